This design comes from an exercise in tuning for small area, a short achievable clock period and few clock cycles per item on the open sky130 flow, not from production work.
Where RTL was checked, it was by simulation tests only, not by an equivalence proof against the original.
Runs are listed by start time; runs that overlapped did not see each other's results, and the first one shown may already differ from the original design.
Some runs may be left out. An edit can pass the tests and still lose a function that they never use.
For runs 6, 8, 9, 12 to 19, 23, 25 and 34 to 37, only the layout was checked, not whether the RTL still works.

==> design/flow/design.v <==
module cordic #(
    parameter WL = 16,       
    parameter FL = 14,       
    parameter N_ITER = 15    
)(
    input  wire                clk,         
    input  wire                rst_n,       
    input  wire                start,       
    input  wire signed [WL-1:0] angle_in,   
    output reg  signed [WL-1:0] cos_out,    
    output reg  signed [WL-1:0] sin_out,    
    output reg                 done         
);
    reg signed [WL-1:0] atan_i;
    always @(*) begin
        case (i)
            5'd0:    atan_i = 16'sb0011_0010_0100_0100;    
            5'd1:    atan_i = 16'sb0001_1101_1010_1100;    
            5'd2:    atan_i = 16'sb0000_1111_1010_1110;    
            5'd3:    atan_i = 16'sb0000_0111_1111_0101;    
            5'd4:    atan_i = 16'sb0000_0011_1111_1111;    
            5'd5:    atan_i = 16'sb0000_0010_0000_0000;    
            5'd6:    atan_i = 16'sb0000_0001_0000_0000;    
            5'd7:    atan_i = 16'sb0000_0000_1000_0000;    
            5'd8:    atan_i = 16'sb0000_0000_0100_0000;    
            5'd9:    atan_i = 16'sb0000_0000_0010_0000;    
            5'd10:   atan_i = 16'sb0000_0000_0001_0000;    
            5'd11:   atan_i = 16'sb0000_0000_0000_1000;    
            5'd12:   atan_i = 16'sb0000_0000_0000_0100;    
            5'd13:   atan_i = 16'sb0000_0000_0000_0010;    
            5'd14:   atan_i = 16'sb0000_0000_0000_0001;    
            default: atan_i = 16'sb0000_0000_0000_0000;
        endcase
    end
    reg signed [WL-1:0] x;               
    reg signed [WL-1:0] y;               
    reg signed [WL-1:0] z;               
    reg [4:0] i;                         
    reg [1:0] state, next_state;         
    localparam IDLE   = 2'd0;
    localparam ROTATE = 2'd1;
    localparam DONE   = 2'd2;
    localparam signed [WL-1:0] K = 16'sd9949;
    always @(posedge clk or negedge rst_n) begin
        if (!rst_n)
            state <= IDLE;
        else
            state <= next_state;
    end
    always @(*) begin
        case (state)
            IDLE:    next_state = start ? ROTATE : IDLE;
            ROTATE:  next_state = (i == N_ITER-1) ? DONE : ROTATE;
            DONE:    next_state = IDLE;
            default: next_state = IDLE;
        endcase 
    end
    always @(posedge clk or negedge rst_n) begin
        if (!rst_n) begin
            cos_out <= 0;
            sin_out <= 0;
            i       <= 0;
        end 
        else begin
            case (state)
                IDLE: begin
                    if (start) begin
                        x <= K;          
                        y <= 0;          
                        z <= angle_in;   
                        i <= 0;          
                    end
                end
                ROTATE: begin
                    if (z[WL-1] == 0) begin
                        x <= x - (y >>> i);
                        y <= y + (x >>> i);
                        z <= z - atan_i;
                    end 
                    else begin
                        x <= x + (y >>> i);
                        y <= y - (x >>> i);
                        z <= z + atan_i;
                    end
                    i <= i + 1;   
                end
                DONE: begin
                    cos_out <= x;   
                    sin_out <= y;   
                end
            endcase
        end
    end
    always @(posedge clk or negedge rst_n) begin
        if (!rst_n)
            done <= 0;
        else begin
            case (state)
                IDLE:    done <= 0;
                DONE:    done <= 1;
                default: done <= done;
            endcase
        end
    end
endmodule
==> design/flow/run.sh <==
#!/bin/bash
# synth_recipe.tcl (not shown) runs the flow's synth.tcl, then flattens the netlist and writes it again
# the make line also repeats each setting of config.mk as NAME=value (left out here)
make -C /OpenROAD-flow-scripts/flow DESIGN_CONFIG=/design/flow/config.mk WORK_HOME=/design/flow/orfs CLKGATE_MAP_FILE= SYNTH_SCRIPT=/design/flow/synth_recipe.tcl finish
==> design/flow/config.mk <==
export PLATFORM = sky130hd
export DESIGN_NAME = cordic
export DESIGN_NICKNAME = cordic
export VERILOG_FILES = /design/flow/design.v
export SDC_FILE = /design/flow/constraint.sdc
export NUM_CORES = 4
export LEC_CHECK = 0
export CAP_MARGIN = 20
export CORE_MARGIN = 2
export CORE_UTILIZATION = 40
export SLEW_MARGIN = 20
==> design/flow/constraint.sdc <==
create_clock -name core_clock -period 7.0 [get_ports {clk}]
set_input_delay 1.4000 -clock core_clock [delete_from_list [all_inputs] [get_ports {clk}]]
set_output_delay 1.4000 -clock core_clock [all_outputs]
set_load 0.01 [all_outputs]
==> run_results.csv, run 1 <==
group,metric,value,unit
detailed_routing,finalWirelength,22000,um
sta,max_freq,167,MHz
floorplanning,rows,52,
cts,clock_sinks,88,
sta,final.setup.tns,0,ns
detailed_routing,drt_iter0_drc,423,
detailed_routing,ant_nets,0,
cts,cts_resized,0,
yosys,syn_area,8370,um^2
run_status,status,"no timing/DRC/antenna violations",
cts,ctsHoldBuffers,0,
floorplanning,initial_core_util,0.411,
setup_path,crit_type,"reg2reg",
detailed_routing,wire_per_inst,18.4,um
global_route,grt_max_degree,45,
global_route,grt_pass1_vias,6504,
layout,final_cell_mix,"95 x nand2_1, 81 x nor2_1, 58 x a21oi_1, 58 x ha_1, 50 x clkdlybuf4s50_1",
layout,final_cell_area,9360,um^2
sta,fin_crit_sh,0.855,
floorplanning,chipHeight,149,um
placed_design,hpwlAfterDp,15900,um
sta,hold_viol_final,0,
layout,final_nets,1000,
yosys,synth_seq_area_share,0.292,
sta,drv_slew,0,
global_route,grt_pass1_wl,35500,um
cts,clk_pin_slew,0.07,ns
yosys,synth_cell_types,84,
placed_design,port_buffers,51,
cts,clock-root-buffer,"clkbuf_16",
yosys,yosysWarnings,1,
min_path,hold_class,"reg2reg",
global_route,grt_usage,0.204,
yosys,synth_cells,897,
placed_design,dp_slack,1.12,ns
detailed_routing,route.detailed.drc,0,
global_route,grt-ovfl-total,0,
floorplanning,die_w,149,um
cts,worstSkewPairLatency,0.37,ns
sta,rsz0062_at_grt,"no",
sta,relSlewSlack,0.321,
placed_design,gp_congestion,0.930,
detailed_routing,dr.pass1.iters,6,
cts,clk_path_buf_depth,2,
run,max_cap_viol_count,0,
layout,layout-drive-gt1-share,0.137,
layout,syn_to_final_growth,11.8,%
cts,postCtsSetupBuffers,0,
sta,tightest_slew,1.02,ns
detailed_routing,vias,6841,
yosys,postSynthAreaPerCell,9.34,um^2
floorplanning,design.core.area,20400,um^2
detailed_routing,via_per_inst,5.72,
setup_path,path_max_fanout,44,
setup_path,cp_data_required_time,7.21,ns
cts,tritoncts,"yes",
setup_path,arrival,6.20,ns
yosys,syn_nets,977,
cts,h-tree-depth,3,
yosys,yosys_most_used_dff,"edfxtp_1",
global_route,antenna_found_initial,0,
floorplanning,die_area,22100,um^2
layout,n_antenna_cell,0,
sta,min_period,5.98,ns
setup_path,start_kind,"flip-flop",
placed_design,placed_cell_area,9080,um^2
sta,clock_skew,0.0134,ns
layout,final_common_cell,"nand2_1",
sta,setup_viol,0,
floorplanning,ios,52,
sta,fin_ws,1.02,ns
setup_path,setup.worst_path.end_class,"flip-flop",
cts,cts_buffers,9,
yosys,synth_seq_cells,88,
yosys,async_reset_ff_frac,0.455,
yosys,synth-edff-count,48,
-- Yosys cell counts, types with 15 or more instances --
master | n | share of area
xnor2_1 | 36 | 0.038
a21o_1 | 19 | 0.017
clkbuf_1 | 33 | 0.015
inv_1 | 26 | 0.012
dfrtp_1 | 40 | 0.12
nand2_1 | 95 | 0.043
mux2i_1 | 15 | 0.018
o21ai_0 | 34 | 0.020
mux4_2 | 17 | 0.046
nor3_1 | 24 | 0.014
xor2_1 | 36 | 0.038
mux2_2 | 41 | 0.055
a21oi_1 | 58 | 0.035
nor2_1 | 82 | 0.037
ha_1 | 58 | 0.087
edfxtp_1 | 48 | 0.17
-- path summary, 6_finish.rpt --
check | slack [ns] | from | cells past startpoint | endpoint
setup reg to reg | 1.02 | i[0] | 18 | x[15]
hold reg to reg | 0.51 | done | 2 | done
min in group asynchronous | 1.10 | rst_n | 2 | cos_out[14]
setup / recovery | 1.02 | i[0] | 18 | x[15]
max in group asynchronous | 5.48 | rst_n | 2 | i[1]
hold / removal | 0.51 | done | 2 | done
-- metal layers --
layer | routed length (um) | up-vias | track usage
met3 | 1320 | 26 | 0.0383
met2 | 9670 | 193 | 0.318
met4 | 349 | 0 | 0.0557
li1 | - | 3364 | -
met1 | 10700 | 3258 | 0.293
met5 | 0 | - | 0
-- state kept, by name, summed over array words and instances (netlist names) --
signal   count
done         1
state        2
sin_out     16
x           16
z           16
y           16
i            5
cos_out     16
-- final cells by class --
type	instances	area [um^2]
clock buffers	10	229
inverters	28	105
multi-input cells	728	5580
fillers	1987	11000
repair buffers	65	611
clock inverters	6	48.8
well taps	270	338
flip-flops and latches	88	2440
-- critical path: stages (launching register included) --
cell and delay, ns:
dfrtp_2 1.04, clkinv_1 0.54, mux2i_1 0.42, o221a_2 0.26, and2_1 0.16, ha_1 0.21
nand3_1 0.13, nor2_1 0.27, nand3_1 0.14, a31oi_1 0.19, o221ai_1 0.15, ha_1 0.35
a21o_1 0.19, a21oi_1 0.26, o22ai_1 0.14, a2111oi_0 0.78, o31ai_1 0.21, or2_2 0.31
mux2i_1 0.12
-- cell families after synthesis --
family | synth area share
buffers and inverters | 0.0435
multiplexers | 0.141
adder cells (fa/ha/maj) | 0.0938
AO/OA/AOI/OAI | 0.186
flip-flops | 0.292
XOR/XNOR | 0.0753
AND/OR/NAND/NOR | 0.169
-- per-stage QoR --
step                      cells   util  hold WS, ns
after global routing       1195  0.460        0.527
final                      1195  0.460        0.505
after global placement     1179  0.446        0.481
after CTS                  1195  0.460        0.510
after detailed placement   1179  0.446        0.483
after floorplan             897      -        0.509
Testbench counts, summed over its fixed seeds: cycles 27,208, items 1,600.
Power of run 1 is left out: the tool's default activity adds up to more than one toggle a clock period on the data nets, which glitch-free logic cannot reach.
==> inputs of run 2 (changes only) <==
==> design/flow/design.v (replaced) <==
module cordic (
    input  wire               clk,
    input  wire               rst_n,
    input  wire               start,
    input  wire signed [15:0] angle_in,
    output wire signed [15:0] cos_out,
    output wire signed [15:0] sin_out,
    output reg                done
);
    localparam signed [15:0] K = 16'sd9949;
    reg signed [15:0] x, y, z;
    reg [3:0] cnt;
    reg busy;
    reg [15:0] atan_i;
    always @(*) begin
        case (cnt)
            4'd1:    atan_i = 16'h1DAC;
            4'd2:    atan_i = 16'h0FAE;
            4'd3:    atan_i = 16'h07F5;
            4'd4:    atan_i = 16'h03FF;
            4'd5:    atan_i = 16'h0200;
            4'd6:    atan_i = 16'h0100;
            4'd7:    atan_i = 16'h0080;
            4'd8:    atan_i = 16'h0040;
            4'd9:    atan_i = 16'h0020;
            4'd10:   atan_i = 16'h0010;
            4'd11:   atan_i = 16'h0008;
            4'd12:   atan_i = 16'h0004;
            4'd13:   atan_i = 16'h0002;
            4'd14:   atan_i = 16'h0001;
            default: atan_i = 16'h0000;
        endcase
    end
    wire dz = ~z[15];                        
    wire signed [15:0] ysh = y >>> cnt;
    wire signed [15:0] xsh = x >>> cnt;
    wire [15:0] x_n = x + (ysh ^ {16{dz}}) + {15'd0, dz};
    wire [15:0] y_n = y + (xsh ^ {16{~dz}}) + {15'd0, ~dz};
    wire [15:0] z_n = z + (atan_i ^ {16{dz}}) + {15'd0, dz};
    wire d0 = ~angle_in[15];
    wire [15:0] z1 = d0 ? angle_in - 16'h3244 : angle_in + 16'h3244;
    always @(posedge clk) begin
        if (start) begin
            x   <= K;
            y   <= d0 ? K : -K;
            z   <= z1;
            cnt <= 4'd1;
        end else begin
            x   <= x_n;
            y   <= y_n;
            z   <= z_n;
            cnt <= cnt + 4'd1;
        end
    end
    wire last = (cnt == 4'd14);
    always @(posedge clk or negedge rst_n) begin
        if (!rst_n) begin
            busy <= 1'b0;
            done <= 1'b0;
        end else begin
            busy <= start | (busy & ~last);
            done <= busy & last;
        end
    end
    assign cos_out = x;
    assign sin_out = y;
endmodule
==> run 2 against run 1 <==
  * Clock skew is 0.0015 ns lower
  * Count of clock-buffer cells in the layout stayed put
  * Hold slack worse by 0.027 ns
  * Final cell count is 16% lower
  * Sequential share of layout area is 7.6 points lower
==> run_results.csv, run 2 <==
group,metric,value,unit
global_route,grt_usage,0.197,
global_route,grt_pass1_wl,26200,um
detailed_routing,ant_nets,0,
sta,drv_slew,0,
placed_design,port_buffers,51,
cts,postCtsSetupBuffers,0,
floorplanning,initial_core_util,0.404,
setup_path,critical_path.cell_chain,"mux2_2 -> nor2_1 -> a21oi_1 -> inv_1 -> mux4_2 -> xnor2_1 -> ha_1 -> nor2b_1 -> o21ai_0 -> a21boi_0 -> o21ai_0 -> a21oi_1 -> o21ai_0 -> a21oi_1 -> o41ai_1 -> mux2_2",
detailed_routing,drt_iter0_drc,393,
setup_path,start_kind,"flip-flop",
layout,final_cell_mix,"71 x xnor2_1, 67 x o21ai_0, 64 x ha_1, 63 x a21oi_1, 62 x dfxtp_1",
yosys,synth_cell_types,53,
yosys,synth_seq_cells,67,
global_route,grt_pass1_vias,5204,
cts,ctsHoldBuffers,0,
yosys,synth_top_cell_by_area,"dfxtp_1",
detailed_routing,route.detailed.drc,0,
cts,clk_path_buf_depth,2,
detailed_routing,vias,5431,
yosys,synth_seq_area_share,0.213,
yosys,yosys.area.top_type_share,0.205,
yosys,synth-edff-count,0,
layout,n_antenna_cell,0,
sta,setup_viol,0,
yosys,synth.most_common_cell,"xnor2_1",
placed_design,gp_congestion,0.874,
setup_path,critical-path-top-delay-family,"compound AO/OA/AOI/OAI gates",
floorplanning,design.core.area,15700,um^2
cts,tritoncts,"yes",
global_route,antenna_found_initial,0,
run,max_cap_viol_count,0,
setup_path,crit_buf_inv,1,
layout,final_common_cell,"xnor2_1",
floorplanning,die_w,130,um
setup_path,arrival,4.91,ns
layout,syn_to_final_growth,15.0,%
yosys,postSynthAreaPerCell,8.48,um^2
run_status,status,"no timing/DRC/antenna violations",
yosys,async_reset_ff_frac,0.0299,
cts,cts_resized,0,
sta,fin_crit_sh,0.667,
detailed_routing,via_per_inst,5.44,
floorplanning,ios,52,
detailed_routing,wire_per_inst,16.0,um
cts,clk_pin_slew,0.07,ns
cts,clock-root-buffer,"clkbuf_16",
sta,rsz0062_at_grt,"no",
placed_design,hpwlAfterDp,11900,um
floorplanning,die_area,16900,um^2
cts,worstSkewPairLatency,0.35,ns
yosys,synth_cells,749,
yosys,synth_area_leaders,"dfxtp_1 20%, ha_1 13%, xnor2_1 9.8%, mux2i_1 7.7%, o21ai_0 5.3%",
floorplanning,chipHeight,130,um
sta,tightest_slew,1.09,ns
setup_path,path_max_fanout,47,
cts,cts_buffers,9,
detailed_routing,dr.pass1.iters,5,
cts,h-tree-depth,3,
yosys,yosys_most_used_dff,"dfxtp_1",
global_route,grt_max_degree,75,
yosys,yosysWarnings,1,
setup_path,crit_type,"reg2reg",
floorplanning,rows,46,
layout,final_nets,865,
sta,min_period,4.67,ns
global_route,grt-ovfl-total,0,
sta,final.setup.tns,0,ns
detailed_routing,finalWirelength,16000,um
min_path,hold_class,"reg2reg",
sta,clock_skew,0.0119,ns
setup_path,cp_data_required_time,7.24,ns
cts,clock_sinks,67,
setup_path,cpMaxStageDelayCell,"dfxtp_2",
layout,reg_top3,"x (16), y (16), z (16)",
sta,max_freq,214,MHz
sta,hold_viol_final,0,
yosys,syn_nets,836,
sta,relSlewSlack,0.272,
setup_path,setup.worst_path.end_class,"flip-flop",
yosys,ys_top_cells_by_count,"71 x xnor2_1, 67 x o21ai_0, 65 x dfxtp_1, 64 x ha_1, 63 x a21oi_1",
setup_path,max_stage_delay,1.05,ns
yosys,syn_area,6350,um^2
layout,layout-drive-gt1-share,0.0817,
run 2: worst paths after layout:
path	from	slack (ns)	cells after the start	endpoint
max	cnt[1]	2.33	16	x[14]
min	busy	0.48	1	busy
max reg2reg	cnt[1]	2.33	16	x[14]
min reg2reg	busy	0.48	1	busy
max in group asynchronous	rst_n	5.67	1	busy
min in group asynchronous	rst_n	1.21	1	done
run 2: layout make-up:
class | count | area (um^2)
Clock buffer | 10 | 239
Clock inverter | 6 | 71.3
Fill cell | 1547 | 8400
Inverter | 28 | 105
Multi-Input combinational cell | 616 | 4720
Sequential cell | 67 | 1360
Tap cell | 216 | 270
Timing Repair Buffer | 56 | 543
run 2: kinds of logic after synthesis:
group           Yosys count  synth area share
mux                      80             0.155
buf+inv                  66            0.0435
compound gates          202             0.195
xor+xnor                 96             0.132
fa+ha+maj                68             0.139
simple gates            170             0.123
flops                    67             0.213
run 2: per-stage QoR:
| stage | utilization | hold slack (ns) | area (um^2) | worst slack (ns) | cells |
|---|---|---|---|---|---|
| 2_1_floorplan | - | 0.450 | 6350 | 2.80 | 749 |
| 3_3_place_gp | 0.445 | 0.461 | 7000 | 2.25 | 983 |
| 3_5_place_dp | 0.445 | 0.470 | 7000 | 2.23 | 983 |
| 4_1_cts | 0.465 | 0.484 | 7310 | 2.36 | 999 |
| 5_1_grt | 0.465 | 0.502 | 7310 | 1.99 | 999 |
| 6_report | 0.465 | 0.478 | 7310 | 2.33 | 999 |
run 2: layer usage:
layer  track usage  share of wire  up-vias
li1              -              -     2722
met1         0.249           0.45     2599
met2         0.345           0.51       93
met3        0.0369          0.030       17
met4        0.0512          0.015        0
met5             0              0        -
run 2: worst reg2reg max path, cell delays in order, from the launching register on:
cell and delay, ns:
dfxtp_2 1.05, mux2_2 0.35, nor2_1 0.04, a21oi_1 0.13
inv_1 0.05, mux4_2 0.46, xnor2_1 0.15, ha_1 0.36
nor2b_1 0.17, o21ai_0 0.20, a21boi_0 0.15, o21ai_0 0.29
a21oi_1 0.11, o21ai_0 0.24, a21oi_1 0.15, o41ai_1 0.28
mux2_2 0.38
Testbench counts for the RTL of run 2, summed over its fixed seeds: cycles 24,008, items 1,600.
Power of run 2 is not shown: the default activity estimate is doubtful for this run.
==> inputs of run 3 (changes only) <==
--- a/design/flow/config.mk
+++ b/design/flow/config.mk
@@ -8,4 +8,5 @@
 export CAP_MARGIN = 20
 export CORE_MARGIN = 2
-export CORE_UTILIZATION = 40
+export CORE_UTILIZATION = 65
+export SETUP_SLACK_MARGIN = 3.0
 export SLEW_MARGIN = 20
==> run 3 against run 2 <==
  * Synthesized cell count is the same
  * Sequential share of layout area grew 0.091 points
  * First-iteration DRC count shrank 11%
  * Largest cell class unchanged
==> run_results.csv, run 3 <==
group,metric,value,unit
sta,holdWs,0.489,ns
yosys,syn_area,6350,um^2
sta,hold_viol_final,0,
floorplanning,initial_core_util,0.659,
setup_path,arrival,4.21,ns
floorplanning,rows,36,
setup_path,cp_data_required_time,7.25,ns
setup_path,crit_type,"reg2reg",
layout,final_nets,880,
layout,nFillCells,766,
global_route,grt_max_degree,75,
layout,final_cell_mix,"71 x xnor2_1, 65 x o21ai_0, 63 x ha_1, 60 x a21oi_1, 58 x dfxtp_1",
min_path,hold_class,"reg2reg",
placed_design,port_buffers,51,
detailed_routing,wire_per_inst,17.2,um
yosys,synth-edff-count,0,
placed_design,gp_congestion,0.907,
cts,cts_buffers,9,
sta,rsz0062_at_grt,"yes",
detailed_routing,finalWirelength,16000,um
layout,multi_input_area,4760,um^2
layout,stdcell_count,931,
yosys,synth_cell_types,53,
detailed_routing,route.detailed.drc,0,
detailed_routing,dr.pass1.iters,4,
sta,relSlewSlack,0.388,
floorplanning,die_w,103,um
cts,clock-root-buffer,"clkbuf_8",
yosys,syn_nets,836,
yosys,synth_area_leaders,"dfxtp_1 20%, ha_1 13%, xnor2_1 9.8%, mux2i_1 7.7%, o21ai_0 5.3%",
sta,min_period,3.96,ns
cts,clk_path_buf_depth,2,
detailed_routing,via_per_inst,6.13,
floorplanning,ios,52,
yosys,ys_top_cells_by_count,"71 x xnor2_1, 67 x o21ai_0, 65 x dfxtp_1, 64 x ha_1, 63 x a21oi_1",
detailed_routing,ant_nets,0,
layout,reg_top3,"x (16), y (16), z (16)",
global_route,grt_pass1_vias,5277,
yosys,async_reset_ff_frac,0.0299,
global_route,grt-ovfl-total,0,
setup_path,setup.worst_path.end_class,"flip-flop",
placed_design,place_inst,900,
yosys,synth_cells,749,
layout,syn_to_final_growth,15.5,%
layout,final_common_cell,"xnor2_1",
setup_path,start_kind,"flip-flop",
floorplanning,die_area,10600,um^2
cts,h-tree-depth,3,
yosys,synth_top_cell_by_area,"dfxtp_1",
setup_path,path_max_fanout,12,
sta,fin_crit_sh,0.566,
yosys,yosysWarnings,1,
floorplanning,chipHeight,103,um
floorplanning,design.core.area,9640,um^2
placed_design,placed_cell_area,6890,um^2
sta,drv_slew,0,
global_route,grt_usage,0.307,
sta,max_freq,252,MHz
detailed_routing,drt_iter0_drc,348,
global_route,antenna_found_initial,0,
cts,worstSkewPairLatency,0.36,ns
sta,clock_skew,0.00770,ns
global_route,grt_pass1_wl,25100,um
sta,final.setup.tns,0,ns
yosys,yosys_most_used_dff,"dfxtp_1",
yosys,synth_seq_area_share,0.213,
detailed_routing,vias,5703,
yosys,postSynthAreaPerCell,8.48,um^2
run,max_cap_viol_count,0,
placed_design,hpwlAfterDp,11500,um
cts,clk_pin_slew,0.08,ns
layout,final_cell_area,7340,um^2
sta,setup_viol,0,
cts,ctsHoldBuffers,0,
sta,tightest_slew,0.915,ns
yosys,yosys.area.top_type_share,0.205,
cts,tritoncts,"yes",
layout,regArea,1370,um^2
yosys,synth_seq_cells,67,
layout,n_antenna_cell,0,
layout,layout-drive-gt1-share,0.118,
yosys,synth.most_common_cell,"xnor2_1",
cts,clock_sinks,67,
run_status,status,"no timing/DRC/antenna violations",
[run 3: cells by family after synthesis]
kind of cell	Yosys count	synth area share
and+or+nand+nor	170	0.123
xor gates and xnor gates	96	0.132
muxes	80	0.155
AOI/OAI and AO/OA	202	0.195
adders and majority gates	68	0.139
buffers and inverters	66	0.0435
DFF	67	0.213
[run 3: per-stage QoR]
stage	utilization	setup slack (ns)
6_report	0.761	3.04
5_1_grt	0.761	2.86
4_1_cts	0.744	2.99
3_5_place_dp	0.715	2.30
3_3_place_gp	0.715	2.39
2_1_floorplan	-	3.08
[run 3: final timing paths]
path	from	to	slack [ns]	cells after the start
worst min register to register	busy	busy	0.49	1
worst max register to register	cnt[3]	x[14]	3.04	16
worst max-delay path	cnt[3]	x[14]	3.04	16
min in group asynchronous	rst_n	busy	1.19	1
worst min-delay path	busy	busy	0.49	1
max in group asynchronous	rst_n	done	5.69	1
[run 3: per-layer routing]
layer / global-route usage / vias up / part of all wire
li1: - / 2760 / -
met1: 0.375 / 2733 / 0.42
met2: 0.541 / 176 / 0.51
met3: 0.0569 / 34 / 0.048
met4: 0.105 / 0 / 0.021
met5: 0 / - / 0
[run 3: worst max-delay path: stages (launching register included)]
cell and delay, ns:
dfxtp_4 0.47, buf_4 0.16, mux2i_1 0.09, mux4_2 0.48, mux2i_2 0.23, mux2_2 0.41, inv_1 0.08, fa_1 0.17
nor2b_1 0.06, o21ai_0 0.20, a21boi_0 0.16, o21ai_1 0.18, a21oi_1 0.09, o21ai_0 0.24, a21oi_1 0.15, o41ai_1 0.29
mux2_2 0.37
[run 3: what timing repair did]
item,in CTS,in global routing
cloned,0,2
setup endpoints to repair,17,11
setup buffers,4,9
gates resized for setup,11,19
[run 3: cell type report]
class | count | share of cell area
clock buffer | 10 | 0.0188
clock inverter | 6 | 0.00989
inverter | 28 | 0.0153
multi-input combinational | 616 | 0.649
sequential | 67 | 0.186
tap | 133 | 0.0227
timing repair buffer | 70 | 0.0972
timing repair inverter | 1 | 0.000682
Power of run 3 is not shown: the default activity estimate is doubtful for this run.
==> inputs of run 4 (changes only) <==
--- a/design/flow/config.mk
+++ b/design/flow/config.mk
@@ -6,7 +6,7 @@
 export NUM_CORES = 4
 export LEC_CHECK = 0
+export ABC_CLOCK_PERIOD_IN_PS = 3000
 export CAP_MARGIN = 20
 export CORE_MARGIN = 2
 export CORE_UTILIZATION = 65
-export SETUP_SLACK_MARGIN = 3.0
 export SLEW_MARGIN = 20
==> run 4 against run 3 <==
  * Setup slack got worse by 0.77 ns
  * Non-clock buffer count decreased by 15
  * Highest routed layer unchanged
  * Via count decreased by 2.7%
  * Maximum frequency decreased by 16%
  * Clock skew increased by 0.0096 ns
  * Hold slack got worse by 0.00055 ns
  * Still clean on timing, DRC and antenna
  * Register-to-register slack got worse by 0.77 ns
==> run_results.csv, run 4 <==
group,metric,value,unit
setup_path,start_kind,"flip-flop",
sta,final.setup.tns,0,ns
layout,final_common_cell,"xnor2_1",
layout,final_cell_mix,"71 x xnor2_1, 67 x o21ai_0, 64 x ha_1, 63 x a21oi_1, 62 x dfxtp_1",
detailed_routing,route.detailed.drc,0,
sta,max_freq,211,MHz
yosys,synth.most_common_cell,"xnor2_1",
yosys,synth_cells,749,
run,max_cap_viol_count,0,
floorplanning,design.core.area,9640,um^2
detailed_routing,dr.pass1.iters,5,
global_route,grt_pass1_vias,5206,
sta,min_period,4.73,ns
global_route,grt_usage,0.308,
yosys,async_reset_ff_frac,0.0299,
setup_path,path_max_fanout,47,
global_route,gr-usage-met1,0.390,
cts,clock_sinks,67,
detailed_routing,finalWirelength,15600,um
cts,h-tree-depth,3,
sta,hold_viol_final,0,
placed_design,gp_congestion,0.896,
yosys,syn_nets,836,
cts,ctsHoldBuffers,0,
yosys,syn_area,6350,um^2
yosys,synth_seq_cells,67,
sta,rsz0062_at_grt,"no",
yosys,yosys_most_used_dff,"dfxtp_1",
cts,tritoncts,"yes",
detailed_routing,wire_per_inst,17.1,um
min_path,hold_class,"reg2reg",
detailed_routing,ant_nets,0,
floorplanning,ios,52,
floorplanning,die_w,103,um
cts,postCtsSetupBuffers,0,
sta,setup_viol,0,
global_route,use_met3,0.0563,
cts,cts_resized,0,
run_status,status,"no timing/DRC/antenna violations",
layout,nFillCells,759,
setup_path,arrival,4.98,ns
yosys,ys_top_cells_by_count,"71 x xnor2_1, 67 x o21ai_0, 65 x dfxtp_1, 64 x ha_1, 63 x a21oi_1",
yosys,synth_cell_types,53,
layout,syn_to_final_growth,12.2,%
yosys,yosys.area.top_type_share,0.205,
detailed_routing,vias,5547,
layout,layout-drive-gt1-share,0.0781,
detailed_routing,drt_iter0_drc,323,
detailed_routing,via_per_inst,6.07,
layout,n_antenna_cell,0,
yosys,synth-edff-count,0,
setup_path,crit_type,"reg2reg",
layout,reg_top3,"x (16), y (16), z (16)",
global_route,grt_max_degree,75,
yosys,synth_area_leaders,"dfxtp_1 20%, ha_1 13%, xnor2_1 9.8%, mux2i_1 7.7%, o21ai_0 5.3%",
global_route,grt-ovfl-total,0,
sta,drv_slew,0,
global_route,antenna_found_initial,0,
cts,clk_path_buf_depth,2,
global_route,grt-busiest-layer,"met2",
floorplanning,rows,36,
cts,clock-root-buffer,"clkbuf_8",
floorplanning,chipHeight,103,um
yosys,synth_seq_area_share,0.213,
floorplanning,initial_core_util,0.659,
sta,fin_crit_sh,0.676,
yosys,yosysWarnings,1,
cts,cts_buffers,9,
cts,worstSkewPairLatency,0.37,ns
placed_design,hpwlAfterDp,11500,um
global_route,grt_pass1_wl,25300,um
yosys,postSynthAreaPerCell,8.48,um^2
sta,relSlewSlack,0.305,
setup_path,setup.worst_path.end_class,"flip-flop",
sta,clock_skew,0.0173,ns
layout,regArea,1360,um^2
layout,multi_input_area,4720,um^2
placed_design,port_buffers,51,
global_route,grt_util_met2,0.529,
cts,clk_pin_slew,0.09,ns
layout,final_nets,864,
floorplanning,die_area,10600,um^2
setup_path,cp_data_required_time,7.24,ns
yosys,synth_top_cell_by_area,"dfxtp_1",
sta,tightest_slew,1.04,ns
==> run 4: cell count changes in the layout (fill, tap and decap cells not counted), moves of 3 or more <==
cell        before  now
dfxtp_1         58   62
buf_12           3    0
dfxtp_4          3    0
clkinvlp_4       3    0
a21oi_1         60   63
mux2i_2          3    0
mux2i_1         46   49
buf_4           12    4
==> run 4: per-layer routing <==
layer,share of wire,vias up
met2,0.51,149
li1,-,2712
met3,0.039,25
met1,0.43,2661
met4,0.025,0
met5,0,-
==> run 4: final timing paths <==
kind	startpoint	end	slack [ns]	cells after the start
setup reg to reg	cnt[3]	x[14]	2.27	15
setup / recovery	cnt[3]	x[14]	2.27	15
hold / removal	busy	busy	0.49	1
hold reg to reg	busy	busy	0.49	1
max in group asynchronous	rst_n	busy	5.68	1
min in group asynchronous	rst_n	done	1.20	1
==> run 4: per-stage QoR <==
| stage | area, um^2 | hold WS, ns | std cells | setup slack [ns] | util |
|---|---|---|---|---|---|
| after global placement | 6890 | 0.460 | 899 | 2.42 | 0.714 |
| after detailed placement | 6890 | 0.479 | 899 | 2.35 | 0.714 |
| after floorplan | 6350 | 0.450 | 749 | 2.80 | - |
| after CTS | 7130 | 0.494 | 914 | 2.31 | 0.739 |
| after global routing | 7130 | 0.513 | 914 | 1.94 | 0.739 |
| final | 7130 | 0.489 | 914 | 2.27 | 0.739 |
==> run 4: cells by family after synthesis <==
kind of cell,count (synthesis),synth area share
compound gates,202,0.195
buf+inv,66,0.0435
flops,67,0.213
xor+xnor,96,0.132
mux,80,0.155
simple gates,170,0.123
fa+ha+maj,68,0.139
==> run 4: critical path, stage by stage (launching register included) <==
cell	delay (ns)
dfxtp_2	1.00
mux2i_1	0.22
mux4_2	0.50
mux2i_1	0.26
mux2_2	0.42
inv_1	0.08
fa_1	0.18
nor2b_1	0.06
o21ai_0	0.19
a21boi_0	0.18
o21ai_0	0.32
a21oi_1	0.11
o21ai_0	0.24
a21oi_1	0.15
o41ai_1	0.29
mux2_2	0.37
==> run 4: cell type report <==
| type | count | area share |
|---|---|---|
| Clock buffer | 11 | 0.0198 |
| Clock inverter | 4 | 0.0139 |
| Inverter | 28 | 0.0147 |
| Multi-Input combinational cell | 616 | 0.663 |
| Sequential cell | 67 | 0.190 |
| Tap cell | 133 | 0.0233 |
| Timing Repair Buffer | 55 | 0.0751 |
Power of run 4 is not shown: the default activity estimate is doubtful for this run.
==> inputs of run 5 (changes only) <==
--- a/design/flow/config.mk
+++ b/design/flow/config.mk
@@ -6,7 +6,7 @@
 export NUM_CORES = 4
 export LEC_CHECK = 0
-export ABC_CLOCK_PERIOD_IN_PS = 3000
 export CAP_MARGIN = 20
 export CORE_MARGIN = 2
 export CORE_UTILIZATION = 65
+export SETUP_SLACK_MARGIN = 4.0
 export SLEW_MARGIN = 20
==> run 5 against run 4 <==
  * Core utilization is 12 points higher
  * Routed wire length is 24% higher
  * Critical endpoint is now x[15]
  * Setup slack better by 1.1 ns
==> run_results.csv, run 5 <==
group,metric,value,unit
run_status,status,"no timing/DRC/antenna violations",
detailed_routing,finalWirelength,19400,um
detailed_routing,route.detailed.drc,0,
yosys,yosys.area.top_type_share,0.205,
cts,clock_sinks,67,
cts,clock-root-buffer,"clkbuf_8",
yosys,syn_area,6350,um^2
setup_path,cpMaxStageDelayCell,"mux4_2",
global_route,grt_pass1_wl,28000,um
layout,final_cell_mix,"67 x xnor2_1, 58 x ha_1, 58 x buf_4, 56 x dfxtp_1, 49 x nor2_1",
floorplanning,rows,36,
cts,tritoncts,"yes",
floorplanning,ios,52,
floorplanning,die_area,10600,um^2
cts,clk_pin_slew,0.09,ns
setup_path,critical_path.cell_chain,"buf_12 -> mux4_2 -> and2_1 -> a311oi_2 -> a21oi_2 -> xnor2_1 -> ha_1 -> a21oi_2 -> o21ai_0 -> a21oi_1 -> o21ai_1 -> a21oi_1 -> o221ai_1 -> a31oi_1 -> xor2_1 -> nor2_1",
layout,syn_to_final_growth,29.8,%
sta,tightest_slew,0.946,ns
layout,final_nets,936,
global_route,grt-ovfl-total,0,
setup_path,path_max_fanout,6,
yosys,synth-edff-count,0,
layout,final_common_cell,"xnor2_1",
sta,hold_viol_final,0,
global_route,grt_max_degree,69,
yosys,async_reset_ff_frac,0.0299,
floorplanning,die_w,103,um
layout,n_antenna_cell,0,
sta,drv_slew,0,
setup_path,start_kind,"flip-flop",
yosys,yosys_most_used_dff,"dfxtp_1",
placed_design,port_buffers,51,
yosys,synth_cells,749,
global_route,grt_usage,0.345,
detailed_routing,drt_iter0_drc,630,
setup_path,cp_data_required_time,7.25,ns
cts,cts_buffers,9,
detailed_routing,vias,6219,
yosys,ys_top_cells_by_count,"71 x xnor2_1, 67 x o21ai_0, 65 x dfxtp_1, 64 x ha_1, 63 x a21oi_1",
placed_design,hpwlAfterDp,11600,um
yosys,synth_area_leaders,"dfxtp_1 20%, ha_1 13%, xnor2_1 9.8%, mux2i_1 7.7%, o21ai_0 5.3%",
setup_path,crit_type,"reg2reg",
detailed_routing,via_per_inst,6.31,
run,max_cap_viol_count,0,
global_route,antenna_found_initial,0,
placed_design,gp_congestion,0.932,
detailed_routing,ant_nets,0,
setup_path,critical-path-top-delay-family,"compound AO/OA/AOI/OAI gates",
sta,fin_crit_sh,0.526,
sta,min_period,3.68,ns
cts,clk_path_buf_depth,2,
yosys,postSynthAreaPerCell,8.48,um^2
sta,clock_skew,0.0157,ns
sta,rsz0062_at_grt,"yes",
detailed_routing,dr.pass1.iters,6,
yosys,synth.most_common_cell,"xnor2_1",
min_path,hold_class,"reg2reg",
floorplanning,initial_core_util,0.659,
layout,nFillCells,545,
yosys,synth_top_cell_by_area,"dfxtp_1",
global_route,grt_pass1_vias,5757,
sta,setup_viol,0,
setup_path,max_stage_delay,0.53,ns
sta,relSlewSlack,0.367,
layout,layout-drive-gt1-share,0.256,
yosys,synth_cell_types,53,
sta,max_freq,272,MHz
yosys,synth_seq_area_share,0.213,
cts,worstSkewPairLatency,0.38,ns
setup_path,arrival,3.93,ns
yosys,synth_seq_cells,67,
setup_path,crit_buf_inv,1,
yosys,syn_nets,836,
detailed_routing,wire_per_inst,19.7,um
floorplanning,design.core.area,9640,um^2
cts,h-tree-depth,3,
floorplanning,chipHeight,103,um
layout,reg_top3,"x (16), y (16), z (16)",
setup_path,setup.worst_path.end_class,"flip-flop",
sta,final.setup.tns,0,ns
yosys,yosysWarnings,1,
==> run 5: cell counts after synthesis <==
Identical to the previous run, type by type.
==> run 5: cell type report <==
class / count / area [um^2] / share of cell area
clock inverter: 6 / 90.1 / 0.0109
clock buffer: 9 / 124 / 0.0150
sequential: 67 / 1380 / 0.167
tap: 133 / 166 / 0.0202
multi-input combinational: 616 / 5120 / 0.621
timing repair inverter: 1 / 7.51 / 0.000910
timing repair buffer: 126 / 1250 / 0.151
inverter: 28 / 113 / 0.0137
==> run 5: repair_timing <==
item	4_1_cts	5_1_grt
setup buffers	36	31
endpoints found under the setup margin	43	30
gates cloned	4	0
gates resized for setup	73	35
pin swaps	34	42
hold buffers	0	0
==> run 5: worst paths after layout <==
check	from	slack [ns]	to	cells past startpoint
setup / recovery	cnt[1]	3.32	x[15]	16
hold / removal	busy	0.48	busy	1
setup reg to reg	cnt[1]	3.32	x[15]	16
hold reg to reg	busy	0.48	busy	1
max in group asynchronous	rst_n	5.70	busy	1
min in group asynchronous	rst_n	1.18	done	1
==> run 5: per-layer routing <==
metal,GRT usage,share of wire,up-vias,routed length [um]
li1,-,-,2850,-
met1,0.405,0.36,2909,7080
met2,0.597,0.49,342,9490
met3,0.0624,0.088,118,1710
met4,0.187,0.058,0,1120
met5,0,0,-,0
==> run 5: logic make-up after synthesis <==
kind of cell / share of synthesized area
AO/OA/AOI/OAI: 0.195
XOR/XNOR: 0.132
adder cells (fa/ha/maj): 0.139
buffers and inverters: 0.0435
flip-flops: 0.213
multiplexers: 0.155
AND/OR/NAND/NOR: 0.123
==> run 5: through the flow <==
| stage | cells | util | worst slack [ns] | hold WS (ns) | area (um^2) |
|---|---|---|---|---|---|
| finish | 986 | 0.856 | 3.32 | 0.485 | 8250 |
| global route | 986 | 0.856 | 3.14 | 0.517 | 8250 |
| CTS | 955 | 0.818 | 3.45 | 0.487 | 7890 |
| detailed placement | 900 | 0.732 | 2.62 | 0.471 | 7060 |
| global placement | 900 | 0.732 | 2.72 | 0.459 | 7060 |
| floorplan | 749 | - | 3.54 | 0.450 | 6610 |
Power of run 5 is not shown: the default activity estimate is doubtful for this run.
==> inputs of run 6 (changes only) <==
--- a/design/flow/design.v
+++ b/design/flow/design.v
@@ -10,5 +10,7 @@
     localparam signed [15:0] K = 16'sd9949;
     reg signed [15:0] x, y, z;
-    reg [3:0] cnt;
+    reg [3:0] cnt;       
+    reg [3:0] cntb;      
+    reg dx, dy, dz;      
     reg busy;
     reg [15:0] atan_i;
@@ -32,9 +34,8 @@
         endcase
     end
-    wire dz = ~z[15];                        
     wire signed [15:0] ysh = y >>> cnt;
-    wire signed [15:0] xsh = x >>> cnt;
-    wire [15:0] x_n = x + (ysh ^ {16{dz}}) + {15'd0, dz};
-    wire [15:0] y_n = y + (xsh ^ {16{~dz}}) + {15'd0, ~dz};
+    wire signed [15:0] xsh = x >>> (~cntb);
+    wire [15:0] x_n = x + (ysh ^ {16{dx}}) + {15'd0, dx};
+    wire [15:0] y_n = y + (xsh ^ {16{~dy}}) + {15'd0, ~dy};
     wire [15:0] z_n = z + (atan_i ^ {16{dz}}) + {15'd0, dz};
     wire d0 = ~angle_in[15];
@@ -42,13 +43,21 @@
     always @(posedge clk) begin
         if (start) begin
-            x   <= K;
-            y   <= d0 ? K : -K;
-            z   <= z1;
-            cnt <= 4'd1;
+            x    <= K;
+            y    <= d0 ? K : -K;
+            z    <= z1;
+            cnt  <= 4'd1;
+            cntb <= ~4'd1;
+            dx   <= ~z1[15];
+            dy   <= ~z1[15];
+            dz   <= ~z1[15];
         end else begin
-            x   <= x_n;
-            y   <= y_n;
-            z   <= z_n;
-            cnt <= cnt + 4'd1;
+            x    <= x_n;
+            y    <= y_n;
+            z    <= z_n;
+            cnt  <= cnt + 4'd1;
+            cntb <= cntb - 4'd1;
+            dx   <= ~z_n[15];
+            dy   <= ~z_n[15];
+            dz   <= ~z_n[15];
         end
     end
==> run 6 against run 5 <==
  * Routed wire length increased by 5.7%
  * Final cell count increased by 5.7%
  * Critical endpoint unchanged
  * First-iteration DRC count increased by 5.1%
  * Final area increased by 4.1%
==> run_results.csv, run 6 <==
group,metric,value,unit
run_status,status,"no timing/DRC/antenna violations",
setup_path,startpoint,"cnt[1]",
setup_path,crit_type,"reg2reg",
global_route,grt-ovfl-total,0,
sta,tightest_slew,0.949,ns
layout,reg_top3,"x (16), y (16), z (16)",
detailed_routing,via_per_inst,6.52,
yosys,postSynthAreaPerCell,8.43,um^2
sta,holdWs,0.498,ns
setup_path,arrival,3.78,ns
cts,cts_buffers,9,
yosys,yosys_most_used_dff,"dfxtp_1",
cts,worstSkewPairLatency,0.39,ns
yosys,syn_area,6820,um^2
yosys,synth_top_cell_by_area,"dfxtp_1",
sta,setup_viol,0,
detailed_routing,drt_iter0_drc,662,
floorplanning,ios,52,
yosys,synth_area_leaders,"dfxtp_1 21%, ha_1 12%, xnor2_1 7.6%, mux2i_1 7.0%, mux4_2 5.3%",
detailed_routing,wire_per_inst,19.7,um
cts,ctsHoldBuffers,0,
placed_design,hpwlAfterDp,13200,um
detailed_routing,ant_nets,0,
run,max_cap_viol_count,0,
cts,clk_pin_slew,0.10,ns
floorplanning,rows,37,
cts,clock-root-buffer,"clkbuf_8",
setup_path,path_max_fanout,7,
sta,clock_skew,0.0133,ns
setup_path,critical_path.cell_chain,"buf_8 -> mux2_2 -> nor2_1 -> a21oi_1 -> inv_1 -> mux4_2 -> xnor2_1 -> ha_2 -> a21oi_2 -> o31ai_2 -> o31ai_2 -> o21a_1 -> o21ai_4 -> a31oi_1 -> mux2_2",
cts,h-tree-depth,3,
global_route,grt_usage,0.354,
setup_path,r2r_cells,15,
sta,relSlewSlack,0.365,
setup_path,cp.depth,15,
layout,final_common_cell,"nand2_1",
floorplanning,chipHeight,106,um
detailed_routing,vias,6790,
placed_design,port_buffers,51,
yosys,synth_cells,808,
setup_path,r2r-end,"x[15]",
yosys,synth.most_common_cell,"nand2_1",
yosys,ys_top_cells_by_count,"82 x nand2_1, 70 x dfxtp_1, 66 x o21ai_0, 65 x ha_1, 59 x xnor2_1",
cts,clock_sinks,72,
floorplanning,die_w,106,um
sta,drv_slew,0,
yosys,synth_cell_types,62,
sta,min_period,3.50,ns
layout,nFillCells,620,
yosys,yosys.area.top_type_share,0.206,
setup_path,ff2ff_setup_slack,3.50,ns
global_route,grt_pass1_vias,6471,
placed_design,gp_congestion,0.901,
yosys,async_reset_ff_frac,0.0278,
sta,fin_crit_sh,0.500,
layout,layout-drive-gt1-share,0.240,
layout,final_cell_mix,"78 x nand2_1, 62 x ha_1, 59 x buf_4, 56 x xnor2_1, 55 x dfxtp_1",
cts,clk_path_buf_depth,2,
yosys,syn_nets,896,
detailed_routing,finalWirelength,20500,um
sta,rsz0062_at_grt,"yes",
setup_path,endpoint,"x[15]",
detailed_routing,route.detailed.drc,0,
sta,max_freq,286,MHz
setup_path,setup.worst_path.end_class,"flip-flop",
sta,final.setup.tns,0,ns
setup_path,crit_buf_inv,2,
sta,hold_viol_final,0,
yosys,yosysWarnings,1,
yosys,synth_seq_area_share,0.213,
floorplanning,design.core.area,10200,um^2
setup_path,critical-path-top-delay-family,"compound AO/OA/AOI/OAI gates",
setup_path,max_stage_delay,0.47,ns
layout,final_cell_area,8580,um^2
setup_path,cp_data_required_time,7.28,ns
global_route,grt_max_degree,53,
setup_path,worstReg2RegStart,"cnt[1]",
layout,syn_to_final_growth,25.9,%
setup_path,cpMaxStageDelayCell,"mux4_2",
detailed_routing,dr.pass1.iters,8,
floorplanning,initial_core_util,0.666,
layout,final_nets,989,
min_path,hold_class,"reg2reg",
placed_design,placed_cell_area,7440,um^2
global_route,antenna_found_initial,0,
yosys,synth_seq_cells,72,
layout,n_antenna_cell,0,
floorplanning,die_area,11300,um^2
cts,tritoncts,"yes",
global_route,grt_pass1_wl,31700,um
setup_path,start_kind,"flip-flop",
yosys,synth-edff-count,0,
-- run 6: cell count changes after synthesis, sizes merged, moves of 6 or more --
cell	previous run	this run
nand2	48	82
nand2b	20	5
xnor2	71	59
a21oi	64	54
mux4	13	21
o31ai	1	7
-- run 6: worst min-delay path by stage --
stage	endpoint	cells after the start	startpoint	slack (ns)
CTS	busy	2	busy	0.50
finish	busy	2	busy	0.50
floorplan	busy	2	busy	0.45
global placement	busy	2	busy	0.47
detailed placement	busy	2	busy	0.48
global route	busy	2	busy	0.53
-- run 6: kinds of logic (layout without fill, tap and decap cells) --
| group | Yosys count | in the layout | share of synthesized area |
|---|---|---|---|
| AO/OA/AOI/OAI | 217 | 217 | 0.196 |
| XOR/XNOR | 89 | 89 | 0.114 |
| AND/OR/NAND/NOR | 208 | 208 | 0.139 |
| adder cells (fa/ha/maj) | 69 | 69 | 0.131 |
| buffers and inverters | 70 | 168 | 0.0404 |
| flip-flops | 72 | 72 | 0.213 |
| multiplexers | 83 | 83 | 0.166 |
-- run 6: final cells by class --
| cell class | count | area (um^2) | share of cell area |
|---|---|---|---|
| Clock buffer | 9 | 124 | 0.0144 |
| Sequential cell | 72 | 1490 | 0.173 |
| Timing Repair Buffer | 121 | 1090 | 0.127 |
| Clock inverter | 7 | 73.8 | 0.00860 |
| Tap cell | 136 | 170 | 0.0198 |
| Inverter | 31 | 128 | 0.0149 |
| Multi-Input combinational cell | 666 | 5500 | 0.641 |
-- run 6: per-stage QoR --
stage / setup WS (ns) / util / cells
6_report: 3.50 / 0.839 / 1042
5_1_grt: 3.34 / 0.839 / 1042
4_1_cts: 3.55 / 0.811 / 1030
3_5_place_dp: 2.72 / 0.727 / 960
3_3_place_gp: 2.83 / 0.727 / 960
2_1_floorplan: 3.53 / - / 808
-- run 6: timing repair --
action                                  CTS  global route
pin swaps                                39            34
endpoints found under the setup margin   54            34
setup buffers                            54            12
gates resized for setup                  86            47
-- run 6: tightest hold or removal path, cell delays in order, from the launching register on --
cell     delay, ns
dfrtp_1       0.36
nand2_1       0.05
nand2_1       0.06
-- run 6: per-layer routing --
metal	track usage	vias up	part of all wire
li1	-	3117	-
met1	0.445	3221	0.40
met3	0.0766	99	0.072
met4	0.134	0	0.043
met5	0	-	0
met2	0.594	353	0.48
Power of run 6 is not shown: the default activity estimate is doubtful for this run.
==> inputs of run 7 (changes only) <==
--- a/design/flow/design.v
+++ b/design/flow/design.v
@@ -10,7 +10,5 @@
     localparam signed [15:0] K = 16'sd9949;
     reg signed [15:0] x, y, z;
-    reg [3:0] cnt;       
-    reg [3:0] cntb;      
-    reg dx, dy, dz;      
+    reg [3:0] cnt;
     reg busy;
     reg [15:0] atan_i;
@@ -34,32 +32,29 @@
         endcase
     end
+    wire dz = ~z[15];                        
     wire signed [15:0] ysh = y >>> cnt;
-    wire signed [15:0] xsh = x >>> (~cntb);
-    wire [15:0] x_n = x + (ysh ^ {16{dx}}) + {15'd0, dx};
-    wire [15:0] y_n = y + (xsh ^ {16{~dy}}) + {15'd0, ~dy};
-    wire [15:0] z_n = z + (atan_i ^ {16{dz}}) + {15'd0, dz};
+    wire signed [15:0] xsh = x >>> cnt;
+    wire [15:0] x_n = x + (ysh ^ {16{dz}}) + {15'd0, dz};
+    wire [15:0] y_n = y + (xsh ^ {16{~dz}}) + {15'd0, ~dz};
     wire d0 = ~angle_in[15];
-    wire [15:0] z1 = d0 ? angle_in - 16'h3244 : angle_in + 16'h3244;
+    wire [15:0] za = start ? angle_in : z;
+    wire [15:0] ata = start ? 16'h3244 : atan_i;
+    wire        dza = start ? d0 : dz;
+    wire [15:0] z_n = za + (ata ^ {16{dza}}) + {15'd0, dza};
     always @(posedge clk) begin
         if (start) begin
-            x    <= K;
-            y    <= d0 ? K : -K;
-            z    <= z1;
-            cnt  <= 4'd1;
-            cntb <= ~4'd1;
-            dx   <= ~z1[15];
-            dy   <= ~z1[15];
-            dz   <= ~z1[15];
+            x   <= K;
+            y   <= d0 ? K : -K;
         end else begin
-            x    <= x_n;
-            y    <= y_n;
-            z    <= z_n;
-            cnt  <= cnt + 4'd1;
-            cntb <= cntb - 4'd1;
-            dx   <= ~z_n[15];
-            dy   <= ~z_n[15];
-            dz   <= ~z_n[15];
+            x   <= x_n;
+            y   <= y_n;
+        end
+        if (start) begin
+            cnt <= 4'd1;
+        end else begin
+            cnt <= cnt + 4'd1;
         end
     end
+    always @(posedge clk) z <= z_n;
     wire last = (cnt == 4'd14);
     always @(posedge clk or negedge rst_n) begin
--- a/design/flow/config.mk
+++ b/design/flow/config.mk
@@ -9,4 +9,4 @@
 export CORE_MARGIN = 2
 export CORE_UTILIZATION = 65
-export SETUP_SLACK_MARGIN = 4.0
+export SETUP_SLACK_MARGIN = 3.0
 export SLEW_MARGIN = 20
==> run 7 against run 6 <==
  * Still clean
  * Routed wire length shrank 19%
  * Clock skew grew 0.0015 ns
  * Sequential share of layout area up 2.1 points
  * Critical path type unchanged
  * Critical endpoint is now y[5]
  * Largest cell class unchanged
  * Highest routed layer unchanged
==> run_results.csv, run 7 <==
group,metric,value,unit
detailed_routing,ant_nets,0,
min_path,hold_start,"busy",
setup_path,crit_type,"reg2reg",
cts,cts_buffers,9,
yosys,syn_nets,827,
floorplanning,design.core.area,9240,um^2
detailed_routing,route.detailed.drc,0,
floorplanning,rows,35,
sta,rsz0062_at_grt,"yes",
sta,max_freq,253,MHz
setup_path,start_kind,"flip-flop",
yosys,synth_area_leaders,"dfxtp_1 21%, ha_1 11%, xnor2_1 6.9%, mux2i_1 6.0%, o21ai_0 5.8%",
global_route,grt-ovfl-total,0,
detailed_routing,vias,5746,
global_route,grt_max_degree,63,
sta,setup_viol,0,
yosys,synth_top_cell_by_area,"dfxtp_1",
min_path,hold_class,"reg2reg",
floorplanning,ios,52,
setup_path,arrival,4.18,ns
placed_design,port_buffers,51,
sta,fin_ws,3.05,ns
layout,final_cell_mix,"72 x nand2_1, 72 x o21ai_0, 63 x dfxtp_1, 61 x a21oi_1, 52 x ha_1",
placed_design,gp_congestion,0.951,
cts,clock-root-buffer,"clkbuf_8",
sta,final.setup.tns,0,ns
floorplanning,die_w,102,um
placed_design,dp_slack,2.55,ns
run,max_cap_viol_count,0,
detailed_routing,wire_per_inst,18.2,um
global_route,grt_usage,0.331,
layout,layout-drive-gt1-share,0.103,
yosys,ys_top_cells_by_count,"72 x nand2_1, 72 x o21ai_0, 65 x dfxtp_1, 64 x a21oi_1, 52 x ha_1",
yosys,async_reset_ff_frac,0.0299,
run_status,status,"no timing/DRC/antenna violations",
sta,drv_slew,0,
yosys,postSynthAreaPerCell,8.21,um^2
detailed_routing,drt_iter0_drc,392,
detailed_routing,via_per_inst,6.28,
min_path,hold_depth,2,
setup_path,ff2ff_setup_slack,3.05,ns
setup_path,r2r_cells,13,
setup_path,path_max_fanout,13,
detailed_routing,finalWirelength,16700,um
placed_design,hpwlAfterDp,12200,um
layout,final_nets,855,
yosys,yosysWarnings,1,
yosys,synth-edff-count,0,
sta,tightest_slew,1.03,ns
cts,clock_sinks,67,
layout,reg_top3,"x (16), y (16), z (16)",
cts,tritoncts,"yes",
detailed_routing,wl_met3,1120,um
yosys,synth_seq_area_share,0.219,
yosys,synth_cells,753,
layout,n_antenna_cell,0,
yosys,synth_seq_cells,67,
floorplanning,initial_core_util,0.669,
floorplanning,chipHeight,102,um
cts,clk_pin_slew,0.09,ns
sta,clock_skew,0.0148,ns
detailed_routing,met1_length,7360,um
yosys,yosys_most_used_dff,"dfxtp_1",
yosys,synth_cell_types,67,
yosys,syn_area,6180,um^2
yosys,yosys.area.top_type_share,0.211,
layout,syn_to_final_growth,12.8,%
sta,fin_crit_sh,0.565,
sta,hold_viol_final,0,
cts,ctsHoldBuffers,0,
global_route,grt_pass1_wl,26900,um
sta,min_period,3.95,ns
setup_path,setup.worst_path.end_class,"flip-flop",
detailed_routing,dr.max_layer_used,"met4",
global_route,antenna_found_initial,0,
detailed_routing,wl_met2,7590,um
setup_path,worstReg2RegStart,"cnt[1]",
min_path,holdPathEnd,"busy",
global_route,grt_pass1_vias,5492,
floorplanning,die_area,10300,um^2
cts,h-tree-depth,3,
detailed_routing,dr.pass1.iters,5,
setup_path,cp_data_required_time,7.22,ns
cts,worstSkewPairLatency,0.36,ns
cts,clk_path_buf_depth,2,
setup_path,r2r-end,"y[5]",
sta,relSlewSlack,0.310,
run 7: changes by cell type after synthesis, moves of 10 or more:
cell / previous run / this run
mux2_2: 13 / 32
ha_1: 65 / 52
mux2i_1: 48 / 37
a21oi_1: 54 / 64
inv_1: 31 / 21
nand2_1: 82 / 72
xnor2_1: 59 / 49
run 7: timing repair:
item	CTS	global route
endpoints found under the setup margin	25	19
setup buffers	1	1
resized for setup	2	7
run 7: final cells by class:
| type | count | area [um^2] |
|---|---|---|
| clock buffer | 9 | 124 |
| tap | 129 | 161 |
| inverter | 22 | 82.6 |
| multi-input combinational | 623 | 4600 |
| timing repair buffer | 58 | 577 |
| clock inverter | 7 | 76.3 |
| fill | 709 | 2270 |
| sequential | 67 | 1360 |
run 7: stage by stage:
stage	hold WS (ns)	utilization	std cells	area, um^2
after floorplan	0.447	-	753	6190
after global placement	0.459	0.726	897	6710
after detailed placement	0.464	0.726	897	6710
after CTS	0.485	0.750	914	6930
after global routing	0.537	0.755	915	6970
final	0.481	0.755	915	6970
run 7: routing by layer:
layer,track usage,vias up
li1,-,2759
met1,0.447,2680
met2,0.532,251
met3,0.0386,56
met4,0.147,0
met5,0,-
run 7: worst max-delay path, cell delays in order, from the launching register on:
cell,delay (ns)
dfxtp_4,0.49
buf_6,0.22
mux2i_1,0.12
nand2_1,0.09
o21ai_0,0.17
mux4_2,0.51
xnor2_1,0.26
ha_1,0.29
and3_1,0.22
nand2_1,0.07
nor3_1,0.05
a311oi_2,0.60
a2111oi_0,0.24
or4_1,0.51
run 7: how the worst max path moves through the flow:
stage                     endpoint   start
after global routing         x[15]  cnt[0]
final                         y[5]  cnt[1]
after floorplan              x[15]  cnt[1]
after global placement       y[12]  cnt[1]
after CTS                    x[15]  cnt[1]
after detailed placement     z[10]   start
run 7: cells by family (layout without fill, tap and decap cells):
logic type | after synthesis | in the layout | synth area share
adders and majority gates | 55 | 55 | 0.115
AOI/OAI and AO/OA | 218 | 218 | 0.216
and+or+nand+nor | 194 | 194 | 0.144
buffers and inverters | 63 | 96 | 0.0427
muxes | 79 | 79 | 0.154
DFF | 67 | 67 | 0.219
xor gates and xnor gates | 77 | 77 | 0.109
Testbench counts for the RTL of run 7, summed over its fixed seeds: cycles 24,008, items 1,600.
Power of run 7 is not shown: the default activity estimate is doubtful for this run.
==> inputs of run 8 (changes only) <==
==> design/flow/design.v (replaced) <==
module cordic (
    input  wire               clk,
    input  wire               rst_n,
    input  wire               start,
    input  wire signed [15:0] angle_in,
    output wire signed [15:0] cos_out,
    output wire signed [15:0] sin_out,
    output reg                done
);
    localparam signed [15:0] K = 16'sd9949;
    reg signed [15:0] x, y, z;
    reg [14:1] oh;       
    reg busy;
    wire [15:0] atan_i =
          ({16{oh[1]}}  & 16'h1DAC) | ({16{oh[2]}}  & 16'h0FAE)
        | ({16{oh[3]}}  & 16'h07F5) | ({16{oh[4]}}  & 16'h03FF)
        | ({16{oh[5]}}  & 16'h0200) | ({16{oh[6]}}  & 16'h0100)
        | ({16{oh[7]}}  & 16'h0080) | ({16{oh[8]}}  & 16'h0040)
        | ({16{oh[9]}}  & 16'h0020) | ({16{oh[10]}} & 16'h0010)
        | ({16{oh[11]}} & 16'h0008) | ({16{oh[12]}} & 16'h0004)
        | ({16{oh[13]}} & 16'h0002) | ({16{oh[14]}} & 16'h0001);
    function [15:0] shr(input [15:0] v, input [14:1] s);
        integer b, i;
        begin
            for (b = 0; b < 16; b = b + 1) begin
                shr[b] = 1'b0;
                for (i = 1; i < 15; i = i + 1)
                    shr[b] = shr[b] | (s[i] & v[(b + i > 15) ? 15 : b + i]);
            end
        end
    endfunction
    wire dz = ~z[15];                        
    wire [15:0] ysh = shr(y, oh);
    wire [15:0] xsh = shr(x, oh);
    wire [15:0] x_n = x + (ysh ^ {16{dz}}) + {15'd0, dz};
    wire [15:0] y_n = y + (xsh ^ {16{~dz}}) + {15'd0, ~dz};
    wire [15:0] z_n = z + (atan_i ^ {16{dz}}) + {15'd0, dz};
    wire d0 = ~angle_in[15];
    wire [15:0] z1 = d0 ? angle_in - 16'h3244 : angle_in + 16'h3244;
    always @(posedge clk) begin
        if (start) begin
            x  <= K;
            y  <= d0 ? K : -K;
            z  <= z1;
            oh <= 14'd1;
        end else begin
            x  <= x_n;
            y  <= y_n;
            z  <= z_n;
            oh <= {oh[13:1], 1'b0};
        end
    end
    always @(posedge clk or negedge rst_n) begin
        if (!rst_n) begin
            busy <= 1'b0;
            done <= 1'b0;
        end else begin
            busy <= start | (busy & ~oh[14]);
            done <= busy & oh[14];
        end
    end
    assign cos_out = x;
    assign sin_out = y;
endmodule
--- a/design/flow/config.mk
+++ b/design/flow/config.mk
@@ -6,4 +6,5 @@
 export NUM_CORES = 4
 export LEC_CHECK = 0
+export ABC_AREA = 1
 export CAP_MARGIN = 20
 export CORE_MARGIN = 2
==> run 8 against run 7 <==
  * Flip-flop and latch count decreased by 3
  * Hold slack improved by 0.0017 ns
  * Final cell count is 27% higher
  * Largest cell class unchanged
  * Critical endpoint is now y[14]
==> run_results.csv, run 8 <==
group,metric,value,unit
layout,final_nets,1105,
yosys,synth_top_cell_by_area,"dfxtp_1",
cts,cts_resized,0,
yosys,synth_cell_types,50,
yosys,async_reset_ff_frac,0.0313,
floorplanning,initial_core_util,0.667,
sta,final.setup.tns,0,ns
global_route,antenna_found_initial,0,
global_route,grt-ovfl-total,0,
layout,stdcell_count,1162,
yosys,ys_top_cells_by_count,"265 x nand2_1, 87 x a21oi_1, 78 x inv_1, 64 x nand3_1, 64 x o21ai_0",
global_route,grt_pass1_wl,33900,um
setup_path,start_kind,"flip-flop",
cts,postCtsSetupBuffers,0,
yosys,postSynthAreaPerCell,6.54,um^2
sta,clock_skew,0.0156,ns
setup_path,critPathMostFrequentCell,"nand3_1",
cts,worstSkewPairLatency,0.38,ns
detailed_routing,dr.pass1.iters,7,
floorplanning,rows,36,
detailed_routing,ant_nets,0,
floorplanning,die_w,104,um
detailed_routing,finalWirelength,21100,um
placed_design,placed_cell_area,7020,um^2
global_route,grt_pass1_vias,6768,
placed_design,hpwlAfterDp,15000,um
cts,clock-root-buffer,"clkbuf_8",
cts,clk_path_buf_depth,2,
setup_path,path_max_fanout,23,
yosys,synth.most_common_cell,"nand2_1",
layout,syn_to_final_growth,10.6,%
layout,final_common_cell,"nand2_1",
sta,min_period,3.84,ns
floorplanning,die_area,10800,um^2
cts,cts_buffers,9,
detailed_routing,vias,7329,
layout,n_antenna_cell,0,
setup_path,arrival,4.09,ns
yosys,syn_area,6520,um^2
layout,final_cell_area,7210,um^2
detailed_routing,drt_iter0_drc,1035,
sta,drv_slew,0,
layout,reg_top3,"x (16), y (16), z (16)",
cts,h-tree-depth,3,
yosys,yosysWarnings,1,
floorplanning,design.core.area,9770,um^2
cts,tritoncts,"yes",
cts,clock_sinks,64,
sta,fin_crit_sh,0.549,
sta,setup_viol,0,
cts,clk_pin_slew,0.07,ns
yosys,synth_seq_area_share,0.198,
cts,ctsHoldBuffers,0,
floorplanning,chipHeight,104,um
setup_path,critical_path.cell_chain,"inv_1 -> o22ai_1 -> a21oi_1 -> nand3_1 -> nor3_1 -> xor2_1 -> ha_1 -> nand2_1 -> nor2_1 -> nand3_1 -> nand3_1 -> a21oi_1 -> o21bai_1 -> or2_2 -> nand3_1 -> nand2_1",
placed_design,port_buffers,51,
setup_path,crit_type,"reg2reg",
setup_path,setup.worst_path.end_class,"flip-flop",
min_path,hold_class,"reg2reg",
detailed_routing,via_per_inst,6.31,
run_status,status,"no timing/DRC/antenna violations",
sta,max_freq,260,MHz
yosys,syn_nets,1078,
floorplanning,ios,52,
placed_design,place_inst,1146,
yosys,synth_seq_cells,64,
layout,layout-drive-gt1-share,0.0544,
detailed_routing,wire_per_inst,18.2,um
sta,holdWs,0.483,ns
sta,rsz0062_at_grt,"no",
sta,hold_viol_final,0,
sta,relSlewSlack,0.345,
detailed_routing,route.detailed.drc,0,
placed_design,gp_congestion,1.03,
setup_path,cp_data_required_time,7.25,ns
global_route,grt_max_degree,43,
setup_path,cpMaxStageDelayCell,"dfxtp_1",
sta,tightest_slew,0.981,ns
yosys,synth_area_leaders,"dfxtp_1 19%, nand2_1 15%, ha_1 11%, a21oi_1 6.7%, xor2_1 6.2%",
layout,final_cell_mix,"265 x nand2_1, 87 x a21oi_1, 78 x inv_1, 64 x nand3_1, 64 x o21ai_0",
yosys,yosys.area.top_type_share,0.190,
run,max_cap_viol_count,0,
yosys,synth_cells,997,
yosys,yosys_most_used_dff,"dfxtp_1",
setup_path,max_stage_delay,0.96,ns
global_route,grt_usage,0.388,
yosys,synth-edff-count,0,
-- run 8: cell types whose count changed in the layout (fill, tap and decap cells not counted), moves of 32 or more --
cell     change
mux2_2      -32
inv_1       +57
xnor2_1     -40
nand3_1     +56
mux2i_1     -37
nand2_1    +193
-- run 8: critical path, delay by kind of cell, from the launching register on --
kind | cells | cell delay (ns)
xor+xnor | 1 | 0.29
fa+ha+maj | 1 | 0.34
flops | 1 | 0.96
buf+inv | 1 | 0.48
simple gates | 9 | 1.04
compound gates | 4 | 0.62
-- run 8: final cells by class --
cell class,count,area [um^2]
inverter,87,327
clock buffer,14,173
sequential,64,1290
clock inverter,2,12.5
multi-input combinational,807,4700
fill,850,2570
tap,133,166
timing repair buffer,55,541
-- run 8: kinds of logic after synthesis --
| logic type | Yosys count | synth area share |
|---|---|---|
| simple gates | 444 | 0.297 |
| buf+inv | 126 | 0.0814 |
| flops | 64 | 0.198 |
| xor+xnor | 56 | 0.0764 |
| compound gates | 245 | 0.224 |
| fa+ha+maj | 62 | 0.124 |
-- run 8: through the flow --
stage                      util  worst slack, ns
after floorplan               -             3.92
after global placement    0.719             3.20
after global routing      0.737             3.01
after CTS                 0.737             3.39
final                     0.737             3.16
after detailed placement  0.719             3.09
-- run 8: layer usage --
layer | global-route usage | share of wire | vias to the layer above
met1 | 0.510 | 0.41 | 3226
met4 | 0.160 | 0.037 | 0
met3 | 0.110 | 0.13 | 99
li1 | - | - | 3488
met5 | 0 | 0 | -
met2 | 0.597 | 0.43 | 516
-- run 8: path summary, 6_finish.rpt --
kind | cells after the start | slack [ns] | startpoint | endpoint
max | 16 | 3.16 | oh[1] | y[14]
min | 2 | 0.48 | busy | done
max reg2reg | 16 | 3.16 | oh[1] | y[14]
min reg2reg | 2 | 0.48 | busy | done
max in group asynchronous | 1 | 5.68 | rst_n | done
min in group asynchronous | 1 | 1.20 | rst_n | busy
Power of run 8 is not shown: the default activity estimate is doubtful for this run.
==> inputs of run 9 (changes only) <==
--- a/design/flow/design.v
+++ b/design/flow/design.v
@@ -10,5 +10,7 @@
     localparam signed [15:0] K = 16'sd9949;
     reg signed [15:0] x, y, z;
-    reg [14:1] oh;       
+    reg [14:2] th;       
+    wire [15:1] t = {1'b0, th, 1'b1};
+    wire [14:1] oh = t[14:1] & ~t[15:2];     
     reg busy;
     wire [15:0] atan_i =
@@ -20,17 +22,17 @@
         | ({16{oh[11]}} & 16'h0008) | ({16{oh[12]}} & 16'h0004)
         | ({16{oh[13]}} & 16'h0002) | ({16{oh[14]}} & 16'h0001);
-    function [15:0] shr(input [15:0] v, input [14:1] s);
+    function [15:0] shr(input [15:0] v, input [14:1] s, input [15:1] tt);
         integer b, i;
         begin
             for (b = 0; b < 16; b = b + 1) begin
-                shr[b] = 1'b0;
-                for (i = 1; i < 15; i = i + 1)
-                    shr[b] = shr[b] | (s[i] & v[(b + i > 15) ? 15 : b + i]);
+                shr[b] = (b == 0) ? 1'b0 : (b == 15) ? v[15] : v[15] & tt[15 - b];
+                for (i = 1; b + i < 15; i = i + 1)
+                    shr[b] = shr[b] | (s[i] & v[b + i]);
             end
         end
     endfunction
     wire dz = ~z[15];                        
-    wire [15:0] ysh = shr(y, oh);
-    wire [15:0] xsh = shr(x, oh);
+    wire [15:0] ysh = shr(y, oh, t);
+    wire [15:0] xsh = shr(x, oh, t);
     wire [15:0] x_n = x + (ysh ^ {16{dz}}) + {15'd0, dz};
     wire [15:0] y_n = y + (xsh ^ {16{~dz}}) + {15'd0, ~dz};
@@ -43,10 +45,10 @@
             y  <= d0 ? K : -K;
             z  <= z1;
-            oh <= 14'd1;
+            th <= 13'd0;
         end else begin
             x  <= x_n;
             y  <= y_n;
             z  <= z_n;
-            oh <= {oh[13:1], 1'b0};
+            th <= {th[13:2], 1'b1};
         end
     end
==> run 9 against run 8 <==
  * Critical path depth increased by 1
  * Routed wire length increased by 2.8%
  * Die area decreased by 3.5%
  * Largest cell class unchanged
  * Register-to-register slack improved by 0.11 ns
  * Flip-flop and latch count fell by 1
  * Final cell count down 3.3%
==> run_results.csv, run 9 <==
group,metric,value,unit
cts,worstSkewPairLatency,0.38,ns
global_route,antenna_found_initial,0,
sta,tightest_slew,0.641,ns
layout,final_nets,1067,
sta,setup_viol,0,
layout,syn_to_final_growth,13.2,%
yosys,yosys.area.top_type_share,0.194,
placed_design,port_buffers,51,
detailed_routing,finalWirelength,21700,um
floorplanning,design.core.area,9330,um^2
setup_path,cp_data_required_time,7.26,ns
global_route,grt_pass1_vias,7003,
global_route,grt-ovfl-total,0,
detailed_routing,vias,7352,
layout,final_common_cell,"nand2_1",
cts,ctsHoldBuffers,0,
yosys,postSynthAreaPerCell,6.62,um^2
setup_path,setup.worst_path.end_class,"flip-flop",
floorplanning,rows,35,
sta,drv_slew,0,
cts,clock-root-buffer,"clkbuf_8",
yosys,synth-edff-count,0,
sta,rsz0062_at_grt,"no",
run,max_cap_viol_count,0,
global_route,grt_pass1_wl,34300,um
yosys,synth_cells,948,
yosys,synth_seq_area_share,0.202,
placed_design,gp_congestion,1.15,
floorplanning,die_w,102,um
yosys,ys_top_cells_by_count,"163 x nand2_1, 112 x inv_1, 87 x a21oi_1, 76 x nand3_1, 67 x nor2_1",
setup_path,crit_type,"reg2reg",
sta,clock_skew,0.0202,ns
cts,clock_sinks,63,
cts,cts_buffers,9,
yosys,yosys_most_used_dff,"dfxtp_1",
yosys,synth_seq_cells,63,
layout,layout-drive-gt1-share,0.0653,
setup_path,arrival,3.99,ns
floorplanning,die_area,10500,um^2
global_route,grt_max_degree,47,
sta,max_freq,268,MHz
floorplanning,chipHeight,102,um
sta,hold_viol_final,0,
yosys,synth.most_common_cell,"nand2_1",
layout,final_cell_mix,"163 x nand2_1, 110 x inv_1, 87 x a21oi_1, 76 x nand3_1, 63 x nor2_1",
sta,relSlewSlack,0.572,
min_path,hold_class,"reg2reg",
run_status,status,"no timing/DRC/antenna violations",
layout,reg_top3,"x (16), y (16), z (16)",
detailed_routing,dr.pass1.iters,8,
yosys,syn_area,6280,um^2
cts,clk_pin_slew,0.08,ns
layout,nFillCells,760,
detailed_routing,drt_iter0_drc,1077,
sta,final.setup.tns,0,ns
detailed_routing,route.detailed.drc,0,
layout,n_antenna_cell,0,
floorplanning,ios,52,
setup_path,start_kind,"flip-flop",
floorplanning,initial_core_util,0.673,
cts,h-tree-depth,3,
detailed_routing,via_per_inst,6.54,
yosys,yosysWarnings,1,
yosys,async_reset_ff_frac,0.0317,
yosys,syn_nets,1025,
detailed_routing,wire_per_inst,19.3,um
cts,tritoncts,"yes",
global_route,grt_usage,0.423,
placed_design,hpwlAfterDp,15900,um
sta,fin_crit_sh,0.533,
sta,min_period,3.73,ns
detailed_routing,ant_nets,0,
yosys,synth_top_cell_by_area,"dfxtp_1",
yosys,synth_cell_types,49,
cts,clk_path_buf_depth,2,
setup_path,path_max_fanout,14,
yosys,synth_area_leaders,"dfxtp_1 19%, ha_1 11%, nand2_1 9.7%, a21oi_1 6.9%, inv_1 6.7%",
## run 9: cell types whose count changed after synthesis, sizes merged, moves of 11 or more
cell   before  now
buf        26    9
o22ai      20   47
nand2     275  175
nand3      68   79
o21ai      75   64
inv        84  118
## run 9: cell type report
type / count / area [um^2] / share of cell area
clock inverters: 5 / 33.8 / 0.00475
well taps: 129 / 161 / 0.0227
repair buffers: 59 / 571 / 0.0802
flip-flops and latches: 63 / 1280 / 0.179
multi-input cells: 734 / 4450 / 0.625
clock buffers: 11 / 141 / 0.0199
inverters: 123 / 482 / 0.0677
## run 9: final timing paths
check / start / end / slack (ns) / cells after the start
worst max-delay path: th[3] / y[12] / 3.27 / 17
worst min register to register: busy / done / 0.48 / 2
worst max register to register: th[3] / y[12] / 3.27 / 17
worst min-delay path: busy / done / 0.48 / 2
min in group asynchronous: rst_n / done / 1.19 / 1
max in group asynchronous: rst_n / busy / 5.70 / 1
## run 9: kinds of logic (layout without fill, tap and decap cells)
| kind of cell | Yosys count | count (layout) | synth area share |
|---|---|---|---|
| simple gates | 353 | 353 | 0.249 |
| compound gates | 268 | 268 | 0.258 |
| buf+inv | 151 | 198 | 0.0936 |
| flops | 63 | 63 | 0.202 |
| fa+ha+maj | 58 | 58 | 0.120 |
| xor+xnor | 55 | 55 | 0.0767 |
## run 9: metal layers
layer,track usage,share of wire,up-vias
met5,0,0,-
met2,0.674,0.43,524
met3,0.131,0.12,162
met1,0.507,0.38,3276
li1,-,-,3390
met4,0.236,0.067,0
## run 9: stage by stage
stage          cell area (um^2)  utilization  setup slack [ns]  std cells  hold WS [ns]
2_1_floorplan              6280            -              3.89        948         0.436
3_3_place_gp               6860        0.736              2.45       1104         0.452
3_5_place_dp               6860        0.736              2.27       1104         0.460
4_1_cts                    7050        0.756              3.01       1120         0.477
5_1_grt                    7110        0.762              3.00       1124         0.511
6_report                   7110        0.762              3.27       1124         0.479
## run 9: critical path, stage by stage, from the launching register on
cell,delay [ns]
dfxtp_1,0.65
nor2_4,0.18
clkinvlp_4,0.15
o22ai_1,0.07
a221oi_1,0.26
nand2_1,0.08
nor4_1,0.25
xor2_1,0.17
fa_1,0.46
nand3_1,0.10
nand2_1,0.10
a21boi_1,0.26
o21ai_0,0.18
a21boi_1,0.24
o21ai_0,0.13
or2_0,0.21
nand3_1,0.07
nand2_1,0.06
## run 9: timing repair
| item | in CTS | in global routing |
|---|---|---|
| gates resized for setup | 3 | 10 |
| pin swaps | 0 | 0 |
| setup endpoints to repair | 26 | 15 |
| setup buffers | 0 | 4 |
Power of run 9 is not shown: the default activity estimate is doubtful for this run.
==> inputs of run 10 (changes only) <==
==> design/flow/design.v (replaced) <==
module cordic (
    input  wire               clk,
    input  wire               rst_n,
    input  wire               start,
    input  wire signed [15:0] angle_in,
    output wire signed [15:0] cos_out,
    output wire signed [15:0] sin_out,
    output reg                done
);
    localparam signed [15:0] K = 16'sd9949;
    reg signed [15:0] x, y, z;
    reg [3:0] cnt;
    reg busy;
    reg [15:0] atan_i;
    always @(*) begin
        case (cnt)
            4'd1:    atan_i = 16'h1DAC;
            4'd2:    atan_i = 16'h0FAE;
            4'd3:    atan_i = 16'h07F5;
            4'd4:    atan_i = 16'h03FF;
            4'd5:    atan_i = 16'h0200;
            4'd6:    atan_i = 16'h0100;
            4'd7:    atan_i = 16'h0080;
            4'd8:    atan_i = 16'h0040;
            4'd9:    atan_i = 16'h0020;
            4'd10:   atan_i = 16'h0010;
            4'd11:   atan_i = 16'h0008;
            4'd12:   atan_i = 16'h0004;
            4'd13:   atan_i = 16'h0002;
            4'd14:   atan_i = 16'h0001;
            default: atan_i = 16'h0000;
        endcase
    end
    wire dz = ~z[15];                        
    wire signed [15:0] ysh = y >>> cnt;
    wire signed [15:0] xsh = x >>> cnt;
    wire [15:0] x_n = x + (ysh ^ {16{dz}}) + {15'd0, dz};
    wire [15:0] y_n = y + (xsh ^ {16{~dz}}) + {15'd0, ~dz};
    wire d0 = ~angle_in[15];
    wire [15:0] za = start ? angle_in : z;
    wire [15:0] ata = start ? 16'h3244 : atan_i;
    wire        dza = start ? d0 : dz;
    wire [15:0] z_n = za + (ata ^ {16{dza}}) + {15'd0, dza};
    always @(posedge clk) begin
        if (start) begin
            x   <= K;
            y   <= d0 ? K : -K;
        end else begin
            x   <= x_n;
            y   <= y_n;
        end
        if (start) begin
            cnt <= 4'd1;
        end else begin
            cnt <= cnt + 4'd1;
        end
    end
    always @(posedge clk) z <= z_n;
    wire last = (cnt == 4'd14);
    always @(posedge clk or negedge rst_n) begin
        if (!rst_n) begin
            busy <= 1'b0;
            done <= 1'b0;
        end else begin
            busy <= start | (busy & ~last);
            done <= busy & last;
        end
    end
    assign cos_out = x;
    assign sin_out = y;
endmodule
--- a/design/flow/config.mk
+++ b/design/flow/config.mk
@@ -10,4 +10,4 @@
 export CORE_MARGIN = 2
 export CORE_UTILIZATION = 65
-export SETUP_SLACK_MARGIN = 3.0
+export SETUP_SLACK_MARGIN = 4.0
 export SLEW_MARGIN = 20
==> run 10 against run 9 <==
  * Via count up 8.2%
  * Synthesized cell count down 5.0%
  * Flip-flop and latch count up 4
  * Setup slack better by 0.30 ns
  * Global-route usage down 4.2 points
  * Critical endpoint is now z[12]
==> run_results.csv, run 10 <==
group,metric,value,unit
setup_path,ff2ff_setup_slack,3.71,ns
detailed_routing,route.detailed.drc,0,
yosys,synth_fa_ha_area_frac,0.118,
sta,fin_crit_sh,0.489,
detailed_routing,ant_nets,0,
layout,nFillCells,361,
floorplanning,ios,52,
global_route,grt_pass1_vias,6593,
sta,rsz0062_at_grt,"yes",
yosys,synth_cells,901,
setup_path,cpMaxStageDelayCell,"o21ai_1",
sta,hold_viol_final,0,
detailed_routing,wire_per_inst,22.9,um
sta,relSlewSlack,0.552,
detailed_routing,drt_iter0_drc,1301,
sta,final.setup.tns,0,ns
layout,final_nets,1098,
setup_path,path_max_fanout,6,
yosys,synth_top_cell_by_area,"dfxtp_1",
global_route,grt_pass1_wl,30800,um
yosys,synth_cell_types,45,
floorplanning,design.core.area,9110,um^2
yosys,synth_xor_xnor_area_share,0.0814,
yosys,synth_area_leaders,"dfxtp_1 22%, nand2_1 15%, ha_1 11%, o21ai_0 7.1%, nand3_1 6.2%",
cts,clock_sinks,67,
yosys,async_reset_ff_frac,0.0299,
floorplanning,die_area,10100,um^2
setup_path,crit_type,"in2reg",
layout,syn_to_final_growth,37.7,%
floorplanning,initial_core_util,0.662,
cts,clock-root-buffer,"clkbuf_8",
detailed_routing,via_per_inst,6.98,
sta,min_period,3.42,ns
yosys,ys_top_cells_by_count,"234 x nand2_1, 86 x o21ai_0, 75 x nand3_1, 69 x inv_1, 65 x dfxtp_1",
placed_design,port_buffers,51,
yosys,synth-simple-area-share,0.318,
sta,clock_skew,0.0146,ns
layout,reg_top3,"x (16), y (16), z (16)",
yosys,synthMuxAreaShare,0.00498,
detailed_routing,finalWirelength,26100,um
setup_path,r2r_cells,19,
detailed_routing,dr.pass1.iters,12,
yosys,synth_top_family_by_area,"simple AND/OR/NAND/NOR gates",
floorplanning,chipHeight,100,um
sta,max_freq,292,MHz
global_route,grt_usage,0.381,
global_route,antenna_found_initial,1,
sta,drv_slew,0,
setup_path,max_stage_delay,0.30,ns
setup_path,endpoint,"z[12]",
floorplanning,rows,35,
run,max_cap_viol_count,0,
yosys,yosysWarnings,1,
yosys,yosys.area.top_type_share,0.216,
setup_path,cp_data_required_time,7.28,ns
layout,final_cell_mix,"212 x nand2_1, 70 x nand3_1, 70 x buf_4, 63 x inv_1, 60 x dfxtp_1",
cts,tritoncts,"yes",
setup_path,startpoint,"start",
placed_design,hpwlAfterDp,11900,um
layout,n_antenna_cell,0,
yosys,syn_nets,975,
sta,setup_viol,0,
yosys,synth-edff-count,0,
min_path,hold_class,"reg2reg",
setup_path,critical_path.cell_chain,"buf_12 -> buf_12 -> inv_16 -> buf_4 -> nand2_1 -> o21ai_1 -> ha_4 -> a21oi_2 -> and2_4 -> nor3_4 -> nor2_2 -> o21ai_2 -> a21oi_1 -> nor2_1 -> nor2_1 -> xor2_1",
cts,clk_pin_slew,0.09,ns
layout,layout-drive-gt1-share,0.285,
yosys,synth_seq_cells,67,
run_status,status,"no timing/DRC/antenna violations",
cts,cts_buffers,9,
global_route,grt_max_degree,33,
cts,clk_path_buf_depth,2,
cts,worstSkewPairLatency,0.36,ns
setup_path,start_kind,"input port",
setup_path,worstReg2RegStart,"cnt[0]",
yosys,postSynthAreaPerCell,6.69,um^2
sta,tightest_slew,0.672,ns
layout,final_common_cell,"nand2_1",
detailed_routing,vias,7958,
global_route,grt-ovfl-total,0,
cts,h-tree-depth,3,
yosys,yosys_most_used_dff,"dfxtp_1",
setup_path,r2r-end,"y[12]",
placed_design,gp_congestion,0.997,
yosys,syn_area,6030,um^2
setup_path,arrival,3.70,ns
yosys,synth-compound-area-share,0.171,
setup_path,setup.worst_path.end_class,"flip-flop",
floorplanning,die_w,100,um
yosys,synth.most_common_cell,"nand2_1",
yosys,synth_seq_area_share,0.224,
## run 10: changes by cell type after synthesis, moves of 12 or more
cell | before | now
a21oi_1 | 87 | 55
a221oi_1 | 20 | 0
inv_1 | 112 | 69
nand2_1 | 163 | 234
nand2_2 | 9 | 21
nor2_1 | 67 | 48
o21ai_0 | 61 | 86
o21ai_1 | 0 | 14
o22ai_1 | 47 | 1
## run 10: cell type report
cell class / instances / area [um^2] / share of cell area
clock buffer: 9 / 124 / 0.0149
clock inverter: 7 / 98.8 / 0.0119
inverter: 75 / 357 / 0.0430
multi-input combinational: 723 / 4770 / 0.575
sequential: 67 / 1370 / 0.165
tap: 111 / 139 / 0.0167
timing repair buffer: 142 / 1390 / 0.167
timing repair inverter: 6 / 53.8 / 0.00648
## run 10: cells by family after synthesis
logic type	Yosys count
and+or+nand+nor	420
AOI/OAI and AO/OA	189
buffers and inverters	111
DFF	67
xor gates and xnor gates	56
adders and majority gates	55
muxes	3
## run 10: worst max-delay path: cells and delay by family
| kind | cells | cell delay, ns |
|---|---|---|
| xor+xnor | 1 | 0.20 |
| buf+inv | 4 | 0.45 |
| fa+ha+maj | 1 | 0.27 |
| compound gates | 4 | 0.69 |
| simple gates | 6 | 0.68 |
## run 10: how the worst min path moves through the flow
| stage | startpoint | to | cells past startpoint |
|---|---|---|---|
| CTS | busy | busy | 2 |
| global route | busy | busy | 2 |
| detailed placement | busy | busy | 2 |
| finish | busy | busy | 2 |
| global placement | busy | busy | 2 |
| floorplan | busy | busy | 2 |
## run 10: metal layers
layer	global-route usage	vias up	routed length, um
met2	0.654	875	11500
met3	0.0655	325	3480
met1	0.464	3517	8550
li1	-	3241	-
met4	0.174	0	2600
met5	0	-	0
## run 10: stage by stage
stage / hold slack [ns] / setup slack (ns) / cell area, um^2 / util / cells
finish: 0.487 / 3.58 / 8300 / 0.911 / 1140
detailed placement: 0.470 / 2.55 / 6540 / 0.718 / 1030
global route: 0.511 / 3.47 / 8300 / 0.911 / 1140
CTS: 0.490 / 3.80 / 7550 / 0.829 / 1107
floorplan: 0.442 / 3.50 / 6100 / - / 901
global placement: 0.454 / 2.64 / 6540 / 0.718 / 1030
## run 10: repair_timing
| action | CTS | global route |
|---|---|---|
| cloned | 7 | 3 |
| hold buffers | 0 | 0 |
| endpoints found under the setup margin | 45 | 32 |
| setup buffers | 54 | 30 |
| gates resized for setup | 92 | 130 |
| pin swaps | 46 | 41 |
Testbench counts for the RTL of run 10, summed over its fixed seeds: cycles 24,008, items 1,600.
Power of run 10 is not shown: the default activity estimate is doubtful for this run.
==> inputs of run 11 (changes only) <==
--- a/design/flow/config.mk
+++ b/design/flow/config.mk
@@ -10,4 +10,4 @@
 export CORE_MARGIN = 2
 export CORE_UTILIZATION = 65
-export SETUP_SLACK_MARGIN = 4.0
+export SETUP_SLACK_MARGIN = 3.0
 export SLEW_MARGIN = 20
==> run 11 against run 10 <==
  * Still clean
  * Die area stayed put
  * Register-to-register slack worse by 0.42 ns
  * Hold slack worse by 0.0064 ns
  * Core utilization is 17 points lower
  * Routed wire length is 40% lower
  * Area after synthesis stayed put
  * Flip-flop and latch count stayed put
  * Final cell count is 7.7% lower
  * Largest cell class unchanged
==> run_results.csv, run 11 <==
group,metric,value,unit
detailed_routing,wire_per_inst,15.0,um
yosys,yosys.area.top_type_share,0.216,
detailed_routing,ant_nets,0,
sta,tightest_slew,0.964,ns
placed_design,dp_slack,1.95,ns
global_route,grt_usage,0.319,
yosys,postSynthAreaPerCell,6.69,um^2
detailed_routing,vias,6082,
cts,clk_path_buf_depth,2,
setup_path,start_kind,"input port",
setup_path,critPathMostFrequentCell,"nor2_1",
floorplanning,die_w,100,um
yosys,synth_seq_area_share,0.224,
sta,fin_crit_sh,0.548,
detailed_routing,route.detailed.drc,0,
yosys,async_reset_ff_frac,0.0299,
layout,final_common_cell,"nand2_1",
sta,rsz0062_at_grt,"no",
placed_design,hpwlAfterDp,11900,um
global_route,antenna_found_initial,0,
global_route,grt-busiest-layer,"met2",
layout,final_cell_mix,"234 x nand2_1, 85 x o21ai_0, 75 x nand3_1, 68 x inv_1, 64 x dfxtp_1",
layout,syn_to_final_growth,12.0,%
global_route,grt_util_met2,0.536,
setup_path,critical-path-top-delay-family,"simple AND/OR/NAND/NOR gates",
setup_path,cpMaxStageDelayCell,"clkdlybuf4s50_1",
detailed_routing,drt_iter0_drc,403,
setup_path,path_max_fanout,8,
layout,final_nets,1011,
sta,final.setup.tns,0,ns
yosys,yosys_most_used_dff,"dfxtp_1",
cts,h-tree-depth,3,
cts,clk_pin_slew,0.08,ns
sta,relSlewSlack,0.356,
setup_path,cp_data_required_time,7.23,ns
sta,fin_ws,3.17,ns
min_path,hold_class,"reg2reg",
sta,clock_skew,0.0143,ns
global_route,grt_max_degree,47,
cts,cts_buffers,9,
sta,hold_viol_final,0,
yosys,synth_top_cell_by_area,"dfxtp_1",
setup_path,critical_path.cell_chain,"clkdlybuf4s50_1 -> nand2_4 -> nand2_4 -> clkinvlp_4 -> nand2_1 -> o21a_1 -> fa_1 -> nand3b_1 -> and2_1 -> nor3_1 -> nor2_1 -> o21ai_2 -> a21oi_1 -> nor2_1 -> nor2_1 -> xor2_1",
floorplanning,design.core.area,9110,um^2
run_status,status,"no timing/DRC/antenna violations",
yosys,synth_area_leaders,"dfxtp_1 22%, nand2_1 15%, ha_1 11%, o21ai_0 7.1%, nand3_1 6.2%",
floorplanning,rows,35,
yosys,synth-edff-count,0,
global_route,use_met3,0.0376,
setup_path,setup.worst_path.end_class,"flip-flop",
cts,tritoncts,"yes",
setup_path,arrival,4.07,ns
floorplanning,chipHeight,100,um
sta,max_freq,261,MHz
detailed_routing,finalWirelength,15800,um
global_route,grt_pass1_vias,5674,
cts,clock_sinks,67,
yosys,synth_seq_cells,67,
setup_path,crit_type,"in2reg",
yosys,yosysWarnings,1,
sta,setup_viol,0,
global_route,grt-ovfl-total,0,
yosys,synth.most_common_cell,"nand2_1",
floorplanning,ios,52,
sta,drv_slew,0,
global_route,grt_pass1_wl,25900,um
cts,clock-root-buffer,"clkbuf_8",
setup_path,max_stage_delay,0.48,ns
detailed_routing,dr.pass1.iters,5,
cts,worstSkewPairLatency,0.35,ns
yosys,ys_top_cells_by_count,"234 x nand2_1, 86 x o21ai_0, 75 x nand3_1, 69 x inv_1, 65 x dfxtp_1",
detailed_routing,via_per_inst,5.78,
placed_design,port_buffers,51,
sta,min_period,3.83,ns
yosys,synth_cell_types,45,
layout,n_antenna_cell,0,
cts,ctsHoldBuffers,0,
yosys,synth_cells,901,
yosys,syn_nets,975,
layout,reg_top3,"x (16), y (16), z (16)",
setup_path,crit_buf_inv,2,
floorplanning,die_area,10100,um^2
run,max_cap_viol_count,0,
floorplanning,initial_core_util,0.662,
global_route,gr-usage-met1,0.417,
yosys,syn_area,6030,um^2
placed_design,gp_congestion,0.944,
layout,layout-drive-gt1-share,0.0925,
[run 11: cell counts after synthesis]
Identical to the previous run, type by type.
[run 11: path summary, 6_finish.rpt]
check                              from  endpoint  slack (ns)  depth (start not counted)
max reg2reg                      cnt[3]     y[12]        3.29                         13
min reg2reg                        busy      busy        0.48                          2
min                                busy      busy        0.48                          2
max                        angle_in[15]     z[12]        3.17                         16
min in group asynchronous         rst_n      busy        1.22                          1
max in group asynchronous         rst_n      done        5.65                          1
[run 11: logic make-up after synthesis]
family,synth area share
buffers and inverters,0.0826
DFF,0.224
adders and majority gates,0.118
AOI/OAI and AO/OA,0.171
muxes,0.00498
xor gates and xnor gates,0.0814
and+or+nand+nor,0.318
[run 11: area by class of cell]
| class | count | area [um^2] |
|---|---|---|
| Clock buffer | 13 | 159 |
| Clock inverter | 2 | 12.5 |
| Fill cell | 803 | 2360 |
| Inverter | 75 | 299 |
| Multi-Input combinational cell | 723 | 4190 |
| Sequential cell | 67 | 1350 |
| Tap cell | 111 | 139 |
| Timing Repair Buffer | 60 | 592 |
| Timing Repair inverter | 1 | 7.51 |
[run 11: through the flow]
step                 util  hold WS [ns]  area (um^2)  cells
finish              0.741         0.481         6750   1052
global route        0.741         0.510         6750   1052
CTS                 0.734         0.486         6690   1047
detailed placement  0.714         0.467         6500   1032
global placement    0.714         0.454         6500   1032
floorplan               -         0.442         6030    901
[run 11: worst reg2reg max path: stages, from the launching register on]
cell and delay (ns):
dfxtp_1 0.81, clkinv_2 0.54, o21ai_0 0.22, o22ai_1 0.13
xor2_1 0.20, fa_1 0.47, nand3_1 0.09, nand2_1 0.09
a21oi_1 0.24, o21ai_1 0.12, a21boi_0 0.33, o21ai_1 0.12
xor2_1 0.17, o21ai_1 0.08
[run 11: what timing repair did]
item | CTS | global route
endpoints found under the hold margin | 0 | 0
buffers inserted | 0 | 4
resized for setup | 10 | 10
endpoints found under the setup margin | 15 | 6
cloned | 0 | 1
[run 11: layer usage]
metal	part of all wire	up-vias	routed length [um]
li1	-	3053	-
met1	0.43	2747	6750
met2	0.47	236	7440
met3	0.066	46	1050
met4	0.033	0	521
met5	0	-	0
Power of run 11 is not shown: the default activity estimate is doubtful for this run.
==> inputs of run 12 (changes only) <==
==> design/flow/design.v (replaced) <==
module cordic (
    input  wire               clk,
    input  wire               rst_n,
    input  wire               start,
    input  wire signed [15:0] angle_in,
    output wire signed [15:0] cos_out,
    output wire signed [15:0] sin_out,
    output reg                done
);
    localparam signed [15:0] K = 16'sd9949;
    reg signed [15:0] x, y, z;
    reg [14:2] th;       
    wire [15:1] t = {1'b0, th, 1'b1};
    wire [14:1] oh = t[14:1] & ~t[15:2];     
    reg busy;
    wire [15:0] atan_i =
          ({16{oh[1]}}  & 16'h1DAC) | ({16{oh[2]}}  & 16'h0FAE)
        | ({16{oh[3]}}  & 16'h07F5) | ({16{oh[4]}}  & 16'h03FF)
        | ({16{oh[5]}}  & 16'h0200) | ({16{oh[6]}}  & 16'h0100)
        | ({16{oh[7]}}  & 16'h0080) | ({16{oh[8]}}  & 16'h0040)
        | ({16{oh[9]}}  & 16'h0020) | ({16{oh[10]}} & 16'h0010)
        | ({16{oh[11]}} & 16'h0008) | ({16{oh[12]}} & 16'h0004)
        | ({16{oh[13]}} & 16'h0002) | ({16{oh[14]}} & 16'h0001);
    function [15:0] shr(input [15:0] v, input [14:1] s, input [15:1] tt);
        integer b, i;
        begin
            for (b = 0; b < 16; b = b + 1) begin
                shr[b] = (b == 0) ? 1'b0 : (b == 15) ? v[15] : v[15] & tt[15 - b];
                for (i = 1; b + i < 15; i = i + 1)
                    shr[b] = shr[b] | (s[i] & v[b + i]);
            end
        end
    endfunction
    wire dz = ~z[15];                        
    wire [15:0] ysh = shr(y, oh, t);
    wire [15:0] xsh = shr(x, oh, t);
    wire [15:0] xs = (x ^ {16{dz}}) + ysh;
    wire [15:0] ys = (y ^ {16{~dz}}) + xsh;
    wire [15:0] x_n = xs ^ {16{dz}};
    wire [15:0] y_n = ys ^ {16{~dz}};
    wire d0 = ~angle_in[15];
    wire [15:0] za = start ? angle_in : z;
    wire [15:0] ata = start ? 16'h3244 : atan_i;
    wire        dza = start ? d0 : dz;
    wire [15:0] z_n = za + (ata ^ {16{dza}}) + {15'd0, dza};
    always @(posedge clk) begin
        if (start) begin
            x  <= K;
            y  <= d0 ? K : -K;
            th <= 13'd0;
        end else begin
            x  <= x_n;
            y  <= y_n;
            th <= {th[13:2], 1'b1};
        end
    end
    always @(posedge clk) z <= z_n;
    always @(posedge clk or negedge rst_n) begin
        if (!rst_n) begin
            busy <= 1'b0;
            done <= 1'b0;
        end else begin
            busy <= start | (busy & ~oh[14]);
            done <= busy & oh[14];
        end
    end
    assign cos_out = x;
    assign sin_out = y;
endmodule
--- a/design/flow/config.mk
+++ b/design/flow/config.mk
@@ -9,5 +9,5 @@
 export CAP_MARGIN = 20
 export CORE_MARGIN = 2
-export CORE_UTILIZATION = 65
+export CORE_UTILIZATION = 60
 export SETUP_SLACK_MARGIN = 3.0
 export SLEW_MARGIN = 20
==> run 12 against run 11 <==
  * Final area increased by 2.7%
  * Routed wire length grew 43%
  * Global-route usage up 8.3 points
  * Synthesized cell count rose by 1.6%
  * Sequential share of layout area down 1.6 points
  * Setup slack improved by 0.013 ns
==> run_results.csv, run 12 <==
group,metric,value,unit
floorplanning,design.core.area,9770,um^2
yosys,synth_top_cell_by_area,"dfxtp_1",
cts,clk_pin_slew,0.08,ns
layout,final_nets,1013,
yosys,syn_nets,981,
setup_path,critPathMostFrequentCell,"nand2_1",
setup_path,arrival,4.07,ns
yosys,async_reset_ff_frac,0.0317,
yosys,synth_top_family_by_area,"compound AO/OA/AOI/OAI gates",
yosys,synth-compound-area-share,0.246,
yosys,synth_seq_area_share,0.210,
layout,final_cell_mix,"211 x nand2_1, 88 x inv_1, 75 x a21oi_1, 60 x dfxtp_1, 57 x o22ai_1",
yosys,synth_cells,915,
cts,ctsHoldBuffers,0,
layout,layout-drive-gt1-share,0.0473,
cts,clock_sinks,63,
global_route,grt_max_degree,61,
sta,max_freq,262,MHz
run_status,status,"no timing/DRC/antenna violations",
sta,drv_slew,0,
layout,final_common_cell,"nand2_1",
run,max_cap_viol_count,0,
setup_path,crit_type,"reg2reg",
yosys,synth-simple-area-share,0.244,
global_route,grt-ovfl-total,0,
setup_path,max_stage_delay,0.72,ns
cts,tritoncts,"yes",
layout,reg_top3,"x (16), y (16), z (16)",
yosys,ys_top_cells_by_count,"212 x nand2_1, 88 x inv_1, 75 x a21oi_1, 61 x dfxtp_1, 57 x o22ai_1",
cts,clock-root-buffer,"clkbuf_8",
placed_design,port_buffers,51,
floorplanning,ios,52,
setup_path,cpMaxStageDelayCell,"nand2_1",
setup_path,start_kind,"flip-flop",
layout,syn_to_final_growth,14.2,%
setup_path,critical_path.cell_chain,"inv_1 -> nand2_1 -> o22ai_1 -> a221oi_1 -> nand3_1 -> ha_1 -> or2_2 -> nand2_1 -> o21ai_0 -> nand3_1 -> nand2_1 -> nand2_1 -> nand3_1 -> nand2_1",
yosys,synth_xor_xnor_area_share,0.114,
yosys,synth_fa_ha_area_frac,0.101,
setup_path,path_max_fanout,23,
sta,setup_viol,0,
detailed_routing,vias,7143,
sta,clock_skew,0.0118,ns
detailed_routing,wire_per_inst,20.8,um
yosys,synthMuxAreaShare,0,
detailed_routing,drt_iter0_drc,1199,
yosys,synth.most_common_cell,"nand2_1",
sta,final.setup.tns,0,ns
yosys,syn_area,6070,um^2
detailed_routing,dr.pass1.iters,6,
setup_path,setup.worst_path.end_class,"flip-flop",
min_path,hold_class,"reg2reg",
yosys,synth_area_leaders,"dfxtp_1 20%, nand2_1 13%, ha_1 9.1%, xor2_1 7.1%, a21oi_1 6.2%",
yosys,postSynthAreaPerCell,6.63,um^2
sta,min_period,3.82,ns
global_route,grt_pass1_wl,34900,um
global_route,grt_usage,0.402,
sta,relSlewSlack,0.333,
detailed_routing,finalWirelength,22500,um
sta,tightest_slew,1.00,ns
detailed_routing,route.detailed.drc,0,
cts,worstSkewPairLatency,0.37,ns
setup_path,cp_data_required_time,7.25,ns
global_route,antenna_found_initial,0,
floorplanning,initial_core_util,0.621,
yosys,yosys.area.top_type_share,0.201,
cts,clk_path_buf_depth,2,
placed_design,hpwlAfterDp,16100,um
yosys,yosysWarnings,1,
setup_path,ff2ff_setup_slack,3.18,ns
sta,hold_viol_final,0,
floorplanning,rows,36,
floorplanning,die_area,10900,um^2
layout,n_antenna_cell,0,
detailed_routing,via_per_inst,6.58,
yosys,synth_cell_types,43,
yosys,synth_seq_cells,63,
yosys,yosys_most_used_dff,"dfxtp_1",
sta,fin_crit_sh,0.546,
global_route,grt_pass1_vias,6603,
detailed_routing,ant_nets,0,
yosys,synth-edff-count,0,
floorplanning,die_w,105,um
cts,cts_buffers,9,
placed_design,gp_congestion,1.03,
sta,rsz0062_at_grt,"no",
floorplanning,chipHeight,105,um
sta,holdWs,0.429,ns
cts,h-tree-depth,3,
run 12: cell count changes after synthesis, moves of 14 or more:
cell      change
o22ai_1      +56
o21ai_0      -39
a221oi_1     +22
nand2_1      -22
nand3_1      -21
a21oi_1      +20
inv_1        +19
nand2_2      -16
xnor2_1      +16
nand3_2      -14
run 12: area by class of cell:
cell class	instances	area [um^2]
Clock buffer	9	124
Clock inverter	7	103
Fill cell	804	2840
Inverter	94	353
Multi-Input combinational cell	719	4290
Sequential cell	63	1270
Tap cell	133	166
Timing Repair Buffer	60	623
run 12: per-layer routing:
layer / part of all wire / track usage / up-vias / wire length, um
met5: 0.00093 / 0.0190 / - / 21
li1: - / - / 3218 / -
met1: 0.38 / 0.514 / 3262 / 8530
met3: 0.13 / 0.0930 / 117 / 2850
met4: 0.047 / 0.196 / 2 / 1060
met2: 0.45 / 0.634 / 544 / 10100
run 12: cells by family after synthesis:
logic type / after synthesis
flip-flops: 63
adder cells (fa/ha/maj): 47
AO/OA/AOI/OAI: 243
XOR/XNOR: 79
buffers and inverters: 133
AND/OR/NAND/NOR: 350
run 12: worst max-delay path, delay by kind of cell (launching register included):
family	cells	cell delay (ns)
adders and majority gates	1	0.40
AOI/OAI and AO/OA	3	1.05
buffers and inverters	1	0.13
and+or+nand+nor	9	1.69
DFF	1	0.43
run 12: path summary, 6_finish.rpt:
check | start | endpoint | cells after the start
min in group asynchronous | rst_n | busy | 1
max in group asynchronous | rst_n | done | 1
worst min register to register | th[14] | done | 2
worst max register to register | th[5] | y[13] | 14
worst min-delay path | th[14] | done | 2
worst max-delay path | th[5] | y[13] | 14
run 12: timing repair:
item / CTS / global route
resized for setup: 7 / 4
endpoints found under the setup margin: 13 / 20
pin swaps: 0 / 0
gates cloned: 0 / 1
buffers inserted: 4 / 0
run 12: through the flow:
stage                     utilization  setup slack (ns)  area [um^2]  std cells
after floorplan                     -              3.44         6070        915
after global placement          0.676              2.22         6610       1064
after detailed placement        0.676              2.09         6610       1064
final                           0.709              3.18         6930       1085
after CTS                       0.705              3.00         6890       1084
after global routing            0.709              3.06         6930       1085
Power of run 12 is not shown: the default activity estimate is doubtful for this run.
==> inputs of run 13 (changes only) <==
==> design/flow/design.v (replaced) <==
module cordic (
    input  wire               clk,
    input  wire               rst_n,
    input  wire               start,
    input  wire signed [15:0] angle_in,
    output wire signed [15:0] cos_out,
    output wire signed [15:0] sin_out,
    output reg                done
);
    localparam signed [15:0] K = 16'sd9949;
    reg signed [15:0] x, y, z;
    reg [3:0] cnt;       
    reg [3:0] cntb;      
    reg busy;
    reg [15:0] atan_i;
    always @(*) begin
        case (cnt)
            4'd1:    atan_i = 16'h1DAC;
            4'd2:    atan_i = 16'h0FAE;
            4'd3:    atan_i = 16'h07F5;
            4'd4:    atan_i = 16'h03FF;
            4'd5:    atan_i = 16'h0200;
            4'd6:    atan_i = 16'h0100;
            4'd7:    atan_i = 16'h0080;
            4'd8:    atan_i = 16'h0040;
            4'd9:    atan_i = 16'h0020;
            4'd10:   atan_i = 16'h0010;
            4'd11:   atan_i = 16'h0008;
            4'd12:   atan_i = 16'h0004;
            4'd13:   atan_i = 16'h0002;
            4'd14:   atan_i = 16'h0001;
            default: atan_i = 16'h0000;
        endcase
    end
    wire dz = ~z[15];                        
    wire signed [15:0] ysh = y >>> cnt;
    wire signed [15:0] xsh = x >>> (~cntb);
    wire [15:0] x_n = x + (ysh ^ {16{dz}}) + {15'd0, dz};
    wire [15:0] y_n = y + (xsh ^ {16{~dz}}) + {15'd0, ~dz};
    wire d0 = ~angle_in[15];
    wire [15:0] za = start ? angle_in : z;
    wire [15:0] ata = start ? 16'h3244 : atan_i;
    wire        dza = start ? d0 : dz;
    wire [15:0] z_n = za + (ata ^ {16{dza}}) + {15'd0, dza};
    always @(posedge clk) begin
        if (start) begin
            x   <= K;
            y   <= d0 ? K : -K;
        end else begin
            x   <= x_n;
            y   <= y_n;
        end
        if (start) begin
            cnt  <= 4'd1;
            cntb <= ~4'd1;
        end else begin
            cnt  <= cnt + 4'd1;
            cntb <= cntb - 4'd1;
        end
    end
    always @(posedge clk) z <= z_n;
    wire last = (cnt == 4'd14);
    always @(posedge clk or negedge rst_n) begin
        if (!rst_n) begin
            busy <= 1'b0;
            done <= 1'b0;
        end else begin
            busy <= start | (busy & ~last);
            done <= busy & last;
        end
    end
    assign cos_out = x;
    assign sin_out = y;
endmodule
==> run 13 against run 12 <==
  * Still clean
  * Non-clock buffer count decreased by 1
  * Sequential share of layout area rose by 2.3 points
  * Clock skew fell by 0.0033 ns
  * Routed wire length down 26%
  * Register-to-register slack better by 0.18 ns
  * Die area increased by 0.96%
  * Critical endpoint is now z[12]
==> run_results.csv, run 13 <==
group,metric,value,unit
run_status,status,"no timing/DRC/antenna violations",
layout,syn_to_final_growth,13.5,%
yosys,synth_top_cell_by_area,"dfxtp_1",
cts,worstSkewPairLatency,0.37,ns
floorplanning,chipHeight,105,um
cts,cts_buffers,9,
yosys,syn_area,6130,um^2
yosys,synth_cell_types,46,
sta,holdWs,0.479,ns
detailed_routing,ant_nets,0,
floorplanning,rows,36,
placed_design,port_buffers,51,
global_route,grt_max_degree,26,
sta,rsz0062_at_grt,"yes",
layout,layout-drive-gt1-share,0.0831,
yosys,synth_seq_cells,71,
global_route,grt-ovfl-total,0,
detailed_routing,vias,6239,
sta,min_period,3.76,ns
floorplanning,initial_core_util,0.621,
sta,setup_viol,0,
floorplanning,die_area,11000,um^2
layout,final_common_cell,"nand2_1",
layout,final_cell_area,6950,um^2
detailed_routing,finalWirelength,16700,um
detailed_routing,dr.pass1.iters,6,
setup_path,setup.worst_path.end_class,"flip-flop",
placed_design,hpwlAfterDp,12500,um
yosys,postSynthAreaPerCell,6.65,um^2
placed_design,placed_cell_area,6630,um^2
yosys,yosys_most_used_dff,"dfxtp_1",
detailed_routing,via_per_inst,5.69,
sta,clock_skew,0.00850,ns
detailed_routing,drt_iter0_drc,506,
sta,relSlewSlack,0.465,
global_route,grt_usage,0.304,
floorplanning,design.core.area,9860,um^2
setup_path,arrival,4.02,ns
layout,final_cell_mix,"256 x nand2_1, 80 x nand3_1, 78 x o21ai_0, 68 x inv_1, 64 x dfxtp_1",
placed_design,gp_congestion,0.949,
floorplanning,die_w,105,um
layout,n_antenna_cell,0,
sta,fin_crit_sh,0.537,
placed_design,dp_slack,2.04,ns
detailed_routing,wire_per_inst,15.2,um
yosys,synth_area_leaders,"dfxtp_1 23%, nand2_1 16%, ha_1 11%, nand3_1 6.5%, o21ai_0 6.5%",
cts,clock_sinks,71,
layout,final_nets,1033,
global_route,antenna_found_initial,0,
cts,clock-root-buffer,"clkbuf_8",
setup_path,path_max_fanout,25,
yosys,synth_seq_area_share,0.234,
floorplanning,ios,52,
cts,tritoncts,"yes",
setup_path,crit_type,"in2reg",
setup_path,cp_data_required_time,7.27,ns
yosys,async_reset_ff_frac,0.0282,
cts,clk_path_buf_depth,2,
yosys,yosys.area.top_type_share,0.225,
run,max_cap_viol_count,0,
detailed_routing,route.detailed.drc,0,
sta,drv_slew,0,
yosys,syn_nets,997,
global_route,grt_pass1_vias,5781,
sta,hold_viol_final,0,
sta,max_freq,266,MHz
sta,final.setup.tns,0,ns
sta,tightest_slew,0.798,ns
min_path,hold_class,"reg2reg",
yosys,synth.most_common_cell,"nand2_1",
yosys,yosysWarnings,1,
global_route,grt_pass1_wl,27200,um
yosys,synth_cells,922,
cts,clk_pin_slew,0.08,ns
layout,reg_top3,"x (16), y (16), z (16)",
yosys,synth-edff-count,0,
cts,h-tree-depth,3,
yosys,ys_top_cells_by_count,"257 x nand2_1, 80 x nand3_1, 79 x o21ai_0, 70 x inv_1, 69 x dfxtp_1",
setup_path,start_kind,"input port",
sta,fin_ws,3.24,ns
run 13: cell types whose count changed after synthesis, moves of 14 or more:
cell      delta
o22ai_1     -54
xnor2_1     -14
inv_1       -18
a221oi_1    -22
a21oi_1     -21
o21ai_0     +32
nand3_1     +26
nand2_1     +45
run 13: cell type report:
class | count | area [um^2]
Clock buffer | 9 | 124
Clock inverter | 7 | 55.1
Fill cell | 835 | 2910
Inverter | 79 | 308
Multi-Input combinational cell | 737 | 4210
Sequential cell | 71 | 1440
Tap cell | 133 | 166
Timing Repair Buffer | 59 | 644
Timing Repair inverter | 1 | 5.00
run 13: critical path, cell delays in order:
cell and delay (ns):
dlygate4sd2_1 0.29, buf_12 0.16, clkinvlp_4 0.09, buf_12 0.17, nand2_1 0.10, nand2_1 0.09, o21ai_1 0.13, fa_2 0.43
nand3b_1 0.17, and2_1 0.20, nor3_1 0.16, nor2_1 0.10, o21ai_2 0.15, a21oi_1 0.08, nor2_1 0.10, nor2_1 0.06
xor2_1 0.13
run 13: timing repair:
action	CTS	global route
resized for setup	9	11
cloned	2	1
endpoints found under the setup margin	9	10
pin swaps	0	1
hold buffers	0	0
setup buffers	0	3
run 13: worst paths after layout:
| path | slack (ns) | to | startpoint | cells after the start |
|---|---|---|---|---|
| max | 3.24 | z[12] | start | 17 |
| min | 0.48 | busy | busy | 2 |
| max reg2reg | 3.36 | y[15] | cntb[0] | 17 |
| min reg2reg | 0.48 | busy | busy | 2 |
| max in group asynchronous | 5.69 | done | rst_n | 1 |
| min in group asynchronous | 1.19 | busy | rst_n | 1 |
run 13: kinds of logic (layout without fill, tap and decap cells):
kind of cell | count (synthesis) | in the layout | synth area share
AO/OA/AOI/OAI | 183 | 183 | 0.165
XOR/XNOR | 58 | 58 | 0.0829
adder cells (fa/ha/maj) | 56 | 56 | 0.118
buffers and inverters | 114 | 155 | 0.0809
flip-flops | 71 | 71 | 0.234
multiplexers | 4 | 4 | 0.00653
AND/OR/NAND/NOR | 436 | 436 | 0.313
run 13: through the flow:
step | std cells | utilization
after floorplan | 922 | -
after global placement | 1074 | 0.672
after detailed placement | 1074 | 0.672
after CTS | 1092 | 0.699
after global routing | 1096 | 0.705
final | 1096 | 0.705
run 13: layer usage:
layer / vias to the layer above / part of all wire / GRT usage
met4: 0 / 0.031 / 0.110
met5: - / 0 / 0
met1: 2817 / 0.44 / 0.398
met3: 43 / 0.063 / 0.0474
met2: 247 / 0.46 / 0.507
li1: 3132 / - / -
Power of run 13 is not shown: the default activity estimate is doubtful for this run.
==> inputs of run 14 (changes only) <==
--- a/design/flow/config.mk
+++ b/design/flow/config.mk
@@ -9,5 +9,5 @@
 export CAP_MARGIN = 20
 export CORE_MARGIN = 2
-export CORE_UTILIZATION = 60
-export SETUP_SLACK_MARGIN = 3.0
+export CORE_UTILIZATION = 55
+export SETUP_SLACK_MARGIN = 3.5
 export SLEW_MARGIN = 20
==> run 14 against run 13 <==
  * Non-clock buffer count grew 22
  * Maximum frequency grew 9.7%
  * Die area grew 8.7%
  * Still clean on timing, DRC and antenna
==> run_results.csv, run 14 <==
group,metric,value,unit
yosys,synth.most_common_cell,"nand2_1",
sta,final.setup.tns,0,ns
yosys,syn_nets,997,
yosys,synth-edff-count,0,
floorplanning,initial_core_util,0.565,
layout,final_cell_mix,"256 x nand2_1, 80 x nand3_1, 71 x o21ai_0, 68 x inv_1, 62 x dfxtp_1",
layout,final_cell_area,7290,um^2
setup_path,setup.worst_path.end_class,"flip-flop",
cts,h-tree-depth,3,
yosys,yosys.area.top_type_share,0.225,
floorplanning,ios,52,
yosys,async_reset_ff_frac,0.0282,
cts,clk_pin_slew,0.08,ns
layout,layout-drive-gt1-share,0.119,
sta,fin_crit_sh,0.489,
setup_path,r2r_cells,17,
detailed_routing,ant_nets,0,
layout,reg_top3,"x (16), y (16), z (16)",
setup_path,crit_type,"in2reg",
run,max_cap_viol_count,0,
yosys,syn_area,6130,um^2
sta,relSlewSlack,0.444,
yosys,ys_top_cells_by_count,"257 x nand2_1, 80 x nand3_1, 79 x o21ai_0, 70 x inv_1, 69 x dfxtp_1",
layout,syn_to_final_growth,18.9,%
detailed_routing,dr.pass1.iters,7,
min_path,holdPathEnd,"busy",
cts,tritoncts,"yes",
detailed_routing,wire_per_inst,15.7,um
placed_design,hpwlAfterDp,13100,um
cts,cts_buffers,9,
cts,clock_sinks,71,
detailed_routing,vias,6328,
setup_path,r2r-end,"x[12]",
sta,fin_ws,3.58,ns
yosys,yosysWarnings,1,
yosys,synth_area_leaders,"dfxtp_1 23%, nand2_1 16%, ha_1 11%, nand3_1 6.5%, o21ai_0 6.5%",
yosys,synth_top_cell_by_area,"dfxtp_1",
min_path,hold_depth,2,
global_route,grt_pass1_wl,27900,um
floorplanning,die_area,12000,um^2
sta,clock_skew,0.0116,ns
global_route,grt_usage,0.301,
cts,clock-root-buffer,"clkbuf_8",
yosys,synth_seq_area_share,0.234,
sta,tightest_slew,0.828,ns
layout,final_nets,1056,
sta,drv_slew,0,
sta,max_freq,292,MHz
layout,final_common_cell,"nand2_1",
min_path,hold_class,"reg2reg",
layout,stdcell_count,1126,
setup_path,ff2ff_setup_slack,3.72,ns
layout,regArea,1450,um^2
placed_design,port_buffers,51,
global_route,grt-ovfl-total,0,
sta,rsz0062_at_grt,"yes",
floorplanning,rows,38,
detailed_routing,route.detailed.drc,0,
yosys,yosys_most_used_dff,"dfxtp_1",
placed_design,gp_congestion,0.893,
placed_design,placed_cell_area,6680,um^2
yosys,synth_cell_types,46,
setup_path,path_max_fanout,7,
setup_path,arrival,3.68,ns
detailed_routing,via_per_inst,5.62,
global_route,grt_max_degree,31,
setup_path,startpoint,"start",
sta,hold_viol_final,0,
floorplanning,chipHeight,110,um
setup_path,worstReg2RegStart,"cnt[1]",
floorplanning,design.core.area,10800,um^2
yosys,postSynthAreaPerCell,6.65,um^2
placed_design,dp_slack,1.80,ns
setup_path,cp_data_required_time,7.26,ns
min_path,hold_start,"busy",
cts,worstSkewPairLatency,0.37,ns
layout,n_antenna_cell,0,
placed_design,place_inst,1081,
cts,clk_path_buf_depth,2,
layout,multi_input_area,4280,um^2
detailed_routing,drt_iter0_drc,597,
run_status,status,"no timing/DRC/antenna violations",
global_route,grt_pass1_vias,5610,
yosys,synth_seq_cells,71,
sta,min_period,3.42,ns
setup_path,start_kind,"input port",
global_route,antenna_found_initial,0,
floorplanning,die_w,110,um
layout,nFillCells,986,
sta,setup_viol,0,
detailed_routing,finalWirelength,17700,um
yosys,synth_cells,922,
-- run 14: worst max path at each step --
stage | endpoint | slack [ns] | cells past startpoint
2_1_floorplan | z[12] | 3.50 | 16
3_3_place_gp | z[12] | 1.88 | 18
3_5_place_dp | z[12] | 1.80 | 18
4_1_cts | z[12] | 3.51 | 17
5_1_grt | x[12] | 3.47 | 19
6_report | z[12] | 3.58 | 18
-- run 14: worst max-delay path, cell delays in order --
cell and delay (ns):
buf_4 0.14, buf_12 0.12, clkinvlp_4 0.12, nand2_4 0.12, nand2_8 0.09, clkinv_8 0.06
nand2_1 0.04, o21a_1 0.13, fa_2 0.40, nand3b_1 0.16, and2_4 0.16, nor3_4 0.12
nor2_2 0.07, o21ai_2 0.17, a21oi_2 0.07, nor2_1 0.11, nor2_1 0.05, xor2_1 0.14
-- run 14: cell type report --
cell class	count	area share
repair buffers	81	0.116
well taps	140	0.0240
flip-flops and latches	71	0.199
clock buffers	11	0.0194
inverters	79	0.0441
clock inverters	5	0.00790
repair inverters	2	0.00172
multi-input cells	737	0.588
-- run 14: cells by family (layout without fill, tap and decap cells) --
kind of cell             after synthesis  after routing  synth area share
buffers and inverters                114            178            0.0809
XOR/XNOR                              58             58            0.0829
adder cells (fa/ha/maj)               56             56             0.118
multiplexers                           4              4           0.00653
flip-flops                            71             71             0.234
AO/OA/AOI/OAI                        183            183             0.165
AND/OR/NAND/NOR                      436            436             0.313
-- run 14: stage by stage --
step | util | hold slack [ns]
finish | 0.672 | 0.478
global route | 0.672 | 0.515
CTS | 0.648 | 0.486
detailed placement | 0.616 | 0.469
global placement | 0.616 | 0.464
floorplan | - | 0.442
-- run 14: metal layers --
metal | share of wire | vias up | global-route usage
met4 | 0.025 | 0 | 0.114
met5 | 0 | - | 0
met1 | 0.45 | 2906 | 0.412
met2 | 0.46 | 213 | 0.467
met3 | 0.062 | 30 | 0.0575
li1 | - | 3179 | -
-- run 14: timing repair --
action                     CTS  global route
setup endpoints to repair   39            10
pin swaps                    2            10
setup buffers                4            20
hold buffers                 0             0
cloned                       4             1
resized for setup           26            32
Power of run 14 is not shown: the default activity estimate is doubtful for this run.
==> inputs of run 15 (changes only) <==
--- a/design/flow/config.mk
+++ b/design/flow/config.mk
@@ -10,4 +10,4 @@
 export CORE_MARGIN = 2
 export CORE_UTILIZATION = 55
-export SETUP_SLACK_MARGIN = 3.5
+export SETUP_SLACK_MARGIN = 4.0
 export SLEW_MARGIN = 20
==> run 15 against run 14 <==
  * Largest cell class unchanged
  * Non-clock buffer count increased by 44
  * Global-route usage is 0.53 points higher
  * Still clean
  * Core utilization rose by 7.9 points
  * Sequential share of layout area down 1.9 points
  * Critical path type unchanged
==> run_results.csv, run 15 <==
group,metric,value,unit
sta,max_freq,290,MHz
layout,nFillCells,817,
floorplanning,design.core.area,10800,um^2
sta,fin_crit_sh,0.492,
layout,final_common_cell,"nand2_1",
sta,clock_skew,0.00850,ns
global_route,grt-ovfl-total,0,
floorplanning,die_w,110,um
global_route,grt_pass1_wl,28700,um
detailed_routing,dr.pass1.iters,5,
placed_design,port_buffers,51,
detailed_routing,vias,6758,
layout,final_nets,1100,
sta,fin_ws,3.55,ns
cts,clock-root-buffer,"clkbuf_8",
detailed_routing,ant_nets,0,
sta,min_period,3.45,ns
layout,final_cell_mix,"241 x nand2_1, 76 x nand3_1, 66 x inv_1, 56 x dfxtp_1, 55 x buf_4",
detailed_routing,route.detailed.drc,0,
yosys,yosys_most_used_dff,"dfxtp_1",
setup_path,crit_type,"in2reg",
sta,final.setup.tns,0,ns
layout,fin_util,0.751,
yosys,synth.most_common_cell,"nand2_1",
global_route,grt_max_degree,31,
detailed_routing,wire_per_inst,16.9,um
cts,worstSkewPairLatency,0.36,ns
setup_path,start_kind,"input port",
layout,regArea,1460,um^2
setup_path,cp_data_required_time,7.24,ns
floorplanning,ios,52,
yosys,synth_cells,922,
sta,drv_slew,0,
layout,n_antenna_cell,0,
floorplanning,rows,38,
detailed_routing,drt_iter0_drc,581,
sta,tightest_slew,0.556,ns
cts,clock_sinks,71,
placed_design,hpwlAfterDp,12500,um
floorplanning,die_area,12000,um^2
sta,hold_viol_final,0,
yosys,yosys.area.top_type_share,0.225,
yosys,synth_seq_area_share,0.234,
yosys,synth_cell_types,46,
yosys,synth_seq_cells,71,
floorplanning,chipHeight,110,um
yosys,ys_top_cells_by_count,"257 x nand2_1, 80 x nand3_1, 79 x o21ai_0, 70 x inv_1, 69 x dfxtp_1",
setup_path,path_max_fanout,6,
cts,clk_path_buf_depth,2,
detailed_routing,finalWirelength,19800,um
yosys,synth-edff-count,0,
cts,tritoncts,"yes",
layout,reg_top3,"x (16), y (16), z (16)",
setup_path,ff2ff_setup_slack,3.99,ns
layout,layout-drive-gt1-share,0.236,
setup_path,arrival,3.69,ns
sta,rsz0062_at_grt,"yes",
sta,holdWs,0.480,ns
yosys,async_reset_ff_frac,0.0282,
yosys,synth_top_cell_by_area,"dfxtp_1",
sta,setup_viol,0,
placed_design,gp_congestion,0.915,
cts,ctsHoldBuffers,0,
floorplanning,initial_core_util,0.565,
global_route,grt_usage,0.306,
yosys,syn_area,6130,um^2
cts,h-tree-depth,3,
min_path,hold_class,"reg2reg",
global_route,grt_pass1_vias,6068,
global_route,antenna_found_initial,0,
layout,multi_input_area,4720,um^2
cts,clk_pin_slew,0.08,ns
detailed_routing,via_per_inst,5.78,
sta,relSlewSlack,0.628,
placed_design,dp_slack,1.99,ns
layout,syn_to_final_growth,32.8,%
yosys,synth_area_leaders,"dfxtp_1 23%, nand2_1 16%, ha_1 11%, nand3_1 6.5%, o21ai_0 6.5%",
yosys,syn_nets,997,
run_status,status,"no timing/DRC/antenna violations",
cts,cts_buffers,9,
setup_path,setup.worst_path.end_class,"flip-flop",
run,max_cap_viol_count,0,
yosys,yosysWarnings,1,
yosys,postSynthAreaPerCell,6.65,um^2
-- run 15: changes by cell type in the layout (fill, tap and decap cells not counted), moves of 13 or more --
cell,before,now
buf_4,25,55
buf_6,0,13
nand2_1,256,241
nand2_2,13,26
o21ai_0,71,43
o21ai_2,5,22
-- run 15: path summary, 6_finish.rpt --
| path | startpoint | to | cells past startpoint |
|---|---|---|---|
| worst max register to register | cntb[0] | y[15] | 18 |
| min in group asynchronous | rst_n | busy | 1 |
| worst min-delay path | busy | busy | 2 |
| worst min register to register | busy | busy | 2 |
| worst max-delay path | start | z[15] | 19 |
| max in group asynchronous | rst_n | done | 1 |
-- run 15: cell type report --
cell class                      count  share of cell area
Clock buffer                       10              0.0169
Clock inverter                      6             0.00846
Inverter                           79              0.0424
Multi-Input combinational cell    737               0.579
Sequential cell                    71               0.180
Tap cell                          140              0.0215
Timing Repair Buffer              125               0.150
Timing Repair inverter              2             0.00184
-- run 15: stage by stage --
step	instances	cell area (um^2)
floorplan	922	6260
global placement	1081	6730
detailed placement	1081	6730
CTS	1136	7510
global route	1170	8140
finish	1170	8140
-- run 15: cell families after synthesis --
kind of cell	after synthesis	share of synthesized area
compound gates	183	0.165
xor+xnor	58	0.0829
fa+ha+maj	56	0.118
buf+inv	114	0.0809
flops	71	0.234
mux	4	0.00653
simple gates	436	0.313
-- run 15: what timing repair did --
action	4_1_cts	5_1_grt
setup endpoints to repair	62	26
buffers inserted	35	34
gates cloned	4	0
gates resized for setup	77	108
pin swaps	27	60
-- run 15: worst max-delay path: stages --
cell        delay, ns
buf_8            0.10
buf_12           0.13
clkinvlp_4       0.06
buf_6            0.13
nand2_4          0.08
nand2_8          0.12
clkinv_8         0.07
buf_4            0.13
buf_6            0.12
nand2_1          0.05
o21ai_1          0.13
ha_4             0.35
nand2_4          0.07
nor2_4           0.14
nand3_2          0.12
o21ai_4          0.21
nand3_2          0.09
nand2_2          0.08
a31oi_1          0.09
-- run 15: layer usage --
layer  vias to the layer above  wire [um]  GRT usage
met5                         -          0          0
li1                       3278          -          -
met4                         0        616      0.103
met2                       261       9470      0.510
met1                      3172       8370      0.395
met3                        47       1350     0.0605
Power of run 15 is not shown: the default activity estimate is doubtful for this run.
==> inputs of run 16 (changes only) <==
--- a/design/flow/config.mk
+++ b/design/flow/config.mk
@@ -10,4 +10,5 @@
 export CORE_MARGIN = 2
 export CORE_UTILIZATION = 55
-export SETUP_SLACK_MARGIN = 4.0
+export SETUP_SLACK_MARGIN = 3.5
 export SLEW_MARGIN = 20
+export TNS_END_PERCENT = 5
==> run 16 against run 15 <==
  * Still clean on timing, DRC and antenna
  * Final cell count is 4.0% lower
  * Area after synthesis stayed put
  * Setup slack worse by 0.0099 ns
  * Critical path depth is 3 lower
  * First-iteration DRC count is 9.0% lower
  * Critical endpoint is now z[12]
  * Highest routed layer unchanged
==> run_results.csv, run 16 <==
group,metric,value,unit
sta,drv_slew,0,
min_path,hold_class,"reg2reg",
setup_path,critical_path.cell_chain,"buf_4 -> buf_12 -> clkinvlp_4 -> buf_8 -> nand2_1 -> o21a_1 -> fa_2 -> nand3b_1 -> and2_4 -> nor3_4 -> nor2_2 -> o21ai_2 -> a21oi_2 -> nor2_1 -> nor2_1 -> xor2_1",
layout,final_cell_mix,"256 x nand2_1, 80 x nand3_1, 71 x o21ai_0, 68 x inv_1, 62 x dfxtp_1",
detailed_routing,vias,6318,
layout,layout-drive-gt1-share,0.116,
yosys,yosys_most_used_dff,"dfxtp_1",
sta,min_period,3.46,ns
floorplanning,die_w,110,um
global_route,grt_max_degree,31,
cts,clock-root-buffer,"clkbuf_8",
yosys,ys_top_cells_by_count,"257 x nand2_1, 80 x nand3_1, 79 x o21ai_0, 70 x inv_1, 69 x dfxtp_1",
yosys,synth.most_common_cell,"nand2_1",
global_route,antenna_found_initial,0,
detailed_routing,finalWirelength,17700,um
detailed_routing,drt_iter0_drc,529,
layout,final_nets,1053,
sta,clock_skew,0.0124,ns
yosys,synth_top_cell_by_area,"dfxtp_1",
yosys,yosys.area.top_type_share,0.225,
layout,n_antenna_cell,0,
sta,hold_viol_final,0,
floorplanning,rows,38,
placed_design,gp_congestion,0.893,
placed_design,port_buffers,51,
floorplanning,design.core.area,10800,um^2
setup_path,setup.worst_path.end_class,"flip-flop",
cts,clk_path_buf_depth,2,
sta,setup_viol,0,
global_route,grt_pass1_wl,27900,um
run_status,status,"no timing/DRC/antenna violations",
floorplanning,die_area,12000,um^2
detailed_routing,route.detailed.drc,0,
floorplanning,initial_core_util,0.565,
setup_path,crit_buf_inv,4,
yosys,syn_area,6130,um^2
yosys,synth_cell_types,46,
setup_path,max_stage_delay,0.40,ns
setup_path,critical-path-top-delay-family,"simple AND/OR/NAND/NOR gates",
detailed_routing,wire_per_inst,15.8,um
yosys,synth_seq_cells,71,
cts,worstSkewPairLatency,0.37,ns
cts,clk_pin_slew,0.08,ns
floorplanning,chipHeight,110,um
layout,nFillCells,991,
cts,cts_buffers,9,
sta,fin_crit_sh,0.494,
global_route,grt-ovfl-total,0,
layout,syn_to_final_growth,18.5,%
cts,ctsHoldBuffers,0,
detailed_routing,via_per_inst,5.63,
yosys,synth_area_leaders,"dfxtp_1 23%, nand2_1 16%, ha_1 11%, nand3_1 6.5%, o21ai_0 6.5%",
yosys,synth_cells,922,
setup_path,arrival,3.72,ns
setup_path,cpMaxStageDelayCell,"fa_2",
yosys,synth_seq_area_share,0.234,
placed_design,hpwlAfterDp,13100,um
layout,final_common_cell,"nand2_1",
yosys,async_reset_ff_frac,0.0282,
setup_path,crit_type,"in2reg",
setup_path,ff2ff_setup_slack,3.70,ns
yosys,postSynthAreaPerCell,6.65,um^2
detailed_routing,dr.pass1.iters,6,
sta,tightest_slew,0.818,ns
placed_design,placed_cell_area,6680,um^2
detailed_routing,ant_nets,0,
yosys,yosysWarnings,1,
sta,max_freq,289,MHz
cts,h-tree-depth,3,
cts,tritoncts,"yes",
setup_path,cp_data_required_time,7.26,ns
cts,clock_sinks,71,
yosys,synth-edff-count,0,
setup_path,critPathMostFrequentCell,"nor2_1",
layout,reg_top3,"x (16), y (16), z (16)",
floorplanning,ios,52,
sta,rsz0062_at_grt,"yes",
sta,relSlewSlack,0.451,
setup_path,start_kind,"input port",
layout,final_cell_area,7260,um^2
yosys,syn_nets,997,
sta,final.setup.tns,0,ns
run,max_cap_viol_count,0,
global_route,grt_pass1_vias,5610,
setup_path,path_max_fanout,11,
global_route,grt_usage,0.301,
run 16: tightest hold or removal path: cells and delay by family, from the launching register on:
| family | cells | cell delay (ns) |
|---|---|---|
| simple gates | 2 | 0.10 |
| flops | 1 | 0.35 |
run 16: repair_timing:
item / 4_1_cts / 5_1_grt
gates resized for setup: 24 / 33
setup buffers: 4 / 17
hold endpoints to repair: 0 / 0
gates cloned: 4 / 1
setup endpoints to repair: 39 / 12
pin swaps: 2 / 9
run 16: layout make-up:
class,count,area (um^2),share of cell area
multi-input combinational,737,4280,0.590
clock buffer,11,141,0.0195
clock inverter,5,57.6,0.00793
timing repair inverter,2,12.5,0.00172
tap,140,175,0.0241
inverter,79,322,0.0443
sequential,71,1450,0.200
timing repair buffer,78,817,0.113
run 16: path summary, 6_finish.rpt:
path	startpoint	depth (start not counted)	endpoint
setup / recovery	start	16	z[12]
hold / removal	busy	2	busy
setup reg to reg	cnt[1]	17	x[12]
hold reg to reg	busy	2	busy
max in group asynchronous	rst_n	1	done
min in group asynchronous	rst_n	1	busy
run 16: metrics by stage:
stage	utilization	setup WS [ns]	std cells	hold WS (ns)
after floorplan	-	3.50	922	0.442
after global placement	0.616	1.88	1081	0.464
after detailed placement	0.616	1.80	1081	0.469
after CTS	0.648	3.48	1105	0.486
after global routing	0.670	3.45	1123	0.515
final	0.670	3.54	1123	0.478
run 16: kinds of logic after synthesis:
kind of cell               Yosys count  share of synthesized area
AOI/OAI and AO/OA                  183                      0.165
xor gates and xnor gates            58                     0.0829
adders and majority gates           56                      0.118
muxes                                4                    0.00653
and+or+nand+nor                    436                      0.313
DFF                                 71                      0.234
buffers and inverters              114                     0.0809
run 16: layer usage:
| layer | vias to the layer above | global-route usage | wire (um) |
|---|---|---|---|
| met5 | - | 0 | 0 |
| met4 | 0 | 0.114 | 460 |
| met3 | 35 | 0.0575 | 1120 |
| met2 | 214 | 0.467 | 8080 |
| met1 | 2904 | 0.412 | 8080 |
| li1 | 3165 | - | - |
Power of run 16 is not shown: the default activity estimate is doubtful for this run.
==> inputs of run 17 (changes only) <==
--- a/design/flow/config.mk
+++ b/design/flow/config.mk
@@ -10,5 +10,4 @@
 export CORE_MARGIN = 2
 export CORE_UTILIZATION = 55
-export SETUP_SLACK_MARGIN = 3.5
+export SETUP_SLACK_MARGIN = 3.7
 export SLEW_MARGIN = 20
-export TNS_END_PERCENT = 5
==> run 17 against run 16 <==
  * Still clean on timing, DRC and antenna
  * Hold slack about the same
  * Global-route usage up 0.63 points
  * First-iteration DRC count up 17%
  * Count of clock-buffer cells in the layout unchanged
  * Routed wire length up 5.4%
  * Final area up 5.5%
  * Highest routed layer unchanged
==> run_results.csv, run 17 <==
group,metric,value,unit
floorplanning,die_area,12000,um^2
yosys,yosysWarnings,1,
detailed_routing,finalWirelength,18700,um
yosys,synth_cell_types,46,
layout,final_nets,1083,
run,max_cap_viol_count,0,
layout,reg_top3,"x (16), y (16), z (16)",
sta,clock_skew,0.0109,ns
floorplanning,ios,52,
layout,final_cell_area,7660,um^2
yosys,synth.most_common_cell,"nand2_1",
sta,drv_slew,0,
setup_path,path_max_fanout,6,
sta,final.setup.tns,0,ns
layout,regArea,1450,um^2
global_route,grt-ovfl-total,0,
sta,setup_viol,0,
yosys,synth_seq_cells,71,
placed_design,hpwlAfterDp,13100,um
detailed_routing,route.detailed.drc,0,
setup_path,start_kind,"input port",
cts,h-tree-depth,3,
sta,tightest_slew,0.460,ns
yosys,synth_top_cell_by_area,"dfxtp_1",
floorplanning,chipHeight,110,um
detailed_routing,ant_nets,0,
setup_path,setup.worst_path.end_class,"flip-flop",
cts,ctsHoldBuffers,0,
global_route,grt_max_degree,31,
yosys,syn_nets,997,
floorplanning,rows,38,
yosys,async_reset_ff_frac,0.0282,
yosys,synth-edff-count,0,
placed_design,place_inst,1081,
detailed_routing,wire_per_inst,16.2,um
setup_path,cp_data_required_time,7.26,ns
sta,min_period,3.32,ns
detailed_routing,vias,6580,
sta,rsz0062_at_grt,"yes",
yosys,synth_cells,922,
cts,clock_sinks,71,
placed_design,gp_congestion,0.893,
cts,worstSkewPairLatency,0.37,ns
sta,hold_viol_final,0,
detailed_routing,dr.pass1.iters,6,
yosys,ys_top_cells_by_count,"257 x nand2_1, 80 x nand3_1, 79 x o21ai_0, 70 x inv_1, 69 x dfxtp_1",
placed_design,placed_cell_area,6680,um^2
floorplanning,design.core.area,10800,um^2
global_route,grt_usage,0.307,
setup_path,arrival,3.58,ns
sta,relSlewSlack,0.693,
layout,final_common_cell,"nand2_1",
setup_path,crit_type,"in2reg",
detailed_routing,drt_iter0_drc,620,
cts,clock-root-buffer,"clkbuf_8",
yosys,postSynthAreaPerCell,6.65,um^2
layout,multi_input_area,4420,um^2
sta,fin_crit_sh,0.474,
layout,n_antenna_cell,0,
layout,layout-drive-gt1-share,0.173,
yosys,syn_area,6130,um^2
layout,nFillCells,927,
global_route,grt_pass1_wl,28500,um
sta,max_freq,301,MHz
global_route,antenna_found_initial,0,
min_path,hold_class,"reg2reg",
run_status,status,"no timing/DRC/antenna violations",
cts,cts_buffers,9,
global_route,grt_pass1_vias,5748,
yosys,yosys_most_used_dff,"dfxtp_1",
cts,clk_path_buf_depth,2,
cts,clk_pin_slew,0.08,ns
placed_design,port_buffers,51,
yosys,synth_area_leaders,"dfxtp_1 23%, nand2_1 16%, ha_1 11%, nand3_1 6.5%, o21ai_0 6.5%",
floorplanning,die_w,110,um
yosys,yosys.area.top_type_share,0.225,
floorplanning,initial_core_util,0.565,
yosys,synth_seq_area_share,0.234,
layout,syn_to_final_growth,25.0,%
layout,stdcell_count,1153,
layout,final_cell_mix,"247 x nand2_1, 79 x nand3_1, 67 x inv_1, 62 x dfxtp_1, 59 x o21ai_0",
detailed_routing,via_per_inst,5.71,
cts,tritoncts,"yes",
layout,fin_util,0.706,
## run 17: cell count changes in the layout (fill, tap and decap cells not counted), moves of 7 or more
cell	change
o21ai_0	-12
o21ai_1	+7
nand2_1	-9
nand2_2	+9
buf_4	+23
## run 17: logic make-up (layout without fill, tap and decap cells)
kind of cell	count (synthesis)	count (layout)	share of synthesized area
AND/OR/NAND/NOR	436	436	0.313
AO/OA/AOI/OAI	183	183	0.165
buffers and inverters	114	205	0.0809
flip-flops	71	71	0.234
XOR/XNOR	58	58	0.0829
adder cells (fa/ha/maj)	56	56	0.118
multiplexers	4	4	0.00653
## run 17: critical path, stage by stage
cell	delay, ns
buf_12	0.08
buf_12	0.10
clkinvlp_4	0.14
nand2_4	0.12
nand2_8	0.08
clkinv_8	0.05
nand2_2	0.03
o21a_1	0.13
fa_2	0.37
nand3b_1	0.18
and2_4	0.19
nor3_4	0.11
nor2_2	0.07
o21ai_2	0.15
a21oi_1	0.08
nor2_1	0.09
nor2_1	0.05
xor2_1	0.14
## run 17: timing repair
item                       4_1_cts  5_1_grt
gates resized for setup         47       66
cloned                           4        3
setup buffers                   19       30
pin swaps                       13       35
setup endpoints to repair       49       14
## run 17: layout make-up
cell class | count | area share
well taps | 140 | 0.0229
repair buffers | 107 | 0.138
flip-flops and latches | 71 | 0.190
clock inverters | 5 | 0.00752
multi-input cells | 737 | 0.577
repair inverters | 3 | 0.00261
clock buffers | 11 | 0.0185
inverters | 79 | 0.0433
## run 17: worst paths after layout
check                      cells past startpoint  slack, ns  endpoint   start
hold reg to reg                                2       0.48      busy    busy
setup reg to reg                              20       3.79     x[12]  cnt[0]
hold / removal                                 2       0.48      busy    busy
max in group asynchronous                      1       5.69      done   rst_n
setup / recovery                              18       3.68     z[12]   start
min in group asynchronous                      1       1.19      busy   rst_n
## run 17: through the flow
step | setup WS (ns) | hold slack, ns
final | 3.68 | 0.478
after CTS | 3.66 | 0.486
after global placement | 1.88 | 0.464
after global routing | 3.54 | 0.515
after detailed placement | 1.80 | 0.469
after floorplan | 3.50 | 0.442
## run 17: routing by layer
| layer | vias up | global-route usage | wire (um) |
|---|---|---|---|
| li1 | 3235 | - | - |
| met1 | 3030 | 0.415 | 8220 |
| met2 | 260 | 0.480 | 8580 |
| met3 | 55 | 0.0646 | 1240 |
| met4 | 0 | 0.117 | 673 |
| met5 | - | 0 | 0 |
Power of run 17 is not shown: the default activity estimate is doubtful for this run.
==> inputs of run 18 (changes only) <==
--- a/design/flow/design.v
+++ b/design/flow/design.v
@@ -12,4 +12,5 @@
     reg [3:0] cnt;       
     reg [3:0] cntb;      
+    reg px;              
     reg busy;
     reg [15:0] atan_i;
@@ -34,8 +35,10 @@
     end
     wire dz = ~z[15];                        
-    wire signed [15:0] ysh = y >>> cnt;
-    wire signed [15:0] xsh = x >>> (~cntb);
-    wire [15:0] x_n = x + (ysh ^ {16{dz}}) + {15'd0, dz};
-    wire [15:0] y_n = y + (xsh ^ {16{~dz}}) + {15'd0, ~dz};
+    wire signed [15:0] yc = y ^ {16{px}};
+    wire signed [15:0] xc = x ^ {16{~px}};
+    wire signed [15:0] ysh = yc >>> cnt;
+    wire signed [15:0] xsh = xc >>> (~cntb);
+    wire [15:0] x_n = x + ysh + {15'd0, px};
+    wire [15:0] y_n = y + xsh + {15'd0, ~px};
     wire d0 = ~angle_in[15];
     wire [15:0] za = start ? angle_in : z;
@@ -59,5 +62,8 @@
         end
     end
-    always @(posedge clk) z <= z_n;
+    always @(posedge clk) begin
+        z  <= z_n;
+        px <= ~z_n[15];
+    end
     wire last = (cnt == 4'd14);
     always @(posedge clk or negedge rst_n) begin
--- a/design/flow/config.mk
+++ b/design/flow/config.mk
@@ -10,4 +10,4 @@
 export CORE_MARGIN = 2
 export CORE_UTILIZATION = 55
-export SETUP_SLACK_MARGIN = 3.7
+export SETUP_SLACK_MARGIN = 3.5
 export SLEW_MARGIN = 20
==> run 18 against run 17 <==
  * Critical path depth fell by 4
  * Area after synthesis rose by 10%
  * Via count rose by 6.9%
  * Still clean
  * Core utilization fell by 6.9 points
  * Count of clock-buffer cells in the layout fell by 2
  * Critical path type unchanged
  * Synthesized cell count rose by 23%
  * Setup slack improved by 0.077 ns
  * Clock skew fell by 0.0030 ns
  * First-iteration DRC count fell by 12%
==> run_results.csv, run 18 <==
group,metric,value,unit
run_status,status,"no timing/DRC/antenna violations",
yosys,synth_seq_cells,72,
yosys,synth_cell_types,43,
sta,clock_skew,0.00786,ns
floorplanning,chipHeight,115,um
cts,worstSkewPairLatency,0.36,ns
layout,reg_top3,"x (16), y (16), z (16)",
yosys,synth_area_leaders,"nand2_1 23%, dfxtp_1 21%, nand3_1 14%, ha_1 9.5%, inv_1 7.1%",
detailed_routing,drt_iter0_drc,543,
setup_path,critPathMostFrequentCell,"nand2_1",
setup_path,crit_buf_inv,4,
cts,clock-root-buffer,"clkbuf_16",
cts,cts_buffers,9,
global_route,antenna_found_initial,0,
yosys,syn_nets,1207,
floorplanning,rows,40,
global_route,grt_max_degree,28,
cts,clk_pin_slew,0.06,ns
sta,drv_slew,0,
sta,fin_ws,3.76,ns
detailed_routing,dr.pass1.iters,5,
setup_path,setup.worst_path.end_class,"flip-flop",
layout,n_antenna_cell,0,
detailed_routing,vias,7037,
layout,syn_to_final_growth,13.6,%
sta,final.setup.tns,0,ns
placed_design,gp_congestion,0.929,
yosys,synth-edff-count,0,
floorplanning,design.core.area,12000,um^2
layout,layout-drive-gt1-share,0.0522,
cts,h-tree-depth,3,
yosys,postSynthAreaPerCell,5.96,um^2
setup_path,cp_data_required_time,7.25,ns
sta,setup_viol,0,
setup_path,critical-path-top-delay-family,"simple AND/OR/NAND/NOR gates",
cts,tritoncts,"yes",
sta,relSlewSlack,0.558,
placed_design,dp_slack,2.45,ns
floorplanning,ios,52,
yosys,synth_seq_area_share,0.215,
yosys,yosys_most_used_dff,"dfxtp_1",
layout,final_nets,1239,
setup_path,critical_path.cell_chain,"clkbuf_2 -> buf_12 -> inv_16 -> nand2_2 -> nand2_8 -> xnor2_1 -> inv_1 -> ha_1 -> a21o_1 -> or2_2 -> a21oi_1 -> nand2_1 -> nand2_1 -> nand2_1",
floorplanning,initial_core_util,0.562,
sta,rsz0062_at_grt,"no",
sta,max_freq,309,MHz
detailed_routing,via_per_inst,5.35,
global_route,grt_pass1_wl,29800,um
cts,clock_sinks,72,
setup_path,path_max_fanout,27,
setup_path,cpMaxStageDelayCell,"ha_1",
sta,holdWs,0.490,ns
setup_path,crit_type,"in2reg",
detailed_routing,finalWirelength,18300,um
global_route,grt_pass1_vias,6264,
layout,final_common_cell,"nand2_1",
yosys,syn_area,6750,um^2
cts,clk_path_buf_depth,2,
sta,min_period,3.24,ns
layout,final_cell_mix,"409 x nand2_1, 192 x nand3_1, 127 x inv_1, 65 x dfxtp_1, 62 x nor2_1",
setup_path,start_kind,"input port",
placed_design,hpwlAfterDp,13800,um
yosys,synth_top_cell_by_area,"nand2_1",
min_path,hold_class,"reg2reg",
global_route,grt-ovfl-total,0,
floorplanning,die_w,115,um
yosys,yosys.area.top_type_share,0.228,
yosys,synth_cells,1132,
sta,fin_crit_sh,0.463,
yosys,yosysWarnings,1,
yosys,synth.most_common_cell,"nand2_1",
setup_path,arrival,3.50,ns
sta,hold_viol_final,0,
cts,ctsHoldBuffers,0,
setup_path,max_stage_delay,0.35,ns
yosys,async_reset_ff_frac,0.0278,
yosys,ys_top_cells_by_count,"410 x nand2_1, 192 x nand3_1, 127 x inv_1, 70 x dfxtp_1, 62 x nor2_1",
layout,fin_util,0.638,
global_route,grt_usage,0.288,
detailed_routing,wire_per_inst,13.9,um
detailed_routing,route.detailed.drc,0,
floorplanning,die_area,13200,um^2
sta,tightest_slew,0.662,ns
placed_design,port_buffers,51,
run,max_cap_viol_count,0,
detailed_routing,ant_nets,0,
[run 18: cell types whose count changed in the layout (fill, tap and decap cells not counted), moves of 21 or more]
cell	previous run	this run
xor2_1	42	19
buf_4	45	4
o21ai_0	59	21
o21ai_1	24	3
inv_1	67	127
nand3_1	79	192
nand2_1	247	409
[run 18: per-stage QoR]
stage                     std cells  instance area (um^2)
after floorplan                1132                  6750
after global placement         1294                  7250
after detailed placement       1294                  7250
after CTS                      1313                  7620
after global routing           1316                  7660
final                          1316                  7660
[run 18: timing repair]
action,CTS,global route
resized for setup,15,12
buffers inserted,1,3
gates cloned,2,0
setup endpoints to repair,28,20
pin swaps,0,1
[run 18: worst register-to-register path, stage by stage (launching register included)]
cell and delay (ns):
dfxtp_2 0.57, clkinv_2 0.34, nand2_1 0.18, nand2_1 0.07, nand2_1 0.07, nand3_1 0.08, nand3_1 0.12, nand2_1 0.08
fa_1 0.38, inv_1 0.11, fa_1 0.19, nand2_1 0.09, a21oi_2 0.28, nand2_1 0.08, nand2_1 0.13, nand2_1 0.06
nand2_1 0.10, nand2_1 0.06, nand2_1 0.05, nor2_1 0.04
[run 18: path summary, 6_finish.rpt]
| check | start | endpoint | slack [ns] | depth (start not counted) |
|---|---|---|---|---|
| hold reg to reg | busy | busy | 0.49 | 2 |
| min in group asynchronous | rst_n | busy | 1.20 | 1 |
| setup reg to reg | cnt[0] | x[14] | 3.81 | 19 |
| hold / removal | busy | busy | 0.49 | 2 |
| setup / recovery | start | z[14] | 3.76 | 14 |
| max in group asynchronous | rst_n | done | 5.68 | 1 |
[run 18: per-layer routing]
layer,GRT usage,part of all wire
met5,0,0
met3,0.0327,0.042
met4,0.111,0.025
met1,0.373,0.46
met2,0.493,0.47
[run 18: kinds of logic (layout without fill, tap and decap cells)]
kind of cell,count (synthesis),in the layout,synth area share
AO/OA/AOI/OAI,89,89,0.0727
XOR/XNOR,40,40,0.0541
adder cells (fa/ha/maj),56,56,0.109
buffers and inverters,171,208,0.105
flip-flops,72,72,0.215
AND/OR/NAND/NOR,704,704,0.444
[run 18: cell type report]
cell class / count / area (um^2)
clock buffers: 9 / 225
clock inverters: 7 / 55.1
fillers: 1242 / 4350
inverters: 133 / 522
multi-input cells: 889 / 4600
flip-flops and latches: 72 / 1460
well taps: 147 / 184
repair buffers: 58 / 606
repair inverters: 1 / 8.76
Power of run 18 is not shown: the default activity estimate is doubtful for this run.
==> inputs of run 19 (changes only) <==
--- a/design/flow/design.v
+++ b/design/flow/design.v
@@ -12,5 +12,4 @@
     reg [3:0] cnt;       
     reg [3:0] cntb;      
-    reg px;              
     reg busy;
     reg [15:0] atan_i;
@@ -35,10 +34,10 @@
     end
     wire dz = ~z[15];                        
-    wire signed [15:0] yc = y ^ {16{px}};
-    wire signed [15:0] xc = x ^ {16{~px}};
+    wire signed [15:0] yc = y ^ {16{dz}};
+    wire signed [15:0] xc = x ^ {16{~dz}};
     wire signed [15:0] ysh = yc >>> cnt;
     wire signed [15:0] xsh = xc >>> (~cntb);
-    wire [15:0] x_n = x + ysh + {15'd0, px};
-    wire [15:0] y_n = y + xsh + {15'd0, ~px};
+    wire [15:0] x_n = x + ysh + {15'd0, dz};
+    wire [15:0] y_n = y + xsh + {15'd0, ~dz};
     wire d0 = ~angle_in[15];
     wire [15:0] za = start ? angle_in : z;
@@ -62,8 +61,5 @@
         end
     end
-    always @(posedge clk) begin
-        z  <= z_n;
-        px <= ~z_n[15];
-    end
+    always @(posedge clk) z <= z_n;
     wire last = (cnt == 4'd14);
     always @(posedge clk or negedge rst_n) begin
==> run 19 against run 18 <==
  * Still clean on timing, DRC and antenna
  * Register-to-register slack worse by 0.07 ns
  * Sequential share of layout area down 0.46 points
  * Flip-flop and latch count down 1
  * Maximum frequency down 1.8%
  * Area after synthesis up 0.19%
  * Count of clock-buffer cells in the layout up 1
  * Final cell count down 0.53%
  * Via count about the same
  * Critical endpoint unchanged
  * Largest cell class unchanged
  * Highest routed layer unchanged
==> run_results.csv, run 19 <==
group,metric,value,unit
sta,min_period,3.30,ns
detailed_routing,dr.pass1.iters,5,
detailed_routing,finalWirelength,19000,um
sta,drv_slew,0,
setup_path,crit_type,"in2reg",
layout,layout-drive-gt1-share,0.0594,
setup_path,path_max_fanout,9,
cts,tritoncts,"yes",
cts,clock_sinks,71,
floorplanning,design.core.area,12000,um^2
sta,clock_skew,0.0132,ns
layout,final_nets,1232,
cts,clk_pin_slew,0.06,ns
yosys,yosysWarnings,1,
global_route,grt_pass1_wl,30700,um
sta,hold_viol_final,0,
placed_design,port_buffers,51,
cts,cts_buffers,9,
yosys,synth_cells,1127,
yosys,synth.most_common_cell,"nand2_1",
detailed_routing,ant_nets,0,
setup_path,worstReg2RegStart,"cntb[0]",
cts,ctsHoldBuffers,0,
yosys,ys_top_cells_by_count,"407 x nand2_1, 188 x nand3_1, 123 x inv_1, 69 x dfxtp_1, 55 x nor2_1",
sta,holdWs,0.491,ns
global_route,grt_usage,0.295,
sta,rsz0062_at_grt,"no",
yosys,synth_top_cell_by_area,"nand2_1",
yosys,synth_seq_area_share,0.212,
floorplanning,chipHeight,115,um
cts,h-tree-depth,3,
setup_path,ff2ff_setup_slack,3.74,ns
placed_design,gp_congestion,0.944,
sta,final.setup.tns,0,ns
floorplanning,initial_core_util,0.563,
yosys,yosys.area.top_type_share,0.226,
min_path,hold_start,"busy",
detailed_routing,vias,7040,
layout,final_cell_mix,"406 x nand2_1, 188 x nand3_1, 123 x inv_1, 66 x dfxtp_1, 55 x nor2_1",
sta,setup_viol,0,
layout,syn_to_final_growth,14.3,%
cts,clk_path_buf_depth,2,
detailed_routing,drt_iter0_drc,572,
cts,clock-root-buffer,"clkbuf_16",
yosys,yosys_most_used_dff,"dfxtp_1",
setup_path,start_kind,"input port",
yosys,postSynthAreaPerCell,6.00,um^2
floorplanning,ios,52,
setup_path,setup.worst_path.end_class,"flip-flop",
floorplanning,rows,40,
sta,tightest_slew,0.682,ns
detailed_routing,wire_per_inst,14.5,um
global_route,antenna_found_initial,0,
setup_path,arrival,3.54,ns
yosys,synth-edff-count,0,
min_path,hold_class,"reg2reg",
setup_path,cp_data_required_time,7.23,ns
global_route,grt-ovfl-total,0,
layout,n_antenna_cell,0,
placed_design,hpwlAfterDp,14600,um
sta,max_freq,303,MHz
detailed_routing,via_per_inst,5.38,
layout,reg_top3,"x (16), y (16), z (16)",
sta,fin_crit_sh,0.472,
yosys,async_reset_ff_frac,0.0282,
yosys,syn_area,6760,um^2
sta,relSlewSlack,0.545,
global_route,grt_pass1_vias,6339,
run,max_cap_viol_count,0,
layout,final_common_cell,"nand2_1",
floorplanning,die_area,13200,um^2
cts,worstSkewPairLatency,0.34,ns
setup_path,startpoint,"angle_in[15]",
yosys,synth_area_leaders,"nand2_1 23%, dfxtp_1 20%, nand3_1 14%, ha_1 9.4%, inv_1 6.8%",
run_status,status,"no timing/DRC/antenna violations",
global_route,grt_max_degree,23,
yosys,synth_seq_cells,71,
floorplanning,die_w,115,um
yosys,synth_cell_types,42,
detailed_routing,route.detailed.drc,0,
yosys,syn_nets,1202,
-- run 19: changes by cell type after synthesis, moves of 5 or more --
cell	delta
nand3_2	+10
buf_2	+8
nor2_1	-7
inv_2	+6
a21oi_1	-5
buf_4	-5
o21ai_1	+5
or2_2	-5
-- run 19: worst paths after layout --
path | to | depth (start not counted)
min in group asynchronous | done | 1
setup / recovery | z[14] | 14
setup reg to reg | y[6] | 18
hold reg to reg | busy | 2
hold / removal | busy | 2
max in group asynchronous | busy | 1
-- run 19: cell type report --
type	instances	area, um^2
multi-input combinational	885	4620
tap	147	184
timing repair buffer	58	641
inverter	132	515
fill	1214	4280
clock inverter	6	91.3
sequential	71	1440
clock buffer	10	239
-- run 19: worst max-delay path: stages --
cell	delay (ns)
clkdlybuf4s50_1	0.45
nand2_4	0.11
nand2_4	0.10
inv_4	0.12
nand2_1	0.06
o21a_1	0.13
fa_1	0.43
nand3b_1	0.19
nand2_2	0.12
nand2_1	0.06
nand2_1	0.10
nand3b_1	0.11
nand3_1	0.09
nand2_1	0.05
-- run 19: metal layers --
layer / up-vias / wire length (um) / global-route usage
met3: 23 / 1010 / 0.0543
met5: - / 0 / 0
met2: 204 / 8900 / 0.498
li1: 3683 / - / -
met1: 3130 / 8790 / 0.391
met4: 0 / 307 / 0.0755
-- run 19: cells by family (layout without fill, tap and decap cells) --
group,after synthesis,in the layout,share of synthesized area
XOR/XNOR,34,34,0.0463
flip-flops,71,71,0.212
adder cells (fa/ha/maj),56,56,0.109
buffers and inverters,171,206,0.106
AND/OR/NAND/NOR,702,702,0.452
AO/OA/AOI/OAI,93,93,0.0755
-- run 19: repair_timing --
| action | CTS | global route |
|---|---|---|
| pin swaps | 0 | 1 |
| resized for setup | 11 | 11 |
| setup endpoints to repair | 33 | 20 |
| gates cloned | 2 | 0 |
| setup buffers | 1 | 2 |
-- run 19: per-stage QoR --
step / area, um^2 / setup WS (ns) / std cells / util
after global placement: 7250 / 2.51 / 1288 / 0.604
after global routing: 7730 / 3.50 / 1309 / 0.644
after floorplan: 6760 / 3.76 / 1127 / -
after detailed placement: 7250 / 2.46 / 1288 / 0.604
after CTS: 7700 / 3.50 / 1307 / 0.641
final: 7730 / 3.70 / 1309 / 0.644
Power of run 19 is not shown: the default activity estimate is doubtful for this run.
==> inputs of run 20 (changes only) <==
--- a/design/flow/design.v
+++ b/design/flow/design.v
@@ -12,32 +12,21 @@
     reg [3:0] cnt;       
     reg [3:0] cntb;      
+    reg px;              
     reg busy;
-    reg [15:0] atan_i;
-    always @(*) begin
-        case (cnt)
-            4'd1:    atan_i = 16'h1DAC;
-            4'd2:    atan_i = 16'h0FAE;
-            4'd3:    atan_i = 16'h07F5;
-            4'd4:    atan_i = 16'h03FF;
-            4'd5:    atan_i = 16'h0200;
-            4'd6:    atan_i = 16'h0100;
-            4'd7:    atan_i = 16'h0080;
-            4'd8:    atan_i = 16'h0040;
-            4'd9:    atan_i = 16'h0020;
-            4'd10:   atan_i = 16'h0010;
-            4'd11:   atan_i = 16'h0008;
-            4'd12:   atan_i = 16'h0004;
-            4'd13:   atan_i = 16'h0002;
-            4'd14:   atan_i = 16'h0001;
-            default: atan_i = 16'h0000;
-        endcase
-    end
+    wire [15:0] atan_i =
+          ({16{cnt == 4'd1}} & 16'h1DAC) | ({16{cnt == 4'd2}} & 16'h0FAE)
+        | ({16{cnt == 4'd3}} & 16'h07F5) | ({16{cnt == 4'd4}} & 16'h03FF)
+        | ({16{cnt == 4'd5}} & 16'h0200) | ({16{cnt == 4'd6}} & 16'h0100)
+        | ({16{cnt == 4'd7}} & 16'h0080) | ({16{cnt == 4'd8}} & 16'h0040)
+        | ({16{cnt == 4'd9}} & 16'h0020) | ({16{cnt == 4'd10}} & 16'h0010)
+        | ({16{cnt == 4'd11}} & 16'h0008) | ({16{cnt == 4'd12}} & 16'h0004)
+        | ({16{cnt == 4'd13}} & 16'h0002) | ({16{cnt == 4'd14}} & 16'h0001);
     wire dz = ~z[15];                        
-    wire signed [15:0] yc = y ^ {16{dz}};
-    wire signed [15:0] xc = x ^ {16{~dz}};
+    wire signed [15:0] yc = y ^ {16{px}};
+    wire signed [15:0] xc = x ^ {16{~px}};
     wire signed [15:0] ysh = yc >>> cnt;
     wire signed [15:0] xsh = xc >>> (~cntb);
-    wire [15:0] x_n = x + ysh + {15'd0, dz};
-    wire [15:0] y_n = y + xsh + {15'd0, ~dz};
+    wire [15:0] x_n = x + ysh + {15'd0, px};
+    wire [15:0] y_n = y + xsh + {15'd0, ~px};
     wire d0 = ~angle_in[15];
     wire [15:0] za = start ? angle_in : z;
@@ -61,5 +50,8 @@
         end
     end
-    always @(posedge clk) z <= z_n;
+    always @(posedge clk) begin
+        z  <= z_n;
+        px <= ~z_n[15];
+    end
     wire last = (cnt == 4'd14);
     always @(posedge clk or negedge rst_n) begin
==> run 20 against run 19 <==
  * Flip-flop and latch count decreased by 12
  * Synthesized cell count shrank 13%
  * Non-clock buffer count rose by 16
  * Hold slack got worse by 0.016 ns
  * Critical path depth did not move
  * Still clean on timing, DRC and antenna
==> run_results.csv, run 20 <==
group,metric,value,unit
detailed_routing,ant_nets,0,
sta,rsz0062_at_grt,"yes",
sta,fin_crit_sh,0.483,
sta,tightest_slew,0.622,ns
setup_path,ff2ff_setup_slack,3.64,ns
floorplanning,rows,38,
yosys,synth_top_cell_by_area,"dfxtp_1",
floorplanning,die_area,11900,um^2
yosys,yosys.area.top_type_share,0.188,
detailed_routing,vias,6724,
cts,h-tree-depth,3,
layout,final_nets,1101,
setup_path,arrival,3.63,ns
placed_design,port_buffers,51,
yosys,synth-edff-count,0,
cts,worstSkewPairLatency,0.35,ns
cts,cts_buffers,9,
detailed_routing,drt_iter0_drc,688,
yosys,synth_cells,979,
yosys,ys_top_cells_by_count,"296 x nand2_1, 90 x inv_1, 84 x nand3_1, 82 x o21ai_0, 66 x a21oi_1",
placed_design,gp_congestion,0.942,
yosys,synth.most_common_cell,"nand2_1",
yosys,synth_area_leaders,"dfxtp_1 19%, nand2_1 18%, ha_1 9.7%, nand3_1 6.9%, o21ai_0 6.7%",
global_route,antenna_found_initial,0,
yosys,yosys_most_used_dff,"dfxtp_1",
detailed_routing,dr.pass1.iters,7,
yosys,syn_area,6080,um^2
cts,clk_pin_slew,0.06,ns
floorplanning,chipHeight,109,um
setup_path,path_max_fanout,11,
sta,setup_viol,0,
setup_path,r2r-end,"y[10]",
setup_path,cp_data_required_time,7.24,ns
setup_path,cpMaxStageDelayCell,"dlygate4sd2_1",
setup_path,worstReg2RegStart,"px",
sta,hold_viol_final,0,
detailed_routing,route.detailed.drc,0,
sta,min_period,3.38,ns
cts,clk_path_buf_depth,2,
cts,clock_sinks,59,
yosys,postSynthAreaPerCell,6.21,um^2
cts,tritoncts,"yes",
layout,final_cell_mix,"293 x nand2_1, 86 x inv_1, 82 x nand3_1, 75 x o21ai_0, 60 x a21oi_1",
setup_path,critPathMostFrequentCell,"nand2_1",
layout,syn_to_final_growth,18.2,%
floorplanning,design.core.area,10800,um^2
global_route,grt_usage,0.311,
setup_path,max_stage_delay,0.29,ns
floorplanning,die_w,109,um
detailed_routing,via_per_inst,5.73,
yosys,synth_cell_types,43,
min_path,hold_class,"reg2reg",
min_path,hold_start,"busy",
sta,max_freq,296,MHz
setup_path,r2r_cells,17,
global_route,grt_pass1_wl,29300,um
sta,relSlewSlack,0.585,
min_path,holdPathEnd,"busy",
cts,ctsHoldBuffers,0,
setup_path,critical_path.cell_chain,"dlygate4sd2_1 -> buf_12 -> buf_4 -> nor3_2 -> xor2_1 -> ha_1 -> buf_4 -> nand2_1 -> nor2_2 -> inv_1 -> nor3_1 -> nand2_1 -> nand3_1 -> nand2_1",
layout,n_antenna_cell,0,
cts,clock-root-buffer,"clkbuf_8",
sta,final.setup.tns,0,ns
placed_design,hpwlAfterDp,13700,um
layout,reg_top3,"x (16), y (16), z (16)",
setup_path,crit_type,"in2reg",
sta,clock_skew,0.0156,ns
run_status,status,"no timing/DRC/antenna violations",
global_route,grt_max_degree,29,
yosys,yosysWarnings,1,
detailed_routing,wire_per_inst,16.0,um
setup_path,setup.worst_path.end_class,"flip-flop",
global_route,grt-ovfl-total,0,
floorplanning,ios,52,
detailed_routing,finalWirelength,18700,um
floorplanning,initial_core_util,0.563,
yosys,synth_seq_cells,59,
global_route,grt_pass1_vias,6149,
layout,layout-drive-gt1-share,0.0909,
setup_path,start_kind,"input port",
sta,drv_slew,0,
layout,final_common_cell,"nand2_1",
yosys,async_reset_ff_frac,0.0339,
yosys,synth_seq_area_share,0.196,
run,max_cap_viol_count,0,
min_path,hold_depth,2,
yosys,syn_nets,1050,
==> run 20: changes by cell type after synthesis, moves of 11 or more <==
cell	previous run	this run
clkbuf_1	9	23
o211ai_1	2	25
xor2_1	15	26
dfxtp_1	69	57
nand3_1	188	84
o21ai_0	25	82
a21oi_1	43	66
nand2_1	407	296
inv_1	123	90
buf_2	19	5
==> run 20: worst max path at each step <==
stage / startpoint / endpoint / slack, ns / cells past startpoint
3_5_place_dp: start / z[8] / 2.07 / 15
4_1_cts: px / y[10] / 3.51 / 19
6_report: start / z[11] / 3.62 / 14
3_3_place_gp: start / z[8] / 2.21 / 15
5_1_grt: px / y[10] / 3.46 / 17
2_1_floorplan: start / z[8] / 3.56 / 13
==> run 20: logic make-up after synthesis <==
group                      count (synthesis)  share of synthesized area
adders and majority gates                 52                      0.113
AOI/OAI and AO/OA                        210                      0.194
buffers and inverters                    130                     0.0895
and+or+nand+nor                          474                      0.325
muxes                                      2                    0.00329
xor gates and xnor gates                  52                     0.0786
DFF                                       59                      0.196
==> run 20: final cells by class <==
cell class / count / area, um^2
clock inverters: 3 / 15.0
multi-input cells: 790 / 4490
flip-flops and latches: 59 / 1210
clock buffers: 12 / 145
inverters: 94 / 383
repair buffers: 74 / 759
repair inverters: 2 / 13.8
well taps: 140 / 175
fillers: 980 / 3610
==> run 20: what timing repair did <==
item / CTS / global route
setup endpoints to repair: 38 / 23
cloned: 2 / 1
resized for setup: 21 / 40
pin swaps: 0 / 10
endpoints found under the hold margin: 0 / 0
setup buffers: 3 / 18
==> run 20: routing by layer <==
layer / track usage / share of wire
met5: 0 / 0
met4: 0.107 / 0.028
met3: 0.0436 / 0.063
met2: 0.524 / 0.48
met1: 0.405 / 0.43
==> run 20: worst max-delay path: cells and delay by family <==
| family | cells | cell delay [ns] |
|---|---|---|
| xor+xnor | 1 | 0.29 |
| fa+ha+maj | 1 | 0.23 |
| buf+inv | 5 | 0.86 |
| simple gates | 7 | 0.84 |
==> run 20: stage by stage <==
step | setup slack (ns) | instance area (um^2) | hold slack, ns | util | instances
global placement | 2.21 | 6580 | 0.454 | 0.610 | 1135
floorplan | 3.56 | 6080 | 0.442 | - | 979
CTS | 3.51 | 6890 | 0.475 | 0.638 | 1155
finish | 3.62 | 7190 | 0.475 | 0.666 | 1174
detailed placement | 2.07 | 6580 | 0.460 | 0.610 | 1135
global route | 3.46 | 7190 | 0.504 | 0.666 | 1174
Testbench counts for the RTL of run 20, summed over its fixed seeds: cycles 24,008, items 1,600.
Power of run 20 is not shown: the default activity estimate is doubtful for this run.
==> inputs of run 21 (changes only) <==
--- a/design/flow/config.mk
+++ b/design/flow/config.mk
@@ -6,5 +6,4 @@
 export NUM_CORES = 4
 export LEC_CHECK = 0
-export ABC_AREA = 1
 export CAP_MARGIN = 20
 export CORE_MARGIN = 2
==> run 21 against run 20 <==
  * Critical path depth unchanged
  * Core utilization up 3.4 points
  * Via count down 21%
==> run_results.csv, run 21 <==
group,metric,value,unit
placed_design,placed_cell_area,6330,um^2
detailed_routing,route.detailed.drc,0,
setup_path,start_kind,"flip-flop",
detailed_routing,wire_per_inst,18.3,um
setup_path,worstReg2RegStart,"cntb[0]",
cts,clock_sinks,59,
cts,tritoncts,"yes",
setup_path,r2r-end,"y[15]",
yosys,postSynthAreaPerCell,8.53,um^2
min_path,holdPathEnd,"busy",
yosys,yosysWarnings,1,
floorplanning,design.core.area,10200,um^2
yosys,synth_area_leaders,"dfxtp_1 20%, ha_1 10%, xnor2_1 9.3%, mux4_2 8.6%, o21ai_0 5.1%",
setup_path,critical_path.cell_chain,"buf_12 -> mux4_2 -> mux2i_2 -> xnor2_1 -> mux2i_1 -> fa_2 -> buf_6 -> a211oi_4 -> o211ai_1 -> a31o_2 -> o31a_1 -> nand4_1 -> a31oi_1 -> o31a_1",
yosys,synth_cells,672,
setup_path,path_max_fanout,6,
setup_path,cp_data_required_time,7.23,ns
sta,relSlewSlack,0.383,
floorplanning,die_area,11300,um^2
layout,n_antenna_cell,0,
layout,final_common_cell,"xnor2_1",
yosys,synth_cell_types,55,
yosys,yosys_most_used_dff,"dfxtp_1",
floorplanning,ios,52,
global_route,grt-ovfl-total,0,
detailed_routing,vias,5310,
detailed_routing,via_per_inst,6.03,
layout,syn_to_final_growth,25.0,%
min_path,hold_class,"reg2reg",
yosys,syn_nets,743,
sta,min_period,3.70,ns
sta,max_freq,270,MHz
global_route,grt_usage,0.281,
min_path,hold_start,"busy",
placed_design,place_inst,827,
layout,final_nets,810,
setup_path,cpMaxStageDelayCell,"mux4_2",
sta,drv_slew,0,
cts,ctsHoldBuffers,0,
sta,fin_crit_sh,0.529,
floorplanning,rows,37,
global_route,antenna_found_initial,0,
setup_path,ff2ff_setup_slack,3.30,ns
setup_path,r2r_cells,14,
floorplanning,die_w,106,um
cts,clock-root-buffer,"clkbuf_8",
yosys,synth-edff-count,0,
yosys,synth.most_common_cell,"xnor2_1",
floorplanning,chipHeight,106,um
run_status,status,"no timing/DRC/antenna violations",
detailed_routing,drt_iter0_drc,284,
layout,fin_util,0.700,
global_route,grt_pass1_wl,24900,um
placed_design,hpwlAfterDp,11100,um
sta,rsz0062_at_grt,"yes",
setup_path,crit_type,"reg2reg",
cts,worstSkewPairLatency,0.35,ns
sta,setup_viol,0,
setup_path,critPathMostFrequentCell,"o31a_1",
cts,clk_pin_slew,0.07,ns
yosys,ys_top_cells_by_count,"61 x xnor2_1, 58 x o21ai_0, 57 x dfxtp_1, 57 x nor2_1",
detailed_routing,dr.pass1.iters,4,
yosys,syn_area,5730,um^2
yosys,yosys.area.top_type_share,0.199,
yosys,async_reset_ff_frac,0.0339,
cts,h-tree-depth,3,
min_path,hold_depth,2,
sta,final.setup.tns,0,ns
layout,stdcell_count,880,
cts,cts_buffers,9,
layout,layout-drive-gt1-share,0.214,
yosys,synth_seq_area_share,0.208,
layout,reg_top3,"x (16), y (16), z (16)",
run,max_cap_viol_count,0,
global_route,grt_max_degree,34,
sta,clock_skew,0.0114,ns
placed_design,gp_congestion,0.888,
sta,hold_viol_final,0,
yosys,synth_top_cell_by_area,"dfxtp_1",
setup_path,max_stage_delay,0.51,ns
layout,final_cell_area,7170,um^2
global_route,grt_pass1_vias,4996,
detailed_routing,ant_nets,0,
cts,clk_path_buf_depth,2,
floorplanning,initial_core_util,0.560,
setup_path,setup.worst_path.end_class,"flip-flop",
detailed_routing,finalWirelength,16100,um
yosys,synth_seq_cells,59,
setup_path,arrival,3.94,ns
sta,tightest_slew,0.924,ns
layout,final_cell_mix,"56 x xnor2_1, 54 x nor2_1, 51 x o21ai_0, 51 x dfxtp_1, 49 x clkdlybuf4s50_1",
placed_design,port_buffers,51,
-- run 21: changes by cell type in the layout (fill, tap and decap cells not counted), sizes merged, moves of 22 or more --
cell	change
nand2	-250
nand3	-79
inv	-70
xnor2	+37
o21ai	-33
mux2i	+22
mux4	+22
-- run 21: stage by stage --
| stage | worst slack, ns | hold slack (ns) |
|---|---|---|
| after floorplan | 3.42 | 0.447 |
| after global placement | 2.43 | 0.459 |
| after detailed placement | 2.28 | 0.465 |
| after CTS | 3.25 | 0.481 |
| after global routing | 3.15 | 0.530 |
| final | 3.30 | 0.478 |
-- run 21: how the worst max path moves through the flow --
stage | startpoint | to | slack (ns)
final | cntb[0] | y[15] | 3.30
after global routing | cntb[2] | y[15] | 3.15
after CTS | cntb[0] | y[14] | 3.25
after floorplan | cnt[0] | x[12] | 3.42
after detailed placement | start | z[10] | 2.28
after global placement | start | z[12] | 2.43
-- run 21: critical path, delay by kind of cell (launching register included) --
family / cells / cell delay, ns
compound gates: 6 / 1.32
mux: 3 / 0.83
fa+ha+maj: 1 / 0.48
flops: 1 / 0.42
buf+inv: 2 / 0.26
xor+xnor: 1 / 0.16
simple gates: 1 / 0.12
-- run 21: kinds of logic (layout without fill, tap and decap cells) --
family                     count (synthesis)  in the layout  synth area share
xor gates and xnor gates                  83             83             0.127
and+or+nand+nor                          158            158             0.126
buffers and inverters                     58            130            0.0391
muxes                                     67             67             0.170
adders and majority gates                 52             52             0.120
DFF                                       59             59             0.208
AOI/OAI and AO/OA                        195            195             0.211
-- run 21: area by class of cell --
| class | instances | area (um^2) |
|---|---|---|
| clock buffers | 14 | 163 |
| flip-flops and latches | 59 | 1210 |
| clock inverters | 2 | 10.0 |
| repair inverters | 1 | 5.00 |
| well taps | 136 | 170 |
| multi-input cells | 555 | 4570 |
| repair buffers | 91 | 948 |
| fillers | 829 | 3070 |
| inverters | 22 | 88.8 |
-- run 21: repair_timing --
action                                  CTS  global route
endpoints found under the hold margin     0             0
buffers inserted                         16            16
resized for setup                        32            51
endpoints found under the setup margin   35            30
pin swaps                                 8            27
cloned                                    2             3
-- run 21: layer usage --
layer / track usage / share of wire / vias up
li1: - / - / 2579
met1: 0.368 / 0.45 / 2550
met2: 0.481 / 0.50 / 156
met3: 0.0423 / 0.042 / 25
met4: 0.0818 / 0.017 / 0
met5: 0 / 0 / -
Power of run 21 is not shown: the default activity estimate is doubtful for this run.
==> inputs of run 22 (changes only) <==
--- a/design/flow/config.mk
+++ b/design/flow/config.mk
@@ -6,7 +6,9 @@
 export NUM_CORES = 4
 export LEC_CHECK = 0
+export ABC_AREA = 1
 export CAP_MARGIN = 20
 export CORE_MARGIN = 2
-export CORE_UTILIZATION = 55
+export CORE_UTILIZATION = 70
+export PLACE_DENSITY = 0.8
 export SETUP_SLACK_MARGIN = 3.5
 export SLEW_MARGIN = 20
==> run 22 against run 21 <==
  * Still clean on timing, DRC and antenna
  * Synthesized cell count is 46% higher
  * Final area is 1.5% higher
  * Flip-flop and latch count stayed put
  * Global-route usage is 10 points higher
  * Hold slack worse by 0.0015 ns
  * Area after synthesis is 6.0% higher
  * Die area is 16% lower
  * Final cell count is 31% higher
  * First-iteration DRC count grew to 3.7 times the previous value
  * Clock skew hardly changed
  * Routed wire length is 35% higher
  * Sequential share of layout area is 0.23 points lower
  * Largest cell class unchanged
==> run_results.csv, run 22 <==
group,metric,value,unit
yosys,synth_cells,979,
cts,h-tree-depth,3,
setup_path,critical-path-top-delay-family,"buffers and inverters",
floorplanning,rows,34,
cts,clock-root-buffer,"clkbuf_8",
cts,worstSkewPairLatency,0.35,ns
yosys,synth_top_cell_by_area,"dfxtp_1",
setup_path,arrival,3.85,ns
yosys,postSynthAreaPerCell,6.21,um^2
sta,hold_viol_final,0,
yosys,async_reset_ff_frac,0.0339,
global_route,grt-ovfl-total,0,
detailed_routing,vias,7616,
min_path,hold_class,"reg2reg",
run_status,status,"no timing/DRC/antenna violations",
setup_path,cp_data_required_time,7.24,ns
sta,tightest_slew,0.553,ns
yosys,ys_top_cells_by_count,"296 x nand2_1, 90 x inv_1, 84 x nand3_1, 82 x o21ai_0, 66 x a21oi_1",
setup_path,critPathMostFrequentCell,"nand2_1",
placed_design,hpwlAfterDp,13100,um
yosys,synth_area_leaders,"dfxtp_1 19%, nand2_1 18%, ha_1 9.7%, nand3_1 6.9%, o21ai_0 6.7%",
floorplanning,chipHeight,97.2,um
yosys,yosysWarnings,1,
global_route,grt_pass1_wl,30200,um
yosys,syn_nets,1050,
sta,drv_slew,0,
global_route,antenna_found_initial,0,
yosys,yosys_most_used_dff,"dfxtp_1",
cts,cts_buffers,9,
sta,clock_skew,0.0113,ns
sta,max_freq,277,MHz
placed_design,gp_congestion,0.978,
sta,relSlewSlack,0.631,
cts,ctsHoldBuffers,0,
setup_path,path_max_fanout,27,
detailed_routing,drt_iter0_drc,1052,
setup_path,start_kind,"input port",
yosys,yosys.area.top_type_share,0.188,
cts,clock_sinks,59,
setup_path,critical_path.cell_chain,"dlygate4sd2_1 -> buf_12 -> inv_16 -> nand2_2 -> nand2_4 -> clkinvlp_4 -> nand2_1 -> o21ai_0 -> ha_1 -> a21o_1 -> nand3_1 -> nand2_1 -> nor2_1 -> o21ai_1 -> xor2_1",
layout,reg_top3,"x (16), y (16), z (16)",
layout,syn_to_final_growth,19.6,%
setup_path,max_stage_delay,0.40,ns
yosys,synth_seq_cells,59,
cts,clk_pin_slew,0.07,ns
layout,final_common_cell,"nand2_1",
placed_design,placed_cell_area,6540,um^2
setup_path,crit_buf_inv,4,
run,max_cap_viol_count,0,
yosys,syn_area,6080,um^2
global_route,grt_usage,0.386,
detailed_routing,route.detailed.drc,0,
global_route,grt_pass1_vias,6578,
yosys,synth_seq_area_share,0.196,
detailed_routing,ant_nets,0,
setup_path,cpMaxStageDelayCell,"ha_1",
floorplanning,initial_core_util,0.711,
sta,rsz0062_at_grt,"yes",
setup_path,crit_type,"in2reg",
layout,layout-drive-gt1-share,0.110,
detailed_routing,finalWirelength,21800,um
floorplanning,die_w,97.2,um
sta,fin_crit_sh,0.516,
layout,nFillCells,493,
sta,setup_viol,0,
cts,tritoncts,"yes",
yosys,synth.most_common_cell,"nand2_1",
layout,final_nets,1114,
detailed_routing,via_per_inst,6.59,
layout,final_cell_mix,"287 x nand2_1, 85 x inv_1, 84 x nand3_1, 74 x o21ai_0, 60 x a21oi_1",
floorplanning,die_area,9450,um^2
detailed_routing,dr.pass1.iters,8,
layout,final_cell_area,7270,um^2
sta,min_period,3.61,ns
setup_path,setup.worst_path.end_class,"flip-flop",
sta,final.setup.tns,0,ns
yosys,synth-edff-count,0,
floorplanning,design.core.area,8550,um^2
cts,clk_path_buf_depth,2,
detailed_routing,wire_per_inst,18.8,um
layout,n_antenna_cell,0,
global_route,grt_max_degree,29,
yosys,synth_cell_types,43,
placed_design,port_buffers,51,
floorplanning,ios,52,
## run 22: cell count changes in the layout (fill, tap and decap cells not counted), sizes merged, moves of 11 or more
cell / before / now
nand2: 49 / 299
nand3: 9 / 88
inv: 21 / 90
xnor2: 61 / 24
o21ai: 60 / 93
mux2i: 24 / 2
mux4: 22 / 0
mux2: 21 / 0
o211ai: 4 / 25
a21oi: 49 / 66
a211oi: 12 / 0
a21boi: 11 / 0
## run 22: final timing paths
| check | slack [ns] | cells after the start | to | from |
|---|---|---|---|---|
| worst min register to register | 0.48 | 2 | busy | busy |
| worst min-delay path | 0.48 | 2 | busy | busy |
| min in group asynchronous | 1.21 | 1 | busy | rst_n |
| worst max-delay path | 3.39 | 15 | z[14] | start |
| max in group asynchronous | 5.68 | 1 | done | rst_n |
| worst max register to register | 3.51 | 20 | y[10] | px |
## run 22: through the flow
stage / std cells / utilization / hold WS [ns] / setup slack [ns]
6_report: 1156 / 0.851 / 0.477 / 3.39
5_1_grt: 1156 / 0.851 / 0.529 / 3.34
4_1_cts: 1131 / 0.817 / 0.478 / 3.54
3_5_place_dp: 1103 / 0.765 / 0.464 / 2.06
3_3_place_gp: 1103 / 0.765 / 0.454 / 2.25
2_1_floorplan: 979 / - / 0.442 / 3.56
## run 22: tightest hold or removal path, stage by stage (launching register included)
cell	delay (ns)
dfrtp_1	0.34
nand2_1	0.05
nand2_1	0.05
## run 22: kinds of logic after synthesis
kind of cell,share of synthesized area
fa+ha+maj,0.113
flops,0.196
simple gates,0.325
xor+xnor,0.0786
buf+inv,0.0895
compound gates,0.194
mux,0.00329
## run 22: timing repair
action	CTS	global route
gates resized for setup	23	39
buffers inserted	9	24
pin swaps	4	11
cloned	3	1
endpoints found under the setup margin	38	25
## run 22: final cells by class
| cell class | count | area, um^2 | share of cell area |
|---|---|---|---|
| tap | 108 | 135 | 0.0186 |
| timing repair inverter | 3 | 21.3 | 0.00292 |
| timing repair buffer | 86 | 833 | 0.115 |
| sequential | 59 | 1210 | 0.166 |
| multi-input combinational | 790 | 4450 | 0.612 |
| clock buffer | 11 | 141 | 0.0194 |
| inverter | 94 | 384 | 0.0528 |
| clock inverter | 5 | 100 | 0.0138 |
## run 22: routing by layer
metal / share of wire / vias up / global-route usage
li1: - / 3375 / -
met1: 0.36 / 3329 / 0.481
met2: 0.44 / 696 / 0.635
met3: 0.13 / 216 / 0.0885
met4: 0.075 / 0 / 0.173
met5: 0 / - / 0
Power of run 22 is not shown: the default activity estimate is doubtful for this run.
==> inputs of run 23 (changes only) <==
--- a/design/flow/design.v
+++ b/design/flow/design.v
@@ -9,8 +9,9 @@
 );
     localparam signed [15:0] K = 16'sd9949;
-    reg signed [15:0] x, y, z;
-    reg [3:0] cnt;       
-    reg [3:0] cntb;      
-    reg px;              
+    reg signed [15:0] xc, yc;    
+    reg signed [15:0] z;
+    reg d;                       
+    reg [3:0] cnt;               
+    reg [3:0] cntb;              
     reg busy;
     wire [15:0] atan_i =
@@ -22,11 +23,11 @@
         | ({16{cnt == 4'd11}} & 16'h0008) | ({16{cnt == 4'd12}} & 16'h0004)
         | ({16{cnt == 4'd13}} & 16'h0002) | ({16{cnt == 4'd14}} & 16'h0001);
-    wire dz = ~z[15];                        
-    wire signed [15:0] yc = y ^ {16{px}};
-    wire signed [15:0] xc = x ^ {16{~px}};
+    wire [15:0] x = xc ^ {16{~d}};
+    wire [15:0] y = yc ^ {16{d}};
     wire signed [15:0] ysh = yc >>> cnt;
     wire signed [15:0] xsh = xc >>> (~cntb);
-    wire [15:0] x_n = x + ysh + {15'd0, px};
-    wire [15:0] y_n = y + xsh + {15'd0, ~px};
+    wire [15:0] x_n = x + ysh + {15'd0, d};
+    wire [15:0] y_n = y + xsh + {15'd0, ~d};
+    wire dz = ~z[15];
     wire d0 = ~angle_in[15];
     wire [15:0] za = start ? angle_in : z;
@@ -34,12 +35,12 @@
     wire        dza = start ? d0 : dz;
     wire [15:0] z_n = za + (ata ^ {16{dza}}) + {15'd0, dza};
+    wire        d_n = ~z_n[15];
+    wire [15:0] x_v = start ? K : x_n;
+    wire [15:0] y_v = start ? (d0 ? K : -K) : y_n;
     always @(posedge clk) begin
-        if (start) begin
-            x   <= K;
-            y   <= d0 ? K : -K;
-        end else begin
-            x   <= x_n;
-            y   <= y_n;
-        end
+        xc <= x_v ^ {16{~d_n}};
+        yc <= y_v ^ {16{d_n}};
+        z  <= z_n;
+        d  <= d_n;
         if (start) begin
             cnt  <= 4'd1;
@@ -49,8 +50,4 @@
             cntb <= cntb - 4'd1;
         end
-    end
-    always @(posedge clk) begin
-        z  <= z_n;
-        px <= ~z_n[15];
     end
     wire last = (cnt == 4'd14);
--- a/design/flow/config.mk
+++ b/design/flow/config.mk
@@ -9,6 +9,5 @@
 export CAP_MARGIN = 20
 export CORE_MARGIN = 2
-export CORE_UTILIZATION = 70
-export PLACE_DENSITY = 0.8
-export SETUP_SLACK_MARGIN = 3.5
+export CORE_UTILIZATION = 55
+export SETUP_SLACK_MARGIN = 3.7
 export SLEW_MARGIN = 20
==> run 23 against run 22 <==
  * Via count is 6.3% lower
  * Area after synthesis is 0.56% lower
  * First-iteration DRC count is 38% lower
  * Synthesized cell count is 2.9% lower
  * Die area is 25% higher
  * Critical path type unchanged
==> run_results.csv, run 23 <==
group,metric,value,unit
sta,rsz0062_at_grt,"yes",
floorplanning,design.core.area,10800,um^2
setup_path,start_kind,"input port",
yosys,synth_seq_cells,59,
setup_path,critical_path.cell_chain,"buf_12 -> buf_12 -> inv_16 -> nand2_8 -> nand2_8 -> nand2_1 -> o21a_1 -> ha_1 -> nand2_2 -> nor2_1 -> nand2_1 -> o21ai_2 -> nand3_2 -> nand2_4 -> nand2_8 -> nand2_8 -> inv_8 -> xor2_1",
setup_path,crit_type,"in2reg",
floorplanning,chipHeight,109,um
layout,reg_top3,"xc (16), yc (16), z (16)",
global_route,antenna_found_initial,0,
yosys,syn_nets,1021,
placed_design,port_buffers,51,
run,max_cap_viol_count,0,
setup_path,ff2ff_setup_slack,3.50,ns
global_route,grt-ovfl-total,0,
layout,n_antenna_cell,0,
yosys,synth-edff-count,0,
floorplanning,initial_core_util,0.560,
setup_path,max_stage_delay,0.33,ns
detailed_routing,wire_per_inst,18.5,um
layout,final_nets,1109,
layout,syn_to_final_growth,31.6,%
run_status,status,"no timing/DRC/antenna violations",
min_path,hold_depth,2,
sta,min_period,3.62,ns
yosys,ys_top_cells_by_count,"279 x nand2_1, 93 x nand3_1, 85 x o21ai_0, 73 x inv_1",
setup_path,r2r-end,"xc[14]",
layout,final_common_cell,"nand2_1",
yosys,postSynthAreaPerCell,6.36,um^2
sta,max_freq,276,MHz
setup_path,arrival,3.84,ns
yosys,yosys_most_used_dff,"dfxtp_1",
floorplanning,die_w,109,um
detailed_routing,drt_iter0_drc,649,
global_route,grt_pass1_vias,6473,
yosys,yosysWarnings,1,
detailed_routing,vias,7134,
global_route,grt_usage,0.340,
layout,layout-drive-gt1-share,0.184,
sta,setup_viol,0,
layout,nFillCells,804,
yosys,synth_seq_area_share,0.197,
setup_path,cpMaxStageDelayCell,"ha_1",
setup_path,path_max_fanout,8,
yosys,yosys.area.top_type_share,0.189,
setup_path,r2r_cells,21,
detailed_routing,dr.pass1.iters,6,
layout,final_cell_mix,"262 x nand2_1, 91 x nand3_1, 65 x inv_1, 57 x o21ai_0, 52 x xor2_1",
detailed_routing,finalWirelength,21900,um
yosys,synth_top_cell_by_area,"dfxtp_1",
setup_path,critical-path-top-delay-family,"simple AND/OR/NAND/NOR gates",
setup_path,critPathMostFrequentCell,"nand2_8",
sta,hold_viol_final,0,
floorplanning,die_area,11800,um^2
cts,clk_pin_slew,0.07,ns
floorplanning,rows,38,
global_route,grt_pass1_wl,31300,um
detailed_routing,route.detailed.drc,0,
placed_design,hpwlAfterDp,13600,um
sta,relSlewSlack,0.653,
setup_path,worstReg2RegStart,"cnt[1]",
floorplanning,ios,52,
yosys,synth_cells,951,
cts,clk_path_buf_depth,2,
yosys,synth.most_common_cell,"nand2_1",
setup_path,setup.worst_path.end_class,"flip-flop",
setup_path,crit_buf_inv,4,
sta,final.setup.tns,0,ns
sta,tightest_slew,0.519,ns
cts,cts_buffers,9,
detailed_routing,via_per_inst,6.03,
cts,h-tree-depth,3,
yosys,syn_area,6050,um^2
min_path,hold_class,"reg2reg",
cts,clock_sinks,59,
sta,fin_crit_sh,0.517,
cts,clock-root-buffer,"clkbuf_8",
yosys,synth_cell_types,46,
placed_design,gp_congestion,1.02,
sta,drv_slew,0,
yosys,async_reset_ff_frac,0.0339,
cts,worstSkewPairLatency,0.35,ns
min_path,hold_start,"busy",
detailed_routing,ant_nets,0,
yosys,synth_area_leaders,"dfxtp_1 19%, nand2_1 17%, ha_1 9.9%, xor2_1 8.1%, nand3_1 7.7%",
min_path,holdPathEnd,"busy",
setup_path,cp_data_required_time,7.22,ns
global_route,grt_max_degree,30,
cts,tritoncts,"yes",
sta,clock_skew,0.00977,ns
==> run 23: cell types whose count changed after synthesis, sizes merged, moves of 14 or more <==
cell    previous run  this run
xor2              28        56
inv               93        78
nand2            299       285
nor2              61        45
o211ai            25         7
==> run 23: how the worst max path moves through the flow <==
stage / startpoint / slack, ns / endpoint / cells past startpoint
after global placement: start / 2.15 / yc[14] / 17
final: start / 3.38 / yc[14] / 18
after detailed placement: start / 2.02 / yc[14] / 17
after floorplan: start / 3.43 / z[14] / 19
after CTS: start / 3.68 / yc[14] / 17
after global routing: start / 3.36 / yc[14] / 18
==> run 23: routing by layer <==
metal	share of wire	GRT usage	vias to the layer above
met1	0.40	0.422	3319
met5	0	0	-
li1	-	-	3341
met3	0.069	0.0484	100
met4	0.048	0.142	0
met2	0.49	0.588	374
==> run 23: what timing repair did <==
action                     in CTS  in global routing
setup buffers                  36                 21
hold buffers                    0                  0
pin swaps                      29                 36
resized for setup              90                 83
setup endpoints to repair      80                 41
cloned                          8                  1
==> run 23: final cells by class <==
cell class	count	area [um^2]	share of cell area
Multi-Input combinational cell	776	4920	0.618
Sequential cell	59	1210	0.153
Tap cell	140	175	0.0220
Timing Repair inverter	3	28.8	0.00362
Clock inverter	5	52.6	0.00660
Clock buffer	11	141	0.0178
Timing Repair Buffer	111	1080	0.136
Inverter	79	344	0.0432
==> run 23: kinds of logic (layout without fill, tap and decap cells) <==
family                     count (synthesis)  count (layout)  share of synthesized area
adders and majority gates                 51              51                      0.109
DFF                                       59              59                      0.197
muxes                                      3               3                    0.00497
xor gates and xnor gates                  83              83                      0.120
AOI/OAI and AO/OA                        187             187                      0.173
buffers and inverters                    121             209                     0.0848
and+or+nand+nor                          447             452                      0.311
==> run 23: per-stage QoR <==
step,hold WS (ns),util,worst slack (ns),cell area (um^2),std cells
global route,0.535,0.737,3.36,7960,1184
CTS,0.477,0.692,3.68,7470,1162
finish,0.500,0.737,3.38,7960,1184
detailed placement,0.459,0.609,2.02,6580,1102
global placement,0.454,0.609,2.15,6580,1102
floorplan,0.442,-,3.43,6140,951
==> run 23: worst register-to-register path, stage by stage, from the launching register on <==
cell        delay, ns
dfxtp_4          0.37
clkinvlp_4       0.13
buf_4            0.19
ha_1             0.21
nand2_2          0.12
nand2_4          0.09
nor2_4           0.12
o21ai_1          0.12
nor2_2           0.24
nor2_2           0.08
a21oi_4          0.18
ha_4             0.24
a21oi_4          0.16
o21ai_1          0.09
a21oi_1          0.21
o21ai_2          0.12
nand3_2          0.10
nand2_4          0.08
nand2_8          0.18
nand2_8          0.13
inv_8            0.11
xor2_1           0.17
Power of run 23 is not shown: the default activity estimate is doubtful for this run.
==> inputs of run 24 (changes only) <==
--- a/design/flow/design.v
+++ b/design/flow/design.v
@@ -9,9 +9,8 @@
 );
     localparam signed [15:0] K = 16'sd9949;
-    reg signed [15:0] xc, yc;    
-    reg signed [15:0] z;
-    reg d;                       
-    reg [3:0] cnt;               
-    reg [3:0] cntb;              
+    reg signed [15:0] x, y, z;
+    reg [3:0] cnt;       
+    reg [3:0] cntb;      
+    reg px;              
     reg busy;
     wire [15:0] atan_i =
@@ -23,11 +22,11 @@
         | ({16{cnt == 4'd11}} & 16'h0008) | ({16{cnt == 4'd12}} & 16'h0004)
         | ({16{cnt == 4'd13}} & 16'h0002) | ({16{cnt == 4'd14}} & 16'h0001);
-    wire [15:0] x = xc ^ {16{~d}};
-    wire [15:0] y = yc ^ {16{d}};
+    wire dz = ~z[15];                        
+    wire signed [15:0] yc = y ^ {16{px}};
+    wire signed [15:0] xc = x ^ {16{~px}};
     wire signed [15:0] ysh = yc >>> cnt;
     wire signed [15:0] xsh = xc >>> (~cntb);
-    wire [15:0] x_n = x + ysh + {15'd0, d};
-    wire [15:0] y_n = y + xsh + {15'd0, ~d};
-    wire dz = ~z[15];
+    wire [15:0] x_n = x + ysh + {15'd0, px};
+    wire [15:0] y_n = y + xsh + {15'd0, ~px};
     wire d0 = ~angle_in[15];
     wire [15:0] za = start ? angle_in : z;
@@ -35,12 +34,12 @@
     wire        dza = start ? d0 : dz;
     wire [15:0] z_n = za + (ata ^ {16{dza}}) + {15'd0, dza};
-    wire        d_n = ~z_n[15];
-    wire [15:0] x_v = start ? K : x_n;
-    wire [15:0] y_v = start ? (d0 ? K : -K) : y_n;
     always @(posedge clk) begin
-        xc <= x_v ^ {16{~d_n}};
-        yc <= y_v ^ {16{d_n}};
-        z  <= z_n;
-        d  <= d_n;
+        if (start) begin
+            x   <= K;
+            y   <= d0 ? K : -K;
+        end else begin
+            x   <= x_n;
+            y   <= y_n;
+        end
         if (start) begin
             cnt  <= 4'd1;
@@ -50,4 +49,8 @@
             cntb <= cntb - 4'd1;
         end
+    end
+    always @(posedge clk) begin
+        z  <= z_n;
+        px <= ~z_n[15];
     end
     wire last = (cnt == 4'd14);
==> run 24 against run 23 <==
  * Non-clock buffer count down 26
  * Setup slack better by 0.45 ns
  * Die area up 0.53%
  * Largest cell class unchanged
  * Maximum frequency up 14%
  * Critical path depth up 1
  * Final area down 6.3%
==> run_results.csv, run 24 <==
group,metric,value,unit
min_path,hold_class,"reg2reg",
floorplanning,rows,38,
layout,reg_top3,"x (16), y (16), z (16)",
floorplanning,design.core.area,10800,um^2
cts,clock-root-buffer,"clkbuf_8",
sta,fin_crit_sh,0.453,
layout,n_antenna_cell,0,
sta,tightest_slew,0.596,ns
setup_path,cp.depth,19,
placed_design,port_buffers,51,
layout,final_nets,1113,
floorplanning,ios,52,
run,max_cap_viol_count,0,
placed_design,gp_congestion,0.968,
placed_design,dp_slack,2.19,ns
sta,final.setup.tns,0,ns
yosys,synth_area_leaders,"dfxtp_1 19%, nand2_1 18%, ha_1 9.7%, nand3_1 6.9%, o21ai_0 6.7%",
sta,fin_ws,3.83,ns
floorplanning,initial_core_util,0.563,
layout,nFillCells,930,
yosys,ys_top_cells_by_count,"296 x nand2_1, 90 x inv_1, 84 x nand3_1, 82 x o21ai_0, 66 x a21oi_1",
yosys,syn_nets,1050,
cts,clk_pin_slew,0.07,ns
yosys,yosys_most_used_dff,"dfxtp_1",
yosys,synth_seq_area_share,0.196,
setup_path,path_max_fanout,10,
detailed_routing,via_per_inst,5.75,
detailed_routing,vias,6830,
setup_path,critical_path.cell_chain,"buf_12 -> buf_4 -> xnor2_1 -> nand2_1 -> o21ai_1 -> o21ai_1 -> nand2_1 -> nand3_1 -> nand3_1 -> fa_2 -> inv_2 -> fa_2 -> nand3_1 -> nand2_2 -> inv_1 -> o21ai_4 -> a21oi_2 -> or2_0 -> nand3_1",
sta,relSlewSlack,0.602,
yosys,postSynthAreaPerCell,6.21,um^2
detailed_routing,finalWirelength,19100,um
yosys,synth.most_common_cell,"nand2_1",
setup_path,critPathMostFrequentCell,"nand3_1",
sta,max_freq,315,MHz
sta,setup_viol,0,
cts,clk_path_buf_depth,2,
sta,drv_slew,0,
global_route,grt-ovfl-total,0,
setup_path,cpMaxStageDelayCell,"dfxtp_4",
setup_path,setup.worst_path.end_class,"flip-flop",
layout,final_common_cell,"nand2_1",
setup_path,endpoint,"x[10]",
detailed_routing,wire_per_inst,16.1,um
yosys,yosys.area.top_type_share,0.188,
detailed_routing,route.detailed.drc,0,
sta,clock_skew,0.00909,ns
detailed_routing,ant_nets,0,
yosys,synth_cells,979,
setup_path,crit_buf_inv,4,
yosys,syn_area,6080,um^2
global_route,grt_max_degree,29,
yosys,yosysWarnings,1,
setup_path,max_stage_delay,0.37,ns
layout,syn_to_final_growth,22.6,%
cts,h-tree-depth,3,
detailed_routing,drt_iter0_drc,831,
setup_path,startpoint,"px",
setup_path,worstReg2RegStart,"px",
setup_path,cp_data_required_time,7.24,ns
cts,ctsHoldBuffers,0,
cts,tritoncts,"yes",
layout,fin_util,0.691,
detailed_routing,dr.pass1.iters,5,
sta,holdWs,0.477,ns
min_path,hold_depth,2,
floorplanning,die_w,109,um
cts,cts_buffers,9,
global_route,grt_usage,0.317,
layout,final_cell_mix,"285 x nand2_1, 82 x inv_1, 82 x nand3_1, 68 x o21ai_0, 57 x nor2_1",
yosys,synth-edff-count,0,
sta,rsz0062_at_grt,"yes",
setup_path,arrival,3.41,ns
sta,min_period,3.17,ns
yosys,synth_top_cell_by_area,"dfxtp_1",
sta,hold_viol_final,0,
setup_path,r2r-end,"x[10]",
run_status,status,"no timing/DRC/antenna violations",
layout,layout-drive-gt1-share,0.132,
floorplanning,die_area,11900,um^2
yosys,synth_seq_cells,59,
cts,worstSkewPairLatency,0.36,ns
placed_design,hpwlAfterDp,13600,um
global_route,grt_pass1_vias,6088,
setup_path,r2r_cells,19,
setup_path,ff2ff_setup_slack,3.83,ns
global_route,grt_pass1_wl,29600,um
global_route,antenna_found_initial,0,
setup_path,start_kind,"flip-flop",
yosys,synth_cell_types,43,
floorplanning,chipHeight,109,um
setup_path,critical-path-top-delay-family,"simple AND/OR/NAND/NOR gates",
cts,clock_sinks,59,
setup_path,crit_type,"reg2reg",
yosys,async_reset_ff_frac,0.0339,
run 24: area by class of cell:
cell class              instances  area, um^2  area share
multi-input cells             790        4610       0.619
flip-flops and latches         59        1210       0.162
well taps                     140         175      0.0235
repair buffers                 85         872       0.117
clock inverters                 2        10.0     0.00134
clock buffers                  14         163      0.0218
inverters                      94         397      0.0532
repair inverters                3        18.8     0.00252
run 24: worst reg2reg max path, stage by stage (launching register included):
cell and delay [ns]:
dfxtp_4 0.37, buf_12 0.16, buf_4 0.16, xnor2_1 0.31, nand2_1 0.13, o21ai_1 0.16, o21ai_1 0.10, nand2_1 0.08
nand3_1 0.10, nand3_1 0.12, fa_2 0.21, inv_2 0.05, fa_2 0.37, nand3_1 0.09, nand2_2 0.08, inv_1 0.13
o21ai_4 0.10, a21oi_2 0.17, or2_0 0.12, nand3_1 0.06
run 24: worst min-delay path by stage:
stage	startpoint	endpoint	slack, ns
6_report	busy	busy	0.48
5_1_grt	busy	busy	0.53
4_1_cts	busy	busy	0.48
3_5_place_dp	busy	busy	0.46
3_3_place_gp	busy	busy	0.45
2_1_floorplan	busy	busy	0.44
run 24: kinds of logic after synthesis:
family,share of synthesized area
AO/OA/AOI/OAI,0.194
XOR/XNOR,0.0786
adder cells (fa/ha/maj),0.113
buffers and inverters,0.0895
flip-flops,0.196
multiplexers,0.00329
AND/OR/NAND/NOR,0.325
run 24: routing by layer:
metal,part of all wire,up-vias,track usage
met3,0.063,49,0.0478
met1,0.44,3120,0.419
li1,-,3372,-
met2,0.46,289,0.515
met4,0.032,0,0.134
met5,0,-,0
run 24: per-stage QoR:
step,instances,area [um^2]
floorplan,979,6100
global placement,1135,6600
detailed placement,1135,6600
CTS,1161,7030
global route,1187,7460
finish,1187,7460
run 24: what timing repair did:
| item | 4_1_cts | 5_1_grt |
|---|---|---|
| setup buffers | 8 | 22 |
| pin swaps | 7 | 18 |
| setup endpoints to repair | 43 | 26 |
| gates resized for setup | 37 | 62 |
| gates cloned | 2 | 4 |
Testbench counts for the RTL of run 24, summed over its fixed seeds: cycles 24,008, items 1,600.
Power of run 24 is not shown: the default activity estimate is doubtful for this run.
==> inputs of run 25 (changes only) <==
--- a/design/flow/design.v
+++ b/design/flow/design.v
@@ -24,9 +24,9 @@
     wire dz = ~z[15];                        
     wire signed [15:0] yc = y ^ {16{px}};
-    wire signed [15:0] xc = x ^ {16{~px}};
+    wire signed [15:0] xc = x ^ {16{z[15]}};      
     wire signed [15:0] ysh = yc >>> cnt;
     wire signed [15:0] xsh = xc >>> (~cntb);
     wire [15:0] x_n = x + ysh + {15'd0, px};
-    wire [15:0] y_n = y + xsh + {15'd0, ~px};
+    wire [15:0] y_n = y + xsh + {15'd0, z[15]};
     wire d0 = ~angle_in[15];
     wire [15:0] za = start ? angle_in : z;
==> run 25 against run 24 <==
  * Hold slack worse by 0.00067 ns
  * Non-clock buffer count up 7
  * Global-route usage down 1.6 points
  * Critical endpoint is now z[13]
  * Still clean
  * Clock skew down 0.0021 ns
  * Highest routed layer unchanged
  * First-iteration DRC count down 19%
  * Critical path type is now in2reg
  * Final cell count up 0.51%
==> run_results.csv, run 25 <==
group,metric,value,unit
cts,worstSkewPairLatency,0.36,ns
layout,reg_top3,"x (16), y (16), z (16)",
detailed_routing,wire_per_inst,15.9,um
sta,clock_skew,0.00703,ns
setup_path,crit_type,"in2reg",
sta,fin_ws,3.72,ns
detailed_routing,ant_nets,0,
sta,fin_crit_sh,0.468,
cts,clock-root-buffer,"clkbuf_8",
yosys,yosys.area.top_type_share,0.198,
layout,fin_util,0.700,
global_route,grt_pass1_vias,5984,
floorplanning,chipHeight,109,um
cts,tritoncts,"yes",
yosys,synth_area_leaders,"nand2_1 20%, dfxtp_1 19%, ha_1 9.7%, nand3_1 7.0%, o21ai_0 6.1%",
sta,tightest_slew,0.704,ns
setup_path,path_max_fanout,7,
cts,clock_sinks,59,
cts,ctsHoldBuffers,0,
global_route,grt_usage,0.302,
global_route,grt_pass1_wl,28300,um
setup_path,cpMaxStageDelayCell,"or2_2",
yosys,ys_top_cells_by_count,"318 x nand2_1, 88 x inv_1, 85 x nand3_1, 74 x o21ai_0, 65 x a21oi_1",
sta,rsz0062_at_grt,"yes",
setup_path,startpoint,"start",
sta,drv_slew,0,
yosys,syn_area,6040,um^2
global_route,antenna_found_initial,0,
layout,final_cell_mix,"309 x nand2_1, 85 x nand3_1, 84 x inv_1, 66 x o21ai_0, 56 x a21oi_1",
detailed_routing,vias,6744,
detailed_routing,dr.pass1.iters,6,
run,max_cap_viol_count,0,
sta,hold_viol_final,0,
setup_path,critical_path.cell_chain,"buf_2 -> buf_12 -> clkinvlp_4 -> buf_12 -> or2_2 -> o21ai_2 -> inv_1 -> ha_1 -> nand2_1 -> nor2_1 -> nand3_1 -> nand2_2 -> nand2_1 -> nand3_1 -> nand2_1",
yosys,yosysWarnings,1,
sta,max_freq,305,MHz
sta,final.setup.tns,0,ns
detailed_routing,route.detailed.drc,0,
floorplanning,die_w,109,um
placed_design,dp_slack,2.34,ns
sta,setup_viol,0,
layout,nFillCells,932,
yosys,postSynthAreaPerCell,6.16,um^2
detailed_routing,finalWirelength,19000,um
yosys,syn_nets,1052,
cts,cts_buffers,9,
setup_path,critPathMostFrequentCell,"nand2_1",
layout,final_cell_area,7550,um^2
detailed_routing,via_per_inst,5.65,
layout,regArea,1210,um^2
yosys,synth-edff-count,0,
global_route,grt-ovfl-total,0,
run_status,status,"no timing/DRC/antenna violations",
yosys,synth.most_common_cell,"nand2_1",
layout,n_antenna_cell,0,
yosys,synth_cells,981,
placed_design,placed_cell_area,6580,um^2
cts,clk_pin_slew,0.07,ns
placed_design,gp_congestion,0.927,
cts,h-tree-depth,3,
yosys,synth_seq_area_share,0.197,
yosys,synth_cell_types,36,
layout,syn_to_final_growth,25.0,%
global_route,grt_max_degree,38,
floorplanning,design.core.area,10800,um^2
sta,min_period,3.28,ns
cts,clk_path_buf_depth,2,
floorplanning,ios,52,
sta,relSlewSlack,0.530,
setup_path,cp_data_required_time,7.25,ns
floorplanning,initial_core_util,0.560,
min_path,hold_start,"busy",
min_path,hold_class,"reg2reg",
layout,layout-drive-gt1-share,0.123,
detailed_routing,drt_iter0_drc,672,
floorplanning,die_area,11800,um^2
layout,final_common_cell,"nand2_1",
setup_path,worstReg2RegStart,"cnt[1]",
placed_design,port_buffers,51,
layout,multi_input_area,4600,um^2
setup_path,start_kind,"input port",
placed_design,hpwlAfterDp,13400,um
yosys,async_reset_ff_frac,0.0339,
floorplanning,rows,38,
setup_path,arrival,3.53,ns
yosys,synth_top_cell_by_area,"nand2_1",
yosys,yosys_most_used_dff,"dfxtp_1",
yosys,synth_seq_cells,59,
setup_path,max_stage_delay,0.28,ns
layout,final_nets,1119,
setup_path,setup.worst_path.end_class,"flip-flop",
run 25: changes by cell type in the layout (fill, tap and decap cells not counted), sizes merged, moves of 3 or more:
cell    previous run  this run
buf               31        37
clkinv             4         1
nand2            299       320
nand3             88        85
nor2              61        51
o21ai             93        81
or2               10         7
xnor2             24        27
xor2              28        32
run 25: worst paths after layout:
path	slack (ns)	cells past startpoint	endpoint
max	3.72	15	z[13]
min	0.48	2	busy
max reg2reg	3.91	17	z[12]
min reg2reg	0.48	2	busy
max in group asynchronous	5.68	1	busy
min in group asynchronous	1.20	1	done
run 25: area by class of cell:
type                    count  area share
clock buffers              12      0.0205
clock inverters             4     0.00961
inverters                  93      0.0499
multi-input cells         791       0.609
flip-flops and latches     59       0.161
well taps                 140      0.0232
repair buffers             92       0.126
repair inverters            2     0.00133
run 25: per-stage QoR:
stage / hold slack (ns) / cells
after CTS: 0.480 / 1156
after global placement: 0.454 / 1137
after global routing: 0.510 / 1193
final: 0.477 / 1193
after detailed placement: 0.462 / 1137
after floorplan: 0.442 / 981
run 25: cell families (layout without fill, tap and decap cells):
| logic type | count (synthesis) | after routing | share of synthesized area |
|---|---|---|---|
| and+or+nand+nor | 477 | 477 | 0.323 |
| adders and majority gates | 52 | 52 | 0.114 |
| DFF | 59 | 59 | 0.197 |
| xor gates and xnor gates | 59 | 59 | 0.0855 |
| AOI/OAI and AO/OA | 199 | 199 | 0.186 |
| muxes | 4 | 4 | 0.00663 |
| buffers and inverters | 131 | 203 | 0.0876 |
run 25: worst max-delay path: cells and delay by family:
family | cells | cell delay, ns
and+or+nand+nor | 8 | 0.98
buffers and inverters | 5 | 0.77
adders and majority gates | 1 | 0.27
AOI/OAI and AO/OA | 1 | 0.09
run 25: timing repair:
item                       4_1_cts  5_1_grt
hold endpoints to repair         0        0
setup endpoints to repair       32       32
resized for setup               28       69
cloned                           2        5
buffers inserted                 1       32
pin swaps                        1       20
run 25: per-layer routing:
layer,wire (um),GRT usage
met3,1080,0.0347
met4,590,0.113
met5,0,0
met2,8830,0.490
met1,8490,0.412
Power of run 25 is not shown: the default activity estimate is doubtful for this run.
==> inputs of run 26 (changes only) <==
--- a/design/flow/design.v
+++ b/design/flow/design.v
@@ -24,9 +24,9 @@
     wire dz = ~z[15];                        
     wire signed [15:0] yc = y ^ {16{px}};
-    wire signed [15:0] xc = x ^ {16{z[15]}};      
+    wire signed [15:0] xc = x ^ {16{~px}};
     wire signed [15:0] ysh = yc >>> cnt;
     wire signed [15:0] xsh = xc >>> (~cntb);
     wire [15:0] x_n = x + ysh + {15'd0, px};
-    wire [15:0] y_n = y + xsh + {15'd0, z[15]};
+    wire [15:0] y_n = y + xsh + {15'd0, ~px};
     wire d0 = ~angle_in[15];
     wire [15:0] za = start ? angle_in : z;
--- a/design/flow/config.mk
+++ b/design/flow/config.mk
@@ -9,5 +9,5 @@
 export CAP_MARGIN = 20
 export CORE_MARGIN = 2
-export CORE_UTILIZATION = 55
+export CORE_UTILIZATION = 45
 export SETUP_SLACK_MARGIN = 3.7
 export SLEW_MARGIN = 20
==> run 26 against run 25 <==
  * Area after synthesis increased by 0.64%
  * Register-to-register slack worse by 0.02 ns
  * Critical path depth stayed put
  * Core utilization shrank 12 points
  * Synthesized cell count down 0.20%
  * Final area is 1.0% higher
  * Global-route usage down 4.9 points
  * Critical path type unchanged
  * Highest routed layer unchanged
==> run_results.csv, run 26 <==
group,metric,value,unit
run_status,status,"no timing/DRC/antenna violations",
yosys,synthMuxAreaShare,0.00329,
setup_path,endpoint,"z[9]",
yosys,postSynthAreaPerCell,6.21,um^2
cts,ctsHoldBuffers,0,
detailed_routing,vias,6524,
setup_path,startpoint,"start",
layout,syn_to_final_growth,25.5,%
setup_path,setup.worst_path.end_class,"flip-flop",
layout,nFillCells,1368,
setup_path,ff2ff_setup_slack,3.89,ns
setup_path,cpMaxStageDelayCell,"ha_2",
yosys,ys_top_cells_by_count,"296 x nand2_1, 90 x inv_1, 84 x nand3_1, 82 x o21ai_0, 66 x a21oi_1",
detailed_routing,route.detailed.drc,0,
setup_path,crit_buf_inv,4,
detailed_routing,drt_iter0_drc,625,
layout,final_nets,1113,
yosys,yosys_most_used_dff,"dfxtp_1",
yosys,synth_fa_ha_area_frac,0.113,
yosys,synth-edff-count,0,
sta,final.setup.tns,0,ns
setup_path,critical-path-top-delay-family,"buffers and inverters",
layout,reg_top3,"x (16), y (16), z (16)",
setup_path,r2r-end,"x[10]",
setup_path,critPathMostFrequentCell,"nand2_1",
cts,clk_pin_slew,0.05,ns
yosys,synth_seq_cells,59,
sta,fin_crit_sh,0.448,
sta,rsz0062_at_grt,"no",
yosys,async_reset_ff_frac,0.0339,
global_route,grt-ovfl-total,0,
yosys,synth-compound-area-share,0.194,
global_route,antenna_found_initial,0,
yosys,synth_cells,979,
detailed_routing,dr.pass1.iters,5,
sta,setup_viol,0,
layout,final_common_cell,"nand2_1",
setup_path,worstReg2RegStart,"px",
layout,layout-drive-gt1-share,0.131,
cts,worstSkewPairLatency,0.34,ns
global_route,grt_max_degree,29,
global_route,grt_pass1_vias,5619,
global_route,gr-usage-met1,0.355,
setup_path,max_stage_delay,0.33,ns
cts,cts_buffers,9,
layout,regArea,1200,um^2
setup_path,start_kind,"input port",
sta,min_period,3.13,ns
detailed_routing,finalWirelength,18500,um
global_route,grt_util_met2,0.398,
floorplanning,rows,42,
detailed_routing,wire_per_inst,15.1,um
detailed_routing,ant_nets,0,
yosys,syn_area,6080,um^2
yosys,yosysWarnings,1,
sta,tightest_slew,0.588,ns
floorplanning,die_area,14500,um^2
sta,drv_slew,0,
cts,clock-root-buffer,"clkbuf_16",
yosys,synth_cell_types,43,
yosys,syn_nets,1050,
yosys,synth-simple-area-share,0.325,
cts,clk_path_buf_depth,2,
yosys,synth_top_family_by_area,"simple AND/OR/NAND/NOR gates",
setup_path,path_max_fanout,6,
yosys,synth_xor_xnor_area_share,0.0786,
cts,h-tree-depth,3,
floorplanning,die_w,120,um
global_route,grt_pass1_wl,28700,um
sta,hold_viol_final,0,
setup_path,cp_data_required_time,7.24,ns
floorplanning,chipHeight,120,um
setup_path,r2r_cells,19,
cts,clock_sinks,59,
sta,max_freq,319,MHz
floorplanning,initial_core_util,0.459,
yosys,synth.most_common_cell,"nand2_1",
floorplanning,design.core.area,13200,um^2
setup_path,arrival,3.37,ns
global_route,grt-busiest-layer,"met2",
global_route,use_met3,0.0387,
setup_path,crit_type,"in2reg",
min_path,hold_class,"reg2reg",
layout,multi_input_area,4580,um^2
detailed_routing,via_per_inst,5.33,
placed_design,hpwlAfterDp,13500,um
yosys,synth_area_leaders,"dfxtp_1 19%, nand2_1 18%, ha_1 9.7%, nand3_1 6.9%, o21ai_0 6.7%",
yosys,synth_top_cell_by_area,"dfxtp_1",
layout,final_cell_mix,"285 x nand2_1, 84 x inv_1, 80 x nand3_1, 70 x o21ai_0, 57 x a21oi_1",
setup_path,critical_path.cell_chain,"buf_2 -> buf_12 -> buf_4 -> buf_4 -> nor2_2 -> nor2_1 -> a21oi_1 -> ha_2 -> a21oi_2 -> o21a_1 -> nand2_2 -> nand2_1 -> nand2_1 -> nand2_1 -> nand2_1",
placed_design,port_buffers,51,
layout,n_antenna_cell,0,
yosys,yosys.area.top_type_share,0.188,
sta,clock_skew,0.00676,ns
sta,relSlewSlack,0.608,
yosys,synth_seq_area_share,0.196,
run,max_cap_viol_count,0,
setup_path,cp.depth,15,
floorplanning,ios,52,
global_route,grt_usage,0.253,
cts,tritoncts,"yes",
placed_design,gp_congestion,0.917,
-- run 26: cell count changes after synthesis, sizes merged, moves of 3 or more --
cell,previous run,this run
nand2,320,299
o21ai,81,93
nor2,51,61
xor2,32,28
nand3,85,88
or2,7,10
xnor2,27,24
-- run 26: tightest hold or removal path: cells and delay by family, from the launching register on --
kind,cells,cell delay [ns]
flip-flops,1,0.34
AND/OR/NAND/NOR,2,0.09
-- run 26: per-layer routing --
metal,vias up,part of all wire
li1,3383,-
met1,2907,0.48
met2,206,0.45
met3,28,0.046
met4,0,0.023
met5,-,0
-- run 26: layout make-up --
class,count,share of cell area
Multi-Input combinational cell,790,0.601
Tap cell,176,0.0289
Inverter,94,0.0507
Clock inverter,5,0.0131
Timing Repair inverter,2,0.00180
Clock buffer,11,0.0318
Sequential cell,59,0.158
Timing Repair Buffer,86,0.115
-- run 26: metrics by stage --
step                      setup WS, ns  hold WS (ns)  cells  cell area, um^2  utilization
final                             3.87         0.471   1223             7630        0.576
after global routing              3.69         0.523   1223             7630        0.576
after floorplan                   3.71         0.442    979             6100            -
after CTS                         3.70         0.481   1202             7250        0.548
after global placement            2.19         0.457   1173             6660        0.503
after detailed placement          2.14         0.468   1173             6660        0.503
-- run 26: repair_timing --
item,in CTS,in global routing
endpoints found under the setup margin,36,24
resized for setup,37,57
setup buffers,9,19
pin swaps,5,19
gates cloned,4,2
-- run 26: worst min path at each step --
stage               start  slack [ns]    to  depth (start not counted)
global route         busy        0.52  busy                          2
detailed placement   busy        0.47  busy                          2
CTS                  busy        0.48  busy                          2
global placement     busy        0.46  busy                          2
finish               busy        0.47  busy                          2
floorplan            busy        0.44  busy                          2
-- run 26: cell families after synthesis --
| family | Yosys count |
|---|---|
| xor gates and xnor gates | 52 |
| AOI/OAI and AO/OA | 210 |
| and+or+nand+nor | 474 |
| DFF | 59 |
| adders and majority gates | 52 |
| buffers and inverters | 130 |
| muxes | 2 |
Testbench counts for the RTL of run 26, summed over its fixed seeds: cycles 24,008, items 1,600.
Power of run 26 is not shown: the default activity estimate is doubtful for this run.
==> inputs of run 27 (changes only) <==
--- a/design/flow/config.mk
+++ b/design/flow/config.mk
@@ -9,5 +9,5 @@
 export CAP_MARGIN = 20
 export CORE_MARGIN = 2
-export CORE_UTILIZATION = 45
-export SETUP_SLACK_MARGIN = 3.7
+export CORE_UTILIZATION = 55
+export SETUP_SLACK_MARGIN = 3.85
 export SLEW_MARGIN = 20
==> run 27 against run 26 <==
  * Global-route usage is 7.0 points higher
  * Area after synthesis stayed put
  * Setup slack better by 0.041 ns
  * Sequential share of layout area is 0.17 points lower
  * Core utilization is 14 points higher
  * Routed wire length is 9.1% higher
  * Final cell count is 1.6% lower
  * Critical path type is now reg2reg
  * Largest cell class unchanged
==> run_results.csv, run 27 <==
group,metric,value,unit
layout,final_nets,1129,
layout,regArea,1210,um^2
detailed_routing,dr.pass1.iters,7,
yosys,synth_seq_cells,59,
yosys,synthMuxAreaShare,0.00329,
global_route,grt_usage,0.323,
detailed_routing,finalWirelength,20200,um
yosys,postSynthAreaPerCell,6.21,um^2
setup_path,cp_data_required_time,7.26,ns
sta,relSlewSlack,0.598,
setup_path,path_max_fanout,9,
floorplanning,design.core.area,10800,um^2
yosys,synth_top_family_by_area,"simple AND/OR/NAND/NOR gates",
setup_path,start_kind,"flip-flop",
yosys,synth_xor_xnor_area_share,0.0786,
yosys,synth_area_leaders,"dfxtp_1 19%, nand2_1 18%, ha_1 9.7%, nand3_1 6.9%, o21ai_0 6.7%",
yosys,yosys_most_used_dff,"dfxtp_1",
yosys,synth_cell_types,43,
detailed_routing,drt_iter0_drc,982,
yosys,synth_top_cell_by_area,"dfxtp_1",
floorplanning,initial_core_util,0.563,
setup_path,arrival,3.35,ns
cts,ctsHoldBuffers,0,
detailed_routing,vias,6992,
sta,max_freq,323,MHz
global_route,antenna_found_initial,0,
cts,clk_pin_slew,0.08,ns
cts,worstSkewPairLatency,0.36,ns
cts,tritoncts,"yes",
sta,min_period,3.09,ns
floorplanning,rows,38,
global_route,grt_max_degree,29,
placed_design,hpwlAfterDp,13400,um
yosys,synth.most_common_cell,"nand2_1",
yosys,syn_nets,1050,
yosys,yosysWarnings,1,
floorplanning,chipHeight,109,um
detailed_routing,via_per_inst,5.81,
yosys,synth_seq_area_share,0.196,
yosys,synth-edff-count,0,
layout,reg_top3,"x (16), y (16), z (16)",
cts,cts_buffers,9,
global_route,grt_pass1_vias,6180,
yosys,synth-simple-area-share,0.325,
setup_path,setup.worst_path.end_class,"flip-flop",
layout,syn_to_final_growth,27.4,%
sta,final.setup.tns,0,ns
setup_path,crit_type,"reg2reg",
layout,final_common_cell,"nand2_1",
detailed_routing,ant_nets,0,
sta,tightest_slew,0.603,ns
detailed_routing,wire_per_inst,16.8,um
sta,setup_viol,0,
sta,drv_slew,0,
yosys,syn_area,6080,um^2
yosys,synth_cells,979,
floorplanning,die_area,11900,um^2
global_route,grt_pass1_wl,29900,um
placed_design,port_buffers,51,
placed_design,gp_congestion,0.988,
yosys,synth_fa_ha_area_frac,0.113,
layout,final_cell_mix,"283 x nand2_1, 85 x inv_1, 75 x nand3_1, 65 x o21ai_0, 58 x nor2_1",
yosys,async_reset_ff_frac,0.0339,
layout,multi_input_area,4710,um^2
min_path,hold_class,"reg2reg",
cts,clock-root-buffer,"clkbuf_8",
yosys,synth-compound-area-share,0.194,
cts,clk_path_buf_depth,2,
yosys,yosys.area.top_type_share,0.188,
sta,rsz0062_at_grt,"yes",
sta,clock_skew,0.0143,ns
global_route,grt-ovfl-total,0,
layout,nFillCells,881,
floorplanning,ios,52,
sta,fin_crit_sh,0.442,
layout,layout-drive-gt1-share,0.161,
cts,clock_sinks,59,
detailed_routing,route.detailed.drc,0,
layout,n_antenna_cell,0,
run,max_cap_viol_count,0,
floorplanning,die_w,109,um
run_status,status,"no timing/DRC/antenna violations",
cts,h-tree-depth,3,
sta,fin_ws,3.91,ns
sta,hold_viol_final,0,
placed_design,dp_slack,2.58,ns
yosys,ys_top_cells_by_count,"296 x nand2_1, 90 x inv_1, 84 x nand3_1, 82 x o21ai_0, 66 x a21oi_1",
[run 27: cell counts after synthesis]
Identical to the previous run, type by type.
[run 27: layer usage]
metal  track usage  vias to the layer above  part of all wire
met5             0                        -                 0
li1              -                     3398                 -
met4         0.117                        0             0.028
met3        0.0550                       50             0.062
met1         0.420                     3246              0.44
met2         0.536                      298              0.47
[run 27: layout make-up]
type | instances | area share
inverter | 94 | 0.0507
clock inverter | 3 | 0.00872
tap | 140 | 0.0226
sequential | 59 | 0.156
multi-input combinational | 790 | 0.608
timing repair inverter | 4 | 0.00355
clock buffer | 13 | 0.0231
timing repair buffer | 100 | 0.127
[run 27: worst paths after layout]
path | start | end | slack, ns | cells after the start
worst max-delay path | px | x[14] | 3.91 | 19
worst min-delay path | busy | busy | 0.48 | 2
worst max register to register | px | x[14] | 3.91 | 19
worst min register to register | busy | busy | 0.48 | 2
max in group asynchronous | rst_n | done | 5.69 | 1
min in group asynchronous | rst_n | busy | 1.19 | 1
[run 27: repair_timing]
| action | in CTS | in global routing |
|---|---|---|
| pin swaps | 14 | 24 |
| gates resized for setup | 42 | 71 |
| cloned | 3 | 3 |
| hold endpoints to repair | 0 | 0 |
| setup endpoints to repair | 46 | 31 |
| setup buffers | 29 | 17 |
[run 27: cells by family after synthesis]
kind of cell	Yosys count
AND/OR/NAND/NOR	474
AO/OA/AOI/OAI	210
buffers and inverters	130
flip-flops	59
XOR/XNOR	52
adder cells (fa/ha/maj)	52
multiplexers	2
[run 27: critical path: stages (launching register included)]
cell,delay [ns]
dfxtp_4,0.35
buf_12,0.15
buf_16,0.16
xnor2_1,0.16
o21ai_2,0.21
nand2_1,0.11
o21ai_1,0.09
nand2_1,0.10
nand3_2,0.08
nand3_1,0.08
fa_1,0.37
inv_1,0.10
fa_2,0.22
nand3_1,0.09
nand2_2,0.11
inv_1,0.08
o21ai_4,0.20
nand3_2,0.10
a21oi_1,0.17
nor2_1,0.06
[run 27: per-stage QoR]
stage	area, um^2	std cells	hold WS, ns	util
global route	7750	1203	0.497	0.718
detailed placement	6620	1135	0.465	0.614
global placement	6620	1135	0.454	0.614
CTS	7300	1183	0.480	0.676
finish	7750	1203	0.478	0.718
floorplan	6130	979	0.442	-
Power of run 27 is not shown: the default activity estimate is doubtful for this run.
==> inputs of run 28 (changes only) <==
--- a/design/flow/config.mk
+++ b/design/flow/config.mk
@@ -9,5 +9,6 @@
 export CAP_MARGIN = 20
 export CORE_MARGIN = 2
-export CORE_UTILIZATION = 55
-export SETUP_SLACK_MARGIN = 3.85
+export CORE_UTILIZATION = 45
+export CTS_BUF_LIST = sky130_fd_sc_hd__clkbuf_4 sky130_fd_sc_hd__clkbuf_8
+export SETUP_SLACK_MARGIN = 3.7
 export SLEW_MARGIN = 20
==> run 28 against run 27 <==
  * Non-clock buffer count shrank 13
  * Largest cell class unchanged
  * Critical path depth shrank 4
  * First-iteration DRC count shrank 47%
  * Final area shrank 3.0%
  * Final cell count grew 1.7%
  * Critical endpoint is now z[11]
==> run_results.csv, run 28 <==
group,metric,value,unit
yosys,synth-edff-count,0,
run,max_cap_viol_count,0,
yosys,synth.most_common_cell,"nand2_1",
setup_path,ff2ff_setup_slack,3.85,ns
setup_path,max_stage_delay,0.40,ns
sta,min_period,3.25,ns
global_route,grt-ovfl-total,0,
detailed_routing,via_per_inst,5.33,
setup_path,startpoint,"start",
cts,clk_pin_slew,0.07,ns
sta,fin_crit_sh,0.465,
layout,fin_util,0.567,
yosys,synth_top_cell_by_area,"dfxtp_1",
floorplanning,chipHeight,120,um
sta,clock_skew,0.00857,ns
global_route,grt_pass1_wl,28700,um
layout,nFillCells,1375,
layout,final_common_cell,"nand2_1",
yosys,synth_cells,979,
layout,syn_to_final_growth,23.6,%
yosys,synth_seq_area_share,0.196,
sta,tightest_slew,0.591,ns
cts,clock-root-buffer,"clkbuf_8",
yosys,yosys.area.top_type_share,0.188,
cts,tritoncts,"yes",
yosys,syn_area,6080,um^2
setup_path,arrival,3.52,ns
run_status,status,"no timing/DRC/antenna violations",
cts,ctsHoldBuffers,0,
setup_path,endpoint,"z[11]",
setup_path,critical_path.cell_chain,"clkdlybuf4s15_2 -> buf_12 -> inv_16 -> nand2_2 -> nand2_4 -> buf_4 -> xor2_1 -> ha_1 -> nand2_1 -> nor2_2 -> inv_1 -> nor3_1 -> nand2_1 -> nand3_1 -> nand2_1",
layout,final_cell_mix,"285 x nand2_1, 85 x inv_1, 80 x nand3_1, 71 x o21ai_0, 57 x a21oi_1",
detailed_routing,dr.pass1.iters,5,
detailed_routing,route.detailed.drc,0,
global_route,antenna_found_initial,0,
cts,clock_sinks,59,
yosys,syn_nets,1050,
layout,final_nets,1114,
sta,setup_viol,0,
sta,rsz0062_at_grt,"yes",
floorplanning,die_w,120,um
setup_path,cp_data_required_time,7.27,ns
setup_path,path_max_fanout,27,
detailed_routing,drt_iter0_drc,521,
detailed_routing,wire_per_inst,15.1,um
setup_path,start_kind,"input port",
cts,worstSkewPairLatency,0.37,ns
yosys,synth_seq_cells,59,
detailed_routing,ant_nets,0,
layout,layout-drive-gt1-share,0.128,
cts,h-tree-depth,3,
setup_path,cp.depth,15,
sta,drv_slew,0,
placed_design,gp_congestion,0.917,
layout,reg_top3,"x (16), y (16), z (16)",
sta,relSlewSlack,0.606,
layout,regArea,1200,um^2
cts,clk_path_buf_depth,2,
floorplanning,ios,52,
setup_path,worstReg2RegStart,"px",
floorplanning,die_area,14500,um^2
setup_path,setup.worst_path.end_class,"flip-flop",
placed_design,port_buffers,51,
setup_path,r2r-end,"y[10]",
sta,hold_viol_final,0,
setup_path,crit_type,"in2reg",
sta,final.setup.tns,0,ns
layout,multi_input_area,4550,um^2
global_route,grt_max_degree,29,
min_path,hold_class,"reg2reg",
yosys,async_reset_ff_frac,0.0339,
setup_path,critPathMostFrequentCell,"nand2_1",
detailed_routing,finalWirelength,18500,um
yosys,ys_top_cells_by_count,"296 x nand2_1, 90 x inv_1, 84 x nand3_1, 82 x o21ai_0, 66 x a21oi_1",
floorplanning,initial_core_util,0.459,
sta,max_freq,308,MHz
floorplanning,design.core.area,13200,um^2
setup_path,critical-path-top-delay-family,"simple AND/OR/NAND/NOR gates",
global_route,grt_pass1_vias,5612,
detailed_routing,vias,6530,
cts,cts_buffers,9,
yosys,synth_cell_types,43,
setup_path,r2r_cells,20,
yosys,synth_area_leaders,"dfxtp_1 19%, nand2_1 18%, ha_1 9.7%, nand3_1 6.9%, o21ai_0 6.7%",
setup_path,crit_buf_inv,5,
floorplanning,rows,42,
setup_path,cpMaxStageDelayCell,"ha_1",
global_route,grt_usage,0.253,
layout,n_antenna_cell,0,
placed_design,hpwlAfterDp,13500,um
yosys,postSynthAreaPerCell,6.21,um^2
yosys,yosys_most_used_dff,"dfxtp_1",
yosys,yosysWarnings,1,
==> run 28: cell counts after synthesis <==
Identical to the previous run, type by type.
==> run 28: through the flow <==
step                      hold slack (ns)  setup slack, ns  area [um^2]  cells
after global routing                0.528             3.66         7510   1224
after floorplan                     0.442             3.71         6100    979
after detailed placement            0.468             2.14         6660   1173
final                               0.474             3.75         7510   1224
after global placement              0.457             2.19         6660   1173
after CTS                           0.485             3.70         7140   1201
==> run 28: logic make-up (layout without fill, tap and decap cells) <==
kind of cell / after synthesis / count (layout) / synth area share
adders and majority gates: 52 / 52 / 0.113
DFF: 59 / 59 / 0.196
muxes: 2 / 2 / 0.00329
and+or+nand+nor: 474 / 474 / 0.325
buffers and inverters: 130 / 199 / 0.0895
AOI/OAI and AO/OA: 210 / 210 / 0.194
xor gates and xnor gates: 52 / 52 / 0.0786
==> run 28: repair_timing <==
item / in CTS / in global routing
endpoints found under the setup margin: 36 / 26
cloned: 3 / 3
pin swaps: 4 / 19
resized for setup: 35 / 52
buffers inserted: 9 / 20
==> run 28: final cells by class <==
cell class,instances,area share
Timing Repair Buffer,87,0.119
Inverter,94,0.0515
Clock inverter,5,0.0133
Tap cell,176,0.0293
Clock buffer,11,0.0193
Multi-Input combinational cell,790,0.605
Timing Repair inverter,2,0.00183
Sequential cell,59,0.160
==> run 28: worst min path at each step <==
| stage | startpoint | end | slack (ns) | cells after the start |
|---|---|---|---|---|
| after detailed placement | busy | busy | 0.47 | 2 |
| after floorplan | busy | busy | 0.44 | 2 |
| final | busy | busy | 0.47 | 2 |
| after global routing | busy | done | 0.53 | 2 |
| after global placement | busy | busy | 0.46 | 2 |
| after CTS | busy | busy | 0.49 | 2 |
==> run 28: worst min-delay path, cell delays in order (launching register included) <==
cell and delay [ns]:
dfrtp_1 0.35, nand2_1 0.05, nand2_1 0.04
==> run 28: layer usage <==
metal | wire [um] | part of all wire | global-route usage | vias to the layer above
met4 | 425 | 0.023 | 0.0814 | 0
met1 | 8760 | 0.47 | 0.355 | 2912
met3 | 910 | 0.049 | 0.0415 | 33
li1 | - | - | - | 3380
met2 | 8370 | 0.45 | 0.395 | 205
met5 | 0 | 0 | 0 | -
Power of run 28 is not shown: the default activity estimate is doubtful for this run.
==> inputs of run 29 (changes only) <==
--- a/design/flow/config.mk
+++ b/design/flow/config.mk
@@ -10,5 +10,6 @@
 export CORE_MARGIN = 2
 export CORE_UTILIZATION = 45
-export CTS_BUF_LIST = sky130_fd_sc_hd__clkbuf_4 sky130_fd_sc_hd__clkbuf_8
+export CTS_BUF_LIST = sky130_fd_sc_hd__clkbuf_4
+export CTS_CLUSTER_SIZE = 20
 export SETUP_SLACK_MARGIN = 3.7
 export SLEW_MARGIN = 20
==> run 29 against run 28 <==
  * Non-clock buffer count rose by 5
  * Synthesized cell count is the same
  * First-iteration DRC count shrank 0.58%
  * Hold slack better by 0.0076 ns
  * Global-route usage is essentially flat
  * Final area is 0.93% lower
  * Final cell count rose by 0.57%
==> run_results.csv, run 29 <==
group,metric,value,unit
run_status,status,"no timing/DRC/antenna violations",
global_route,grt_pass1_vias,5604,
placed_design,hpwlAfterDp,13500,um
floorplanning,die_w,120,um
floorplanning,design.core.area,13200,um^2
layout,fin_util,0.562,
layout,reg_top3,"x (16), y (16), z (16)",
cts,ctsHoldBuffers,0,
setup_path,ff2ff_setup_slack,3.87,ns
layout,final_common_cell,"nand2_1",
yosys,synth-edff-count,0,
yosys,postSynthAreaPerCell,6.21,um^2
sta,tightest_slew,0.595,ns
setup_path,arrival,3.53,ns
global_route,grt_usage,0.252,
min_path,hold_start,"busy",
yosys,synth.most_common_cell,"nand2_1",
yosys,synth_seq_area_share,0.196,
global_route,antenna_found_initial,1,
global_route,grt-busiest-layer,"met2",
yosys,ys_top_cells_by_count,"296 x nand2_1, 90 x inv_1, 84 x nand3_1, 82 x o21ai_0, 66 x a21oi_1",
setup_path,crit_type,"in2reg",
sta,final.setup.tns,0,ns
sta,drv_slew,0,
detailed_routing,drt_iter0_drc,518,
detailed_routing,dr.pass1.iters,7,
yosys,yosys.area.top_type_share,0.188,
floorplanning,die_area,14500,um^2
yosys,synth_area_leaders,"dfxtp_1 19%, nand2_1 18%, ha_1 9.7%, nand3_1 6.9%, o21ai_0 6.7%",
sta,clock_skew,0.0133,ns
floorplanning,initial_core_util,0.459,
layout,final_nets,1119,
yosys,synth_cells,979,
yosys,synth_cell_types,43,
sta,relSlewSlack,0.602,
setup_path,path_max_fanout,10,
sta,rsz0062_at_grt,"yes",
setup_path,r2r_cells,19,
yosys,synth_seq_cells,59,
cts,worstSkewPairLatency,0.47,ns
layout,nFillCells,1389,
layout,syn_to_final_growth,22.4,%
min_path,hold_class,"reg2reg",
global_route,grt_max_degree,29,
detailed_routing,finalWirelength,18300,um
placed_design,gp_congestion,0.917,
cts,h-tree-depth,3,
global_route,grt-ovfl-total,0,
yosys,syn_area,6080,um^2
min_path,holdPathEnd,"busy",
detailed_routing,wire_per_inst,14.9,um
global_route,use_met3,0.0429,
run,max_cap_viol_count,0,
cts,cts_buffers,9,
sta,setup_viol,0,
detailed_routing,ant_nets,0,
cts,clk_path_buf_depth,2,
yosys,yosysWarnings,1,
setup_path,start_kind,"input port",
detailed_routing,vias,6473,
yosys,syn_nets,1050,
detailed_routing,via_per_inst,5.26,
yosys,async_reset_ff_frac,0.0339,
sta,hold_viol_final,0,
setup_path,cp_data_required_time,7.36,ns
cts,clock_sinks,59,
global_route,gr-usage-met1,0.354,
sta,fin_crit_sh,0.452,
floorplanning,chipHeight,120,um
setup_path,setup.worst_path.end_class,"flip-flop",
global_route,grt_pass1_wl,28600,um
cts,clk_pin_slew,0.10,ns
detailed_routing,route.detailed.drc,0,
layout,final_cell_mix,"289 x nand2_1, 85 x inv_1, 81 x nand3_1, 70 x o21ai_0, 59 x a21oi_1",
cts,tritoncts,"yes",
min_path,hold_depth,2,
yosys,synth_top_cell_by_area,"dfxtp_1",
sta,holdWs,0.482,ns
layout,layout-drive-gt1-share,0.120,
floorplanning,ios,52,
yosys,yosys_most_used_dff,"dfxtp_1",
placed_design,port_buffers,51,
global_route,grt_util_met2,0.392,
setup_path,r2r-end,"y[10]",
sta,max_freq,316,MHz
cts,clock-root-buffer,"clkbuf_4",
sta,min_period,3.16,ns
setup_path,worstReg2RegStart,"px",
floorplanning,rows,42,
-- run 29: repair_timing --
action                                  in CTS  in global routing
endpoints found under the setup margin      36                 26
resized for setup                           26                 47
pin swaps                                    1                 15
cloned                                       3                  2
buffers inserted                             9                 26
-- run 29: kinds of logic after synthesis --
group                    count (synthesis)  share of synthesized area
AND/OR/NAND/NOR                        474                      0.325
AO/OA/AOI/OAI                          210                      0.194
buffers and inverters                  130                     0.0895
flip-flops                              59                      0.196
XOR/XNOR                                52                     0.0786
adder cells (fa/ha/maj)                 52                      0.113
multiplexers                             2                    0.00329
-- run 29: cell type report --
type,instances,area [um^2],share of cell area
flip-flops and latches,59,1200,0.162
clock buffers,10,75.1,0.0101
repair buffers,92,930,0.125
well taps,176,220,0.0296
inverters,94,390,0.0524
clock inverters,6,104,0.0140
repair inverters,2,13.8,0.00185
multi-input cells,790,4500,0.605
diodes,2,5.00,0.000672
-- run 29: worst max-delay path, cell delays in order --
cell and delay (ns):
clkdlybuf4s50_1 0.52, nand2_4 0.08, nand2_4 0.10, inv_4 0.07
nand2_1 0.06, o21ai_0 0.11, ha_1 0.41, nand2_2 0.11
nor2_2 0.14, inv_1 0.08, nor3_1 0.21, nand2_1 0.11
nand3_1 0.07, nand2_1 0.05
-- run 29: worst max-delay path by stage --
stage                 startpoint  endpoint  slack, ns  cells after the start
floorplan                  start      z[8]       3.71                     14
global placement           start     z[15]       2.19                     13
detailed placement         start     z[14]       2.14                     16
CTS                       cnt[0]     z[15]       3.71                     15
global route              cnt[1]     z[14]       3.68                     18
finish              angle_in[15]     z[11]       3.84                     14
-- run 29: stage by stage --
step | std cells | setup WS, ns | cell area [um^2]
floorplan | 979 | 3.71 | 6100
CTS | 1201 | 3.71 | 7050
global placement | 1173 | 2.19 | 6660
global route | 1231 | 3.68 | 7440
finish | 1231 | 3.84 | 7440
detailed placement | 1173 | 2.14 | 6660
-- run 29: layer usage --
| layer | vias up | wire (um) |
|---|---|---|
| met2 | 184 | 8240 |
| met4 | 0 | 420 |
| met3 | 30 | 885 |
| met1 | 2873 | 8750 |
| li1 | 3386 | - |
| met5 | - | 0 |
Power of run 29 is not shown: the default activity estimate is doubtful for this run.
==> inputs of run 30 (changes only) <==
--- a/design/flow/config.mk
+++ b/design/flow/config.mk
@@ -12,4 +12,4 @@
 export CTS_BUF_LIST = sky130_fd_sc_hd__clkbuf_4
 export CTS_CLUSTER_SIZE = 20
-export SETUP_SLACK_MARGIN = 3.7
+export SETUP_SLACK_MARGIN = 4.0
 export SLEW_MARGIN = 20
==> run 30 against run 29 <==
  * Still clean
  * Core utilization up 6.8 points
  * Critical endpoint is now y[10]
  * Sequential share of layout area fell by 1.6 points
  * Critical path type is now reg2reg
  * Die area unchanged
  * Final cell count increased by 2.8%
==> run_results.csv, run 30 <==
group,metric,value,unit
detailed_routing,vias,6884,
setup_path,ff2ff_setup_slack,4.01,ns
min_path,hold_depth,2,
setup_path,startpoint,"px",
setup_path,setup.worst_path.end_class,"flip-flop",
setup_path,cp.depth,21,
global_route,antenna_found_initial,1,
run,max_cap_viol_count,0,
yosys,yosys.area.top_type_share,0.188,
cts,cts_buffers,9,
floorplanning,ios,52,
setup_path,r2r-end,"y[10]",
detailed_routing,route.detailed.drc,0,
setup_path,max_stage_delay,0.44,ns
yosys,syn_nets,1050,
setup_path,critPathMostFrequentCell,"nand3_2",
placed_design,port_buffers,51,
yosys,synth-edff-count,0,
setup_path,start_kind,"flip-flop",
setup_path,r2r_cells,21,
layout,reg_top3,"x (16), y (16), z (16)",
sta,fin_crit_sh,0.427,
yosys,synth_top_cell_by_area,"dfxtp_1",
yosys,synth_seq_area_share,0.196,
layout,nFillCells,1280,
sta,tightest_slew,0.598,ns
yosys,synth_cell_types,43,
detailed_routing,dr.pass1.iters,6,
detailed_routing,via_per_inst,5.44,
floorplanning,die_area,14500,um^2
min_path,hold_start,"busy",
cts,clk_path_buf_depth,2,
floorplanning,initial_core_util,0.459,
layout,syn_to_final_growth,37.2,%
cts,clock-root-buffer,"clkbuf_4",
floorplanning,design.core.area,13200,um^2
setup_path,crit_type,"reg2reg",
global_route,grt_pass1_vias,5936,
sta,clock_skew,0.0180,ns
floorplanning,chipHeight,120,um
cts,tritoncts,"yes",
placed_design,hpwlAfterDp,13900,um
yosys,synth.most_common_cell,"nand2_1",
sta,min_period,2.99,ns
setup_path,worstReg2RegStart,"px",
floorplanning,rows,42,
cts,clk_pin_slew,0.12,ns
setup_path,arrival,3.39,ns
global_route,grt_max_degree,28,
min_path,hold_class,"reg2reg",
yosys,async_reset_ff_frac,0.0339,
run_status,status,"no timing/DRC/antenna violations",
sta,rsz0062_at_grt,"yes",
yosys,syn_area,6080,um^2
yosys,synth_area_leaders,"dfxtp_1 19%, nand2_1 18%, ha_1 9.7%, nand3_1 6.9%, o21ai_0 6.7%",
setup_path,crit_buf_inv,3,
sta,final.setup.tns,0,ns
yosys,postSynthAreaPerCell,6.21,um^2
sta,relSlewSlack,0.601,
sta,hold_viol_final,0,
sta,setup_viol,0,
layout,final_nets,1154,
detailed_routing,finalWirelength,20400,um
setup_path,cp_data_required_time,7.40,ns
yosys,ys_top_cells_by_count,"296 x nand2_1, 90 x inv_1, 84 x nand3_1, 82 x o21ai_0, 66 x a21oi_1",
setup_path,critical_path.cell_chain,"buf_12 -> clkinvlp_4 -> nand2_2 -> nand2_4 -> nand2_4 -> nand2_2 -> nand2_2 -> nand3_2 -> nand3_2 -> o21ai_4 -> fa_2 -> fa_2 -> nand3_2 -> nand3_4 -> nand3_2 -> nand2_4 -> a21oi_2 -> inv_1 -> nand2_1 -> nand3_1 -> nand2_1",
yosys,synth_seq_cells,59,
layout,layout-drive-gt1-share,0.256,
cts,h-tree-depth,3,
setup_path,cpMaxStageDelayCell,"dfxtp_4",
yosys,yosys_most_used_dff,"dfxtp_1",
global_route,grt_usage,0.268,
cts,ctsHoldBuffers,0,
yosys,yosysWarnings,1,
layout,final_cell_mix,"264 x nand2_1, 80 x inv_1, 70 x nand3_1, 63 x buf_4, 53 x nor2_1",
layout,multi_input_area,5150,um^2
setup_path,critical-path-top-delay-family,"simple AND/OR/NAND/NOR gates",
global_route,grt-ovfl-total,0,
detailed_routing,wire_per_inst,16.1,um
sta,drv_slew,0,
global_route,grt_pass1_wl,30300,um
sta,max_freq,335,MHz
min_path,holdPathEnd,"busy",
layout,final_common_cell,"nand2_1",
setup_path,path_max_fanout,8,
layout,regArea,1220,um^2
detailed_routing,ant_nets,0,
cts,worstSkewPairLatency,0.46,ns
floorplanning,die_w,120,um
yosys,synth_cells,979,
detailed_routing,drt_iter0_drc,586,
cts,clock_sinks,59,
placed_design,gp_congestion,0.889,
-- run 30: cell count changes in the layout (fill, tap and decap cells not counted), sizes merged --
cell,previous run,this run
clkbuf,12,15
clkinvlp,6,5
dlygate4sd2,0,1
diode,2,1
clkdlybuf4s50,50,49
buf,39,73
clkinv,4,5
bufinv,3,0
inv,89,90
-- run 30: cell type report --
type	instances	share of cell area
Multi-Input combinational cell	790	0.617
Timing Repair Buffer	127	0.148
Sequential cell	59	0.146
Inverter	94	0.0474
Tap cell	176	0.0264
Clock buffer	12	0.0108
Clock inverter	4	0.00225
Timing Repair inverter	2	0.00210
Antenna cell	1	0.000300
-- run 30: worst min-delay path: stages (launching register included) --
cell     delay [ns]
dfrtp_1        0.37
nand2_1        0.05
nand2_1        0.05
-- run 30: per-stage QoR --
stage | area, um^2 | util | setup slack (ns) | hold slack [ns] | cells
after floorplan | 6220 | - | 3.98 | 0.442 | 979
after global placement | 6740 | 0.509 | 2.77 | 0.460 | 1172
after detailed placement | 6740 | 0.509 | 2.73 | 0.463 | 1172
after CTS | 7470 | 0.564 | 3.98 | 0.493 | 1224
after global routing | 8340 | 0.630 | 3.82 | 0.519 | 1265
final | 8340 | 0.630 | 4.01 | 0.491 | 1265
-- run 30: worst max-delay path by stage --
stage	to	slack, ns
after floorplan	z[14]	3.98
after global placement	z[12]	2.77
after detailed placement	z[14]	2.73
after CTS	y[10]	3.98
after global routing	y[10]	3.82
final	y[10]	4.01
-- run 30: what timing repair did --
| action | CTS | global route |
|---|---|---|
| gates resized for setup | 80 | 136 |
| endpoints found under the setup margin | 46 | 39 |
| pin swaps | 24 | 59 |
| gates cloned | 5 | 2 |
| setup buffers | 31 | 38 |
-- run 30: logic make-up after synthesis --
| logic type | Yosys count | share of synthesized area |
|---|---|---|
| buffers and inverters | 130 | 0.0895 |
| DFF | 59 | 0.196 |
| adders and majority gates | 52 | 0.113 |
| muxes | 2 | 0.00329 |
| AOI/OAI and AO/OA | 210 | 0.194 |
| xor gates and xnor gates | 52 | 0.0786 |
| and+or+nand+nor | 474 | 0.325 |
-- run 30: routing by layer --
metal / global-route usage / part of all wire / wire (um) / vias to the layer above
met5: 0 / 0 / 0 / -
met1: 0.381 / 0.46 / 9380 / 3156
met3: 0.0307 / 0.052 / 1060 / 35
li1: - / - / - / 3458
met4: 0.0908 / 0.022 / 459 / 0
met2: 0.424 / 0.47 / 9500 / 235
Power of run 30 is not shown: the default activity estimate is doubtful for this run.
==> inputs of run 31 (changes only) <==
--- a/design/flow/config.mk
+++ b/design/flow/config.mk
@@ -12,4 +12,4 @@
 export CTS_BUF_LIST = sky130_fd_sc_hd__clkbuf_4
 export CTS_CLUSTER_SIZE = 20
-export SETUP_SLACK_MARGIN = 4.0
+export SETUP_SLACK_MARGIN = 3.85
 export SLEW_MARGIN = 20
==> run 31 against run 30 <==
  * Count of clock-buffer cells in the layout decreased by 3
  * First-iteration DRC count is 11% lower
  * Die area is the same
  * Synthesized cell count unchanged
  * Non-clock buffer count shrank 33
  * Routed wire length decreased by 7.9%
  * Sequential share of layout area rose by 1.5 points
  * Setup slack got worse by 0.049 ns
  * Global-route usage fell by 1.3 points
  * Flip-flop and latch count unchanged
==> run_results.csv, run 31 <==
group,metric,value,unit
global_route,grt_usage,0.255,
run,max_cap_viol_count,0,
sta,final.setup.tns,0,ns
cts,tritoncts,"yes",
yosys,syn_area,6080,um^2
min_path,hold_start,"busy",
sta,relSlewSlack,0.608,
detailed_routing,route.detailed.drc,0,
yosys,yosys.area.top_type_share,0.188,
setup_path,worstReg2RegStart,"cntb[2]",
floorplanning,die_area,14500,um^2
global_route,grt-ovfl-total,0,
sta,fin_crit_sh,0.434,
cts,clock-root-buffer,"clkbuf_4",
yosys,synthMuxAreaShare,0.00329,
setup_path,start_kind,"input port",
yosys,ys_top_cells_by_count,"296 x nand2_1, 90 x inv_1, 84 x nand3_1, 82 x o21ai_0, 66 x a21oi_1",
yosys,synth_top_family_by_area,"simple AND/OR/NAND/NOR gates",
setup_path,startpoint,"start",
yosys,synth-simple-area-share,0.325,
yosys,synth_area_leaders,"dfxtp_1 19%, nand2_1 18%, ha_1 9.7%, nand3_1 6.9%, o21ai_0 6.7%",
layout,reg_top3,"x (16), y (16), z (16)",
sta,holdWs,0.481,ns
yosys,postSynthAreaPerCell,6.21,um^2
placed_design,place_inst,1172,
layout,n_antenna_cell,0,
sta,tightest_slew,0.588,ns
cts,h-tree-depth,3,
placed_design,placed_cell_area,6680,um^2
sta,setup_viol,0,
yosys,async_reset_ff_frac,0.0339,
sta,hold_viol_final,0,
layout,final_common_cell,"nand2_1",
layout,final_nets,1121,
placed_design,gp_congestion,0.913,
floorplanning,ios,52,
cts,ctsHoldBuffers,0,
yosys,synth_fa_ha_area_frac,0.113,
setup_path,arrival,3.41,ns
setup_path,crit_type,"in2reg",
sta,max_freq,329,MHz
floorplanning,design.core.area,13200,um^2
cts,clk_path_buf_depth,2,
cts,clock_sinks,59,
floorplanning,chipHeight,120,um
detailed_routing,dr.pass1.iters,5,
layout,syn_to_final_growth,24.1,%
run_status,status,"no timing/DRC/antenna violations",
placed_design,hpwlAfterDp,13400,um
sta,min_period,3.04,ns
placed_design,port_buffers,51,
yosys,yosysWarnings,1,
yosys,synth_cell_types,43,
sta,rsz0062_at_grt,"yes",
cts,cts_buffers,9,
floorplanning,initial_core_util,0.459,
yosys,synth-compound-area-share,0.194,
yosys,synth-edff-count,0,
layout,final_cell_mix,"283 x nand2_1, 83 x inv_1, 76 x nand3_1, 65 x o21ai_0, 58 x nor2_1",
yosys,synth_xor_xnor_area_share,0.0786,
cts,worstSkewPairLatency,0.47,ns
yosys,synth_seq_cells,59,
global_route,grt_pass1_vias,5699,
floorplanning,rows,42,
setup_path,path_max_fanout,27,
layout,stdcell_count,1231,
yosys,synth.most_common_cell,"nand2_1",
cts,clk_pin_slew,0.12,ns
floorplanning,die_w,120,um
yosys,syn_nets,1050,
detailed_routing,ant_nets,0,
min_path,hold_class,"reg2reg",
layout,final_cell_area,7550,um^2
global_route,grt_pass1_wl,28900,um
detailed_routing,finalWirelength,18800,um
global_route,grt_max_degree,29,
yosys,synth_seq_area_share,0.196,
detailed_routing,wire_per_inst,15.3,um
yosys,yosys_most_used_dff,"dfxtp_1",
yosys,synth_cells,979,
detailed_routing,vias,6646,
setup_path,cp_data_required_time,7.37,ns
sta,clock_skew,0.0150,ns
global_route,antenna_found_initial,0,
detailed_routing,via_per_inst,5.40,
sta,drv_slew,0,
setup_path,setup.worst_path.end_class,"flip-flop",
yosys,synth_top_cell_by_area,"dfxtp_1",
detailed_routing,drt_iter0_drc,522,
layout,layout-drive-gt1-share,0.151,
run 31: changes by cell type in the layout (fill, tap and decap cells not counted), sizes merged:
cell and delta:
dlymetal6s2s +1, bufinv +2, clkbuf -5, buf -33, bufbuf +2, diode -1, clkinv +1, dlygate4sd2 -1
run 31: worst paths after layout:
check                           endpoint  slack, ns  cells after the start
worst min-delay path                busy       0.48                      2
worst max register to register     y[13]       4.01                     14
worst min register to register      busy       0.48                      2
worst max-delay path               z[14]       3.96                     17
max in group asynchronous           done       5.79                      1
min in group asynchronous           busy       1.09                      1
run 31: layout make-up:
cell class | instances | area, um^2
Multi-Input combinational cell | 790 | 4630
Timing Repair inverter | 2 | 13.8
Sequential cell | 59 | 1210
Timing Repair Buffer | 94 | 941
Inverter | 94 | 387
Clock inverter | 7 | 82.6
Tap cell | 176 | 220
Clock buffer | 9 | 67.6
Fill cell | 1375 | 5700
run 31: kinds of logic (layout without fill, tap and decap cells):
family,Yosys count,after routing
AO/OA/AOI/OAI,210,210
XOR/XNOR,52,52
adder cells (fa/ha/maj),52,52
buffers and inverters,130,206
flip-flops,59,59
multiplexers,2,2
AND/OR/NAND/NOR,474,474
run 31: metal layers:
| metal | vias up | routed length (um) | track usage |
|---|---|---|---|
| met3 | 23 | 1030 | 0.0335 |
| met1 | 3024 | 8880 | 0.363 |
| met2 | 204 | 8570 | 0.406 |
| met5 | - | 0 | 0 |
| li1 | 3395 | - | - |
| met4 | 0 | 312 | 0.0727 |
run 31: critical path, stage by stage:
cell and delay (ns):
clkbuf_2 0.14, buf_12 0.17, inv_16 0.10, nand2_2 0.08
nand2_4 0.12, inv_4 0.07, nand2_1 0.06, o21ai_0 0.09
ha_1 0.35, buf_4 0.15, nand2_1 0.10, nor2_1 0.07
nor2_1 0.14, nor2_1 0.06, nor2_1 0.08, o21ai_1 0.08
xor2_1 0.14
run 31: per-stage QoR:
stage,utilization,worst slack (ns)
floorplan,-,3.85
global placement,0.504,2.56
detailed placement,0.504,2.55
CTS,0.544,3.85
global route,0.570,3.81
finish,0.570,3.96
run 31: repair_timing:
action,in CTS,in global routing
gates resized for setup,47,56
gates cloned,5,0
pin swaps,6,20
setup endpoints to repair,42,33
setup buffers,14,24
Power of run 31 is not shown: the default activity estimate is doubtful for this run.
==> inputs of run 32 (changes only) <==
--- a/design/flow/config.mk
+++ b/design/flow/config.mk
@@ -10,5 +10,5 @@
 export CORE_MARGIN = 2
 export CORE_UTILIZATION = 45
-export CTS_BUF_LIST = sky130_fd_sc_hd__clkbuf_4
+export CTS_BUF_LIST = sky130_fd_sc_hd__clkbuf_4 sky130_fd_sc_hd__clkbuf_8
 export CTS_CLUSTER_SIZE = 20
 export SETUP_SLACK_MARGIN = 3.85
==> run 32 against run 31 <==
  * Flip-flop and latch count is the same
  * Routed wire length is 1.7% higher
  * Non-clock buffer count rose by 6
  * Critical path type unchanged
  * Final area up 2.7%
  * Die area is the same
  * Final cell count grew 0.49%
  * Critical endpoint is now z[8]
  * Setup slack got worse by 0.040 ns
==> run_results.csv, run 32 <==
group,metric,value,unit
yosys,yosys.area.top_type_share,0.188,
sta,rsz0062_at_grt,"yes",
cts,worstSkewPairLatency,0.38,ns
layout,n_antenna_cell,0,
yosys,synth_seq_area_share,0.196,
floorplanning,rows,42,
yosys,synth_cells,979,
detailed_routing,vias,6636,
placed_design,gp_congestion,0.913,
sta,setup_viol,0,
detailed_routing,wire_per_inst,15.4,um
yosys,postSynthAreaPerCell,6.21,um^2
cts,h-tree-depth,3,
run,max_cap_viol_count,0,
global_route,use_met3,0.0335,
setup_path,r2r_cells,19,
min_path,hold_depth,2,
cts,tritoncts,"yes",
detailed_routing,via_per_inst,5.36,
global_route,grt-busiest-layer,"met2",
yosys,async_reset_ff_frac,0.0339,
placed_design,hpwlAfterDp,13400,um
cts,clk_path_buf_depth,2,
floorplanning,design.core.area,13200,um^2
floorplanning,initial_core_util,0.459,
global_route,grt_pass1_wl,28800,um
layout,final_cell_mix,"280 x nand2_1, 83 x inv_1, 78 x nand3_1, 64 x o21ai_0, 58 x nor2_1",
sta,min_period,3.08,ns
sta,drv_slew,0,
run_status,status,"no timing/DRC/antenna violations",
cts,ctsHoldBuffers,0,
yosys,synth-edff-count,0,
cts,cts_buffers,9,
yosys,synth_area_leaders,"dfxtp_1 19%, nand2_1 18%, ha_1 9.7%, nand3_1 6.9%, o21ai_0 6.7%",
sta,tightest_slew,0.550,ns
detailed_routing,ant_nets,0,
yosys,syn_nets,1050,
yosys,yosysWarnings,1,
setup_path,crit_type,"in2reg",
floorplanning,chipHeight,120,um
global_route,grt_max_degree,29,
sta,max_freq,325,MHz
sta,clock_skew,0.0113,ns
layout,syn_to_final_growth,27.4,%
cts,clk_pin_slew,0.08,ns
min_path,hold_start,"busy",
setup_path,arrival,3.36,ns
yosys,yosys_most_used_dff,"dfxtp_1",
sta,relSlewSlack,0.633,
setup_path,start_kind,"input port",
yosys,synth_cell_types,43,
sta,final.setup.tns,0,ns
detailed_routing,drt_iter0_drc,590,
setup_path,setup.worst_path.end_class,"flip-flop",
setup_path,worstReg2RegStart,"px",
global_route,grt_util_met2,0.409,
cts,clock-root-buffer,"clkbuf_8",
floorplanning,ios,52,
cts,clock_sinks,59,
setup_path,r2r-end,"x[14]",
global_route,grt_usage,0.255,
layout,final_cell_area,7750,um^2
yosys,synth.most_common_cell,"nand2_1",
global_route,grt-ovfl-total,0,
detailed_routing,finalWirelength,19100,um
detailed_routing,dr.pass1.iters,6,
layout,reg_top3,"x (16), y (16), z (16)",
sta,fin_crit_sh,0.440,
layout,final_nets,1127,
setup_path,cp_data_required_time,7.28,ns
floorplanning,die_area,14500,um^2
global_route,gr-usage-met1,0.358,
yosys,synth_seq_cells,59,
layout,layout-drive-gt1-share,0.160,
yosys,ys_top_cells_by_count,"296 x nand2_1, 90 x inv_1, 84 x nand3_1, 82 x o21ai_0, 66 x a21oi_1",
setup_path,path_max_fanout,27,
yosys,syn_area,6080,um^2
placed_design,port_buffers,51,
sta,hold_viol_final,0,
layout,final_common_cell,"nand2_1",
global_route,grt_pass1_vias,5706,
min_path,hold_class,"reg2reg",
yosys,synth_top_cell_by_area,"dfxtp_1",
detailed_routing,route.detailed.drc,0,
floorplanning,die_w,120,um
placed_design,placed_cell_area,6680,um^2
setup_path,ff2ff_setup_slack,4.01,ns
min_path,holdPathEnd,"busy",
global_route,antenna_found_initial,0,
## run 32: cell counts after synthesis
No cell type changed its count.
## run 32: repair_timing
item / 4_1_cts / 5_1_grt
endpoints found under the hold margin: 0 / 0
buffers inserted: 19 / 24
setup endpoints to repair: 42 / 32
cloned: 4 / 2
resized for setup: 48 / 69
pin swaps: 7 / 24
## run 32: cell type report
type / count / area (um^2)
clock buffer: 11 / 151
clock inverter: 5 / 75.1
fill: 1344 / 5490
inverter: 94 / 397
multi-input combinational: 790 / 4680
sequential: 59 / 1210
tap: 176 / 220
timing repair buffer: 100 / 1000
timing repair inverter: 2 / 13.8
## run 32: per-layer routing
| metal | wire [um] | part of all wire | vias up |
|---|---|---|---|
| met1 | 8970 | 0.47 | 3012 |
| li1 | - | - | 3405 |
| met4 | 270 | 0.014 | 0 |
| met5 | 0 | 0 | - |
| met3 | 944 | 0.049 | 22 |
| met2 | 8920 | 0.47 | 197 |
## run 32: kinds of logic (layout without fill, tap and decap cells)
| group | Yosys count | in the layout | share of synthesized area |
|---|---|---|---|
| AOI/OAI and AO/OA | 210 | 210 | 0.194 |
| xor gates and xnor gates | 52 | 52 | 0.0786 |
| adders and majority gates | 52 | 52 | 0.113 |
| buffers and inverters | 130 | 212 | 0.0895 |
| DFF | 59 | 59 | 0.196 |
| muxes | 2 | 2 | 0.00329 |
| and+or+nand+nor | 474 | 474 | 0.325 |
## run 32: how the worst max path moves through the flow
stage          startpoint    end  cells past startpoint
4_1_cts             start  z[14]                     13
5_1_grt             start  z[11]                     15
2_1_floorplan       start  z[14]                     12
3_5_place_dp        start     px                     17
3_3_place_gp        start   z[8]                     15
6_report            start   z[8]                     15
## run 32: metrics by stage
| step | instances | setup slack, ns | util | hold slack (ns) |
|---|---|---|---|---|
| after floorplan | 979 | 3.85 | - | 0.442 |
| after global placement | 1172 | 2.56 | 0.504 | 0.459 |
| after detailed placement | 1172 | 2.55 | 0.504 | 0.459 |
| after CTS | 1211 | 3.85 | 0.550 | 0.477 |
| after global routing | 1237 | 3.79 | 0.585 | 0.515 |
| final | 1237 | 3.92 | 0.585 | 0.474 |
## run 32: worst max-delay path, stage by stage
cell and delay (ns):
clkbuf_4 0.16, buf_12 0.15, clkinv_16 0.09, nand2_4 0.08, nand2_4 0.07, buf_4 0.13, nand2_2 0.08, nand2_1 0.09
fa_2 0.46, o21ai_4 0.20, a21oi_4 0.10, nor3_2 0.15, nor2_1 0.06, nand2_1 0.06, nand2_1 0.05
Power of run 32 is not shown: the default activity estimate is doubtful for this run.
==> inputs of run 33 (changes only) <==
--- a/design/flow/config.mk
+++ b/design/flow/config.mk
@@ -10,6 +10,6 @@
 export CORE_MARGIN = 2
 export CORE_UTILIZATION = 45
-export CTS_BUF_LIST = sky130_fd_sc_hd__clkbuf_4 sky130_fd_sc_hd__clkbuf_8
-export CTS_CLUSTER_SIZE = 20
+export CTS_BUF_LIST = sky130_fd_sc_hd__clkbuf_4
+export CTS_CLUSTER_SIZE = 12
 export SETUP_SLACK_MARGIN = 3.85
 export SLEW_MARGIN = 20
==> run 33 against run 32 <==
  * Still clean
  * Area after synthesis unchanged
  * Setup slack improved by 0.040 ns
  * Count of clock-buffer cells in the layout decreased by 2
  * Flip-flop and latch count unchanged
  * Global-route usage about the same
  * Non-clock buffer count decreased by 6
  * Largest cell class unchanged
==> run_results.csv, run 33 <==
group,metric,value,unit
sta,drv_slew,0,
run_status,status,"no timing/DRC/antenna violations",
floorplanning,rows,42,
yosys,postSynthAreaPerCell,6.21,um^2
sta,hold_viol_final,0,
cts,clk_path_buf_depth,2,
floorplanning,ios,52,
sta,tightest_slew,0.588,ns
setup_path,cpMaxStageDelayCell,"ha_1",
yosys,yosys.area.top_type_share,0.188,
yosys,syn_area,6080,um^2
sta,rsz0062_at_grt,"yes",
detailed_routing,route.detailed.drc,0,
yosys,synth_area_leaders,"dfxtp_1 19%, nand2_1 18%, ha_1 9.7%, nand3_1 6.9%, o21ai_0 6.7%",
yosys,synth_seq_area_share,0.196,
yosys,synth-edff-count,0,
run,max_cap_viol_count,0,
global_route,grt_pass1_vias,5699,
setup_path,max_stage_delay,0.35,ns
setup_path,crit_type,"in2reg",
global_route,grt_max_degree,29,
setup_path,setup.worst_path.end_class,"flip-flop",
sta,final.setup.tns,0,ns
layout,reg_top3,"x (16), y (16), z (16)",
setup_path,arrival,3.41,ns
setup_path,path_max_fanout,27,
sta,max_freq,329,MHz
detailed_routing,dr.pass1.iters,5,
cts,clk_pin_slew,0.12,ns
setup_path,critical_path.cell_chain,"clkbuf_2 -> buf_12 -> inv_16 -> nand2_2 -> nand2_4 -> inv_4 -> nand2_1 -> o21ai_0 -> ha_1 -> buf_4 -> nand2_1 -> nor2_1 -> nor2_1 -> nor2_1 -> nor2_1 -> o21ai_1 -> xor2_1",
yosys,async_reset_ff_frac,0.0339,
detailed_routing,drt_iter0_drc,522,
global_route,grt_pass1_wl,28900,um
setup_path,critPathMostFrequentCell,"nor2_1",
placed_design,gp_congestion,0.913,
layout,final_nets,1121,
min_path,hold_class,"reg2reg",
yosys,synth_cell_types,43,
floorplanning,design.core.area,13200,um^2
yosys,synth_top_cell_by_area,"dfxtp_1",
detailed_routing,wire_per_inst,15.3,um
yosys,ys_top_cells_by_count,"296 x nand2_1, 90 x inv_1, 84 x nand3_1, 82 x o21ai_0, 66 x a21oi_1",
layout,stdcell_count,1231,
yosys,yosys_most_used_dff,"dfxtp_1",
layout,syn_to_final_growth,24.1,%
cts,ctsHoldBuffers,0,
sta,min_period,3.04,ns
sta,fin_crit_sh,0.434,
layout,n_antenna_cell,0,
detailed_routing,ant_nets,0,
floorplanning,die_area,14500,um^2
layout,layout-drive-gt1-share,0.151,
cts,tritoncts,"yes",
cts,clock-root-buffer,"clkbuf_4",
cts,clock_sinks,59,
global_route,antenna_found_initial,0,
placed_design,place_inst,1172,
detailed_routing,vias,6646,
yosys,synth.most_common_cell,"nand2_1",
floorplanning,initial_core_util,0.459,
sta,clock_skew,0.0150,ns
detailed_routing,finalWirelength,18800,um
yosys,synth_seq_cells,59,
global_route,grt_usage,0.255,
detailed_routing,via_per_inst,5.40,
global_route,grt-ovfl-total,0,
cts,cts_buffers,9,
placed_design,placed_cell_area,6680,um^2
sta,setup_viol,0,
layout,fin_util,0.570,
sta,relSlewSlack,0.608,
setup_path,start_kind,"input port",
yosys,syn_nets,1050,
setup_path,cp_data_required_time,7.37,ns
floorplanning,die_w,120,um
placed_design,port_buffers,51,
layout,final_common_cell,"nand2_1",
cts,worstSkewPairLatency,0.47,ns
placed_design,hpwlAfterDp,13400,um
yosys,yosysWarnings,1,
layout,final_cell_area,7550,um^2
floorplanning,chipHeight,120,um
layout,final_cell_mix,"283 x nand2_1, 83 x inv_1, 76 x nand3_1, 65 x o21ai_0, 58 x nor2_1",
cts,h-tree-depth,3,
yosys,synth_cells,979,
==> run 33: cell counts after synthesis <==
No cell type changed its count.
==> run 33: stage by stage <==
step           hold WS [ns]  setup slack [ns]
2_1_floorplan         0.442              3.85
3_3_place_gp          0.459              2.56
3_5_place_dp          0.459              2.55
4_1_cts               0.486              3.85
5_1_grt               0.526              3.81
6_report              0.481              3.96
==> run 33: logic make-up (layout without fill, tap and decap cells) <==
kind of cell | after synthesis | count (layout) | share of synthesized area
AO/OA/AOI/OAI | 210 | 210 | 0.194
XOR/XNOR | 52 | 52 | 0.0786
multiplexers | 2 | 2 | 0.00329
adder cells (fa/ha/maj) | 52 | 52 | 0.113
AND/OR/NAND/NOR | 474 | 474 | 0.325
buffers and inverters | 130 | 206 | 0.0895
flip-flops | 59 | 59 | 0.196
==> run 33: cell type report <==
class | instances | area (um^2)
Multi-Input combinational cell | 790 | 4630
Timing Repair inverter | 2 | 13.8
Timing Repair Buffer | 94 | 941
Fill cell | 1375 | 5700
Inverter | 94 | 387
Clock buffer | 9 | 67.6
Clock inverter | 7 | 82.6
Sequential cell | 59 | 1210
Tap cell | 176 | 220
==> run 33: critical path: cells and delay by family <==
family	cells	cell delay, ns
AOI/OAI and AO/OA	2	0.17
xor gates and xnor gates	1	0.14
and+or+nand+nor	8	0.71
buffers and inverters	5	0.63
adders and majority gates	1	0.35
==> run 33: worst paths after layout <==
kind | startpoint | end | slack (ns) | cells after the start
max in group asynchronous | rst_n | done | 5.79 | 1
min reg2reg | busy | busy | 0.48 | 2
min | busy | busy | 0.48 | 2
max reg2reg | cntb[2] | y[13] | 4.01 | 14
min in group asynchronous | rst_n | busy | 1.09 | 1
max | start | z[14] | 3.96 | 17
==> run 33: layer usage <==
metal,GRT usage,vias to the layer above,part of all wire
met2,0.406,204,0.46
met5,0,-,0
met1,0.363,3024,0.47
li1,-,3395,-
met3,0.0335,23,0.055
met4,0.0727,0,0.017
==> run 33: repair_timing <==
| item | 4_1_cts | 5_1_grt |
|---|---|---|
| gates resized for setup | 47 | 56 |
| setup endpoints to repair | 42 | 33 |
| buffers inserted | 14 | 24 |
| gates cloned | 5 | 0 |
| hold endpoints to repair | 0 | 0 |
| pin swaps | 6 | 20 |
Power of run 33 is not shown: the default activity estimate is doubtful for this run.
==> inputs of run 34 (changes only) <==
--- a/design/flow/design.v
+++ b/design/flow/design.v
@@ -29,9 +29,8 @@
     wire [15:0] x_n = x + ysh + {15'd0, px};
     wire [15:0] y_n = y + xsh + {15'd0, ~px};
+    wire [15:0] z_n = z + (atan_i ^ {16{dz}}) + {15'd0, dz};
     wire d0 = ~angle_in[15];
-    wire [15:0] za = start ? angle_in : z;
-    wire [15:0] ata = start ? 16'h3244 : atan_i;
-    wire        dza = start ? d0 : dz;
-    wire [15:0] z_n = za + (ata ^ {16{dza}}) + {15'd0, dza};
+    wire [15:0] z1 = d0 ? angle_in - 16'h3244 : angle_in + 16'h3244;
+    wire [15:0] z_v = start ? z1 : z_n;
     always @(posedge clk) begin
         if (start) begin
@@ -51,6 +50,6 @@
     end
     always @(posedge clk) begin
-        z  <= z_n;
-        px <= ~z_n[15];
+        z  <= z_v;
+        px <= ~z_v[15];
     end
     wire last = (cnt == 4'd14);
--- a/design/flow/config.mk
+++ b/design/flow/config.mk
@@ -11,5 +11,5 @@
 export CORE_UTILIZATION = 45
 export CTS_BUF_LIST = sky130_fd_sc_hd__clkbuf_4
-export CTS_CLUSTER_SIZE = 12
+export CTS_CLUSTER_SIZE = 20
 export SETUP_SLACK_MARGIN = 3.85
 export SLEW_MARGIN = 20
==> run 34 against run 33 <==
  * Still clean on timing, DRC and antenna
  * Synthesized cell count grew 3.8%
  * Critical path depth grew 2
  * Hold slack got worse by 0.028 ns
  * Register-to-register slack barely moved
  * Maximum frequency grew 1.4%
  * Critical endpoint is now y[10]
  * Largest cell class unchanged
==> run_results.csv, run 34 <==
group,metric,value,unit
yosys,syn_area,6350,um^2
detailed_routing,drt_iter0_drc,464,
sta,max_freq,334,MHz
detailed_routing,finalWirelength,18800,um
yosys,yosys_most_used_dff,"dfxtp_1",
yosys,synth-edff-count,0,
yosys,async_reset_ff_frac,0.0339,
yosys,synth_seq_area_share,0.188,
min_path,hold_class,"reg2reg",
floorplanning,die_w,123,um
yosys,synthMuxAreaShare,0.00630,
global_route,grt_usage,0.252,
floorplanning,design.core.area,13800,um^2
run_status,status,"no timing/DRC/antenna violations",
floorplanning,die_area,15100,um^2
floorplanning,initial_core_util,0.459,
floorplanning,rows,43,
detailed_routing,vias,6750,
sta,drv_slew,0,
yosys,synth_xor_xnor_area_share,0.0745,
setup_path,cp_data_required_time,7.36,ns
setup_path,ff2ff_setup_slack,4.00,ns
cts,clk_path_buf_depth,2,
setup_path,r2r-end,"y[10]",
setup_path,arrival,3.35,ns
layout,reg_top3,"x (16), y (16), z (16)",
cts,clock_sinks,59,
global_route,grt_max_degree,47,
detailed_routing,dr.pass1.iters,5,
layout,n_antenna_cell,0,
yosys,synth_top_cell_by_area,"dfxtp_1",
yosys,synth_area_leaders,"dfxtp_1 18%, nand2_1 16%, ha_1 12%, nand3_1 7.4%, a21oi_1 6.9%",
cts,cts_buffers,9,
placed_design,hpwlAfterDp,14100,um
setup_path,crit_type,"reg2reg",
setup_path,worstReg2RegStart,"px",
yosys,synth_top_family_by_area,"simple AND/OR/NAND/NOR gates",
layout,final_common_cell,"nand2_1",
detailed_routing,ant_nets,0,
min_path,holdPathEnd,"cntb[0]",
cts,h-tree-depth,3,
run,max_cap_viol_count,0,
detailed_routing,via_per_inst,5.33,
sta,final.setup.tns,0,ns
setup_path,r2r_cells,19,
detailed_routing,wire_per_inst,14.8,um
cts,clk_pin_slew,0.11,ns
min_path,hold_start,"cntb[0]",
floorplanning,ios,52,
setup_path,start_kind,"flip-flop",
sta,clock_skew,0.0148,ns
detailed_routing,route.detailed.drc,0,
yosys,postSynthAreaPerCell,6.25,um^2
cts,ctsHoldBuffers,0,
layout,layout-drive-gt1-share,0.107,
yosys,yosysWarnings,1,
yosys,synth-compound-area-share,0.199,
placed_design,port_buffers,51,
setup_path,setup.worst_path.end_class,"flip-flop",
yosys,ys_top_cells_by_count,"277 x nand2_1, 94 x nand3_1, 93 x inv_1, 87 x a21oi_1, 81 x o21ai_0",
yosys,syn_nets,1101,
setup_path,path_max_fanout,7,
placed_design,gp_congestion,0.919,
sta,tightest_slew,0.962,ns
cts,worstSkewPairLatency,0.47,ns
yosys,synth_seq_cells,59,
sta,relSlewSlack,0.358,
yosys,synth_cells,1016,
sta,min_period,3.00,ns
yosys,synth_fa_ha_area_frac,0.137,
cts,tritoncts,"yes",
sta,setup_viol,0,
yosys,synth_cell_types,43,
cts,clock-root-buffer,"clkbuf_4",
layout,syn_to_final_growth,19.8,%
global_route,grt_pass1_vias,6059,
min_path,hold_depth,1,
sta,rsz0062_at_grt,"yes",
floorplanning,chipHeight,123,um
yosys,yosys.area.top_type_share,0.180,
yosys,synth.most_common_cell,"nand2_1",
layout,final_nets,1167,
global_route,antenna_found_initial,0,
layout,final_cell_mix,"272 x nand2_1, 90 x nand3_1, 89 x inv_1, 86 x a21oi_1, 70 x o21ai_0",
sta,hold_viol_final,0,
sta,fin_crit_sh,0.428,
yosys,synth-simple-area-share,0.309,
global_route,grt-ovfl-total,0,
global_route,grt_pass1_wl,29600,um
[run 34: changes by cell type after synthesis, sizes merged, moves of 9 or more]
cell | before | now
clkbuf | 23 | 14
ha | 47 | 60
nor2 | 61 | 71
nand2 | 299 | 279
o21ai | 93 | 105
a21oi | 66 | 87
o211ai | 25 | 12
[run 34: critical path, cell delays in order, from the launching register on]
cell and delay [ns]:
dfxtp_4 0.41, buf_6 0.14, buf_4 0.13, xnor2_1 0.13
nand2_1 0.06, nand2_1 0.06, nand2_1 0.05, o21ai_1 0.10
o21ai_2 0.19, o21ai_2 0.08, fa_2 0.39, fa_2 0.36
nand3_1 0.10, nand3_2 0.11, a21boi_2 0.19, nor2_2 0.08
nand2_1 0.08, nand3b_1 0.08, nand3_1 0.09, nand2_1 0.06
[run 34: through the flow]
step	hold slack [ns]	util	std cells	setup WS, ns	instance area [um^2]
after floorplan	0.442	-	1016	4.01	6350
after global placement	0.454	0.500	1217	3.14	6920
after detailed placement	0.463	0.500	1217	3.16	6920
after CTS	0.491	0.524	1247	3.83	7250
after global routing	0.472	0.550	1267	3.78	7610
final	0.453	0.550	1267	4.00	7610
[run 34: kinds of logic after synthesis]
group           Yosys count
mux                       4
flops                    59
buf+inv                 130
fa+ha+maj                66
simple gates            471
compound gates          232
xor+xnor                 54
[run 34: repair_timing]
| item | in CTS | in global routing |
|---|---|---|
| pin swaps | 3 | 12 |
| endpoints found under the setup margin | 37 | 33 |
| buffers inserted | 14 | 19 |
| cloned | 0 | 1 |
| resized for setup | 22 | 59 |
[run 34: how the worst max path moves through the flow]
stage	start	to	slack (ns)	depth (start not counted)
6_report	px	y[10]	4.00	19
5_1_grt	px	y[10]	3.78	18
4_1_cts	cnt[0]	x[10]	3.83	19
3_5_place_dp	px	x[10]	3.16	21
3_3_place_gp	px	x[10]	3.14	21
2_1_floorplan	px	y[14]	4.01	20
[run 34: metal layers]
metal | vias up | track usage | part of all wire
li1 | 3523 | - | -
met1 | 3038 | 0.334 | 0.47
met2 | 158 | 0.423 | 0.47
met3 | 31 | 0.0395 | 0.040
met4 | 0 | 0.0675 | 0.018
met5 | - | 0 | 0
[run 34: area by class of cell]
cell class	instances	area, um^2
Clock buffer	13	97.6
Sequential cell	59	1210
Tap cell	180	225
Fill cell	1440	6220
Inverter	99	387
Clock inverter	3	38.8
Timing Repair Buffer	86	837
Multi-Input combinational cell	827	4810
Power of run 34 is not shown: the default activity estimate is doubtful for this run.
==> inputs of run 35 (changes only) <==
--- a/design/flow/config.mk
+++ b/design/flow/config.mk
@@ -12,4 +12,4 @@
 export CTS_BUF_LIST = sky130_fd_sc_hd__clkbuf_4
 export CTS_CLUSTER_SIZE = 20
-export SETUP_SLACK_MARGIN = 3.85
+export SETUP_SLACK_MARGIN = 3.95
 export SLEW_MARGIN = 20
==> run 35 against run 34 <==
  * Critical path type is now reg2out
  * Highest routed layer unchanged
  * Critical endpoint is now sin_out[13]
  * Final cell count up 0.87%
  * Setup slack gained 0.012 ns
  * Register-to-register slack improved by 0.04 ns
  * Largest cell class unchanged
  * Flip-flop and latch count stayed put
  * Count of clock-buffer cells in the layout is the same
  * Core utilization is 1.9 points higher
==> run_results.csv, run 35 <==
group,metric,value,unit
global_route,antenna_found_initial,0,
setup_path,cp_data_required_time,5.60,ns
cts,clock_sinks,59,
cts,ctsHoldBuffers,0,
setup_path,arrival,1.58,ns
global_route,grt_max_degree,47,
run_status,status,"no timing/DRC/antenna violations",
yosys,synth_cells,1016,
sta,drv_slew,0,
setup_path,crit_buf_inv,1,
sta,rsz0062_at_grt,"yes",
global_route,grt_usage,0.252,
yosys,synth-edff-count,0,
floorplanning,die_area,15100,um^2
yosys,synth_cell_types,43,
yosys,synth.most_common_cell,"nand2_1",
cts,cts_buffers,9,
detailed_routing,finalWirelength,19000,um
floorplanning,rows,43,
layout,n_antenna_cell,0,
layout,syn_to_final_growth,24.0,%
global_route,grt-ovfl-total,0,
cts,worstSkewPairLatency,0.47,ns
layout,layout-drive-gt1-share,0.142,
yosys,syn_nets,1101,
floorplanning,initial_core_util,0.459,
sta,hold_viol_final,0,
global_route,grt_pass1_vias,6083,
detailed_routing,route.detailed.drc,0,
detailed_routing,dr.pass1.iters,5,
floorplanning,design.core.area,13800,um^2
yosys,ys_top_cells_by_count,"277 x nand2_1, 94 x nand3_1, 93 x inv_1, 87 x a21oi_1, 81 x o21ai_0",
setup_path,cpMaxStageDelayCell,"clkdlybuf4s50_1",
cts,tritoncts,"yes",
min_path,hold_class,"reg2reg",
yosys,syn_area,6350,um^2
setup_path,setup.worst_path.end_class,"primary output",
yosys,synth_seq_area_share,0.188,
floorplanning,die_w,123,um
layout,final_cell_area,7880,um^2
sta,max_freq,335,MHz
sta,fin_crit_sh,0.426,
sta,final.setup.tns,0,ns
sta,relSlewSlack,0.498,
yosys,async_reset_ff_frac,0.0339,
yosys,synth_seq_cells,59,
yosys,yosys.area.top_type_share,0.180,
setup_path,critical_path.cell_chain,"clkdlybuf4s50_1",
yosys,synth_area_leaders,"dfxtp_1 18%, nand2_1 16%, ha_1 12%, nand3_1 7.4%, a21oi_1 6.9%",
yosys,postSynthAreaPerCell,6.25,um^2
yosys,yosysWarnings,1,
cts,h-tree-depth,3,
yosys,synth_top_cell_by_area,"dfxtp_1",
setup_path,start_kind,"flip-flop",
yosys,yosys_most_used_dff,"dfxtp_1",
cts,clock-root-buffer,"clkbuf_4",
floorplanning,chipHeight,123,um
detailed_routing,ant_nets,0,
sta,setup_viol,0,
setup_path,crit_type,"reg2out",
floorplanning,ios,52,
setup_path,max_stage_delay,0.60,ns
global_route,grt_pass1_wl,29700,um
detailed_routing,vias,6849,
layout,final_common_cell,"nand2_1",
placed_design,placed_cell_area,6920,um^2
sta,min_period,2.98,ns
detailed_routing,drt_iter0_drc,374,
placed_design,gp_congestion,0.919,
layout,reg_top3,"x (16), y (16), z (16)",
sta,tightest_slew,0.753,ns
placed_design,hpwlAfterDp,14100,um
sta,clock_skew,0.0104,ns
detailed_routing,wire_per_inst,14.9,um
placed_design,port_buffers,51,
cts,clk_pin_slew,0.11,ns
layout,final_cell_mix,"267 x nand2_1, 87 x nand3_1, 87 x inv_1, 83 x a21oi_1, 66 x o21ai_0",
run,max_cap_viol_count,0,
layout,final_nets,1178,
cts,clk_path_buf_depth,2,
detailed_routing,via_per_inst,5.36,
setup_path,critical-path-top-delay-family,"buffers and inverters",
setup_path,path_max_fanout,3,
-- run 35: cell count changes in the layout (fill, tap and decap cells not counted), sizes merged --
cell           change
buf               +11
clkbuf             +1
clkdlybuf4s15      -1
clkinv             +1
clkinvlp           +1
inv                -2
-- run 35: path summary, 6_finish.rpt --
| path | from | end | slack [ns] | cells after the start |
|---|---|---|---|---|
| worst max-delay path | y[13] | sin_out[13] | 4.02 | 1 |
| worst min-delay path | cntb[0] | cntb[0] | 0.45 | 1 |
| worst max register to register | px | y[10] | 4.04 | 17 |
| worst min register to register | cntb[0] | cntb[0] | 0.45 | 1 |
| max in group asynchronous | rst_n | busy | 5.81 | 1 |
| min in group asynchronous | rst_n | done | 1.08 | 1 |
-- run 35: per-stage QoR --
step / setup slack [ns] / cells / hold slack [ns] / util
after CTS: 3.90 / 1248 / 0.491 / 0.526
after global routing: 3.87 / 1278 / 0.472 / 0.570
final: 4.02 / 1278 / 0.453 / 0.570
after detailed placement: 3.16 / 1217 / 0.463 / 0.500
after global placement: 3.14 / 1217 / 0.454 / 0.500
after floorplan: 4.01 / 1016 / 0.442 / -
-- run 35: layout make-up --
class	instances	area (um^2)
multi-input cells	827	4970
repair buffers	97	931
flip-flops and latches	59	1220
clock buffers	13	97.6
well taps	180	225
clock inverters	3	38.8
fillers	1402	5950
inverters	99	398
-- run 35: logic make-up after synthesis --
group,share of synthesized area
flops,0.188
simple gates,0.309
fa+ha+maj,0.137
mux,0.00630
xor+xnor,0.0745
buf+inv,0.0865
compound gates,0.199
-- run 35: what timing repair did --
item / CTS / global route
setup endpoints to repair: 42 / 35
pin swaps: 3 / 30
resized for setup: 29 / 99
cloned: 0 / 1
endpoints found under the hold margin: 0 / 0
buffers inserted: 15 / 29
-- run 35: metal layers --
metal,part of all wire,global-route usage
met3,0.036,0.0395
met2,0.47,0.424
met5,0,0
met4,0.021,0.0675
met1,0.47,0.335
Power of run 35 is not shown: the default activity estimate is doubtful for this run.
==> inputs of run 36 (changes only) <==
--- a/design/flow/config.mk
+++ b/design/flow/config.mk
@@ -12,4 +12,4 @@
 export CTS_BUF_LIST = sky130_fd_sc_hd__clkbuf_4
 export CTS_CLUSTER_SIZE = 20
-export SETUP_SLACK_MARGIN = 3.95
+export SETUP_SLACK_MARGIN = 3.75
 export SLEW_MARGIN = 20
==> run 36 against run 35 <==
  * Sequential share of layout area increased by 0.81 points
  * Setup slack got worse by 0.10 ns
  * Hold slack improved by 0.0014 ns
  * First-iteration DRC count increased by 13%
  * Clock skew increased by 0.0051 ns
  * Core utilization decreased by 3.0 points
  * Final cell count decreased by 1.5%
  * Final area decreased by 5.3%
  * Critical endpoint is now y[10]
  * Highest routed layer unchanged
==> run_results.csv, run 36 <==
group,metric,value,unit
min_path,hold_class,"reg2reg",
setup_path,cp.depth,19,
floorplanning,ios,52,
setup_path,cp_data_required_time,7.35,ns
yosys,synth_cells,1016,
floorplanning,chipHeight,123,um
setup_path,setup.worst_path.end_class,"flip-flop",
yosys,yosys_most_used_dff,"dfxtp_1",
cts,clock-root-buffer,"clkbuf_4",
layout,final_cell_mix,"273 x nand2_1, 90 x nand3_1, 89 x inv_1, 87 x a21oi_1, 77 x o21ai_0",
setup_path,start_kind,"flip-flop",
yosys,syn_nets,1101,
global_route,grt-ovfl-total,0,
layout,layout-drive-gt1-share,0.0890,
placed_design,port_buffers,51,
layout,final_common_cell,"nand2_1",
cts,cts_buffers,9,
cts,h-tree-depth,3,
cts,tritoncts,"yes",
layout,n_antenna_cell,0,
yosys,yosysWarnings,1,
yosys,synth.most_common_cell,"nand2_1",
cts,clk_pin_slew,0.10,ns
sta,hold_viol_final,0,
sta,relSlewSlack,0.352,
setup_path,path_max_fanout,7,
yosys,synth_seq_area_share,0.188,
detailed_routing,dr.pass1.iters,5,
run_status,status,"no timing/DRC/antenna violations",
yosys,yosys.area.top_type_share,0.180,
detailed_routing,drt_iter0_drc,421,
placed_design,placed_cell_area,6920,um^2
detailed_routing,ant_nets,0,
setup_path,critical-path-top-delay-family,"simple AND/OR/NAND/NOR gates",
setup_path,arrival,3.44,ns
yosys,syn_area,6350,um^2
layout,reg_top3,"x (16), y (16), z (16)",
min_path,hold_depth,1,
layout,final_nets,1159,
setup_path,max_stage_delay,0.46,ns
layout,final_cell_area,7460,um^2
yosys,synth_seq_cells,59,
setup_path,crit_buf_inv,1,
global_route,antenna_found_initial,0,
global_route,grt_pass1_wl,29300,um
floorplanning,die_area,15100,um^2
placed_design,gp_congestion,0.919,
setup_path,r2r_cells,19,
setup_path,critical_path.cell_chain,"buf_6 -> or2_1 -> nand2_1 -> nand2_1 -> nand2_1 -> nand2_1 -> o21ai_1 -> o21ai_1 -> o21ai_2 -> fa_2 -> fa_2 -> nand3_1 -> nand3_2 -> a21boi_2 -> nor2_2 -> nand2_1 -> nand3b_1 -> nand3_1 -> nand2_1",
layout,regArea,1210,um^2
sta,setup_viol,0,
detailed_routing,via_per_inst,5.33,
detailed_routing,wire_per_inst,14.7,um
sta,rsz0062_at_grt,"no",
sta,final.setup.tns,0,ns
placed_design,hpwlAfterDp,14100,um
sta,drv_slew,0,
global_route,grt_usage,0.249,
min_path,hold_start,"cntb[0]",
global_route,grt_pass1_vias,6000,
yosys,synth_area_leaders,"dfxtp_1 18%, nand2_1 16%, ha_1 12%, nand3_1 7.4%, a21oi_1 6.9%",
layout,nFillCells,1458,
run,max_cap_viol_count,0,
setup_path,crit_type,"reg2reg",
setup_path,worstReg2RegStart,"px",
setup_path,critPathMostFrequentCell,"nand2_1",
yosys,synth_cell_types,43,
sta,max_freq,324,MHz
layout,syn_to_final_growth,17.4,%
setup_path,cpMaxStageDelayCell,"dfxtp_4",
floorplanning,die_w,123,um
yosys,synth_top_cell_by_area,"dfxtp_1",
floorplanning,initial_core_util,0.459,
layout,fin_util,0.539,
sta,clock_skew,0.0155,ns
floorplanning,rows,43,
detailed_routing,finalWirelength,18500,um
detailed_routing,route.detailed.drc,0,
yosys,synth-edff-count,0,
sta,fin_crit_sh,0.441,
yosys,postSynthAreaPerCell,6.25,um^2
sta,min_period,3.09,ns
detailed_routing,vias,6709,
cts,ctsHoldBuffers,0,
global_route,grt_max_degree,47,
cts,clock_sinks,59,
sta,tightest_slew,0.971,ns
yosys,async_reset_ff_frac,0.0339,
yosys,ys_top_cells_by_count,"277 x nand2_1, 94 x nand3_1, 93 x inv_1, 87 x a21oi_1, 81 x o21ai_0",
floorplanning,design.core.area,13800,um^2
cts,worstSkewPairLatency,0.47,ns
setup_path,startpoint,"px",
cts,clk_path_buf_depth,2,
layout,multi_input_area,4730,um^2
==> run 36: cell types whose count changed in the layout (fill, tap and decap cells not counted), sizes merged <==
cell,previous run,this run
buf,45,25
inv,95,97
clkinv,3,2
clkinvlp,3,2
dlymetal6s2s,0,1
==> run 36: timing repair <==
action | 4_1_cts | 5_1_grt
cloned | 0 | 1
setup buffers | 8 | 17
setup endpoints to repair | 34 | 28
pin swaps | 0 | 9
gates resized for setup | 13 | 45
==> run 36: final timing paths <==
kind / endpoint / slack, ns
max: y[10] / 3.91
min: cntb[0] / 0.45
max reg2reg: y[10] / 3.91
min reg2reg: cntb[0] / 0.45
max in group asynchronous: busy / 5.81
min in group asynchronous: done / 1.08
==> run 36: final cells by class <==
class	count	area share
clock buffers	13	0.0131
clock inverters	3	0.00520
inverters	99	0.0515
multi-input cells	827	0.635
flip-flops and latches	59	0.163
well taps	180	0.0302
repair buffers	78	0.103
==> run 36: logic make-up (layout without fill, tap and decap cells) <==
family | Yosys count | after routing | share of synthesized area
buf+inv | 130 | 193 | 0.0865
mux | 4 | 4 | 0.00630
simple gates | 471 | 471 | 0.309
compound gates | 232 | 232 | 0.199
flops | 59 | 59 | 0.188
fa+ha+maj | 66 | 66 | 0.137
xor+xnor | 54 | 54 | 0.0745
==> run 36: per-stage QoR <==
stage          setup slack, ns  cells  hold slack, ns
2_1_floorplan             4.01   1016           0.442
3_3_place_gp              3.14   1217           0.454
3_5_place_dp              3.16   1217           0.463
4_1_cts                   3.70   1241           0.491
5_1_grt                   3.70   1259           0.469
6_report                  3.91   1259           0.454
==> run 36: routing by layer <==
layer	vias to the layer above	GRT usage	part of all wire
li1	3511	-	-
met1	3024	0.332	0.47
met2	145	0.421	0.47
met3	29	0.0390	0.038
met4	0	0.0589	0.017
met5	-	0	0
==> run 36: worst register-to-register path: stages, from the launching register on <==
cell and delay (ns):
dfxtp_4 0.46, buf_6 0.15, or2_1 0.11, nand2_1 0.08
nand2_1 0.07, nand2_1 0.06, nand2_1 0.05, o21ai_1 0.09
o21ai_1 0.25, o21ai_2 0.09, fa_2 0.40, fa_2 0.36
nand3_1 0.10, nand3_2 0.11, a21boi_2 0.21, nor2_2 0.08
nand2_1 0.08, nand3b_1 0.08, nand3_1 0.09, nand2_1 0.06
Power of run 36 is not shown: the default activity estimate is doubtful for this run.
==> inputs of run 37 (changes only) <==
--- a/design/flow/config.mk
+++ b/design/flow/config.mk
@@ -9,7 +9,7 @@
 export CAP_MARGIN = 20
 export CORE_MARGIN = 2
-export CORE_UTILIZATION = 45
+export CORE_UTILIZATION = 35
 export CTS_BUF_LIST = sky130_fd_sc_hd__clkbuf_4
 export CTS_CLUSTER_SIZE = 20
-export SETUP_SLACK_MARGIN = 3.75
+export SETUP_SLACK_MARGIN = 3.85
 export SLEW_MARGIN = 20
==> run 37 against run 36 <==
  * Flip-flop and latch count is the same
  * Setup slack gained 0.064 ns
  * Hold slack gained 0.0087 ns
  * First-iteration DRC count grew 29%
  * Critical path depth grew 3
  * Clock skew grew 0.0033 ns
  * Final area grew 1.8%
  * Non-clock buffer count shrank 3
  * Count of clock-buffer cells in the layout shrank 3
  * Critical endpoint is now x[10]
  * Highest routed layer unchanged
==> run_results.csv, run 37 <==
group,metric,value,unit
yosys,postSynthAreaPerCell,6.25,um^2
sta,drv_slew,0,
setup_path,start_kind,"flip-flop",
yosys,yosys.area.top_type_share,0.180,
setup_path,ff2ff_setup_slack,3.98,ns
yosys,yosysWarnings,1,
yosys,syn_nets,1101,
detailed_routing,ant_nets,0,
layout,final_cell_area,7600,um^2
floorplanning,chipHeight,139,um
global_route,grt_usage,0.192,
layout,final_common_cell,"nand2_1",
layout,final_nets,1156,
setup_path,setup.worst_path.end_class,"flip-flop",
placed_design,gp_congestion,0.915,
yosys,synth_area_leaders,"dfxtp_1 18%, nand2_1 16%, ha_1 12%, nand3_1 7.4%, a21oi_1 6.9%",
detailed_routing,wl_met2,8650,um
detailed_routing,dr.pass1.iters,7,
sta,hold_viol_final,0,
floorplanning,die_w,139,um
detailed_routing,wl_met3,598,um
placed_design,port_buffers,51,
sta,rsz0062_at_grt,"yes",
setup_path,critical_path.cell_chain,"clkbuf_16 -> nand2_1 -> nand2_2 -> nand2_1 -> o21ai_2 -> nand2_1 -> o21ai_2 -> nand2_2 -> nand3_2 -> nand3_2 -> fa_2 -> inv_2 -> fa_2 -> nand3_1 -> nand2_2 -> inv_1 -> o21ai_2 -> inv_2 -> nor2_4 -> nand2_2 -> nand3_1 -> nand3_1",
layout,stdcell_count,1306,
floorplanning,design.core.area,17900,um^2
sta,tightest_slew,0.967,ns
layout,final_cell_mix,"271 x nand2_1, 91 x nand3_1, 89 x inv_1, 81 x a21oi_1, 73 x o21ai_0",
cts,ctsHoldBuffers,0,
global_route,grt_pass1_vias,6213,
yosys,synth.most_common_cell,"nand2_1",
sta,clock_skew,0.0188,ns
min_path,hold_class,"reg2reg",
cts,h-tree-depth,3,
floorplanning,die_area,19200,um^2
sta,final.setup.tns,0,ns
setup_path,worstReg2RegStart,"px",
cts,clock-root-buffer,"clkbuf_4",
detailed_routing,drt_iter0_drc,544,
run,max_cap_viol_count,0,
cts,cts_buffers,9,
yosys,async_reset_ff_frac,0.0339,
yosys,syn_area,6350,um^2
detailed_routing,vias,6730,
detailed_routing,dr.max_layer_used,"met4",
cts,worstSkewPairLatency,0.47,ns
detailed_routing,finalWirelength,18500,um
detailed_routing,wire_per_inst,14.2,um
global_route,grt_pass1_wl,30300,um
setup_path,max_stage_delay,0.45,ns
yosys,synth_seq_area_share,0.188,
floorplanning,rows,49,
layout,fin_util,0.424,
yosys,synth_seq_cells,59,
setup_path,r2r-end,"x[10]",
setup_path,path_max_fanout,7,
global_route,grt_max_degree,47,
yosys,yosys_most_used_dff,"dfxtp_1",
cts,clk_path_buf_depth,2,
yosys,synth-edff-count,0,
layout,layout-drive-gt1-share,0.106,
cts,tritoncts,"yes",
setup_path,crit_type,"reg2reg",
floorplanning,ios,52,
sta,relSlewSlack,0.355,
sta,max_freq,331,MHz
placed_design,place_inst,1266,
setup_path,cpMaxStageDelayCell,"dfxtp_4",
yosys,ys_top_cells_by_count,"277 x nand2_1, 94 x nand3_1, 93 x inv_1, 87 x a21oi_1, 81 x o21ai_0",
setup_path,cp_data_required_time,7.31,ns
min_path,hold_start,"cnt[0]",
global_route,antenna_found_initial,1,
setup_path,arrival,3.34,ns
sta,fin_crit_sh,0.432,
placed_design,hpwlAfterDp,14000,um
detailed_routing,met1_length,8790,um
run_status,status,"no timing/DRC/antenna violations",
cts,clock_sinks,59,
cts,clk_pin_slew,0.11,ns
setup_path,critPathMostFrequentCell,"nand2_2",
placed_design,placed_cell_area,6980,um^2
sta,setup_viol,0,
global_route,grt-ovfl-total,0,
detailed_routing,via_per_inst,5.15,
yosys,synth_top_cell_by_area,"dfxtp_1",
yosys,synth_cell_types,43,
detailed_routing,route.detailed.drc,0,
layout,syn_to_final_growth,19.6,%
sta,min_period,3.02,ns
min_path,holdPathEnd,"cnt[0]",
layout,reg_top3,"x (16), y (16), z (16)",
floorplanning,initial_core_util,0.355,
min_path,hold_depth,1,
yosys,synth_cells,1016,
setup_path,r2r_cells,22,
==> run 37: cell counts after synthesis <==
No cell type changed its count.
==> run 37: worst max path at each step <==
stage,startpoint,endpoint,slack [ns],depth (start not counted)
after floorplan,px,y[14],4.01,20
after global placement,px,x[10],3.21,21
after detailed placement,px,x[10],3.20,21
after CTS,px,x[10],3.83,23
after global routing,px,x[10],3.73,23
final,px,x[10],3.98,22
==> run 37: timing repair <==
| action | CTS | global route |
|---|---|---|
| gates cloned | 0 | 2 |
| gates resized for setup | 21 | 66 |
| setup endpoints to repair | 36 | 31 |
| setup buffers | 8 | 13 |
| pin swaps | 1 | 17 |
==> run 37: final cells by class <==
type                       instances  area (um^2)
timing repair buffer              75          749
clock buffer                      10         75.1
tap                              229          287
multi-input combinational        827         4850
clock inverter                     6         32.5
sequential                        59         1210
antenna                            1         2.50
fill                            1983        10300
inverter                          99          389
==> run 37: per-stage QoR <==
stage,worst slack [ns],hold slack (ns)
after floorplan,4.01,0.442
after global placement,3.21,0.455
after detailed placement,3.20,0.461
after CTS,3.83,0.492
after global routing,3.73,0.485
final,3.98,0.463
==> run 37: per-layer routing <==
layer	GRT usage	vias up
met5	0	-
met4	0.0670	0
li1	-	3498
met1	0.255	3056
met2	0.325	146
met3	0.0197	30
==> run 37: cells by family (layout without fill, tap and decap cells) <==
logic type / Yosys count / after routing / synth area share
compound gates: 232 / 232 / 0.199
xor+xnor: 54 / 54 / 0.0745
buf+inv: 130 / 190 / 0.0865
other cells: 0 / 1 / 0
simple gates: 471 / 471 / 0.309
fa+ha+maj: 66 / 66 / 0.137
flops: 59 / 59 / 0.188
mux: 4 / 4 / 0.00630
==> run 37: critical path, delay by kind of cell, from the launching register on <==
family | cells | cell delay (ns)
AOI/OAI and AO/OA | 3 | 0.37
DFF | 1 | 0.45
buffers and inverters | 4 | 0.41
and+or+nand+nor | 13 | 1.05
adders and majority gates | 2 | 0.59
Power of run 37 is not shown: the default activity estimate is doubtful for this run.
==> inputs of run 38 (changes only) <==
--- a/design/flow/design.v
+++ b/design/flow/design.v
@@ -24,9 +24,9 @@
     wire dz = ~z[15];                        
     wire signed [15:0] yc = y ^ {16{px}};
-    wire signed [15:0] xc = x ^ {16{~px}};
+    wire signed [15:0] xc = x ^ {16{z[15]}};      
     wire signed [15:0] ysh = yc >>> cnt;
     wire signed [15:0] xsh = xc >>> (~cntb);
     wire [15:0] x_n = x + ysh + {15'd0, px};
-    wire [15:0] y_n = y + xsh + {15'd0, ~px};
+    wire [15:0] y_n = y + xsh + {15'd0, z[15]};
     wire [15:0] z_n = z + (atan_i ^ {16{dz}}) + {15'd0, dz};
     wire d0 = ~angle_in[15];
--- a/design/flow/config.mk
+++ b/design/flow/config.mk
@@ -9,7 +9,7 @@
 export CAP_MARGIN = 20
 export CORE_MARGIN = 2
-export CORE_UTILIZATION = 35
+export CORE_UTILIZATION = 45
 export CTS_BUF_LIST = sky130_fd_sc_hd__clkbuf_4
 export CTS_CLUSTER_SIZE = 20
-export SETUP_SLACK_MARGIN = 3.85
+export SETUP_SLACK_MARGIN = 3.92
 export SLEW_MARGIN = 20
==> run 38 against run 37 <==
  * Die area is 20% lower
  * Critical path depth is 2 lower
  * Core utilization is 12 points higher
  * Routed wire length is 2.3% higher
==> run_results.csv, run 38 <==
group,metric,value,unit
setup_path,crit_type,"reg2reg",
detailed_routing,drt_iter0_drc,432,
yosys,postSynthAreaPerCell,6.27,um^2
detailed_routing,finalWirelength,18900,um
layout,final_common_cell,"nand2_1",
setup_path,start_kind,"flip-flop",
cts,clk_path_buf_depth,2,
yosys,synth_fa_ha_area_frac,0.134,
yosys,synth-compound-area-share,0.190,
layout,fin_util,0.547,
yosys,synth_seq_area_share,0.184,
setup_path,cp_data_required_time,7.35,ns
floorplanning,ios,52,
yosys,synth.most_common_cell,"nand2_1",
detailed_routing,wire_per_inst,14.7,um
setup_path,cpMaxStageDelayCell,"dfxtp_4",
setup_path,critical_path.cell_chain,"buf_6 -> buf_4 -> xor2_2 -> nand2_1 -> o21ai_1 -> nand2_1 -> nand3_1 -> nand3_1 -> fa_1 -> inv_1 -> fa_2 -> nand3_1 -> nand2_1 -> inv_1 -> o21ai_2 -> inv_1 -> nor2_2 -> nand2_1 -> nand3_1 -> nand3_1",
yosys,synth_cell_types,47,
floorplanning,die_area,15400,um^2
sta,relSlewSlack,0.558,
floorplanning,design.core.area,14000,um^2
cts,ctsHoldBuffers,0,
layout,reg_top3,"x (16), y (16), z (16)",
yosys,async_reset_ff_frac,0.0339,
sta,hold_viol_final,0,
global_route,grt_usage,0.249,
cts,h-tree-depth,3,
layout,final_nets,1181,
setup_path,setup.worst_path.end_class,"flip-flop",
min_path,hold_class,"reg2reg",
sta,setup_viol,0,
yosys,syn_area,6490,um^2
setup_path,crit_buf_inv,5,
floorplanning,die_w,124,um
sta,tightest_slew,0.662,ns
yosys,ys_top_cells_by_count,"280 x nand2_1, 110 x inv_1, 89 x nand3_1, 83 x o21ai_0, 79 x a21oi_1",
sta,fin_crit_sh,0.430,
global_route,grt_pass1_wl,29800,um
yosys,synth_xor_xnor_area_share,0.0768,
setup_path,critical-path-top-delay-family,"simple AND/OR/NAND/NOR gates",
yosys,synth_seq_cells,59,
placed_design,gp_congestion,0.912,
placed_design,hpwlAfterDp,14700,um
detailed_routing,vias,6730,
placed_design,port_buffers,51,
yosys,synth-simple-area-share,0.316,
cts,cts_buffers,9,
floorplanning,initial_core_util,0.464,
layout,syn_to_final_growth,17.9,%
setup_path,arrival,3.36,ns
cts,tritoncts,"yes",
global_route,antenna_found_initial,2,
sta,rsz0062_at_grt,"yes",
sta,final.setup.tns,0,ns
layout,final_cell_mix,"277 x nand2_1, 105 x inv_1, 88 x nand3_1, 78 x a21oi_1, 68 x o21ai_0",
yosys,yosysWarnings,1,
setup_path,max_stage_delay,0.43,ns
sta,max_freq,332,MHz
cts,clk_pin_slew,0.12,ns
yosys,synth_cells,1035,
run,max_cap_viol_count,0,
floorplanning,rows,43,
floorplanning,chipHeight,124,um
global_route,grt_pass1_vias,6181,
layout,final_cell_area,7650,um^2
detailed_routing,ant_nets,0,
yosys,yosys_most_used_dff,"dfxtp_1",
yosys,synth_top_cell_by_area,"dfxtp_1",
setup_path,critPathMostFrequentCell,"nand3_1",
yosys,yosys.area.top_type_share,0.176,
sta,min_period,3.01,ns
sta,holdWs,0.489,ns
setup_path,path_max_fanout,7,
global_route,grt-ovfl-total,0,
cts,clock-root-buffer,"clkbuf_4",
detailed_routing,route.detailed.drc,0,
yosys,synth_area_leaders,"dfxtp_1 18%, nand2_1 16%, ha_1 12%, nand3_1 6.9%, o21ai_0 6.4%",
placed_design,placed_cell_area,7060,um^2
layout,nFillCells,1462,
cts,clock_sinks,59,
detailed_routing,dr.pass1.iters,5,
cts,worstSkewPairLatency,0.48,ns
layout,layout-drive-gt1-share,0.103,
global_route,grt_max_degree,34,
yosys,syn_nets,1120,
yosys,synth-edff-count,0,
yosys,synthMuxAreaShare,0.00617,
yosys,synth_top_family_by_area,"simple AND/OR/NAND/NOR gates",
run_status,status,"no timing/DRC/antenna violations",
sta,drv_slew,0,
sta,clock_skew,0.0133,ns
detailed_routing,via_per_inst,5.24,
==> run 38: cell types whose count changed in the layout (fill, tap and decap cells not counted), moves of 4 or more <==
cell / delta
inv_1: +16
o21ai_1: +9
nor3_1: +4
o21ai_2: -7
clkinvlp_4: +5
nand2_1: +6
buf_4: +5
o21ai_0: -5
a21oi_2: -4
==> run 38: through the flow <==
step	setup slack [ns]	std cells
after floorplan	4.09	1035
after CTS	3.91	1258
final	3.99	1284
after detailed placement	3.17	1238
after global placement	3.13	1238
after global routing	3.74	1284
==> run 38: worst paths after layout <==
path | cells after the start | slack [ns] | startpoint | endpoint
worst max-delay path | 20 | 3.99 | px | x[10]
worst min-delay path | 2 | 0.49 | busy | busy
worst max register to register | 20 | 3.99 | px | x[10]
worst min register to register | 2 | 0.49 | busy | busy
max in group asynchronous | 1 | 5.81 | rst_n | done
min in group asynchronous | 1 | 1.07 | rst_n | busy
==> run 38: worst reg2reg max path, delay by kind of cell, from the launching register on <==
kind,cells,cell delay [ns]
AOI/OAI and AO/OA,2,0.27
xor gates and xnor gates,1,0.16
buffers and inverters,5,0.57
adders and majority gates,2,0.60
and+or+nand+nor,10,0.86
DFF,1,0.43
==> run 38: kinds of logic after synthesis <==
logic type | Yosys count
and+or+nand+nor | 481
AOI/OAI and AO/OA | 225
buffers and inverters | 144
DFF | 59
muxes | 4
adders and majority gates | 66
xor gates and xnor gates | 56
==> run 38: what timing repair did <==
action | in CTS | in global routing
pin swaps | 0 | 6
endpoints found under the setup margin | 38 | 34
setup buffers | 2 | 23
gates resized for setup | 20 | 61
cloned | 2 | 0
==> run 38: layer usage <==
| metal | global-route usage | routed length, um | share of wire | vias to the layer above |
|---|---|---|---|---|
| met4 | 0.0765 | 352 | 0.019 | 0 |
| li1 | - | - | - | 3569 |
| met1 | 0.310 | 8560 | 0.45 | 3039 |
| met3 | 0.0435 | 566 | 0.030 | 23 |
| met2 | 0.438 | 9430 | 0.50 | 99 |
| met5 | 0 | 0 | 0 | - |
==> run 38: cell type report <==
class	instances	area, um^2	share of cell area
repair inverters	2	15.0	0.00196
clock inverters	7	92.6	0.0121
well taps	180	225	0.0294
repair buffers	78	737	0.0963
inverters	114	453	0.0592
flip-flops and latches	59	1220	0.159
multi-input cells	832	4830	0.632
diodes	3	7.51	0.000981
clock buffers	9	67.6	0.00883
Testbench counts for the RTL of run 38, summed over its fixed seeds: cycles 24,008, items 1,600.
Power of run 38 is not shown: the default activity estimate is doubtful for this run.
==> inputs of run 39 (changes only) <==
--- a/design/flow/config.mk
+++ b/design/flow/config.mk
@@ -12,4 +12,4 @@
 export CTS_BUF_LIST = sky130_fd_sc_hd__clkbuf_4
 export CTS_CLUSTER_SIZE = 20
-export SETUP_SLACK_MARGIN = 3.92
+export SETUP_SLACK_MARGIN = 3.85
 export SLEW_MARGIN = 20
==> run 39 against run 38 <==
  * Die area stayed put
  * Area after synthesis did not move
  * Core utilization shrank 0.29 points
  * Synthesized cell count unchanged
  * Final cell count about the same
  * Sequential share of layout area grew 0.051 points
  * Setup slack better by 0.035 ns
  * Flip-flop and latch count unchanged
  * Maximum frequency increased by 1.2%
  * Clock skew rose by 0.0014 ns
  * Via count barely moved
==> run_results.csv, run 39 <==
group,metric,value,unit
detailed_routing,finalWirelength,18800,um
detailed_routing,wire_per_inst,14.7,um
setup_path,critical-path-top-delay-family,"buffers and inverters",
setup_path,cp_data_required_time,5.60,ns
yosys,synth_seq_cells,59,
min_path,hold_class,"reg2reg",
detailed_routing,vias,6732,
layout,syn_to_final_growth,17.3,%
setup_path,r2r_cells,20,
sta,relSlewSlack,0.542,
yosys,async_reset_ff_frac,0.0339,
detailed_routing,route.detailed.drc,0,
sta,max_freq,336,MHz
sta,final.setup.tns,0,ns
setup_path,startpoint,"y[1]",
global_route,grt_usage,0.248,
placed_design,dp_slack,3.17,ns
sta,clock_skew,0.0147,ns
layout,layout-drive-gt1-share,0.0955,
yosys,synth_seq_area_share,0.184,
global_route,antenna_found_initial,2,
sta,hold_viol_final,0,
setup_path,critical_path.cell_chain,"clkdlybuf4s50_1",
sta,fin_crit_sh,0.425,
sta,drv_slew,0,
floorplanning,rows,43,
yosys,yosysWarnings,1,
yosys,ys_top_cells_by_count,"280 x nand2_1, 110 x inv_1, 89 x nand3_1, 83 x o21ai_0, 79 x a21oi_1",
global_route,grt_max_degree,34,
detailed_routing,dr.pass1.iters,5,
yosys,synth_top_cell_by_area,"dfxtp_1",
cts,tritoncts,"yes",
cts,h-tree-depth,3,
sta,fin_ws,4.03,ns
cts,cts_buffers,9,
yosys,synth_cells,1035,
global_route,grt_pass1_wl,29700,um
setup_path,cpMaxStageDelayCell,"clkdlybuf4s50_1",
detailed_routing,ant_nets,0,
floorplanning,design.core.area,14000,um^2
sta,min_period,2.97,ns
setup_path,path_max_fanout,4,
layout,final_cell_mix,"277 x nand2_1, 105 x inv_1, 88 x nand3_1, 78 x a21oi_1, 71 x o21ai_0",
sta,rsz0062_at_grt,"yes",
yosys,yosys.area.top_type_share,0.176,
floorplanning,die_w,124,um
global_route,grt_pass1_vias,6143,
sta,setup_viol,0,
placed_design,gp_congestion,0.912,
yosys,synth_area_leaders,"dfxtp_1 18%, nand2_1 16%, ha_1 12%, nand3_1 6.9%, o21ai_0 6.4%",
layout,final_nets,1180,
layout,final_common_cell,"nand2_1",
placed_design,port_buffers,51,
floorplanning,ios,52,
cts,clock-root-buffer,"clkbuf_4",
floorplanning,die_area,15400,um^2
setup_path,worstReg2RegStart,"px",
min_path,hold_depth,1,
floorplanning,initial_core_util,0.464,
floorplanning,chipHeight,124,um
placed_design,placed_cell_area,7060,um^2
setup_path,r2r-end,"x[10]",
yosys,postSynthAreaPerCell,6.27,um^2
cts,clk_path_buf_depth,2,
placed_design,hpwlAfterDp,14700,um
cts,clk_pin_slew,0.11,ns
global_route,grt-ovfl-total,0,
setup_path,crit_buf_inv,1,
detailed_routing,drt_iter0_drc,430,
setup_path,endpoint,"sin_out[1]",
sta,tightest_slew,0.687,ns
setup_path,crit_type,"reg2out",
yosys,syn_area,6490,um^2
setup_path,cp.depth,1,
yosys,synth-edff-count,0,
layout,reg_top3,"x (16), y (16), z (16)",
setup_path,arrival,1.57,ns
setup_path,start_kind,"flip-flop",
setup_path,ff2ff_setup_slack,4.06,ns
run,max_cap_viol_count,0,
cts,worstSkewPairLatency,0.47,ns
yosys,synth_cell_types,47,
yosys,syn_nets,1120,
yosys,yosys_most_used_dff,"dfxtp_1",
detailed_routing,via_per_inst,5.25,
run_status,status,"no timing/DRC/antenna violations",
setup_path,max_stage_delay,0.60,ns
setup_path,setup.worst_path.end_class,"primary output",
layout,final_cell_area,7610,um^2
cts,clock_sinks,59,
yosys,synth.most_common_cell,"nand2_1",
==> run 39: cell counts after synthesis <==
No cell type changed its count.
==> run 39: layout make-up <==
cell class / count / area [um^2]
clock inverters: 7 / 92.6
repair buffers: 77 / 729
repair inverters: 2 / 15.0
flip-flops and latches: 59 / 1220
well taps: 180 / 225
inverters: 114 / 444
diodes: 3 / 7.51
fillers: 1462 / 6380
multi-input cells: 832 / 4810
clock buffers: 9 / 67.6
==> run 39: layer usage <==
| layer | track usage | vias up | share of wire |
|---|---|---|---|
| met2 | 0.432 | 109 | 0.49 |
| met4 | 0.0808 | 0 | 0.022 |
| met3 | 0.0435 | 29 | 0.032 |
| met1 | 0.309 | 3031 | 0.45 |
| li1 | - | 3563 | - |
| met5 | 0 | - | 0 |
==> run 39: kinds of logic (layout without fill, tap and decap cells) <==
| logic type | count (synthesis) | in the layout | share of synthesized area |
|---|---|---|---|
| multiplexers | 4 | 4 | 0.00617 |
| adder cells (fa/ha/maj) | 66 | 66 | 0.134 |
| flip-flops | 59 | 59 | 0.184 |
| AO/OA/AOI/OAI | 225 | 225 | 0.190 |
| AND/OR/NAND/NOR | 481 | 481 | 0.316 |
| XOR/XNOR | 56 | 56 | 0.0768 |
| buffers and inverters | 144 | 209 | 0.0928 |
| other | 0 | 3 | 0 |
==> run 39: stage by stage <==
stage               instances  hold WS, ns   util
floorplan                1035        0.442      -
global placement         1238        0.456  0.505
detailed placement       1238        0.464  0.505
CTS                      1255        0.494  0.518
global route             1283        0.508  0.544
finish                   1283        0.489  0.544
==> run 39: how the worst min path moves through the flow <==
stage / to / slack (ns) / from
6_report: cnt[0] / 0.49 / cnt[0]
5_1_grt: cnt[0] / 0.51 / cnt[0]
4_1_cts: busy / 0.49 / busy
3_5_place_dp: busy / 0.46 / busy
3_3_place_gp: busy / 0.46 / busy
2_1_floorplan: busy / 0.44 / busy
==> run 39: worst register-to-register path: cells and delay by family (launching register included) <==
family                     cells  cell delay, ns
and+or+nand+nor                9            0.86
muxes                          1            0.17
xor gates and xnor gates       1            0.13
adders and majority gates      2            0.56
buffers and inverters          5            0.51
DFF                            1            0.37
AOI/OAI and AO/OA              2            0.25
==> run 39: timing repair <==
item                                    4_1_cts  5_1_grt
hold buffers                                  0        0
endpoints found under the setup margin       35       34
setup buffers                                 0       24
pin swaps                                     0        6
resized for setup                            15       51
gates cloned                                  1        1
Power of run 39 is not shown: the default activity estimate is doubtful for this run.
==> inputs of run 40 (changes only) <==
--- a/design/flow/config.mk
+++ b/design/flow/config.mk
@@ -12,4 +12,4 @@
 export CTS_BUF_LIST = sky130_fd_sc_hd__clkbuf_4
 export CTS_CLUSTER_SIZE = 20
-export SETUP_SLACK_MARGIN = 3.85
+export SETUP_SLACK_MARGIN = 3.8
 export SLEW_MARGIN = 20
==> run 40 against run 39 <==
  * Synthesized cell count unchanged
  * Largest cell class unchanged
  * Highest routed layer unchanged
  * Routed wire length is 0.24% lower
  * Die area is the same
  * Via count down 1.0%
  * Critical path type is now in2reg
  * Core utilization shrank 0.45 points
==> run_results.csv, run 40 <==
group,metric,value,unit
run_status,status,"no timing/DRC/antenna violations",
global_route,grt-ovfl-total,0,
sta,fin_crit_sh,0.426,
layout,reg_top3,"x (16), y (16), z (16)",
yosys,postSynthAreaPerCell,6.27,um^2
setup_path,cp_data_required_time,7.37,ns
setup_path,setup.worst_path.end_class,"flip-flop",
min_path,hold_class,"reg2reg",
yosys,synth_top_cell_by_area,"dfxtp_1",
placed_design,place_inst,1238,
layout,final_cell_mix,"278 x nand2_1, 105 x inv_1, 86 x nand3_1, 79 x a21oi_1, 71 x o21ai_0",
placed_design,port_buffers,51,
detailed_routing,vias,6662,
detailed_routing,ant_nets,0,
yosys,yosysWarnings,1,
detailed_routing,wire_per_inst,14.7,um
floorplanning,initial_core_util,0.464,
layout,final_common_cell,"nand2_1",
cts,tritoncts,"yes",
cts,h-tree-depth,3,
setup_path,start_kind,"input port",
sta,max_freq,335,MHz
layout,stdcell_count,1277,
detailed_routing,drt_iter0_drc,401,
yosys,synth_cells,1035,
yosys,async_reset_ff_frac,0.0339,
floorplanning,design.core.area,14000,um^2
floorplanning,rows,43,
yosys,yosys.area.top_type_share,0.176,
yosys,synth_cell_types,47,
cts,worstSkewPairLatency,0.47,ns
floorplanning,die_w,124,um
global_route,grt_usage,0.248,
setup_path,arrival,3.35,ns
yosys,syn_nets,1120,
yosys,synth.most_common_cell,"nand2_1",
min_path,hold_depth,1,
layout,final_nets,1176,
yosys,synth-edff-count,0,
yosys,syn_area,6490,um^2
floorplanning,ios,52,
setup_path,path_max_fanout,9,
yosys,synth_area_leaders,"dfxtp_1 18%, nand2_1 16%, ha_1 12%, nand3_1 6.9%, o21ai_0 6.4%",
placed_design,hpwlAfterDp,14700,um
detailed_routing,via_per_inst,5.22,
detailed_routing,dr.pass1.iters,5,
cts,cts_buffers,9,
cts,clk_path_buf_depth,2,
sta,final.setup.tns,0,ns
layout,syn_to_final_growth,16.4,%
sta,relSlewSlack,0.543,
sta,min_period,2.98,ns
sta,hold_viol_final,0,
cts,ctsHoldBuffers,0,
global_route,antenna_found_initial,1,
detailed_routing,route.detailed.drc,0,
placed_design,gp_congestion,0.912,
yosys,yosys_most_used_dff,"dfxtp_1",
sta,clock_skew,0.0152,ns
global_route,grt_pass1_wl,29700,um
sta,setup_viol,0,
cts,clk_pin_slew,0.12,ns
sta,rsz0062_at_grt,"no",
floorplanning,die_area,15400,um^2
cts,clock_sinks,59,
yosys,synth_seq_cells,59,
run,max_cap_viol_count,0,
floorplanning,chipHeight,124,um
layout,layout-drive-gt1-share,0.0885,
detailed_routing,finalWirelength,18800,um
setup_path,crit_type,"in2reg",
setup_path,r2r_cells,20,
sta,tightest_slew,0.685,ns
sta,drv_slew,0,
yosys,synth_seq_area_share,0.184,
global_route,grt_max_degree,34,
yosys,ys_top_cells_by_count,"280 x nand2_1, 110 x inv_1, 89 x nand3_1, 83 x o21ai_0, 79 x a21oi_1",
global_route,grt_pass1_vias,6143,
cts,clock-root-buffer,"clkbuf_4",
run 40: cell types whose count changed in the layout (fill, tap and decap cells not counted), sizes merged:
cell / delta
buf: -4
diode: -2
clkdlybuf4s15: -1
dlygate4sd2: +1
run 40: kinds of logic after synthesis:
kind of cell             count (synthesis)  synth area share
XOR/XNOR                                56            0.0768
AND/OR/NAND/NOR                        481             0.316
adder cells (fa/ha/maj)                 66             0.134
AO/OA/AOI/OAI                          225             0.190
flip-flops                              59             0.184
multiplexers                             4           0.00617
buffers and inverters                  144            0.0928
run 40: path summary, 6_finish.rpt:
path                               from     end  slack, ns
max in group asynchronous         rst_n    busy       5.81
min in group asynchronous         rst_n    done       1.07
hold reg to reg                  cnt[0]  cnt[0]       0.49
hold / removal                   cnt[0]  cnt[0]       0.49
setup / recovery           angle_in[15]    z[8]       4.02
setup reg to reg                     px   x[10]       4.04
run 40: what timing repair did:
item | in CTS | in global routing
endpoints found under the hold margin | 0 | 0
gates resized for setup | 15 | 46
cloned | 1 | 1
endpoints found under the setup margin | 35 | 32
setup buffers | 0 | 20
pin swaps | 0 | 9
run 40: metrics by stage:
step	hold WS [ns]	utilization	area (um^2)	worst slack, ns
finish	0.486	0.540	7550	4.02
global route	0.504	0.540	7550	3.76
CTS	0.494	0.518	7250	3.85
detailed placement	0.464	0.505	7060	3.17
global placement	0.456	0.505	7060	3.13
floorplan	0.442	-	6490	4.09
run 40: final cells by class:
cell class | instances | area [um^2]
repair inverters | 2 | 15.0
fillers | 1468 | 6440
inverters | 114 | 444
flip-flops and latches | 59 | 1220
clock inverters | 7 | 92.6
clock buffers | 9 | 67.6
multi-input cells | 832 | 4790
well taps | 180 | 225
diodes | 1 | 2.50
repair buffers | 73 | 694
run 40: routing by layer:
layer	up-vias	part of all wire	track usage
li1	3548	-	-
met1	2972	0.45	0.309
met2	118	0.49	0.432
met3	24	0.035	0.0435
met4	0	0.019	0.0808
met5	-	0	0
run 40: worst max-delay path: stages:
cell and delay [ns]:
dlygate4sd2_1 0.37, inv_2 0.18, ha_1 0.38, a21oi_1 0.22, o21ai_0 0.13, a21oi_1 0.21
nor2_1 0.06, nor3_1 0.32, nor2_1 0.08
Power of run 40 is not shown: the default activity estimate is doubtful for this run.
==> inputs of run 41 (changes only) <==
--- a/design/flow/config.mk
+++ b/design/flow/config.mk
@@ -11,5 +11,6 @@
 export CORE_UTILIZATION = 45
 export CTS_BUF_LIST = sky130_fd_sc_hd__clkbuf_4
-export CTS_CLUSTER_SIZE = 20
-export SETUP_SLACK_MARGIN = 3.8
+export CTS_CLUSTER_DIAMETER = 30
+export CTS_CLUSTER_SIZE = 10
+export SETUP_SLACK_MARGIN = 3.85
 export SLEW_MARGIN = 20
==> run 41 against run 40 <==
  * Via count increased by 1.1%
  * Critical path depth down 8
  * Flip-flop and latch count unchanged
  * Hold slack improved by 0.0027 ns
  * Non-clock buffer count up 4
  * Maximum frequency increased by 0.23%
  * Count of clock-buffer cells in the layout is the same
  * Critical endpoint is now sin_out[1]
==> run_results.csv, run 41 <==
group,metric,value,unit
setup_path,cp.depth,1,
setup_path,ff2ff_setup_slack,4.06,ns
setup_path,arrival,1.57,ns
yosys,yosys.area.top_type_share,0.176,
cts,cts_buffers,9,
sta,setup_viol,0,
setup_path,max_stage_delay,0.60,ns
sta,final.setup.tns,0,ns
setup_path,crit_buf_inv,1,
yosys,syn_area,6490,um^2
layout,final_nets,1180,
setup_path,cpMaxStageDelayCell,"clkdlybuf4s50_1",
setup_path,path_max_fanout,4,
sta,relSlewSlack,0.542,
yosys,yosysWarnings,1,
setup_path,endpoint,"sin_out[1]",
layout,nFillCells,1462,
sta,hold_viol_final,0,
sta,clock_skew,0.0147,ns
yosys,synth_seq_area_share,0.184,
yosys,synth-edff-count,0,
global_route,grt_pass1_wl,29700,um
detailed_routing,wire_per_inst,14.7,um
floorplanning,rows,43,
placed_design,gp_congestion,0.912,
detailed_routing,ant_nets,0,
detailed_routing,wl_met2,9260,um
layout,reg_top3,"x (16), y (16), z (16)",
cts,tritoncts,"yes",
detailed_routing,finalWirelength,18800,um
setup_path,worstReg2RegStart,"px",
run,max_cap_viol_count,0,
cts,clock-root-buffer,"clkbuf_4",
setup_path,r2r_cells,20,
run_status,status,"no timing/DRC/antenna violations",
floorplanning,chipHeight,124,um
yosys,synth_seq_cells,59,
setup_path,cp_data_required_time,5.60,ns
setup_path,critical_path.cell_chain,"clkdlybuf4s50_1",
yosys,async_reset_ff_frac,0.0339,
detailed_routing,dr.max_layer_used,"met4",
cts,clk_path_buf_depth,2,
sta,tightest_slew,0.687,ns
layout,final_common_cell,"nand2_1",
floorplanning,initial_core_util,0.464,
yosys,yosys_most_used_dff,"dfxtp_1",
global_route,antenna_found_initial,2,
min_path,hold_class,"reg2reg",
floorplanning,die_w,124,um
global_route,grt-ovfl-total,0,
floorplanning,ios,52,
sta,drv_slew,0,
detailed_routing,route.detailed.drc,0,
yosys,synth_area_leaders,"dfxtp_1 18%, nand2_1 16%, ha_1 12%, nand3_1 6.9%, o21ai_0 6.4%",
layout,layout-drive-gt1-share,0.0955,
detailed_routing,via_per_inst,5.25,
setup_path,crit_type,"reg2out",
yosys,synth_cells,1035,
global_route,grt_pass1_vias,6143,
detailed_routing,drt_iter0_drc,430,
yosys,synth_top_cell_by_area,"dfxtp_1",
layout,final_cell_mix,"277 x nand2_1, 105 x inv_1, 88 x nand3_1, 78 x a21oi_1, 71 x o21ai_0",
sta,rsz0062_at_grt,"yes",
setup_path,start_kind,"flip-flop",
detailed_routing,met1_length,8530,um
yosys,syn_nets,1120,
yosys,synth_cell_types,47,
cts,worstSkewPairLatency,0.47,ns
setup_path,startpoint,"y[1]",
sta,min_period,2.97,ns
detailed_routing,dr.pass1.iters,5,
cts,clock_sinks,59,
detailed_routing,vias,6732,
sta,max_freq,336,MHz
yosys,postSynthAreaPerCell,6.27,um^2
setup_path,setup.worst_path.end_class,"primary output",
global_route,grt_max_degree,34,
yosys,ys_top_cells_by_count,"280 x nand2_1, 110 x inv_1, 89 x nand3_1, 83 x o21ai_0, 79 x a21oi_1",
floorplanning,die_area,15400,um^2
min_path,hold_depth,1,
placed_design,port_buffers,51,
cts,h-tree-depth,3,
yosys,synth.most_common_cell,"nand2_1",
setup_path,r2r-end,"x[10]",
cts,clk_pin_slew,0.11,ns
sta,fin_crit_sh,0.425,
floorplanning,design.core.area,14000,um^2
detailed_routing,wl_met3,610,um
global_route,grt_usage,0.248,
setup_path,critical-path-top-delay-family,"buffers and inverters",
layout,syn_to_final_growth,17.3,%
placed_design,hpwlAfterDp,14700,um
## run 41: cell counts after synthesis
Identical to the previous run, type by type.
## run 41: area by class of cell
cell class	count	area [um^2]	area share
antenna	3	7.51	0.000986
clock buffer	9	67.6	0.00888
clock inverter	7	92.6	0.0122
inverter	114	444	0.0584
multi-input combinational	832	4810	0.632
sequential	59	1220	0.160
tap	180	225	0.0296
timing repair buffer	77	729	0.0958
timing repair inverter	2	15.0	0.00197
## run 41: routing by layer
layer / vias to the layer above / GRT usage
li1: 3563 / -
met1: 3031 / 0.309
met2: 109 / 0.432
met3: 29 / 0.0435
met4: 0 / 0.0808
met5: - / 0
## run 41: stage by stage
stage / cell area [um^2] / cells / util / hold slack, ns / worst slack (ns)
detailed placement: 7060 / 1238 / 0.505 / 0.464 / 3.17
CTS: 7250 / 1255 / 0.518 / 0.494 / 3.85
floorplan: 6490 / 1035 / - / 0.442 / 4.09
global route: 7610 / 1283 / 0.544 / 0.508 / 3.76
finish: 7610 / 1283 / 0.544 / 0.489 / 4.03
global placement: 7060 / 1238 / 0.505 / 0.456 / 3.13
## run 41: worst min-delay path by stage
stage | startpoint | end
6_report | cnt[0] | cnt[0]
4_1_cts | busy | busy
3_3_place_gp | busy | busy
3_5_place_dp | busy | busy
2_1_floorplan | busy | busy
5_1_grt | cnt[0] | cnt[0]
## run 41: what timing repair did
item	in CTS	in global routing
hold buffers	0	0
gates resized for setup	15	51
hold endpoints to repair	0	0
buffers inserted	0	24
endpoints found under the setup margin	35	34
gates cloned	1	1
pin swaps	0	6
## run 41: kinds of logic (layout without fill, tap and decap cells)
| group | Yosys count | after routing | synth area share |
|---|---|---|---|
| simple gates | 481 | 481 | 0.316 |
| compound gates | 225 | 225 | 0.190 |
| buf+inv | 144 | 209 | 0.0928 |
| fa+ha+maj | 66 | 66 | 0.134 |
| flops | 59 | 59 | 0.184 |
| xor+xnor | 56 | 56 | 0.0768 |
| mux | 4 | 4 | 0.00617 |
| other cells | 0 | 3 | 0 |
## run 41: worst reg2reg max path: stages, from the launching register on
cell	delay, ns
dfxtp_4	0.37
buf_4	0.16
buf_4	0.13
xnor2_1	0.13
nand2_1	0.06
o21ai_1	0.09
mux2i_1	0.17
or2_0	0.13
nand3_1	0.10
fa_2	0.36
inv_2	0.07
fa_2	0.20
nand3_1	0.08
nand2_2	0.10
inv_1	0.07
o21ai_2	0.16
inv_1	0.08
nor2_2	0.15
nand2_1	0.09
nand3_1	0.07
nand3_1	0.08
Power of run 41 is not shown: the default activity estimate is doubtful for this run.
==> inputs of run 42 (changes only) <==
--- a/design/flow/config.mk
+++ b/design/flow/config.mk
@@ -10,7 +10,7 @@
 export CORE_MARGIN = 2
 export CORE_UTILIZATION = 45
-export CTS_BUF_LIST = sky130_fd_sc_hd__clkbuf_4
-export CTS_CLUSTER_DIAMETER = 30
-export CTS_CLUSTER_SIZE = 10
+export CTS_BUF_LIST = sky130_fd_sc_hd__clkbuf_2 sky130_fd_sc_hd__clkbuf_4
+export CTS_CLUSTER_DIAMETER = 25
+export CTS_CLUSTER_SIZE = 8
 export SETUP_SLACK_MARGIN = 3.85
 export SLEW_MARGIN = 20
==> run 42 against run 41 <==
  * Highest routed layer unchanged
  * First-iteration DRC count stayed put
  * Global-route usage stayed put
  * Critical path type unchanged
  * Count of clock-buffer cells in the layout stayed put
  * Maximum frequency stayed put
==> run_results.csv, run 42 <==
group,metric,value,unit
detailed_routing,drt_iter0_drc,430,
placed_design,placed_cell_area,7060,um^2
setup_path,cp_data_required_time,5.60,ns
detailed_routing,wl_met2,9260,um
layout,fin_util,0.544,
setup_path,cpMaxStageDelayCell,"clkdlybuf4s50_1",
detailed_routing,finalWirelength,18800,um
layout,reg_top3,"x (16), y (16), z (16)",
layout,final_nets,1180,
sta,tightest_slew,0.687,ns
setup_path,critical_path.cell_chain,"clkdlybuf4s50_1",
layout,multi_input_area,4810,um^2
yosys,synth_top_cell_by_area,"dfxtp_1",
detailed_routing,dr.pass1.iters,5,
layout,final_cell_area,7610,um^2
sta,fin_crit_sh,0.425,
cts,worstSkewPairLatency,0.47,ns
setup_path,crit_type,"reg2out",
floorplanning,design.core.area,14000,um^2
global_route,grt-ovfl-total,0,
cts,cts_buffers,9,
global_route,antenna_found_initial,2,
layout,syn_to_final_growth,17.3,%
setup_path,ff2ff_setup_slack,4.06,ns
global_route,grt_max_degree,34,
cts,tritoncts,"yes",
setup_path,max_stage_delay,0.60,ns
setup_path,worstReg2RegStart,"px",
layout,final_cell_mix,"277 x nand2_1, 105 x inv_1, 88 x nand3_1, 78 x a21oi_1, 71 x o21ai_0",
setup_path,setup.worst_path.end_class,"primary output",
yosys,yosys_most_used_dff,"dfxtp_1",
min_path,hold_class,"reg2reg",
min_path,holdPathEnd,"cnt[0]",
yosys,synthMuxAreaShare,0.00617,
detailed_routing,wl_met3,610,um
layout,nFillCells,1462,
floorplanning,die_w,124,um
placed_design,hpwlAfterDp,14700,um
yosys,synth_seq_cells,59,
setup_path,r2r_cells,20,
global_route,grt_pass1_wl,29700,um
sta,clock_skew,0.0147,ns
yosys,synth.most_common_cell,"nand2_1",
global_route,grt_usage,0.248,
sta,setup_viol,0,
detailed_routing,vias,6732,
run,max_cap_viol_count,0,
yosys,synth_seq_area_share,0.184,
cts,clock_sinks,59,
sta,relSlewSlack,0.542,
yosys,yosys.area.top_type_share,0.176,
placed_design,gp_congestion,0.912,
detailed_routing,ant_nets,0,
yosys,async_reset_ff_frac,0.0339,
floorplanning,chipHeight,124,um
setup_path,crit_buf_inv,1,
detailed_routing,via_per_inst,5.25,
detailed_routing,route.detailed.drc,0,
setup_path,path_max_fanout,4,
detailed_routing,dr.max_layer_used,"met4",
yosys,syn_nets,1120,
global_route,grt_pass1_vias,6143,
floorplanning,rows,43,
yosys,syn_area,6490,um^2
placed_design,port_buffers,51,
yosys,synth_cell_types,47,
yosys,synth_fa_ha_area_frac,0.134,
yosys,synth_area_leaders,"dfxtp_1 18%, nand2_1 16%, ha_1 12%, nand3_1 6.9%, o21ai_0 6.4%",
sta,fin_ws,4.03,ns
yosys,synth-simple-area-share,0.316,
yosys,synth_cells,1035,
yosys,synth-compound-area-share,0.190,
yosys,yosysWarnings,1,
detailed_routing,wire_per_inst,14.7,um
yosys,synth-edff-count,0,
cts,clock-root-buffer,"clkbuf_4",
sta,hold_viol_final,0,
cts,h-tree-depth,3,
floorplanning,initial_core_util,0.464,
layout,regArea,1220,um^2
setup_path,r2r-end,"x[10]",
sta,final.setup.tns,0,ns
min_path,hold_depth,1,
yosys,synth_top_family_by_area,"simple AND/OR/NAND/NOR gates",
setup_path,start_kind,"flip-flop",
yosys,ys_top_cells_by_count,"280 x nand2_1, 110 x inv_1, 89 x nand3_1, 83 x o21ai_0, 79 x a21oi_1",
yosys,postSynthAreaPerCell,6.27,um^2
setup_path,critical-path-top-delay-family,"buffers and inverters",
yosys,synth_xor_xnor_area_share,0.0768,
min_path,hold_start,"cnt[0]",
layout,layout-drive-gt1-share,0.0955,
sta,max_freq,336,MHz
placed_design,dp_slack,3.17,ns
layout,final_common_cell,"nand2_1",
cts,clk_path_buf_depth,2,
sta,min_period,2.97,ns
cts,clk_pin_slew,0.11,ns
sta,rsz0062_at_grt,"yes",
detailed_routing,met1_length,8530,um
run_status,status,"no timing/DRC/antenna violations",
sta,drv_slew,0,
floorplanning,die_area,15400,um^2
setup_path,arrival,1.57,ns
floorplanning,ios,52,
-- run 42: final cells by class --
type / instances / share of cell area
Timing Repair inverter: 2 / 0.00197
Clock inverter: 7 / 0.0122
Sequential cell: 59 / 0.160
Tap cell: 180 / 0.0296
Multi-Input combinational cell: 832 / 0.632
Timing Repair Buffer: 77 / 0.0958
Inverter: 114 / 0.0584
Antenna cell: 3 / 0.000986
Clock buffer: 9 / 0.00888
-- run 42: cells by family (layout without fill, tap and decap cells) --
family                   Yosys count  count (layout)
XOR/XNOR                          56              56
multiplexers                       4               4
other                              0               3
AO/OA/AOI/OAI                    225             225
flip-flops                        59              59
buffers and inverters            144             209
adder cells (fa/ha/maj)           66              66
AND/OR/NAND/NOR                  481             481
-- run 42: worst max path at each step --
| stage | from | endpoint | slack, ns | cells after the start |
|---|---|---|---|---|
| floorplan | cnt[1] | z[15] | 4.09 | 16 |
| global placement | angle_in[15] | z[8] | 3.13 | 9 |
| detailed placement | angle_in[15] | z[8] | 3.17 | 9 |
| CTS | cntb[0] | y[14] | 3.85 | 16 |
| global route | px | x[10] | 3.76 | 20 |
| finish | y[1] | sin_out[1] | 4.03 | 1 |
-- run 42: repair_timing --
action,in CTS,in global routing
pin swaps,0,6
hold buffers,0,0
hold endpoints to repair,0,0
gates cloned,1,1
setup buffers,0,24
gates resized for setup,15,51
endpoints found under the setup margin,35,34
-- run 42: stage by stage --
step	hold WS, ns	instances
3_5_place_dp	0.464	1238
6_report	0.489	1283
4_1_cts	0.494	1255
2_1_floorplan	0.442	1035
5_1_grt	0.508	1283
3_3_place_gp	0.456	1238
-- run 42: routing by layer --
metal  vias up  GRT usage
met3        29     0.0435
met5         -          0
met2       109      0.432
met1      3031      0.309
li1       3563          -
met4         0     0.0808
Power of run 42 is not shown: the default activity estimate is doubtful for this run.
==> inputs of run 43 (changes only) <==
--- a/design/flow/config.mk
+++ b/design/flow/config.mk
@@ -10,7 +10,6 @@
 export CORE_MARGIN = 2
 export CORE_UTILIZATION = 45
-export CTS_BUF_LIST = sky130_fd_sc_hd__clkbuf_2 sky130_fd_sc_hd__clkbuf_4
-export CTS_CLUSTER_DIAMETER = 25
-export CTS_CLUSTER_SIZE = 8
+export CTS_BUF_LIST = sky130_fd_sc_hd__clkbuf_4 sky130_fd_sc_hd__clkbuf_8
+export CTS_CLUSTER_SIZE = 20
 export SETUP_SLACK_MARGIN = 3.85
 export SLEW_MARGIN = 20
==> run 43 against run 42 <==
  * Via count is 0.33% lower
  * Still clean
  * Die area stayed put
  * Global-route usage hardly changed
  * Routed wire length is 0.14% lower
  * Core utilization is 0.13 points lower
  * Register-to-register slack worse by 0.02 ns
  * Critical path type is now reg2reg
  * Highest routed layer unchanged
  * Non-clock buffer count is 9 lower
  * Final area is 0.25% lower
  * Area after synthesis stayed put
  * Critical path depth is 19 higher
==> run_results.csv, run 43 <==
group,metric,value,unit
min_path,hold_class,"reg2reg",
setup_path,arrival,3.20,ns
setup_path,critPathMostFrequentCell,"nand3_1",
yosys,synth_seq_area_share,0.184,
global_route,grt_util_met2,0.434,
setup_path,start_kind,"flip-flop",
floorplanning,initial_core_util,0.464,
setup_path,setup.worst_path.end_class,"flip-flop",
floorplanning,die_area,15400,um^2
sta,final.setup.tns,0,ns
yosys,async_reset_ff_frac,0.0339,
detailed_routing,drt_iter0_drc,379,
layout,n_antenna_cell,0,
detailed_routing,finalWirelength,18800,um
sta,clock_skew,0.00872,ns
sta,hold_viol_final,0,
setup_path,critical-path-top-delay-family,"simple AND/OR/NAND/NOR gates",
setup_path,cp_data_required_time,7.24,ns
global_route,grt_pass1_vias,6166,
cts,clock_sinks,59,
run,max_cap_viol_count,0,
detailed_routing,route.detailed.drc,0,
setup_path,ff2ff_setup_slack,4.04,ns
setup_path,critical_path.cell_chain,"buf_8 -> buf_4 -> xor2_2 -> nand2_1 -> o21ai_1 -> nand2_1 -> nand3_1 -> nand3_2 -> fa_2 -> inv_2 -> fa_2 -> nand3_1 -> nand2_2 -> inv_1 -> o21ai_2 -> inv_1 -> nor2_2 -> nand2_1 -> nand3_1 -> nand3_1",
floorplanning,chipHeight,124,um
cts,clock-root-buffer,"clkbuf_8",
setup_path,cpMaxStageDelayCell,"dfxtp_4",
sta,tightest_slew,0.665,ns
layout,final_cell_mix,"279 x nand2_1, 105 x inv_1, 87 x nand3_1, 78 x a21oi_1, 71 x o21ai_0",
cts,ctsHoldBuffers,0,
yosys,syn_nets,1120,
sta,fin_crit_sh,0.423,
sta,min_period,2.96,ns
floorplanning,die_w,124,um
cts,worstSkewPairLatency,0.38,ns
layout,layout-drive-gt1-share,0.0889,
yosys,syn_area,6490,um^2
setup_path,max_stage_delay,0.45,ns
yosys,synth_cell_types,47,
sta,rsz0062_at_grt,"yes",
setup_path,crit_buf_inv,5,
detailed_routing,vias,6710,
cts,clk_path_buf_depth,2,
layout,final_common_cell,"nand2_1",
global_route,grt-busiest-layer,"met2",
yosys,yosys_most_used_dff,"dfxtp_1",
run_status,status,"no timing/DRC/antenna violations",
sta,holdWs,0.479,ns
layout,final_nets,1171,
detailed_routing,wire_per_inst,14.8,um
yosys,ys_top_cells_by_count,"280 x nand2_1, 110 x inv_1, 89 x nand3_1, 83 x o21ai_0, 79 x a21oi_1",
cts,tritoncts,"yes",
global_route,use_met3,0.0508,
cts,clk_pin_slew,0.08,ns
setup_path,crit_type,"reg2reg",
yosys,synth.most_common_cell,"nand2_1",
floorplanning,ios,52,
global_route,grt_pass1_wl,29700,um
sta,drv_slew,0,
yosys,synth_area_leaders,"dfxtp_1 18%, nand2_1 16%, ha_1 12%, nand3_1 6.9%, o21ai_0 6.4%",
yosys,postSynthAreaPerCell,6.27,um^2
placed_design,hpwlAfterDp,14700,um
yosys,synth_seq_cells,59,
floorplanning,rows,43,
detailed_routing,via_per_inst,5.28,
sta,max_freq,338,MHz
detailed_routing,ant_nets,0,
cts,h-tree-depth,3,
yosys,synth-edff-count,0,
yosys,synth_cells,1035,
global_route,grt_max_degree,34,
placed_design,port_buffers,51,
placed_design,gp_congestion,0.912,
layout,syn_to_final_growth,17.0,%
detailed_routing,dr.pass1.iters,5,
setup_path,path_max_fanout,8,
floorplanning,design.core.area,14000,um^2
yosys,yosys.area.top_type_share,0.176,
global_route,gr-usage-met1,0.307,
global_route,grt_usage,0.248,
global_route,antenna_found_initial,0,
yosys,yosysWarnings,1,
yosys,synth_top_cell_by_area,"dfxtp_1",
cts,cts_buffers,9,
global_route,grt-ovfl-total,0,
sta,relSlewSlack,0.556,
sta,setup_viol,0,
layout,reg_top3,"x (16), y (16), z (16)",
run 43: tightest hold or removal path: cells and delay by family (launching register included):
kind,cells,cell delay (ns)
DFF,1,0.35
and+or+nand+nor,2,0.10
run 43: what timing repair did:
item	CTS	global route
buffers inserted	1	14
gates cloned	1	1
pin swaps	0	6
endpoints found under the setup margin	37	30
resized for setup	16	58
run 43: through the flow:
stage          instance area (um^2)  worst slack [ns]  cells  utilization
2_1_floorplan                  6490              4.09   1035            -
3_3_place_gp                   7060              3.13   1238        0.505
3_5_place_dp                   7060              3.17   1238        0.505
4_1_cts                        7320              3.86   1256        0.523
5_1_grt                        7590              3.80   1271        0.543
6_report                       7590              4.04   1271        0.543
run 43: logic make-up (layout without fill, tap and decap cells):
family	count (synthesis)	count (layout)	synth area share
xor gates and xnor gates	56	56	0.0768
DFF	59	59	0.184
and+or+nand+nor	481	481	0.316
buffers and inverters	144	200	0.0928
adders and majority gates	66	66	0.134
AOI/OAI and AO/OA	225	225	0.190
muxes	4	4	0.00617
run 43: per-layer routing:
layer / vias up / share of wire
li1: 3542 / -
met1: 3009 / 0.45
met2: 132 / 0.49
met3: 27 / 0.037
met4: 0 / 0.022
met5: - / 0
run 43: cell type report:
type                       instances  area, um^2
fill                            1452        6400
multi-input combinational        832        4800
sequential                        59        1220
timing repair buffer              68         669
inverter                         114         449
tap                              180         225
clock buffer                       9         124
clock inverter                     7        92.6
timing repair inverter             2        15.0
run 43: worst paths after layout:
kind	from	endpoint	depth (start not counted)
min in group asynchronous	rst_n	busy	1
worst min register to register	busy	busy	2
max in group asynchronous	rst_n	done	1
worst max register to register	px	x[10]	20
worst max-delay path	px	x[10]	20
worst min-delay path	busy	busy	2
Power of run 43 is not shown: the default activity estimate is doubtful for this run.
==> inputs of run 44 (changes only) <==
--- a/design/flow/config.mk
+++ b/design/flow/config.mk
@@ -10,5 +10,5 @@
 export CORE_MARGIN = 2
 export CORE_UTILIZATION = 45
-export CTS_BUF_LIST = sky130_fd_sc_hd__clkbuf_4 sky130_fd_sc_hd__clkbuf_8
+export CTS_BUF_LIST = sky130_fd_sc_hd__clkbuf_8
 export CTS_CLUSTER_SIZE = 20
 export SETUP_SLACK_MARGIN = 3.85
==> run 44 against run 43 <==
  * Global-route usage is the same
  * Via count did not move
  * Routed wire length is the same
  * Final area unchanged
  * Count of clock-buffer cells in the layout did not move
  * Area after synthesis stayed put
  * Synthesized cell count is the same
  * Non-clock buffer count did not move
  * Largest cell class unchanged
==> run_results.csv, run 44 <==
group,metric,value,unit
detailed_routing,ant_nets,0,
yosys,syn_area,6490,um^2
min_path,hold_class,"reg2reg",
cts,clk_pin_slew,0.08,ns
cts,worstSkewPairLatency,0.38,ns
layout,final_common_cell,"nand2_1",
detailed_routing,finalWirelength,18800,um
layout,n_antenna_cell,0,
setup_path,crit_type,"reg2reg",
detailed_routing,vias,6710,
layout,stdcell_count,1271,
global_route,grt_usage,0.248,
sta,tightest_slew,0.665,ns
detailed_routing,dr.pass1.iters,5,
global_route,antenna_found_initial,0,
yosys,async_reset_ff_frac,0.0339,
sta,final.setup.tns,0,ns
floorplanning,initial_core_util,0.464,
cts,tritoncts,"yes",
setup_path,setup.worst_path.end_class,"flip-flop",
cts,h-tree-depth,3,
cts,clk_path_buf_depth,2,
detailed_routing,route.detailed.drc,0,
yosys,yosys_most_used_dff,"dfxtp_1",
layout,syn_to_final_growth,17.0,%
yosys,postSynthAreaPerCell,6.27,um^2
setup_path,arrival,3.20,ns
global_route,grt-ovfl-total,0,
yosys,synth_cells,1035,
placed_design,hpwlAfterDp,14700,um
floorplanning,die_area,15400,um^2
run_status,status,"no timing/DRC/antenna violations",
setup_path,start_kind,"flip-flop",
sta,clock_skew,0.00872,ns
placed_design,place_inst,1238,
floorplanning,rows,43,
cts,clock_sinks,59,
sta,hold_viol_final,0,
setup_path,max_stage_delay,0.45,ns
global_route,grt_max_degree,34,
cts,ctsHoldBuffers,0,
floorplanning,die_w,124,um
detailed_routing,via_per_inst,5.28,
yosys,syn_nets,1120,
yosys,yosys.area.top_type_share,0.176,
sta,setup_viol,0,
sta,max_freq,338,MHz
sta,fin_crit_sh,0.423,
cts,clock-root-buffer,"clkbuf_8",
setup_path,cp_data_required_time,7.24,ns
yosys,synth_cell_types,47,
sta,rsz0062_at_grt,"yes",
yosys,ys_top_cells_by_count,"280 x nand2_1, 110 x inv_1, 89 x nand3_1, 83 x o21ai_0, 79 x a21oi_1",
floorplanning,ios,52,
yosys,synth_seq_cells,59,
global_route,grt_pass1_vias,6166,
layout,reg_top3,"x (16), y (16), z (16)",
yosys,synth.most_common_cell,"nand2_1",
layout,final_cell_mix,"279 x nand2_1, 105 x inv_1, 87 x nand3_1, 78 x a21oi_1, 71 x o21ai_0",
setup_path,critical_path.cell_chain,"buf_8 -> buf_4 -> xor2_2 -> nand2_1 -> o21ai_1 -> nand2_1 -> nand3_1 -> nand3_2 -> fa_2 -> inv_2 -> fa_2 -> nand3_1 -> nand2_2 -> inv_1 -> o21ai_2 -> inv_1 -> nor2_2 -> nand2_1 -> nand3_1 -> nand3_1",
global_route,grt_pass1_wl,29700,um
run,max_cap_viol_count,0,
layout,fin_util,0.543,
yosys,synth_area_leaders,"dfxtp_1 18%, nand2_1 16%, ha_1 12%, nand3_1 6.9%, o21ai_0 6.4%",
setup_path,cpMaxStageDelayCell,"dfxtp_4",
floorplanning,chipHeight,124,um
layout,final_cell_area,7590,um^2
yosys,synth_seq_area_share,0.184,
placed_design,placed_cell_area,7060,um^2
yosys,yosysWarnings,1,
yosys,synth-edff-count,0,
sta,min_period,2.96,ns
layout,layout-drive-gt1-share,0.0889,
floorplanning,design.core.area,14000,um^2
setup_path,critPathMostFrequentCell,"nand3_1",
yosys,synth_top_cell_by_area,"dfxtp_1",
sta,relSlewSlack,0.556,
setup_path,path_max_fanout,8,
layout,final_nets,1171,
placed_design,gp_congestion,0.912,
detailed_routing,wire_per_inst,14.8,um
placed_design,port_buffers,51,
detailed_routing,drt_iter0_drc,379,
cts,cts_buffers,9,
sta,drv_slew,0,
## run 44: cell counts in the layout (fill, tap and decap cells not counted)
Identical to the previous run, type by type.
## run 44: final cells by class
class / instances / area [um^2]
tap: 180 / 225
timing repair buffer: 68 / 669
timing repair inverter: 2 / 15.0
clock inverter: 7 / 92.6
clock buffer: 9 / 124
multi-input combinational: 832 / 4800
fill: 1452 / 6400
sequential: 59 / 1220
inverter: 114 / 449
## run 44: final timing paths
path,from,endpoint,slack (ns),depth (start not counted)
worst min register to register,busy,busy,0.48,2
worst min-delay path,busy,busy,0.48,2
worst max-delay path,px,x[10],4.04,20
max in group asynchronous,rst_n,done,5.70,1
worst max register to register,px,x[10],4.04,20
min in group asynchronous,rst_n,busy,1.18,1
## run 44: worst max-delay path, delay by kind of cell (launching register included)
| family | cells | cell delay (ns) |
|---|---|---|
| simple gates | 10 | 0.90 |
| fa+ha+maj | 2 | 0.55 |
| buf+inv | 5 | 0.51 |
| flops | 1 | 0.45 |
| compound gates | 2 | 0.28 |
| xor+xnor | 1 | 0.14 |
## run 44: kinds of logic (layout without fill, tap and decap cells)
family,count (synthesis),count (layout),synth area share
AND/OR/NAND/NOR,481,481,0.316
AO/OA/AOI/OAI,225,225,0.190
buffers and inverters,144,200,0.0928
adder cells (fa/ha/maj),66,66,0.134
flip-flops,59,59,0.184
XOR/XNOR,56,56,0.0768
multiplexers,4,4,0.00617
## run 44: per-stage QoR
step	hold WS, ns	setup WS [ns]
floorplan	0.442	4.09
global placement	0.456	3.13
detailed placement	0.464	3.17
CTS	0.484	3.86
global route	0.513	3.80
finish	0.479	4.04
## run 44: what timing repair did
item	CTS	global route
gates cloned	1	1
pin swaps	0	6
gates resized for setup	16	58
buffers inserted	1	14
endpoints found under the setup margin	37	30
## run 44: metal layers
| layer | part of all wire | up-vias | global-route usage |
|---|---|---|---|
| met1 | 0.45 | 3009 | 0.307 |
| met4 | 0.022 | 0 | 0.0744 |
| li1 | - | 3542 | - |
| met2 | 0.49 | 132 | 0.434 |
| met5 | 0 | - | 0 |
| met3 | 0.037 | 27 | 0.0508 |
Power of run 44 is not shown: the default activity estimate is doubtful for this run.
==> inputs of run 45 (changes only) <==
--- a/design/flow/config.mk
+++ b/design/flow/config.mk
@@ -12,4 +12,4 @@
 export CTS_BUF_LIST = sky130_fd_sc_hd__clkbuf_8
 export CTS_CLUSTER_SIZE = 20
-export SETUP_SLACK_MARGIN = 3.85
+export SETUP_SLACK_MARGIN = 3.92
 export SLEW_MARGIN = 20
==> run 45 against run 44 <==
  * Still clean
  * Count of clock-buffer cells in the layout stayed put
  * Via count is 0.55% higher
  * Sequential share of layout area is 0.23 points lower
  * Register-to-register slack better by 0.05 ns
  * Non-clock buffer count is 5 higher
  * Hold slack worse by 0.0014 ns
  * Routed wire length is 1.5% higher
  * Largest cell class unchanged
==> run_results.csv, run 45 <==
group,metric,value,unit
detailed_routing,ant_nets,0,
cts,cts_buffers,9,
yosys,syn_nets,1120,
floorplanning,die_w,124,um
sta,tightest_slew,0.666,ns
detailed_routing,drt_iter0_drc,456,
placed_design,hpwlAfterDp,14700,um
yosys,ys_top_cells_by_count,"280 x nand2_1, 110 x inv_1, 89 x nand3_1, 83 x o21ai_0, 79 x a21oi_1",
sta,fin_crit_sh,0.418,
floorplanning,rows,43,
yosys,yosys.area.top_type_share,0.176,
cts,worstSkewPairLatency,0.38,ns
global_route,antenna_found_initial,0,
detailed_routing,vias,6747,
yosys,synth_top_family_by_area,"simple AND/OR/NAND/NOR gates",
yosys,synth_top_cell_by_area,"dfxtp_1",
layout,syn_to_final_growth,18.7,%
yosys,synth_cell_types,47,
cts,clock_sinks,59,
sta,setup_viol,0,
setup_path,setup.worst_path.end_class,"flip-flop",
yosys,synthMuxAreaShare,0.00617,
sta,final.setup.tns,0,ns
cts,clk_path_buf_depth,2,
setup_path,ff2ff_setup_slack,4.09,ns
yosys,synth-compound-area-share,0.190,
sta,drv_slew,0,
floorplanning,initial_core_util,0.464,
sta,max_freq,342,MHz
layout,layout-drive-gt1-share,0.103,
sta,rsz0062_at_grt,"yes",
floorplanning,die_area,15400,um^2
detailed_routing,dr.pass1.iters,5,
floorplanning,chipHeight,124,um
layout,nFillCells,1444,
sta,min_period,2.92,ns
yosys,synth_seq_area_share,0.184,
yosys,synth-simple-area-share,0.316,
layout,final_cell_mix,"277 x nand2_1, 104 x inv_1, 86 x nand3_1, 77 x a21oi_1",
run,max_cap_viol_count,0,
layout,final_common_cell,"nand2_1",
min_path,hold_depth,2,
yosys,syn_area,6490,um^2
placed_design,port_buffers,51,
setup_path,arrival,3.19,ns
run_status,status,"no timing/DRC/antenna violations",
cts,ctsHoldBuffers,0,
yosys,synth_cells,1035,
global_route,grt_usage,0.250,
yosys,synth_area_leaders,"dfxtp_1 18%, nand2_1 16%, ha_1 12%, nand3_1 6.9%, o21ai_0 6.4%",
global_route,grt_pass1_wl,29900,um
sta,holdWs,0.478,ns
cts,tritoncts,"yes",
layout,final_nets,1176,
yosys,async_reset_ff_frac,0.0339,
yosys,synth-edff-count,0,
layout,n_antenna_cell,0,
global_route,grt_pass1_vias,6204,
cts,h-tree-depth,3,
layout,reg_top3,"x (16), y (16), z (16)",
floorplanning,design.core.area,14000,um^2
floorplanning,ios,52,
setup_path,r2r_cells,20,
setup_path,path_max_fanout,4,
sta,relSlewSlack,0.556,
cts,clock-root-buffer,"clkbuf_8",
detailed_routing,via_per_inst,5.29,
setup_path,cp_data_required_time,7.26,ns
setup_path,crit_type,"in2reg",
yosys,synth_xor_xnor_area_share,0.0768,
detailed_routing,route.detailed.drc,0,
yosys,synth_fa_ha_area_frac,0.134,
detailed_routing,wire_per_inst,15.0,um
yosys,yosysWarnings,1,
detailed_routing,finalWirelength,19100,um
sta,hold_viol_final,0,
setup_path,start_kind,"input port",
yosys,synth_seq_cells,59,
cts,clk_pin_slew,0.08,ns
yosys,postSynthAreaPerCell,6.27,um^2
yosys,yosys_most_used_dff,"dfxtp_1",
global_route,grt_max_degree,34,
yosys,synth.most_common_cell,"nand2_1",
min_path,hold_class,"reg2reg",
sta,clock_skew,0.00867,ns
placed_design,gp_congestion,0.912,
global_route,grt-ovfl-total,0,
-- run 45: cell counts after synthesis --
Identical to the previous run, type by type.
-- run 45: critical path, stage by stage --
cell and delay, ns:
clkdlybuf4s50_1 0.54, fa_1 0.56, a21oi_1 0.23, nor2_1 0.06, nor3_1 0.31, nor2_1 0.08
-- run 45: layer usage --
metal | track usage | share of wire | up-vias
li1 | - | - | 3550
met1 | 0.308 | 0.44 | 3035
met2 | 0.440 | 0.50 | 137
met3 | 0.0508 | 0.038 | 25
met4 | 0.0702 | 0.019 | 0
met5 | 0 | 0 | -
-- run 45: final timing paths --
kind	endpoint	from
min	busy	busy
max	z[8]	angle_in[2]
min in group asynchronous	busy	rst_n
max reg2reg	x[10]	px
max in group asynchronous	done	rst_n
min reg2reg	busy	busy
-- run 45: logic make-up after synthesis --
group                      count (synthesis)
and+or+nand+nor                          481
AOI/OAI and AO/OA                        225
buffers and inverters                    144
adders and majority gates                 66
DFF                                       59
xor gates and xnor gates                  56
muxes                                      4
-- run 45: layout make-up --
| class | instances | area [um^2] | share of cell area |
|---|---|---|---|
| well taps | 180 | 225 | 0.0292 |
| clock inverters | 7 | 92.6 | 0.0120 |
| inverters | 114 | 455 | 0.0591 |
| multi-input cells | 832 | 4870 | 0.632 |
| flip-flops and latches | 59 | 1220 | 0.158 |
| repair buffers | 73 | 701 | 0.0910 |
| clock buffers | 9 | 124 | 0.0161 |
| repair inverters | 2 | 15.0 | 0.00195 |
-- run 45: timing repair --
item | in CTS | in global routing
endpoints found under the setup margin | 39 | 31
gates resized for setup | 20 | 70
pin swaps | 0 | 11
buffers inserted | 3 | 17
cloned | 2 | 0
-- run 45: metrics by stage --
stage	instances	utilization	cell area (um^2)	worst slack, ns
2_1_floorplan	1035	-	6490	4.09
3_3_place_gp	1238	0.505	7060	3.13
3_5_place_dp	1238	0.505	7060	3.17
4_1_cts	1259	0.525	7350	3.92
5_1_grt	1276	0.551	7700	3.86
6_report	1276	0.551	7700	4.08
Power of run 45 is not shown: the default activity estimate is doubtful for this run.

[separate check: timing with driven ports]
In the flow no input, the clock included, has a driving cell. The finished layouts below were timed again as built, in two steps.
Step 1 (the two cells are an assumption about what drives the block):
set clk [get_ports {clk}]
set_driving_cell -lib_cell sky130_fd_sc_hd__clkbuf_16 $clk
set_driving_cell -lib_cell sky130_fd_sc_hd__buf_2 [delete_from_list [all_inputs] $clk]
Step 2, shift: input delay + t, output delay - t, t = (earliest + latest rising clock arrival at the registers) / 2. This alone moves slack from input paths to output paths.
Slacks: ideal / step 1 / step 2; pairs: ideal / step 1.
run	t, ns	slack for setup (ns)	worst setup path at the end	worst data-port slew with drivers (ns)
run 1	0.401	1.016 / 1.016 / 1.016	register to register	0.03
run 2	0.379	2.332 / 2.332 / 2.234	input to register	0.04
run 3	0.391	3.039 / 3.039 / 2.834	input to register	0.03
run 4	0.395	2.265 / 2.265 / 2.265	register to register	0.04
run 5	0.411	3.320 / 3.320 / 3.320	register to register	0.05
run 6	0.424	3.497 / 3.497 / 3.495	input to register	0.06
run 7	0.386	3.048 / 3.048 / 2.843	input to register	0.04
run 8	0.405	3.160 / 3.160 / 3.060	input to register	0.04
run 9	0.405	3.272 / 3.272 / 2.949	input to register	0.04
run 10	0.394	3.576 / 3.565 / 3.172	input to register	0.06
run 11	0.377	3.166 / 3.181 / 2.804	input to register	0.03
run 12	0.403	3.179 / 3.179 / 2.852	input to register	0.04
run 13	0.407	3.244 / 3.265 / 2.858	input to register	0.03
run 14	0.406	3.578 / 3.595 / 3.188	input to register	0.03
run 15	0.396	3.555 / 3.550 / 3.155	input to register	0.05
run 16	0.408	3.545 / 3.563 / 3.155	input to register	0.03
run 17	0.407	3.682 / 3.661 / 3.254	input to register	0.06
run 18	0.394	3.759 / 3.782 / 3.388	input to register	0.03
run 19	0.380	3.699 / 3.722 / 3.343	input to register	0.04
run 20	0.379	3.617 / 3.631 / 3.252	input to register	0.04
run 21	0.378	3.298 / 3.298 / 2.996	input to register	0.16
run 22	0.382	3.390 / 3.405 / 3.023	input to register	0.04
run 23	0.378	3.380 / 3.369 / 2.991	input to register	0.06
run 24	0.390	3.829 / 3.829 / 3.531	input to register	0.04
run 25	0.386	3.725 / 3.734 / 3.348	input to register	0.04
run 26	0.380	3.866 / 3.887 / 3.507	input to register	0.04
run 27	0.393	3.907 / 3.907 / 3.547	input to register	0.04
run 28	0.398	3.748 / 3.760 / 3.362	input to register	0.04
run 29	0.495	3.838 / 3.849 / 3.354	input to register	0.04
run 30	0.483	4.011 / 4.008 / 3.617	input to register	0.04
run 31	0.491	3.962 / 3.973 / 3.482	input to register	0.04
run 32	0.407	3.922 / 3.934 / 3.526	input to register	0.04
run 33	0.491	3.962 / 3.973 / 3.482	input to register	0.04
run 34	0.495	4.004 / 3.983 / 3.544	input to register	0.04
run 35	0.497	4.016 / 3.979 / 3.716	input to register	0.04
run 36	0.496	3.913 / 3.913 / 3.520	input to register	0.04
run 37	0.495	3.977 / 3.977 / 3.597	input to register	0.03
run 38	0.504	3.991 / 3.982 / 3.673	input to register	0.04
run 39	0.502	4.026 / 3.991 / 3.556	input to register	0.04
run 40	0.504	4.019 / 3.991 / 3.532	input to register	0.04
run 41	0.502	4.026 / 3.991 / 3.556	input to register	0.04
run 42	0.502	4.026 / 3.991 / 3.556	input to register	0.04
run 43	0.409	4.039 / 4.039 / 3.674	input to register	0.04
run 44	0.409	4.039 / 4.039 / 3.674	input to register	0.04
run 45	0.410	4.077 / 4.086 / 3.686	input to register	0.04
After both steps every run listed still meets setup and hold. For run 40, which loses most, drivers alone change the setup slack by -0.028 ns; drivers and shift together by -0.487 ns.
